Source: an optimization exercise on an open RTL-to-GDS flow (aim: small area). Production flows keep margins and buffers that such runs may drop.
At most, simulation tests tie the RTL to the original design; equivalence was not proved.
Order is by start time. A run may have started before the one above it ended, and the first run may already hold edits.
Not every run is shown, and edits may drop behaviour that the tests do not exercise.
For runs 5, 17 to 20, 22 and 23, only the layout was checked, not whether the RTL still works.
Power and IR drop assume default switching activity.

==> design/flow/design.v <==
module reflet_alu
    #(parameter wordsize = 16
    )(
    input [wordsize-1:0] working_register,
    input [wordsize-1:0] other_register,
    input [wordsize-1:0] status_register,
    input [7:0] instruction,
    output [wordsize-1:0] out,
    output [3:0] out_reg
    );
    wire [3:0] opperand = instruction[7:4];
    wire [wordsize-1:0] defaultValue = 0;
    wire [wordsize-1:0] add_out = ( opperand == 4'h3 ? working_register + other_register : defaultValue );
    wire [wordsize-1:0] and_out = ( opperand == 4'h4 ? working_register & other_register : defaultValue );
    wire [wordsize-1:0] or_out  = ( opperand == 4'h5  ? working_register | other_register : defaultValue );
    wire [wordsize-1:0] xor_out = ( opperand == 4'h6 ? working_register ^ other_register : defaultValue );
    wire [wordsize-1:0] not_out = ( opperand == 4'h7 ? ~other_register : defaultValue );
    wire [wordsize-1:0] lsl_out = ( opperand == 4'h8 ? working_register << other_register : defaultValue );
    wire [wordsize-1:0] lsr_out = ( opperand == 4'h9 ? working_register >> other_register : defaultValue );
    wire [wordsize-1:0] cc2_out = ( instruction == 8'hE5 ? ~working_register + 1 : defaultValue );
    wire [wordsize-1:0] raw_out = ( opperand == 4'h1 || instruction == 8'hE0 || instruction == 8'hE9 ? working_register : defaultValue );
    wire [wordsize-1:0] set_out = ( opperand == 4'h2 ? instruction[3:0] : defaultValue );
    wire [wordsize-1:0] oth_out = ( opperand == 4'h0 ? other_register : defaultValue );
    wire [wordsize-1:0] out_nocmp = add_out | and_out | or_out | xor_out | not_out | lsl_out | lsr_out | cc2_out | raw_out | set_out | oth_out;
    wire [3:0] out_reg_nocmp = ( opperand == 4'h1 
                                    ? instruction[3:0] 
                                    : ( (instruction == 8'hE0 && status_register[0])
                                        ? 4'hE  
                                        : 4'h0 ));
    wire cmp_eq  = ( opperand == 4'hA ? working_register == other_register : 1'b0 );
    wire cmp_les = ( opperand == 4'hB ? working_register <  other_register : 1'b0 );
    wire cmp_cmpnot = ( instruction == 8'hE6 ? !status_register[0] : 1'b0 );
    wire cmp = cmp_eq | cmp_les | cmp_cmpnot;
    wire [wordsize-1:0] out_cmp = {status_register[wordsize-1:1], cmp};
    wire cmp_opp = (opperand == 4'hA) || (opperand == 4'hB) || (instruction == 8'hE6);
    assign out = (cmp_opp ? out_cmp : out_nocmp);
    assign out_reg = (cmp_opp ? 4'hD   : out_reg_nocmp);
endmodule
module reflet_addr #(
    parameter wordsize = 16
    )(
    input clk,
    input reset,
    input enable,
    input [wordsize-1:0] workingRegister,
    input [wordsize-1:0] programCounter,
    input [wordsize-1:0] stackPointer,
    input [wordsize-1:0] otherRegister,
    input [wordsize-1:0] statusRegister,
    input [7:0] reduced_behaviour_bits,
    input in_interrupt_context,
    output reg [7:0] instruction,
    output alignment_error,
    output reg [wordsize-1:0] addr,
    output [wordsize-1:0] data_out,
    input [wordsize-1:0] data_in,
    output write_en,
    output [wordsize-1:0] out,
    output [3:0] out_reg,
    output reg ram_not_ready
    );
    reg instruction_ok;
    wire [3:0] opperand = instruction[7:4];
    wire [wordsize-1:0] addr_pop = ( instruction == 8'hE3 || instruction == 8'hE2 ? stackPointer - wordsize/8 : 0 );  
    wire [wordsize-1:0] addr_push = ( instruction == 8'hE4 || instruction == 8'hE1 ? stackPointer : 0 );
    wire [wordsize-1:0] addr_reg = ( opperand == 4'hC || opperand == 4'hD ? otherRegister : 0 );
    wire [wordsize-1:0] addr_wr  = ( instruction == 8'hEA ? workingRegister : 0 );
    wire [wordsize-1:0] cpu_addr = ( instruction_ok ? addr_reg | addr_pop | addr_push | addr_wr : programCounter );  
    always @ (posedge clk)
        if (enable && reset)
            addr <= cpu_addr;
    assign out_reg = ( instruction == 8'hE2 || instruction == 8'hE1 ? 4'hE   : ( instruction == 8'hEA ? 4'hD   : 0 ) ); 
    wire [wordsize-1:0] data_in_cpu;
    wire returning_value = instruction == 8'hE3 || instruction == 8'hE2 || opperand == 4'hD;
    wire [wordsize-1:0] data_in_usable = ( returning_value ? (instruction == 8'hE2 ? data_in_cpu + 1 : data_in_cpu) : 0 );  
    wire [wordsize-1:0] wr_out = ( instruction == 8'hE4 || instruction == 8'hE1 || opperand == 4'hC || instruction == 8'hE7 ? workingRegister : 0 );  
    wire [wordsize-1:0] atom_out = ( instruction == 8'hEA ? ( |data_in_cpu ? statusRegister & ~1 : statusRegister | 1) : 0 );
    assign out = wr_out | data_in_usable | atom_out;
    wire [wordsize-1:0] data_out_wr   = ( instruction == 8'hE4 || opperand == 4'hC ? workingRegister : 0 );
    wire [wordsize-1:0] data_out_pc   = ( instruction == 8'hE1 ? programCounter : 0 );
    wire [wordsize-1:0] data_out_atom = (instruction == 8'hEA ? 1 : 0);
    wire [wordsize-1:0] data_out_cpu  = data_out_wr | data_out_pc | data_out_atom;
    reg byte_mode;
    wire [$clog2(wordsize/8):0] size_used_max = $clog2(wordsize/8);
    wire [$clog2(wordsize/8):0] size_normal_access = (reduced_behaviour_bits == 8'h0 ? size_used_max : reduced_behaviour_bits - 1);
    wire [$clog2(wordsize/8):0] size_used = 
        ( !instruction_ok ? 0 : 
          ( (!in_interrupt_context & byte_mode) ? 0 : (
            ( instruction_ok && (instruction == 8'hE3 || instruction == 8'hE4 || instruction == 8'hE2 || instruction == 8'hE1) ? size_used_max :
              (size_normal_access)))));
    always @ (posedge clk)
        if (!reset)
            byte_mode <= 0;
        else if(enable && (instruction == 8'hE7) && (!ram_not_ready))
            byte_mode <= !byte_mode;
    wire inst_read = opperand == 4'hD || instruction == 8'hE3 || instruction == 8'hE2 || instruction == 8'hEA;
    wire inst_write = opperand == 4'hC || instruction == 8'hE4 || instruction == 8'hE1 || instruction == 8'hEA;
    reg inst_mem, readying_ram, inst_mem_r, read_ready_reset, read_ready_latched;
    wire read_ready, write_ready;
    wire read_request = inst_mem & !inst_mem_r;
    reg [1:0] delay;  
    always @ (posedge clk)
        if (enable)
            inst_mem_r <= inst_mem;
    always @ (posedge clk)
        if (!reset)
            read_ready_latched <= 0;
        else if (enable)
            if (read_ready_reset)
                read_ready_latched <= 0;
            else if(read_ready)
                read_ready_latched <= 1;
    always @ (posedge clk)
        if (!reset)
        begin
            read_ready_reset <= 0;
            instruction_ok <= 0;
            inst_mem <= 0;
            ram_not_ready <= 1;
            readying_ram <= 0;
            delay <= 1;
        end
        else if (enable)
        begin
            if (instruction_ok)
            begin
                read_ready_reset <= 0;
                if (inst_mem)
                begin
                    if (inst_read & read_ready)
                    begin
                        readying_ram <= 1;
                        instruction_ok <= 0;
                    end
                    else if (inst_write & write_ready)
                    begin
                        readying_ram <= 1;
                        instruction_ok <= 0;
                    end
                end
                else
                begin
                    if (inst_read | inst_write)
                        inst_mem <= 1;
                    else
                    begin
                        readying_ram <= 1;
                        instruction_ok <= 0;
                    end
                end
            end
            else
            begin
                inst_mem <= 0;
                if (readying_ram)
                begin
                    ram_not_ready <= 0;
                    readying_ram <= 0;
                end
                else if (!ram_not_ready)
                begin
                    delay <= 1;
                    ram_not_ready <= 1;
                end
                else if (&delay)
                    delay <= 0;
                else if (|delay)
                    delay <= delay + 1;
                else
                begin
                    if (read_ready_latched)
                    begin
                        read_ready_reset <= 1;
                        instruction <= data_in_cpu;
                        instruction_ok <= 1;
                    end
                end
            end
        end
    reflet_mem_reader #(wordsize) reader (
        .clk(clk),
        .reset(reset),
        .enable(enable),
        .size_used(size_used),
        .addr(cpu_addr),
        .data_in_ram(data_in),
        .data_in_cpu(data_in_cpu),
        .read_request(delay == 2'b10 || read_request),
        .read_ready(read_ready));
    reflet_mem_writer #(wordsize) writer (
        .clk(clk),
        .reset(reset),
        .enable(enable),
        .size_used(size_used),
        .addr(cpu_addr),
        .data_in_ram(data_in),
        .data_out_cpu(data_out_cpu),
        .data_out_ram(data_out),
        .write_request(inst_write && read_ready && instruction_ok),
        .write_ready(write_ready));
    wire alignment_error_continuous;
    reflet_mem_shift_mask #(wordsize) rmsm (
        .addr(addr),
        .size_used(size_used),
        .mask(),
        .shift(),
        .alignment_error(alignment_error_continuous));
    assign write_en = write_ready;
    assign alignment_error = alignment_error_continuous & inst_mem;
endmodule
module reflet_mem_reader #(
    parameter wordsize = 16
    )(
    input clk,
    input reset,
    input enable,
    input [$clog2(wordsize/8):0] size_used,
    input [wordsize-1:0] addr,
    input [wordsize-1:0] data_in_ram,
    output reg [wordsize-1:0] data_in_cpu,
    input read_request,
    output reg read_ready
    );
    wire [wordsize-1:0] mask;
    wire [$clog2(wordsize):0] shift;
    reflet_mem_shift_mask #(wordsize) rmsm (
        .addr(addr),
        .size_used(size_used),
        .mask(mask),
        .shift(shift),
        .alignment_error());
    reg read_request_r;
    wire new_request = read_request & !read_request_r;
    reg new_request_r;
    always @ (posedge clk)
        if (!reset)
        begin
            read_request_r <= 0;
            new_request_r <= 0;
            read_ready <= 0;
        end
        else if(enable)
        begin
            read_request_r <= read_request;
            new_request_r <= new_request;
            if (new_request_r)
            begin
                data_in_cpu <= (data_in_ram & mask) >> shift;
                read_ready <= 1;
            end
            else
                read_ready <= 0;
        end
endmodule
module reflet_mem_writer #(
    parameter wordsize = 16
    )(
    input clk,
    input reset,
    input enable,
    input [$clog2(wordsize/8):0] size_used,
    input [wordsize-1:0] addr,
    input [wordsize-1:0] data_in_ram,
    input [wordsize-1:0] data_out_cpu,
    output reg [wordsize-1:0] data_out_ram,
    input write_request,
    output reg write_ready
    );
    wire [wordsize-1:0] mask;
    wire [$clog2(wordsize):0] shift;
    reflet_mem_shift_mask #(wordsize) rmsm (
        .addr(addr),
        .size_used(size_used),
        .mask(mask),
        .shift(shift),
        .alignment_error());
    wire [wordsize-1:0] data_to_write = (data_in_ram & ~mask) | ((data_out_cpu << shift) & mask);
    reg write_request_r;
    wire new_request = write_request & !write_request_r;
    always @ (posedge clk)
        if (!reset)
        begin
            write_request_r <= 0;
            write_ready <= 0;
        end
        else if(enable)
        begin
            write_request_r <= write_request;
            if (new_request)
            begin
                data_out_ram <= data_to_write;
                write_ready <= 1;
            end
            else
                write_ready <= 0;
        end
endmodule
module reflet_mem_shift_mask #(
    parameter wordsize = 16
)(
    input [wordsize-1:0] addr,
    input [$clog2(wordsize/8):0] size_used,
    output [wordsize-1:0] mask,
    output [$clog2(wordsize):0] shift,
    output alignment_error
    );
    wire [wordsize-1:0] invalid_addr_mask = (1 << size_used) - 1;
    assign alignment_error = |(addr & invalid_addr_mask);
    wire [wordsize-1:0] off_mask = (wordsize / 8) - 1;
    wire [wordsize-1:0] bytes_off_from_align = addr & off_mask;
    wire [wordsize-1:0] off_from_align = bytes_off_from_align * 8;
    assign shift = off_from_align[$clog2(wordsize):0];
    wire [wordsize-1:0] bits_used = (1 << size_used) * 8;
    wire [wordsize-1:0] size_mask = (1 << bits_used) - 1;
    assign mask = size_mask << shift;
endmodule
module reflet_interrupt#(
    parameter wordsize = 16
    )(
    input clk,
    input reset,
    input enable,
    input [3:0] interrupt_request,  
    input [7:0] instruction,
    input [wordsize-1:0] working_register,
    input [wordsize-1:0] program_counter,
    input [3:0] int_mask,
    output [wordsize-1:0] out,
    output [3:0] out_reg,
    output [wordsize-1:0] out_routine,
    input cpu_update,
    output interrupt,  
    output in_interrupt_context  
    );
    integer i;  
    wire [5:0] oppcode = instruction[7:2];
    wire [1:0] arg = instruction[1:0];
    wire [3:0] softint_request = (oppcode == 6'b111111 ?
        (4'h1 << arg) : 4'h0);
    wire [3:0] int_masked = (interrupt_request | softint_request) & int_mask;
    reg [3:0] int_masked_latched;
    always @ (posedge clk)
        if (!reset)
            int_masked_latched <= 0;
        else
            if (enable)
                for (i=0; i<4; i=i+1)
                begin
                if (cpu_update)
                    int_masked_latched[i] <= int_masked[i];
                else
                    if (int_masked[i])
                        int_masked_latched[i] <= 1;
                end
    reg [2:0] level;  
    assign in_interrupt_context = !(level == 4);
    reg [2:0] prev_level_slow;  
    wire [2:0] target_level = ( int_masked_latched[0] ? 0 :
                                ( int_masked_latched[1] ? 1 : 
                                  ( int_masked_latched[2] ? 2 :
                                    ( int_masked_latched[3] ? 3 : 4))));
    wire new_int = target_level < level;
    reg [2:0] level_memory [3:0];  
    reg [wordsize-1:0] addr_memory [3:0];
    wire [2:0] previous_level = ( level[2] ? 3'h4 : level_memory[level[1:0]] );
    wire [wordsize-1:0] previous_addr = ( level[2] ? 0 : addr_memory[level[1:0]] );
    always @ (posedge clk)
        if (!reset)
        begin
            level <= 4;
            for (i=0; i<4; i=i+1)
                addr_memory[i] <= 0;
        end
        else if (enable)
        begin
            if (new_int & cpu_update)
            begin
                level <= target_level;
                addr_memory[target_level] <= (oppcode == 6'b111111 ? program_counter + 1 : program_counter);
                level_memory[target_level] <= level;
            end
            else if (instruction == 8'hEB)
            begin
                if (cpu_update)
                begin
                    level <= previous_level;
                end
            end
            else if (oppcode == 6'b111110)
            begin
                addr_memory[arg] <= working_register;
            end
        end
    wire [wordsize-1:0] addr_memory_out =
        ( instruction == 8'hEB ? previous_addr :
          ( oppcode == 6'b111101 ? addr_memory[arg] :
            ( oppcode == 6'b111110 ? working_register : 0 )));
    reg [wordsize-1:0] routines [3:0];
    reg [wordsize-1:0] getint_out;
    always @ (posedge clk)
        if (!reset)
        begin
            getint_out <= 0;
            for (i=0; i<4; i=i+1)
                routines[i] <= 0;
        end
        else if(enable)
        begin
            if(oppcode == 6'b111011 && cpu_update)
            begin
                routines[arg] <= working_register;
                getint_out <= 0;
            end
            else if (oppcode == 6'b111100)
                getint_out <= routines[arg];
            else
                getint_out <= 0;
        end
    assign out = getint_out | addr_memory_out;
    assign out_reg = ( instruction == 8'hEB ? 4'hE   : 0 );
    assign interrupt = new_int;
    assign out_routine = routines[target_level]; 
endmodule
module reflet_cpu #(
    parameter wordsize = 16,
    debug_output = 1
    )(
    input clk,
    input reset,
    input enable,
    input [wordsize-1:0] data_in,
    output [wordsize-1:0] addr,
    output [wordsize-1:0] data_out,
    output write_en,
    output reg quit,  
    output debug,
    input [3:0] interrupt_request,
    output [wordsize-1:0] debug_wr
    );
    integer i;  
    reg [wordsize-1:0] registers [15:0];  
    wire [3:0] index_addr;
    wire [3:0] index_alu;
    wire [3:0] index_int;
    wire [3:0] index = index_addr | index_alu | index_int;
    wire [wordsize-1:0] content_addr, content_alu, content_int;
    reg [wordsize-1:0] content_addr_r, content_alu_r, content_int_r;
    wire [wordsize-1:0] content = content_addr_r | content_alu_r | content_int_r;
    always @ (posedge clk)
        if (!reset)
        begin
            content_alu_r <= 0;
            content_addr_r <= 0;
            content_int_r <= 0;
        end
        else
        begin
            content_alu_r <= content_alu;
            content_addr_r <= content_addr;
            content_int_r <= content_int;
        end
    wire [7:0] instruction;
    wire [3:0] argument_id = instruction[3:0];
    reg [7:0] instruction_alu, instruction_int, instruction_cpu;
    wire [wordsize-1:0] other_register = registers[argument_id];
    wire ram_not_ready;
    wire interrupt, in_interrupt_context;
    wire [wordsize-1:0] int_routine;
    wire alignment_error;
    wire [3:0] used_int = {interrupt_request[3:1], interrupt_request[0] | (registers[4'hD  ][5] & alignment_error)};  
    reflet_alu #(.wordsize(wordsize)) alu(
        .working_register(registers[4'h0  ]),
        .other_register(other_register),
        .status_register(registers[4'hD  ]),
        .instruction(instruction_alu),
        .out(content_alu),
        .out_reg(index_alu));
    wire [7:0] reduced_behaviour_bits = (wordsize == 8 ? 8'h0 : registers[4'hD  ][15:8]);
    reflet_addr #(.wordsize(wordsize)) ram_interface(
        .clk(clk),
        .reset(reset),
        .enable(enable & !quit),
        .workingRegister(registers[4'h0  ]),
        .programCounter(registers[4'hE  ]),
        .stackPointer(registers[4'hF  ]),
        .otherRegister(other_register),
        .statusRegister(registers[4'hD  ]),
        .reduced_behaviour_bits(reduced_behaviour_bits),
        .in_interrupt_context(in_interrupt_context),
        .instruction(instruction),
        .alignment_error(alignment_error),
        .addr(addr),
        .data_out(data_out),
        .data_in(data_in),
        .write_en(write_en),
        .out(content_addr),
        .out_reg(index_addr),
        .ram_not_ready(ram_not_ready));
    reflet_interrupt #(.wordsize(wordsize)) interrupt_ctrl (
        .clk(clk),
        .reset(reset),
        .enable(enable & !quit),
        .interrupt_request(used_int),
        .instruction(instruction_int),
        .working_register(registers[4'h0  ]),
        .program_counter(registers[4'hE  ]),
        .int_mask(registers[4'hD  ][4:1]),
        .out(content_int),
        .out_reg(index_int),
        .out_routine(int_routine),
        .cpu_update(!ram_not_ready),
        .interrupt(interrupt),
        .in_interrupt_context(in_interrupt_context));
    assign debug = instruction == 8'hE9 && !ram_not_ready;
    generate
        if (debug_output)
            assign debug_wr = registers[4'h0  ];
        else
            assign debug_wr = 0;
    endgenerate
    always @ (posedge clk)
        if(!reset)
        begin
           registers[4'h0  ] <= 0  ;
           registers[4'hD  ] <= 0  ;
           registers[4'hE  ] <= 4  ;
           registers[4'hF  ] <= 0  ;
           for(i=4'h1  ; i<=4'hC; i=i+1)
               registers[i] <= 0  ;
           quit = 0;
        end
        else if(enable & !quit)
        begin
            instruction_cpu <= instruction;
            instruction_int <= instruction;
            instruction_alu <= instruction;
            if(!ram_not_ready & !quit)
            begin
                if(interrupt)
                begin
                    registers[4'hE  ] <= int_routine;
                end
                else
                begin
                    case(instruction_cpu)
                        8'hE8 : quit <= 1'b1;
                        8'hE3 :
                        begin
                            registers[4'hF  ] <= registers[4'hF  ] - wordsize/8;
                            registers[index] <= content;
                        end
                        8'hE2 :
                        begin
                            registers[4'hF  ] <= registers[4'hF  ] - wordsize/8;
                            registers[index] <= content;
                        end
                        8'hE4 : registers[4'hF  ] <= registers[4'hF  ] + wordsize/8;
                        8'hE1 : 
                        begin
                            registers[4'hF  ] <= registers[4'hF  ] + wordsize/8;
                            registers[index] <= content;
                        end
                        default : registers[index] <= content;
                    endcase
                    if (index != 4'hE  )
                        registers[4'hE  ] <= registers[4'hE  ] + 1;
                end
            end
        end
endmodule
==> design/flow/run.sh <==
#!/bin/bash
# synth_recipe.tcl (not shown) runs the flow's synth.tcl, then flattens the netlist and writes it again
# the make line also repeats each setting of config.mk as NAME=value (left out here)
make -C /OpenROAD-flow-scripts/flow DESIGN_CONFIG=/design/flow/config.mk WORK_HOME=/design/flow/orfs CLKGATE_MAP_FILE= SYNTH_SCRIPT=/design/flow/synth_recipe.tcl finish
==> design/flow/config.mk <==
export PLATFORM = sky130hd
export DESIGN_NAME = reflet_cpu
export DESIGN_NICKNAME = reflet_cpu
export VERILOG_FILES = /design/flow/design.v
export SDC_FILE = /design/flow/constraint.sdc
export NUM_CORES = 4
export LEC_CHECK = 0
export CAP_MARGIN = 20
export CORE_MARGIN = 2
export CORE_UTILIZATION = 40
export SLEW_MARGIN = 20
==> design/flow/constraint.sdc <==
create_clock -name core_clock -period 8.0 [get_ports {clk}]
set_input_delay 1.6000 -clock core_clock [delete_from_list [all_inputs] [get_ports {clk}]]
set_output_delay 1.6000 -clock core_clock [all_outputs]
set_load 0.01 [all_outputs]
==> out/qor.yml, run 1 <==
floorplanning:
  core_area_um2: 76200
  die-area_um2: 79500
  ios: 74
  num_rows: 101
  start_util_pct: 40.6
  die_x_um: 282
  die_height_um: 282
worst_setup_path:
  slowest_stage: "nand2_1"
  crit_chain: "clkdlybuf4s50_1, nand2b_1, clkinv_1, nand2_1, clkinv_1, nand2_1, a311oi_2, buf_4, nand2b_1, o21ai_0, nand2_1, nand2_1"
  setup.worst_path.start: "enable"
  crit_type: "in2reg"
  path_common_cell: "nand2_1"
  cp_max_fo: 17
  rrSetupSlack_ns: 2.37
  critPathMaxStageDelay_ns: 0.67
  critPathRequiredTime_ns: 8.18
  crit_path_end_kind: "flop"
  worstReg2RegEnd: "content_alu_r[13]$_SDFF_PN0_"
  arrival_ns: 6.01
  r2r_cells: 15
  start_kind: "input pin"
sta:
  max_freq_mhz: 171
  hold_viol_final: 0
  finalSetupViolations: 0
  worst_slack_ns: 2.17
  period_needed_ns: 5.83
  timing.final.crit_share_pct: 72.9
  tns_ns: 0
  skew_ns: 0.0312
  rsz0062_at_grt: "false"
  drv_slew: 0
  maxSlewHeadroom_pct: 22.9
  max_slew.worst_pin.slew_ns: 1.15
cts:
  postCtsHoldBufs: 0
  clkSlewWorstSetupHoldPaths_ns: 0.06
  cts_tree: "yes"
  post_cts.repair.setup_buffers: 0
  cts.sink_count: 555
  clock_latency_ns: 0.65
  htreeDepth: 2
  cts-root-buf: "clkbuf_16"
  clockBufferDepth: 3
  cts_buffers: 58
  post_cts_resized: 0
placement:
  place_ws_ns: 1.33
  dp_hpwl_mm: 82.6
  io_buffers: 73
  dp_cells: 3875
  globalplace.congestion: 0.998
power_and_ir_drop:
  p_leak_nw: 12.3
  cellPowerDensity_nw_per_um2: 195
  ir_worst_vdd_mv: 0.191
synth:
  synth_xor_area_share_pct: 2.24
  synthArstFlopShare_pct: 0
  synth_compound_area_share_pct: 13.5
  yosys.area.top_type: "edfxtp_1"
  synth_top_area_share_pct: 44.8
  synth.top_cells.by_count: "nor2_1 (491), edfxtp_1 (461), nand2_1 (251)"
  syn-cell-area_um2: 30900
  yosys-top-cells-area: "edfxtp_1 (45%), mux4_2 (8.5%), dfxtp_1 (6.1%)"
  synthMostInstantiatedCell: "nor2_1"
  yosys.area_share.simple_pct: 15.9
  synthAdderAreaFrac_pct: 3.06
  synth_enable_flop_cells: 461
  synth_top_flop_cell: "edfxtp_1"
  synth_top_family_by_area: "simple AND/OR/NAND/NOR gates"
  syn_inst: 2911
  ys_ff_latch: 555
  syn_area_per_cell_um2: 10.6
  synthDistinctLibCells: 85
  yosysSeqAreaShare_pct: 50.9
  synth_mux_area_share_pct: 10.2
  yosys_warnings: 5
drt:
  drtPass1Iterations: 8
  viasPerCell: 6.36
  wire_per_inst_um: 29.8
  finalWirelength_mm: 119
  final_antenna_net_count: 0
  drc: 0
  vias: 25300
  drt_iter0_markers: 3707
status:
  status: "complete, no violations"
finish:
  biggestRegsByFlops: "registers x256, interrupt_ctrl.addr_memory x64, interrupt_ctrl.routines x64"
  fin_nets: 3004
  largest_register_ffs: 256
  top_register: "registers"
  stdcell_count: 3986
  fill_cells: 7054
  area_growth_syn_to_layout_pct: 12.8
  diodes: 0
  drive_above_1_share_pct: 12.8
global_routing:
  grt_pass1_wl_mm: 169
  grt_antenna_before_repair: 1
  overflow: 0
  grt_pass1_vias: 24100
  grt_start_max_net_pins: 59
  grt.total_usage_pct: 29.5
worst_hold_path:
  min_path_cells: 2
  min_from: "ram_interface.writer.write_request_r$_SDFFE_PN0P_"
  hp-class: "reg2reg"
  hold_path_end: "ram_interface.writer.write_request_r$_SDFFE_PN0P_"
job:
  drv_cap: 0
critical path: cells and delay by family:
| family | cells | cell delay [ns] |
|---|---|---|
| and+or+nand+nor | 6 | 2.48 |
| buffers and inverters | 4 | 1.74 |
| AOI/OAI and AO/OA | 2 | 0.17 |
final cells by class:
type / count / area, um^2 / area share [%]
Clock buffer: 74 / 1520 / 4.36
Clock inverter: 36 / 453 / 1.30
Inverter: 96 / 360 / 1.03
Multi-Input combinational cell: 2023 / 14000 / 40.2
Sequential cell: 555 / 15700 / 45.1
Tap cell: 1030 / 1290 / 3.70
Timing Repair Buffer: 172 / 1480 / 4.24
per-stage QoR:
step / power, W / utilization [%] / area, um^2 / hold slack [ns]
floorplan: 0.00369 / - / 30900 / 0.424
global placement: 0.00397 / 43.1 / 32900 / 0.466
detailed placement: 0.00398 / 43.1 / 32900 / 0.470
CTS: 0.00679 / 45.7 / 34800 / 0.489
global route: 0.00696 / 45.7 / 34900 / 0.504
finish: 0.00681 / 45.7 / 34900 / 0.486
layout by cell type (no fill, tap or decap), types with 17 or more instances in the layout:
cell type        instances
or3_1                   25
o211ai_1                26
edfxtp_1               461
a221oi_1                24
and3_1                  23
nor2b_1                 30
xor2_1                  37
mux4_2                 116
o221ai_1                20
inv_1                   86
dfxtp_1                 91
nand4_1                 23
buf_4                   99
xnor2_1                 42
clkbuf_16               58
a22oi_1                 57
a222oi_1                17
a31oi_1                 23
nor2_1                 491
ha_1                    74
o22ai_1                 22
nand3_1                 55
nand2b_1                20
clkdlybuf4s50_1         72
mux2i_1                 51
nor3_2                  18
nor3_1                  84
a22o_1                  20
o21ai_0                112
a21boi_0                24
nand2_1                251
a21oi_1                117
how the worst max path moves through the flow:
stage,endpoint,cells past startpoint
6_report,interrupt_ctrl.addr_memory[0][7]$_SDFFCE_PN0P_,12
5_1_grt,interrupt_ctrl.addr_memory[0][9]$_SDFFCE_PN0P_,12
4_1_cts,interrupt_ctrl.addr_memory[0][13]$_SDFFCE_PN0P_,12
3_5_place_dp,interrupt_ctrl.addr_memory[0][2]$_SDFFCE_PN0P_,12
3_3_place_gp,interrupt_ctrl.addr_memory[0][10]$_SDFFCE_PN0P_,12
2_1_floorplan,interrupt_ctrl.addr_memory[1][0]$_SDFFCE_PN0P_,11
layer usage:
| metal | routed length, um | vias to the layer above | global-route usage [%] |
|---|---|---|---|
| met4 | 6900 | 2 | 15.2 |
| met2 | 53400 | 1672 | 45.8 |
| met5 | 14 | - | 0 |
| met3 | 13500 | 337 | 6.14 |
| met1 | 44800 | 12500 | 38.9 |
| li1 | - | 10800 | - |
cell families (layout without fill, tap and decap cells):
logic type / count (synthesis) / in the layout
multiplexers: 170 / 170
AO/OA/AOI/OAI: 604 / 604
AND/OR/NAND/NOR: 1095 / 1095
adder cells (fa/ha/maj): 75 / 75
flip-flops: 555 / 555
XOR/XNOR: 79 / 79
buffers and inverters: 333 / 378
power breakdown:
part / switching (W) / total, W / internal (W)
clock: 0.00121 / 0.00286 / 0.00165
sequential: 0.0000901 / 0.00331 / 0.00322
combinational: 0.000429 / 0.000638 / 0.000209
total: 0.00173 / 0.00681 / 0.00508
==> inputs of run 2 (changes only) <==
--- a/design/flow/design.v
+++ b/design/flow/design.v
@@ -360,9 +360,13 @@
                                   ( int_masked_latched[2] ? 2 :
                                     ( int_masked_latched[3] ? 3 : 4))));
     wire new_int = target_level < level;
-    reg [2:0] level_memory [3:0];  
+    reg [1:0] level_memory_0, level_memory_1;
+    reg level_memory_2;
     reg [wordsize-1:0] addr_memory [3:0];
-    wire [2:0] previous_level = ( level[2] ? 3'h4 : level_memory[level[1:0]] );
+    wire [2:0] level_memory_out = ( level[1:0] == 2'd0 ? {1'b0, level_memory_0} + 3'd1 :
+                                  ( level[1:0] == 2'd1 ? {1'b0, level_memory_1} + 3'd1 :
+                                  ( level[1:0] == 2'd2 ? {level_memory_2, ~level_memory_2, ~level_memory_2} : 3'h4 )));
+    wire [2:0] previous_level = ( level[2] ? 3'h4 : level_memory_out );
     wire [wordsize-1:0] previous_addr = ( level[2] ? 0 : addr_memory[level[1:0]] );
     always @ (posedge clk)
         if (!reset)
@@ -377,7 +381,12 @@
             begin
                 level <= target_level;
                 addr_memory[target_level] <= (oppcode == 6'b111111 ? program_counter + 1 : program_counter);
-                level_memory[target_level] <= level;
+                case (target_level[1:0])
+                    2'd0 : level_memory_0 <= level[1:0] - 2'd1;
+                    2'd1 : level_memory_1 <= level[1:0] - 2'd1;
+                    2'd2 : level_memory_2 <= level[2];
+                    default : ;
+                endcase
             end
             else if (instruction == 8'hEB)
             begin
@@ -396,11 +405,12 @@
           ( oppcode == 6'b111101 ? addr_memory[arg] :
             ( oppcode == 6'b111110 ? working_register : 0 )));
     reg [wordsize-1:0] routines [3:0];
-    reg [wordsize-1:0] getint_out;
+    reg getint_valid, getint_valid_d;
+    reg [1:0] getint_arg, getint_arg_d;
     always @ (posedge clk)
         if (!reset)
         begin
-            getint_out <= 0;
+            getint_valid <= 0;
             for (i=0; i<4; i=i+1)
                 routines[i] <= 0;
         end
@@ -409,13 +419,22 @@
             if(oppcode == 6'b111011 && cpu_update)
             begin
                 routines[arg] <= working_register;
-                getint_out <= 0;
+                getint_valid <= 0;
             end
             else if (oppcode == 6'b111100)
-                getint_out <= routines[arg];
+            begin
+                getint_valid <= 1;
+                getint_arg <= arg;
+            end
             else
-                getint_out <= 0;
+                getint_valid <= 0;
         end
+    always @ (posedge clk)
+    begin
+        getint_valid_d <= getint_valid;
+        getint_arg_d <= getint_arg;
+    end
+    wire [wordsize-1:0] getint_out = ( getint_valid_d ? routines[getint_arg_d] : 0 );
     assign out = getint_out | addr_memory_out;
     assign out_reg = ( instruction == 8'hEB ? 4'hE   : 0 );
     assign interrupt = new_int;
@@ -444,24 +463,12 @@
     wire [3:0] index_int;
     wire [3:0] index = index_addr | index_alu | index_int;
     wire [wordsize-1:0] content_addr, content_alu, content_int;
-    reg [wordsize-1:0] content_addr_r, content_alu_r, content_int_r;
-    wire [wordsize-1:0] content = content_addr_r | content_alu_r | content_int_r;
-    always @ (posedge clk)
-        if (!reset)
-        begin
-            content_alu_r <= 0;
-            content_addr_r <= 0;
-            content_int_r <= 0;
-        end
-        else
-        begin
-            content_alu_r <= content_alu;
-            content_addr_r <= content_addr;
-            content_int_r <= content_int;
-        end
+    wire [wordsize-1:0] content = content_addr | content_alu | content_int;
     wire [7:0] instruction;
     wire [3:0] argument_id = instruction[3:0];
-    reg [7:0] instruction_alu, instruction_int, instruction_cpu;
+    reg [7:0] instruction_cpu;
+    wire [7:0] instruction_alu = instruction_cpu;
+    wire [7:0] instruction_int = instruction_cpu;
     wire [wordsize-1:0] other_register = registers[argument_id];
     wire ram_not_ready;
     wire interrupt, in_interrupt_context;
@@ -532,8 +539,6 @@
         else if(enable & !quit)
         begin
             instruction_cpu <= instruction;
-            instruction_int <= instruction;
-            instruction_alu <= instruction;
             if(!ram_not_ready & !quit)
             begin
                 if(interrupt)
==> out/qor.yml, run 2 <==
drt:
  drt_iter0_markers: 3530  # -4.8%
  finalWirelength_mm: 122  # +2.7%
  drc: 0  # unchanged
  vias: 24800  # -2.3%
  wire_per_inst_um: 32.0  # +7.4%
  final_antenna_net_count: 0  # unchanged
  viasPerCell: 6.50  # +2.2%
  drtPass1Iterations: 6  # -2
placement:
  io_buffers: 73  # unchanged
  dp_hpwl_mm: 87.8  # +6.3%
  place_ws_ns: 1.33  # +0.000350 ns
  globalplace.congestion: 0.998  # about the same
finish:
  final_common_cell: "edfxtp_1"
  fill_cells: 6847  # -2.9%
  fin_nets: 2909  # -3.2%
  drive_above_1_share_pct: 12.7  # -0.090 points
  biggestRegsByFlops: "registers x256, interrupt_ctrl.addr_memory x64, interrupt_ctrl.routines x64"
  top_register: "registers"
  final_cell_mix: "edfxtp_1 (456), nor2_1 (430), nand2_1 (256)"
  largest_register_ffs: 256  # unchanged
  diodes: 0  # unchanged
  area_growth_syn_to_layout_pct: 12.0
synth:
  synth_enable_flop_cells: 456  # -1.1%
  yosys.area.top_type: "edfxtp_1"
  synth_top_area_share_pct: 46.3  # +1.6 points
  syn_area_per_cell_um2: 10.5  # -1.4%
  synthMostInstantiatedCell: "edfxtp_1"
  yosys_warnings: 5  # unchanged
  yosysSeqAreaShare_pct: 48.7  # -2.2 points
  synth_top_flop_cell: "edfxtp_1"
  synthArstFlopShare_pct: 0  # unchanged
  yosys-top-cells-area: "edfxtp_1 (46%), mux4_2 (8.5%), nor2_1 (5.5%)"
  ys_ff_latch: 490  # -12%
  syn_inst: 2821  # -3.1%
  syn-cell-area_um2: 29500  # -4.4%
  synthDistinctLibCells: 92  # +8.2%
  synth.top_cells.by_count: "edfxtp_1 (456), nor2_1 (430), nand2_1 (256)"
sta:
  worst_slack_ns: 1.36  # -0.804 ns
  hold_viol_final: 0  # unchanged
  tns_ns: 0  # unchanged
  whs_ns: 0.339  # -0.147 ns
  drv_slew: 0  # unchanged
  maxSlewHeadroom_pct: 17.6  # -5.2 points
  timing.final.crit_share_pct: 83.0  # +10 points
  rsz0062_at_grt: "false"
  finalSetupViolations: 0  # unchanged
  skew_ns: 0.0302  # -0.000971 ns
  max_freq_mhz: 151  # -12%
  max_slew.worst_pin.slew_ns: 1.22  # +0.0698 ns
  period_needed_ns: 6.64  # +0.804 ns
global_routing:
  grt_antenna_before_repair: 1  # unchanged
  overflow: 0  # unchanged
  grt_pass1_wl_mm: 171  # +1.3%
  grt_pass1_vias: 23600  # -2.5%
  grt.total_usage_pct: 31.6  # +2.1 points
  grt_start_max_net_pins: 50  # -15%
worst_setup_path:
  crit_path_end_kind: "flop"
  crit_type: "reg2reg"
  arrival_ns: 6.97  # +0.96 ns
  crit_chain: "mux4_2, mux2_2, nand2b_1, and2_1, inv_1, ha_1, nand2_1, o21ai_0, a211oi_1, o21bai_1, a21o_1, xor2_1, a221oi_1, a21boi_1, buf_4, nor2_1"
  cp_max_fo: 45  # +28
  slowest_stage: "dfxtp_4"
  critPathMaxStageDelay_ns: 0.94  # +0.27 ns
  start_kind: "flop"
  critPathRequiredTime_ns: 8.33  # +0.15 ns
cts:
  clockBufferDepth: 3  # unchanged
  cts-root-buf: "clkbuf_16"
  clock_latency_ns: 0.63  # -0.02 ns
  htreeDepth: 2  # unchanged
  cts.sink_count: 490  # -12%
  post_cts_resized: 0  # unchanged
  post_cts.repair.setup_buffers: 0  # unchanged
  clkSlewWorstSetupHoldPaths_ns: 0.07  # about the same
  cts_buffers: 52  # -10%
  postCtsHoldBufs: 0  # unchanged
  cts_tree: "yes"
floorplanning:
  die_x_um: 276  # -2.2%
  die_height_um: 276  # -2.2%
  core_area_um2: 73100  # -4.1%
  ios: 74  # unchanged
  start_util_pct: 40.4  # -0.14 points
  num_rows: 99  # -2.0%
  die-area_um2: 76100  # -4.4%
power_and_ir_drop:
  ir_worst_vdd_mv: 0.180  # -5.9%
  cellPowerDensity_nw_per_um2: 183  # -6.4%
  p_leak_nw: 11.6  # -5.0%
status:
  status: "complete, no violations"
worst_hold_path:
  hp-class: "reg2reg"
job:
  drv_cap: 0  # unchanged
==> run 2: path summary, 6_finish.rpt <==
path / startpoint / slack [ns] / to / cells past startpoint
hold / removal: interrupt_ctrl.getint_arg[0]$_DFFE_PP_ / 0.34 / flop / 0
setup / recovery: flop / 1.36 / registers[9][11]$_SDFFCE_PN0P_ / 16
setup reg to reg: flop / 1.36 / registers[9][11]$_SDFFCE_PN0P_ / 16
hold reg to reg: interrupt_ctrl.getint_arg[0]$_DFFE_PP_ / 0.34 / flop / 0
==> run 2: metal layers <==
| metal | routed length, um | part of all wire, % | vias to the layer above | track usage, % |
|---|---|---|---|---|
| li1 | - | - | 10500 | - |
| met1 | 47800 | 39 | 12400 | 42.1 |
| met2 | 56100 | 46 | 1515 | 50.5 |
| met3 | 11700 | 9.6 | 279 | 5.42 |
| met4 | 6220 | 5.1 | 2 | 14.3 |
| met5 | 13 | 0.011 | - | 0 |
==> run 2: layout make-up <==
class | instances | area, um^2 | share of cell area (%)
clock buffer | 69 | 1440 | 4.34
clock inverter | 27 | 244 | 0.737
inverter | 92 | 345 | 1.04
multi-input combinational | 2003 | 14000 | 42.3
sequential | 490 | 14400 | 43.5
tap | 959 | 1200 | 3.63
timing repair buffer | 170 | 1490 | 4.50
==> run 2: metrics by stage <==
step	utilization (%)	instances	power, W	cell area (um^2)
after floorplan	-	2821	0.00335	29500
final	45.3	3810	0.00605	33100
after CTS	45.2	3807	0.00604	33000
after global routing	45.3	3810	0.00618	33100
after detailed placement	42.9	3711	0.00364	31400
after global placement	42.9	3710	0.00363	31300
==> run 2: critical path, delay by kind of cell (launching register included) <==
| family | cells | cell delay [ns] |
|---|---|---|
| compound gates | 6 | 2.18 |
| xor+xnor | 1 | 0.15 |
| fa+ha+maj | 1 | 0.27 |
| buf+inv | 2 | 0.51 |
| flops | 1 | 0.94 |
| mux | 2 | 0.97 |
| simple gates | 4 | 1.25 |
==> run 2: power breakdown <==
group	switching, W	internal, W	total, W
clock	0.00105	0.00139	0.00244
combinational	0.000426	0.000205	0.000630
sequential	0.0000945	0.00289	0.00298
==> run 2: logic make-up after synthesis <==
logic type	share of synthesized area (%)
buffers and inverters	4.47
multiplexers	10.3
XOR/XNOR	2.46
AND/OR/NAND/NOR	16.3
adder cells (fa/ha/maj)	3.29
flip-flops	48.7
AO/OA/AOI/OAI	14.6
==> inputs of run 3 (changes only) <==
==> design/flow/design.v (replaced) <==
module reflet_alu
    #(parameter wordsize = 16
    )(
    input [wordsize-1:0] working_register,
    input [wordsize-1:0] other_register,
    input [wordsize-1:0] status_register,
    input [7:0] instruction,
    output reg [wordsize-1:0] out
    );
    wire [3:0] opperand = instruction[7:4];
    wire [wordsize-1:0] wr = working_register;
    wire [wordsize-1:0] oth = other_register;
    wire big_shift = |oth[wordsize-1:$clog2(wordsize)];
    wire [wordsize-1:0] lsl = ( big_shift ? 0 : wr << oth[$clog2(wordsize)-1:0] );
    wire [wordsize-1:0] lsr = ( big_shift ? 0 : wr >> oth[$clog2(wordsize)-1:0] );
    wire cmp_eq  = wr == oth;
    wire cmp_les = wr < oth;
    always @ (*)
        case (opperand)
            4'h0 : out = oth;
            4'h1  : out = wr;
            4'h2  : out = {{(wordsize-4){1'b0}}, instruction[3:0]};
            4'h3  : out = wr + oth;
            4'h4  : out = wr & oth;
            4'h5   : out = wr | oth;
            4'h6  : out = wr ^ oth;
            4'h7  : out = ~oth;
            4'h8  : out = lsl;
            4'h9  : out = lsr;
            4'hA   : out = {status_register[wordsize-1:1], cmp_eq};
            4'hB  : out = {status_register[wordsize-1:1], cmp_les};
            4'hC  : out = wr;
            4'hE :
                case (instruction[3:0])
                    4'h0, 4'h1, 4'h4, 4'h7, 4'h9 : out = wr;  
                    4'h5 : out = ~wr + 1;  
                    4'h6 : out = {status_register[wordsize-1:1], ~status_register[0]};  
                    default : out = 0;
                endcase
            4'hF : out = ( instruction[3:2] == 2'b10 ? wr : 0 );  
            default : out = 0;
        endcase
endmodule
module reflet_cpu #(
    parameter wordsize = 16,
    debug_output = 1
    )(
    input clk,
    input reset,
    input enable,
    input [wordsize-1:0] data_in,
    output reg [wordsize-1:0] addr,
    output reg [wordsize-1:0] data_out,
    output write_en,
    output reg quit,  
    output debug,
    input [3:0] interrupt_request,
    output [wordsize-1:0] debug_wr
    );
    integer i;  
    wire en = enable & !quit;
    reg [wordsize-1:0] registers [15:0];  
    wire [wordsize-1:0] wr = registers[4'h0  ];
    wire [wordsize-1:0] sr = registers[4'hD  ];
    wire [wordsize-1:0] pc = registers[4'hE  ];
    wire [wordsize-1:0] sp = registers[4'hF  ];
    reg [7:0] instruction;
    wire [3:0] opperand = instruction[7:4];
    wire [1:0] arg = instruction[1:0];
    wire [wordsize-1:0] other_register = registers[instruction[3:0]];
    localparam [3:0] ph_a = 4'd0, ph_b = 4'd1, ph_c = 4'd2, ph_d = 4'd3,
                     ph_e = 4'd4, ph_g = 4'd5, ph_h = 4'd6,
                     ph_f = 4'd8, ph_f2 = 4'd9, ph_f3 = 4'd10, ph_f4 = 4'd11, ph_f5 = 4'd12;
    reg [3:0] phase;
    reg mem_done;  
    wire iok = phase[3];
    wire in_h = phase == ph_h;
    wire in_g = phase == ph_g;
    wire in_f = phase == ph_f;
    wire fetch = (phase == ph_d && mem_done) || phase == ph_e;
    wire i_pop  = instruction == 8'hE3;
    wire i_push = instruction == 8'hE4;
    wire i_ret  = instruction == 8'hE2;
    wire i_call = instruction == 8'hE1;
    wire i_atom = instruction == 8'hEA;
    wire i_str  = opperand == 4'hC;
    wire i_load = opperand == 4'hD;
    wire inst_read = i_load || i_pop || i_ret || i_atom;
    wire inst_write = i_str || i_push || i_call || i_atom;
    always @ (posedge clk)
        if (!reset)
        begin
            phase <= ph_a;
            mem_done <= 0;
        end
        else if (en)
        begin
            case (phase)
                ph_a : phase <= ph_b;
                ph_b : phase <= ph_c;
                ph_c : phase <= ph_d;
                ph_d : phase <= ( mem_done ? ph_f : ph_e );
                ph_e : phase <= ph_f;
                ph_f : phase <= ( inst_read || inst_write ? ph_f2 : ph_g );
                ph_f2 : phase <= ph_f3;
                ph_f3 : phase <= ph_f4;
                ph_f4 : phase <= ( inst_read ? ph_g : ph_f5 );
                ph_f5 : phase <= ph_g;
                ph_g : phase <= ph_h;
                default : phase <= ph_a;
            endcase
            if (in_f)
                mem_done <= 0;
            else if (phase == ph_d || phase == ph_f4)
                mem_done <= 1;
        end
    reg byte_mode;
    wire in_interrupt_context;
    wire [7:0] reduced_behaviour_bits = sr[15:8];
    wire [1:0] size_normal_access = ( reduced_behaviour_bits == 8'h0 ? 2'd1 : reduced_behaviour_bits[1:0] - 2'd1 );
    wire [1:0] size_used =
        ( !iok ? 2'd0 :
          ( (!in_interrupt_context & byte_mode) ? 2'd0 :
            ( i_pop || i_push || i_ret || i_call ? 2'd1 : size_normal_access )));
    wire byte_access = size_used == 2'd0;
    always @ (posedge clk)
        if (!reset)
            byte_mode <= 0;
        else if (en && (instruction == 8'hE7) && in_h)
            byte_mode <= !byte_mode;
    wire [wordsize-1:0] sp_dec = sp - wordsize/8;
    wire [wordsize-1:0] sp_inc = sp + wordsize/8;
    wire [wordsize-1:0] mem_addr = ( i_str || i_load ? other_register :
                                   ( i_pop || i_ret ? sp_dec :
                                   ( i_push || i_call ? sp :
                                   ( i_atom ? wr : 0 ))));
    wire [wordsize-1:0] cpu_addr = ( iok ? mem_addr : pc );
    always @ (posedge clk)
        if (en && reset)
            addr <= cpu_addr;
    reg [wordsize-1:0] data_in_cpu;
    always @ (posedge clk)
        if (en && (phase == ph_c || phase == ph_f3))
            data_in_cpu <= ( cpu_addr[0] ? {8'h0, data_in[15:8]} :
                           ( byte_access ? {8'h0, data_in[7:0]} : data_in ));
    wire [wordsize-1:0] data_out_cpu = ( i_push || i_str ? wr :
                                       ( i_call ? pc :
                                       ( i_atom ? 1 : 0 )));
    always @ (posedge clk)
        if (en && phase == ph_f4 && inst_write)
            data_out <= ( cpu_addr[0] ? {data_out_cpu[7:0], data_in[7:0]} :
                        ( byte_access ? {data_in[15:8], data_out_cpu[7:0]} : data_out_cpu ));
    assign write_en = phase == ph_f5 || (in_g && i_atom);
    wire alignment_error = (phase == ph_f2 || phase == ph_f3 || phase == ph_f4 || phase == ph_f5) &&
                           |(addr[2:0] & {size_used == 2'd3, size_used[1], size_used != 2'd0});
    always @ (posedge clk)
        if (en && fetch)
            instruction <= data_in_cpu[7:0];
    reg old_softint, old_setintstack, old_getint;
    reg [1:0] old_arg;
    wire op_softint      = instruction[7:2] == 6'b111111;
    wire op_setintstack  = instruction[7:2] == 6'b111110;
    wire op_getintstack  = instruction[7:2] == 6'b111101;
    wire op_getint       = instruction[7:2] == 6'b111100;
    wire op_setint       = instruction[7:2] == 6'b111011;
    always @ (posedge clk)
        if (en && fetch)
        begin
            old_softint <= op_softint;
            old_setintstack <= op_setintstack;
            old_getint <= op_getint;
            old_arg <= arg;
        end
    wire d_softint     = ( in_f ? old_softint : op_softint );
    wire d_setintstack = ( in_f ? old_setintstack : op_setintstack );
    wire [1:0] d_arg   = ( in_f ? old_arg : arg );
    wire [3:0] used_int = {interrupt_request[3:1], interrupt_request[0] | (sr[5] & alignment_error)};
    wire [3:0] softint_request = ( d_softint ? (4'h1 << d_arg) : 4'h0 );
    wire [3:0] int_masked = (used_int | softint_request) & sr[4:1];
    reg [3:0] int_masked_latched;
    always @ (posedge clk)
        if (!reset)
            int_masked_latched <= 0;
        else if (en)
            int_masked_latched <= ( in_h ? int_masked : int_masked_latched | int_masked );
    reg [2:0] level;  
    assign in_interrupt_context = !level[2];
    wire [2:0] target_level = ( int_masked_latched[0] ? 3'd0 :
                              ( int_masked_latched[1] ? 3'd1 :
                              ( int_masked_latched[2] ? 3'd2 :
                              ( int_masked_latched[3] ? 3'd3 : 3'd4))));
    wire new_int = target_level < level;
    wire take_int = new_int & in_h;
    reg [1:0] level_memory_0, level_memory_1;
    reg level_memory_2;
    wire [2:0] previous_level = ( level[2] ? 3'h4 :
                                ( level[1:0] == 2'd0 ? {1'b0, level_memory_0} + 3'd1 :
                                ( level[1:0] == 2'd1 ? {1'b0, level_memory_1} + 3'd1 :
                                ( level[1:0] == 2'd2 ? {level_memory_2, ~level_memory_2, ~level_memory_2} : 3'h4 ))));
    reg [wordsize-1:0] addr_memory [3:0];
    reg [wordsize-1:0] routines [3:0];
    always @ (posedge clk)
        if (!reset)
        begin
            level <= 4;
            for (i=0; i<4; i=i+1)
                addr_memory[i] <= 0;
        end
        else if (en)
        begin
            if (take_int)
            begin
                level <= target_level;
                addr_memory[target_level[1:0]] <= ( op_softint ? pc + 1 : pc );
                case (target_level[1:0])
                    2'd0 : level_memory_0 <= level[1:0] - 2'd1;
                    2'd1 : level_memory_1 <= level[1:0] - 2'd1;
                    2'd2 : level_memory_2 <= level[2];
                    default : ;
                endcase
            end
            else if (instruction == 8'hEB && !in_f)
            begin
                if (in_h)
                    level <= previous_level;
            end
            else if (d_setintstack)
                addr_memory[d_arg] <= wr;
        end
    always @ (posedge clk)
        if (!reset)
        begin
            for (i=0; i<4; i=i+1)
                routines[i] <= 0;
        end
        else if (en && op_setint && in_h)
            routines[arg] <= wr;
    reg h_first;
    always @ (posedge clk)
        h_first <= in_g;
    wire getint_valid = ( h_first ? old_getint & !(inst_read || inst_write) : op_getint );
    wire [1:0] routine_index = ( new_int ? target_level[1:0] : ( h_first ? old_arg : arg ) );
    wire [wordsize-1:0] routine = routines[routine_index];
    wire [wordsize-1:0] getint_out = ( getint_valid ? routine : 0 );
    wire i_retint = instruction == 8'hEB;
    wire [wordsize-1:0] addr_memory_out = addr_memory[i_retint ? level[1:0] : arg];
    wire [wordsize-1:0] int_out = ( (i_retint && !level[2]) || op_getintstack ? addr_memory_out : 0 );
    wire [wordsize-1:0] alu_out;
    reflet_alu #(.wordsize(wordsize)) alu(
        .working_register(wr),
        .other_register(other_register),
        .status_register(sr),
        .instruction(instruction),
        .out(alu_out));
    wire [wordsize-1:0] mem_out = ( i_load || i_pop ? data_in_cpu :
                                  ( i_ret ? data_in_cpu + 1 :
                                  ( i_atom ? ( |data_in_cpu ? sr & ~1 : sr | 1 ) : 0 )));
    wire [wordsize-1:0] content = alu_out | mem_out | int_out | getint_out;
    wire [3:0] index = ( opperand == 4'h1 ? instruction[3:0] :
                       ( opperand == 4'hA || opperand == 4'hB || instruction == 8'hE6 || i_atom ? 4'hD   :
                       ( i_ret || i_call || i_retint || (instruction == 8'hE0 && sr[0]) ? 4'hE   : 4'h0   )));
    wire write_back = en && in_h;
    wire write_reg = write_back && !new_int && !i_push && instruction != 8'hE8;
    always @ (posedge clk)
        if(!reset)
        begin
            for(i=0; i<16; i=i+1)
                registers[i] <= ( i == 4'hE   ? 4   : 0 );
            quit <= 0;
        end
        else if (write_back)
        begin
            if (new_int)
                registers[4'hE  ] <= routine;
            else
            begin
                if (instruction == 8'hE8)
                    quit <= 1;
                if (i_pop || i_ret)
                    registers[4'hF  ] <= sp_dec;
                if (i_push || i_call)
                    registers[4'hF  ] <= sp_inc;
                if (write_reg)
                    registers[index] <= content;
                if (index != 4'hE  )
                    registers[4'hE  ] <= pc + 1;
            end
        end
    assign debug = instruction == 8'hE9 && in_h;
    generate
        if (debug_output)
            assign debug_wr = wr;
        else
            assign debug_wr = 0;
    endgenerate
endmodule
==> out/qor.yml, run 3 <==
status:
  status: "complete, no violations"
placement:
  place_ws_ns: 1.33  # +0.000340 ns
  place_area_um2: 30300  # -3.4%
  dp_hpwl_mm: 91.9  # +4.7%
  io_buffers: 73  # unchanged
  globalplace.congestion: 1.04  # +4.5%
power_and_ir_drop:
  switching_share_pct: 28.3  # +2.4 points
  power_frac_comb_pct: 14.3  # +3.9 points
  switchingPower_w: 0.00177  # +13%
  fin_total_pwr_w: 0.00625  # +3.3%
  seqPwrFrac_pct: 45.4  # -3.9 points
  p_int_w: 0.00448  # about the same
  cellPowerDensity_nw_per_um2: 195  # +6.6%
  clock_power_share_pct: 40.3  # about the same
  p_leak_nw: 11.4  # -2.0%
  ir_worst_vdd_mv: 0.174  # -3.2%
sta:
  tns_ns: 0  # unchanged
  rsz0062_at_grt: "false"
  worst_slack_ns: 1.08  # -0.280 ns
  max_slew.worst_pin.slew_ns: 1.26  # +0.0389 ns
  finalSetupViolations: 0  # unchanged
  max_freq_mhz: 145  # -4.1%
  maxSlewHeadroom_pct: 16.2  # -1.4 points
  hold_viol_final: 0  # unchanged
  period_needed_ns: 6.92  # +0.280 ns
  timing.final.crit_share_pct: 86.5  # +3.5 points
  skew_ns: 0.0501  # +0.0199 ns
  drv_slew: 0  # unchanged
  whs_ns: 0.499  # +0.160 ns
synth:
  synth_enable_flop_cells: 450  # -1.3%
  synth_top_area_share_pct: 47.2  # +0.81 points
  synthMostInstantiatedCell: "nor2_1"
  syn-cell-area_um2: 28700  # -3.0%
  synth_compound_area_share_pct: 14.8  # +0.22 points
  synthDistinctLibCells: 90  # -2.2%
  yosysSeqAreaShare_pct: 48.5  # -0.16 points
  yosys.area_share.simple_pct: 16.8  # +0.54 points
  syn_area_per_cell_um2: 10.2  # -2.9%
  yosys.area.top_type: "edfxtp_1"
  ys_ff_latch: 469  # -4.3%
  synth_mux_area_share_pct: 9.61  # -0.68 points
  synthAdderAreaFrac_pct: 3.26  # -0.029 points
  synth_top_family_by_area: "simple AND/OR/NAND/NOR gates"
  yosys-top-cells-area: "edfxtp_1 (47%), nor2_1 (6.5%), mux4_2 (5.5%)"
  synth_top_flop_cell: "edfxtp_1"
  synthArstFlopShare_pct: 0  # unchanged
  synth.top_cells.by_count: "nor2_1 (496), edfxtp_1 (450), nand2_1 (275)"
  yosys_warnings: 2  # -3
  synth_xor_area_share_pct: 1.96  # -0.50 points
  syn_inst: 2819  # -0.071%
drt:
  drt_iter0_markers: 3873  # +9.7%
  vias: 25100  # +1.2%
  viasPerCell: 6.58  # +1.3%
  wire_per_inst_um: 34.2  # +7.1%
  drc: 0  # unchanged
  final_antenna_net_count: 0  # unchanged
  drtPass1Iterations: 6  # unchanged
  finalWirelength_mm: 130  # +7.0%
finish:
  final_cell_mix: "nor2_1 (494), edfxtp_1 (450), nand2_1 (275)"
  final_common_cell: "nor2_1"
  seqCellArea_um2: 13900  # -3.3%
  fill_cells: 6720  # -1.9%
  drive_above_1_share_pct: 11.4  # -1.3 points
  largest_register_ffs: 256  # unchanged
  biggestRegsByFlops: "registers x256, addr_memory x64, routines x64"
  top_register: "registers"
  fin_nets: 2908  # -0.034%
  finish.instance_area_um2: 32100  # -3.1%
  area_growth_syn_to_layout_pct: 11.9  # about the same
  multi_input_area_um2: 13400  # -4.4%
worst_setup_path:
  slowest_stage: "dfxtp_4"
  crit_type: "reg2reg"
  rrSetupSlack_ns: 1.08  # -0.28 ns
  arrival_ns: 7.28  # +0.31 ns
  critPathMaxStageDelay_ns: 0.92  # -0.02 ns
  cp_max_fo: 50  # +11%
  start_kind: "flop"
  worstReg2RegEnd: "registers[2][12]$_SDFFCE_PN0P_"
  r2r_cells: 14  # -2
  cp-endpoint: "registers[2][12]$_SDFFCE_PN0P_"
  critPathRequiredTime_ns: 8.36  # +0.03 ns
  crit_chain: "buf_4, mux4_2, mux2i_1, a21oi_1, inv_1, ha_1, a22o_1, a221o_1, a221oi_1, o221a_2, o2111ai_1, a2111oi_2, a21boi_2, nor2_1"
  crit_path_end_kind: "flop"
cts:
  post_cts_resized: 0  # unchanged
  cts_buffers: 51  # -1.9%
  clock_latency_ns: 0.64  # about the same
  htreeDepth: 2  # unchanged
  post_cts.repair.setup_buffers: 0  # unchanged
  clkSlewWorstSetupHoldPaths_ns: 0.06  # about the same
  clockBufferDepth: 3  # unchanged
  cts.sink_count: 469  # -4.3%
  cts-root-buf: "clkbuf_16"
  postCtsHoldBufs: 0  # unchanged
  cts_tree: "yes"
floorplanning:
  die_x_um: 272  # -1.5%
  start_util_pct: 40.2  # -0.21 points
  ios: 74  # unchanged
  core_area_um2: 71200  # -2.5%
  num_rows: 98  # -1.0%
  die-area_um2: 73800  # -3.0%
  die_height_um: 272  # -1.5%
global_routing:
  overflow: 0  # unchanged
  grt_antenna_before_repair: 7  # +6
  grt_pass1_vias: 23900  # +1.3%
  grt_start_max_net_pins: 51  # +2.0%
  grt_pass1_wl_mm: 183  # +7.0%
  grt.total_usage_pct: 34.8  # +3.2 points
job:
  drv_cap: 0  # unchanged
worst_hold_path:
  hp-class: "reg2reg"
  min_from: "int_masked_latched[2]$_SDFFE_PN0P_"
run 3: cell types whose count changed after synthesis, sizes merged, moves of 20 or more:
cell	delta
a21oi	+20
a31oi	-22
and2	-38
buf	+24
clkbuf	-36
mux2i	+48
mux4	-41
nor2	+67
run 3: metrics by stage:
step | utilization [%] | instances
floorplan | - | 2819
global placement | 42.4 | 3706
detailed placement | 42.5 | 3708
CTS | 45.0 | 3804
global route | 45.0 | 3805
finish | 45.0 | 3807
run 3: kinds of logic after synthesis:
family | Yosys count
adders and majority gates | 74
muxes | 184
and+or+nand+nor | 1090
AOI/OAI and AO/OA | 610
xor gates and xnor gates | 64
buffers and inverters | 328
DFF | 469
run 3: worst min path at each step:
stage	depth (start not counted)	slack, ns	endpoint
floorplan	0	0.42	old_arg[0]$_DFFE_PP_
global placement	2	0.48	int_masked_latched[2]$_SDFFE_PN0P_
detailed placement	2	0.48	int_masked_latched[2]$_SDFFE_PN0P_
CTS	2	0.49	int_masked_latched[2]$_SDFFE_PN0P_
global route	2	0.53	int_masked_latched[2]$_SDFFE_PN0P_
finish	2	0.50	int_masked_latched[2]$_SDFFE_PN0P_
run 3: cell type report:
type	instances	area share, %
timing repair buffer	163	4.40
clock inverter	36	1.47
inverter	104	1.22
tap	950	3.71
sequential	469	43.3
antenna	3	0.0234
multi-input combinational	2022	41.7
clock buffer	60	4.12
run 3: critical path, delay by kind of cell (launching register included):
| family | cells | cell delay [ns] |
|---|---|---|
| AOI/OAI and AO/OA | 8 | 4.13 |
| DFF | 1 | 0.92 |
| buffers and inverters | 2 | 0.62 |
| adders and majority gates | 1 | 0.45 |
| muxes | 2 | 0.36 |
| and+or+nand+nor | 1 | 0.11 |
run 3: power by group through the flow:
stage | clock network, W | logic (W) | registers (W)
floorplan | 0 | 0.000530 | 0.00284
global placement | 0 | 0.000857 | 0.00289
detailed placement | 0 | 0.000859 | 0.00289
CTS | 0.00253 | 0.000863 | 0.00284
global route | 0.00262 | 0.000922 | 0.00285
finish | 0.00252 | 0.000892 | 0.00284
run 3: layer usage:
layer	track usage [%]	share of wire, %	vias up	wire, um
li1	-	-	10400	-
met5	0	0	-	0
met4	20.4	6.9	0	9050
met1	46.4	38	12400	49800
met2	51.8	43	1832	56700
met3	8.23	11	399	14900
==> inputs of run 4 (changes only) <==
--- a/design/flow/design.v
+++ b/design/flow/design.v
@@ -5,41 +5,67 @@
     input [wordsize-1:0] other_register,
     input [wordsize-1:0] status_register,
     input [7:0] instruction,
-    output reg [wordsize-1:0] out
+    output [wordsize-1:0] out
     );
     wire [3:0] opperand = instruction[7:4];
     wire [wordsize-1:0] wr = working_register;
     wire [wordsize-1:0] oth = other_register;
+    wire is_e = opperand == 4'hE;
+    wire op_read = opperand == 4'h0;
+    wire op_wr   = opperand == 4'h1 || opperand == 4'hC ||
+                   (is_e && (instruction[3:0] == 4'h0 || instruction[3:0] == 4'h1 || instruction[3:0] == 4'h4 ||
+                             instruction[3:0] == 4'h7 || instruction[3:0] == 4'h9)) ||
+                   instruction[7:2] == 6'b111110;
+    wire op_set  = opperand == 4'h2;
+    wire op_add  = opperand == 4'h3;
+    wire op_and  = opperand == 4'h4;
+    wire op_or   = opperand == 4'h5;
+    wire op_xor  = opperand == 4'h6;
+    wire op_not  = opperand == 4'h7;
+    wire op_lsl  = opperand == 4'h8;
+    wire op_lsr  = opperand == 4'h9;
+    wire op_eq   = opperand == 4'hA;
+    wire op_les  = opperand == 4'hB;
+    wire op_cc2  = instruction == 8'hE5;
+    wire op_cmpnot = instruction == 8'hE6;
+    wire [wordsize-1:0] add_a = ( op_cc2 ? 0 : wr );
+    wire [wordsize-1:0] add_b = ( op_cc2 ? ~wr : ( op_les ? ~oth : oth ) );
+    wire [wordsize:0] carry;
+    wire [wordsize:0] sum;
+    assign carry[0] = op_les | op_cc2;
+    genvar j;
+    generate for (j=0; j<wordsize; j=j+1) begin : adder
+        assign sum[j] = add_a[j] ^ add_b[j] ^ carry[j];
+        assign carry[j+1] = (add_a[j] & add_b[j]) | (carry[j] & (add_a[j] ^ add_b[j]));
+    end endgenerate
+    assign sum[wordsize] = carry[wordsize];
+    wire cmp_les = !sum[wordsize];
+    wire [wordsize-1:0] x = wr ^ oth;
+    wire cmp_eq = ~|x;
+    wire [wordsize-1:0] wr_rev;
+    genvar k;
+    generate for (k=0; k<wordsize; k=k+1) begin : rev_in
+        assign wr_rev[k] = wr[wordsize-1-k];
+    end endgenerate
     wire big_shift = |oth[wordsize-1:$clog2(wordsize)];
-    wire [wordsize-1:0] lsl = ( big_shift ? 0 : wr << oth[$clog2(wordsize)-1:0] );
-    wire [wordsize-1:0] lsr = ( big_shift ? 0 : wr >> oth[$clog2(wordsize)-1:0] );
-    wire cmp_eq  = wr == oth;
-    wire cmp_les = wr < oth;
-    always @ (*)
-        case (opperand)
-            4'h0 : out = oth;
-            4'h1  : out = wr;
-            4'h2  : out = {{(wordsize-4){1'b0}}, instruction[3:0]};
-            4'h3  : out = wr + oth;
-            4'h4  : out = wr & oth;
-            4'h5   : out = wr | oth;
-            4'h6  : out = wr ^ oth;
-            4'h7  : out = ~oth;
-            4'h8  : out = lsl;
-            4'h9  : out = lsr;
-            4'hA   : out = {status_register[wordsize-1:1], cmp_eq};
-            4'hB  : out = {status_register[wordsize-1:1], cmp_les};
-            4'hC  : out = wr;
-            4'hE :
-                case (instruction[3:0])
-                    4'h0, 4'h1, 4'h4, 4'h7, 4'h9 : out = wr;  
-                    4'h5 : out = ~wr + 1;  
-                    4'h6 : out = {status_register[wordsize-1:1], ~status_register[0]};  
-                    default : out = 0;
-                endcase
-            4'hF : out = ( instruction[3:2] == 2'b10 ? wr : 0 );  
-            default : out = 0;
-        endcase
+    wire [wordsize-1:0] sh = ( op_lsr ? wr_rev : wr ) << oth[$clog2(wordsize)-1:0];
+    wire [wordsize-1:0] sh_rev;
+    generate for (k=0; k<wordsize; k=k+1) begin : rev_out
+        assign sh_rev[k] = sh[wordsize-1-k];
+    end endgenerate
+    wire cmp = (op_eq & cmp_eq) | (op_les & cmp_les) | (op_cmpnot & ~status_register[0]);
+    wire cmp_op = op_eq | op_les | op_cmpnot;
+    assign out = ( {wordsize{op_read}} & oth ) |
+                 ( {wordsize{op_wr}} & wr ) |
+                 ( {wordsize{op_set}} & {{(wordsize-4){1'b0}}, instruction[3:0]} ) |
+                 ( {wordsize{op_add | op_cc2}} & sum[wordsize-1:0] ) |
+                 ( {wordsize{op_and}} & (wr & oth) ) |
+                 ( {wordsize{op_or}} & (wr | oth) ) |
+                 ( {wordsize{op_xor}} & x ) |
+                 ( {wordsize{op_not}} & ~oth ) |
+                 ( {wordsize{op_lsl & !big_shift}} & sh ) |
+                 ( {wordsize{op_lsr & !big_shift}} & sh_rev ) |
+                 ( {wordsize{cmp_op}} & {status_register[wordsize-1:1], cmp} );
 endmodule
 module reflet_cpu #(
     parameter wordsize = 16,
@@ -58,8 +84,32 @@
     output [wordsize-1:0] debug_wr
     );
     integer i;  
+    function [wordsize-1:0] inc(input [wordsize-1:0] a);
+        integer b;
+        reg c;
+        begin
+            c = 1;
+            for (b=0; b<wordsize; b=b+1)
+            begin
+                inc[b] = a[b] ^ c;
+                c = c & a[b];
+            end
+        end
+    endfunction
+    function [wordsize-1:0] dec(input [wordsize-1:0] a);
+        integer b;
+        reg c;
+        begin
+            c = 1;
+            for (b=0; b<wordsize; b=b+1)
+            begin
+                dec[b] = a[b] ^ c;
+                c = c & !a[b];
+            end
+        end
+    endfunction
     wire en = enable & !quit;
-    reg [wordsize-1:0] registers [15:0];  
+    wire [wordsize-1:0] registers [15:0];  
     wire [wordsize-1:0] wr = registers[4'h0  ];
     wire [wordsize-1:0] sr = registers[4'hD  ];
     wire [wordsize-1:0] pc = registers[4'hE  ];
@@ -128,8 +178,8 @@
             byte_mode <= 0;
         else if (en && (instruction == 8'hE7) && in_h)
             byte_mode <= !byte_mode;
-    wire [wordsize-1:0] sp_dec = sp - wordsize/8;
-    wire [wordsize-1:0] sp_inc = sp + wordsize/8;
+    wire [wordsize-1:0] sp_dec = {dec(sp >> 1), sp[0]};
+    wire [wordsize-1:0] sp_inc = {inc(sp >> 1), sp[0]};
     wire [wordsize-1:0] mem_addr = ( i_str || i_load ? other_register :
                                    ( i_pop || i_ret ? sp_dec :
                                    ( i_push || i_call ? sp :
@@ -143,6 +193,7 @@
         if (en && (phase == ph_c || phase == ph_f3))
             data_in_cpu <= ( cpu_addr[0] ? {8'h0, data_in[15:8]} :
                            ( byte_access ? {8'h0, data_in[7:0]} : data_in ));
+    wire [wordsize-1:0] pc_inc = inc( i_ret ? data_in_cpu : pc );
     wire [wordsize-1:0] data_out_cpu = ( i_push || i_str ? wr :
                                        ( i_call ? pc :
                                        ( i_atom ? 1 : 0 )));
@@ -197,21 +248,35 @@
                                 ( level[1:0] == 2'd0 ? {1'b0, level_memory_0} + 3'd1 :
                                 ( level[1:0] == 2'd1 ? {1'b0, level_memory_1} + 3'd1 :
                                 ( level[1:0] == 2'd2 ? {level_memory_2, ~level_memory_2, ~level_memory_2} : 3'h4 ))));
-    reg [wordsize-1:0] addr_memory [3:0];
-    reg [wordsize-1:0] routines [3:0];
+    wire [3:0] addr_memory_load, routine_load;
+    wire [wordsize-1:0] addr_memory_in = ( !reset ? 0 : ( take_int ? ( op_softint ? pc_inc : pc ) : wr ) );
+    wire [wordsize-1:0] routine_in = ( !reset ? 0 : wr );
+    wire [wordsize-1:0] addr_memory [3:0];
+    wire [wordsize-1:0] routines [3:0];
+    genvar k;
+    generate for (k=0; k<4; k=k+1) begin : int_tables
+        reg [wordsize-1:0] addr_memory_q, routines_q;
+        assign addr_memory_load[k] = !reset || (en && ( take_int ? target_level[1:0] == k :
+                                     !(instruction == 8'hEB && !in_f) && d_setintstack && d_arg == k ));
+        assign routine_load[k] = !reset || (en && op_setint && in_h && arg == k);
+        always @ (posedge clk)
+        begin
+            if (addr_memory_load[k])
+                addr_memory_q <= addr_memory_in;
+            if (routine_load[k])
+                routines_q <= routine_in;
+        end
+        assign addr_memory[k] = addr_memory_q;
+        assign routines[k] = routines_q;
+    end endgenerate
     always @ (posedge clk)
         if (!reset)
-        begin
             level <= 4;
-            for (i=0; i<4; i=i+1)
-                addr_memory[i] <= 0;
-        end
         else if (en)
         begin
             if (take_int)
             begin
                 level <= target_level;
-                addr_memory[target_level[1:0]] <= ( op_softint ? pc + 1 : pc );
                 case (target_level[1:0])
                     2'd0 : level_memory_0 <= level[1:0] - 2'd1;
                     2'd1 : level_memory_1 <= level[1:0] - 2'd1;
@@ -219,22 +284,9 @@
                     default : ;
                 endcase
             end
-            else if (instruction == 8'hEB && !in_f)
-            begin
-                if (in_h)
-                    level <= previous_level;
-            end
-            else if (d_setintstack)
-                addr_memory[d_arg] <= wr;
+            else if (instruction == 8'hEB && in_h)
+                level <= previous_level;
         end
-    always @ (posedge clk)
-        if (!reset)
-        begin
-            for (i=0; i<4; i=i+1)
-                routines[i] <= 0;
-        end
-        else if (en && op_setint && in_h)
-            routines[arg] <= wr;
     reg h_first;
     always @ (posedge clk)
         h_first <= in_g;
@@ -253,7 +305,7 @@
         .instruction(instruction),
         .out(alu_out));
     wire [wordsize-1:0] mem_out = ( i_load || i_pop ? data_in_cpu :
-                                  ( i_ret ? data_in_cpu + 1 :
+                                  ( i_ret ? pc_inc :
                                   ( i_atom ? ( |data_in_cpu ? sr & ~1 : sr | 1 ) : 0 )));
     wire [wordsize-1:0] content = alu_out | mem_out | int_out | getint_out;
     wire [3:0] index = ( opperand == 4'h1 ? instruction[3:0] :
@@ -262,30 +314,39 @@
     wire write_back = en && in_h;
     wire write_reg = write_back && !new_int && !i_push && instruction != 8'hE8;
     always @ (posedge clk)
-        if(!reset)
-        begin
-            for(i=0; i<16; i=i+1)
-                registers[i] <= ( i == 4'hE   ? 4   : 0 );
+        if (!reset)
             quit <= 0;
+        else if (write_back && !new_int && instruction == 8'hE8)
+            quit <= 1;
+    wire [wordsize-1:0] reg_in = ( !reset ? 0 : content );
+    wire [wordsize-1:0] pc_in = ( !reset ? 4   : ( new_int ? routine : ( index == 4'hE   ? content : pc_inc ) ) );
+    wire [wordsize-1:0] sp_in = ( !reset ? 0   : ( index == 4'hF   ? content : ( i_pop || i_ret ? sp_dec : sp_inc ) ) );
+    generate for (k=0; k<16; k=k+1) begin : regs
+        reg [wordsize-1:0] q;
+        wire load;
+        if (k == 4'hE  )
+        begin
+            assign load = !reset || write_back;
+            always @ (posedge clk)
+                if (load)
+                    q <= pc_in;
         end
-        else if (write_back)
+        else if (k == 4'hF  )
         begin
-            if (new_int)
-                registers[4'hE  ] <= routine;
-            else
-            begin
-                if (instruction == 8'hE8)
-                    quit <= 1;
-                if (i_pop || i_ret)
-                    registers[4'hF  ] <= sp_dec;
-                if (i_push || i_call)
-                    registers[4'hF  ] <= sp_inc;
-                if (write_reg)
-                    registers[index] <= content;
-                if (index != 4'hE  )
-                    registers[4'hE  ] <= pc + 1;
-            end
+            assign load = !reset || (write_back && !new_int && (i_pop || i_ret || i_push || i_call || index == 4'hF  ));
+            always @ (posedge clk)
+                if (load)
+                    q <= sp_in;
+        end
+        else
+        begin
+            assign load = !reset || (write_reg && index == k);
+            always @ (posedge clk)
+                if (load)
+                    q <= reg_in;
         end
+        assign registers[k] = q;
+    end endgenerate
     assign debug = instruction == 8'hE9 && in_h;
     generate
         if (debug_output)
==> out/qor.yml, run 4 <==
finish:
  final_common_cell: "edfxtp_1"
  finish.instance_area_um2: 31400  # -2.2%
  largest_register_ffs: 256  # unchanged
  fin_nets: 2656  # -8.7%
  final_core_util_pct: 49.5  # +4.5 points
  biggestRegsByFlops: "regs.q x256, int_tables.addr_memory_q x64, int_tables.routines_q x64"
  drive_above_1_share_pct: 21.2  # +9.9 points
  stdcell_count: 3428  # -10%
  top_register: "regs.q"
  area_growth_syn_to_layout_pct: 22.0
  final_cell_mix: "edfxtp_1 (450), buf_4 (258), nand2_1 (224)"
cts:
  postCtsHoldBufs: 0  # unchanged
  clockBufferDepth: 3  # unchanged
  cts-root-buf: "clkbuf_16"
  clock_latency_ns: 0.65  # about the same
  cts_tree: "yes"
  htreeDepth: 2  # unchanged
  clkSlewWorstSetupHoldPaths_ns: 0.07  # about the same
  cts_buffers: 52  # +2.0%
  cts.sink_count: 465  # -0.85%
power_and_ir_drop:
  clock_power_share_pct: 39.9  # -0.4 points
  cellPowerDensity_nw_per_um2: 196  # +0.33%
  seqPwrFrac_pct: 47.2  # +1.8 points
  ir_worst_vdd_mv: 0.185  # +6.0%
  switching_share_pct: 27.7  # -0.59 points
  fin_total_pwr_w: 0.00614  # -1.9%
  p_leak_nw: 11.6  # +1.8%
  switchingPower_w: 0.00170  # -3.9%
  p_int_w: 0.00444  # -1.1%
  power_frac_comb_pct: 12.9  # -1.4 points
drt:
  viasPerCell: 6.62  # +0.53%
  drt_iter0_markers: 3507  # -9.5%
  drtPass1Iterations: 7  # +1
  final_antenna_net_count: 0  # unchanged
  wire_per_inst_um: 38.5  # +13%
  finalWirelength_mm: 132  # +1.3%
  vias: 22700  # -9.5%
  drc: 0  # unchanged
synth:
  synthMostInstantiatedCell: "edfxtp_1"
  ys_ff_latch: 465  # -0.85%
  synth.top_cells.by_count: "edfxtp_1 (450), nand2_1 (226), nor2_1 (185)"
  synthDistinctLibCells: 86  # -4.4%
  yosysSeqAreaShare_pct: 53.7  # +5.2 points
  syn-cell-area_um2: 25700  # -10%
  syn_area_per_cell_um2: 11.1  # +9.5%
  synthArstFlopShare_pct: 0  # unchanged
  yosys_warnings: 1  # -1
  synth_top_area_share_pct: 52.6  # +5.4 points
  yosys-top-cells-area: "edfxtp_1 (53%), ha_1 (3.9%), mux2i_1 (3.5%)"
  synth_enable_flop_cells: 450  # unchanged
  yosys.area.top_type: "edfxtp_1"
  syn_inst: 2309  # -18%
  synth_top_flop_cell: "edfxtp_1"
floorplanning:
  die_x_um: 258  # -5.2%
  num_rows: 92  # -6.1%
  start_util_pct: 40.6  # +0.38 points
  core_area_um2: 63300  # -11%
  ios: 74  # unchanged
  die_height_um: 258  # -5.2%
  die-area_um2: 66300  # -10%
worst_setup_path:
  critPathMaxStageDelay_ns: 0.44  # -0.48 ns
  arrival_ns: 9.24  # +1.96 ns
  crit_type: "reg2reg"
  crit_path_end_kind: "flop"
  slowest_stage: "edfxtp_1"
  start_kind: "flop"
  path_common_cell: "fa_2"
  critPathRequiredTime_ns: 8.36  # about the same
  cp_max_fo: 14  # -72%
placement:
  dp_cells: 3314  # -11%
  place_area_um2: 29100  # -3.8%
  globalplace.congestion: 1.06  # +1.2%
  dp_hpwl_mm: 99.2  # +7.9%
  place_ws_ns: -1.01  # -2.34 ns
  io_buffers: 73  # unchanged
sta:
  skew_ns: 0.0613  # +0.0112 ns
  worst_slack_ns: -0.889  # -1.97 ns
  hold_viol_final: 0  # unchanged
  rsz0062_at_grt: "true"
  drv_slew: 0  # unchanged
  max_slew.worst_pin.slew_ns: 1.12  # -0.140 ns
  finalSetupViolations: 80  # +80
  maxSlewHeadroom_pct: 25.5  # +9.3 points
  max_freq_mhz: 113  # -22%
  period_needed_ns: 8.89  # +1.97 ns
  timing.final.crit_share_pct: 111  # +25 points
global_routing:
  grt.total_usage_pct: 39.0  # +4.2 points
  grt_start_max_net_pins: 48  # -5.9%
  grt_pass1_wl_mm: 178  # -2.9%
  overflow: 0  # unchanged
  grt_antenna_before_repair: 8  # +1
  grt_pass1_vias: 21300  # -11%
status:
  status: "finished with violations"
  so_faults: "negative setup slack"
worst_hold_path:
  hp-class: "reg2reg"
job:
  drv_cap: 0  # unchanged
run 4: final cells by class:
type                    count  area [um^2]
diodes                      3         7.51
clock buffers              62         1340
clock inverters            34          394
fillers                  5724        31900
inverters                  85          320
multi-input cells        1582        11500
flip-flops and latches    465        13800
well taps                 846         1060
repair buffers            351         2960
run 4: logic make-up after synthesis:
kind of cell | share of synthesized area [%]
DFF | 53.7
and+or+nand+nor | 12.5
AOI/OAI and AO/OA | 17.6
adders and majority gates | 5.14
muxes | 6.61
xor gates and xnor gates | 0.204
buffers and inverters | 4.21
run 4: repair_timing:
item                       4_1_cts  5_1_grt
gates cloned                     2        1
resized for setup               35       38
setup endpoints to repair       94      111
pin swaps                       10        9
setup buffers                    5        7
run 4: metal layers:
metal / vias up / global-route usage, % / part of all wire [%]
met1: 11300 / 50.8 / 38
met3: 382 / 7.40 / 9.9
met2: 1615 / 60.8 / 45
met5: - / 0 / 0.018
met4: 4 / 22.9 / 7.2
li1: 9342 / - / -
run 4: per-stage QoR:
step	hold WS [ns]	TNS, ns
floorplan	0.470	-37.05
finish	0.527	-38.13
global placement	0.494	-41.49
global route	0.561	-51.08
CTS	0.529	-31.79
detailed placement	0.513	-45.81
run 4: path summary, 6_finish.rpt:
path / from / to / slack (ns) / depth (start not counted)
setup / recovery: instruction[1]$_DFFE_PP_ / regs[4].q[15]$_DFFE_PP_ / -0.89 / 32
setup reg to reg: instruction[1]$_DFFE_PP_ / regs[4].q[15]$_DFFE_PP_ / -0.89 / 32
hold reg to reg: int_masked_latched[2]$_SDFFE_PN0P_ / int_masked_latched[2]$_SDFFE_PN0P_ / 0.53 / 1
hold / removal: int_masked_latched[2]$_SDFFE_PN0P_ / int_masked_latched[2]$_SDFFE_PN0P_ / 0.53 / 1
run 4: critical path, delay by kind of cell (launching register included):
family,cells,cell delay (ns)
compound gates,11,1.99
fa+ha+maj,16,5.35
flops,1,0.44
buf+inv,3,0.28
simple gates,2,0.50
run 4: power groups by stage:
| stage | combinational (W) | sequential (W) | clock (W) |
|---|---|---|---|
| after floorplan | 0.000363 | 0.00290 | 0 |
| after global placement | 0.000747 | 0.00294 | 0 |
| after detailed placement | 0.000752 | 0.00294 | 0 |
| after CTS | 0.000763 | 0.00289 | 0.00247 |
| after global routing | 0.000817 | 0.00290 | 0.00256 |
| final | 0.000792 | 0.00290 | 0.00245 |
==> inputs of run 5 (changes only) <==
--- a/design/flow/design.v
+++ b/design/flow/design.v
@@ -189,18 +189,25 @@
         if (en && reset)
             addr <= cpu_addr;
     reg [wordsize-1:0] data_in_cpu;
-    always @ (posedge clk)
-        if (en && (phase == ph_c || phase == ph_f3))
-            data_in_cpu <= ( cpu_addr[0] ? {8'h0, data_in[15:8]} :
-                           ( byte_access ? {8'h0, data_in[7:0]} : data_in ));
-    wire [wordsize-1:0] pc_inc = inc( i_ret ? data_in_cpu : pc );
+    reg atom_zero;
     wire [wordsize-1:0] data_out_cpu = ( i_push || i_str ? wr :
                                        ( i_call ? pc :
                                        ( i_atom ? 1 : 0 )));
+    wire [wordsize-1:0] data_read = ( cpu_addr[0] ? {8'h0, data_in[15:8]} :
+                                    ( byte_access ? {8'h0, data_in[7:0]} : data_in ));
+    wire [wordsize-1:0] data_write = ( cpu_addr[0] ? {data_out_cpu[7:0], data_in[7:0]} :
+                                     ( byte_access ? {data_in[15:8], data_out_cpu[7:0]} : data_out_cpu ));
     always @ (posedge clk)
-        if (en && phase == ph_f4 && inst_write)
-            data_out <= ( cpu_addr[0] ? {data_out_cpu[7:0], data_in[7:0]} :
-                        ( byte_access ? {data_in[15:8], data_out_cpu[7:0]} : data_out_cpu ));
+        if (en && (phase == ph_c || phase == ph_f3))
+            data_in_cpu <= data_read;
+        else if (en && phase == ph_f4 && inst_write)
+            data_in_cpu <= data_write;
+    always @ (posedge clk)
+        if (en && phase == ph_f3)
+            atom_zero <= ~|data_read;
+    always @ (*)
+        data_out = data_in_cpu;
+    wire [wordsize-1:0] pc_inc = inc( i_ret ? data_in_cpu : pc );
     assign write_en = phase == ph_f5 || (in_g && i_atom);
     wire alignment_error = (phase == ph_f2 || phase == ph_f3 || phase == ph_f4 || phase == ph_f5) &&
                            |(addr[2:0] & {size_used == 2'd3, size_used[1], size_used != 2'd0});
@@ -306,7 +313,7 @@
         .out(alu_out));
     wire [wordsize-1:0] mem_out = ( i_load || i_pop ? data_in_cpu :
                                   ( i_ret ? pc_inc :
-                                  ( i_atom ? ( |data_in_cpu ? sr & ~1 : sr | 1 ) : 0 )));
+                                  ( i_atom ? {sr[wordsize-1:1], atom_zero} : 0 )));
     wire [wordsize-1:0] content = alu_out | mem_out | int_out | getint_out;
     wire [3:0] index = ( opperand == 4'h1 ? instruction[3:0] :
                        ( opperand == 4'hA || opperand == 4'hB || instruction == 8'hE6 || i_atom ? 4'hD   :
--- a/design/flow/config.mk
+++ b/design/flow/config.mk
@@ -8,4 +8,5 @@
 export CAP_MARGIN = 20
 export CORE_MARGIN = 2
 export CORE_UTILIZATION = 40
+export GPL_TIMING_DRIVEN = 0
 export SLEW_MARGIN = 20
==> out/qor.yml, run 5 <==
sta:
  maxSlewHeadroom_pct: 11.7  # -14 points
  rsz0062_at_grt: "true"
  max_slew.worst_pin.slew_ns: 1.32  # +0.207 ns
  skew_ns: 0.0659  # +0.00459 ns
  period_needed_ns: 9.48  # +0.589 ns
  drv_slew: 0  # unchanged
  worst_slack_ns: -1.48  # -0.589 ns
  max_freq_mhz: 106  # -6.2%
  timing.final.crit_share_pct: 118  # +7.4 points
  whs_ns: 0.509  # -0.0186 ns
  finalSetupViolations: 101  # +26%
  tns_ns: -88.42  # -50.29 ns
  hold_viol_final: 0  # unchanged
worst_setup_path:
  r2r_start: "instruction[2]$_DFFE_PP_"
  critPathMaxStageDelay_ns: 0.53  # +0.09 ns
  crit_type: "reg2reg"
  start_kind: "flop"
  slowest_stage: "a221oi_2"
  crit_path_end_kind: "flop"
  arrival_ns: 9.81  # +0.57 ns
  critPathRequiredTime_ns: 8.33  # -0.03 ns
  r2r_cells: 32  # unchanged
  path_common_cell: "fa_2"
  cp_max_fo: 10  # -4
  worstReg2RegEnd: "regs[7].q[15]$_DFFE_PP_"
  rrSetupSlack_ns: -1.48  # -0.59 ns
cts:
  postCtsHoldBufs: 0  # unchanged
  cts_tree: "yes"
  clkSlewWorstSetupHoldPaths_ns: 0.06  # about the same
  cts_buffers: 50  # -3.8%
  clockBufferDepth: 3  # unchanged
  clock_latency_ns: 0.65  # about the same
  htreeDepth: 2  # unchanged
  cts-root-buf: "clkbuf_16"
  cts.sink_count: 450  # -3.2%
worst_hold_path:
  hold_path_end: "int_masked_latched[2]$_SDFFE_PN0P_"
  hp-class: "reg2reg"
  min_path_cells: 2  # +1
  min_from: "int_masked_latched[2]$_SDFFE_PN0P_"
synth:
  synthDistinctLibCells: 101  # +17%
  synthAdderAreaFrac_pct: 5.18  # +0.045 points
  yosys.area.top_type: "edfxtp_1"
  syn_area_per_cell_um2: 11.2  # +0.30%
  synthArstFlopShare_pct: 0  # unchanged
  synth_top_flop_cell: "edfxtp_1"
  yosysSeqAreaShare_pct: 52.4  # -1.3 points
  yosys-top-cells-area: "edfxtp_1 (51%), mux2i_1 (4.8%), ha_1 (3.9%)"
  synth_compound_area_share_pct: 17.4  # -0.16 points
  syn_inst: 2282  # -1.2%
  synth_top_family_by_area: "compound AO/OA/AOI/OAI gates"
  synth_top_area_share_pct: 51.3  # -1.3 points
  synth_enable_flop_cells: 435  # -3.3%
  synth.top_cells.by_count: "edfxtp_1 (435), nor2_1 (208), nand2_1 (181)"
  synthMostInstantiatedCell: "edfxtp_1"
  yosys.area_share.simple_pct: 12.8  # +0.28 points
  synth_xor_area_share_pct: 0.378  # +0.17 points
  ys_ff_latch: 450  # -3.2%
  syn-cell-area_um2: 25500  # -0.87%
  synth_mux_area_share_pct: 7.31  # +0.70 points
  yosys_warnings: 1  # unchanged
finish:
  drive_above_1_share_pct: 17.8  # -3.5 points
  final_common_cell: "edfxtp_1"
  top_register: "regs.q"
  fill_cells: 5726  # +0.035%
  final_cell_mix: "edfxtp_1 (435), nor2_1 (197), nand2_1 (181)"
  biggestRegsByFlops: "regs.q x256, int_tables.addr_memory_q x64, int_tables.routines_q x64"
  largest_register_ffs: 256  # unchanged
  seqCellArea_um2: 13400  # -3.3%
  fin_nets: 2595  # -2.3%
  stdcell_count: 3367  # -1.8%
  multi_input_area_um2: 11900  # +3.8%
  area_growth_syn_to_layout_pct: 21.8
floorplanning:
  start_util_pct: 40.4  # -0.21 points
  die_x_um: 256  # -0.43%
  die_height_um: 256  # -0.43%
  num_rows: 92  # unchanged
  die-area_um2: 65700  # -0.86%
  core_area_um2: 63100  # -0.36%
  ios: 74  # unchanged
global_routing:
  grt_pass1_wl_mm: 180  # +1.1%
  grt_start_max_net_pins: 20  # -58%
  grt_pass1_vias: 21300  # -0.29%
  grt_antenna_before_repair: 12  # +4
  overflow: 0  # unchanged
  grt.total_usage_pct: 39.9  # +0.89 points
placement:
  dp_hpwl_mm: 100  # +0.94%
  globalplace.congestion: 1.06  # about the same
  io_buffers: 73  # unchanged
  dp_cells: 3243  # -2.1%
job:
  drv_cap: 0  # unchanged
drt:
  drt_iter0_markers: 3830  # +9.2%
  finalWirelength_mm: 134  # +1.7%
  drtPass1Iterations: 6  # -1
  viasPerCell: 6.88  # +3.9%
  vias: 23200  # +2.1%
  wire_per_inst_um: 39.9  # +3.5%
  final_antenna_net_count: 0  # unchanged
  drc: 0  # unchanged
power_and_ir_drop:
  ir_worst_vdd_mv: 0.171  # -7.4%
  cellPowerDensity_nw_per_um2: 207  # +6.0%
  p_leak_nw: 11.2  # -3.2%
status:
  status: "finished with violations"
  so_faults: "negative setup slack"
[run 5: metal layers]
metal | vias to the layer above | track usage, % | part of all wire, %
met5 | - | 0 | 0.039
met4 | 8 | 22.1 | 6.9
met3 | 438 | 16.6 | 15
met2 | 2036 | 54.5 | 39
met1 | 11500 | 53.2 | 38
li1 | 9220 | - | -
[run 5: timing repair]
action / in CTS / in global routing
endpoints found under the hold margin: 0 / 0
pin swaps: 25 / 14
setup buffers: 27 / 9
cloned: 3 / 0
setup endpoints to repair: 172 / 142
resized for setup: 93 / 37
[run 5: critical path, delay by kind of cell (launching register included)]
family                   cells  cell delay, ns
adder cells (fa/ha/maj)     15            5.11
AO/OA/AOI/OAI                8            2.00
buffers and inverters        6            0.96
AND/OR/NAND/NOR              3            0.69
flip-flops                   1            0.38
[run 5: logic make-up after synthesis]
group / count (synthesis)
fa+ha+maj: 96
mux: 162
flops: 450
buf+inv: 261
xor+xnor: 11
compound gates: 632
simple gates: 670
[run 5: cell type report]
cell class | count | area share [%]
Clock buffer | 56 | 4.10
Buffer | 157 | 2.69
Clock inverter | 35 | 1.40
Tap cell | 846 | 3.41
Antenna cell | 6 | 0.0484
Timing Repair Buffer | 150 | 5.75
Multi-Input combinational cell | 1572 | 38.4
Inverter | 95 | 1.19
Sequential cell | 450 | 43.0
[run 5: per-stage QoR]
step                      power (W)  setup slack [ns]  cell area, um^2  utilization, %
after global routing        0.00656             -1.56            31000            49.2
after detailed placement    0.00394             -2.59            28500            45.2
final                       0.00644             -1.48            31000            49.2
after CTS                   0.00637             -1.48            30900            49.0
after global placement      0.00389             -2.83            27400            43.5
after floorplan             0.00338            -0.548            25600               -
[run 5: where the power goes]
part	total, W	leakage, nW	internal, W	switching (W)
registers	0.00290	4.52	0.00276	0.000138
logic	0.00111	5.90	0.000359	0.000752
clock network	0.00243	0.813	0.00139	0.00104
[run 5: how the worst max path moves through the flow]
stage	start	endpoint	slack, ns
after floorplan	instruction[0]$_DFFE_PP_	regs[0].q[15]$_DFFE_PP_	-0.55
after global placement	instruction[7]$_DFFE_PP_	regs[5].q[10]$_DFFE_PP_	-2.83
after detailed placement	instruction[2]$_DFFE_PP_	regs[11].q[15]$_DFFE_PP_	-2.59
after CTS	instruction[2]$_DFFE_PP_	regs[12].q[15]$_DFFE_PP_	-1.48
after global routing	instruction[2]$_DFFE_PP_	regs[15].q[15]$_SDFFCE_PN0P_	-1.56
final	instruction[2]$_DFFE_PP_	regs[7].q[15]$_DFFE_PP_	-1.48
==> inputs of run 6 (changes only) <==
--- a/design/flow/design.v
+++ b/design/flow/design.v
@@ -30,15 +30,7 @@
     wire op_cmpnot = instruction == 8'hE6;
     wire [wordsize-1:0] add_a = ( op_cc2 ? 0 : wr );
     wire [wordsize-1:0] add_b = ( op_cc2 ? ~wr : ( op_les ? ~oth : oth ) );
-    wire [wordsize:0] carry;
-    wire [wordsize:0] sum;
-    assign carry[0] = op_les | op_cc2;
-    genvar j;
-    generate for (j=0; j<wordsize; j=j+1) begin : adder
-        assign sum[j] = add_a[j] ^ add_b[j] ^ carry[j];
-        assign carry[j+1] = (add_a[j] & add_b[j]) | (carry[j] & (add_a[j] ^ add_b[j]));
-    end endgenerate
-    assign sum[wordsize] = carry[wordsize];
+    wire [wordsize:0] sum = add_a + add_b + (op_les | op_cc2);
     wire cmp_les = !sum[wordsize];
     wire [wordsize-1:0] x = wr ^ oth;
     wire cmp_eq = ~|x;
--- a/design/flow/config.mk
+++ b/design/flow/config.mk
@@ -8,5 +8,4 @@
 export CAP_MARGIN = 20
 export CORE_MARGIN = 2
 export CORE_UTILIZATION = 40
-export GPL_TIMING_DRIVEN = 0
 export SLEW_MARGIN = 20
==> out/qor.yml, run 6 <==
status:
  status: "complete, no violations"
placement:
  globalplace.congestion: 1.09  # +3.0%
  place_area_um2: 27800  # -2.6%
  io_buffers: 73  # unchanged
  dp_hpwl_mm: 84.4  # -16%
floorplanning:
  start_util_pct: 40.2  # -0.21 points
  die_height_um: 258  # +0.55%
  die-area_um2: 66500  # +1.1%
  ios: 74  # unchanged
  core_area_um2: 64100  # +1.6%
  num_rows: 93  # +1.1%
  die_x_um: 258  # +0.55%
job:
  drv_cap: 0  # unchanged
synth:
  synth_top_area_share_pct: 50.7  # -0.57 points
  synthMostInstantiatedCell: "edfxtp_1"
  synth_top_flop_cell: "edfxtp_1"
  syn_inst: 2279  # -0.13%
  ys_ff_latch: 450  # unchanged
  synthDistinctLibCells: 86  # -15%
  syn-cell-area_um2: 25800  # +1.1%
  syn_area_per_cell_um2: 11.3  # +1.3%
  synth.top_cells.by_count: "edfxtp_1 (435), nor2_1 (196), nand2_1 (148)"
  synth_enable_flop_cells: 435  # unchanged
  yosysSeqAreaShare_pct: 51.9  # -0.58 points
  synthArstFlopShare_pct: 0  # unchanged
  yosys_warnings: 1  # unchanged
  yosys.area.top_type: "edfxtp_1"
  yosys-top-cells-area: "edfxtp_1 (51%), mux2i_1 (5.2%), ha_1 (4.7%)"
cts:
  htreeDepth: 2  # unchanged
  postCtsHoldBufs: 0  # unchanged
  post_cts.repair.setup_buffers: 0  # -100%
  cts-root-buf: "clkbuf_16"
  clock_latency_ns: 0.63  # -0.02 ns
  cts.sink_count: 450  # unchanged
  cts_buffers: 50  # unchanged
  clkSlewWorstSetupHoldPaths_ns: 0.07  # about the same
  cts_tree: "yes"
  post_cts_resized: 0  # -100%
  clockBufferDepth: 3  # unchanged
drt:
  drc: 0  # unchanged
  finalWirelength_mm: 118  # -12%
  drtPass1Iterations: 7  # +1
  final_antenna_net_count: 0  # unchanged
  viasPerCell: 6.68  # -2.9%
  wire_per_inst_um: 36.3  # -9.0%
  drt_iter0_markers: 3288  # -14%
  vias: 21600  # -6.6%
worst_setup_path:
  path_common_cell: "ha_1"
  crit_path_end_kind: "flop"
  cp_max_fo: 23  # +13
  crit_type: "reg2reg"
  start_kind: "flop"
  critPathMaxStageDelay_ns: 0.78  # +0.25 ns
  setup.worst_path.start: "instruction[6]$_DFFE_PP_"
  slowest_stage: "edfxtp_1"
  critPathRequiredTime_ns: 8.29  # -0.04 ns
  r2r_start: "instruction[6]$_DFFE_PP_"
  arrival_ns: 7.04  # -2.77 ns
finish:
  multi_input_area_um2: 11500  # -3.5%
  largest_register_ffs: 256  # unchanged
  top_register: "regs.q"
  finish.instance_area_um2: 29500  # -5.1%
  fill_cells: 5871  # +2.5%
  fin_nets: 2459  # -5.2%
  drive_above_1_share_pct: 13.7  # -4.1 points
  area_growth_syn_to_layout_pct: 14.3
  final_cell_mix: "edfxtp_1 (435), nor2_1 (188), nand2_1 (148)"
  biggestRegsByFlops: "regs.q x256, int_tables.addr_memory_q x64, int_tables.routines_q x64"
  seqCellArea_um2: 13400  # about the same
  final_common_cell: "edfxtp_1"
sta:
  rsz0062_at_grt: "false"
  maxSlewHeadroom_pct: 17.5  # +5.8 points
  timing.final.crit_share_pct: 84.4  # -34 points
  finalSetupViolations: 0  # -100%
  max_freq_mhz: 148  # +40%
  max_slew.worst_pin.slew_ns: 1.23  # -0.0914 ns
  drv_slew: 0  # unchanged
  hold_viol_final: 0  # unchanged
  whs_ns: 0.545  # +0.0363 ns
  skew_ns: 0.0439  # -0.0220 ns
  period_needed_ns: 6.75  # -2.73 ns
  tns_ns: 0  # +88.42 ns
global_routing:
  grt_pass1_wl_mm: 162  # -10%
  grt.total_usage_pct: 34.7  # -5.2 points
  grt_start_max_net_pins: 93  # +370%
  grt_pass1_vias: 20200  # -5.2%
  grt_antenna_before_repair: 10  # -2
  overflow: 0  # unchanged
worst_hold_path:
  hp-class: "reg2reg"
  min_from: "byte_mode$_SDFFE_PN0P_"
power_and_ir_drop:
  ir_worst_vdd_mv: 0.169  # -1.1%
  p_leak_nw: 10.5  # -6.3%
  cellPowerDensity_nw_per_um2: 201  # -3.3%
run 6: cell families after synthesis:
group / synth area share (%)
adder cells (fa/ha/maj): 4.74
AO/OA/AOI/OAI: 17.4
XOR/XNOR: 0.714
flip-flops: 51.9
buffers and inverters: 4.22
multiplexers: 9.35
AND/OR/NAND/NOR: 11.8
run 6: report_power, final:
part	switching, W	total [W]	internal, W
Sequential	0.000106	0.00284	0.00273
Combinational	0.000500	0.000741	0.000240
Clock	0.00102	0.00233	0.00131
run 6: metal layers:
layer / routed length [um] / GRT usage, %
met1: 44800 / 45.6
met5: 35 / 0
met4: 9130 / 23.1
met2: 49300 / 49.9
met3: 14300 / 9.61
run 6: cell type report:
cell class | instances | area share (%)
multi-input cells | 1583 | 39.0
clock buffers | 54 | 4.37
inverters | 74 | 0.943
repair buffers | 180 | 5.40
clock inverters | 39 | 1.24
diodes | 5 | 0.0425
flip-flops and latches | 450 | 45.4
well taps | 855 | 3.63
run 6: worst paths after layout:
path,end,slack (ns),cells past startpoint
min reg2reg,byte_mode$_SDFFE_PN0P_,0.54,2
max reg2reg,regs[4].q[14]$_DFFE_PP_,1.25,26
min,byte_mode$_SDFFE_PN0P_,0.54,2
max,regs[4].q[14]$_DFFE_PP_,1.25,26
run 6: worst max-delay path: cells and delay by family (launching register included):
kind / cells / cell delay, ns
adders and majority gates: 14 / 2.80
AOI/OAI and AO/OA: 7 / 1.67
DFF: 1 / 0.78
and+or+nand+nor: 2 / 0.42
buffers and inverters: 2 / 0.36
muxes: 1 / 0.34
run 6: stage by stage:
step                      util (%)  worst slack, ns  power [W]  cells
after global routing          45.9            0.922    0.00604   3235
after detailed placement      43.3             1.47    0.00358   3141
after floorplan                  -             1.42    0.00321   2279
final                         46.0             1.25    0.00591   3240
after global placement        43.3             1.53    0.00358   3140
after CTS                     45.9             1.40    0.00590   3234
==> inputs of run 7 (changes only) <==
==> design/flow/flow/run.sh (new file) <==
#!/bin/bash
set -euo pipefail
cd "$(dirname "$0")/.."
export REMOVE_ABC_BUFFERS=1
export BUFFER_PORTS_ARGS="-buffer_cell sky130_fd_sc_hd__buf_1"
export CTS_ARGS="-sink_clustering_enable -repair_clock_nets -dont_use_dummy_load"
bash standard.sh > run.log 2>&1
==> design/flow/standard.sh (new file) <==
#!/bin/bash
# synth_recipe.tcl (not shown) runs the flow's synth.tcl, then flattens the netlist and writes it again
# the make line also repeats each setting of config.mk as NAME=value (left out here)
make -C /OpenROAD-flow-scripts/flow DESIGN_CONFIG=/design/flow/config.mk WORK_HOME=/design/flow/orfs CLKGATE_MAP_FILE= SYNTH_SCRIPT=/design/flow/synth_recipe.tcl "${@:-finish}"
--- a/design/flow/config.mk
+++ b/design/flow/config.mk
@@ -8,4 +8,5 @@
 export CAP_MARGIN = 20
 export CORE_MARGIN = 2
 export CORE_UTILIZATION = 40
+export GPL_TIMING_DRIVEN = 0
 export SLEW_MARGIN = 20
removed: design/flow/run.sh
==> out/qor.yml, run 7 <==
status:
  status: "complete, no violations"
drt:
  drt_iter0_markers: 2960  # -10%
  drc: 0  # unchanged
  drtPass1Iterations: 6  # -1
  final_antenna_net_count: 0  # unchanged
  vias: 21300  # -1.7%
  wire_per_inst_um: 35.3  # -2.6%
  viasPerCell: 6.72  # +0.59%
  finalWirelength_mm: 112  # -4.9%
floorplanning:
  die_x_um: 258  # unchanged
  die_height_um: 258  # unchanged
  ios: 74  # unchanged
  core_area_um2: 64100  # unchanged
  num_rows: 93  # unchanged
  start_util_pct: 40.2  # unchanged
  die-area_um2: 66500  # unchanged
finish:
  biggestRegsByFlops: "regs.q x256, int_tables.addr_memory_q x64, int_tables.routines_q x64"
  final_common_cell: "edfxtp_1"
  fill_cells: 5917  # +0.78%
  fin_nets: 2429  # -1.2%
  drive_above_1_share_pct: 12.7  # -1.0 points
  multi_input_area_um2: 11800  # +2.4%
  largest_register_ffs: 256  # unchanged
  final_cell_mix: "edfxtp_1 (435), nor2_1 (182), nand2_1 (148)"
  top_register: "regs.q"
  seqCellArea_um2: 13400  # unchanged
  area_growth_syn_to_layout_pct: 13.9
power_and_ir_drop:
  switchingPower_w: 0.00145  # -11%
  seqPwrFrac_pct: 51.9  # +3.9 points
  power_frac_comb_pct: 12.2  # -0.3 points
  switching_share_pct: 26.2  # -1.4 points
  clock_power_share_pct: 36.0  # -3.5 points
  p_leak_nw: 10.3  # -2.2%
  ir_worst_vdd_mv: 0.180  # +6.4%
  cellPowerDensity_nw_per_um2: 188  # -6.1%
  p_int_w: 0.00408  # -4.7%
global_routing:
  grt.total_usage_pct: 33.0  # -1.7 points
  grt_pass1_wl_mm: 155  # -4.0%
  grt_start_max_net_pins: 63  # -32%
  met2_usage_pct: 50.5  # +0.66 points
  grt_antenna_before_repair: 3  # -7
  overflow: 0  # unchanged
  grt_use_met3_pct: 8.26  # -1.3 points
  grt_busiest_layer: "met2"
  met1_usage_pct: 42.5  # -3.1 points
  grt_pass1_vias: 20300  # +0.70%
placement:
  globalplace.congestion: 0.995  # -8.5%
  dp_hpwl_mm: 80.9  # -4.1%
  place_ws_ns: -0.824  # -2.30 ns
  io_buffers: 73  # unchanged
synth:
  yosys-top-cells-area: "edfxtp_1 (51%), mux2i_1 (5.2%), ha_1 (4.7%)"
  yosys.area.top_type: "edfxtp_1"
  yosysSeqAreaShare_pct: 51.9  # unchanged
  synthDistinctLibCells: 86  # unchanged
  syn-cell-area_um2: 25800  # unchanged
  synthArstFlopShare_pct: 0  # unchanged
  ys_ff_latch: 450  # unchanged
  yosys_warnings: 1  # unchanged
  synth_top_area_share_pct: 50.7  # unchanged
  synth_enable_flop_cells: 435  # unchanged
  syn_area_per_cell_um2: 11.3  # unchanged
  synth_top_flop_cell: "edfxtp_1"
  synth.top_cells.by_count: "edfxtp_1 (435), nor2_1 (196), nand2_1 (148)"
  syn_inst: 2279  # unchanged
  synthMostInstantiatedCell: "edfxtp_1"
worst_setup_path:
  crit_type: "reg2reg"
  crit_path_end_kind: "flop"
  critPathTopFamily: "compound AO/OA/AOI/OAI gates"
  critPathMaxStageDelay_ns: 0.82  # +0.04 ns
  crit_chain: "buf_16, buf_8, nor2b_2, a22oi_1, o2111ai_1, o32a_2, inv_2, nor2_1, a21oi_1, a21boi_0, fa_1, nand2b_1, a32oi_1, nand3_1, a221oi_1, o2111ai_1, nor2_1, o21a_1, nor2_1"
  timing.critical_path.buf_inv: 3  # +1
  critPathRequiredTime_ns: 8.22  # -0.07 ns
  rrSetupSlack_ns: 0.20  # -1.05 ns
  slowest_stage: "edfxtp_1"
  start_kind: "flop"
  arrival_ns: 8.02  # +0.98 ns
  path_common_cell: "nor2_1"
  cp_max_fo: 23  # unchanged
cts:
  clock_latency_ns: 0.61  # -0.02 ns
  cts-root-buf: "clkbuf_16"
  clockBufferDepth: 3  # unchanged
  cts_tree: "yes"
  clkSlewWorstSetupHoldPaths_ns: 0.06  # about the same
  cts_buffers: 51  # +2.0%
  postCtsHoldBufs: 0  # unchanged
  htreeDepth: 2  # unchanged
  cts.sink_count: 450  # unchanged
sta:
  max_freq_mhz: 128  # -13%
  finalSetupViolations: 0  # unchanged
  worst_slack_ns: 0.204  # -1.05 ns
  timing.final.crit_share_pct: 97.4  # +13 points
  rsz0062_at_grt: "false"
  skew_ns: 0.0686  # +0.0247 ns
  tns_ns: 0  # unchanged
  max_slew.worst_pin.slew_ns: 1.27  # +0.0402 ns
  period_needed_ns: 7.80  # +1.05 ns
  drv_slew: 0  # unchanged
  maxSlewHeadroom_pct: 15.1  # -2.4 points
  hold_viol_final: 0  # unchanged
job:
  drv_cap: 0  # unchanged
worst_hold_path:
  hp-class: "reg2reg"
[run 7: cell counts after synthesis]
Identical to the previous run, type by type.
[run 7: worst paths after layout]
check / from / depth (start not counted) / end
hold reg to reg: int_masked_latched[3]$_SDFFE_PN0P_ / 1 / int_masked_latched[3]$_SDFFE_PN0P_
setup reg to reg: instruction[3]$_DFFE_PP_ / 19 / regs[13].q[2]$_DFFE_PP_
hold / removal: int_masked_latched[3]$_SDFFE_PN0P_ / 1 / int_masked_latched[3]$_SDFFE_PN0P_
setup / recovery: instruction[3]$_DFFE_PP_ / 19 / regs[13].q[2]$_DFFE_PP_
[run 7: worst register-to-register path: stages, from the launching register on]
cell	delay (ns)
edfxtp_1	0.82
buf_16	0.25
buf_8	0.20
nor2b_2	0.70
a22oi_1	0.25
o2111ai_1	0.25
o32a_2	0.55
inv_2	0.37
nor2_1	0.18
a21oi_1	0.07
a21boi_0	0.21
fa_1	0.41
nand2b_1	0.26
a32oi_1	0.56
nand3_1	0.31
a221oi_1	0.29
o2111ai_1	0.38
nor2_1	0.20
o21a_1	0.70
nor2_1	0.45
[run 7: final cells by class]
type                            instances  share of cell area, %
Clock buffer                           51                   4.35
Tap cell                              855                   3.65
Inverter                               74                  0.964
Antenna cell                            4                 0.0341
Sequential cell                       450                   45.5
Multi-Input combinational cell       1583                   40.1
Timing Repair Buffer                  149                   5.35
[run 7: timing repair]
action,in CTS,in global routing
pin swaps,2,0
gates resized for setup,1,3
gates cloned,0,0
setup buffers,2,0
endpoints found under the setup margin,92,28
[run 7: layer usage]
layer / wire, um / vias to the layer above
met5: 0 / -
met4: 7400 / 0
met3: 12600 / 332
met2: 49500 / 1439
met1: 42300 / 10600
li1: - / 8873
[run 7: kinds of logic (layout without fill, tap and decap cells)]
group	Yosys count	after routing	share of synthesized area, %
multiplexers	209	209	9.35
flip-flops	450	450	51.9
AO/OA/AOI/OAI	640	640	17.4
other	0	4	0
XOR/XNOR	21	21	0.714
AND/OR/NAND/NOR	616	616	11.8
buffers and inverters	246	274	4.22
adder cells (fa/ha/maj)	97	97	4.74
[run 7: through the flow]
step           instances  area, um^2  total power (W)  util (%)  hold WS (ns)
6_report            3166       29300          0.00553      45.8         0.554
5_1_grt             3162       29300          0.00566      45.7         0.585
4_1_cts             3162       29300          0.00552      45.7         0.557
3_5_place_dp        3109       28000          0.00356      43.7         0.544
3_3_place_gp        3035       26300          0.00350      41.0         0.503
2_1_floorplan       2107       25000          0.00319         -         0.484
[run 7: power by group through the flow]
stage | Sequential, W | Clock [W] | Combinational [W]
global route | 0.00287 | 0.00209 | 0.000705
finish | 0.00287 | 0.00199 | 0.000674
detailed placement | 0.00290 | 0 | 0.000656
CTS | 0.00285 | 0.00201 | 0.000659
global placement | 0.00291 | 0 | 0.000596
floorplan | 0.00283 | 0 | 0.000362
==> inputs of run 8 (changes only) <==
==> design/flow/flow/run.sh (replaced) <==
#!/bin/bash
# The standard layout (standard.sh), changed in three ways:
#  - synthesis is synth_recipe.tcl unchanged except that ABC maps the logic
#    with flow/abc.script, an area-oriented script (registers are mapped
#    before ABC runs, so they are the standard synthesis's);
#  - ports are buffered with sky130_fd_sc_hd__buf_1;
#    placement removes the synthesis buffers as usual;
#  - the clock tree is built with CTS_ARGS below, without dummy loads.
# make's output goes to run.log; each ORFS step keeps its own log under
# orfs/logs/.
set -euo pipefail
cd "$(dirname "$0")/.."
W=$PWD
cat > flow_synth.tcl <<EOT
proc abc {args} {
  set i [lsearch \$args -script]
  if {\$i >= 0} { lset args [expr {\$i + 1}] $W/flow/abc.script }
  yosys abc {*}\$args
}
source $W/synth_recipe.tcl
EOT
sed "s#SYNTH_SCRIPT=[^ ]*#SYNTH_SCRIPT=$W/flow_synth.tcl#" standard.sh > flow_standard.sh
grep -q "SYNTH_SCRIPT=$W/flow_synth.tcl" flow_standard.sh
export BUFFER_PORTS_ARGS="-buffer_cell sky130_fd_sc_hd__buf_1"
export CTS_ARGS="-sink_clustering_enable -repair_clock_nets -dont_use_dummy_load -buf_list sky130_fd_sc_hd__clkbuf_8"
bash flow_standard.sh > run.log 2>&1
==> design/flow/flow/abc.script (new file) <==
strash
dch
map -a
strash
dch
map -a
topo
stime -c
--- a/design/flow/config.mk
+++ b/design/flow/config.mk
@@ -8,5 +8,5 @@
 export CAP_MARGIN = 20
 export CORE_MARGIN = 2
 export CORE_UTILIZATION = 40
-export GPL_TIMING_DRIVEN = 0
+export SETUP_SLACK_MARGIN = 0.15
 export SLEW_MARGIN = 20
==> out/qor.yml, run 8 <==
synth:
  ys_ff_latch: 450  # unchanged
  syn-cell-area_um2: 23300  # -9.7%
  synth_mux_area_share_pct: 0.129  # -9.2 points
  synthMostInstantiatedCell: "edfxtp_1"
  synthArstFlopShare_pct: 0  # unchanged
  syn_area_per_cell_um2: 10.3  # -8.9%
  synth_enable_flop_cells: 435  # unchanged
  synth_top_area_share_pct: 56.1  # +5.4 points
  synth.top_cells.by_count: "edfxtp_1 (435), nor2_1 (277), o21ai_0 (271)"
  syn_inst: 2261  # -0.79%
  synth_top_family_by_area: "compound AO/OA/AOI/OAI gates"
  synthDistinctLibCells: 39  # -55%
  yosys_warnings: 1  # unchanged
  synthAdderAreaFrac_pct: 5.25  # +0.51 points
  synth_xor_area_share_pct: 0.188  # -0.53 points
  yosysSeqAreaShare_pct: 57.4  # +5.5 points
  synth_top_flop_cell: "edfxtp_1"
  yosys.area_share.simple_pct: 10.8  # -0.92 points
  yosys.area.top_type: "edfxtp_1"
  yosys-top-cells-area: "edfxtp_1 (56%), o21ai_0 (5.8%), ha_1 (5.2%)"
  synth_compound_area_share_pct: 22.1  # +4.8 points
cts:
  cts-root-buf: "clkbuf_8"
  cts_tree: "yes"
  htreeDepth: 3  # +1
  cts_buffers: 76  # +49%
  post_cts.repair.setup_buffers: 0  # -2
  clkSlewWorstSetupHoldPaths_ns: 0.07  # about the same
  clockBufferDepth: 3  # unchanged
  cts.sink_count: 450  # unchanged
  clock_latency_ns: 0.72  # +0.11 ns
  postCtsHoldBufs: 0  # unchanged
floorplanning:
  die_height_um: 245  # -4.9%
  core_area_um2: 57600  # -10%
  start_util_pct: 40.4  # +0.23 points
  num_rows: 88  # -5.4%
  die_x_um: 245  # -4.9%
  die-area_um2: 60100  # -9.5%
  ios: 74  # unchanged
finish:
  final_common_cell: "edfxtp_1"
  biggestRegsByFlops: "regs.q x256, int_tables.addr_memory_q x64, int_tables.routines_q x64"
  area_growth_syn_to_layout_pct: 13.8  # about the same
  fin_nets: 2645  # +8.9%
  finish.instance_area_um2: 26500  # -9.7%
  top_register: "regs.q"
  final_cell_mix: "edfxtp_1 (435), nor2_1 (273), clkinv_1 (252)"
  fill_cells: 5507  # -6.9%
  final_core_util_pct: 46.0  # +0.22 points
  drive_above_1_share_pct: 8.92  # -3.7 points
  largest_register_ffs: 256  # unchanged
power_and_ir_drop:
  fin_total_pwr_w: 0.00533  # -3.6%
  p_leak_nw: 9.13  # -11%
  cellPowerDensity_nw_per_um2: 201  # +6.8%
  ir_worst_vdd_mv: 0.144  # -20%
worst_hold_path:
  hold_path_end: "quit$_SDFFE_PN0P_"
  min_path_cells: 2  # +1
  hp-class: "reg2reg"
  min_from: "quit$_SDFFE_PN0P_"
sta:
  maxSlewHeadroom_pct: 17.3  # +2.2 points
  rsz0062_at_grt: "false"
  skew_ns: 0.104  # +0.0356 ns
  finalSetupViolations: 0  # unchanged
  whs_ns: 0.470  # -0.0836 ns
  drv_slew: 0  # unchanged
  timing.final.crit_share_pct: 89.8  # -7.7 points
  hold_viol_final: 0  # unchanged
  max_slew.worst_pin.slew_ns: 1.23  # -0.0408 ns
  tns_ns: 0  # unchanged
  max_freq_mhz: 139  # +8.6%
  period_needed_ns: 7.18  # -0.615 ns
drt:
  drtPass1Iterations: 6  # unchanged
  drc: 0  # unchanged
  finalWirelength_mm: 109  # -2.4%
  wire_per_inst_um: 33.2  # -6.1%
  viasPerCell: 6.41  # -4.6%
  vias: 21100  # -0.85%
  drt_iter0_markers: 3074  # +3.9%
  final_antenna_net_count: 0  # unchanged
worst_setup_path:
  slowest_stage: "a2111oi_0"
  worstReg2RegEnd: "regs[15].q[15]$_SDFFCE_PN0P_"
  critPathMaxStageDelay_ns: 0.60  # -0.22 ns
  critPathRequiredTime_ns: 8.41  # +0.19 ns
  path_common_cell: "ha_1"
  arrival_ns: 7.59  # -0.43 ns
  r2r_start: "instruction[5]$_DFFE_PP_"
  crit_path_end_kind: "flop"
  r2r_cells: 31  # +12
  start_kind: "flop"
  cp_max_fo: 36  # +57%
  crit_type: "reg2reg"
  rrSetupSlack_ns: 0.82  # +0.62 ns
placement:
  place_area_um2: 25400  # -9.2%
  globalplace.congestion: 1.05  # +5.1%
  dp_hpwl_mm: 80.0  # -1.2%
  io_buffers: 73  # unchanged
global_routing:
  grt.total_usage_pct: 36.1  # +3.1 points
  grt_pass1_vias: 19800  # -2.5%
  grt_start_max_net_pins: 63  # unchanged
  overflow: 0  # unchanged
  grt_pass1_wl_mm: 151  # -3.0%
  grt_antenna_before_repair: 6  # +3
job:
  drv_cap: 0  # unchanged
status:
  status: "complete, no violations"
[run 8: changes by cell type in the layout (fill, tap and decap cells not counted), moves of 50 or more]
cell	change
a21oi_1	+103
a22oi_1	+61
buf_4	+103
clkbuf_16	-51
clkbuf_8	+76
clkinv_1	+252
inv_1	-69
mux2_2	-50
mux2i_1	-130
nand2_1	+70
nor2_1	+91
o21ai_0	+140
[run 8: critical path: cells and delay by family (launching register included)]
family          cells  cell delay (ns)
compound gates      7             1.73
flops               1             0.47
xor+xnor            1             0.19
fa+ha+maj          14             2.62
simple gates        5             0.83
buf+inv             4             1.02
[run 8: timing repair]
action,in CTS,in global routing
endpoints found under the setup margin,0,1
hold endpoints to repair,0,0
gates resized for setup,0,1
[run 8: area by class of cell]
class / count / area (um^2) / share of cell area (%)
tap: 765 / 957 / 3.61
timing repair buffer: 186 / 1120 / 4.24
antenna: 3 / 7.51 / 0.0283
multi-input combinational: 1558 / 9030 / 34.1
sequential: 450 / 13400 / 50.5
inverter: 253 / 953 / 3.60
clock buffer: 76 / 1050 / 3.95
[run 8: how the worst max path moves through the flow]
stage | startpoint | to | slack [ns] | cells past startpoint
5_1_grt | instruction[5]$_DFFE_PP_ | regs[15].q[15]$_SDFFCE_PN0P_ | 0.24 | 31
2_1_floorplan | instruction[1]$_DFFE_PP_ | regs[15].q[15]$_SDFFCE_PN0P_ | 0.35 | 32
6_report | instruction[5]$_DFFE_PP_ | regs[15].q[15]$_SDFFCE_PN0P_ | 0.82 | 31
3_5_place_dp | instruction[5]$_DFFE_PP_ | regs[15].q[15]$_SDFFCE_PN0P_ | 0.83 | 31
4_1_cts | instruction[5]$_DFFE_PP_ | regs[15].q[15]$_SDFFCE_PN0P_ | 0.80 | 31
3_3_place_gp | instruction[5]$_DFFE_PP_ | regs[15].q[15]$_SDFFCE_PN0P_ | 0.71 | 31
[run 8: power by group]
part           leakage (nW)  switching (W)  total, W  internal, W
logic                  4.07       0.000616  0.000815     0.000198
clock network         0.546       0.000847   0.00168     0.000835
registers              4.51      0.0000827   0.00283      0.00275
total                  9.13        0.00155   0.00533      0.00378
[run 8: per-layer routing]
metal	up-vias	part of all wire [%]	global-route usage, %
li1	9108	-	-
met1	10300	39	46.8
met2	1350	44	54.4
met3	324	9.8	8.20
met4	6	7.2	23.1
met5	-	0.038	0
[run 8: per-stage QoR]
stage               worst slack [ns]  cells
CTS                            0.804   3288
global route                   0.238   3288
finish                         0.819   3291
floorplan                      0.353   2261
global placement               0.713   3212
detailed placement             0.835   3212
[run 8: cell families after synthesis]
kind of cell / count (synthesis)
flops: 450
simple gates: 613
xor+xnor: 5
buf+inv: 253
compound gates: 840
mux: 3
fa+ha+maj: 97
==> inputs of run 9 (changes only) <==
--- a/design/flow/design.v
+++ b/design/flow/design.v
@@ -47,14 +47,19 @@
     end endgenerate
     wire cmp = (op_eq & cmp_eq) | (op_les & cmp_les) | (op_cmpnot & ~status_register[0]);
     wire cmp_op = op_eq | op_les | op_cmpnot;
-    assign out = ( {wordsize{op_read}} & oth ) |
-                 ( {wordsize{op_wr}} & wr ) |
+    wire [3:0] tt = ( {4{op_read}} & 4'b1010 ) |
+                    ( {4{op_wr}}   & 4'b1100 ) |
+                    ( {4{op_and}}  & 4'b1000 ) |
+                    ( {4{op_or}}   & 4'b1110 ) |
+                    ( {4{op_xor}}  & 4'b0110 ) |
+                    ( {4{op_not}}  & 4'b0101 );
+    wire [wordsize-1:0] bitwise;
+    generate for (k=0; k<wordsize; k=k+1) begin : lut
+        assign bitwise[k] = tt[{wr[k], oth[k]}];
+    end endgenerate
+    assign out = bitwise |
                  ( {wordsize{op_set}} & {{(wordsize-4){1'b0}}, instruction[3:0]} ) |
                  ( {wordsize{op_add | op_cc2}} & sum[wordsize-1:0] ) |
-                 ( {wordsize{op_and}} & (wr & oth) ) |
-                 ( {wordsize{op_or}} & (wr | oth) ) |
-                 ( {wordsize{op_xor}} & x ) |
-                 ( {wordsize{op_not}} & ~oth ) |
                  ( {wordsize{op_lsl & !big_shift}} & sh ) |
                  ( {wordsize{op_lsr & !big_shift}} & sh_rev ) |
                  ( {wordsize{cmp_op}} & {status_register[wordsize-1:1], cmp} );
--- a/design/flow/flow/run.sh
+++ b/design/flow/flow/run.sh
@@ -22,5 +22,5 @@
 sed "s#SYNTH_SCRIPT=[^ ]*#SYNTH_SCRIPT=$W/flow_synth.tcl#" standard.sh > flow_standard.sh
 grep -q "SYNTH_SCRIPT=$W/flow_synth.tcl" flow_standard.sh
 export BUFFER_PORTS_ARGS="-buffer_cell sky130_fd_sc_hd__buf_1"
-export CTS_ARGS="-sink_clustering_enable -repair_clock_nets -dont_use_dummy_load -buf_list sky130_fd_sc_hd__clkbuf_8"
+export CTS_ARGS="-sink_clustering_enable -repair_clock_nets -dont_use_dummy_load -buf_list sky130_fd_sc_hd__clkbuf_16 -sink_clustering_size 30 -sink_clustering_max_diameter 80"
 bash flow_standard.sh > run.log 2>&1
==> design/flow/flow/abc.script (replaced) <==
strash
dch
map -a
strash
dch
map -a
strash
dch
map -a
topo
stime -c
==> out/qor.yml, run 9 <==
placement:
  dp_hpwl_mm: 75.4  # -5.7%
  io_buffers: 73  # unchanged
  place_area_um2: 24900  # -2.2%
  globalplace.congestion: 1.02  # -2.9%
  place_ws_ns: 1.22  # +0.385 ns
worst_setup_path:
  path_common_cell: "nor2_1"
  slowest_stage: "edfxtp_1"
  critPathRequiredTime_ns: 8.11  # -0.30 ns
  start_kind: "flop"
  critPathMaxStageDelay_ns: 0.49  # -0.11 ns
  crit_path_end_kind: "flop"
  rrSetupSlack_ns: 0.87  # +0.05 ns
  r2r_start: "instruction[1]$_DFFE_PP_"
  critPathTopFamily: "simple AND/OR/NAND/NOR gates"
  cp_max_fo: 14  # -61%
  setup.worst_path.start: "instruction[1]$_DFFE_PP_"
  arrival_ns: 7.24  # -0.35 ns
  crit_type: "reg2reg"
  timing.critical_path.buf_inv: 6  # +2
drt:
  finalWirelength_mm: 103  # -5.2%
  wire_per_inst_um: 32.4  # -2.3%
  viasPerCell: 6.49  # +1.3%
  final_antenna_net_count: 0  # unchanged
  drt_iter0_markers: 3116  # +1.4%
  vias: 20700  # -1.7%
  drc: 0  # unchanged
  drtPass1Iterations: 6  # unchanged
global_routing:
  grt_antenna_before_repair: 4  # -2
  grt_start_max_net_pins: 41  # -35%
  grt_pass1_vias: 18900  # -4.6%
  grt.total_usage_pct: 34.0  # -2.0 points
  grt_pass1_wl_mm: 144  # -4.7%
  overflow: 0  # unchanged
status:
  status: "complete, no violations"
synth:
  synth_top_area_share_pct: 57.1  # +1.0 points
  syn_area_per_cell_um2: 10.2  # -0.92%
  synth_enable_flop_cells: 435  # unchanged
  synth.top_cells.by_count: "edfxtp_1 (435), o21ai_0 (288), nor2_1 (262)"
  yosys-top-cells-area: "edfxtp_1 (57%), o21ai_0 (6.3%), a21oi_1 (5.2%)"
  yosysSeqAreaShare_pct: 58.5  # +1.0 points
  synthDistinctLibCells: 41  # +5.1%
  yosys.area.top_type: "edfxtp_1"
  synthMostInstantiatedCell: "edfxtp_1"
  synth_top_flop_cell: "edfxtp_1"
  yosys_warnings: 1  # unchanged
  syn-cell-area_um2: 22900  # -1.8%
  synthArstFlopShare_pct: 0  # unchanged
  syn_inst: 2241  # -0.88%
  ys_ff_latch: 450  # unchanged
floorplanning:
  start_util_pct: 40.5  # about the same
  die-area_um2: 59100  # -1.8%
  num_rows: 87  # -1.1%
  die_x_um: 243  # -0.89%
  core_area_um2: 56500  # -1.9%
  die_height_um: 243  # -0.89%
  ios: 74  # unchanged
cts:
  cts_tree: "yes"
  post_cts.repair.setup_buffers: 0  # unchanged
  clockBufferDepth: 3  # unchanged
  clkSlewWorstSetupHoldPaths_ns: 0.08  # about the same
  cts-root-buf: "clkbuf_16"
  clock_latency_ns: 0.60  # -0.12 ns
  cts.sink_count: 450  # unchanged
  htreeDepth: 1  # -2
  postCtsHoldBufs: 0  # unchanged
  post_cts_resized: 0  # unchanged
  cts_buffers: 26  # -66%
job:
  drv_cap: 0  # unchanged
finish:
  fin_nets: 2527  # -4.5%
  finish.instance_area_um2: 25500  # -3.5%
  final_core_util_pct: 45.2  # -0.77 points
  final_common_cell: "edfxtp_1"
  top_register: "regs.q"
  biggestRegsByFlops: "regs.q x256, int_tables.addr_memory_q x64, int_tables.routines_q x64"
  largest_register_ffs: 256  # unchanged
  drive_above_1_share_pct: 6.57  # -2.4 points
  area_growth_syn_to_layout_pct: 11.8
  final_cell_mix: "edfxtp_1 (435), o21ai_0 (261), nor2_1 (255)"
power_and_ir_drop:
  ir_worst_vdd_mv: 0.235  # +63%
  cellPowerDensity_nw_per_um2: 208  # +3.3%
  p_leak_nw: 8.67  # -5.0%
sta:
  drv_slew: 0  # unchanged
  maxSlewHeadroom_pct: 18.8  # +1.5 points
  finalSetupViolations: 0  # unchanged
  max_slew.worst_pin.slew_ns: 1.21  # -0.0181 ns
  tns_ns: 0  # unchanged
  max_freq_mhz: 140  # +0.69%
  skew_ns: 0.0697  # -0.0345 ns
  rsz0062_at_grt: "false"
  worst_slack_ns: 0.868  # +0.0489 ns
  period_needed_ns: 7.13  # -0.0489 ns
  whs_ns: 0.471  # +0.00118 ns
  hold_viol_final: 0  # unchanged
  timing.final.crit_share_pct: 89.1  # -0.61 points
worst_hold_path:
  hp-class: "reg2reg"
  min_from: "quit$_SDFFE_PN0P_"
-- run 9: through the flow --
step | instances | total power, W
final | 3194 | 0.00531
after global routing | 3193 | 0.00546
after CTS | 3191 | 0.00528
after detailed placement | 3165 | 0.00401
after global placement | 3165 | 0.00400
after floorplan | 2241 | 0.00347
-- run 9: worst paths after layout --
path | cells past startpoint | end
max | 38 | regs[5].q[0]$_DFFE_PP_
min reg2reg | 2 | quit$_SDFFE_PN0P_
min | 2 | quit$_SDFFE_PN0P_
max reg2reg | 38 | regs[5].q[0]$_DFFE_PP_
-- run 9: worst min-delay path, cell delays in order, from the launching register on --
cell	delay, ns
dfxtp_1	0.32
clkinv_1	0.05
a21oi_1	0.05
-- run 9: cells by family after synthesis --
| group | synth area share, % |
|---|---|
| flops | 58.5 |
| xor+xnor | 0.153 |
| compound gates | 22.7 |
| simple gates | 11.2 |
| mux | 0.0438 |
| buf+inv | 3.89 |
| fa+ha+maj | 3.59 |
-- run 9: layer usage --
metal / wire length [um] / GRT usage [%]
met1: 41500 / 46.9
met2: 45700 / 52.2
met3: 10300 / 5.98
met4: 5970 / 16.1
met5: 0 / 0
-- run 9: area by class of cell --
cell class                 instances  area [um^2]
timing repair buffer             170         1010
clock buffer                      26          651
antenna                            1         2.50
inverter                         237          890
tap                              756          946
sequential                       450        13400
multi-input combinational       1554         8690
fill                            5341        30900
-- run 9: where the power goes --
group	switching [W]	leakage (nW)	internal, W	total [W]
logic	0.000815	3.85	0.000265	0.00108
clock network	0.000734	0.320	0.000576	0.00131
registers	0.000107	4.50	0.00281	0.00292
total	0.00166	8.67	0.00365	0.00531
==> inputs of run 10 (changes only) <==
--- a/design/flow/design.v
+++ b/design/flow/design.v
@@ -47,19 +47,14 @@
     end endgenerate
     wire cmp = (op_eq & cmp_eq) | (op_les & cmp_les) | (op_cmpnot & ~status_register[0]);
     wire cmp_op = op_eq | op_les | op_cmpnot;
-    wire [3:0] tt = ( {4{op_read}} & 4'b1010 ) |
-                    ( {4{op_wr}}   & 4'b1100 ) |
-                    ( {4{op_and}}  & 4'b1000 ) |
-                    ( {4{op_or}}   & 4'b1110 ) |
-                    ( {4{op_xor}}  & 4'b0110 ) |
-                    ( {4{op_not}}  & 4'b0101 );
-    wire [wordsize-1:0] bitwise;
-    generate for (k=0; k<wordsize; k=k+1) begin : lut
-        assign bitwise[k] = tt[{wr[k], oth[k]}];
-    end endgenerate
-    assign out = bitwise |
+    assign out = ( {wordsize{op_read}} & oth ) |
+                 ( {wordsize{op_wr}} & wr ) |
                  ( {wordsize{op_set}} & {{(wordsize-4){1'b0}}, instruction[3:0]} ) |
                  ( {wordsize{op_add | op_cc2}} & sum[wordsize-1:0] ) |
+                 ( {wordsize{op_and}} & (wr & oth) ) |
+                 ( {wordsize{op_or}} & (wr | oth) ) |
+                 ( {wordsize{op_xor}} & x ) |
+                 ( {wordsize{op_not}} & ~oth ) |
                  ( {wordsize{op_lsl & !big_shift}} & sh ) |
                  ( {wordsize{op_lsr & !big_shift}} & sh_rev ) |
                  ( {wordsize{cmp_op}} & {status_register[wordsize-1:1], cmp} );
--- a/design/flow/flow/run.sh
+++ b/design/flow/flow/run.sh
@@ -22,5 +22,5 @@
 sed "s#SYNTH_SCRIPT=[^ ]*#SYNTH_SCRIPT=$W/flow_synth.tcl#" standard.sh > flow_standard.sh
 grep -q "SYNTH_SCRIPT=$W/flow_synth.tcl" flow_standard.sh
 export BUFFER_PORTS_ARGS="-buffer_cell sky130_fd_sc_hd__buf_1"
-export CTS_ARGS="-sink_clustering_enable -repair_clock_nets -dont_use_dummy_load -buf_list sky130_fd_sc_hd__clkbuf_16 -sink_clustering_size 30 -sink_clustering_max_diameter 80"
+export CTS_ARGS="-sink_clustering_enable -repair_clock_nets -dont_use_dummy_load -buf_list sky130_fd_sc_hd__clkbuf_4"
 bash flow_standard.sh > run.log 2>&1
==> design/flow/flow/abc.script (replaced) <==
strash
dch
map -a
strash
dch
map -a
topo
stime -c
==> out/qor.yml, run 10 <==
status:
  status: "complete, no violations"
worst_setup_path:
  path_common_cell: "ha_1"
  setup.worst_path.start: "instruction[5]$_DFFE_PP_"
  slowest_stage: "a2111oi_0"
  critPathRequiredTime_ns: 8.65  # +0.54 ns
  cp_max_fo: 36  # +22
  crit_type: "reg2reg"
  timing.critical_path.buf_inv: 4  # -2
  critPathTopFamily: "adder cells"
  critPathMaxStageDelay_ns: 0.63  # +0.14 ns
  start_kind: "flop"
  crit_path_end_kind: "flop"
  r2r_start: "instruction[5]$_DFFE_PP_"
  rrSetupSlack_ns: 0.76  # -0.11 ns
  arrival_ns: 7.89  # +0.65 ns
sta:
  skew_ns: 0.125  # +0.0557 ns
  max_slew.worst_pin.slew_ns: 1.20  # -0.0111 ns
  worst_slack_ns: 0.760  # -0.108 ns
  tns_ns: 0  # unchanged
  drv_slew: 0  # unchanged
  timing.final.crit_share_pct: 90.5  # +1.3 points
  period_needed_ns: 7.24  # +0.108 ns
  max_freq_mhz: 138  # -1.5%
  rsz0062_at_grt: "false"
  finalSetupViolations: 0  # unchanged
  maxSlewHeadroom_pct: 19.3  # +0.50 points
  hold_viol_final: 0  # unchanged
  whs_ns: 0.473  # +0.00159 ns
worst_hold_path:
  min_from: "quit$_SDFFE_PN0P_"
  hp-class: "reg2reg"
synth:
  synthArstFlopShare_pct: 0  # unchanged
  yosys.area_share.simple_pct: 10.8  # -0.37 points
  yosys.area.top_type: "edfxtp_1"
  synth_top_family_by_area: "compound AO/OA/AOI/OAI gates"
  synth.top_cells.by_count: "edfxtp_1 (435), nor2_1 (277), o21ai_0 (271)"
  yosysSeqAreaShare_pct: 57.4  # -1.0 points
  synth_top_flop_cell: "edfxtp_1"
  syn_inst: 2261  # +0.89%
  synth_mux_area_share_pct: 0.129  # +0.085 points
  synth_top_area_share_pct: 56.1  # -1.0 points
  synthMostInstantiatedCell: "edfxtp_1"
  syn_area_per_cell_um2: 10.3  # +0.93%
  synthAdderAreaFrac_pct: 5.25  # +1.7 points
  yosys-top-cells-area: "edfxtp_1 (56%), o21ai_0 (5.8%), ha_1 (5.2%)"
  synthDistinctLibCells: 39  # -4.9%
  synth_xor_area_share_pct: 0.188  # +0.035 points
  yosys_warnings: 1  # unchanged
  ys_ff_latch: 450  # unchanged
  synth_enable_flop_cells: 435  # unchanged
  syn-cell-area_um2: 23300  # +1.8%
  synth_compound_area_share_pct: 22.1  # -0.55 points
finish:
  drive_above_1_share_pct: 10.3  # +3.8 points
  finish.instance_area_um2: 26300  # +3.0%
  largest_register_ffs: 256  # unchanged
  top_register: "regs.q"
  multi_input_area_um2: 9030  # +4.0%
  fill_cells: 5559  # +4.1%
  area_growth_syn_to_layout_pct: 13.0
  final_cell_mix: "edfxtp_1 (435), nor2_1 (273), clkinv_1 (252)"
  fin_nets: 2685  # +6.3%
  seqCellArea_um2: 13400  # unchanged
  final_common_cell: "edfxtp_1"
  biggestRegsByFlops: "regs.q x256, int_tables.addr_memory_q x64, int_tables.routines_q x64"
job:
  drv_cap: 0  # unchanged
global_routing:
  grt_start_max_net_pins: 63  # +54%
  grt_antenna_before_repair: 4  # unchanged
  grt_pass1_wl_mm: 151  # +5.3%
  overflow: 0  # unchanged
  grt.total_usage_pct: 36.1  # +2.1 points
  grt_pass1_vias: 20200  # +7.0%
power_and_ir_drop:
  switching_share_pct: 29.9  # -1.3 points
  ir_worst_vdd_mv: 0.134  # -43%
  power_frac_comb_pct: 15.9  # -4.4 points
  clock_power_share_pct: 28.9  # +4.2 points
  seqPwrFrac_pct: 55.2  # +0.2 points
  cellPowerDensity_nw_per_um2: 195  # -6.3%
  switchingPower_w: 0.00153  # -7.5%
  fin_total_pwr_w: 0.00513  # -3.5%
  p_int_w: 0.00359  # -1.6%
  p_leak_nw: 9.12  # +5.1%
placement:
  dp_hpwl_mm: 80.0  # +6.1%
  io_buffers: 73  # unchanged
  place_ws_ns: 0.835  # -0.385 ns
  globalplace.congestion: 1.05  # +3.0%
  place_area_um2: 25400  # +2.2%
drt:
  drc: 0  # unchanged
  vias: 21300  # +2.8%
  wire_per_inst_um: 32.8  # +1.2%
  finalWirelength_mm: 109  # +5.6%
  drtPass1Iterations: 6  # unchanged
  viasPerCell: 6.39  # -1.5%
  drt_iter0_markers: 3070  # -1.5%
  final_antenna_net_count: 0  # unchanged
floorplanning:
  core_area_um2: 57600  # +1.9%
  die_x_um: 245  # +0.89%
  die-area_um2: 60100  # +1.8%
  die_height_um: 245  # +0.89%
  start_util_pct: 40.4  # about the same
  ios: 74  # unchanged
  num_rows: 88  # +1.1%
cts:
  post_cts_resized: 0  # unchanged
  htreeDepth: 3  # +2
  cts_buffers: 116  # +350%
  cts-root-buf: "clkbuf_4"
  clockBufferDepth: 3  # unchanged
  post_cts.repair.setup_buffers: 0  # unchanged
  cts.sink_count: 450  # unchanged
  clock_latency_ns: 0.93  # +0.33 ns
  postCtsHoldBufs: 0  # unchanged
  clkSlewWorstSetupHoldPaths_ns: 0.06  # -0.02 ns
  cts_tree: "yes"
## run 10: cell count changes after synthesis, sizes merged, moves of 7 or more
cell and delta:
o21ai -17, a31oi +7, nand4 +9, a21oi -16, ha +32, o211ai +12
o22ai -18, a221oi +13, nand2 -25, nor2 +15, clkinv +16
## run 10: cell families after synthesis
kind of cell | Yosys count
compound gates | 840
simple gates | 613
flops | 450
buf+inv | 253
fa+ha+maj | 97
xor+xnor | 5
mux | 3
## run 10: metrics by stage
| step | util, % | instances |
|---|---|---|
| global route | 45.7 | 3329 |
| global placement | 44.1 | 3212 |
| finish | 45.7 | 3333 |
| floorplan | - | 2261 |
| detailed placement | 44.2 | 3212 |
| CTS | 45.7 | 3328 |
## run 10: metal layers
| layer | part of all wire, % | GRT usage, % | vias to the layer above |
|---|---|---|---|
| li1 | - | - | 9240 |
| met1 | 39 | 46.7 | 10400 |
| met2 | 44 | 54.2 | 1384 |
| met3 | 10 | 8.18 | 304 |
| met4 | 7.1 | 24.1 | 8 |
| met5 | 0.054 | 0 | - |
## run 10: cell type report
cell class,instances,share of cell area [%]
Sequential cell,450,50.8
Multi-Input combinational cell,1558,34.3
Timing Repair Buffer,186,4.27
Tap cell,765,3.64
Inverter,253,3.62
Clock buffer,116,3.31
Antenna cell,5,0.0476
## run 10: final timing paths
check,to,depth (start not counted)
worst min register to register,quit$_SDFFE_PN0P_,2
worst max-delay path,regs[15].q[15]$_SDFFCE_PN0P_,31
worst min-delay path,quit$_SDFFE_PN0P_,2
worst max register to register,regs[15].q[15]$_SDFFCE_PN0P_,31
## run 10: worst min-delay path, delay by kind of cell (launching register included)
family | cells | cell delay, ns
buffers and inverters | 1 | 0.06
AO/OA/AOI/OAI | 1 | 0.06
flip-flops | 1 | 0.31
## run 10: power groups by stage
stage	Combinational (W)	Sequential, W	Clock [W]
finish	0.000814	0.00283	0.00148
detailed placement	0.000785	0.00287	0
floorplan	0.000394	0.00284	0
CTS	0.000787	0.00282	0.00151
global placement	0.000783	0.00287	0
global route	0.000854	0.00283	0.00162
==> inputs of run 11 (changes only) <==
--- a/design/flow/design.v
+++ b/design/flow/design.v
@@ -47,14 +47,19 @@
     end endgenerate
     wire cmp = (op_eq & cmp_eq) | (op_les & cmp_les) | (op_cmpnot & ~status_register[0]);
     wire cmp_op = op_eq | op_les | op_cmpnot;
-    assign out = ( {wordsize{op_read}} & oth ) |
-                 ( {wordsize{op_wr}} & wr ) |
+    wire [3:0] tt = ( {4{op_read}} & 4'b1010 ) |
+                    ( {4{op_wr}}   & 4'b1100 ) |
+                    ( {4{op_and}}  & 4'b1000 ) |
+                    ( {4{op_or}}   & 4'b1110 ) |
+                    ( {4{op_xor}}  & 4'b0110 ) |
+                    ( {4{op_not}}  & 4'b0101 );
+    wire [wordsize-1:0] bitwise;
+    generate for (k=0; k<wordsize; k=k+1) begin : lut
+        assign bitwise[k] = tt[{wr[k], oth[k]}];
+    end endgenerate
+    assign out = bitwise |
                  ( {wordsize{op_set}} & {{(wordsize-4){1'b0}}, instruction[3:0]} ) |
                  ( {wordsize{op_add | op_cc2}} & sum[wordsize-1:0] ) |
-                 ( {wordsize{op_and}} & (wr & oth) ) |
-                 ( {wordsize{op_or}} & (wr | oth) ) |
-                 ( {wordsize{op_xor}} & x ) |
-                 ( {wordsize{op_not}} & ~oth ) |
                  ( {wordsize{op_lsl & !big_shift}} & sh ) |
                  ( {wordsize{op_lsr & !big_shift}} & sh_rev ) |
                  ( {wordsize{cmp_op}} & {status_register[wordsize-1:1], cmp} );
--- a/design/flow/flow/run.sh
+++ b/design/flow/flow/run.sh
@@ -22,5 +22,5 @@
 sed "s#SYNTH_SCRIPT=[^ ]*#SYNTH_SCRIPT=$W/flow_synth.tcl#" standard.sh > flow_standard.sh
 grep -q "SYNTH_SCRIPT=$W/flow_synth.tcl" flow_standard.sh
 export BUFFER_PORTS_ARGS="-buffer_cell sky130_fd_sc_hd__buf_1"
-export CTS_ARGS="-sink_clustering_enable -repair_clock_nets -dont_use_dummy_load -buf_list sky130_fd_sc_hd__clkbuf_4"
+export CTS_ARGS="-sink_clustering_enable -repair_clock_nets -dont_use_dummy_load -buf_list sky130_fd_sc_hd__clkbuf_8 -sink_clustering_size 18 -sink_clustering_max_diameter 55"
 bash flow_standard.sh > run.log 2>&1
==> design/flow/flow/abc.script (replaced) <==
strash
dch
amap
topo
stime -c
--- a/design/flow/config.mk
+++ b/design/flow/config.mk
@@ -5,8 +5,8 @@
 export SDC_FILE = /design/flow/constraint.sdc
 export NUM_CORES = 4
 export LEC_CHECK = 0
-export CAP_MARGIN = 20
+export CAP_MARGIN = 0
 export CORE_MARGIN = 2
 export CORE_UTILIZATION = 40
 export SETUP_SLACK_MARGIN = 0.15
-export SLEW_MARGIN = 20
+export SLEW_MARGIN = 0
==> out/qor.yml, run 11 <==
status:
  status: "complete, no violations"
finish:
  fill_cells: 5212  # -6.2%
  fin_nets: 2341  # -13%
  final_common_cell: "edfxtp_1"
  seqCellArea_um2: 13400  # unchanged
  top_register: "regs.q"
  drive_above_1_share_pct: 9.11  # -1.2 points
  multi_input_area_um2: 8490  # -6.0%
  area_growth_syn_to_layout_pct: 13.2
  biggestRegsByFlops: "regs.q x256, int_tables.addr_memory_q x64, int_tables.routines_q x64"
  largest_register_ffs: 256  # unchanged
  final_cell_mix: "edfxtp_1 (435), nor2_1 (245), clkinv_1 (195), o22ai_1 (195), buf_4 (139)"
  stdcell_count: 3001  # -10%
  final_core_util_pct: 46.0  # +0.29 points
floorplanning:
  num_rows: 86  # -2.3%
  die_x_um: 241  # -1.6%
  ios: 74  # unchanged
  core_area_um2: 55400  # -3.8%
  start_util_pct: 40.6  # +0.20 points
  die_height_um: 241  # -1.6%
  die-area_um2: 58200  # -3.2%
power_and_ir_drop:
  seqPwrFrac_pct: 58.4  # +3.2 points
  p_int_w: 0.00346  # -3.7%
  clock_power_share_pct: 25.9  # -3.0 points
  switching_share_pct: 28.6  # -1.3 points
  p_leak_nw: 8.77  # -3.8%
  cellPowerDensity_nw_per_um2: 190  # -2.3%
  ir_worst_vdd_mv: 0.174  # +29%
  switchingPower_w: 0.00139  # -9.4%
  power_frac_comb_pct: 15.7  # -0.2 points
cts:
  clkSlewWorstSetupHoldPaths_ns: 0.10  # +0.04 ns
  htreeDepth: 2  # -1
  cts-root-buf: "clkbuf_8"
  cts.sink_count: 450  # unchanged
  clockBufferDepth: 3  # unchanged
  clock_latency_ns: 0.67  # -0.26 ns
  postCtsHoldBufs: 0  # unchanged
  cts_buffers: 45  # -61%
  cts_tree: "yes"
synth:
  yosys.area.top_type: "edfxtp_1"
  syn-cell-area_um2: 22500  # -3.3%
  syn_area_per_cell_um2: 11.3  # +9.7%
  synthMostInstantiatedCell: "edfxtp_1"
  synth_top_area_share_pct: 58.0  # +1.9 points
  syn_inst: 1994  # -12%
  ys_ff_latch: 450  # unchanged
  synthDistinctLibCells: 45  # +15%
  synth.top_cells.by_count: "edfxtp_1 (435), nor2_1 (248), clkinv_1 (199)"
  yosysSeqAreaShare_pct: 59.3  # +1.9 points
  synthArstFlopShare_pct: 0  # unchanged
  yosys_warnings: 1  # unchanged
  yosys-top-cells-area: "edfxtp_1 (58%), o22ai_1 (5.4%), nor2_1 (4.1%)"
  synth_top_flop_cell: "edfxtp_1"
  synth_enable_flop_cells: 435  # unchanged
drt:
  finalWirelength_mm: 98.2  # -10%
  final_antenna_net_count: 0  # unchanged
  viasPerCell: 6.72  # +5.2%
  drtPass1Iterations: 8  # +2
  drc: 0  # unchanged
  wire_per_inst_um: 32.7  # -0.15%
  vias: 20200  # -5.3%
  drt_iter0_markers: 3068  # -0.065%
worst_setup_path:
  start_kind: "flop"
  critPathTopFamily: "adder cells"
  slowest_stage: "nor2_1"
  critPathRequiredTime_ns: 8.49  # -0.16 ns
  timing.critical_path.buf_inv: 4  # unchanged
  critPathMaxStageDelay_ns: 1.03  # +0.40 ns
  arrival_ns: 8.05  # +0.16 ns
  path_common_cell: "ha_1"
  crit_type: "reg2reg"
  crit_path_end_kind: "flop"
  cp_max_fo: 11  # -69%
global_routing:
  overflow: 0  # unchanged
  grt.total_usage_pct: 33.4  # -2.7 points
  grt_pass1_wl_mm: 137  # -9.6%
  grt_start_max_net_pins: 58  # -7.9%
  grt_antenna_before_repair: 4  # unchanged
  grt_pass1_vias: 18700  # -7.5%
sta:
  timing.final.crit_share_pct: 94.5  # +4.0 points
  drv_slew: 0  # unchanged
  hold_viol_final: 0  # unchanged
  skew_ns: 0.110  # -0.0149 ns
  finalSetupViolations: 0  # unchanged
  max_freq_mhz: 132  # -4.2%
  tns_ns: 0  # unchanged
  rsz0062_at_grt: "false"
  period_needed_ns: 7.56  # +0.320 ns
  maxSlewHeadroom_pct: 8.13  # -11 points
  max_slew.worst_pin.slew_ns: 1.37  # +0.170 ns
placement:
  dp_hpwl_mm: 70.6  # -12%
  globalplace.congestion: 1.05  # +0.93%
  io_buffers: 73  # unchanged
  dp_cells: 2949  # -8.2%
job:
  drv_cap: 0  # unchanged
worst_hold_path:
  hp-class: "reg2reg"
## run 11: cell count changes in the layout (fill, tap and decap cells not counted), moves of 57 or more
cell / delta
nand2_1: -80
clkbuf_4: -116
o22ai_1: +141
clkinv_1: -57
a21oi_1: -147
o21ai_0: -185
## run 11: cells by family (layout without fill, tap and decap cells)
group | Yosys count | in the layout | share of synthesized area (%)
flops | 450 | 450 | 59.3
buf+inv | 199 | 456 | 3.32
fa+ha+maj | 65 | 65 | 3.65
other cells | 0 | 2 | 0
xor+xnor | 1 | 1 | 0.0389
simple gates | 532 | 532 | 10.1
compound gates | 747 | 747 | 23.6
## run 11: cell type report
class / count / area share (%)
Clock buffer: 45 / 2.43
Tap cell: 748 / 3.67
Multi-Input combinational cell: 1345 / 33.3
Timing Repair Buffer: 212 / 5.17
Sequential cell: 450 / 52.4
Inverter: 199 / 2.96
Antenna cell: 2 / 0.0196
## run 11: worst paths after layout
path	cells after the start	slack, ns	start	endpoint
setup / recovery	28	0.44	instruction[3]$_DFFE_PP_	regs[7].q[14]$_DFFE_PP_
hold / removal	1	0.48	byte_mode$_SDFFE_PN0P_	byte_mode$_SDFFE_PN0P_
setup reg to reg	28	0.44	instruction[3]$_DFFE_PP_	regs[7].q[14]$_DFFE_PP_
hold reg to reg	1	0.48	byte_mode$_SDFFE_PN0P_	byte_mode$_SDFFE_PN0P_
## run 11: through the flow
stage	worst slack [ns]	area [um^2]	total power, W	hold slack, ns
3_3_place_gp	0.604	24800	0.00361	0.447
2_1_floorplan	0.511	22500	0.00324	0.422
3_5_place_dp	0.569	24800	0.00361	0.457
6_report	0.440	25500	0.00485	0.477
4_1_cts	0.564	25400	0.00485	0.466
5_1_grt	0.179	25500	0.00499	0.497
## run 11: power by group through the flow
stage                     clock network (W)  registers [W]  logic [W]
after floorplan                           0        0.00285   0.000388
after global placement                    0        0.00288   0.000734
after detailed placement                  0        0.00288   0.000734
after CTS                           0.00129        0.00283   0.000737
after global routing                0.00135        0.00284   0.000795
final                               0.00126        0.00283   0.000762
## run 11: routing by layer
| layer | wire, um | global-route usage (%) | part of all wire (%) | up-vias |
|---|---|---|---|---|
| li1 | - | - | - | 8576 |
| met1 | 39400 | 45.5 | 40 | 9991 |
| met2 | 42300 | 49.5 | 43 | 1315 |
| met3 | 10500 | 7.81 | 11 | 292 |
| met4 | 6090 | 18.1 | 6.2 | 2 |
| met5 | 11 | 0 | 0.011 | - |
## run 11: what timing repair did
| item | CTS | global route |
|---|---|---|
| resized for setup | 0 | 12 |
| endpoints found under the setup margin | 0 | 32 |
| setup buffers | 0 | 5 |
==> inputs of run 12 (changes only) <==
--- a/design/flow/flow/run.sh
+++ b/design/flow/flow/run.sh
@@ -22,5 +22,5 @@
 sed "s#SYNTH_SCRIPT=[^ ]*#SYNTH_SCRIPT=$W/flow_synth.tcl#" standard.sh > flow_standard.sh
 grep -q "SYNTH_SCRIPT=$W/flow_synth.tcl" flow_standard.sh
 export BUFFER_PORTS_ARGS="-buffer_cell sky130_fd_sc_hd__buf_1"
-export CTS_ARGS="-sink_clustering_enable -repair_clock_nets -dont_use_dummy_load -buf_list sky130_fd_sc_hd__clkbuf_8 -sink_clustering_size 18 -sink_clustering_max_diameter 55"
+export CTS_ARGS="-sink_clustering_enable -repair_clock_nets -dont_use_dummy_load -buf_list sky130_fd_sc_hd__clkbuf_8 -sink_clustering_size 20 -sink_clustering_max_diameter 60"
 bash flow_standard.sh > run.log 2>&1
==> design/flow/flow/abc.script (replaced) <==
strash
dch
map -a
strash
dch
map -a
strash
dch
map -a
topo
stime -c
--- a/design/flow/config.mk
+++ b/design/flow/config.mk
@@ -5,8 +5,8 @@
 export SDC_FILE = /design/flow/constraint.sdc
 export NUM_CORES = 4
 export LEC_CHECK = 0
-export CAP_MARGIN = 0
+export CAP_MARGIN = 20
 export CORE_MARGIN = 2
 export CORE_UTILIZATION = 40
 export SETUP_SLACK_MARGIN = 0.15
-export SLEW_MARGIN = 0
+export SLEW_MARGIN = 20
==> out/qor.yml, run 12 <==
status:
  status: "complete, no violations"
sta:
  max_slew.worst_pin.slew_ns: 1.17  # -0.199 ns
  tns_ns: 0  # unchanged
  hold_viol_final: 0  # unchanged
  rsz0062_at_grt: "false"
  drv_slew: 0  # unchanged
  skew_ns: 0.152  # +0.0413 ns
  finalSetupViolations: 0  # unchanged
  maxSlewHeadroom_pct: 21.7  # +14 points
  max_freq_mhz: 139  # +5.4%
  timing.final.crit_share_pct: 89.6  # -4.9 points
  period_needed_ns: 7.17  # -0.389 ns
drt:
  vias: 20600  # +2.3%
  drc: 0  # unchanged
  drtPass1Iterations: 7  # -1
  finalWirelength_mm: 104  # +5.4%
  wire_per_inst_um: 32.3  # -1.4%
  viasPerCell: 6.43  # -4.3%
  drt_iter0_markers: 3215  # +4.8%
  final_antenna_net_count: 0  # unchanged
synth:
  synth.top_cells.by_count: "edfxtp_1 (435), o21ai_0 (288), nor2_1 (262)"
  yosys.area.top_type: "edfxtp_1"
  synthArstFlopShare_pct: 0  # unchanged
  syn_area_per_cell_um2: 10.2  # -9.7%
  syn-cell-area_um2: 22900  # +1.5%
  synth_top_flop_cell: "edfxtp_1"
  yosys-top-cells-area: "edfxtp_1 (57%), o21ai_0 (6.3%), a21oi_1 (5.2%)"
  synth_enable_flop_cells: 435  # unchanged
  synthDistinctLibCells: 41  # -8.9%
  synthMostInstantiatedCell: "edfxtp_1"
  yosysSeqAreaShare_pct: 58.5  # -0.90 points
  syn_inst: 2241  # +12%
  synth_top_area_share_pct: 57.1  # -0.88 points
  ys_ff_latch: 450  # unchanged
  yosys_warnings: 1  # unchanged
worst_hold_path:
  min_path_cells: 2  # +1
  hold_path_end: "quit$_SDFFE_PN0P_"
  hp-class: "reg2reg"
  min_from: "quit$_SDFFE_PN0P_"
worst_setup_path:
  slowest_stage: "edfxtp_1"
  critPathTopFamily: "simple AND/OR/NAND/NOR gates"
  worstReg2RegEnd: "regs[5].q[0]$_DFFE_PP_"
  rrSetupSlack_ns: 0.83  # +0.39 ns
  r2r_cells: 38  # +36%
  critPathRequiredTime_ns: 8.20  # -0.29 ns
  critPathMaxStageDelay_ns: 0.48  # -0.55 ns
  timing.critical_path.buf_inv: 6  # +2
  crit_type: "reg2reg"
  crit_path_end_kind: "flop"
  path_common_cell: "nor2_1"
  r2r_start: "instruction[1]$_DFFE_PP_"
  arrival_ns: 7.37  # -0.68 ns
  cp_max_fo: 14  # +3
  start_kind: "flop"
placement:
  io_buffers: 73  # unchanged
  globalplace.congestion: 1.02  # -3.8%
  dp_hpwl_mm: 75.4  # +6.8%
cts:
  clkSlewWorstSetupHoldPaths_ns: 0.09  # about the same
  htreeDepth: 2  # unchanged
  postCtsHoldBufs: 0  # unchanged
  cts_buffers: 40  # -11%
  post_cts.repair.setup_buffers: 0  # unchanged
  clockBufferDepth: 3  # unchanged
  cts_tree: "yes"
  clock_latency_ns: 0.71  # +0.04 ns
  post_cts_resized: 0  # unchanged
  cts-root-buf: "clkbuf_8"
  cts.sink_count: 450  # unchanged
floorplanning:
  core_area_um2: 56500  # +1.9%
  die_x_um: 243  # +0.75%
  die_height_um: 243  # +0.75%
  ios: 74  # unchanged
  die-area_um2: 59100  # +1.5%
  start_util_pct: 40.5  # -0.16 points
  num_rows: 87  # +1.2%
global_routing:
  grt_busiest_layer: "met2"
  grt.total_usage_pct: 34.3  # +0.86 points
  grt_start_max_net_pins: 41  # -29%
  met2_usage_pct: 52.2  # +2.8 points
  grt_use_met3_pct: 6.16  # -1.6 points
  grt_antenna_before_repair: 3  # -1
  met1_usage_pct: 47.0  # +1.5 points
  grt_pass1_wl_mm: 144  # +5.3%
  grt_pass1_vias: 19000  # +1.8%
  overflow: 0  # unchanged
finish:
  top_register: "regs.q"
  diodes: 0  # -2
  fill_cells: 5348  # +2.6%
  final_common_cell: "edfxtp_1"
  drive_above_1_share_pct: 7.10  # -2.0 points
  multi_input_area_um2: 8690  # +2.4%
  largest_register_ffs: 256  # unchanged
  seqCellArea_um2: 13400  # unchanged
  area_growth_syn_to_layout_pct: 11.3
  biggestRegsByFlops: "regs.q x256, int_tables.addr_memory_q x64, int_tables.routines_q x64"
  fin_nets: 2541  # +8.5%
  final_cell_mix: "edfxtp_1 (435), o21ai_0 (261), nor2_1 (255)"
  final_core_util_pct: 45.0  # -0.94 points
power_and_ir_drop:
  cellPowerDensity_nw_per_um2: 204  # +7.3%
  ir_worst_vdd_mv: 0.168  # -3.2%
  p_leak_nw: 8.64  # -1.4%
  fin_total_pwr_w: 0.00520  # +7.1%
job:
  drv_cap: 0  # unchanged
==> run 12: routing by layer <==
layer	vias to the layer above	part of all wire (%)
li1	8914	-
met1	10100	40
met2	1342	44
met3	286	9.8
met4	0	5.9
met5	-	0
==> run 12: power by group <==
part | switching, W | internal (W) | total [W] | leakage, nW
sequential | 0.000107 | 0.00281 | 0.00292 | 4.50
combinational | 0.000815 | 0.000265 | 0.00108 | 3.85
clock | 0.000750 | 0.000447 | 0.00120 | 0.288
==> run 12: worst max-delay path by stage <==
stage	slack [ns]	from	end	cells after the start
detailed placement	1.22	instruction[1]$_DFFE_PP_	regs[6].q[0]$_DFFE_PP_	38
CTS	1.11	instruction[1]$_DFFE_PP_	regs[5].q[0]$_DFFE_PP_	38
floorplan	0.54	instruction[1]$_DFFE_PP_	regs[15].q[15]$_SDFFCE_PN0P_	31
global placement	1.43	instruction[0]$_DFFE_PP_	regs[7].q[0]$_DFFE_PP_	35
global route	0.36	instruction[3]$_DFFE_PP_	regs[5].q[0]$_DFFE_PP_	38
finish	0.83	instruction[1]$_DFFE_PP_	regs[5].q[0]$_DFFE_PP_	38
==> run 12: final cells by class <==
type	count	share of cell area (%)
sequential	450	52.5
tap	756	3.72
clock buffer	40	2.16
inverter	237	3.50
timing repair buffer	170	3.97
multi-input combinational	1554	34.1
==> run 12: metrics by stage <==
step | instance area (um^2) | worst slack [ns] | hold slack [ns] | cells
after floorplan | 22900 | 0.541 | 0.450 | 2241
after global placement | 24900 | 1.43 | 0.452 | 3165
after detailed placement | 24900 | 1.22 | 0.465 | 3165
after CTS | 25400 | 1.11 | 0.479 | 3205
after global routing | 25400 | 0.364 | 0.489 | 3207
final | 25400 | 0.829 | 0.477 | 3207
==> run 12: worst reg2reg max path: cells and delay by family, from the launching register on <==
| kind | cells | cell delay (ns) |
|---|---|---|
| AND/OR/NAND/NOR | 20 | 2.80 |
| adder cells (fa/ha/maj) | 2 | 0.63 |
| AO/OA/AOI/OAI | 10 | 1.31 |
| flip-flops | 1 | 0.48 |
| buffers and inverters | 6 | 1.46 |
==> run 12: kinds of logic after synthesis <==
logic type / count (synthesis) / share of synthesized area [%]
adders and majority gates: 65 / 3.59
AOI/OAI and AO/OA: 860 / 22.7
xor gates and xnor gates: 4 / 0.153
muxes: 1 / 0.0438
DFF: 450 / 58.5
and+or+nand+nor: 624 / 11.2
buffers and inverters: 237 / 3.89
==> inputs of run 13 (changes only) <==
--- a/design/flow/flow/run.sh
+++ b/design/flow/flow/run.sh
@@ -22,5 +22,5 @@
 sed "s#SYNTH_SCRIPT=[^ ]*#SYNTH_SCRIPT=$W/flow_synth.tcl#" standard.sh > flow_standard.sh
 grep -q "SYNTH_SCRIPT=$W/flow_synth.tcl" flow_standard.sh
 export BUFFER_PORTS_ARGS="-buffer_cell sky130_fd_sc_hd__buf_1"
-export CTS_ARGS="-sink_clustering_enable -repair_clock_nets -dont_use_dummy_load -buf_list sky130_fd_sc_hd__clkbuf_8 -sink_clustering_size 20 -sink_clustering_max_diameter 60"
+export CTS_ARGS="-sink_clustering_enable -repair_clock_nets -dont_use_dummy_load -buf_list sky130_fd_sc_hd__clkbuf_8 -sink_clustering_size 18 -sink_clustering_max_diameter 55"
 bash flow_standard.sh > run.log 2>&1
==> design/flow/flow/abc.script (replaced) <==
strash
dch
amap
topo
stime -c
--- a/design/flow/config.mk
+++ b/design/flow/config.mk
@@ -7,6 +7,7 @@
 export LEC_CHECK = 0
 export CAP_MARGIN = 20
 export CORE_MARGIN = 2
-export CORE_UTILIZATION = 40
+export CORE_UTILIZATION = 55
+export GPL_TIMING_DRIVEN = 0
 export SETUP_SLACK_MARGIN = 0.15
 export SLEW_MARGIN = 20
==> out/qor.yml, run 13 <==
worst_hold_path:
  hp-class: "reg2reg"
  min_path_cells: 1  # -1
  hold_path_end: "byte_mode$_SDFFE_PN0P_"
  min_from: "byte_mode$_SDFFE_PN0P_"
power_and_ir_drop:
  cellPowerDensity_nw_per_um2: 187  # -8.3%
  ir_worst_vdd_mv: 0.229  # +36%
  p_leak_nw: 8.63  # -0.12%
floorplanning:
  die_height_um: 206  # -15%
  core_area_um2: 40600  # -28%
  die-area_um2: 42600  # -28%
  num_rows: 74  # -15%
  ios: 74  # unchanged
  start_util_pct: 55.4  # +15 points
  die_x_um: 206  # -15%
worst_setup_path:
  slowest_stage: "a2111oi_1"
  critPathMaxStageDelay_ns: 0.64  # +0.16 ns
  crit_path_end_kind: "flop"
  cp_max_fo: 37  # +23
  path_common_cell: "ha_1"
  r2r_start: "instruction[3]$_DFFE_PP_"
  critPathRequiredTime_ns: 8.33  # +0.13 ns
  worstReg2RegEnd: "regs[14].q[15]$_SDFFCE_PN0P_"
  rrSetupSlack_ns: 0.41  # -0.42 ns
  start_kind: "flop"
  arrival_ns: 7.92  # +0.55 ns
  r2r_cells: 28  # -26%
  crit_type: "reg2reg"
global_routing:
  grt_start_max_net_pins: 73  # +78%
  grt_pass1_vias: 18400  # -3.4%
  overflow: 0  # unchanged
  grt_antenna_before_repair: 1  # -2
  grt_pass1_wl_mm: 125  # -13%
  grt.total_usage_pct: 41.6  # +7.3 points
cts:
  cts_buffers: 39  # -2.5%
  clock_latency_ns: 0.66  # -0.05 ns
  cts_tree: "yes"
  clockBufferDepth: 3  # unchanged
  clkSlewWorstSetupHoldPaths_ns: 0.08  # about the same
  cts-root-buf: "clkbuf_8"
  cts.sink_count: 450  # unchanged
  htreeDepth: 2  # unchanged
  postCtsHoldBufs: 0  # unchanged
drt:
  vias: 20000  # -3.3%
  drtPass1Iterations: 9  # +2
  final_antenna_net_count: 0  # unchanged
  drt_iter0_markers: 3327  # +3.5%
  drc: 0  # unchanged
  wire_per_inst_um: 32.5  # +0.73%
  viasPerCell: 7.32  # +14%
  finalWirelength_mm: 88.7  # -14%
finish:
  finish.instance_area_um2: 25300  # -0.52%
  final_cell_mix: "edfxtp_1 (435), nor2_1 (214), o22ai_1 (190)"
  final_common_cell: "edfxtp_1"
  fill_cells: 3284  # -39%
  biggestRegsByFlops: "regs.q x256, int_tables.addr_memory_q x64, int_tables.routines_q x64"
  drive_above_1_share_pct: 10.5  # +3.4 points
  fin_nets: 2283  # -10%
  area_growth_syn_to_layout_pct: 12.4
  largest_register_ffs: 256  # unchanged
  top_register: "regs.q"
placement:
  globalplace.congestion: 1.10  # +8.2%
  place_ws_ns: -1.63  # -2.85 ns
  io_buffers: 73  # unchanged
  place_area_um2: 24300  # -2.1%
  dp_hpwl_mm: 64.1  # -15%
synth:
  yosys.area.top_type: "edfxtp_1"
  synth_top_area_share_pct: 58.0  # +0.88 points
  yosysSeqAreaShare_pct: 59.3  # +0.90 points
  syn_area_per_cell_um2: 11.3  # +11%
  synth_top_flop_cell: "edfxtp_1"
  yosys_warnings: 1  # unchanged
  synthDistinctLibCells: 45  # +9.8%
  synthMostInstantiatedCell: "edfxtp_1"
  synth_enable_flop_cells: 435  # unchanged
  synthArstFlopShare_pct: 0  # unchanged
  ys_ff_latch: 450  # unchanged
  yosys-top-cells-area: "edfxtp_1 (58%), o22ai_1 (5.4%), nor2_1 (4.1%)"
  syn_inst: 1994  # -11%
  syn-cell-area_um2: 22500  # -1.5%
  synth.top_cells.by_count: "edfxtp_1 (435), nor2_1 (248), clkinv_1 (199)"
sta:
  drv_slew: 0  # unchanged
  maxSlewHeadroom_pct: 22.1  # +0.39 points
  period_needed_ns: 7.59  # +0.418 ns
  hold_viol_final: 0  # unchanged
  worst_slack_ns: 0.411  # -0.418 ns
  rsz0062_at_grt: "false"
  finalSetupViolations: 0  # unchanged
  max_freq_mhz: 132  # -5.5%
  tns_ns: 0  # unchanged
  max_slew.worst_pin.slew_ns: 1.17  # -0.00748 ns
  skew_ns: 0.0729  # -0.0788 ns
  timing.final.crit_share_pct: 94.9  # +5.2 points
job:
  drv_cap: 0  # unchanged
status:
  status: "complete, no violations"
[run 13: cells by family (layout without fill, tap and decap cells)]
family,count (synthesis),in the layout,share of synthesized area [%]
buffers and inverters,199,398,3.32
adder cells (fa/ha/maj),65,65,3.65
flip-flops,450,450,59.3
AND/OR/NAND/NOR,532,532,10.1
XOR/XNOR,1,1,0.0389
other,0,1,0
AO/OA/AOI/OAI,747,747,23.6
[run 13: area by class of cell]
| cell class | count | area [um^2] | area share [%] |
|---|---|---|---|
| antenna | 1 | 2.50 | 0.00989 |
| timing repair inverter | 1 | 5.00 | 0.0198 |
| inverter | 199 | 782 | 3.09 |
| clock buffer | 39 | 537 | 2.12 |
| timing repair buffer | 159 | 1130 | 4.47 |
| sequential | 450 | 13400 | 52.8 |
| tap | 532 | 666 | 2.63 |
| multi-input combinational | 1345 | 8830 | 34.9 |
[run 13: power breakdown]
part	internal (W)	switching, W	leakage [nW]
sequential	0.00275	0.0000753	4.52
combinational	0.000211	0.000526	3.83
clock	0.000438	0.000737	0.280
total	0.00340	0.00134	8.63
[run 13: worst max path at each step]
stage,slack (ns),start,to,cells after the start
after floorplan,0.51,instruction[0]$_DFFE_PP_,regs[14].q[0]$_SDFFCE_PN0P_,31
after global placement,-3.38,instruction[0]$_DFFE_PP_,regs[2].q[14]$_DFFE_PP_,24
after detailed placement,-1.63,instruction[0]$_DFFE_PP_,regs[14].q[0]$_SDFFCE_PN0P_,35
after CTS,0.16,instruction[1]$_DFFE_PP_,regs[14].q[0]$_SDFFCE_PN0P_,35
after global routing,0.07,instruction[3]$_DFFE_PP_,regs[14].q[0]$_SDFFCE_PN0P_,35
final,0.41,instruction[3]$_DFFE_PP_,regs[14].q[15]$_SDFFCE_PN0P_,28
[run 13: worst max-delay path, delay by kind of cell, from the launching register on]
kind | cells | cell delay, ns
buf+inv | 3 | 0.71
compound gates | 6 | 1.87
flops | 1 | 0.51
simple gates | 5 | 1.45
fa+ha+maj | 14 | 2.70
[run 13: what timing repair did]
action | in CTS | in global routing
endpoints found under the setup margin | 206 | 72
gates cloned | 0 | 2
setup buffers | 9 | 24
resized for setup | 21 | 21
pin swaps | 3 | 6
[run 13: stage by stage]
step	hold WS, ns	power [W]	util (%)	cells
floorplan	0.422	0.00324	-	1994
global placement	0.443	0.00352	57.7	2599
detailed placement	0.453	0.00357	59.9	2650
CTS	0.464	0.00469	61.6	2698
global route	0.497	0.00485	62.3	2725
finish	0.468	0.00474	62.3	2726
[run 13: routing by layer]
metal,GRT usage (%),share of wire [%]
met5,0,0
met4,27.1,8.4
met3,11.3,12
met2,62.7,43
met1,52.9,36
==> inputs of run 14 (changes only) <==
--- a/design/flow/flow/run.sh
+++ b/design/flow/flow/run.sh
@@ -22,5 +22,6 @@
 sed "s#SYNTH_SCRIPT=[^ ]*#SYNTH_SCRIPT=$W/flow_synth.tcl#" standard.sh > flow_standard.sh
 grep -q "SYNTH_SCRIPT=$W/flow_synth.tcl" flow_standard.sh
 export BUFFER_PORTS_ARGS="-buffer_cell sky130_fd_sc_hd__buf_1"
+export GPL_KEEP_OVERFLOW=0
 export CTS_ARGS="-sink_clustering_enable -repair_clock_nets -dont_use_dummy_load -buf_list sky130_fd_sc_hd__clkbuf_8 -sink_clustering_size 18 -sink_clustering_max_diameter 55"
 bash flow_standard.sh > run.log 2>&1
--- a/design/flow/config.mk
+++ b/design/flow/config.mk
@@ -8,6 +8,5 @@
 export CAP_MARGIN = 20
 export CORE_MARGIN = 2
 export CORE_UTILIZATION = 55
-export GPL_TIMING_DRIVEN = 0
 export SETUP_SLACK_MARGIN = 0.15
 export SLEW_MARGIN = 20
==> out/qor.yml, run 14 <==
worst_setup_path:
  setup.worst_path.start: "instruction[3]$_DFFE_PP_"
  slowest_stage: "nor4_1"
  cp_max_fo: 37  # unchanged
  start_kind: "flop"
  cp-endpoint: "regs[15].q[12]$_SDFFCE_PN0P_"
  worstReg2RegEnd: "regs[15].q[12]$_SDFFCE_PN0P_"
  r2r_start: "instruction[3]$_DFFE_PP_"
  crit_path_end_kind: "flop"
  crit_type: "reg2reg"
  path_common_cell: "ha_1"
  critPathRequiredTime_ns: 8.41  # +0.08 ns
  rrSetupSlack_ns: 0.35  # -0.06 ns
  r2r_cells: 28  # unchanged
  critPathMaxStageDelay_ns: 0.69  # +0.05 ns
  arrival_ns: 8.07  # +0.15 ns
worst_hold_path:
  hp-class: "reg2reg"
synth:
  syn_inst: 1994  # unchanged
  synth_top_flop_cell: "edfxtp_1"
  synthArstFlopShare_pct: 0  # unchanged
  synth_top_area_share_pct: 58.0  # unchanged
  ys_ff_latch: 450  # unchanged
  syn_area_per_cell_um2: 11.3  # unchanged
  synthDistinctLibCells: 45  # unchanged
  yosys_warnings: 1  # unchanged
  yosysSeqAreaShare_pct: 59.3  # unchanged
  synth.top_cells.by_count: "edfxtp_1 (435), nor2_1 (248), clkinv_1 (199)"
  synthMostInstantiatedCell: "edfxtp_1"
  synth_enable_flop_cells: 435  # unchanged
  syn-cell-area_um2: 22500  # unchanged
  yosys.area.top_type: "edfxtp_1"
  yosys-top-cells-area: "edfxtp_1 (58%), o22ai_1 (5.4%), nor2_1 (4.1%)"
global_routing:
  grt_pass1_vias: 18700  # +2.0%
  grt_start_max_net_pins: 73  # unchanged
  grt_antenna_before_repair: 5  # +4
  grt.total_usage_pct: 44.5  # +2.9 points
  overflow: 0  # unchanged
  grt_pass1_wl_mm: 132  # +5.6%
sta:
  worst_slack_ns: 0.349  # -0.0621 ns
  period_needed_ns: 7.65  # +0.0621 ns
  finalSetupViolations: 0  # unchanged
  whs_ns: 0.468  # +0.000105 ns
  drv_slew: 0  # unchanged
  rsz0062_at_grt: "true"
  timing.final.crit_share_pct: 95.6  # +0.78 points
  maxSlewHeadroom_pct: 18.8  # -3.3 points
  max_slew.worst_pin.slew_ns: 1.21  # +0.0473 ns
  skew_ns: 0.0769  # +0.00393 ns
  hold_viol_final: 0  # unchanged
  max_freq_mhz: 131  # -0.81%
placement:
  globalplace.congestion: 1.02  # -7.4%
  dp_hpwl_mm: 69.3  # +8.1%
  place_ws_ns: -1.29  # +0.337 ns
  io_buffers: 73  # unchanged
cts:
  clock_latency_ns: 0.66  # about the same
  cts_tree: "yes"
  cts-root-buf: "clkbuf_8"
  clockBufferDepth: 3  # unchanged
  cts.sink_count: 450  # unchanged
  postCtsHoldBufs: 0  # unchanged
  clkSlewWorstSetupHoldPaths_ns: 0.10  # +0.02 ns
  htreeDepth: 2  # unchanged
  cts_buffers: 39  # unchanged
finish:
  drive_above_1_share_pct: 9.93  # -0.56 points
  multi_input_area_um2: 8850  # +0.30%
  seqCellArea_um2: 13400  # unchanged
  largest_register_ffs: 256  # unchanged
  top_register: "regs.q"
  fin_nets: 2276  # -0.31%
  final_cell_mix: "edfxtp_1 (435), nor2_1 (214), clkinv_1 (191), o22ai_1 (191), nand2_1 (133)"
  biggestRegsByFlops: "regs.q x256, int_tables.addr_memory_q x64, int_tables.routines_q x64"
  area_growth_syn_to_layout_pct: 12.3
  final_common_cell: "edfxtp_1"
  fill_cells: 3259  # -0.76%
drt:
  drtPass1Iterations: 6  # -3
  vias: 20300  # +1.5%
  drc: 0  # unchanged
  wire_per_inst_um: 34.9  # +7.3%
  drt_iter0_markers: 3516  # +5.7%
  final_antenna_net_count: 0  # unchanged
  viasPerCell: 7.45  # +1.7%
  finalWirelength_mm: 95.0  # +7.1%
power_and_ir_drop:
  p_leak_nw: 8.58  # -0.58%
  cellPowerDensity_nw_per_um2: 188  # +0.60%
  ir_worst_vdd_mv: 0.208  # -8.9%
floorplanning:
  core_area_um2: 40600  # unchanged
  die_height_um: 206  # unchanged
  ios: 74  # unchanged
  die-area_um2: 42600  # unchanged
  start_util_pct: 55.4  # unchanged
  die_x_um: 206  # unchanged
  num_rows: 74  # unchanged
job:
  drv_cap: 0  # unchanged
status:
  status: "complete, no violations"
-- run 14: cell counts after synthesis --
Identical to the previous run, type by type.
-- run 14: stage by stage --
stage	utilization, %	total power (W)	instance area (um^2)	TNS, ns	instances
global placement	57.7	0.00354	23500	-713.38	2599
finish	62.2	0.00476	25300	0	2721
CTS	61.3	0.00470	24900	0	2689
floorplan	-	0.00324	22500	0	1994
detailed placement	59.8	0.00359	24300	-59.97	2649
global route	62.2	0.00486	25300	0	2718
-- run 14: cell families after synthesis --
group / count (synthesis) / share of synthesized area [%]
XOR/XNOR: 1 / 0.0389
buffers and inverters: 199 / 3.32
AO/OA/AOI/OAI: 747 / 23.6
adder cells (fa/ha/maj): 65 / 3.65
flip-flops: 450 / 59.3
AND/OR/NAND/NOR: 532 / 10.1
-- run 14: worst max-delay path, delay by kind of cell, from the launching register on --
kind,cells,cell delay [ns]
buf+inv,4,0.96
flops,1,0.53
fa+ha+maj,12,2.43
compound gates,6,1.34
simple gates,6,2.13
-- run 14: repair_timing --
action / in CTS / in global routing
setup endpoints to repair: 169 / 49
gates cloned: 0 / 1
buffers inserted: 1 / 27
pin swaps: 0 / 4
gates resized for setup: 14 / 29
endpoints found under the hold margin: 0 / 0
-- run 14: power breakdown --
part | switching (W) | total, W | internal, W
Sequential | 0.0000867 | 0.00284 | 0.00275
Combinational | 0.000536 | 0.000751 | 0.000214
Clock | 0.000734 | 0.00117 | 0.000437
-- run 14: how the worst min path moves through the flow --
stage | to | depth (start not counted) | slack (ns) | startpoint
2_1_floorplan | byte_mode$_SDFFE_PN0P_ | 1 | 0.42 | byte_mode$_SDFFE_PN0P_
3_3_place_gp | byte_mode$_SDFFE_PN0P_ | 1 | 0.45 | byte_mode$_SDFFE_PN0P_
3_5_place_dp | byte_mode$_SDFFE_PN0P_ | 1 | 0.45 | byte_mode$_SDFFE_PN0P_
4_1_cts | byte_mode$_SDFFE_PN0P_ | 1 | 0.46 | byte_mode$_SDFFE_PN0P_
5_1_grt | byte_mode$_SDFFE_PN0P_ | 1 | 0.49 | byte_mode$_SDFFE_PN0P_
6_report | byte_mode$_SDFFE_PN0P_ | 1 | 0.47 | byte_mode$_SDFFE_PN0P_
-- run 14: layer usage --
layer / GRT usage [%] / vias to the layer above / routed length, um
met4: 28.5 / 2 / 7440
met3: 12.1 / 370 / 12400
met2: 66.9 / 1683 / 41800
met1: 56.9 / 9772 / 33400
met5: 0 / - / 13
li1: - / 8438 / -
-- run 14: final cells by class --
cell class                      instances  share of cell area, %
Inverter                              199                   3.05
Timing Repair inverter                  1                 0.0198
Sequential cell                       450                   52.9
Timing Repair Buffer                  152                   4.26
Tap cell                              532                   2.63
Multi-Input combinational cell       1345                   35.0
Clock buffer                           39                   2.12
Antenna cell                            3                 0.0297
==> inputs of run 15 (changes only) <==
--- a/design/flow/flow/run.sh
+++ b/design/flow/flow/run.sh
@@ -22,6 +22,5 @@
 sed "s#SYNTH_SCRIPT=[^ ]*#SYNTH_SCRIPT=$W/flow_synth.tcl#" standard.sh > flow_standard.sh
 grep -q "SYNTH_SCRIPT=$W/flow_synth.tcl" flow_standard.sh
 export BUFFER_PORTS_ARGS="-buffer_cell sky130_fd_sc_hd__buf_1"
-export GPL_KEEP_OVERFLOW=0
-export CTS_ARGS="-sink_clustering_enable -repair_clock_nets -dont_use_dummy_load -buf_list sky130_fd_sc_hd__clkbuf_8 -sink_clustering_size 18 -sink_clustering_max_diameter 55"
+export CTS_ARGS="-sink_clustering_enable -repair_clock_nets -dont_use_dummy_load -buf_list sky130_fd_sc_hd__clkbuf_4 -sink_clustering_size 12 -sink_clustering_max_diameter 40"
 bash flow_standard.sh > run.log 2>&1
==> out/qor.yml, run 15 <==
global_routing:
  grt_busiest_layer: "met2"
  grt_start_max_net_pins: 68  # -6.8%
  grt_pass1_wl_mm: 131  # -0.99%
  grt.total_usage_pct: 43.8  # -0.67 points
  met1_usage_pct: 55.7  # -1.3 points
  met2_usage_pct: 65.8  # -1.1 points
  grt_antenna_before_repair: 5  # unchanged
  grt_pass1_vias: 18800  # +0.51%
  overflow: 0  # unchanged
  grt_use_met3_pct: 11.8  # -0.24 points
finish:
  largest_register_ffs: 256  # unchanged
  top_register: "regs.q"
  stdcell_count: 2782  # +2.2%
  final_cell_mix: "edfxtp_1 (435), nor2_1 (245), clkinv_1 (197)"
  final_common_cell: "edfxtp_1"
  area_growth_syn_to_layout_pct: 10.5
  biggestRegsByFlops: "regs.q x256, int_tables.addr_memory_q x64, int_tables.routines_q x64"
  fill_cells: 3337  # +2.4%
  drive_above_1_share_pct: 8.82  # -1.1 points
  fin_nets: 2336  # +2.6%
synth:
  syn-cell-area_um2: 22500  # unchanged
  synth_enable_flop_cells: 435  # unchanged
  syn_area_per_cell_um2: 11.3  # unchanged
  synth_top_area_share_pct: 58.0  # unchanged
  ys_ff_latch: 450  # unchanged
  yosys.area.top_type: "edfxtp_1"
  yosysSeqAreaShare_pct: 59.3  # unchanged
  synthDistinctLibCells: 45  # unchanged
  syn_inst: 1994  # unchanged
  synth_top_flop_cell: "edfxtp_1"
  synth.top_cells.by_count: "edfxtp_1 (435), nor2_1 (248), clkinv_1 (199)"
  synthArstFlopShare_pct: 0  # unchanged
  yosys-top-cells-area: "edfxtp_1 (58%), o22ai_1 (5.4%), nor2_1 (4.1%)"
  yosys_warnings: 1  # unchanged
  synthMostInstantiatedCell: "edfxtp_1"
sta:
  max_slew.worst_pin.slew_ns: 1.12  # -0.0900 ns
  timing.final.crit_share_pct: 93.0  # -2.7 points
  finalSetupViolations: 0  # unchanged
  period_needed_ns: 7.44  # -0.214 ns
  tns_ns: 0  # unchanged
  drv_slew: 0  # unchanged
  maxSlewHeadroom_pct: 24.9  # +6.1 points
  hold_viol_final: 0  # unchanged
  max_freq_mhz: 134  # +2.9%
  skew_ns: 0.125  # +0.0482 ns
  rsz0062_at_grt: "false"
drt:
  drt_iter0_markers: 3645  # +3.7%
  drc: 0  # unchanged
  viasPerCell: 7.40  # -0.67%
  wire_per_inst_um: 33.7  # -3.6%
  vias: 20600  # +1.6%
  finalWirelength_mm: 93.6  # -1.4%
  final_antenna_net_count: 0  # unchanged
  drtPass1Iterations: 8  # +2
floorplanning:
  die_height_um: 206  # unchanged
  die_x_um: 206  # unchanged
  num_rows: 74  # unchanged
  ios: 74  # unchanged
  core_area_um2: 40600  # unchanged
  start_util_pct: 55.4  # unchanged
  die-area_um2: 42600  # unchanged
cts:
  postCtsHoldBufs: 0  # unchanged
  clkSlewWorstSetupHoldPaths_ns: 0.08  # -0.02 ns
  cts_tree: "yes"
  cts_buffers: 58  # +49%
  htreeDepth: 2  # unchanged
  clockBufferDepth: 3  # unchanged
  cts.sink_count: 450  # unchanged
  cts-root-buf: "clkbuf_4"
  clock_latency_ns: 0.89  # +0.23 ns
power_and_ir_drop:
  cellPowerDensity_nw_per_um2: 186  # -1.2%
  p_leak_nw: 8.62  # +0.42%
  ir_worst_vdd_mv: 0.198  # -4.9%
placement:
  io_buffers: 73  # unchanged
  dp_cells: 2714  # +2.5%
  dp_hpwl_mm: 67.7  # -2.3%
  globalplace.congestion: 1.07  # +5.4%
status:
  status: "complete, no violations"
worst_setup_path:
  crit_path_end_kind: "flop"
  slowest_stage: "a21oi_1"
  critPathRequiredTime_ns: 8.61  # +0.20 ns
  path_common_cell: "ha_1"
  arrival_ns: 8.05  # -0.02 ns
  critPathMaxStageDelay_ns: 0.58  # -0.11 ns
  cp_max_fo: 17  # -54%
  start_kind: "flop"
  crit_type: "reg2reg"
worst_hold_path:
  hp-class: "reg2reg"
job:
  drv_cap: 0  # unchanged
==> run 15: cell counts after synthesis <==
No cell type changed its count.
==> run 15: cell type report <==
cell class	instances	area [um^2]	area share [%]
multi-input combinational	1345	8480	34.1
timing repair buffer	194	1180	4.75
tap	532	666	2.67
antenna	4	10.0	0.0402
clock buffer	58	435	1.75
sequential	450	13400	53.7
inverter	199	751	3.02
==> run 15: report_power, final <==
group	internal [W]	switching [W]
sequential	0.00275	0.0000770
clock	0.000330	0.000732
combinational	0.000207	0.000536
total	0.00329	0.00134
==> run 15: repair_timing <==
item,CTS,global route
setup buffers,0,6
endpoints found under the setup margin,0,16
resized for setup,0,7
==> run 15: worst paths after layout <==
path | from | end | slack [ns] | cells after the start
max | instruction[3]$_DFFE_PP_ | regs[15].q[14]$_SDFFCE_PN0P_ | 0.56 | 30
min | byte_mode$_SDFFE_PN0P_ | byte_mode$_SDFFE_PN0P_ | 0.48 | 1
max reg2reg | instruction[3]$_DFFE_PP_ | regs[15].q[14]$_SDFFCE_PN0P_ | 0.56 | 30
min reg2reg | byte_mode$_SDFFE_PN0P_ | byte_mode$_SDFFE_PN0P_ | 0.48 | 1
==> run 15: logic make-up after synthesis <==
| logic type | Yosys count | synth area share [%] |
|---|---|---|
| simple gates | 532 | 10.1 |
| buf+inv | 199 | 3.32 |
| xor+xnor | 1 | 0.0389 |
| flops | 450 | 59.3 |
| compound gates | 747 | 23.6 |
| fa+ha+maj | 65 | 3.65 |
==> run 15: per-stage QoR <==
| step | total power [W] | hold slack, ns | utilization, % | area (um^2) | worst slack [ns] |
|---|---|---|---|---|---|
| after floorplan | 0.00324 | 0.422 | - | 22500 | 0.511 |
| after global placement | 0.00357 | 0.445 | 60.0 | 24400 | 0.369 |
| after detailed placement | 0.00358 | 0.452 | 60.0 | 24400 | 0.379 |
| after CTS | 0.00459 | 0.466 | 61.0 | 24800 | 0.295 |
| after global routing | 0.00475 | 0.498 | 61.2 | 24900 | 0.212 |
| final | 0.00463 | 0.483 | 61.2 | 24900 | 0.563 |
==> run 15: worst max-delay path, delay by kind of cell, from the launching register on <==
| family | cells | cell delay [ns] |
|---|---|---|
| fa+ha+maj | 14 | 2.81 |
| compound gates | 7 | 1.94 |
| simple gates | 5 | 1.03 |
| buf+inv | 4 | 0.86 |
| flops | 1 | 0.51 |
==> run 15: routing by layer <==
metal	part of all wire, %	wire (um)
met5	0.013	12
met4	7.9	7400
met3	13	12100
met2	44	41100
met1	35	33000
==> inputs of run 16 (changes only) <==
--- a/design/flow/flow/run.sh
+++ b/design/flow/flow/run.sh
@@ -22,5 +22,5 @@
 sed "s#SYNTH_SCRIPT=[^ ]*#SYNTH_SCRIPT=$W/flow_synth.tcl#" standard.sh > flow_standard.sh
 grep -q "SYNTH_SCRIPT=$W/flow_synth.tcl" flow_standard.sh
 export BUFFER_PORTS_ARGS="-buffer_cell sky130_fd_sc_hd__buf_1"
-export CTS_ARGS="-sink_clustering_enable -repair_clock_nets -dont_use_dummy_load -buf_list sky130_fd_sc_hd__clkbuf_4 -sink_clustering_size 12 -sink_clustering_max_diameter 40"
+export CTS_ARGS="-sink_clustering_enable -repair_clock_nets -dont_use_dummy_load -buf_list sky130_fd_sc_hd__clkbuf_8 -sink_clustering_size 18 -sink_clustering_max_diameter 55"
 bash flow_standard.sh > run.log 2>&1
==> out/qor.yml, run 16 <==
status:
  status: "complete, no violations"
sta:
  maxSlewHeadroom_pct: 23.3  # -1.6 points
  rsz0062_at_grt: "false"
  finalSetupViolations: 0  # unchanged
  skew_ns: 0.100  # -0.0249 ns
  whs_ns: 0.475  # -0.00826 ns
  tns_ns: 0  # unchanged
  drv_slew: 0  # unchanged
  period_needed_ns: 7.44  # -0.00154 ns
  max_slew.worst_pin.slew_ns: 1.14  # +0.0147 ns
  timing.final.crit_share_pct: 92.9  # about the same
  hold_viol_final: 0  # unchanged
  max_freq_mhz: 134  # about the same
placement:
  globalplace.congestion: 1.07  # unchanged
  io_buffers: 73  # unchanged
  dp_hpwl_mm: 67.7  # unchanged
worst_setup_path:
  crit_path_end_kind: "flop"
  arrival_ns: 7.85  # -0.20 ns
  r2r_start: "instruction[3]$_DFFE_PP_"
  crit_type: "reg2reg"
  worstReg2RegEnd: "regs[15].q[15]$_SDFFCE_PN0P_"
  cp_max_fo: 17  # unchanged
  slowest_stage: "a2111oi_0"
  path_common_cell: "ha_1"
  r2r_cells: 29  # -3.3%
  critPathRequiredTime_ns: 8.41  # -0.20 ns
  critPathMaxStageDelay_ns: 0.74  # +0.16 ns
  rrSetupSlack_ns: 0.56  # about the same
  start_kind: "flop"
floorplanning:
  die_height_um: 206  # unchanged
  core_area_um2: 40600  # unchanged
  ios: 74  # unchanged
  num_rows: 74  # unchanged
  die_x_um: 206  # unchanged
  die-area_um2: 42600  # unchanged
  start_util_pct: 55.4  # unchanged
finish:
  largest_register_ffs: 256  # unchanged
  area_growth_syn_to_layout_pct: 11.0
  seqCellArea_um2: 13400  # unchanged
  top_register: "regs.q"
  fill_cells: 3330  # -0.21%
  final_common_cell: "edfxtp_1"
  final_cell_mix: "edfxtp_1 (435), nor2_1 (245), clkinv_1 (197)"
  fin_nets: 2317  # -0.81%
  multi_input_area_um2: 8480  # unchanged
  biggestRegsByFlops: "regs.q x256, int_tables.addr_memory_q x64, int_tables.routines_q x64"
  drive_above_1_share_pct: 8.04  # -0.78 points
synth:
  syn_area_per_cell_um2: 11.3  # unchanged
  ys_ff_latch: 450  # unchanged
  yosysSeqAreaShare_pct: 59.3  # unchanged
  syn-cell-area_um2: 22500  # unchanged
  synthDistinctLibCells: 45  # unchanged
  synth_top_flop_cell: "edfxtp_1"
  yosys.area.top_type: "edfxtp_1"
  synth.top_cells.by_count: "edfxtp_1 (435), nor2_1 (248), clkinv_1 (199)"
  yosys-top-cells-area: "edfxtp_1 (58%), o22ai_1 (5.4%), nor2_1 (4.1%)"
  synthArstFlopShare_pct: 0  # unchanged
  synth_enable_flop_cells: 435  # unchanged
  syn_inst: 1994  # unchanged
  synth_top_area_share_pct: 58.0  # unchanged
  yosys_warnings: 1  # unchanged
  synthMostInstantiatedCell: "edfxtp_1"
cts:
  postCtsHoldBufs: 0  # unchanged
  clkSlewWorstSetupHoldPaths_ns: 0.08  # about the same
  cts_tree: "yes"
  clockBufferDepth: 3  # unchanged
  cts-root-buf: "clkbuf_8"
  cts_buffers: 39  # -33%
  clock_latency_ns: 0.68  # -0.21 ns
  cts.sink_count: 450  # unchanged
  htreeDepth: 2  # unchanged
drt:
  drtPass1Iterations: 7  # -1
  drt_iter0_markers: 3368  # -7.6%
  vias: 20300  # -1.2%
  viasPerCell: 7.36  # -0.47%
  finalWirelength_mm: 93.6  # about the same
  wire_per_inst_um: 33.9  # +0.67%
  final_antenna_net_count: 0  # unchanged
  drc: 0  # unchanged
global_routing:
  grt.total_usage_pct: 43.8  # about the same
  grt_start_max_net_pins: 68  # unchanged
  overflow: 0  # unchanged
  grt_pass1_vias: 18600  # -1.2%
  grt_antenna_before_repair: 5  # unchanged
  grt_pass1_wl_mm: 130  # -0.26%
worst_hold_path:
  hp-class: "reg2reg"
  hold_path_end: "byte_mode$_SDFFE_PN0P_"
  min_from: "byte_mode$_SDFFE_PN0P_"
  min_path_cells: 1  # unchanged
power_and_ir_drop:
  cellPowerDensity_nw_per_um2: 190  # +1.9%
  fin_total_pwr_w: 0.00474  # +2.3%
  ir_worst_vdd_mv: 0.218  # +10%
  p_leak_nw: 8.63  # +0.16%
job:
  drv_cap: 0  # unchanged
run 16: cell types whose count changed in the layout (fill, tap and decap cells not counted):
| cell | previous run | this run |
|---|---|---|
| clkbuf_4 | 58 | 0 |
| clkbuf_8 | 0 | 39 |
| diode_2 | 4 | 2 |
run 16: worst max path at each step:
| stage | startpoint | cells past startpoint | end |
|---|---|---|---|
| 6_report | instruction[3]$_DFFE_PP_ | 29 | regs[15].q[15]$_SDFFCE_PN0P_ |
| 2_1_floorplan | instruction[0]$_DFFE_PP_ | 31 | regs[14].q[0]$_SDFFCE_PN0P_ |
| 5_1_grt | instruction[1]$_DFFE_PP_ | 34 | regs[2].q[0]$_DFFE_PP_ |
| 3_5_place_dp | instruction[1]$_DFFE_PP_ | 36 | regs[14].q[0]$_SDFFCE_PN0P_ |
| 3_3_place_gp | instruction[1]$_DFFE_PP_ | 36 | regs[14].q[0]$_SDFFCE_PN0P_ |
| 4_1_cts | instruction[1]$_DFFE_PP_ | 36 | regs[14].q[0]$_SDFFCE_PN0P_ |
run 16: worst max-delay path: cells and delay by family, from the launching register on:
family / cells / cell delay (ns)
adders and majority gates: 14 / 2.74
and+or+nand+nor: 6 / 1.54
AOI/OAI and AO/OA: 5 / 1.46
buffers and inverters: 4 / 0.92
DFF: 1 / 0.51
run 16: report_power, final:
group	switching, W	internal, W	total (W)	leakage [nW]
clock	0.000733	0.000437	0.00117	0.280
combinational	0.000536	0.000207	0.000743	3.83
sequential	0.0000766	0.00275	0.00283	4.52
total	0.00135	0.00340	0.00474	8.63
run 16: logic make-up after synthesis:
family                   Yosys count  synth area share, %
AND/OR/NAND/NOR                  532                 10.1
XOR/XNOR                           1               0.0389
AO/OA/AOI/OAI                    747                 23.6
buffers and inverters            199                 3.32
adder cells (fa/ha/maj)           65                 3.65
flip-flops                       450                 59.3
run 16: final cells by class:
class | instances | area share [%]
Tap cell | 532 | 2.66
Antenna cell | 2 | 0.0200
Inverter | 199 | 3.00
Sequential cell | 450 | 53.5
Multi-Input combinational cell | 1345 | 34.0
Timing Repair Buffer | 194 | 4.73
Clock buffer | 39 | 2.15
run 16: what timing repair did:
action                     in CTS  in global routing
resized for setup               0                  7
setup endpoints to repair       0                 16
buffers inserted                0                  6
run 16: stage by stage:
step	std cells	util, %	cell area, um^2	setup WS, ns
2_1_floorplan	1994	-	22500	0.511
3_3_place_gp	2714	60.0	24400	0.369
3_5_place_dp	2714	60.0	24400	0.379
4_1_cts	2753	61.3	24900	0.332
5_1_grt	2759	61.5	25000	0.241
6_report	2761	61.5	25000	0.564
run 16: routing by layer:
layer  global-route usage, %  vias up  share of wire (%)
li1                        -     8527                  -
met1                    55.8     9829                 36
met2                    66.3     1580                 44
met3                    12.1      388                 12
met4                    27.7        6                7.4
met5                       0        -              0.051
==> inputs of run 17 (changes only) <==
--- a/design/flow/design.v
+++ b/design/flow/design.v
@@ -93,15 +93,15 @@
             end
         end
     endfunction
-    function [wordsize-1:0] dec(input [wordsize-1:0] a);
+    function [wordsize-1:0] step(input [wordsize-1:0] a, input down);
         integer b;
         reg c;
         begin
             c = 1;
             for (b=0; b<wordsize; b=b+1)
             begin
-                dec[b] = a[b] ^ c;
-                c = c & !a[b];
+                step[b] = a[b] ^ c;
+                c = c & (a[b] ^ down);
             end
         end
     endfunction
@@ -175,10 +175,9 @@
             byte_mode <= 0;
         else if (en && (instruction == 8'hE7) && in_h)
             byte_mode <= !byte_mode;
-    wire [wordsize-1:0] sp_dec = {dec(sp >> 1), sp[0]};
-    wire [wordsize-1:0] sp_inc = {inc(sp >> 1), sp[0]};
+    wire [wordsize-1:0] sp_step = {step(sp >> 1, i_pop || i_ret), sp[0]};
     wire [wordsize-1:0] mem_addr = ( i_str || i_load ? other_register :
-                                   ( i_pop || i_ret ? sp_dec :
+                                   ( i_pop || i_ret ? sp_step :
                                    ( i_push || i_call ? sp :
                                    ( i_atom ? wr : 0 ))));
     wire [wordsize-1:0] cpu_addr = ( iok ? mem_addr : pc );
@@ -324,7 +323,7 @@
             quit <= 1;
     wire [wordsize-1:0] reg_in = ( !reset ? 0 : content );
     wire [wordsize-1:0] pc_in = ( !reset ? 4   : ( new_int ? routine : ( index == 4'hE   ? content : pc_inc ) ) );
-    wire [wordsize-1:0] sp_in = ( !reset ? 0   : ( index == 4'hF   ? content : ( i_pop || i_ret ? sp_dec : sp_inc ) ) );
+    wire [wordsize-1:0] sp_in = ( !reset ? 0   : ( index == 4'hF   ? content : sp_step ) );
     generate for (k=0; k<16; k=k+1) begin : regs
         reg [wordsize-1:0] q;
         wire load;
==> out/qor.yml, run 17 <==
status:
  status: "complete, no violations"
drt:
  finalWirelength_mm: 91.8  # -1.9%
  drc: 0  # unchanged
  final_antenna_net_count: 0  # unchanged
  drt_iter0_markers: 3841  # +14%
  vias: 20800  # +2.1%
  viasPerCell: 7.51  # +2.1%
  drtPass1Iterations: 6  # -1
  wire_per_inst_um: 33.2  # -1.9%
cts:
  clockBufferDepth: 3  # unchanged
  clkSlewWorstSetupHoldPaths_ns: 0.10  # +0.02 ns
  cts-root-buf: "clkbuf_8"
  cts_buffers: 39  # unchanged
  htreeDepth: 2  # unchanged
  cts.sink_count: 450  # unchanged
  clock_latency_ns: 0.67  # about the same
  cts_tree: "yes"
worst_setup_path:
  slowest_stage: "nor2_1"
  critPathMaxStageDelay_ns: 0.81  # +0.07 ns
  critPathRequiredTime_ns: 8.32  # -0.09 ns
  start_kind: "flop"
  path_common_cell: "nor2_1"
  cp_max_fo: 22  # +5
  arrival_ns: 7.82  # -0.03 ns
  crit_path_end_kind: "flop"
  crit_type: "reg2reg"
finish:
  area_growth_syn_to_layout_pct: 11.5
  fill_cells: 3250  # -2.4%
  top_register: "regs.q"
  final_cell_mix: "edfxtp_1 (435), clkinv_1 (232), nor2_1 (225)"
  fin_nets: 2300  # -0.73%
  drive_above_1_share_pct: 8.90  # +0.86 points
  largest_register_ffs: 256  # unchanged
  biggestRegsByFlops: "regs.q x256, int_tables.addr_memory_q x64, int_tables.routines_q x64"
  final_common_cell: "edfxtp_1"
  final_core_util_pct: 62.5  # +1.0 points
sta:
  rsz0062_at_grt: "true"
  worst_slack_ns: 0.508  # -0.0559 ns
  hold_viol_final: 0  # unchanged
  drv_slew: 0  # unchanged
  max_slew.worst_pin.slew_ns: 1.16  # +0.0231 ns
  timing.final.crit_share_pct: 93.6  # +0.70 points
  max_freq_mhz: 133  # -0.75%
  skew_ns: 0.118  # +0.0176 ns
  tns_ns: 0  # unchanged
  period_needed_ns: 7.49  # +0.0559 ns
  finalSetupViolations: 0  # unchanged
  maxSlewHeadroom_pct: 20.5  # -2.7 points
global_routing:
  grt_antenna_before_repair: 7  # +2
  grt_pass1_vias: 18800  # +1.2%
  grt_pass1_wl_mm: 130  # -0.27%
  grt_start_max_net_pins: 73  # +7.4%
  overflow: 0  # unchanged
  grt.total_usage_pct: 43.3  # -0.54 points
power_and_ir_drop:
  cellPowerDensity_nw_per_um2: 190  # -0.10%
  seqPwrFrac_pct: 59.6  # about the same
  switching_share_pct: 28.6  # +0.16 points
  ir_worst_vdd_mv: 0.192  # -12%
  switchingPower_w: 0.00135  # +0.52%
  p_int_w: 0.00339  # -0.29%
  clock_power_share_pct: 24.6  # about the same
  power_frac_comb_pct: 15.9  # +0.2 points
  p_leak_nw: 8.26  # -4.4%
floorplanning:
  num_rows: 73  # -1.4%
  ios: 74  # unchanged
  die-area_um2: 42400  # -0.46%
  die_x_um: 206  # -0.23%
  start_util_pct: 56.0  # +0.62 points
  core_area_um2: 40000  # -1.6%
  die_height_um: 206  # -0.23%
placement:
  dp_hpwl_mm: 65.6  # -3.2%
  place_ws_ns: 0.587  # +0.208 ns
  io_buffers: 73  # unchanged
  globalplace.congestion: 1.08  # +0.94%
synth:
  synth_top_flop_cell: "edfxtp_1"
  syn_inst: 1999  # +0.25%
  syn-cell-area_um2: 22400  # -0.47%
  synthDistinctLibCells: 46  # +2.2%
  yosys-top-cells-area: "edfxtp_1 (58%), o22ai_1 (5.7%), clkinv_1 (3.9%)"
  yosys_warnings: 1  # unchanged
  yosysSeqAreaShare_pct: 59.6  # +0.28 points
  syn_area_per_cell_um2: 11.2  # -0.72%
  synth_top_area_share_pct: 58.3  # +0.28 points
  ys_ff_latch: 450  # unchanged
  yosys.area.top_type: "edfxtp_1"
  synth_enable_flop_cells: 435  # unchanged
  synth.top_cells.by_count: "edfxtp_1 (435), clkinv_1 (235), nor2_1 (228)"
  synthArstFlopShare_pct: 0  # unchanged
  synthMostInstantiatedCell: "edfxtp_1"
worst_hold_path:
  hp-class: "reg2reg"
job:
  drv_cap: 0  # unchanged
==> run 17: cell types whose count changed after synthesis, sizes merged, moves of 4 or more <==
cell and change:
clkinv +36, o221ai +35, a22oi -31, nand3 +29, nand2 -27, ha -26, nor2 -20, a211oi -15
a21oi +15, a21o -14, a221oi +14, o22ai +8, a31oi +4, o31ai +4
==> run 17: final cells by class <==
type / instances / area (um^2) / area share, %
Sequential cell: 450 / 13400 / 53.5
Multi-Input combinational cell: 1314 / 8330 / 33.3
Timing Repair Buffer: 198 / 1210 / 4.86
Inverter: 235 / 890 / 3.56
Tap cell: 525 / 657 / 2.63
Clock buffer: 39 / 537 / 2.15
Antenna cell: 2 / 5.00 / 0.0200
==> run 17: critical path, delay by kind of cell (launching register included) <==
| kind | cells | cell delay, ns |
|---|---|---|
| adders and majority gates | 1 | 0.32 |
| DFF | 1 | 0.58 |
| buffers and inverters | 6 | 1.15 |
| AOI/OAI and AO/OA | 12 | 2.24 |
| and+or+nand+nor | 15 | 2.84 |
==> run 17: per-stage QoR <==
step,instance area [um^2],hold slack (ns),total power (W),std cells
global route,25000,0.517,0.00484,2761
finish,25000,0.511,0.00474,2763
global placement,24400,0.451,0.00357,2718
floorplan,22400,0.437,0.00323,1999
CTS,24900,0.503,0.00469,2757
detailed placement,24400,0.489,0.00358,2718
==> run 17: metal layers <==
layer	wire (um)	track usage, %
met5	24	0
met4	7090	26.8
met3	14000	13.3
met2	37100	60.3
met1	33600	59.2
==> run 17: final timing paths <==
path | slack (ns) | cells past startpoint | end | from
hold / removal | 0.51 | 1 | byte_mode$_SDFFE_PN0P_ | byte_mode$_SDFFE_PN0P_
hold reg to reg | 0.51 | 1 | byte_mode$_SDFFE_PN0P_ | byte_mode$_SDFFE_PN0P_
setup / recovery | 0.51 | 34 | regs[8].q[0]$_DFFE_PP_ | instruction[3]$_DFFE_PP_
setup reg to reg | 0.51 | 34 | regs[8].q[0]$_DFFE_PP_ | instruction[3]$_DFFE_PP_
==> run 17: power by group through the flow <==
stage | sequential (W) | combinational, W | clock [W]
3_5_place_dp | 0.00287 | 0.000710 | 0
2_1_floorplan | 0.00285 | 0.000380 | 0
3_3_place_gp | 0.00287 | 0.000707 | 0
5_1_grt | 0.00283 | 0.000777 | 0.00123
6_report | 0.00282 | 0.000752 | 0.00116
4_1_cts | 0.00282 | 0.000713 | 0.00116
==> run 17: repair_timing <==
| action | 4_1_cts | 5_1_grt |
|---|---|---|
| endpoints found under the hold margin | 0 | 0 |
| setup buffers | 0 | 4 |
| endpoints found under the setup margin | 0 | 46 |
| hold buffers | 0 | 0 |
| gates resized for setup | 0 | 4 |
==> run 17: cells by family after synthesis <==
logic type,count (synthesis),synth area share (%)
and+or+nand+nor,519,10.2
xor gates and xnor gates,1,0.0391
DFF,450,59.6
adders and majority gates,39,2.21
buffers and inverters,235,3.94
AOI/OAI and AO/OA,755,24.0
==> inputs of run 18 (changes only) <==
--- a/design/flow/design.v
+++ b/design/flow/design.v
@@ -186,9 +186,7 @@
             addr <= cpu_addr;
     reg [wordsize-1:0] data_in_cpu;
     reg atom_zero;
-    wire [wordsize-1:0] data_out_cpu = ( i_push || i_str ? wr :
-                                       ( i_call ? pc :
-                                       ( i_atom ? 1 : 0 )));
+    wire [wordsize-1:0] data_out_cpu = ( i_call ? pc : ( i_atom ? 1 : wr ) );
     wire [wordsize-1:0] data_read = ( cpu_addr[0] ? {8'h0, data_in[15:8]} :
                                     ( byte_access ? {8'h0, data_in[7:0]} : data_in ));
     wire [wordsize-1:0] data_write = ( cpu_addr[0] ? {data_out_cpu[7:0], data_in[7:0]} :
--- a/design/flow/flow/run.sh
+++ b/design/flow/flow/run.sh
@@ -22,5 +22,5 @@
 sed "s#SYNTH_SCRIPT=[^ ]*#SYNTH_SCRIPT=$W/flow_synth.tcl#" standard.sh > flow_standard.sh
 grep -q "SYNTH_SCRIPT=$W/flow_synth.tcl" flow_standard.sh
 export BUFFER_PORTS_ARGS="-buffer_cell sky130_fd_sc_hd__buf_1"
-export CTS_ARGS="-sink_clustering_enable -repair_clock_nets -dont_use_dummy_load -buf_list sky130_fd_sc_hd__clkbuf_8 -sink_clustering_size 18 -sink_clustering_max_diameter 55"
+export CTS_ARGS="-sink_clustering_enable -repair_clock_nets -dont_use_dummy_load -buf_list sky130_fd_sc_hd__clkbuf_4 -tree_buf sky130_fd_sc_hd__clkbuf_8 -root_buf sky130_fd_sc_hd__clkbuf_16 -sink_clustering_size 12 -sink_clustering_max_diameter 40"
 bash flow_standard.sh > run.log 2>&1
==> out/qor.yml, run 18 <==
synth:
  syn_area_per_cell_um2: 11.3  # +0.45%
  yosys-top-cells-area: "edfxtp_1 (58%), o22ai_1 (5.1%), nor2_1 (4.1%)"
  yosysSeqAreaShare_pct: 59.7  # +0.063 points
  synth_top_area_share_pct: 58.4  # +0.062 points
  yosys_warnings: 1  # unchanged
  syn-cell-area_um2: 22400  # -0.11%
  synthArstFlopShare_pct: 0  # unchanged
  yosys.area.top_type: "edfxtp_1"
  synthDistinctLibCells: 47  # +2.2%
  synth.top_cells.by_count: "edfxtp_1 (435), nor2_1 (245), clkinv_1 (199)"
  synthMostInstantiatedCell: "edfxtp_1"
  syn_inst: 1988  # -0.55%
  synth_top_flop_cell: "edfxtp_1"
  synth_enable_flop_cells: 435  # unchanged
  ys_ff_latch: 450  # unchanged
worst_setup_path:
  slowest_stage: "edfxtp_1"
  cp_max_fo: 34  # +55%
  start_kind: "flop"
  path_common_cell: "nor2_1"
  critPathRequiredTime_ns: 8.15  # -0.17 ns
  arrival_ns: 7.51  # -0.31 ns
  critPathMaxStageDelay_ns: 0.55  # -0.26 ns
  crit_type: "reg2reg"
  critPathTopFamily: "compound AO/OA/AOI/OAI gates"
  crit_path_end_kind: "flop"
  timing.critical_path.buf_inv: 4  # -2
job:
  drv_cap: 0  # unchanged
sta:
  drv_slew: 0  # unchanged
  hold_viol_final: 0  # unchanged
  finalSetupViolations: 0  # unchanged
  maxSlewHeadroom_pct: 16.6  # -3.9 points
  period_needed_ns: 7.36  # -0.135 ns
  skew_ns: 0.0839  # -0.0338 ns
  rsz0062_at_grt: "false"
  max_freq_mhz: 136  # +1.8%
  timing.final.crit_share_pct: 92.0  # -1.7 points
  max_slew.worst_pin.slew_ns: 1.24  # +0.0761 ns
  tns_ns: 0  # unchanged
global_routing:
  grt_pass1_wl_mm: 133  # +2.0%
  overflow: 0  # unchanged
  grt_start_max_net_pins: 73  # unchanged
  grt_antenna_before_repair: 7  # unchanged
  grt_pass1_vias: 18800  # -0.064%
  grt.total_usage_pct: 44.5  # +1.2 points
cts:
  postCtsHoldBufs: 0  # unchanged
  cts.sink_count: 450  # unchanged
  cts_buffers: 58  # +49%
  htreeDepth: 2  # unchanged
  cts-root-buf: "clkbuf_16"
  cts_tree: "yes"
  clkSlewWorstSetupHoldPaths_ns: 0.10  # about the same
  clock_latency_ns: 0.60  # -0.07 ns
  clockBufferDepth: 3  # unchanged
finish:
  fill_cells: 3206  # -1.4%
  final_core_util_pct: 62.4  # -0.073 points
  final_cell_mix: "edfxtp_1 (435), nor2_1 (242), clkinv_1 (197)"
  largest_register_ffs: 256  # unchanged
  drive_above_1_share_pct: 9.33  # +0.43 points
  fin_nets: 2303  # +0.13%
  top_register: "regs.q"
  final_common_cell: "edfxtp_1"
  biggestRegsByFlops: "regs.q x256, int_tables.addr_memory_q x64, int_tables.routines_q x64"
  area_growth_syn_to_layout_pct: 11.3
  finish.instance_area_um2: 24900  # -0.35%
floorplanning:
  die_x_um: 206  # about the same
  ios: 74  # unchanged
  start_util_pct: 56.1  # +0.069 points
  die_height_um: 206  # about the same
  core_area_um2: 39900  # -0.23%
  num_rows: 73  # unchanged
  die-area_um2: 42300  # -0.10%
placement:
  place_area_um2: 24300  # -0.37%
  io_buffers: 73  # unchanged
  globalplace.congestion: 1.06  # -2.2%
  dp_hpwl_mm: 65.9  # +0.55%
power_and_ir_drop:
  cellPowerDensity_nw_per_um2: 191  # +0.53%
  p_leak_nw: 8.28  # +0.32%
  ir_worst_vdd_mv: 0.177  # -7.9%
drt:
  vias: 20900  # +0.66%
  viasPerCell: 7.56  # +0.55%
  final_antenna_net_count: 0  # unchanged
  drt_iter0_markers: 4043  # +5.3%
  wire_per_inst_um: 33.9  # +2.1%
  drtPass1Iterations: 10  # +4
  finalWirelength_mm: 93.9  # +2.3%
  drc: 0  # unchanged
status:
  status: "complete, no violations"
worst_hold_path:
  hp-class: "reg2reg"
## run 18: cell count changes after synthesis, sizes merged, moves of 5 or more
cell     delta
clkinv     -36
o221ai     -24
o22ai      -20
nor2       +17
a22o        +7
nand3       +7
a21oi       -6
nor3        +6
a211oi      +5
a22oi       +5
a32oi       +5
o2111ai     +5
## run 18: per-layer routing
metal	track usage [%]	part of all wire [%]	up-vias
li1	-	-	8629
met1	60.7	36	9980
met2	62.1	41	1880
met3	15.1	16	406
met4	25.1	6.8	4
met5	0	0.029	-
## run 18: where the power goes
part	switching (W)	internal, W
Combinational	0.000555	0.000201
Sequential	0.0000729	0.00275
Clock	0.000747	0.000422
Total	0.00137	0.00337
## run 18: stage by stage
stage / power [W] / cells / worst slack, ns / hold WS [ns]
floorplan: 0.00323 / 1988 / 0.133 / 0.436
global placement: 0.00357 / 2700 / 0.852 / 0.450
detailed placement: 0.00358 / 2700 / 0.655 / 0.454
CTS: 0.00471 / 2758 / 0.598 / 0.465
global route: 0.00487 / 2764 / 0.203 / 0.492
finish: 0.00475 / 2766 / 0.643 / 0.469
## run 18: cell families (layout without fill, tap and decap cells)
family,Yosys count,in the layout,share of synthesized area (%)
DFF,450,450,59.7
AOI/OAI and AO/OA,742,742,23.8
other,0,2,0
xor gates and xnor gates,1,1,0.0391
buffers and inverters,199,450,3.34
adders and majority gates,39,39,2.21
and+or+nand+nor,557,557,10.9
## run 18: final timing paths
kind / depth (start not counted) / slack (ns) / start / endpoint
min: 1 / 0.47 / byte_mode$_SDFFE_PN0P_ / byte_mode$_SDFFE_PN0P_
min reg2reg: 1 / 0.47 / byte_mode$_SDFFE_PN0P_ / byte_mode$_SDFFE_PN0P_
max reg2reg: 30 / 0.64 / instruction[2]$_DFFE_PP_ / regs[4].q[0]$_DFFE_PP_
max: 30 / 0.64 / instruction[2]$_DFFE_PP_ / regs[4].q[0]$_DFFE_PP_
## run 18: worst reg2reg max path: cells and delay by family, from the launching register on
kind                     cells  cell delay, ns
flip-flops                   1            0.55
AND/OR/NAND/NOR             14            2.02
adder cells (fa/ha/maj)      2            0.63
AO/OA/AOI/OAI               10            2.29
buffers and inverters        4            1.43
## run 18: area by class of cell
cell class                 instances  area [um^2]  area share, %
timing repair buffer             193         1180           4.75
inverter                         199          751           3.01
sequential                       450        13400           53.6
tap                              525          657           2.64
clock buffer                      58          523           2.10
antenna                            2         5.00         0.0201
multi-input combinational       1339         8430           33.8
## run 18: timing repair
action                     4_1_cts  5_1_grt
gates resized for setup          0        2
setup endpoints to repair        0       16
buffers inserted                 0        4
==> inputs of run 19 (changes only) <==
--- a/design/flow/flow/run.sh
+++ b/design/flow/flow/run.sh
@@ -22,5 +22,5 @@
 sed "s#SYNTH_SCRIPT=[^ ]*#SYNTH_SCRIPT=$W/flow_synth.tcl#" standard.sh > flow_standard.sh
 grep -q "SYNTH_SCRIPT=$W/flow_synth.tcl" flow_standard.sh
 export BUFFER_PORTS_ARGS="-buffer_cell sky130_fd_sc_hd__buf_1"
-export CTS_ARGS="-sink_clustering_enable -repair_clock_nets -dont_use_dummy_load -buf_list sky130_fd_sc_hd__clkbuf_4 -tree_buf sky130_fd_sc_hd__clkbuf_8 -root_buf sky130_fd_sc_hd__clkbuf_16 -sink_clustering_size 12 -sink_clustering_max_diameter 40"
+export CTS_ARGS="-sink_clustering_enable -repair_clock_nets -dont_use_dummy_load -buf_list sky130_fd_sc_hd__clkbuf_8 -sink_clustering_size 18 -sink_clustering_max_diameter 55"
 bash flow_standard.sh > run.log 2>&1
==> out/qor.yml, run 19 <==
job:
  drv_cap: 0  # unchanged
cts:
  clockBufferDepth: 3  # unchanged
  clkSlewWorstSetupHoldPaths_ns: 0.08  # -0.02 ns
  htreeDepth: 2  # unchanged
  cts.sink_count: 450  # unchanged
  post_cts_resized: 0  # unchanged
  cts-root-buf: "clkbuf_8"
  cts_tree: "yes"
  post_cts.repair.setup_buffers: 0  # unchanged
  cts_buffers: 39  # -33%
  clock_latency_ns: 0.68  # +0.08 ns
  postCtsHoldBufs: 0  # unchanged
finish:
  top_register: "regs.q"
  fin_nets: 2283  # -0.87%
  biggestRegsByFlops: "regs.q x256, int_tables.addr_memory_q x64, int_tables.routines_q x64"
  fill_cells: 3187  # -0.59%
  drive_above_1_share_pct: 8.43  # -0.91 points
  area_growth_syn_to_layout_pct: 11.3  # about the same
  final_cell_mix: "edfxtp_1 (435), nor2_1 (243), clkinv_1 (198)"
  final_common_cell: "edfxtp_1"
  largest_register_ffs: 256  # unchanged
  final_core_util_pct: 62.4  # about the same
placement:
  io_buffers: 73  # unchanged
  globalplace.congestion: 1.06  # unchanged
  dp_hpwl_mm: 65.9  # unchanged
drt:
  viasPerCell: 7.58  # +0.38%
  drt_iter0_markers: 4022  # -0.52%
  drtPass1Iterations: 7  # -3
  final_antenna_net_count: 0  # unchanged
  drc: 0  # unchanged
  vias: 20800  # -0.31%
  wire_per_inst_um: 34.0  # +0.30%
  finalWirelength_mm: 93.5  # -0.39%
global_routing:
  overflow: 0  # unchanged
  grt.total_usage_pct: 44.2  # -0.31 points
  grt_pass1_wl_mm: 132  # -0.74%
  grt_start_max_net_pins: 73  # unchanged
  grt_pass1_vias: 18500  # -1.8%
  grt_antenna_before_repair: 2  # -5
worst_setup_path:
  worstReg2RegEnd: "regs[14].q[0]$_SDFFCE_PN0P_"
  r2r_cells: 37  # +23%
  timing.critical_path.buf_inv: 7  # +3
  rrSetupSlack_ns: 0.56  # -0.08 ns
  critPathMaxStageDelay_ns: 0.73  # +0.18 ns
  path_common_cell: "nor2_1"
  critPathTopFamily: "compound AO/OA/AOI/OAI gates"
  crit_path_end_kind: "flop"
  crit_type: "reg2reg"
  cp_max_fo: 18  # -47%
  critPathRequiredTime_ns: 8.35  # +0.20 ns
  start_kind: "flop"
  r2r_start: "instruction[0]$_DFFE_PP_"
  arrival_ns: 7.78  # +0.27 ns
  slowest_stage: "nor2_1"
status:
  status: "complete, no violations"
floorplanning:
  ios: 74  # unchanged
  start_util_pct: 56.1  # unchanged
  num_rows: 73  # unchanged
  die_x_um: 206  # unchanged
  die-area_um2: 42300  # unchanged
  die_height_um: 206  # unchanged
  core_area_um2: 39900  # unchanged
power_and_ir_drop:
  cellPowerDensity_nw_per_um2: 190  # about the same
  power_frac_comb_pct: 15.9  # about the same
  switchingPower_w: 0.00136  # -1.4%
  clock_power_share_pct: 24.6  # about the same
  p_int_w: 0.00339  # +0.41%
  p_leak_nw: 8.25  # -0.37%
  ir_worst_vdd_mv: 0.180  # +1.6%
  seqPwrFrac_pct: 59.6  # about the same
  switching_share_pct: 28.6  # -0.36 points
sta:
  maxSlewHeadroom_pct: 16.7  # +0.10 points
  skew_ns: 0.121  # +0.0375 ns
  hold_viol_final: 0  # unchanged
  rsz0062_at_grt: "false"
  timing.final.crit_share_pct: 92.9  # +0.98 points
  max_slew.worst_pin.slew_ns: 1.24  # +0.00692 ns
  drv_slew: 0  # unchanged
  max_freq_mhz: 134  # -1.1%
  finalSetupViolations: 0  # unchanged
  period_needed_ns: 7.44  # +0.0783 ns
  tns_ns: 0  # unchanged
synth:
  synth.top_cells.by_count: "edfxtp_1 (435), nor2_1 (245), clkinv_1 (199)"
  synthMostInstantiatedCell: "edfxtp_1"
  yosys_warnings: 1  # unchanged
  synthDistinctLibCells: 47  # unchanged
  yosys.area.top_type: "edfxtp_1"
  synthArstFlopShare_pct: 0  # unchanged
  synth_top_area_share_pct: 58.4  # unchanged
  synth_enable_flop_cells: 435  # unchanged
  yosysSeqAreaShare_pct: 59.7  # unchanged
  synth_top_flop_cell: "edfxtp_1"
  ys_ff_latch: 450  # unchanged
  syn_area_per_cell_um2: 11.3  # unchanged
  syn_inst: 1988  # unchanged
  yosys-top-cells-area: "edfxtp_1 (58%), o22ai_1 (5.1%), nor2_1 (4.1%)"
  syn-cell-area_um2: 22400  # unchanged
worst_hold_path:
  hold_path_end: "byte_mode$_SDFFE_PN0P_"
  min_path_cells: 1  # unchanged
  hp-class: "reg2reg"
  min_from: "byte_mode$_SDFFE_PN0P_"
==> run 19: cell counts after synthesis <==
No cell type changed its count.
==> run 19: power groups by stage <==
stage,combinational [W],sequential [W],clock [W]
detailed placement,0.000709,0.00287,0
floorplan,0.000381,0.00285,0
finish,0.000752,0.00282,0.00117
global placement,0.000705,0.00287,0
CTS,0.000711,0.00282,0.00117
global route,0.000777,0.00283,0.00124
==> run 19: cell type report <==
type	instances	area (um^2)	area share, %
Inverter	199	747	3.00
Sequential cell	450	13400	53.7
Antenna cell	3	7.51	0.0301
Multi-Input combinational cell	1339	8430	33.8
Timing Repair Buffer	192	1170	4.69
Tap cell	525	657	2.64
Clock buffer	39	537	2.16
==> run 19: worst reg2reg max path, delay by kind of cell, from the launching register on <==
family / cells / cell delay (ns)
flip-flops: 1 / 0.37
buffers and inverters: 7 / 1.16
AND/OR/NAND/NOR: 14 / 2.36
AO/OA/AOI/OAI: 15 / 2.86
adder cells (fa/ha/maj): 1 / 0.40
==> run 19: per-layer routing <==
metal	vias up	track usage [%]	part of all wire, %
met5	-	0	0.0096
met4	2	23.1	6.5
met3	377	14.2	15
met2	1881	62.6	41
met1	9996	60.7	37
li1	8579	-	-
==> run 19: worst max-delay path by stage <==
stage                     cells past startpoint                      from  slack, ns                           end
after floorplan                              27  instruction[1]$_DFFE_PP_       0.13  regs[15].q[15]$_SDFFCE_PN0P_
after global placement                       35  instruction[2]$_DFFE_PP_       0.85   regs[14].q[0]$_SDFFCE_PN0P_
after detailed placement                     35  instruction[2]$_DFFE_PP_       0.66   regs[14].q[0]$_SDFFCE_PN0P_
after CTS                                    35  instruction[2]$_DFFE_PP_       0.67   regs[14].q[0]$_SDFFCE_PN0P_
after global routing                         37  instruction[0]$_DFFE_PP_       0.15   regs[14].q[0]$_SDFFCE_PN0P_
final                                        37  instruction[0]$_DFFE_PP_       0.56   regs[14].q[0]$_SDFFCE_PN0P_
==> run 19: through the flow <==
stage / hold WS (ns) / instance area, um^2 / cells / total power (W) / setup slack, ns
after global routing: 0.489 / 24900 / 2744 / 0.00485 / 0.154
final: 0.469 / 24900 / 2747 / 0.00474 / 0.565
after global placement: 0.450 / 24300 / 2700 / 0.00357 / 0.852
after CTS: 0.462 / 24800 / 2739 / 0.00470 / 0.671
after detailed placement: 0.454 / 24300 / 2700 / 0.00358 / 0.655
after floorplan: 0.436 / 22400 / 1988 / 0.00323 / 0.133
==> run 19: cells by family after synthesis <==
kind of cell             after synthesis  share of synthesized area (%)
AO/OA/AOI/OAI                        742                           23.8
AND/OR/NAND/NOR                      557                           10.9
flip-flops                           450                           59.7
buffers and inverters                199                           3.34
adder cells (fa/ha/maj)               39                           2.21
XOR/XNOR                               1                         0.0391
==> inputs of run 20 (changes only) <==
==> design/flow/flow/abc.script (replaced) <==
strash
dch
amap
strash
dch
amap
topo
stime -c
==> out/qor.yml, run 20 <==
synth:
  synth_mux_area_share_pct: 0  # unchanged
  syn_area_per_cell_um2: 11.3  # +0.41%
  yosys.area.top_type: "edfxtp_1"
  synth_compound_area_share_pct: 23.8  # about the same
  yosys_warnings: 1  # unchanged
  syn-cell-area_um2: 22200  # -0.65%
  synth_xor_area_share_pct: 0.0394  # +0.00026 points
  synth_top_family_by_area: "compound AO/OA/AOI/OAI gates"
  synthArstFlopShare_pct: 0  # unchanged
  synth.top_cells.by_count: "edfxtp_1 (435), nor2_1 (260), clkinv_1 (217)"
  synthMostInstantiatedCell: "edfxtp_1"
  synthDistinctLibCells: 47  # unchanged
  ys_ff_latch: 450  # unchanged
  synthAdderAreaFrac_pct: 2.23  # +0.014 points
  yosysSeqAreaShare_pct: 60.1  # +0.39 points
  yosys.area_share.simple_pct: 10.2  # -0.73 points
  syn_inst: 1967  # -1.1%
  synth_top_flop_cell: "edfxtp_1"
  synth_enable_flop_cells: 435  # unchanged
  synth_top_area_share_pct: 58.7  # +0.38 points
  yosys-top-cells-area: "edfxtp_1 (59%), o22ai_1 (4.6%), nor2_1 (4.4%)"
floorplanning:
  die_height_um: 205  # -0.32%
  die-area_um2: 42100  # -0.64%
  core_area_um2: 39800  # -0.23%
  ios: 74  # unchanged
  die_x_um: 205  # -0.32%
  num_rows: 73  # unchanged
  start_util_pct: 55.8  # -0.24 points
cts:
  cts.sink_count: 450  # unchanged
  cts-root-buf: "clkbuf_8"
  clock_latency_ns: 0.67  # about the same
  htreeDepth: 2  # unchanged
  cts_buffers: 39  # unchanged
  cts_tree: "yes"
  clockBufferDepth: 3  # unchanged
  clkSlewWorstSetupHoldPaths_ns: 0.06  # -0.02 ns
  postCtsHoldBufs: 0  # unchanged
sta:
  max_freq_mhz: 137  # +1.6%
  finalSetupViolations: 0  # unchanged
  period_needed_ns: 7.32  # -0.119 ns
  timing.final.crit_share_pct: 91.5  # -1.5 points
  tns_ns: 0  # unchanged
  drv_slew: 0  # unchanged
  maxSlewHeadroom_pct: 24.9  # +8.1 points
  rsz0062_at_grt: "true"
  hold_viol_final: 0  # unchanged
  skew_ns: 0.0831  # -0.0383 ns
  max_slew.worst_pin.slew_ns: 1.12  # -0.122 ns
finish:
  seqCellArea_um2: 13400  # unchanged
  drive_above_1_share_pct: 8.65  # +0.22 points
  final_cell_mix: "edfxtp_1 (435), nor2_1 (255), clkinv_1 (215)"
  diodes: 0  # -3
  fin_nets: 2260  # -1.0%
  multi_input_area_um2: 8210  # -2.5%
  finish.instance_area_um2: 24700  # -0.67%
  top_register: "regs.q"
  stdcell_count: 2721  # -0.95%
  fill_cells: 3310  # +3.9%
  largest_register_ffs: 256  # unchanged
  final_common_cell: "edfxtp_1"
  area_growth_syn_to_layout_pct: 11.2  # about the same
  biggestRegsByFlops: "regs.q x256, int_tables.addr_memory_q x64, int_tables.routines_q x64"
worst_setup_path:
  critPathRequiredTime_ns: 8.40  # +0.05 ns
  start_kind: "flop"
  worstReg2RegEnd: "regs[15].q[13]$_SDFFCE_PN0P_"
  rrSetupSlack_ns: 0.68  # +0.12 ns
  critPathMaxStageDelay_ns: 0.57  # -0.16 ns
  crit_type: "reg2reg"
  r2r_start: "instruction[1]$_DFFE_PP_"
  cp_max_fo: 23  # +5
  setup.worst_path.start: "instruction[1]$_DFFE_PP_"
  r2r_cells: 27  # -27%
  cp.depth: 27  # -27%
  timing.critical_path.buf_inv: 6  # -1
  cp-endpoint: "regs[15].q[13]$_SDFFCE_PN0P_"
  arrival_ns: 7.71  # -0.07 ns
  slowest_stage: "a311oi_1"
  critPathTopFamily: "compound AO/OA/AOI/OAI gates"
  crit_path_end_kind: "flop"
drt:
  vias: 20100  # -3.7%
  wire_per_inst_um: 32.5  # -4.6%
  drtPass1Iterations: 9  # +2
  drt_iter0_markers: 3729  # -7.3%
  drc: 0  # unchanged
  finalWirelength_mm: 88.4  # -5.5%
  viasPerCell: 7.37  # -2.8%
  final_antenna_net_count: 0  # unchanged
global_routing:
  grt_start_max_net_pins: 73  # unchanged
  overflow: 0  # unchanged
  grt_pass1_wl_mm: 126  # -4.6%
  grt_antenna_before_repair: 1  # -1
  grt.total_usage_pct: 41.7  # -2.4 points
  grt_pass1_vias: 18400  # -0.54%
job:
  drv_cap: 0  # unchanged
worst_hold_path:
  hp-class: "reg2reg"
placement:
  globalplace.congestion: 1.06  # -0.13%
  place_area_um2: 24100  # -0.77%
  dp_cells: 2675  # -0.93%
  io_buffers: 73  # unchanged
  dp_hpwl_mm: 64.6  # -2.0%
power_and_ir_drop:
  p_leak_nw: 8.24  # about the same
  ir_worst_vdd_mv: 0.179  # -0.14%
  cellPowerDensity_nw_per_um2: 197  # +3.6%
  fin_total_pwr_w: 0.00488  # +2.9%
status:
  status: "complete, no violations"
[run 20: cell types whose count changed after synthesis, moves of 13 or more]
cell	before	now
clkinv_1	199	217
a21oi_1	81	107
a222oi_1	31	47
nand2_1	116	103
o22ai_1	184	163
a22oi_1	55	42
and3_1	0	15
nand3_1	72	21
nor2_1	245	260
[run 20: worst min path at each step]
stage | startpoint | endpoint | slack (ns) | depth (start not counted)
floorplan | byte_mode$_SDFFE_PN0P_ | byte_mode$_SDFFE_PN0P_ | 0.44 | 1
global placement | byte_mode$_SDFFE_PN0P_ | byte_mode$_SDFFE_PN0P_ | 0.46 | 1
detailed placement | byte_mode$_SDFFE_PN0P_ | byte_mode$_SDFFE_PN0P_ | 0.46 | 1
CTS | byte_mode$_SDFFE_PN0P_ | byte_mode$_SDFFE_PN0P_ | 0.47 | 1
global route | byte_mode$_SDFFE_PN0P_ | byte_mode$_SDFFE_PN0P_ | 0.49 | 1
finish | byte_mode$_SDFFE_PN0P_ | byte_mode$_SDFFE_PN0P_ | 0.47 | 1
[run 20: kinds of logic after synthesis]
kind of cell	after synthesis
and+or+nand+nor	519
AOI/OAI and AO/OA	741
adders and majority gates	39
xor gates and xnor gates	1
buffers and inverters	217
DFF	450
[run 20: metal layers]
metal | GRT usage, % | vias up | routed length (um)
li1 | - | 8429 | -
met1 | 55.1 | 9696 | 32900
met3 | 11.2 | 377 | 10900
met5 | 0 | - | 9
met4 | 21.2 | 2 | 5840
met2 | 63.8 | 1551 | 38700
[run 20: power breakdown]
| part | internal [W] | switching (W) |
|---|---|---|
| sequential | 0.00278 | 0.0000964 |
| combinational | 0.000247 | 0.000608 |
| clock | 0.000437 | 0.000716 |
[run 20: through the flow]
stage	util, %	setup slack, ns	hold WS, ns
3_5_place_dp	60.6	0.616	0.461
5_1_grt	62.1	0.143	0.493
4_1_cts	61.9	0.562	0.470
2_1_floorplan	-	0.248	0.437
6_report	62.1	0.683	0.468
3_3_place_gp	60.6	0.784	0.458
[run 20: cell type report]
| cell class | instances | share of cell area, % |
|---|---|---|
| sequential | 450 | 54.0 |
| timing repair buffer | 190 | 4.66 |
| inverter | 217 | 3.29 |
| tap | 525 | 2.66 |
| clock buffer | 39 | 2.17 |
| multi-input combinational | 1300 | 33.2 |
[run 20: repair_timing]
action | in CTS | in global routing
endpoints found under the setup margin | 0 | 33
setup buffers | 0 | 7
gates resized for setup | 0 | 6
==> inputs of run 21 (changes only) <==
--- a/design/flow/design.v
+++ b/design/flow/design.v
@@ -80,7 +80,6 @@
     input [3:0] interrupt_request,
     output [wordsize-1:0] debug_wr
     );
-    integer i;  
     function [wordsize-1:0] inc(input [wordsize-1:0] a);
         integer b;
         reg c;
==> design/flow/flow/abc.script (replaced) <==
strash
dch
amap
topo
stime -c
==> out/qor.yml, run 21 <==
global_routing:
  grt_antenna_before_repair: 2  # +1
  grt_pass1_vias: 18500  # +0.54%
  grt_pass1_wl_mm: 132  # +4.9%
  grt_start_max_net_pins: 73  # unchanged
  overflow: 0  # unchanged
  grt.total_usage_pct: 44.2  # +2.4 points
drt:
  viasPerCell: 7.58  # +2.9%
  drt_iter0_markers: 4022  # +7.9%
  vias: 20800  # +3.9%
  wire_per_inst_um: 34.0  # +4.8%
  finalWirelength_mm: 93.5  # +5.9%
  final_antenna_net_count: 0  # unchanged
  drc: 0  # unchanged
  drtPass1Iterations: 7  # -2
sta:
  hold_viol_final: 0  # unchanged
  max_freq_mhz: 134  # -1.6%
  maxSlewHeadroom_pct: 16.7  # -8.1 points
  timing.final.crit_share_pct: 92.9  # +1.5 points
  skew_ns: 0.121  # +0.0383 ns
  max_slew.worst_pin.slew_ns: 1.24  # +0.122 ns
  rsz0062_at_grt: "false"
  drv_slew: 0  # unchanged
  tns_ns: 0  # unchanged
  period_needed_ns: 7.44  # +0.119 ns
  finalSetupViolations: 0  # unchanged
synth:
  synth_enable_flop_cells: 435  # unchanged
  synthAdderAreaFrac_pct: 2.21  # -0.014 points
  yosys-top-cells-area: "edfxtp_1 (58%), o22ai_1 (5.1%), nor2_1 (4.1%)"
  yosys.area_share.simple_pct: 10.9  # +0.73 points
  synthArstFlopShare_pct: 0  # unchanged
  syn-cell-area_um2: 22400  # +0.65%
  synthDistinctLibCells: 47  # unchanged
  ys_ff_latch: 450  # unchanged
  synth_compound_area_share_pct: 23.8  # about the same
  synth_top_flop_cell: "edfxtp_1"
  syn_inst: 1988  # +1.1%
  synth_mux_area_share_pct: 0  # unchanged
  synthMostInstantiatedCell: "edfxtp_1"
  synth_xor_area_share_pct: 0.0391  # -0.00026 points
  yosysSeqAreaShare_pct: 59.7  # -0.39 points
  synth_top_area_share_pct: 58.4  # -0.38 points
  synth.top_cells.by_count: "edfxtp_1 (435), nor2_1 (245), clkinv_1 (199)"
  yosys.area.top_type: "edfxtp_1"
  syn_area_per_cell_um2: 11.3  # -0.41%
  synth_top_family_by_area: "compound AO/OA/AOI/OAI gates"
  yosys_warnings: 1  # unchanged
cts:
  clockBufferDepth: 3  # unchanged
  post_cts_resized: 0  # unchanged
  htreeDepth: 2  # unchanged
  clkSlewWorstSetupHoldPaths_ns: 0.08  # +0.02 ns
  cts.sink_count: 450  # unchanged
  post_cts.repair.setup_buffers: 0  # unchanged
  cts-root-buf: "clkbuf_8"
  postCtsHoldBufs: 0  # unchanged
  cts_tree: "yes"
  clock_latency_ns: 0.68  # about the same
  cts_buffers: 39  # unchanged
worst_setup_path:
  crit_path_end_kind: "flop"
  timing.critical_path.buf_inv: 7  # +1
  critPathRequiredTime_ns: 8.35  # -0.05 ns
  crit_type: "reg2reg"
  cp_max_fo: 18  # -22%
  arrival_ns: 7.78  # +0.07 ns
  slowest_stage: "nor2_1"
  critPathMaxStageDelay_ns: 0.73  # +0.16 ns
  critPathTopFamily: "compound AO/OA/AOI/OAI gates"
  path_common_cell: "nor2_1"
  start_kind: "flop"
worst_hold_path:
  hp-class: "reg2reg"
finish:
  finish.instance_area_um2: 24900  # +0.68%
  area_growth_syn_to_layout_pct: 11.3  # about the same
  fin_nets: 2283  # +1.0%
  biggestRegsByFlops: "regs.q x256, int_tables.addr_memory_q x64, int_tables.routines_q x64"
  final_common_cell: "edfxtp_1"
  final_core_util_pct: 62.4  # +0.28 points
  drive_above_1_share_pct: 8.43  # -0.22 points
  top_register: "regs.q"
  largest_register_ffs: 256  # unchanged
  final_cell_mix: "edfxtp_1 (435), nor2_1 (243), clkinv_1 (198)"
placement:
  io_buffers: 73  # unchanged
  place_area_um2: 24300  # +0.78%
  globalplace.congestion: 1.06  # +0.13%
  dp_hpwl_mm: 65.9  # +2.0%
power_and_ir_drop:
  p_leak_nw: 8.25  # about the same
  cellPowerDensity_nw_per_um2: 190  # -3.5%
  ir_worst_vdd_mv: 0.180  # +0.14%
job:
  drv_cap: 0  # unchanged
floorplanning:
  die-area_um2: 42300  # +0.64%
  num_rows: 73  # unchanged
  ios: 74  # unchanged
  die_x_um: 206  # +0.32%
  core_area_um2: 39900  # +0.23%
  die_height_um: 206  # +0.32%
  start_util_pct: 56.1  # +0.24 points
status:
  status: "complete, no violations"
-- run 21: final timing paths --
path	from	end	slack, ns	cells after the start
max	instruction[0]$_DFFE_PP_	regs[14].q[0]$_SDFFCE_PN0P_	0.56	37
min reg2reg	byte_mode$_SDFFE_PN0P_	byte_mode$_SDFFE_PN0P_	0.47	1
max reg2reg	instruction[0]$_DFFE_PP_	regs[14].q[0]$_SDFFCE_PN0P_	0.56	37
min	byte_mode$_SDFFE_PN0P_	byte_mode$_SDFFE_PN0P_	0.47	1
-- run 21: layout make-up --
class	count	area, um^2
diodes	3	7.51
flip-flops and latches	450	13400
clock buffers	39	537
repair buffers	192	1170
well taps	525	657
fillers	3187	15000
inverters	199	747
multi-input cells	1339	8430
-- run 21: worst reg2reg max path, delay by kind of cell (launching register included) --
kind	cells	cell delay (ns)
AO/OA/AOI/OAI	15	2.86
AND/OR/NAND/NOR	14	2.36
buffers and inverters	7	1.16
adder cells (fa/ha/maj)	1	0.40
flip-flops	1	0.37
-- run 21: cell families after synthesis --
logic type | count (synthesis)
AO/OA/AOI/OAI | 742
XOR/XNOR | 1
adder cells (fa/ha/maj) | 39
buffers and inverters | 199
flip-flops | 450
AND/OR/NAND/NOR | 557
-- run 21: power breakdown --
group / internal [W] / total (W) / switching, W
clock: 0.000436 / 0.00117 / 0.000730
combinational: 0.000200 / 0.000752 / 0.000552
sequential: 0.00275 / 0.00282 / 0.0000737
total: 0.00339 / 0.00474 / 0.00136
-- run 21: stage by stage --
stage          std cells  total power [W]  setup slack (ns)  hold WS [ns]
6_report            2747          0.00474             0.565         0.469
5_1_grt             2744          0.00485             0.154         0.489
4_1_cts             2739          0.00470             0.671         0.462
3_5_place_dp        2700          0.00358             0.655         0.454
3_3_place_gp        2700          0.00357             0.852         0.450
2_1_floorplan       1988          0.00323             0.133         0.436
-- run 21: metal layers --
metal	vias to the layer above	GRT usage, %	wire [um]	share of wire (%)
li1	8579	-	-	-
met1	9996	60.7	34600	37
met2	1881	62.6	38500	41
met3	377	14.2	14300	15
met4	2	23.1	6080	6.5
met5	-	0	9	0.0096
==> inputs of run 22 (changes only) <==
--- a/design/flow/design.v
+++ b/design/flow/design.v
@@ -5,6 +5,7 @@
     input [wordsize-1:0] other_register,
     input [wordsize-1:0] status_register,
     input [7:0] instruction,
+    input atom_zero,  
     output [wordsize-1:0] out
     );
     wire [3:0] opperand = instruction[7:4];
@@ -45,8 +46,9 @@
     generate for (k=0; k<wordsize; k=k+1) begin : rev_out
         assign sh_rev[k] = sh[wordsize-1-k];
     end endgenerate
-    wire cmp = (op_eq & cmp_eq) | (op_les & cmp_les) | (op_cmpnot & ~status_register[0]);
-    wire cmp_op = op_eq | op_les | op_cmpnot;
+    wire op_atom = instruction == 8'hEA;
+    wire cmp = (op_eq & cmp_eq) | (op_les & cmp_les) | (op_cmpnot & ~status_register[0]) | (op_atom & atom_zero);
+    wire cmp_op = op_eq | op_les | op_cmpnot | op_atom;
     wire [3:0] tt = ( {4{op_read}} & 4'b1010 ) |
                     ( {4{op_wr}}   & 4'b1100 ) |
                     ( {4{op_and}}  & 4'b1000 ) |
@@ -303,10 +305,11 @@
         .other_register(other_register),
         .status_register(sr),
         .instruction(instruction),
+        .atom_zero(atom_zero),
         .out(alu_out));
     wire [wordsize-1:0] mem_out = ( i_load || i_pop ? data_in_cpu :
                                   ( i_ret ? pc_inc :
-                                  ( i_atom ? {sr[wordsize-1:1], atom_zero} : 0 )));
+                                  0 ));
     wire [wordsize-1:0] content = alu_out | mem_out | int_out | getint_out;
     wire [3:0] index = ( opperand == 4'h1 ? instruction[3:0] :
                        ( opperand == 4'hA || opperand == 4'hB || instruction == 8'hE6 || i_atom ? 4'hD   :
==> design/flow/flow/abc.script (replaced) <==
strash
dch
amap
strash
dch
amap
topo
stime -c
--- a/design/flow/config.mk
+++ b/design/flow/config.mk
@@ -8,5 +8,5 @@
 export CAP_MARGIN = 20
 export CORE_MARGIN = 2
 export CORE_UTILIZATION = 55
-export SETUP_SLACK_MARGIN = 0.15
+export SETUP_SLACK_MARGIN = 0.05
 export SLEW_MARGIN = 20
==> out/qor.yml, run 22 <==
sta:
  hold_viol_final: 0  # unchanged
  skew_ns: 0.0990  # -0.0224 ns
  drv_slew: 0  # unchanged
  tns_ns: 0  # unchanged
  timing.final.crit_share_pct: 92.7  # -0.27 points
  finalSetupViolations: 0  # unchanged
  period_needed_ns: 7.41  # -0.0215 ns
  worst_slack_ns: 0.586  # +0.0215 ns
  rsz0062_at_grt: "false"
  maxSlewHeadroom_pct: 24.6  # +7.9 points
  max_freq_mhz: 135  # +0.29%
  max_slew.worst_pin.slew_ns: 1.13  # -0.113 ns
synth:
  syn-cell-area_um2: 22300  # -0.50%
  ys_ff_latch: 450  # unchanged
  synth_top_area_share_pct: 58.6  # +0.30 points
  syn_inst: 1975  # -0.65%
  synthMostInstantiatedCell: "edfxtp_1"
  synthDistinctLibCells: 47  # unchanged
  yosys.area.top_type: "edfxtp_1"
  synth_top_flop_cell: "edfxtp_1"
  yosys-top-cells-area: "edfxtp_1 (59%), o22ai_1 (4.7%), nor2_1 (4.5%)"
  synthArstFlopShare_pct: 0  # unchanged
  yosysSeqAreaShare_pct: 60.0  # +0.30 points
  synth_enable_flop_cells: 435  # unchanged
  syn_area_per_cell_um2: 11.3  # +0.15%
  yosys_warnings: 1  # unchanged
  synth.top_cells.by_count: "edfxtp_1 (435), nor2_1 (268), clkinv_1 (205)"
cts:
  cts_buffers: 39  # unchanged
  htreeDepth: 2  # unchanged
  cts.sink_count: 450  # unchanged
  clkSlewWorstSetupHoldPaths_ns: 0.11  # +0.03 ns
  cts_tree: "yes"
  clock_latency_ns: 0.67  # about the same
  clockBufferDepth: 3  # unchanged
  cts-root-buf: "clkbuf_8"
finish:
  top_register: "regs.q"
  fin_nets: 2278  # -0.22%
  final_cell_mix: "edfxtp_1 (435), nor2_1 (264), clkinv_1 (201)"
  drive_above_1_share_pct: 8.58  # +0.15 points
  largest_register_ffs: 256  # unchanged
  final_common_cell: "edfxtp_1"
  stdcell_count: 2742  # -0.18%
  biggestRegsByFlops: "regs.q x256, int_tables.addr_memory_q x64, int_tables.routines_q x64"
  area_growth_syn_to_layout_pct: 11.4
  finish.instance_area_um2: 24800  # -0.40%
global_routing:
  grt_pass1_vias: 19000  # +2.6%
  overflow: 0  # unchanged
  grt.total_usage_pct: 43.8  # -0.42 points
  grt_start_max_net_pins: 72  # -1.4%
  grt_pass1_wl_mm: 130  # -1.1%
  grt_antenna_before_repair: 2  # unchanged
power_and_ir_drop:
  p_int_w: 0.00339  # +0.23%
  ir_worst_vdd_mv: 0.201  # +12%
  switchingPower_w: 0.00134  # -1.0%
  power_frac_comb_pct: 15.4  # -0.5 points
  p_leak_nw: 8.34  # +1.0%
  seqPwrFrac_pct: 60.0  # +0.4 points
  fin_total_pwr_w: 0.00474  # -0.13%
  clock_power_share_pct: 24.7  # about the same
  switching_share_pct: 28.3  # -0.26 points
  cellPowerDensity_nw_per_um2: 191  # +0.26%
worst_setup_path:
  start_kind: "flop"
  cp_max_fo: 24  # +6
  critPathRequiredTime_ns: 8.24  # -0.11 ns
  r2r_cells: 34  # -8.1%
  critPathMaxStageDelay_ns: 0.67  # -0.06 ns
  slowest_stage: "nor2_1"
  crit_type: "reg2reg"
  path_common_cell: "nor2_1"
  crit_path_end_kind: "flop"
  arrival_ns: 7.66  # -0.12 ns
job:
  drv_cap: 0  # unchanged
drt:
  vias: 20300  # -2.3%
  viasPerCell: 7.42  # -2.2%
  finalWirelength_mm: 92.3  # -1.3%
  wire_per_inst_um: 33.7  # -1.1%
  final_antenna_net_count: 0  # unchanged
  drc: 0  # unchanged
  drt_iter0_markers: 3407  # -15%
  drtPass1Iterations: 11  # +4
status:
  status: "complete, no violations"
floorplanning:
  core_area_um2: 39800  # -0.23%
  die-area_um2: 42100  # -0.50%
  die_x_um: 205  # -0.25%
  die_height_um: 205  # -0.25%
  ios: 74  # unchanged
  num_rows: 73  # unchanged
  start_util_pct: 55.9  # -0.15 points
placement:
  io_buffers: 73  # unchanged
  place_ws_ns: 0.416  # -0.239 ns
  dp_hpwl_mm: 66.0  # +0.17%
  dp_cells: 2693  # -0.26%
  globalplace.congestion: 1.03  # -2.3%
  place_area_um2: 24200  # -0.49%
worst_hold_path:
  hp-class: "reg2reg"
  min_path_cells: 1  # unchanged
[run 22: cell count changes after synthesis, sizes merged, moves of 11 or more]
| cell | before | now |
|---|---|---|
| a222oi | 31 | 45 |
| a221oi | 72 | 53 |
| o221ai | 30 | 41 |
| o22a | 27 | 43 |
| nor2 | 245 | 268 |
| nand3 | 72 | 24 |
| a211oi | 36 | 20 |
| a21oi | 81 | 130 |
| o22ai | 184 | 168 |
[run 22: timing repair]
item | CTS | global route
buffers inserted | 0 | 7
hold buffers | 0 | 0
gates resized for setup | 0 | 4
endpoints found under the setup margin | 0 | 21
hold endpoints to repair | 0 | 0
[run 22: path summary, 6_finish.rpt]
| kind | from | endpoint | slack (ns) |
|---|---|---|---|
| setup reg to reg | instruction[2]$_DFFE_PP_ | regs[13].q[0]$_DFFE_PP_ | 0.59 |
| hold / removal | byte_mode$_SDFFE_PN0P_ | byte_mode$_SDFFE_PN0P_ | 0.47 |
| hold reg to reg | byte_mode$_SDFFE_PN0P_ | byte_mode$_SDFFE_PN0P_ | 0.47 |
| setup / recovery | instruction[2]$_DFFE_PP_ | regs[13].q[0]$_DFFE_PP_ | 0.59 |
[run 22: metal layers]
layer / part of all wire, % / GRT usage (%) / vias up
met5: 0.017 / 0 / -
met4: 8.0 / 29.3 / 2
met3: 13 / 9.77 / 369
met2: 44 / 65.7 / 1737
met1: 35 / 57.1 / 9788
li1: - / - / 8450
[run 22: worst max-delay path, delay by kind of cell (launching register included)]
family	cells	cell delay (ns)
DFF	1	0.35
and+or+nand+nor	13	2.07
buffers and inverters	8	1.59
adders and majority gates	1	0.34
AOI/OAI and AO/OA	12	2.65
[run 22: area by class of cell]
class                   instances  area, um^2
fillers                      3242       15000
inverters                     205         781
well taps                     525         657
diodes                          3        7.51
multi-input cells            1320        8230
flip-flops and latches        450       13400
clock buffers                  39         537
repair buffers                200        1230
[run 22: cells by family (layout without fill, tap and decap cells)]
logic type	after synthesis	count (layout)	synth area share, %
AOI/OAI and AO/OA	759	759	24.2
and+or+nand+nor	522	522	10.1
DFF	450	450	60.0
buffers and inverters	205	444	3.45
adders and majority gates	39	39	2.22
other	0	3	0
[run 22: power groups by stage]
stage | Clock, W | Sequential, W | Combinational [W]
after detailed placement | 0 | 0.00288 | 0.000695
after floorplan | 0 | 0.00285 | 0.000382
after global placement | 0 | 0.00288 | 0.000689
after CTS | 0.00117 | 0.00283 | 0.000698
after global routing | 0.00124 | 0.00284 | 0.000758
final | 0.00117 | 0.00284 | 0.000729
[run 22: per-stage QoR]
step,hold WS (ns),util [%]
2_1_floorplan,0.422,-
3_3_place_gp,0.437,60.7
3_5_place_dp,0.450,60.7
4_1_cts,0.468,62.1
5_1_grt,0.499,62.3
6_report,0.475,62.3
==> inputs of run 23 (changes only) <==
--- a/design/flow/config.mk
+++ b/design/flow/config.mk
@@ -8,5 +8,5 @@
 export CAP_MARGIN = 20
 export CORE_MARGIN = 2
 export CORE_UTILIZATION = 55
-export SETUP_SLACK_MARGIN = 0.05
+export SETUP_SLACK_MARGIN = 0.15
 export SLEW_MARGIN = 20
==> out/qor.yml, run 23 <==
worst_setup_path:
  setup.worst_path.start: "instruction[2]$_DFFE_PP_"
  r2r_start: "instruction[2]$_DFFE_PP_"
  crit_type: "reg2reg"
  critPathRequiredTime_ns: 8.25  # about the same
  crit_path_end_kind: "flop"
  arrival_ns: 7.56  # -0.10 ns
  start_kind: "flop"
  path_common_cell: "nor2_1"
  slowest_stage: "nor2_1"
  cp_max_fo: 24  # unchanged
  critPathMaxStageDelay_ns: 0.65  # -0.02 ns
floorplanning:
  ios: 74  # unchanged
  start_util_pct: 55.9  # unchanged
  die-area_um2: 42100  # unchanged
  num_rows: 73  # unchanged
  die_x_um: 205  # unchanged
  die_height_um: 205  # unchanged
  core_area_um2: 39800  # unchanged
synth:
  yosysSeqAreaShare_pct: 60.0  # unchanged
  ys_ff_latch: 450  # unchanged
  yosys-top-cells-area: "edfxtp_1 (59%), o22ai_1 (4.7%), nor2_1 (4.5%)"
  syn-cell-area_um2: 22300  # unchanged
  synthArstFlopShare_pct: 0  # unchanged
  synth_top_area_share_pct: 58.6  # unchanged
  syn_area_per_cell_um2: 11.3  # unchanged
  synth_top_flop_cell: "edfxtp_1"
  yosys.area.top_type: "edfxtp_1"
  synthMostInstantiatedCell: "edfxtp_1"
  yosys_warnings: 1  # unchanged
  syn_inst: 1975  # unchanged
  synth_enable_flop_cells: 435  # unchanged
  synthDistinctLibCells: 47  # unchanged
  synth.top_cells.by_count: "edfxtp_1 (435), nor2_1 (268), clkinv_1 (205)"
cts:
  cts_tree: "yes"
  cts_buffers: 39  # unchanged
  clock_latency_ns: 0.66  # about the same
  cts.sink_count: 450  # unchanged
  cts-root-buf: "clkbuf_8"
  postCtsHoldBufs: 0  # unchanged
  clockBufferDepth: 3  # unchanged
  clkSlewWorstSetupHoldPaths_ns: 0.12  # about the same
  htreeDepth: 2  # unchanged
drt:
  drc: 0  # unchanged
  drt_iter0_markers: 3475  # +2.0%
  finalWirelength_mm: 92.2  # -0.11%
  vias: 20400  # +0.13%
  wire_per_inst_um: 33.6  # about the same
  final_antenna_net_count: 0  # unchanged
  viasPerCell: 7.43  # +0.16%
  drtPass1Iterations: 9  # -2
power_and_ir_drop:
  cellPowerDensity_nw_per_um2: 191  # about the same
  p_leak_nw: 8.34  # about the same
  ir_worst_vdd_mv: 0.200  # -0.39%
finish:
  final_cell_mix: "edfxtp_1 (435), nor2_1 (264), clkinv_1 (201)"
  final_common_cell: "edfxtp_1"
  area_growth_syn_to_layout_pct: 11.4  # about the same
  top_register: "regs.q"
  drive_above_1_share_pct: 8.58  # unchanged
  stdcell_count: 2741  # -0.036%
  largest_register_ffs: 256  # unchanged
  biggestRegsByFlops: "regs.q x256, int_tables.addr_memory_q x64, int_tables.routines_q x64"
  fin_nets: 2278  # unchanged
global_routing:
  overflow: 0  # unchanged
  grt.total_usage_pct: 43.8  # unchanged
  grt_antenna_before_repair: 2  # unchanged
  grt_pass1_vias: 19000  # unchanged
  grt_start_max_net_pins: 72  # unchanged
  grt_pass1_wl_mm: 130  # unchanged
sta:
  max_slew.worst_pin.slew_ns: 1.18  # +0.0476 ns
  rsz0062_at_grt: "false"
  period_needed_ns: 7.31  # -0.101 ns
  whs_ns: 0.479  # +0.00494 ns
  timing.final.crit_share_pct: 91.4  # -1.3 points
  tns_ns: 0  # unchanged
  drv_slew: 0  # unchanged
  maxSlewHeadroom_pct: 21.4  # -3.2 points
  max_freq_mhz: 137  # +1.4%
  hold_viol_final: 0  # unchanged
  finalSetupViolations: 0  # unchanged
  skew_ns: 0.0902  # -0.00885 ns
placement:
  globalplace.congestion: 1.03  # unchanged
  dp_hpwl_mm: 66.0  # unchanged
  dp_cells: 2693  # unchanged
  io_buffers: 73  # unchanged
status:
  status: "complete, no violations"
worst_hold_path:
  hp-class: "reg2reg"
  min_from: "byte_mode$_SDFFE_PN0P_"
job:
  drv_cap: 0  # unchanged
[run 23: cell counts after synthesis]
Identical to the previous run, type by type.
[run 23: final timing paths]
path	cells past startpoint	end	slack, ns
worst max-delay path	34	regs[13].q[0]$_DFFE_PP_	0.69
worst min-delay path	1	byte_mode$_SDFFE_PN0P_	0.48
worst max register to register	34	regs[13].q[0]$_DFFE_PP_	0.69
worst min register to register	1	byte_mode$_SDFFE_PN0P_	0.48
[run 23: critical path: cells and delay by family (launching register included)]
kind,cells,cell delay (ns)
adders and majority gates,1,0.34
and+or+nand+nor,13,2.06
DFF,1,0.35
AOI/OAI and AO/OA,12,2.57
buffers and inverters,8,1.58
[run 23: area by class of cell]
type / instances / area [um^2]
clock buffers: 39 / 537
fillers: 3239 / 15000
flip-flops and latches: 450 / 13400
well taps: 525 / 657
multi-input cells: 1320 / 8240
inverters: 205 / 781
diodes: 2 / 5.00
repair buffers: 200 / 1230
[run 23: metal layers]
layer,vias to the layer above,global-route usage [%],share of wire [%]
li1,8471,-,-
met1,9816,57.1,35
met2,1713,65.7,44
met3,370,9.77,13
met4,2,29.3,8.0
met5,-,0,0.018
[run 23: cell families after synthesis]
kind of cell	after synthesis	share of synthesized area, %
AOI/OAI and AO/OA	759	24.2
and+or+nand+nor	522	10.1
adders and majority gates	39	2.22
buffers and inverters	205	3.45
DFF	450	60.0
[run 23: through the flow]
step	util (%)	cell area, um^2	total power (W)	setup WS (ns)
2_1_floorplan	-	22300	0.00323	0.225
3_3_place_gp	60.7	24200	0.00357	0.628
3_5_place_dp	60.7	24200	0.00358	0.416
4_1_cts	62.1	24700	0.00470	0.339
5_1_grt	62.3	24800	0.00484	0.167
6_report	62.3	24800	0.00473	0.688
[run 23: what timing repair did]
item,in CTS,in global routing
buffers inserted,0,7
gates resized for setup,0,6
setup endpoints to repair,0,34
[run 23: report_power, final]
| group | internal [W] | switching, W |
|---|---|---|
| combinational | 0.000207 | 0.000522 |
| clock | 0.000436 | 0.000729 |
| sequential | 0.00275 | 0.0000883 |
| total | 0.00339 | 0.00134 |
==> inputs of run 24 (changes only) <==
--- a/design/flow/design.v
+++ b/design/flow/design.v
@@ -5,7 +5,6 @@
     input [wordsize-1:0] other_register,
     input [wordsize-1:0] status_register,
     input [7:0] instruction,
-    input atom_zero,  
     output [wordsize-1:0] out
     );
     wire [3:0] opperand = instruction[7:4];
@@ -46,9 +45,8 @@
     generate for (k=0; k<wordsize; k=k+1) begin : rev_out
         assign sh_rev[k] = sh[wordsize-1-k];
     end endgenerate
-    wire op_atom = instruction == 8'hEA;
-    wire cmp = (op_eq & cmp_eq) | (op_les & cmp_les) | (op_cmpnot & ~status_register[0]) | (op_atom & atom_zero);
-    wire cmp_op = op_eq | op_les | op_cmpnot | op_atom;
+    wire cmp = (op_eq & cmp_eq) | (op_les & cmp_les) | (op_cmpnot & ~status_register[0]);
+    wire cmp_op = op_eq | op_les | op_cmpnot;
     wire [3:0] tt = ( {4{op_read}} & 4'b1010 ) |
                     ( {4{op_wr}}   & 4'b1100 ) |
                     ( {4{op_and}}  & 4'b1000 ) |
@@ -305,11 +303,10 @@
         .other_register(other_register),
         .status_register(sr),
         .instruction(instruction),
-        .atom_zero(atom_zero),
         .out(alu_out));
     wire [wordsize-1:0] mem_out = ( i_load || i_pop ? data_in_cpu :
                                   ( i_ret ? pc_inc :
-                                  0 ));
+                                  ( i_atom ? {sr[wordsize-1:1], atom_zero} : 0 )));
     wire [wordsize-1:0] content = alu_out | mem_out | int_out | getint_out;
     wire [3:0] index = ( opperand == 4'h1 ? instruction[3:0] :
                        ( opperand == 4'hA || opperand == 4'hB || instruction == 8'hE6 || i_atom ? 4'hD   :
==> out/qor.yml, run 24 <==
finish:
  final_common_cell: "edfxtp_1"
  diodes: 0  # -2
  largest_register_ffs: 256  # unchanged
  biggestRegsByFlops: "regs.q x256, int_tables.addr_memory_q x64, int_tables.routines_q x64"
  final_cell_mix: "edfxtp_1 (435), nor2_1 (255), clkinv_1 (215)"
  top_register: "regs.q"
  drive_above_1_share_pct: 8.65  # +0.070 points
  area_growth_syn_to_layout_pct: 11.2
  seqCellArea_um2: 13400  # unchanged
  fin_nets: 2260  # -0.79%
  multi_input_area_um2: 8210  # -0.27%
  final_core_util_pct: 62.1  # -0.17 points
  fill_cells: 3310  # +2.2%
worst_setup_path:
  worstReg2RegEnd: "regs[15].q[13]$_SDFFCE_PN0P_"
  start_kind: "flop"
  setup.worst_path.start: "instruction[1]$_DFFE_PP_"
  r2r_start: "instruction[1]$_DFFE_PP_"
  slowest_stage: "a311oi_1"
  cp_max_fo: 23  # -4.2%
  crit_path_end_kind: "flop"
  critPathRequiredTime_ns: 8.40  # +0.15 ns
  r2r_cells: 27  # -21%
  rrSetupSlack_ns: 0.68  # about the same
  crit_type: "reg2reg"
  arrival_ns: 7.71  # +0.15 ns
  critPathMaxStageDelay_ns: 0.57  # -0.08 ns
placement:
  dp_hpwl_mm: 64.6  # -2.2%
  io_buffers: 73  # unchanged
  globalplace.congestion: 1.06  # +2.2%
floorplanning:
  die_height_um: 205  # about the same
  die_x_um: 205  # about the same
  die-area_um2: 42100  # -0.14%
  num_rows: 73  # unchanged
  start_util_pct: 55.8  # -0.082 points
  core_area_um2: 39800  # unchanged
  ios: 74  # unchanged
sta:
  skew_ns: 0.0831  # -0.00705 ns
  period_needed_ns: 7.32  # +0.00449 ns
  whs_ns: 0.468  # -0.0114 ns
  maxSlewHeadroom_pct: 24.9  # +3.5 points
  max_slew.worst_pin.slew_ns: 1.12  # -0.0559 ns
  max_freq_mhz: 137  # about the same
  timing.final.crit_share_pct: 91.5  # about the same
  drv_slew: 0  # unchanged
  rsz0062_at_grt: "true"
  finalSetupViolations: 0  # unchanged
  hold_viol_final: 0  # unchanged
  tns_ns: 0  # unchanged
synth:
  synth_top_area_share_pct: 58.7  # +0.086 points
  syn-cell-area_um2: 22200  # -0.15%
  synthArstFlopShare_pct: 0  # unchanged
  syn_area_per_cell_um2: 11.3  # +0.26%
  yosys-top-cells-area: "edfxtp_1 (59%), o22ai_1 (4.6%), nor2_1 (4.4%)"
  yosys_warnings: 1  # unchanged
  ys_ff_latch: 450  # unchanged
  synth_top_flop_cell: "edfxtp_1"
  yosys.area.top_type: "edfxtp_1"
  synth.top_cells.by_count: "edfxtp_1 (435), nor2_1 (260), clkinv_1 (217)"
  syn_inst: 1967  # -0.41%
  synthMostInstantiatedCell: "edfxtp_1"
  synth_enable_flop_cells: 435  # unchanged
  yosysSeqAreaShare_pct: 60.1  # +0.088 points
  synthDistinctLibCells: 47  # unchanged
global_routing:
  grt_pass1_vias: 18400  # -3.1%
  grt_pass1_wl_mm: 126  # -3.6%
  grt.total_usage_pct: 41.7  # -2.0 points
  grt_antenna_before_repair: 1  # -1
  grt_start_max_net_pins: 73  # +1.4%
  overflow: 0  # unchanged
cts:
  cts_buffers: 39  # unchanged
  cts_tree: "yes"
  clockBufferDepth: 3  # unchanged
  postCtsHoldBufs: 0  # unchanged
  cts.sink_count: 450  # unchanged
  cts-root-buf: "clkbuf_8"
  htreeDepth: 2  # unchanged
  clock_latency_ns: 0.67  # about the same
  clkSlewWorstSetupHoldPaths_ns: 0.06  # -0.06 ns
drt:
  viasPerCell: 7.37  # -0.83%
  drc: 0  # unchanged
  wire_per_inst_um: 32.5  # -3.5%
  drtPass1Iterations: 9  # unchanged
  vias: 20100  # -1.6%
  final_antenna_net_count: 0  # unchanged
  drt_iter0_markers: 3729  # +7.3%
  finalWirelength_mm: 88.4  # -4.2%
power_and_ir_drop:
  p_leak_nw: 8.24  # -1.1%
  cellPowerDensity_nw_per_um2: 197  # +3.4%
  ir_worst_vdd_mv: 0.179  # -11%
worst_hold_path:
  min_path_cells: 1  # unchanged
  hp-class: "reg2reg"
  hold_path_end: "byte_mode$_SDFFE_PN0P_"
  min_from: "byte_mode$_SDFFE_PN0P_"
job:
  drv_cap: 0  # unchanged
status:
  status: "complete, no violations"
-- run 24: cell count changes in the layout (fill, tap and decap cells not counted), moves of 9 or more --
| cell | change |
|---|---|
| a22o_1 | -13 |
| a211oi_1 | +14 |
| a221oi_1 | +17 |
| o21ai_1 | -16 |
| buf_4 | -10 |
| clkinv_1 | +14 |
| a21oi_1 | -23 |
| o21ai_2 | +11 |
| nor2_1 | -9 |
| and3_1 | +13 |
-- run 24: worst max-delay path by stage --
stage | to | slack, ns | cells after the start
floorplan | addr[15]$_DFFE_PP_ | 0.25 | 37
global route | regs[15].q[14]$_SDFFCE_PN0P_ | 0.14 | 35
finish | regs[15].q[13]$_SDFFCE_PN0P_ | 0.68 | 27
detailed placement | regs[15].q[14]$_SDFFCE_PN0P_ | 0.62 | 35
CTS | regs[15].q[14]$_SDFFCE_PN0P_ | 0.56 | 34
global placement | regs[15].q[14]$_SDFFCE_PN0P_ | 0.78 | 34
-- run 24: final cells by class --
type / count / share of cell area (%)
Clock buffer: 39 / 2.17
Multi-Input combinational cell: 1300 / 33.2
Sequential cell: 450 / 54.0
Inverter: 217 / 3.29
Timing Repair Buffer: 190 / 4.66
Tap cell: 525 / 2.66
-- run 24: per-layer routing --
layer  global-route usage (%)  vias to the layer above  share of wire [%]
met5                        0                        -              0.010
met4                     21.2                        2                6.6
met3                     11.2                      377                 12
met2                     63.8                     1551                 44
met1                     55.1                     9696                 37
li1                         -                     8429                  -
-- run 24: cells by family after synthesis --
| family | Yosys count | synth area share [%] |
|---|---|---|
| buf+inv | 217 | 3.66 |
| xor+xnor | 1 | 0.0394 |
| compound gates | 741 | 23.8 |
| flops | 450 | 60.1 |
| simple gates | 519 | 10.2 |
| fa+ha+maj | 39 | 2.23 |
-- run 24: what timing repair did --
| item | CTS | global route |
|---|---|---|
| setup buffers | 0 | 7 |
| endpoints found under the setup margin | 0 | 33 |
| gates resized for setup | 0 | 6 |
-- run 24: power breakdown --
part / total, W / internal, W / switching (W)
Sequential: 0.00287 / 0.00278 / 0.0000964
Clock: 0.00115 / 0.000437 / 0.000716
Combinational: 0.000855 / 0.000247 / 0.000608
-- run 24: critical path: cells and delay by family (launching register included) --
kind | cells | cell delay (ns)
AO/OA/AOI/OAI | 10 | 3.38
adder cells (fa/ha/maj) | 1 | 0.33
buffers and inverters | 6 | 1.22
flip-flops | 1 | 0.54
XOR/XNOR | 1 | 0.08
AND/OR/NAND/NOR | 9 | 1.54
-- run 24: metrics by stage --
stage / area (um^2) / std cells / total power (W) / setup slack, ns
global placement: 24100 / 2675 / 0.00373 / 0.784
detailed placement: 24100 / 2675 / 0.00374 / 0.616
floorplan: 22200 / 1967 / 0.00334 / 0.248
global route: 24700 / 2721 / 0.00500 / 0.143
CTS: 24700 / 2714 / 0.00484 / 0.562
finish: 24700 / 2721 / 0.00488 / 0.683
==> inputs of run 25 (changes only) <==
--- a/design/flow/config.mk
+++ b/design/flow/config.mk
@@ -8,5 +8,6 @@
 export CAP_MARGIN = 20
 export CORE_MARGIN = 2
 export CORE_UTILIZATION = 55
+export PLACE_DENSITY = 0.68
 export SETUP_SLACK_MARGIN = 0.15
 export SLEW_MARGIN = 20
==> out/qor.yml, run 25 <==
finish:
  drive_above_1_share_pct: 8.26  # -0.39 points
  fill_cells: 3260  # -1.5%
  biggestRegsByFlops: "regs.q x256, int_tables.addr_memory_q x64, int_tables.routines_q x64"
  largest_register_ffs: 256  # unchanged
  final_cell_mix: "edfxtp_1 (435), nor2_1 (253), clkinv_1 (216)"
  final_common_cell: "edfxtp_1"
  finish.instance_area_um2: 24700  # -0.15%
  stdcell_count: 2717  # -0.15%
  area_growth_syn_to_layout_pct: 11.1
  fin_nets: 2256  # -0.18%
  top_register: "regs.q"
  diodes: 0  # unchanged
floorplanning:
  core_area_um2: 39800  # unchanged
  ios: 74  # unchanged
  die_height_um: 205  # unchanged
  die-area_um2: 42100  # unchanged
  start_util_pct: 55.8  # unchanged
  num_rows: 73  # unchanged
  die_x_um: 205  # unchanged
placement:
  place_area_um2: 24100  # about the same
  io_buffers: 73  # unchanged
  globalplace.congestion: 1.08  # +1.7%
  dp_hpwl_mm: 65.2  # +0.86%
  dp_cells: 2678  # +0.11%
global_routing:
  grt_antenna_before_repair: 6  # +5
  grt_start_max_net_pins: 54  # -26%
  overflow: 0  # unchanged
  grt_use_met3_pct: 10.9  # -0.33 points
  met2_usage_pct: 63.9  # +0.16 points
  grt_pass1_vias: 18500  # +0.59%
  grt_busiest_layer: "met2"
  met1_usage_pct: 54.7  # -0.40 points
  grt_pass1_wl_mm: 125  # -0.18%
  grt.total_usage_pct: 41.9  # +0.16 points
synth:
  syn_area_per_cell_um2: 11.3  # unchanged
  yosys_warnings: 1  # unchanged
  synth.top_cells.by_count: "edfxtp_1 (435), nor2_1 (260), clkinv_1 (217)"
  yosysSeqAreaShare_pct: 60.1  # unchanged
  synthArstFlopShare_pct: 0  # unchanged
  yosys.area.top_type: "edfxtp_1"
  yosys-top-cells-area: "edfxtp_1 (59%), o22ai_1 (4.6%), nor2_1 (4.4%)"
  synth_enable_flop_cells: 435  # unchanged
  synthMostInstantiatedCell: "edfxtp_1"
  syn_inst: 1967  # unchanged
  ys_ff_latch: 450  # unchanged
  synth_top_flop_cell: "edfxtp_1"
  syn-cell-area_um2: 22200  # unchanged
  synthDistinctLibCells: 47  # unchanged
  synth_top_area_share_pct: 58.7  # unchanged
sta:
  max_slew.worst_pin.slew_ns: 1.28  # +0.158 ns
  rsz0062_at_grt: "false"
  tns_ns: 0  # unchanged
  drv_slew: 0  # unchanged
  skew_ns: 0.114  # +0.0309 ns
  period_needed_ns: 7.39  # +0.0762 ns
  finalSetupViolations: 0  # unchanged
  max_freq_mhz: 135  # -1.0%
  maxSlewHeadroom_pct: 14.4  # -10 points
  whs_ns: 0.500  # +0.0324 ns
  timing.final.crit_share_pct: 92.4  # +0.95 points
  hold_viol_final: 0  # unchanged
cts:
  clkSlewWorstSetupHoldPaths_ns: 0.10  # +0.04 ns
  post_cts_resized: 0  # unchanged
  cts.sink_count: 450  # unchanged
  htreeDepth: 2  # unchanged
  cts_buffers: 38  # -2.6%
  clockBufferDepth: 3  # unchanged
  post_cts.repair.setup_buffers: 0  # unchanged
  cts_tree: "yes"
  clock_latency_ns: 0.69  # +0.02 ns
  postCtsHoldBufs: 0  # unchanged
  cts-root-buf: "clkbuf_8"
power_and_ir_drop:
  fin_total_pwr_w: 0.00487  # -0.15%
  clock_power_share_pct: 23.4  # -0.2 points
  seqPwrFrac_pct: 58.9  # about the same
  switchingPower_w: 0.00142  # about the same
  p_int_w: 0.00345  # -0.24%
  p_leak_nw: 8.22  # -0.33%
  power_frac_comb_pct: 17.6  # about the same
  switching_share_pct: 29.2  # +0.060 points
  cellPowerDensity_nw_per_um2: 197  # about the same
  ir_worst_vdd_mv: 0.165  # -7.7%
worst_setup_path:
  start_kind: "flop"
  cp_max_fo: 19  # -17%
  slowest_stage: "edfxtp_1"
  arrival_ns: 7.72  # about the same
  critPathRequiredTime_ns: 8.32  # -0.08 ns
  critPathMaxStageDelay_ns: 0.61  # +0.04 ns
  crit_path_end_kind: "flop"
  path_common_cell: "clkinv_1"
  crit_type: "reg2reg"
drt:
  finalWirelength_mm: 88.2  # -0.21%
  drt_iter0_markers: 3596  # -3.6%
  wire_per_inst_um: 32.5  # about the same
  viasPerCell: 7.31  # -0.86%
  drc: 0  # unchanged
  vias: 19900  # -1.0%
  drtPass1Iterations: 9  # unchanged
  final_antenna_net_count: 0  # unchanged
job:
  drv_cap: 0  # unchanged
status:
  status: "complete, no violations"
worst_hold_path:
  hp-class: "reg2reg"
run 25: cell counts after synthesis:
Identical to the previous run, type by type.
run 25: critical path, delay by kind of cell, from the launching register on:
kind	cells	cell delay, ns
and+or+nand+nor	3	0.92
buffers and inverters	16	2.53
AOI/OAI and AO/OA	18	2.95
DFF	1	0.61
run 25: metrics by stage:
step / setup slack [ns] / utilization (%)
6_report: 0.607 / 62.0
4_1_cts: 0.349 / 61.9
5_1_grt: 0.167 / 62.0
2_1_floorplan: 0.248 / -
3_5_place_dp: 0.393 / 60.6
3_3_place_gp: 0.746 / 60.6
run 25: logic make-up (layout without fill, tap and decap cells):
| group | Yosys count | count (layout) | share of synthesized area (%) |
|---|---|---|---|
| AO/OA/AOI/OAI | 741 | 741 | 23.8 |
| XOR/XNOR | 1 | 1 | 0.0394 |
| adder cells (fa/ha/maj) | 39 | 39 | 2.23 |
| flip-flops | 450 | 450 | 60.1 |
| buffers and inverters | 217 | 442 | 3.66 |
| AND/OR/NAND/NOR | 519 | 519 | 10.2 |
run 25: layout make-up:
class,count,area [um^2],area share [%]
sequential,450,13400,54.1
multi-input combinational,1300,8210,33.2
timing repair buffer,187,1130,4.59
inverter,217,815,3.30
tap,525,657,2.66
clock buffer,38,523,2.12
run 25: layer usage:
layer	up-vias	routed length (um)
met2	1535	38800
met4	10	6030
met1	9522	32400
met5	-	62
met3	364	10900
li1	8423	-
run 25: worst paths after layout:
check | from | to | slack (ns) | cells after the start
setup / recovery | instruction[3]$_DFFE_PP_ | addr[15]$_DFFE_PP_ | 0.61 | 37
hold reg to reg | byte_mode$_SDFFE_PN0P_ | byte_mode$_SDFFE_PN0P_ | 0.50 | 1
hold / removal | byte_mode$_SDFFE_PN0P_ | byte_mode$_SDFFE_PN0P_ | 0.50 | 1
setup reg to reg | instruction[3]$_DFFE_PP_ | addr[15]$_DFFE_PP_ | 0.61 | 37
run 25: power by group through the flow:
stage,clock network (W),registers (W),logic (W)
floorplan,0,0.00288,0.000460
detailed placement,0,0.00292,0.000821
global route,0.00122,0.00288,0.000901
CTS,0.00114,0.00287,0.000826
finish,0.00114,0.00287,0.000859
global placement,0,0.00291,0.000816
==> inputs of run 26 (changes only) <==
==> design/flow/flow/abc.script (replaced) <==
strash
dch
amap
strash
dch
amap
strash
dch
amap
strash
dch
amap
topo
stime -c
--- a/design/flow/config.mk
+++ b/design/flow/config.mk
@@ -8,6 +8,5 @@
 export CAP_MARGIN = 20
 export CORE_MARGIN = 2
 export CORE_UTILIZATION = 55
-export PLACE_DENSITY = 0.68
 export SETUP_SLACK_MARGIN = 0.15
 export SLEW_MARGIN = 20
==> out/qor.yml, run 26 <==
cts:
  clkSlewWorstSetupHoldPaths_ns: 0.09  # about the same
  clock_latency_ns: 0.65  # -0.04 ns
  cts_tree: "yes"
  htreeDepth: 2  # unchanged
  cts.sink_count: 450  # unchanged
  post_cts_resized: 0  # unchanged
  cts_buffers: 38  # unchanged
  postCtsHoldBufs: 0  # unchanged
  post_cts.repair.setup_buffers: 0  # unchanged
  cts-root-buf: "clkbuf_8"
  clockBufferDepth: 3  # unchanged
global_routing:
  overflow: 0  # unchanged
  grt_pass1_wl_mm: 127  # +1.3%
  grt_start_max_net_pins: 47  # -13%
  grt_pass1_vias: 18300  # -1.2%
  grt_antenna_before_repair: 4  # -2
  grt.total_usage_pct: 42.9  # +1.0 points
drt:
  wire_per_inst_um: 33.7  # +3.7%
  final_antenna_net_count: 0  # unchanged
  drc: 0  # unchanged
  finalWirelength_mm: 90.9  # +3.1%
  vias: 20200  # +1.6%
  drtPass1Iterations: 9  # unchanged
  viasPerCell: 7.47  # +2.3%
  drt_iter0_markers: 3921  # +9.0%
sta:
  rsz0062_at_grt: "false"
  period_needed_ns: 7.56  # +0.171 ns
  skew_ns: 0.0525  # -0.0615 ns
  max_slew.worst_pin.slew_ns: 1.13  # -0.148 ns
  timing.final.crit_share_pct: 94.5  # +2.1 points
  finalSetupViolations: 0  # unchanged
  maxSlewHeadroom_pct: 24.5  # +10 points
  drv_slew: 0  # unchanged
  hold_viol_final: 0  # unchanged
  tns_ns: 0  # unchanged
  max_freq_mhz: 132  # -2.3%
worst_setup_path:
  crit_type: "reg2reg"
  start_kind: "flop"
  arrival_ns: 7.92  # +0.20 ns
  critPathRequiredTime_ns: 8.36  # +0.04 ns
  critPathMaxStageDelay_ns: 0.91  # +0.30 ns
  timing.critical_path.buf_inv: 5  # -11
  crit_path_end_kind: "flop"
  slowest_stage: "a311oi_1"
  cp_max_fo: 21  # +2
  critPathTopFamily: "adder cells"
  path_common_cell: "ha_1"
finish:
  biggestRegsByFlops: "regs.q x256, int_tables.addr_memory_q x64, int_tables.routines_q x64"
  final_common_cell: "edfxtp_1"
  fill_cells: 3215  # -1.4%
  drive_above_1_share_pct: 8.56  # +0.31 points
  final_cell_mix: "edfxtp_1 (435), nor2_1 (281), clkinv_1 (192)"
  fin_nets: 2236  # -0.89%
  largest_register_ffs: 256  # unchanged
  stdcell_count: 2700  # -0.63%
  area_growth_syn_to_layout_pct: 11.4
  top_register: "regs.q"
power_and_ir_drop:
  seqPwrFrac_pct: 58.5  # -0.4 points
  clock_power_share_pct: 23.6  # +0.2 points
  cellPowerDensity_nw_per_um2: 198  # +0.51%
  switchingPower_w: 0.00144  # +1.5%
  power_frac_comb_pct: 17.9  # +0.3 points
  switching_share_pct: 29.5  # +0.32 points
  ir_worst_vdd_mv: 0.181  # +9.5%
  p_leak_nw: 8.17  # -0.56%
  p_int_w: 0.00345  # about the same
synth:
  synth_top_flop_cell: "edfxtp_1"
  syn-cell-area_um2: 22100  # -0.48%
  synth_enable_flop_cells: 435  # unchanged
  yosys.area.top_type: "edfxtp_1"
  yosys_warnings: 1  # unchanged
  yosysSeqAreaShare_pct: 60.4  # +0.29 points
  syn_inst: 1947  # -1.0%
  synth.top_cells.by_count: "edfxtp_1 (435), nor2_1 (284), clkinv_1 (195)"
  synthMostInstantiatedCell: "edfxtp_1"
  syn_area_per_cell_um2: 11.4  # +0.54%
  synthDistinctLibCells: 48  # +2.1%
  synthArstFlopShare_pct: 0  # unchanged
  yosys-top-cells-area: "edfxtp_1 (59%), nor2_1 (4.8%), o22ai_1 (4.1%)"
  synth_top_area_share_pct: 59.0  # +0.29 points
  ys_ff_latch: 450  # unchanged
floorplanning:
  ios: 74  # unchanged
  die_height_um: 205  # -0.24%
  die_x_um: 205  # -0.24%
  die-area_um2: 41900  # -0.48%
  core_area_um2: 39700  # -0.23%
  num_rows: 73  # unchanged
  start_util_pct: 55.7  # -0.14 points
job:
  drv_cap: 0  # unchanged
placement:
  io_buffers: 73  # unchanged
  dp_cells: 2659  # -0.71%
  dp_hpwl_mm: 65.7  # +0.85%
  globalplace.congestion: 1.11  # +2.9%
status:
  status: "complete, no violations"
worst_hold_path:
  hp-class: "reg2reg"
## run 26: changes by cell type after synthesis, moves of 19 or more
| cell | before | now |
|---|---|---|
| a22oi_1 | 42 | 66 |
| clkinv_1 | 217 | 195 |
| nor2_1 | 260 | 284 |
| o21ai_0 | 81 | 109 |
| o22ai_1 | 163 | 144 |
## run 26: cell families (layout without fill, tap and decap cells)
kind of cell | Yosys count | after routing | share of synthesized area (%)
flip-flops | 450 | 450 | 60.4
other | 0 | 3 | 0
AO/OA/AOI/OAI | 737 | 737 | 23.8
AND/OR/NAND/NOR | 526 | 526 | 10.3
adder cells (fa/ha/maj) | 39 | 39 | 2.24
buffers and inverters | 195 | 420 | 3.31
## run 26: power groups by stage
stage / Sequential [W] / Clock (W) / Combinational, W
finish: 0.00286 / 0.00115 / 0.000874
global route: 0.00287 / 0.00122 / 0.000908
CTS: 0.00286 / 0.00114 / 0.000832
detailed placement: 0.00291 / 0 / 0.000828
global placement: 0.00290 / 0 / 0.000822
floorplan: 0.00289 / 0 / 0.000457
## run 26: worst paths after layout
kind | depth (start not counted) | startpoint | end | slack [ns]
worst max-delay path | 29 | instruction[3]$_DFFE_PP_ | regs[15].q[14]$_SDFFCE_PN0P_ | 0.44
worst min-delay path | 1 | byte_mode$_SDFFE_PN0P_ | byte_mode$_SDFFE_PN0P_ | 0.48
worst max register to register | 29 | instruction[3]$_DFFE_PP_ | regs[15].q[14]$_SDFFCE_PN0P_ | 0.44
worst min register to register | 1 | byte_mode$_SDFFE_PN0P_ | byte_mode$_SDFFE_PN0P_ | 0.48
## run 26: area by class of cell
type                    instances  area, um^2  area share [%]
diodes                          3        7.51          0.0304
clock buffers                  38         523            2.12
inverters                     195         739            3.00
multi-input cells            1302        8240            33.4
flip-flops and latches        450       13400            54.2
well taps                     525         657            2.66
repair buffers                187        1130            4.60
## run 26: stage by stage
step	instance area, um^2	total power [W]	util (%)	setup slack [ns]	hold slack (ns)
finish	24700	0.00489	62.1	0.436	0.479
global route	24700	0.00500	62.1	0.168	0.499
CTS	24600	0.00483	61.9	0.341	0.471
detailed placement	24100	0.00374	60.5	0.408	0.462
global placement	24000	0.00373	60.4	0.618	0.456
floorplan	22100	0.00334	-	0.245	0.437
## run 26: per-layer routing
metal	track usage [%]	vias up	wire length [um]
li1	-	8367	-
met1	57.5	9724	33900
met3	12.0	394	11900
met2	64.3	1688	39300
met4	21.5	4	5680
met5	0	-	26
## run 26: worst reg2reg max path, delay by kind of cell, from the launching register on
| family | cells | cell delay (ns) |
|---|---|---|
| flip-flops | 1 | 0.50 |
| AND/OR/NAND/NOR | 6 | 1.01 |
| AO/OA/AOI/OAI | 5 | 1.73 |
| adder cells (fa/ha/maj) | 13 | 2.66 |
| buffers and inverters | 5 | 1.39 |
==> inputs of run 27 (changes only) <==
--- a/design/flow/config.mk
+++ b/design/flow/config.mk
@@ -8,5 +8,6 @@
 export CAP_MARGIN = 20
 export CORE_MARGIN = 2
 export CORE_UTILIZATION = 55
+export PLACE_DENSITY = 0.68
 export SETUP_SLACK_MARGIN = 0.15
 export SLEW_MARGIN = 20
==> out/qor.yml, run 27 <==
global_routing:
  grt_pass1_vias: 18600  # +2.0%
  grt.total_usage_pct: 43.6  # +0.68 points
  overflow: 0  # unchanged
  grt_antenna_before_repair: 5  # +1
  grt_start_max_net_pins: 50  # +6.4%
  grt_pass1_wl_mm: 129  # +1.8%
synth:
  synthArstFlopShare_pct: 0  # unchanged
  syn_inst: 1947  # unchanged
  yosys-top-cells-area: "edfxtp_1 (59%), nor2_1 (4.8%), o22ai_1 (4.1%)"
  synth_top_area_share_pct: 59.0  # unchanged
  syn_area_per_cell_um2: 11.4  # unchanged
  syn-cell-area_um2: 22100  # unchanged
  yosysSeqAreaShare_pct: 60.4  # unchanged
  synth.top_cells.by_count: "edfxtp_1 (435), nor2_1 (284), clkinv_1 (195)"
  synth_top_flop_cell: "edfxtp_1"
  synth_enable_flop_cells: 435  # unchanged
  ys_ff_latch: 450  # unchanged
  synthMostInstantiatedCell: "edfxtp_1"
  synthDistinctLibCells: 48  # unchanged
  yosys.area.top_type: "edfxtp_1"
  yosys_warnings: 1  # unchanged
finish:
  final_common_cell: "edfxtp_1"
  fin_nets: 2241  # +0.22%
  final_cell_mix: "edfxtp_1 (435), nor2_1 (282), clkinv_1 (192)"
  area_growth_syn_to_layout_pct: 11.4  # about the same
  finish.instance_area_um2: 24700  # about the same
  top_register: "regs.q"
  stdcell_count: 2704  # +0.15%
  largest_register_ffs: 256  # unchanged
  drive_above_1_share_pct: 8.68  # +0.12 points
  biggestRegsByFlops: "regs.q x256, int_tables.addr_memory_q x64, int_tables.routines_q x64"
drt:
  viasPerCell: 7.43  # -0.51%
  finalWirelength_mm: 91.5  # +0.69%
  vias: 20100  # -0.37%
  drt_iter0_markers: 3677  # -6.2%
  wire_per_inst_um: 33.8  # +0.54%
  drtPass1Iterations: 10  # +1
  drc: 0  # unchanged
  final_antenna_net_count: 0  # unchanged
power_and_ir_drop:
  clock_power_share_pct: 23.4  # -0.2 points
  p_leak_nw: 8.19  # +0.19%
  cellPowerDensity_nw_per_um2: 199  # +0.18%
  ir_worst_vdd_mv: 0.193  # +6.3%
  seqPwrFrac_pct: 58.6  # about the same
  p_int_w: 0.00345  # about the same
  switching_share_pct: 29.5  # +0.063 points
  power_frac_comb_pct: 18.0  # about the same
  switchingPower_w: 0.00145  # +0.36%
worst_hold_path:
  min_path_cells: 1  # unchanged
  min_from: "byte_mode$_SDFFE_PN0P_"
  hp-class: "reg2reg"
  hold_path_end: "byte_mode$_SDFFE_PN0P_"
floorplanning:
  ios: 74  # unchanged
  die-area_um2: 41900  # unchanged
  num_rows: 73  # unchanged
  core_area_um2: 39700  # unchanged
  die_height_um: 205  # unchanged
  die_x_um: 205  # unchanged
  start_util_pct: 55.7  # unchanged
job:
  drv_cap: 0  # unchanged
sta:
  timing.final.crit_share_pct: 91.0  # -3.5 points
  whs_ns: 0.482  # +0.00350 ns
  maxSlewHeadroom_pct: 21.4  # -3.1 points
  period_needed_ns: 7.28  # -0.283 ns
  drv_slew: 0  # unchanged
  skew_ns: 0.113  # +0.0609 ns
  finalSetupViolations: 0  # unchanged
  hold_viol_final: 0  # unchanged
  rsz0062_at_grt: "false"
  max_slew.worst_pin.slew_ns: 1.18  # +0.0448 ns
  max_freq_mhz: 137  # +3.9%
  tns_ns: 0  # unchanged
cts:
  cts_buffers: 38  # unchanged
  cts.sink_count: 450  # unchanged
  clock_latency_ns: 0.66  # about the same
  cts_tree: "yes"
  clkSlewWorstSetupHoldPaths_ns: 0.10  # about the same
  cts-root-buf: "clkbuf_8"
  clockBufferDepth: 3  # unchanged
  htreeDepth: 2  # unchanged
worst_setup_path:
  crit_path_end_kind: "flop"
  arrival_ns: 7.61  # -0.31 ns
  cp_max_fo: 18  # -14%
  r2r_start: "instruction[3]$_DFFE_PP_"
  rrSetupSlack_ns: 0.72  # +0.28 ns
  critPathRequiredTime_ns: 8.33  # -0.03 ns
  setup.worst_path.start: "instruction[3]$_DFFE_PP_"
  worstReg2RegEnd: "addr[15]$_DFFE_PP_"
  crit_type: "reg2reg"
  start_kind: "flop"
  slowest_stage: "nor3_4"
  r2r_cells: 35  # +21%
  critPathMaxStageDelay_ns: 0.50  # -0.41 ns
  path_common_cell: "clkinv_1"
placement:
  io_buffers: 73  # unchanged
  dp_hpwl_mm: 66.9  # +1.8%
  dp_cells: 2661  # +0.075%
  globalplace.congestion: 1.06  # -4.0%
  place_area_um2: 24100  # about the same
status:
  status: "complete, no violations"
run 27: per-stage QoR:
stage               worst slack [ns]  utilization (%)  power [W]
floorplan                      0.245                -    0.00334
global placement               0.604             60.5    0.00374
detailed placement             0.336             60.5    0.00375
CTS                            0.243             61.9    0.00484
global route                   0.261             62.0    0.00501
finish                         0.719             62.1    0.00490
run 27: layout make-up:
class	instances	area, um^2
inverter	195	739
timing repair buffer	192	1170
sequential	450	13400
clock buffer	38	523
tap	525	657
multi-input combinational	1302	8200
antenna	2	5.00
fill	3276	15100
run 27: worst max path at each step:
stage	end	slack, ns	depth (start not counted)
after floorplan	addr[15]$_DFFE_PP_	0.25	36
after global placement	regs[15].q[15]$_SDFFCE_PN0P_	0.60	28
after detailed placement	regs[15].q[15]$_SDFFCE_PN0P_	0.34	30
after CTS	regs[13].q[15]$_DFFE_PP_	0.24	29
after global routing	regs[15].q[15]$_SDFFCE_PN0P_	0.26	27
final	addr[15]$_DFFE_PP_	0.72	35
run 27: logic make-up (layout without fill, tap and decap cells):
logic type      Yosys count  in the layout  share of synthesized area [%]
flops                   450            450                           60.4
simple gates            526            526                           10.3
other cells               0              2                              0
buf+inv                 195            425                           3.31
fa+ha+maj                39             39                           2.24
compound gates          737            737                           23.8
run 27: timing repair:
action | 4_1_cts | 5_1_grt
endpoints found under the hold margin | 0 | 0
endpoints found under the setup margin | 0 | 18
gates resized for setup | 0 | 9
hold buffers | 0 | 0
buffers inserted | 0 | 2
run 27: power groups by stage:
stage / combinational [W] / sequential [W] / clock (W)
floorplan: 0.000457 / 0.00289 / 0
detailed placement: 0.000834 / 0.00292 / 0
global route: 0.000916 / 0.00288 / 0.00122
CTS: 0.000837 / 0.00286 / 0.00114
finish: 0.000880 / 0.00287 / 0.00115
global placement: 0.000830 / 0.00291 / 0
run 27: worst max-delay path, delay by kind of cell, from the launching register on:
family | cells | cell delay (ns)
AOI/OAI and AO/OA | 17 | 3.12
DFF | 1 | 0.49
buffers and inverters | 15 | 2.26
and+or+nand+nor | 3 | 1.12
run 27: layer usage:
layer / vias up / track usage, % / wire length [um]
met5: - / 0 / 26
met4: 4 / 25.4 / 6410
met3: 381 / 13.6 / 13200
met2: 1699 / 63.8 / 39300
met1: 9667 / 57.5 / 32600
li1: 8352 / - / -

-- static timing again, ports no longer ideal --
No port has a modelled driver above. Below, the same layouts with a new extraction and two added sets of constraints.
Step 1 (the two cells are an assumption about what drives the block):
set clk [get_ports {clk}]
set_driving_cell -lib_cell sky130_fd_sc_hd__clkbuf_16 $clk
set_driving_cell -lib_cell sky130_fd_sc_hd__buf_2 [delete_from_list [all_inputs] $clk]
Step 2 times the ports against the registers' clock, not the clock port: input delays grow and output delays shrink by t, the midpoint of the rising clock arrivals with the driver on.
Slacks: ideal ports / drivers / drivers and shift; pairs: ideal ports / drivers.
run	shift t [ns]	slack for setup (ns)	clock arrival spread, ns	cell pins on the clock port's net
run 1	0.698	2.166 / 2.200 / 1.503	0.032 / 0.031	1
run 2	0.677	1.362 / 1.362 / 1.362	0.030 / 0.030	1
run 3	0.690	1.082 / 1.082 / 1.082	0.050 / 0.050	1
run 4	0.691	-0.889 / -0.889 / -0.889	0.062 / 0.061	1
run 5	0.683	-1.477 / -1.477 / -1.477	0.065 / 0.066	1
run 6	0.673	1.249 / 1.249 / 1.249	0.044 / 0.044	1
run 7	0.635	0.204 / 0.204 / 0.204	0.070 / 0.070	1
run 8	0.733	0.819 / 0.819 / 0.819	0.105 / 0.105	1
run 9	0.628	0.868 / 0.868 / 0.868	0.069 / 0.070	1
run 10	0.916	0.760 / 0.760 / 0.760	0.132 / 0.133	1
run 11	0.673	0.440 / 0.440 / 0.440	0.110 / 0.111	1
run 12	0.694	0.829 / 0.829 / 0.829	0.151 / 0.151	1
run 13	0.685	0.411 / 0.411 / 0.411	0.073 / 0.073	1
run 14	0.675	0.349 / 0.349 / 0.349	0.077 / 0.077	1
run 15	0.887	0.563 / 0.563 / 0.563	0.145 / 0.145	1
run 16	0.690	0.564 / 0.564 / 0.564	0.100 / 0.100	1
run 17	0.664	0.508 / 0.508 / 0.508	0.118 / 0.118	1
run 18	0.614	0.643 / 0.643 / 0.643	0.084 / 0.084	1
run 19	0.671	0.565 / 0.565 / 0.565	0.121 / 0.122	1
run 20	0.680	0.683 / 0.683 / 0.683	0.083 / 0.083	1
run 21	0.671	0.565 / 0.565 / 0.565	0.121 / 0.122	1
run 22	0.669	0.586 / 0.586 / 0.586	0.099 / 0.099	1
run 23	0.668	0.688 / 0.688 / 0.688	0.090 / 0.090	1
run 24	0.680	0.683 / 0.683 / 0.683	0.083 / 0.083	1
run 25	0.688	0.607 / 0.607 / 0.607	0.114 / 0.115	1
run 26	0.683	0.436 / 0.436 / 0.436	0.053 / 0.053	1
run 27	0.658	0.719 / 0.719 / 0.719	0.113 / 0.113	1
For run 1, which loses most, drivers alone change the setup slack by +0.034 ns; drivers and shift together by -0.663 ns.
